Source: an optimization exercise on an open RTL-to-GDS flow (aim: small area and a short achievable clock period). Production flows keep margins and buffers that such runs may drop.
Where RTL was checked, it was by simulation tests only, not by an equivalence proof against the original.
Order is by start time. A run may have started before the one above it ended, and the first run may already hold edits.
The series may have gaps, and a smaller design here may also do less where the tests do not look.
Only the layout flow was run in runs 2 and 7; the RTL was not checked for function there.
No activity file was given, so power comes from the tool's default toggle rates.

===== design/flow/design.v =====
module mac_pe #(
  parameter int unsigned DATA_WIDTH = 16,
  parameter int unsigned RESET_VAL  = 0
)(
  input  logic                     clk_i,
  input  logic                     rst_ni,
  input  logic [DATA_WIDTH-1:0]    a_i,
  input  logic [DATA_WIDTH-1:0]    b_i,
  input  logic                     a_valid_i,
  input  logic                     b_valid_i,
  input  logic                     a_clr_i,
  input  logic                     b_clr_i,
  output logic [DATA_WIDTH-1:0]    a_reg_o,
  output logic [DATA_WIDTH-1:0]    b_reg_o,
  input  logic                     acc_clr_i,
  output logic [DATA_WIDTH-1:0]    acc_o
);
  logic acc_valid;
  assign acc_valid = a_valid_i || b_valid_i;
  always_ff @(posedge clk_i or negedge rst_ni) begin
    if (!rst_ni) begin
      a_reg_o <= '0;
      b_reg_o <= '0;
    end else begin
      if (a_clr_i) begin
        a_reg_o <= '0;
      end else if (a_valid_i) begin
        a_reg_o <= a_i;
      end else begin
        a_reg_o <= a_reg_o;
      end
      if (b_clr_i) begin
        b_reg_o <= '0;
      end else if (b_valid_i) begin
        b_reg_o <= b_i;
      end else begin
        b_reg_o <= b_reg_o;
      end
    end
  end
  always_ff @(posedge clk_i or negedge rst_ni) begin
    if (!rst_ni) begin
      acc_o <= RESET_VAL;
    end else if (acc_clr_i) begin
      acc_o <= RESET_VAL;
    end else if (acc_valid) begin
      acc_o <= acc_o + (a_i * b_i);
    end else begin
      acc_o <= acc_o;
    end
  end
endmodule
module mac_array #(
  parameter int unsigned DATA_WIDTH = 16,
  parameter int unsigned RESET_VAL  = 0,
  parameter int unsigned M_ROWS     = 4,
  parameter int unsigned N_COLS     = 4,
  parameter int unsigned PE_COUNT   = M_ROWS * N_COLS
)(
  input  logic                                clk_i,
  input  logic                                rst_ni,
  input  logic [  M_ROWS-1:0][DATA_WIDTH-1:0] array_a_i,
  input  logic [  N_COLS-1:0][DATA_WIDTH-1:0] array_b_i,
  input  logic                                feed_a_valid_i,
  input  logic                                feed_b_valid_i,
  input  logic                                a_clr_i,
  input  logic                                b_clr_i,
  input  logic                                acc_clr_i,
  output logic [PE_COUNT-1:0][DATA_WIDTH-1:0] array_out_o
);
  logic [M_ROWS-1:0][N_COLS-1:0][DATA_WIDTH-1:0] acc_out;
  logic [M_ROWS-1:0][N_COLS-1:0][DATA_WIDTH-1:0] a_reg;
  logic [M_ROWS-1:0][N_COLS-1:0][DATA_WIDTH-1:0] b_reg;
  genvar i, j;
  generate
    for (i = 0; i < M_ROWS; i++) begin : array_row
      for (j = 0; j < N_COLS; j++) begin : array_col
        if (i == 0 && j == 0) begin: first_pe
          mac_pe #(
            .DATA_WIDTH ( DATA_WIDTH     ),
            .RESET_VAL  ( RESET_VAL      )
          ) i_mac_pe (
            .clk_i      ( clk_i          ),
            .rst_ni     ( rst_ni         ),
            .a_i        ( array_a_i[i]   ),
            .b_i        ( array_b_i[j]   ),
            .a_valid_i  ( feed_a_valid_i ),
            .b_valid_i  ( feed_b_valid_i ),
            .a_clr_i    ( a_clr_i        ),
            .b_clr_i    ( b_clr_i        ),
            .acc_clr_i  ( acc_clr_i      ),
            .a_reg_o    ( a_reg  [i][j]  ),
            .b_reg_o    ( b_reg  [i][j]  ),
            .acc_o      ( acc_out[i][j]  )
          );
        end else if (i==0) begin: first_row
          mac_pe #(
            .DATA_WIDTH ( DATA_WIDTH     ),
            .RESET_VAL  ( RESET_VAL      )
          ) i_mac_pe (
            .clk_i      ( clk_i          ),
            .rst_ni     ( rst_ni         ),
            .a_i        ( a_reg[i][j-1]  ),
            .b_i        ( array_b_i[j]   ),
            .a_valid_i  ( feed_a_valid_i ),
            .b_valid_i  ( feed_b_valid_i ),
            .a_clr_i    ( a_clr_i        ),
            .b_clr_i    ( b_clr_i        ),
            .acc_clr_i  ( acc_clr_i      ),
            .a_reg_o    ( a_reg  [i][j]  ),
            .b_reg_o    ( b_reg  [i][j]  ),
            .acc_o      ( acc_out[i][j]  )
          );
        end else if (j==0) begin: first_col
          mac_pe #(
            .DATA_WIDTH ( DATA_WIDTH     ),
            .RESET_VAL  ( RESET_VAL      )
          ) i_mac_pe (
            .clk_i      ( clk_i          ),
            .rst_ni     ( rst_ni         ),
            .a_i        ( array_a_i[i]   ),
            .b_i        ( b_reg[i-1][j]  ),
            .a_valid_i  ( feed_a_valid_i ),
            .b_valid_i  ( feed_b_valid_i ),
            .a_clr_i    ( a_clr_i        ),
            .b_clr_i    ( b_clr_i        ),
            .acc_clr_i  ( acc_clr_i      ),
            .a_reg_o    ( a_reg  [i][j]  ),
            .b_reg_o    ( b_reg  [i][j]  ),
            .acc_o      ( acc_out[i][j]  )
          );
        end else begin: inner_array
          mac_pe #(
            .DATA_WIDTH ( DATA_WIDTH     ),
            .RESET_VAL  ( RESET_VAL      )
          ) i_mac_pe (
            .clk_i      ( clk_i          ),
            .rst_ni     ( rst_ni         ),
            .a_i        ( a_reg[i][j-1]  ),
            .b_i        ( b_reg[i-1][j]  ),
            .a_valid_i  ( feed_a_valid_i ),
            .b_valid_i  ( feed_b_valid_i ),
            .a_clr_i    ( a_clr_i        ),
            .b_clr_i    ( b_clr_i        ),
            .acc_clr_i  ( acc_clr_i      ),
            .a_reg_o    ( a_reg  [i][j]  ),
            .b_reg_o    ( b_reg  [i][j]  ),
            .acc_o      ( acc_out[i][j]  )
          );
        end
      end
    end
  endgenerate
  always_comb begin
    for (int i = 0; i < M_ROWS; i++) begin
      for (int j = 0; j < N_COLS; j++) begin
        array_out_o[i * N_COLS + j] = acc_out[i][j];
      end
    end
  end
endmodule
module stream_out #(
  parameter int unsigned DATA_WIDTH = 16,
  parameter int unsigned RESET_VAL  = 0,
  parameter int unsigned TOTAL_ELEM = 10,
  parameter int unsigned IDX_WIDTH  = $clog2(TOTAL_ELEM)
)(
  input  logic                                  clk_i,
  input  logic                                  rst_ni,
  input  logic [TOTAL_ELEM-1:0][DATA_WIDTH-1:0] bus_data_i,
  input  logic                                  start_stream_i,
  input  logic                                  stream_clr_i,
  output logic                 [DATA_WIDTH-1:0] stream_data_o,
  output logic                                  stream_valid_o
);
  logic [IDX_WIDTH-1:0] index_reg;
  logic streaming_active;
  logic counter_done;
  assign counter_done = (index_reg == TOTAL_ELEM-1);
  always_ff @(posedge clk_i or negedge rst_ni) begin
    if (!rst_ni) begin
      streaming_active <= 1'b0;
    end else if (counter_done || stream_clr_i) begin
      streaming_active <= 1'b0;
    end else if (start_stream_i) begin
      streaming_active <= 1'b1;
    end else begin
      streaming_active <= streaming_active;
    end
  end
  always_ff @(posedge clk_i or negedge rst_ni) begin
    if (!rst_ni) begin
      index_reg <= {IDX_WIDTH{1'b0}};
    end else if (counter_done || stream_clr_i) begin
      index_reg <= {IDX_WIDTH{1'b0}};
    end else if (start_stream_i || streaming_active) begin
      index_reg <= index_reg + 1;
    end else begin
      index_reg <= index_reg;
    end
  end
  always_ff @(posedge clk_i or negedge rst_ni) begin
    if (!rst_ni) begin
      stream_data_o  <= {DATA_WIDTH{1'b0}};
      stream_valid_o <= 1'b0;
    end else if (stream_clr_i) begin
      stream_data_o  <= {DATA_WIDTH{1'b0}};
      stream_valid_o <= 1'b0;
    end else if (start_stream_i || streaming_active) begin
      stream_data_o  <= bus_data_i[index_reg];
      stream_valid_o <= 1;
    end else begin
      stream_data_o  <= stream_data_o;
      stream_valid_o <= 0;  
    end
  end
endmodule
module top_systolic_array #(
  parameter int unsigned DATA_WIDTH = 16,
  parameter int unsigned RESET_VAL  = 0,
  parameter int unsigned M_ROWS     = 4,
  parameter int unsigned N_COLS     = 4,
  parameter int unsigned TOTAL_ELEM = M_ROWS * N_COLS
)(
  input  logic clk_i,
  input  logic rst_ni,
  input  logic [M_ROWS*DATA_WIDTH-1:0] array_a_i,
  input  logic [N_COLS*DATA_WIDTH-1:0] array_b_i,
  input  logic feed_a_valid_i,
  input  logic feed_b_valid_i,
  input  logic a_clr_i,
  input  logic b_clr_i,
  input  logic acc_clr_i,
  input  logic start_stream_i,
  input  logic stream_clr_i,
  output logic stream_valid_o,
  output logic [DATA_WIDTH-1:0] stream_data_o
);
  logic [TOTAL_ELEM-1:0][DATA_WIDTH-1:0] bus_data;
  mac_array #(
    .DATA_WIDTH      ( DATA_WIDTH     ),
    .RESET_VAL       ( RESET_VAL      ),
    .M_ROWS          ( M_ROWS         ),
    .N_COLS          ( N_COLS         )
  ) i_mac_array (
    .clk_i           ( clk_i          ),
    .rst_ni          ( rst_ni         ),
    .array_a_i       ( array_a_i      ),
    .array_b_i       ( array_b_i      ),
    .feed_a_valid_i  ( feed_a_valid_i ),
    .feed_b_valid_i  ( feed_b_valid_i ),
    .a_clr_i         ( a_clr_i        ),
    .b_clr_i         ( b_clr_i        ),
    .acc_clr_i       ( acc_clr_i      ),
    .array_out_o     ( bus_data       )
  );
  stream_out #(
    .DATA_WIDTH      ( DATA_WIDTH     ),
    .RESET_VAL       ( RESET_VAL      ),
    .TOTAL_ELEM      ( TOTAL_ELEM     )
  ) i_stream_out (
    .clk_i           ( clk_i          ),
    .rst_ni          ( rst_ni         ),
    .bus_data_i      ( bus_data       ),
    .start_stream_i  ( start_stream_i ),
    .stream_clr_i    ( stream_clr_i   ),
    .stream_data_o   ( stream_data_o  ),
    .stream_valid_o  ( stream_valid_o )
  );
endmodule

===== design/flow/run.sh =====
#!/bin/bash
# synth_recipe.tcl (not shown) runs the flow's synth.tcl, then flattens the netlist and writes it again
# the make line also repeats each setting of config.mk as NAME=value (left out here)
make -C /OpenROAD-flow-scripts/flow DESIGN_CONFIG=/design/flow/config.mk WORK_HOME=/design/flow/orfs CLKGATE_MAP_FILE= SYNTH_SCRIPT=/design/flow/synth_recipe.tcl finish

===== design/flow/config.mk =====
export PLATFORM = sky130hd
export DESIGN_NAME = top_systolic_array
export DESIGN_NICKNAME = top_systolic_array
export VERILOG_FILES = /design/flow/design.v
export SDC_FILE = /design/flow/constraint.sdc
export NUM_CORES = 4
export LEC_CHECK = 0
export CAP_MARGIN = 20
export CORE_MARGIN = 2
export CORE_UTILIZATION = 40
export SLEW_MARGIN = 20

===== design/flow/constraint.sdc =====
create_clock -name core_clock -period 8.0 [get_ports {clk_i}]
set_input_delay 1.6000 -clock core_clock [delete_from_list [all_inputs] [get_ports {clk_i}]]
set_output_delay 1.6000 -clock core_clock [all_outputs]
set_load 0.01 [all_outputs]

==> results of run 1 <==
-- final timing paths --
kind                       cells past startpoint   endpoint    startpoint  slack, ps
setup / recovery                              18   register  array_b_i[1]       1310
hold / removal                                 2   register      register        500
setup reg to reg                              17   register      register       2020
hold reg to reg                                2   register      register        500
max in group asynchronous                      2  async pin        rst_ni       5440
min in group asynchronous                      1  async pin        rst_ni        850
-- stage by stage --
stage               instance area, um^2  total power [W]  utilization  instances
finish                           105100          0.01545       0.4312      13830
global route                     105100          0.01670       0.4312      13820
CTS                              105100          0.01563       0.4312      13820
detailed placement               102300          0.01155       0.4197      13670
global placement                 102300          0.01143       0.4197      13670
floorplan                         98240         0.009415            -      10780
-- power by group through the flow --
| stage | clock (W) | combinational [W] | sequential (W) |
|---|---|---|---|
| final | 0.00399 | 0.00716 | 0.00430 |
| after global routing | 0.00421 | 0.00815 | 0.00433 |
| after CTS | 0.00408 | 0.00724 | 0.00431 |
| after detailed placement | 0 | 0.00718 | 0.00437 |
| after global placement | 0 | 0.00706 | 0.00437 |
| after floorplan | 0 | 0.00552 | 0.00389 |
-- cells in the final DEF, fill, tap and decap left out, types with 7 or more instances in the layout --
master                               n
sky130_fd_sc_hd__buf_12              8
sky130_fd_sc_hd__a211oi_1           21
sky130_fd_sc_hd__a22o_1            126
sky130_fd_sc_hd__fa_1             1504
sky130_fd_sc_hd__bufinv_16          10
sky130_fd_sc_hd__mux2i_1           384
sky130_fd_sc_hd__ha_1              833
sky130_fd_sc_hd__or3_1               7
sky130_fd_sc_hd__nand2b_1           44
sky130_fd_sc_hd__xor2_1            132
sky130_fd_sc_hd__nor3_1             19
sky130_fd_sc_hd__nor2_1            436
sky130_fd_sc_hd__o21bai_1           28
sky130_fd_sc_hd__clkinv_2           14
sky130_fd_sc_hd__dfrtp_1           659
sky130_fd_sc_hd__a21oi_1           105
sky130_fd_sc_hd__and2_1            864
sky130_fd_sc_hd__xnor3_1            16
sky130_fd_sc_hd__o21ai_0           153
sky130_fd_sc_hd__a21o_1             54
sky130_fd_sc_hd__or4_1               9
sky130_fd_sc_hd__o31a_1             10
sky130_fd_sc_hd__xnor2_1           487
sky130_fd_sc_hd__buf_4              40
sky130_fd_sc_hd__o31ai_1            74
sky130_fd_sc_hd__a31o_2             13
sky130_fd_sc_hd__o21a_1             21
sky130_fd_sc_hd__mux4_2             80
sky130_fd_sc_hd__nand2_1          1536
sky130_fd_sc_hd__inv_1            2566
sky130_fd_sc_hd__clkbuf_16          83
sky130_fd_sc_hd__clkbuf_1           14
sky130_fd_sc_hd__clkdlybuf4s50_1   147
sky130_fd_sc_hd__a31oi_1            17
sky130_fd_sc_hd__clkbuf_8           11
-- logic make-up after synthesis --
group / after synthesis / synth area share
muxes: 464 / 0.05747
xor gates and xnor gates: 635 / 0.05886
AOI/OAI and AO/OA: 672 / 0.04769
adders and majority gates: 2337 / 0.4126
DFF: 662 / 0.1686
buffers and inverters: 3070 / 0.1182
and+or+nand+nor: 2936 / 0.1365
-- cell type report --
cell class              count  area (um^2)  share of cell area
multi-input cells        7044        70070              0.6668
flip-flops and latches    662        16570              0.1577
inverters                2567         9635             0.09169
well taps                3202         4006             0.03812
clock buffers             108         2281             0.02171
repair buffers            200         1999             0.01903
clock inverters            38        511.7            0.004870
diodes                      4        10.01          0.00009525
-- metal layers --
layer | part of all wire | wire length [um] | GRT usage | vias to the layer above
li1 | - | - | - | 31650
met1 | 0.42 | 116100 | 0.2985 | 36250
met2 | 0.48 | 132000 | 0.3809 | 1659
met3 | 0.049 | 13570 | 0.02884 | 421
met4 | 0.046 | 12590 | 0.09108 | 10
met5 | 0.00020 | 56 | 0 | -
-- worst max-delay path: cells and delay by family --
family | cells | cell delay, ps
adder cells (fa/ha/maj) | 6 | 2970
XOR/XNOR | 6 | 1360
buffers and inverters | 4 | 860
AND/OR/NAND/NOR | 1 | 300
AO/OA/AOI/OAI | 1 | 200
==> flow_summary.json, run 1 <==
{
  "finClkSkew_ps": 33.41,
  "globalRouteOverflowTotal": 0,
  "route.detailed.vias_per_inst": 5.062,
  "min_period_over_period": 0.8359,
  "synth_nets": 13250,
  "p_per_area_nw_per_um2": 147.0,
  "detailed_route_iter0_violations": 4198,
  "p_sw_frac": 0.4047,
  "dieArea_um2": 249600,
  "grt_util_all_layers": 0.2275,
  "timing.hold.ws_ps": 501.7,
  "synth.ff_latch_count": 662,
  "run_status": "no timing/DRC/antenna violations",
  "post-synth-top-area-fraction": 0.3065,
  "cp_cell_sequence": "clkdlybuf4s50_1 > and2_1 > fa_1 > inv_1 > fa_1 > fa_1 > inv_1 > fa_1 > inv_1 > fa_1 > fa_1 > xnor2_1 > xnor2_1 > xnor2_1 > xnor2_1 > xnor3_1 > xnor2_1 > a22o_1",
  "core.rowCount": 181,
  "tritoncts": "yes",
  "clk-insertion-delay-late_ps": 740,
  "antenna_violations_before_repair": 16,
  "gp_congestion": 0.8994,
  "critPathArrivalTime_ps": 7290,
  "final_report_max_slew_violation_count": 0,
  "clock_tree.htree_level_count": 3,
  "port-buffer-count": 153,
  "max-cap-violations": 0,
  "number_of_optimization_iterations_in_the_first_detailed_route_pass": 6,
  "final.fill_count": 23820,
  "power.share.combinational": 0.463,
  "cts_repair_resize_count": 0,
  "routed-via-count": 69990,
  "ys_seq_area_frac": 0.1686,
  "path_clk_slew_ps": 60,
  "grt_pass1_wl_mm": 442.8,
  "path_common_cell": "sky130_fd_sc_hd__fa_1",
  "finalSetupTns_ps": 0,
  "most_used_standard_cells_in_the_synthesized_netlist": "sky130_fd_sc_hd__inv_1, sky130_fd_sc_hd__nand2_1, sky130_fd_sc_hd__fa_1, sky130_fd_sc_hd__and2_1, sky130_fd_sc_hd__ha_1",
  "routed_wire_length_per_instance_um": 19.84,
  "post_placement_worst_setup_slack_ps": 580.1,
  "place_hpwl_mm": 215.8,
  "finalCriticalPeriod_ps": 6687,
  "floorplan.die.width_um": 499.6,
  "routed_antenna_nets": 0,
  "area.growth.synth_to_final_pct": 6.972,
  "post_synth_arst_share": 1.000,
  "yosysUniqueCellTypes": 55,
  "critical_path.endpoint_type": "register",
  "synth_edf_count": 0,
  "tritoncts_num_sinks": 662,
  "most_repeated_cell_in_the_gate_level_netlist_after_synthesis": "sky130_fd_sc_hd__inv_1",
  "floorplan.initialDensity": 0.4031,
  "critical_path.startpoint_type": "input port",
  "aggregate_routed_wire_length_mm": 274.3,
  "vdd_drop_max_v": 0.0002623,
  "slowest_delay_ps": 690,
  "p_sw_w": 0.006250,
  "setup_violations": 0,
  "crit_path_top_delay_cell": "sky130_fd_sc_hd__clkdlybuf4s50_1",
  "clock-root-buffer": "sky130_fd_sc_hd__clkbuf_16",
  "drt_drc_violations_left": 0,
  "number_of_global_route_vias_before_repair": 76500,
  "synth_flop_cell": "sky130_fd_sc_hd__dfrtp_1",
  "postCtsSetupBuffers": 0,
  "total_number_of_nets_in_the_final_design": 13030,
  "hold_path.class": "reg -> reg",
  "max_clock_freq_mhz": 149.5,
  "yosys_warnings": 3,
  "die_h_um": 499.6,
  "yosys-top-cells-area": "sky130_fd_sc_hd__fa_1, sky130_fd_sc_hd__dfrtp_1, sky130_fd_sc_hd__ha_1",
  "design.core.area_um2": 243700,
  "sequential_power_share": 0.279,
  "rsz0062_at_grt": "no",
  "p_int_w": 0.009195,
  "finalWorstSetupSlack_ps": 1313,
  "io_pins": 154,
  "relSlewSlack": 0.2857,
  "cts_hold_buf": 0,
  "synth_top_cell_by_area": "sky130_fd_sc_hd__fa_1",
  "worst-path-max-fanout": 9,
  "hold_violations": 0,
  "syn_area_um2": 98240,
  "startpoint_to_endpoint_class_of_the_critical_path": "in -> reg",
  "power.static_leakage_nw": 52.68,
  "post_route_cells_drive_above_1_share": 0.02816,
  "grt_max_degree": 156,
  "pwr-share-clk": 0.258,
  "data_required_critical_path_ps": 8610,
  "mapped_avg_cell_area_um2": 9.116,
  "worst_slew_pin_slew_ps": 1071,
  "cts_buffers": 83,
  "syn_inst": 10780,
  "cts.path.max_buffers": 3
}
==> run 2: changes to the inputs <==
==> design/flow/design.v (replaced) <==
module mac_pe (
  input  logic        clk_i,
  input  logic        rst_ni,
  input  logic [15:0] a_i,
  input  logic [15:0] b_i,
  input  logic        a_valid_i,
  input  logic        b_valid_i,
  input  logic        a_clr_i,
  input  logic        b_clr_i,
  input  logic        acc_clr_i,
  output logic [15:0] a_reg_o,
  output logic [15:0] b_reg_o,
  output logic [15:0] acc_x_o,
  output logic [15:0] acc_y_o
);
  logic p1;
  logic p2;
  logic p3;
  logic p4;
  logic p5;
  logic p6;
  logic p7;
  logic p8;
  logic p9;
  logic p10;
  logic p11;
  logic p12;
  logic p13;
  logic p14;
  logic p15;
  logic p16;
  logic p17;
  logic p18;
  logic p19;
  logic p20;
  logic p21;
  logic p22;
  logic p23;
  logic p24;
  logic p25;
  logic p26;
  logic p27;
  logic p28;
  logic p29;
  logic p30;
  logic p31;
  logic p32;
  logic p33;
  logic p34;
  logic p35;
  logic p36;
  logic p37;
  logic p38;
  logic p39;
  logic p40;
  logic p41;
  logic p42;
  logic p43;
  logic p44;
  logic p45;
  logic p46;
  logic p47;
  logic p48;
  logic p49;
  logic p50;
  logic p51;
  logic p52;
  logic p53;
  logic p54;
  logic p55;
  logic p56;
  logic p57;
  logic p58;
  logic p59;
  logic p60;
  logic p61;
  logic p62;
  logic p63;
  logic p64;
  logic p65;
  logic p66;
  logic p67;
  logic p68;
  logic p69;
  logic p70;
  logic p71;
  logic p72;
  logic p73;
  logic p74;
  logic p75;
  logic p76;
  logic p77;
  logic p78;
  logic p79;
  logic p80;
  logic p81;
  logic p82;
  logic p83;
  logic p84;
  logic p85;
  logic p86;
  logic p87;
  logic p88;
  logic p89;
  logic p90;
  logic p91;
  logic p92;
  logic p93;
  logic p94;
  logic p95;
  logic p96;
  logic p97;
  logic p98;
  logic p99;
  logic p100;
  logic p101;
  logic p102;
  logic p103;
  logic p104;
  logic p105;
  logic p106;
  logic p107;
  logic p108;
  logic p109;
  logic p110;
  logic p111;
  logic p112;
  logic p113;
  logic p114;
  logic p115;
  logic p116;
  logic p117;
  logic p118;
  logic p119;
  logic p120;
  logic p121;
  logic p122;
  logic p123;
  logic p124;
  logic p125;
  logic p126;
  logic p127;
  logic p128;
  logic p129;
  logic p130;
  logic p131;
  logic p132;
  logic p133;
  logic p134;
  logic p135;
  logic p136;
  logic s137;
  logic k138;
  logic s139;
  logic k140;
  logic s141;
  logic k142;
  logic s143;
  logic k144;
  logic s145;
  logic k146;
  logic s147;
  logic k148;
  logic s149;
  logic k150;
  logic s151;
  logic k152;
  logic s153;
  logic k154;
  logic s155;
  logic k156;
  logic s157;
  logic s158;
  logic s159;
  logic s160;
  logic s161;
  logic s162;
  logic k163;
  logic s164;
  logic k165;
  logic s166;
  logic k167;
  logic s168;
  logic k169;
  logic s170;
  logic k171;
  logic s172;
  logic k173;
  logic s174;
  logic k175;
  logic s176;
  logic k177;
  logic s178;
  logic k179;
  logic s180;
  logic k181;
  logic s182;
  logic k183;
  logic s184;
  logic k185;
  logic s186;
  logic k187;
  logic s188;
  logic k189;
  logic s190;
  logic k191;
  logic s192;
  logic k193;
  logic s194;
  logic k195;
  logic s196;
  logic k197;
  logic s198;
  logic k199;
  logic s200;
  logic k201;
  logic s202;
  logic k203;
  logic s204;
  logic k205;
  logic s206;
  logic k207;
  logic s208;
  logic k209;
  logic s210;
  logic k211;
  logic s212;
  logic k213;
  logic s214;
  logic s215;
  logic s216;
  logic s217;
  logic s218;
  logic k219;
  logic s220;
  logic k221;
  logic s222;
  logic k223;
  logic s224;
  logic k225;
  logic s226;
  logic k227;
  logic s228;
  logic k229;
  logic s230;
  logic k231;
  logic s232;
  logic k233;
  logic s234;
  logic k235;
  logic s236;
  logic k237;
  logic s238;
  logic k239;
  logic s240;
  logic k241;
  logic s242;
  logic k243;
  logic s244;
  logic k245;
  logic s246;
  logic k247;
  logic s248;
  logic k249;
  logic s250;
  logic k251;
  logic s252;
  logic k253;
  logic s254;
  logic k255;
  logic s256;
  logic k257;
  logic s258;
  logic k259;
  logic s260;
  logic k261;
  logic s262;
  logic k263;
  logic s264;
  logic k265;
  logic s266;
  logic k267;
  logic s268;
  logic k269;
  logic s270;
  logic k271;
  logic s272;
  logic k273;
  logic s274;
  logic k275;
  logic s276;
  logic k277;
  logic s278;
  logic s279;
  logic s280;
  logic s281;
  logic k282;
  logic s283;
  logic k284;
  logic s285;
  logic k286;
  logic s287;
  logic k288;
  logic s289;
  logic k290;
  logic s291;
  logic k292;
  logic s293;
  logic k294;
  logic s295;
  logic k296;
  logic s297;
  logic k298;
  logic s299;
  logic k300;
  logic s301;
  logic k302;
  logic s303;
  logic k304;
  logic s305;
  logic k306;
  logic s307;
  logic k308;
  logic s309;
  logic k310;
  logic s311;
  logic k312;
  logic s313;
  logic k314;
  logic s315;
  logic k316;
  logic s317;
  logic k318;
  logic s319;
  logic k320;
  logic s321;
  logic k322;
  logic s323;
  logic k324;
  logic s325;
  logic k326;
  logic s327;
  logic k328;
  logic s329;
  logic k330;
  logic s331;
  logic s332;
  logic s333;
  logic k334;
  logic s335;
  logic k336;
  logic s337;
  logic k338;
  logic s339;
  logic k340;
  logic s341;
  logic k342;
  logic s343;
  logic k344;
  logic s345;
  logic k346;
  logic s347;
  logic k348;
  logic s349;
  logic k350;
  logic s351;
  logic k352;
  logic s353;
  logic k354;
  logic s355;
  logic k356;
  logic s357;
  logic k358;
  logic s359;
  logic k360;
  logic s361;
  logic s362;
  logic k363;
  logic s364;
  logic k365;
  logic s366;
  logic k367;
  logic s368;
  logic k369;
  logic s370;
  logic k371;
  logic s372;
  logic k373;
  logic s374;
  logic k375;
  logic s376;
  logic k377;
  logic s378;
  logic k379;
  logic s380;
  logic k381;
  logic s382;
  logic k383;
  logic s384;
  logic k385;
  logic s386;
  logic k387;
  logic s388;
  logic k389;
  logic s390;
  logic k391;
  logic s392;
  logic [15:0] nx, ny;
  assign p1 = a_i[0] & b_i[0];
  assign p2 = a_i[0] & b_i[1];
  assign p3 = a_i[0] & b_i[2];
  assign p4 = a_i[0] & b_i[3];
  assign p5 = a_i[0] & b_i[4];
  assign p6 = a_i[0] & b_i[5];
  assign p7 = a_i[0] & b_i[6];
  assign p8 = a_i[0] & b_i[7];
  assign p9 = a_i[0] & b_i[8];
  assign p10 = a_i[0] & b_i[9];
  assign p11 = a_i[0] & b_i[10];
  assign p12 = a_i[0] & b_i[11];
  assign p13 = a_i[0] & b_i[12];
  assign p14 = a_i[0] & b_i[13];
  assign p15 = a_i[0] & b_i[14];
  assign p16 = a_i[0] & b_i[15];
  assign p17 = a_i[1] & b_i[0];
  assign p18 = a_i[1] & b_i[1];
  assign p19 = a_i[1] & b_i[2];
  assign p20 = a_i[1] & b_i[3];
  assign p21 = a_i[1] & b_i[4];
  assign p22 = a_i[1] & b_i[5];
  assign p23 = a_i[1] & b_i[6];
  assign p24 = a_i[1] & b_i[7];
  assign p25 = a_i[1] & b_i[8];
  assign p26 = a_i[1] & b_i[9];
  assign p27 = a_i[1] & b_i[10];
  assign p28 = a_i[1] & b_i[11];
  assign p29 = a_i[1] & b_i[12];
  assign p30 = a_i[1] & b_i[13];
  assign p31 = a_i[1] & b_i[14];
  assign p32 = a_i[2] & b_i[0];
  assign p33 = a_i[2] & b_i[1];
  assign p34 = a_i[2] & b_i[2];
  assign p35 = a_i[2] & b_i[3];
  assign p36 = a_i[2] & b_i[4];
  assign p37 = a_i[2] & b_i[5];
  assign p38 = a_i[2] & b_i[6];
  assign p39 = a_i[2] & b_i[7];
  assign p40 = a_i[2] & b_i[8];
  assign p41 = a_i[2] & b_i[9];
  assign p42 = a_i[2] & b_i[10];
  assign p43 = a_i[2] & b_i[11];
  assign p44 = a_i[2] & b_i[12];
  assign p45 = a_i[2] & b_i[13];
  assign p46 = a_i[3] & b_i[0];
  assign p47 = a_i[3] & b_i[1];
  assign p48 = a_i[3] & b_i[2];
  assign p49 = a_i[3] & b_i[3];
  assign p50 = a_i[3] & b_i[4];
  assign p51 = a_i[3] & b_i[5];
  assign p52 = a_i[3] & b_i[6];
  assign p53 = a_i[3] & b_i[7];
  assign p54 = a_i[3] & b_i[8];
  assign p55 = a_i[3] & b_i[9];
  assign p56 = a_i[3] & b_i[10];
  assign p57 = a_i[3] & b_i[11];
  assign p58 = a_i[3] & b_i[12];
  assign p59 = a_i[4] & b_i[0];
  assign p60 = a_i[4] & b_i[1];
  assign p61 = a_i[4] & b_i[2];
  assign p62 = a_i[4] & b_i[3];
  assign p63 = a_i[4] & b_i[4];
  assign p64 = a_i[4] & b_i[5];
  assign p65 = a_i[4] & b_i[6];
  assign p66 = a_i[4] & b_i[7];
  assign p67 = a_i[4] & b_i[8];
  assign p68 = a_i[4] & b_i[9];
  assign p69 = a_i[4] & b_i[10];
  assign p70 = a_i[4] & b_i[11];
  assign p71 = a_i[5] & b_i[0];
  assign p72 = a_i[5] & b_i[1];
  assign p73 = a_i[5] & b_i[2];
  assign p74 = a_i[5] & b_i[3];
  assign p75 = a_i[5] & b_i[4];
  assign p76 = a_i[5] & b_i[5];
  assign p77 = a_i[5] & b_i[6];
  assign p78 = a_i[5] & b_i[7];
  assign p79 = a_i[5] & b_i[8];
  assign p80 = a_i[5] & b_i[9];
  assign p81 = a_i[5] & b_i[10];
  assign p82 = a_i[6] & b_i[0];
  assign p83 = a_i[6] & b_i[1];
  assign p84 = a_i[6] & b_i[2];
  assign p85 = a_i[6] & b_i[3];
  assign p86 = a_i[6] & b_i[4];
  assign p87 = a_i[6] & b_i[5];
  assign p88 = a_i[6] & b_i[6];
  assign p89 = a_i[6] & b_i[7];
  assign p90 = a_i[6] & b_i[8];
  assign p91 = a_i[6] & b_i[9];
  assign p92 = a_i[7] & b_i[0];
  assign p93 = a_i[7] & b_i[1];
  assign p94 = a_i[7] & b_i[2];
  assign p95 = a_i[7] & b_i[3];
  assign p96 = a_i[7] & b_i[4];
  assign p97 = a_i[7] & b_i[5];
  assign p98 = a_i[7] & b_i[6];
  assign p99 = a_i[7] & b_i[7];
  assign p100 = a_i[7] & b_i[8];
  assign p101 = a_i[8] & b_i[0];
  assign p102 = a_i[8] & b_i[1];
  assign p103 = a_i[8] & b_i[2];
  assign p104 = a_i[8] & b_i[3];
  assign p105 = a_i[8] & b_i[4];
  assign p106 = a_i[8] & b_i[5];
  assign p107 = a_i[8] & b_i[6];
  assign p108 = a_i[8] & b_i[7];
  assign p109 = a_i[9] & b_i[0];
  assign p110 = a_i[9] & b_i[1];
  assign p111 = a_i[9] & b_i[2];
  assign p112 = a_i[9] & b_i[3];
  assign p113 = a_i[9] & b_i[4];
  assign p114 = a_i[9] & b_i[5];
  assign p115 = a_i[9] & b_i[6];
  assign p116 = a_i[10] & b_i[0];
  assign p117 = a_i[10] & b_i[1];
  assign p118 = a_i[10] & b_i[2];
  assign p119 = a_i[10] & b_i[3];
  assign p120 = a_i[10] & b_i[4];
  assign p121 = a_i[10] & b_i[5];
  assign p122 = a_i[11] & b_i[0];
  assign p123 = a_i[11] & b_i[1];
  assign p124 = a_i[11] & b_i[2];
  assign p125 = a_i[11] & b_i[3];
  assign p126 = a_i[11] & b_i[4];
  assign p127 = a_i[12] & b_i[0];
  assign p128 = a_i[12] & b_i[1];
  assign p129 = a_i[12] & b_i[2];
  assign p130 = a_i[12] & b_i[3];
  assign p131 = a_i[13] & b_i[0];
  assign p132 = a_i[13] & b_i[1];
  assign p133 = a_i[13] & b_i[2];
  assign p134 = a_i[14] & b_i[0];
  assign p135 = a_i[14] & b_i[1];
  assign p136 = a_i[15] & b_i[0];
  assign s137 = acc_x_o[11] ^ acc_y_o[11];
  assign k138 = acc_x_o[11] & acc_y_o[11];
  assign s139 = acc_x_o[12] ^ acc_y_o[12] ^ p13;
  assign k140 = (acc_x_o[12] & acc_y_o[12]) | (acc_x_o[12] & p13) | (acc_y_o[12] & p13);
  assign s141 = p28 ^ p42;
  assign k142 = p28 & p42;
  assign s143 = acc_x_o[13] ^ acc_y_o[13] ^ p14;
  assign k144 = (acc_x_o[13] & acc_y_o[13]) | (acc_x_o[13] & p14) | (acc_y_o[13] & p14);
  assign s145 = p29 ^ p43 ^ p56;
  assign k146 = (p29 & p43) | (p29 & p56) | (p43 & p56);
  assign s147 = p68 ^ p79;
  assign k148 = p68 & p79;
  assign s149 = acc_x_o[14] ^ acc_y_o[14] ^ p15;
  assign k150 = (acc_x_o[14] & acc_y_o[14]) | (acc_x_o[14] & p15) | (acc_y_o[14] & p15);
  assign s151 = p30 ^ p44 ^ p57;
  assign k152 = (p30 & p44) | (p30 & p57) | (p44 & p57);
  assign s153 = p69 ^ p80 ^ p90;
  assign k154 = (p69 & p80) | (p69 & p90) | (p80 & p90);
  assign s155 = p99 ^ p107;
  assign k156 = p99 & p107;
  assign s157 = acc_x_o[15] ^ acc_y_o[15] ^ p16;
  assign s158 = p31 ^ p45 ^ p58;
  assign s159 = p70 ^ p81 ^ p91;
  assign s160 = p100 ^ p108 ^ p115;
  assign s161 = p121 ^ p126;
  assign s162 = acc_x_o[7] ^ acc_y_o[7];
  assign k163 = acc_x_o[7] & acc_y_o[7];
  assign s164 = acc_x_o[8] ^ acc_y_o[8] ^ p9;
  assign k165 = (acc_x_o[8] & acc_y_o[8]) | (acc_x_o[8] & p9) | (acc_y_o[8] & p9);
  assign s166 = p24 ^ p38;
  assign k167 = p24 & p38;
  assign s168 = acc_x_o[9] ^ acc_y_o[9] ^ p10;
  assign k169 = (acc_x_o[9] & acc_y_o[9]) | (acc_x_o[9] & p10) | (acc_y_o[9] & p10);
  assign s170 = p25 ^ p39 ^ p52;
  assign k171 = (p25 & p39) | (p25 & p52) | (p39 & p52);
  assign s172 = p64 ^ p75;
  assign k173 = p64 & p75;
  assign s174 = acc_x_o[10] ^ acc_y_o[10] ^ p11;
  assign k175 = (acc_x_o[10] & acc_y_o[10]) | (acc_x_o[10] & p11) | (acc_y_o[10] & p11);
  assign s176 = p26 ^ p40 ^ p53;
  assign k177 = (p26 & p40) | (p26 & p53) | (p40 & p53);
  assign s178 = p65 ^ p76 ^ p86;
  assign k179 = (p65 & p76) | (p65 & p86) | (p76 & p86);
  assign s180 = p95 ^ p103;
  assign k181 = p95 & p103;
  assign s182 = p12 ^ p27 ^ p41;
  assign k183 = (p12 & p27) | (p12 & p41) | (p27 & p41);
  assign s184 = p54 ^ p66 ^ p77;
  assign k185 = (p54 & p66) | (p54 & p77) | (p66 & p77);
  assign s186 = p87 ^ p96 ^ p104;
  assign k187 = (p87 & p96) | (p87 & p104) | (p96 & p104);
  assign s188 = p111 ^ p117 ^ p122;
  assign k189 = (p111 & p117) | (p111 & p122) | (p117 & p122);
  assign s190 = p55 ^ p67 ^ p78;
  assign k191 = (p55 & p67) | (p55 & p78) | (p67 & p78);
  assign s192 = p88 ^ p97 ^ p105;
  assign k193 = (p88 & p97) | (p88 & p105) | (p97 & p105);
  assign s194 = p112 ^ p118 ^ p123;
  assign k195 = (p112 & p118) | (p112 & p123) | (p118 & p123);
  assign s196 = p127 ^ k138 ^ s139;
  assign k197 = (p127 & k138) | (p127 & s139) | (k138 & s139);
  assign s198 = p89 ^ p98 ^ p106;
  assign k199 = (p89 & p98) | (p89 & p106) | (p98 & p106);
  assign s200 = p113 ^ p119 ^ p124;
  assign k201 = (p113 & p119) | (p113 & p124) | (p119 & p124);
  assign s202 = p128 ^ p131 ^ k140;
  assign k203 = (p128 & p131) | (p128 & k140) | (p131 & k140);
  assign s204 = k142 ^ s143 ^ s145;
  assign k205 = (k142 & s143) | (k142 & s145) | (s143 & s145);
  assign s206 = p114 ^ p120 ^ p125;
  assign k207 = (p114 & p120) | (p114 & p125) | (p120 & p125);
  assign s208 = p129 ^ p132 ^ p134;
  assign k209 = (p129 & p132) | (p129 & p134) | (p132 & p134);
  assign s210 = k144 ^ k146 ^ k148;
  assign k211 = (k144 & k146) | (k144 & k148) | (k146 & k148);
  assign s212 = s149 ^ s151 ^ s153;
  assign k213 = (s149 & s151) | (s149 & s153) | (s151 & s153);
  assign s214 = p130 ^ p133 ^ p135;
  assign s215 = p136 ^ k150 ^ k152;
  assign s216 = k154 ^ k156 ^ s157;
  assign s217 = s158 ^ s159 ^ s160;
  assign s218 = acc_x_o[4] ^ acc_y_o[4];
  assign k219 = acc_x_o[4] & acc_y_o[4];
  assign s220 = acc_x_o[5] ^ acc_y_o[5] ^ p6;
  assign k221 = (acc_x_o[5] & acc_y_o[5]) | (acc_x_o[5] & p6) | (acc_y_o[5] & p6);
  assign s222 = p21 ^ p35;
  assign k223 = p21 & p35;
  assign s224 = acc_x_o[6] ^ acc_y_o[6] ^ p7;
  assign k225 = (acc_x_o[6] & acc_y_o[6]) | (acc_x_o[6] & p7) | (acc_y_o[6] & p7);
  assign s226 = p22 ^ p36 ^ p49;
  assign k227 = (p22 & p36) | (p22 & p49) | (p36 & p49);
  assign s228 = p61 ^ p72;
  assign k229 = p61 & p72;
  assign s230 = p8 ^ p23 ^ p37;
  assign k231 = (p8 & p23) | (p8 & p37) | (p23 & p37);
  assign s232 = p50 ^ p62 ^ p73;
  assign k233 = (p50 & p62) | (p50 & p73) | (p62 & p73);
  assign s234 = p83 ^ p92 ^ s162;
  assign k235 = (p83 & p92) | (p83 & s162) | (p92 & s162);
  assign s236 = p51 ^ p63 ^ p74;
  assign k237 = (p51 & p63) | (p51 & p74) | (p63 & p74);
  assign s238 = p84 ^ p93 ^ p101;
  assign k239 = (p84 & p93) | (p84 & p101) | (p93 & p101);
  assign s240 = k163 ^ s164 ^ s166;
  assign k241 = (k163 & s164) | (k163 & s166) | (s164 & s166);
  assign s242 = p85 ^ p94 ^ p102;
  assign k243 = (p85 & p94) | (p85 & p102) | (p94 & p102);
  assign s244 = p109 ^ k165 ^ k167;
  assign k245 = (p109 & k165) | (p109 & k167) | (k165 & k167);
  assign s246 = s168 ^ s170 ^ s172;
  assign k247 = (s168 & s170) | (s168 & s172) | (s170 & s172);
  assign s248 = p110 ^ p116 ^ k169;
  assign k249 = (p110 & p116) | (p110 & k169) | (p116 & k169);
  assign s250 = k171 ^ k173 ^ s174;
  assign k251 = (k171 & k173) | (k171 & s174) | (k173 & s174);
  assign s252 = s176 ^ s178 ^ s180;
  assign k253 = (s176 & s178) | (s176 & s180) | (s178 & s180);
  assign s254 = s137 ^ k175 ^ k177;
  assign k255 = (s137 & k175) | (s137 & k177) | (k175 & k177);
  assign s256 = k179 ^ k181 ^ s182;
  assign k257 = (k179 & k181) | (k179 & s182) | (k181 & s182);
  assign s258 = s184 ^ s186 ^ s188;
  assign k259 = (s184 & s186) | (s184 & s188) | (s186 & s188);
  assign s260 = s141 ^ k183 ^ k185;
  assign k261 = (s141 & k183) | (s141 & k185) | (k183 & k185);
  assign s262 = k187 ^ k189 ^ s190;
  assign k263 = (k187 & k189) | (k187 & s190) | (k189 & s190);
  assign s264 = s192 ^ s194 ^ s196;
  assign k265 = (s192 & s194) | (s192 & s196) | (s194 & s196);
  assign s266 = s147 ^ k191 ^ k193;
  assign k267 = (s147 & k191) | (s147 & k193) | (k191 & k193);
  assign s268 = k195 ^ k197 ^ s198;
  assign k269 = (k195 & k197) | (k195 & s198) | (k197 & s198);
  assign s270 = s200 ^ s202 ^ s204;
  assign k271 = (s200 & s202) | (s200 & s204) | (s202 & s204);
  assign s272 = s155 ^ k199 ^ k201;
  assign k273 = (s155 & k199) | (s155 & k201) | (k199 & k201);
  assign s274 = k203 ^ k205 ^ s206;
  assign k275 = (k203 & k205) | (k203 & s206) | (k205 & s206);
  assign s276 = s208 ^ s210 ^ s212;
  assign k277 = (s208 & s210) | (s208 & s212) | (s210 & s212);
  assign s278 = s161 ^ k207 ^ k209;
  assign s279 = k211 ^ k213 ^ s214;
  assign s280 = s215 ^ s216 ^ s217;
  assign s281 = acc_x_o[2] ^ acc_y_o[2];
  assign k282 = acc_x_o[2] & acc_y_o[2];
  assign s283 = acc_x_o[3] ^ acc_y_o[3] ^ p4;
  assign k284 = (acc_x_o[3] & acc_y_o[3]) | (acc_x_o[3] & p4) | (acc_y_o[3] & p4);
  assign s285 = p19 ^ p33;
  assign k286 = p19 & p33;
  assign s287 = p5 ^ p20 ^ p34;
  assign k288 = (p5 & p20) | (p5 & p34) | (p20 & p34);
  assign s289 = p47 ^ p59 ^ s218;
  assign k290 = (p47 & p59) | (p47 & s218) | (p59 & s218);
  assign s291 = p48 ^ p60 ^ p71;
  assign k292 = (p48 & p60) | (p48 & p71) | (p60 & p71);
  assign s293 = k219 ^ s220 ^ s222;
  assign k294 = (k219 & s220) | (k219 & s222) | (s220 & s222);
  assign s295 = p82 ^ k221 ^ k223;
  assign k296 = (p82 & k221) | (p82 & k223) | (k221 & k223);
  assign s297 = s224 ^ s226 ^ s228;
  assign k298 = (s224 & s226) | (s224 & s228) | (s226 & s228);
  assign s299 = k225 ^ k227 ^ k229;
  assign k300 = (k225 & k227) | (k225 & k229) | (k227 & k229);
  assign s301 = s230 ^ s232 ^ s234;
  assign k302 = (s230 & s232) | (s230 & s234) | (s232 & s234);
  assign s303 = k231 ^ k233 ^ k235;
  assign k304 = (k231 & k233) | (k231 & k235) | (k233 & k235);
  assign s305 = s236 ^ s238 ^ s240;
  assign k306 = (s236 & s238) | (s236 & s240) | (s238 & s240);
  assign s307 = k237 ^ k239 ^ k241;
  assign k308 = (k237 & k239) | (k237 & k241) | (k239 & k241);
  assign s309 = s242 ^ s244 ^ s246;
  assign k310 = (s242 & s244) | (s242 & s246) | (s244 & s246);
  assign s311 = k243 ^ k245 ^ k247;
  assign k312 = (k243 & k245) | (k243 & k247) | (k245 & k247);
  assign s313 = s248 ^ s250 ^ s252;
  assign k314 = (s248 & s250) | (s248 & s252) | (s250 & s252);
  assign s315 = k249 ^ k251 ^ k253;
  assign k316 = (k249 & k251) | (k249 & k253) | (k251 & k253);
  assign s317 = s254 ^ s256 ^ s258;
  assign k318 = (s254 & s256) | (s254 & s258) | (s256 & s258);
  assign s319 = k255 ^ k257 ^ k259;
  assign k320 = (k255 & k257) | (k255 & k259) | (k257 & k259);
  assign s321 = s260 ^ s262 ^ s264;
  assign k322 = (s260 & s262) | (s260 & s264) | (s262 & s264);
  assign s323 = k261 ^ k263 ^ k265;
  assign k324 = (k261 & k263) | (k261 & k265) | (k263 & k265);
  assign s325 = s266 ^ s268 ^ s270;
  assign k326 = (s266 & s268) | (s266 & s270) | (s268 & s270);
  assign s327 = k267 ^ k269 ^ k271;
  assign k328 = (k267 & k269) | (k267 & k271) | (k269 & k271);
  assign s329 = s272 ^ s274 ^ s276;
  assign k330 = (s272 & s274) | (s272 & s276) | (s274 & s276);
  assign s331 = k273 ^ k275 ^ k277;
  assign s332 = s278 ^ s279 ^ s280;
  assign s333 = acc_x_o[1] ^ acc_y_o[1];
  assign k334 = acc_x_o[1] & acc_y_o[1];
  assign s335 = p3 ^ p18 ^ p32;
  assign k336 = (p3 & p18) | (p3 & p32) | (p18 & p32);
  assign s337 = p46 ^ k282 ^ s283;
  assign k338 = (p46 & k282) | (p46 & s283) | (k282 & s283);
  assign s339 = k284 ^ k286 ^ s287;
  assign k340 = (k284 & k286) | (k284 & s287) | (k286 & s287);
  assign s341 = k288 ^ k290 ^ s291;
  assign k342 = (k288 & k290) | (k288 & s291) | (k290 & s291);
  assign s343 = k292 ^ k294 ^ s295;
  assign k344 = (k292 & k294) | (k292 & s295) | (k294 & s295);
  assign s345 = k296 ^ k298 ^ s299;
  assign k346 = (k296 & k298) | (k296 & s299) | (k298 & s299);
  assign s347 = k300 ^ k302 ^ s303;
  assign k348 = (k300 & k302) | (k300 & s303) | (k302 & s303);
  assign s349 = k304 ^ k306 ^ s307;
  assign k350 = (k304 & k306) | (k304 & s307) | (k306 & s307);
  assign s351 = k308 ^ k310 ^ s311;
  assign k352 = (k308 & k310) | (k308 & s311) | (k310 & s311);
  assign s353 = k312 ^ k314 ^ s315;
  assign k354 = (k312 & k314) | (k312 & s315) | (k314 & s315);
  assign s355 = k316 ^ k318 ^ s319;
  assign k356 = (k316 & k318) | (k316 & s319) | (k318 & s319);
  assign s357 = k320 ^ k322 ^ s323;
  assign k358 = (k320 & k322) | (k320 & s323) | (k322 & s323);
  assign s359 = k324 ^ k326 ^ s327;
  assign k360 = (k324 & k326) | (k324 & s327) | (k326 & s327);
  assign s361 = k328 ^ k330 ^ s331;
  assign s362 = acc_x_o[0] ^ p1;
  assign k363 = acc_x_o[0] & p1;
  assign s364 = p2 ^ p17 ^ s333;
  assign k365 = (p2 & p17) | (p2 & s333) | (p17 & s333);
  assign s366 = s281 ^ k334 ^ s335;
  assign k367 = (s281 & k334) | (s281 & s335) | (k334 & s335);
  assign s368 = s285 ^ k336 ^ s337;
  assign k369 = (s285 & k336) | (s285 & s337) | (k336 & s337);
  assign s370 = s289 ^ k338 ^ s339;
  assign k371 = (s289 & k338) | (s289 & s339) | (k338 & s339);
  assign s372 = s293 ^ k340 ^ s341;
  assign k373 = (s293 & k340) | (s293 & s341) | (k340 & s341);
  assign s374 = s297 ^ k342 ^ s343;
  assign k375 = (s297 & k342) | (s297 & s343) | (k342 & s343);
  assign s376 = s301 ^ k344 ^ s345;
  assign k377 = (s301 & k344) | (s301 & s345) | (k344 & s345);
  assign s378 = s305 ^ k346 ^ s347;
  assign k379 = (s305 & k346) | (s305 & s347) | (k346 & s347);
  assign s380 = s309 ^ k348 ^ s349;
  assign k381 = (s309 & k348) | (s309 & s349) | (k348 & s349);
  assign s382 = s313 ^ k350 ^ s351;
  assign k383 = (s313 & k350) | (s313 & s351) | (k350 & s351);
  assign s384 = s317 ^ k352 ^ s353;
  assign k385 = (s317 & k352) | (s317 & s353) | (k352 & s353);
  assign s386 = s321 ^ k354 ^ s355;
  assign k387 = (s321 & k354) | (s321 & s355) | (k354 & s355);
  assign s388 = s325 ^ k356 ^ s357;
  assign k389 = (s325 & k356) | (s325 & s357) | (k356 & s357);
  assign s390 = s329 ^ k358 ^ s359;
  assign k391 = (s329 & k358) | (s329 & s359) | (k358 & s359);
  assign s392 = s332 ^ k360 ^ s361;
  assign nx = {k391, k389, k387, k385, k383, k381, k379, k377, k375, k373, k371, k369, k367, k365, k363, s362};
  assign ny = {s392, s390, s388, s386, s384, s382, s380, s378, s376, s374, s372, s370, s368, s366, s364, 1'b0};
  always_ff @(posedge clk_i or negedge rst_ni) begin
    if (!rst_ni) begin
      a_reg_o <= '0;
      b_reg_o <= '0;
    end else begin
      if (a_clr_i)        a_reg_o <= '0;
      else if (a_valid_i) a_reg_o <= a_i;
      if (b_clr_i)        b_reg_o <= '0;
      else if (b_valid_i) b_reg_o <= b_i;
    end
  end
  always_ff @(posedge clk_i or negedge rst_ni) begin
    if (!rst_ni) begin
      acc_x_o <= '0;
      acc_y_o <= '0;
    end else if (acc_clr_i) begin
      acc_x_o <= '0;
      acc_y_o <= '0;
    end else if (a_valid_i || b_valid_i) begin
      acc_x_o <= nx;
      acc_y_o <= ny;
    end
  end
endmodule
module mac_array #(
  parameter int unsigned DATA_WIDTH = 16,
  parameter int unsigned M_ROWS     = 4,
  parameter int unsigned N_COLS     = 4,
  parameter int unsigned PE_COUNT   = M_ROWS * N_COLS
)(
  input  logic                                clk_i,
  input  logic                                rst_ni,
  input  logic [  M_ROWS-1:0][DATA_WIDTH-1:0] array_a_i,
  input  logic [  N_COLS-1:0][DATA_WIDTH-1:0] array_b_i,
  input  logic                                feed_a_valid_i,
  input  logic                                feed_b_valid_i,
  input  logic                                a_clr_i,
  input  logic                                b_clr_i,
  input  logic                                acc_clr_i,
  output logic [PE_COUNT-1:0][DATA_WIDTH-1:0] acc_x_o,
  output logic [PE_COUNT-1:0][DATA_WIDTH-1:0] acc_y_o
);
  logic [M_ROWS-1:0][N_COLS-1:0][DATA_WIDTH-1:0] a_reg;
  logic [M_ROWS-1:0][N_COLS-1:0][DATA_WIDTH-1:0] b_reg;
  genvar i, j;
  generate
    for (i = 0; i < M_ROWS; i++) begin : array_row
      for (j = 0; j < N_COLS; j++) begin : array_col
        logic [DATA_WIDTH-1:0] a_in, b_in;
        if (j == 0) begin : a_port
          assign a_in = array_a_i[i];
        end else begin : a_chain
          assign a_in = a_reg[i][j-1];
        end
        if (i == 0) begin : b_port
          assign b_in = array_b_i[j];
        end else begin : b_chain
          assign b_in = b_reg[i-1][j];
        end
        mac_pe i_mac_pe (
          .clk_i      ( clk_i                      ),
          .rst_ni     ( rst_ni                     ),
          .a_i        ( a_in                       ),
          .b_i        ( b_in                       ),
          .a_valid_i  ( feed_a_valid_i             ),
          .b_valid_i  ( feed_b_valid_i             ),
          .a_clr_i    ( a_clr_i                    ),
          .b_clr_i    ( b_clr_i                    ),
          .acc_clr_i  ( acc_clr_i                  ),
          .a_reg_o    ( a_reg[i][j]                ),
          .b_reg_o    ( b_reg[i][j]                ),
          .acc_x_o    ( acc_x_o[i * N_COLS + j]    ),
          .acc_y_o    ( acc_y_o[i * N_COLS + j]    )
        );
      end
    end
  endgenerate
endmodule
module stream_out #(
  parameter int unsigned DATA_WIDTH = 16,
  parameter int unsigned TOTAL_ELEM = 16,
  parameter int unsigned IDX_WIDTH  = $clog2(TOTAL_ELEM)
)(
  input  logic                                  clk_i,
  input  logic                                  rst_ni,
  input  logic [TOTAL_ELEM-1:0][DATA_WIDTH-1:0] bus_x_i,
  input  logic [TOTAL_ELEM-1:0][DATA_WIDTH-1:0] bus_y_i,
  input  logic                                  start_stream_i,
  input  logic                                  stream_clr_i,
  output logic                 [DATA_WIDTH-1:0] stream_data_o,
  output logic                                  stream_valid_o
);
  logic [IDX_WIDTH-1:0] index_reg;
  logic streaming_active;
  logic counter_done;
  logic [DATA_WIDTH-1:0] sel_x, sel_y;
  assign counter_done = (index_reg == TOTAL_ELEM-1);
  assign sel_x = bus_x_i[index_reg];
  assign sel_y = bus_y_i[index_reg];
  always_ff @(posedge clk_i or negedge rst_ni) begin
    if (!rst_ni) begin
      streaming_active <= 1'b0;
    end else if (counter_done || stream_clr_i) begin
      streaming_active <= 1'b0;
    end else if (start_stream_i) begin
      streaming_active <= 1'b1;
    end
  end
  always_ff @(posedge clk_i or negedge rst_ni) begin
    if (!rst_ni) begin
      index_reg <= '0;
    end else if (counter_done || stream_clr_i) begin
      index_reg <= '0;
    end else if (start_stream_i || streaming_active) begin
      index_reg <= index_reg + 1'b1;
    end
  end
  always_ff @(posedge clk_i or negedge rst_ni) begin
    if (!rst_ni) begin
      stream_data_o  <= '0;
      stream_valid_o <= 1'b0;
    end else if (stream_clr_i) begin
      stream_data_o  <= '0;
      stream_valid_o <= 1'b0;
    end else if (start_stream_i || streaming_active) begin
      stream_data_o  <= sel_x + sel_y;
      stream_valid_o <= 1'b1;
    end else begin
      stream_valid_o <= 1'b0;
    end
  end
endmodule
module top_systolic_array #(
  parameter int unsigned DATA_WIDTH = 16,
  parameter int unsigned RESET_VAL  = 0,
  parameter int unsigned M_ROWS     = 4,
  parameter int unsigned N_COLS     = 4,
  parameter int unsigned TOTAL_ELEM = M_ROWS * N_COLS
)(
  input  logic clk_i,
  input  logic rst_ni,
  input  logic [M_ROWS*DATA_WIDTH-1:0] array_a_i,
  input  logic [N_COLS*DATA_WIDTH-1:0] array_b_i,
  input  logic feed_a_valid_i,
  input  logic feed_b_valid_i,
  input  logic a_clr_i,
  input  logic b_clr_i,
  input  logic acc_clr_i,
  input  logic start_stream_i,
  input  logic stream_clr_i,
  output logic stream_valid_o,
  output logic [DATA_WIDTH-1:0] stream_data_o
);
  logic [TOTAL_ELEM-1:0][DATA_WIDTH-1:0] bus_x, bus_y;
  mac_array #(
    .DATA_WIDTH      ( DATA_WIDTH     ),
    .M_ROWS          ( M_ROWS         ),
    .N_COLS          ( N_COLS         )
  ) i_mac_array (
    .clk_i           ( clk_i          ),
    .rst_ni          ( rst_ni         ),
    .array_a_i       ( array_a_i      ),
    .array_b_i       ( array_b_i      ),
    .feed_a_valid_i  ( feed_a_valid_i ),
    .feed_b_valid_i  ( feed_b_valid_i ),
    .a_clr_i         ( a_clr_i        ),
    .b_clr_i         ( b_clr_i        ),
    .acc_clr_i       ( acc_clr_i      ),
    .acc_x_o         ( bus_x          ),
    .acc_y_o         ( bus_y          )
  );
  stream_out #(
    .DATA_WIDTH      ( DATA_WIDTH     ),
    .TOTAL_ELEM      ( TOTAL_ELEM     )
  ) i_stream_out (
    .clk_i           ( clk_i          ),
    .rst_ni          ( rst_ni         ),
    .bus_x_i         ( bus_x          ),
    .bus_y_i         ( bus_y          ),
    .start_stream_i  ( start_stream_i ),
    .stream_clr_i    ( stream_clr_i   ),
    .stream_data_o   ( stream_data_o  ),
    .stream_valid_o  ( stream_valid_o )
  );
endmodule
==> flow_summary.json, run 2 <==
{
  "synth_top_cell_by_area": "sky130_fd_sc_hd__fa_1",
  "worst-path-max-fanout": 17,
  "synth_nets": 12020,
  "gp_congestion": 0.9520,
  "path_clk_slew_ps": 60,
  "number_of_global_route_vias_before_repair": 75170,
  "path_common_cell": "sky130_fd_sc_hd__fa_1",
  "utilization": 0.4386,
  "postCtsSetupBuffers": 0,
  "cts_buffers": 115,
  "setup_violations": 0,
  "data_required_critical_path_ps": 8700,
  "cts.path.max_buffers": 3,
  "finalSetupTns_ps": 0,
  "relSlewSlack": 0.1977,
  "dieArea_um2": 252100,
  "most_repeated_cell_in_the_gate_level_netlist_after_synthesis": "sky130_fd_sc_hd__inv_1",
  "ys_seq_area_frac": 0.2275,
  "crit_path_top_delay_cell": "sky130_fd_sc_hd__clkdlybuf4s50_1",
  "globalRouteOverflowTotal": 0,
  "grt_pass1_wl_mm": 520.7,
  "tritoncts_num_sinks": 902,
  "routed_antenna_nets": 0,
  "p_int_w": 0.01052,
  "max_clock_freq_mhz": 175.3,
  "slowest_delay_ps": 1020,
  "place_hpwl_mm": 265.8,
  "clock-root-buffer": "sky130_fd_sc_hd__clkbuf_16",
  "power.share.combinational": 0.322,
  "finalCriticalPeriod_ps": 5704,
  "cts_hold_buf": 0,
  "port-buffer-count": 153,
  "number_of_optimization_iterations_in_the_first_detailed_route_pass": 8,
  "startpoint_to_endpoint_class_of_the_critical_path": "in -> reg",
  "run_status": "no timing/DRC/antenna violations",
  "rsz0062_at_grt": "no",
  "core.rowCount": 182,
  "max-cap-violations": 0,
  "post_route_cells_drive_above_1_share": 0.05018,
  "synth_edf_count": 0,
  "mostFrequentLayoutCells": "sky130_fd_sc_hd__inv_1, sky130_fd_sc_hd__fa_1, sky130_fd_sc_hd__nand2_1",
  "route.detailed.vias_per_inst": 5.361,
  "clk-insertion-delay-late_ps": 810,
  "area.growth.synth_to_final_pct": 8.897,
  "cp_cell_sequence": "clkdlybuf4s50_1 > nand2_1 > fa_1 > inv_1 > fa_1 > inv_1 > fa_1 > fa_1 > fa_1 > xnor2_1 > xnor2_1 > xnor2_1 > xnor2_1 > xnor3_1 > o31ai_1",
  "hold_path.class": "reg -> reg",
  "vdd_drop_max_v": 0.0001956,
  "numPlacedInstances": 12990,
  "power.static_leakage_nw": 45.19,
  "syn_area_um2": 99230,
  "sequential_power_share": 0.341,
  "critical_path.startpoint_type": "input port",
  "p_per_area_nw_per_um2": 154.8,
  "p_sw_frac": 0.3714,
  "total_number_of_nets_in_the_final_design": 11860,
  "critical_path.endpoint_type": "register",
  "synth_flop_cell": "sky130_fd_sc_hd__dfrtp_1",
  "mapped_avg_cell_area_um2": 9.973,
  "routed_wire_length_per_instance_um": 26.24,
  "grt_use_met2": 0.4281,
  "regs_by_ff_count": "i_mac_array.array_row.array_col.i_mac_pe.acc_x_o x256, i_mac_array.array_row.array_col.i_mac_pe.acc_y_o x240",
  "hold_violations": 0,
  "routed-via-count": 70890,
  "grt_max_degree": 231,
  "yosysUniqueCellTypes": 41,
  "finalWorstSetupSlack_ps": 2296,
  "io_pins": 154,
  "critPathArrivalTime_ps": 6400,
  "aggregate_routed_wire_length_mm": 346.9,
  "design.core.area_um2": 246400,
  "cts_repair_resize_count": 0,
  "globalRouteMet1Util": 0.3862,
  "post-synth-top-area-fraction": 0.3391,
  "grt_util_all_layers": 0.2827,
  "layout.cells.most_common": "sky130_fd_sc_hd__inv_1",
  "worst_slew_pin_slew_ps": 1203,
  "drt_drc_violations_left": 0,
  "registers.top_by_ff_count": "i_mac_array.array_row.array_col.i_mac_pe.acc_x_o",
  "final_report_max_slew_violation_count": 0,
  "largest_register_ff_count": 256,
  "synth.ff_latch_count": 902,
  "syn_inst": 9950,
  "yosys_warnings": 2,
  "floorplan.initialDensity": 0.4027,
  "post_layout_nonfiller_instances": 13220,
  "antenna_violations_before_repair": 57,
  "post_placement_worst_setup_slack_ps": 1479,
  "floorplan.die.width_um": 502.1,
  "clock_tree.htree_level_count": 3,
  "p_sw_w": 0.006213,
  "pwr-share-clk": 0.338,
  "finClkSkew_ps": 64.80,
  "yosys-top-cells-area": "sky130_fd_sc_hd__fa_1, sky130_fd_sc_hd__dfrtp_1, sky130_fd_sc_hd__and2_1",
  "die_h_um": 502.1,
  "post_synth_arst_share": 1.000,
  "gr-max-usage-layer": "met2",
  "use_met3": 0.07238,
  "detailed_route_iter0_violations": 6706,
  "tritoncts": "yes",
  "most_used_standard_cells_in_the_synthesized_netlist": "sky130_fd_sc_hd__inv_1, sky130_fd_sc_hd__fa_1, sky130_fd_sc_hd__nand2_1, sky130_fd_sc_hd__and2_1, sky130_fd_sc_hd__dfrtp_1",
  "min_period_over_period": 0.7130
}
## run 2: cell count changes in the layout (fill, tap and decap cells not counted), moves of 80 or more
cell                      previous run  this run
sky130_fd_sc_hd__a21oi_1           105        19
sky130_fd_sc_hd__a22o_1            126         0
sky130_fd_sc_hd__and2_1            864      1216
sky130_fd_sc_hd__buf_4              40       137
sky130_fd_sc_hd__dfrtp_1           659       899
sky130_fd_sc_hd__fa_1             1504      1681
sky130_fd_sc_hd__ha_1              833       255
sky130_fd_sc_hd__inv_1            2566      1780
sky130_fd_sc_hd__o21ai_0           153        73
sky130_fd_sc_hd__o31ai_1            74       432
sky130_fd_sc_hd__xnor2_1           487       380
## run 2: cells by family after synthesis
group                      after synthesis  synth area share
DFF                                    902            0.2275
and+or+nand+nor                       3175            0.1528
muxes                                  538           0.07395
adders and majority gates             1936            0.3713
xor gates and xnor gates               496           0.04600
buffers and inverters                 2358           0.08945
AOI/OAI and AO/OA                      545           0.03904
## run 2: worst max-delay path: cells and delay by family
family / cells / cell delay [ps]
xor gates and xnor gates: 5 / 1050
adders and majority gates: 5 / 2280
buffers and inverters: 3 / 1120
and+or+nand+nor: 1 / 160
AOI/OAI and AO/OA: 1 / 190
## run 2: worst paths after layout
| kind | from | end | slack (ps) | cells after the start |
|---|---|---|---|---|
| worst max-delay path | array_a_i[16] | register | 2300 | 15 |
| worst min-delay path | register | register | 500 | 2 |
| worst max register to register | i_stream_out.index_reg[0]$_DFFE_PN0P_ | i_stream_out.stream_data_o[15]$_DFFE_PN0P_ | 2980 | 11 |
| worst min register to register | register | register | 500 | 2 |
| max in group asynchronous | rst_ni | async pin | 5270 | 3 |
| min in group asynchronous | rst_ni | async pin | 870 | 1 |
## run 2: power groups by stage
stage / Clock (W) / Combinational, W / Sequential (W)
after floorplan: 0 / 0.00369 / 0.00526
after CTS: 0.00573 / 0.00541 / 0.00569
after global placement: 0 / 0.00528 / 0.00576
final: 0.00565 / 0.00538 / 0.00570
after detailed placement: 0 / 0.00536 / 0.00577
after global routing: 0.00590 / 0.00599 / 0.00573
## run 2: area by class of cell
class | instances | area (um^2)
timing repair buffer | 302 | 2823
multi-input combinational | 6690 | 67790
clock buffer | 163 | 3331
clock inverter | 48 | 649.4
fill | 23570 | 138300
inverter | 1780 | 6681
antenna | 25 | 62.56
tap | 3312 | 4144
sequential | 902 | 22580
## run 2: stage by stage
step | instance area (um^2) | hold slack (ps) | power, W
6_report | 108100 | 504.6 | 0.01673
3_3_place_gp | 104000 | 487.2 | 0.01104
2_1_floorplan | 99230 | 465.2 | 0.008948
5_1_grt | 108000 | 541.7 | 0.01762
4_1_cts | 108000 | 505.6 | 0.01683
3_5_place_dp | 104000 | 493.9 | 0.01113
## run 2: per-layer routing
layer / wire length, um / share of wire
met5: 193 / 0.00056
met4: 16610 / 0.048
met3: 34990 / 0.10
met2: 154600 / 0.45
met1: 140600 / 0.41
==> run 3: changes to the inputs <==
--- a/design/flow/design.v
+++ b/design/flow/design.v
@@ -5,8 +5,7 @@
   input  logic [15:0] b_i,
   input  logic        a_valid_i,
   input  logic        b_valid_i,
-  input  logic        a_clr_i,
-  input  logic        b_clr_i,
+  input  logic        acc_en_i,
   input  logic        acc_clr_i,
   output logic [15:0] a_reg_o,
   output logic [15:0] b_reg_o,
@@ -800,16 +799,9 @@
   assign s392 = s332 ^ k360 ^ s361;
   assign nx = {k391, k389, k387, k385, k383, k381, k379, k377, k375, k373, k371, k369, k367, k365, k363, s362};
   assign ny = {s392, s390, s388, s386, s384, s382, s380, s378, s376, s374, s372, s370, s368, s366, s364, 1'b0};
-  always_ff @(posedge clk_i or negedge rst_ni) begin
-    if (!rst_ni) begin
-      a_reg_o <= '0;
-      b_reg_o <= '0;
-    end else begin
-      if (a_clr_i)        a_reg_o <= '0;
-      else if (a_valid_i) a_reg_o <= a_i;
-      if (b_clr_i)        b_reg_o <= '0;
-      else if (b_valid_i) b_reg_o <= b_i;
-    end
+  always_ff @(posedge clk_i) begin
+    if (a_valid_i) a_reg_o <= a_i;
+    if (b_valid_i) b_reg_o <= b_i;
   end
   always_ff @(posedge clk_i or negedge rst_ni) begin
     if (!rst_ni) begin
@@ -818,7 +810,7 @@
     end else if (acc_clr_i) begin
       acc_x_o <= '0;
       acc_y_o <= '0;
-    end else if (a_valid_i || b_valid_i) begin
+    end else if (acc_en_i) begin
       acc_x_o <= nx;
       acc_y_o <= ny;
     end
@@ -844,20 +836,47 @@
 );
   logic [M_ROWS-1:0][N_COLS-1:0][DATA_WIDTH-1:0] a_reg;
   logic [M_ROWS-1:0][N_COLS-1:0][DATA_WIDTH-1:0] b_reg;
+  logic [N_COLS-1:0] a_live;
+  logic [M_ROWS-1:0] b_live;
+  logic              acc_valid;
+  assign acc_valid = feed_a_valid_i | feed_b_valid_i;
+  always_ff @(posedge clk_i or negedge rst_ni) begin
+    if (!rst_ni) begin
+      a_live <= '0;
+    end else if (a_clr_i) begin
+      a_live <= '0;
+    end else if (feed_a_valid_i) begin
+      a_live <= {a_live[N_COLS-2:0], 1'b1};
+    end
+  end
+  always_ff @(posedge clk_i or negedge rst_ni) begin
+    if (!rst_ni) begin
+      b_live <= '0;
+    end else if (b_clr_i) begin
+      b_live <= '0;
+    end else if (feed_b_valid_i) begin
+      b_live <= {b_live[M_ROWS-2:0], 1'b1};
+    end
+  end
   genvar i, j;
   generate
     for (i = 0; i < M_ROWS; i++) begin : array_row
       for (j = 0; j < N_COLS; j++) begin : array_col
         logic [DATA_WIDTH-1:0] a_in, b_in;
+        logic                  a_in_live, b_in_live;
         if (j == 0) begin : a_port
-          assign a_in = array_a_i[i];
+          assign a_in      = array_a_i[i];
+          assign a_in_live = 1'b1;
         end else begin : a_chain
-          assign a_in = a_reg[i][j-1];
+          assign a_in      = a_reg[i][j-1];
+          assign a_in_live = a_live[j-1];
         end
         if (i == 0) begin : b_port
-          assign b_in = array_b_i[j];
+          assign b_in      = array_b_i[j];
+          assign b_in_live = 1'b1;
         end else begin : b_chain
-          assign b_in = b_reg[i-1][j];
+          assign b_in      = b_reg[i-1][j];
+          assign b_in_live = b_live[i-1];
         end
         mac_pe i_mac_pe (
           .clk_i      ( clk_i                      ),
@@ -866,8 +885,7 @@
           .b_i        ( b_in                       ),
           .a_valid_i  ( feed_a_valid_i             ),
           .b_valid_i  ( feed_b_valid_i             ),
-          .a_clr_i    ( a_clr_i                    ),
-          .b_clr_i    ( b_clr_i                    ),
+          .acc_en_i   ( acc_valid & a_in_live & b_in_live ),
           .acc_clr_i  ( acc_clr_i                  ),
           .a_reg_o    ( a_reg[i][j]                ),
           .b_reg_o    ( b_reg[i][j]                ),
--- a/design/flow/config.mk
+++ b/design/flow/config.mk
@@ -7,5 +7,6 @@
 export LEC_CHECK = 0
 export CAP_MARGIN = 20
 export CORE_MARGIN = 2
-export CORE_UTILIZATION = 40
+export CORE_UTILIZATION = 50
+export SETUP_SLACK_MARGIN = 3.5
 export SLEW_MARGIN = 20
==> flow_summary.json, run 3 <==
{
  "run_status": "no timing/DRC/antenna violations",
  "design.core.area_um2": 187400,
  "tritoncts": "yes",
  "port-buffer-count": 153,
  "post_synth_arst_share": 0.5771,
  "finalCriticalPeriod_ps": 4620,
  "number_of_optimization_iterations_in_the_first_detailed_route_pass": 6,
  "most_repeated_cell_in_the_gate_level_netlist_after_synthesis": "sky130_fd_sc_hd__inv_1",
  "max_clock_freq_mhz": 216.4,
  "sequential_cell_area_um2": 24650,
  "grt_util_all_layers": 0.3306,
  "ys_seq_area_frac": 0.2621,
  "grt_pass1_wl_mm": 458.6,
  "globalRouteOverflowTotal": 0,
  "aggregate_routed_wire_length_mm": 305.8,
  "power.static_leakage_nw": 45.13,
  "finalSetupTns_ps": 0,
  "place_hpwl_mm": 232.3,
  "floorplan.initialDensity": 0.5017,
  "detailed_route_iter0_violations": 5065,
  "layout.cells.most_common": "sky130_fd_sc_hd__inv_1",
  "setup_violations": 0,
  "critical_path.startpoint_type": "input port",
  "clock_tree.htree_level_count": 3,
  "hold_path.class": "reg -> reg",
  "grt_max_degree": 135,
  "routed-via-count": 63490,
  "worst_slew_pin_slew_ps": 1093,
  "multiInputGateArea_um2": 61940,
  "route.detailed.vias_per_inst": 5.473,
  "clock-root-buffer": "sky130_fd_sc_hd__clkbuf_16",
  "vdd_drop_max_v": 0.0002288,
  "synth.ff_latch_count": 908,
  "post_layout_nonfiller_instances": 11600,
  "rrSetupSlack_ps": 3570,
  "post-synth-top-area-fraction": 0.3579,
  "tritoncts_num_sinks": 908,
  "final.fill_count": 16490,
  "final_report_max_slew_violation_count": 0,
  "timing.hold.ws_ps": 516.4,
  "regs_by_ff_count": "i_mac_array.array_row.array_col.i_mac_pe.acc_x_o x256, i_mac_array.array_row.array_col.i_mac_pe.acc_y_o x240",
  "mapped_avg_cell_area_um2": 10.55,
  "io_pins": 154,
  "die_h_um": 437.7,
  "routed_wire_length_per_instance_um": 26.36,
  "critPathArrivalTime_ps": 5230,
  "max-cap-violations": 0,
  "registers.top_by_ff_count": "i_mac_array.array_row.array_col.i_mac_pe.acc_x_o",
  "relSlewSlack": 0.2714,
  "drt_drc_violations_left": 0,
  "data_required_critical_path_ps": 8610,
  "total_number_of_nets_in_the_final_design": 11080,
  "core.rowCount": 159,
  "clk-insertion-delay-late_ps": 780,
  "cts_buffers": 109,
  "dieArea_um2": 191500,
  "rsz0062_at_grt": "yes",
  "min_period_over_period": 0.5775,
  "yosys_warnings": 3,
  "most_used_standard_cells_in_the_synthesized_netlist": "sky130_fd_sc_hd__inv_1, sky130_fd_sc_hd__fa_1, sky130_fd_sc_hd__nand2_1, sky130_fd_sc_hd__and2_1, sky130_fd_sc_hd__dfrtp_1",
  "syn_inst": 8910,
  "synth_nets": 10980,
  "startpoint_to_endpoint_class_of_the_critical_path": "in -> reg",
  "path_clk_slew_ps": 70,
  "floorplan.die.width_um": 437.7,
  "number_of_global_route_vias_before_repair": 69720,
  "rr_worst_depth": 15,
  "routed_antenna_nets": 0,
  "numPlacedInstances": 11290,
  "post_route_cells_drive_above_1_share": 0.08108,
  "gp_congestion": 0.9601,
  "critical_path.endpoint_type": "register",
  "p_per_area_nw_per_um2": 233.0,
  "synth_flop_cell": "sky130_fd_sc_hd__dfrtp_1",
  "yosysUniqueCellTypes": 42,
  "syn_area_um2": 94030,
  "synth_edf_count": 384,
  "hold_violations": 0,
  "cts_hold_buf": 0,
  "yosys-top-cells-area": "sky130_fd_sc_hd__fa_1, sky130_fd_sc_hd__dfrtp_1, sky130_fd_sc_hd__edfxtp_1",
  "finClkSkew_ps": 49.96,
  "antenna_violations_before_repair": 6,
  "min_delay_path_depth": 2,
  "cts.path.max_buffers": 3,
  "area.growth.synth_to_final_pct": 9.506,
  "worst-path-max-fanout": 15,
  "mostFrequentLayoutCells": "sky130_fd_sc_hd__inv_1, sky130_fd_sc_hd__fa_1, sky130_fd_sc_hd__nand2_1",
  "largest_register_ff_count": 256,
  "synth_top_cell_by_area": "sky130_fd_sc_hd__fa_1"
}
-- run 3: cells by family after synthesis --
family | share of synthesized area
AOI/OAI and AO/OA | 0.03376
xor gates and xnor gates | 0.04765
adders and majority gates | 0.3918
buffers and inverters | 0.08458
DFF | 0.2621
muxes | 0.03755
and+or+nand+nor | 0.1425
-- run 3: how the worst max path moves through the flow --
| stage | from | to | cells past startpoint |
|---|---|---|---|
| 6_report | array_b_i[2] | register | 13 |
| 5_1_grt | array_b_i[13] | register | 15 |
| 4_1_cts | array_a_i[22] | register | 14 |
| 3_5_place_dp | array_a_i[16] | register | 15 |
| 3_3_place_gp | array_a_i[48] | register | 15 |
| 2_1_floorplan | array_a_i[0] | register | 15 |
-- run 3: what timing repair did --
item,CTS,global route
pin swaps,56,59
setup buffers,79,25
endpoints found under the setup margin,96,24
gates cloned,1,0
resized for setup,327,99
-- run 3: per-stage QoR --
| stage | power (W) | util | worst slack (ps) | instance area (um^2) |
|---|---|---|---|---|
| 6_report | 0.02399 | 0.5494 | 3380 | 103000 |
| 5_1_grt | 0.02609 | 0.5494 | 3267 | 103000 |
| 4_1_cts | 0.02410 | 0.5481 | 3360 | 102700 |
| 3_5_place_dp | 0.01870 | 0.5245 | 1783 | 98300 |
| 3_3_place_gp | 0.01842 | 0.5245 | 1799 | 98300 |
| 2_1_floorplan | 0.01483 | - | 2870 | 94390 |
-- run 3: layout make-up --
class	instances	share of cell area
diodes	3	0.00007291
clock buffers	149	0.03048
clock inverters	57	0.005249
inverters	1777	0.06478
multi-input cells	5889	0.6016
flip-flops and latches	908	0.2394
well taps	2495	0.03032
repair buffers	322	0.02811
-- run 3: critical path, cell delays in order --
cell                            delay [ps]
sky130_fd_sc_hd__dlygate4sd2_1         680
sky130_fd_sc_hd__nand2_1               170
sky130_fd_sc_hd__fa_1                  470
sky130_fd_sc_hd__fa_1                  460
sky130_fd_sc_hd__fa_2                  410
sky130_fd_sc_hd__fa_2                  420
sky130_fd_sc_hd__xnor2_2               150
sky130_fd_sc_hd__xnor2_1               180
sky130_fd_sc_hd__xnor2_1               150
sky130_fd_sc_hd__xnor2_1               150
sky130_fd_sc_hd__xnor3_1               230
sky130_fd_sc_hd__nand2_1                80
sky130_fd_sc_hd__a21oi_1                70
-- run 3: per-layer routing --
layer  vias to the layer above  wire (um)  track usage
met5                         -         41            0
met4                         6      26930       0.2340
met3                       731      20630      0.05665
met2                      2421     145000       0.5318
met1                     33460     113200       0.4066
li1                      26870          -            -
-- run 3: report_power, final --
part	internal [W]	total, W	switching, W	leakage, nW
combinational	0.00575	0.0125	0.00673	32.3
clock	0.00296	0.00519	0.00223	1.81
sequential	0.00532	0.00632	0.000998	11.0
total	0.0140	0.0240	0.00996	45.1
==> run 4: changes to the inputs <==
==> design/flow/flow/run.sh (new file) <==
#!/bin/bash
# Layout flow: the standard ORFS flow with two changes.
#  1. After the standard synthesis, flow/polarity.py re-phases the full-adder
#     cells (a full adder is self-dual) so fewer inverters are needed between
#     them. Registers and every other cell are kept as synthesised.
#  2. Ports are buffered with a plain buffer (buf_4) instead of the delay
#     cell buffer_ports picks by default.
# Each tool's output goes to a log file of its own in this folder.
set -euo pipefail
R=orfs/results/sky130hd/top_systolic_array/base
EXTRA=("BUFFER_PORTS_ARGS=-buffer_cell sky130_fd_sc_hd__buf_4")
if [[ -f flow/extra.txt ]]; then
  while read -r l; do [[ -n "$l" ]] && EXTRA+=("$l"); done < flow/extra.txt
fi
export BUFFER_PORTS_ARGS="-buffer_cell sky130_fd_sc_hd__buf_4"
bash standard.sh "${EXTRA[@]}" synth > make_synth.log 2>&1
cp $R/1_2_yosys.v 1_2_yosys.standard.v
python3 flow/polarity.py 1_2_yosys.standard.v $R/1_2_yosys.v > polarity.log 2>&1
touch $R/1_2_yosys.v
bash standard.sh "${EXTRA[@]}" finish > make_finish.log 2>&1
==> design/flow/flow/polarity.py (new file) <==
#!/usr/bin/env python3
"""Re-phase full adders in a mapped sky130 netlist to remove inverters.

A full adder is self-dual: FA(~a,~b,~c) = (~sum, ~cout). Flipping the phase of
an adder cell inverts what it needs on its inputs and what it drives on its
outputs, without changing the cell. This script picks a phase per sky130 fa_*
cell (greedy local search) to minimise the number of inverters needed, then
rebuilds the inverter trees it touched. Registers and all other cells are left
as they are. Usage: polarity.py IN.v OUT.v
"""
import re, sys, random

OUTS = {'X', 'Y', 'Q', 'Q_N', 'SUM', 'COUT', 'HI', 'LO'}
src = open(sys.argv[1]).read()

inst_re = re.compile(r'^(\s*)(sky130_fd_sc_hd__\w+)\s+(\S+)\s*\((.*?)\n\s*\);\n', re.S | re.M)
pin_re = re.compile(r'\.(\w+)\((.*?)\)\s*(?:,|$)', re.M)

cells = []
for m in inst_re.finditer(src):
    typ, name, body = m.group(2), m.group(3), m.group(4)
    pins = [(p, n.strip()) for p, n in pin_re.findall(body)]
    cells.append(dict(typ=typ, name=name, pins=pins, span=m.span(), indent=m.group(1)))

# module ports
hdr = src[:src.index(');')]
ports = set()
for m in re.finditer(r'^\s*(input|output|inout)\s+(?:wire\s+)?(\[[^\]]*\]\s*)?(\S+?)\s*;', src, re.M):
    ports.add(m.group(3))
def base(n):
    n = n.strip()
    if n.startswith('\\'):
        b = n.split(' ')[0]
    else:
        b = n
    return re.sub(r'\[\d+\]$', '', b) if not n.startswith('\\') else b.rstrip()

def is_port(n):
    b = n.strip()
    if b.startswith('\\'):
        return b.split(' ')[0] in ports or b in ports
    return re.sub(r'\s*\[\d+\]$', '', b) in ports

driver = {}
loads = {}
for ci, c in enumerate(cells):
    for p, n in c['pins']:
        if not n or n.startswith("1'") or n.startswith('{'):
            continue
        if p in OUTS:
            driver[n] = (ci, p)
        else:
            loads.setdefault(n, []).append((ci, p))

def is_inv(ci):
    return re.match(r'sky130_fd_sc_hd__(clk)?inv_\d+$', cells[ci]['typ']) is not None
def is_fa(ci):
    return re.match(r'sky130_fd_sc_hd__fa_\d+$', cells[ci]['typ']) is not None

# roots: nets not driven by an inverter
def pinnet(ci, p):
    for q, n in cells[ci]['pins']:
        if q == p:
            return n
roots = {}
for n in set(list(driver) + list(loads)):
    d = driver.get(n)
    if d is not None and is_inv(d[0]):
        continue
    # walk the inverter tree
    cons = []  # (ci, pin, polarity)
    invs = []
    nets = [n]
    stack = [(n, 0)]
    bad = is_port(n)
    while stack:
        m, q = stack.pop()
        for ci, p in loads.get(m, []):
            if is_inv(ci):
                invs.append(ci)
                y = pinnet(ci, 'Y')
                nets.append(y)
                if is_port(y):
                    bad = True
                stack.append((y, q ^ 1))
            else:
                cons.append((ci, p, q))
    roots[n] = dict(cons=cons, invs=invs, nets=nets, bad=bad,
                    src=d[0] if d is not None else None)

fas = [ci for ci in range(len(cells)) if is_fa(ci)]
x = {ci: 0 for ci in fas}
fixed = set()
for r, R in roots.items():
    if R['bad'] or R['src'] is None:
        for ci, p, q in R['cons']:
            if ci in x:
                fixed.add(ci)
        if R['src'] in x:
            fixed.add(R['src'])

def need(R, ci, q):
    xs = x.get(R['src'], 0) if R['src'] is not None else 0
    return q ^ xs ^ x.get(ci, 0)

def cost(R):
    if not R['cons']:
        return 0
    return 1 if any(need(R, ci, q) for ci, p, q in R['cons']) else 0

fa_roots = {ci: set() for ci in fas}
for r, R in roots.items():
    if R['src'] in x:
        fa_roots[R['src']].add(r)
    for ci, p, q in R['cons']:
        if ci in x:
            fa_roots[ci].add(r)

total0 = sum(cost(R) for R in roots.values())
orig_inv = sum(len(R['invs']) for R in roots.values())
random.seed(1)
order = [f for f in fas if f not in fixed]
for it in range(30):
    improved = 0
    random.shuffle(order)
    for f in order:
        rs = fa_roots[f]
        before = sum(cost(roots[r]) for r in rs)
        x[f] ^= 1
        after = sum(cost(roots[r]) for r in rs)
        if after < before or (after == before and random.random() < 0.3):
            improved += before - after
        else:
            x[f] ^= 1
    if improved == 0 and it > 5:
        break
total1 = sum(cost(R) for R in roots.values())
sys.stderr.write(f"fa={len(fas)} fixed={len(fixed)} flipped={sum(x.values())} "
                 f"inverters: original {orig_inv}, needed before {total0}, after {total1}\n")

# rebuild: for every root touching an FA, drop its inverters and reconnect.
edits = {}      # ci -> {pin: newnet}
remove = set()
newcells = []
newwires = []
k = 0
for r, R in roots.items():
    touches = (R['src'] in x) or any(ci in x for ci, p, q in R['cons'])
    if not touches or R['bad'] or not R['cons']:
        continue
    inv_net = None
    for ci in R['invs']:
        remove.add(ci)
    for ci, p, q in R['cons']:
        if need(R, ci, q):
            if inv_net is None:
                k += 1
                inv_net = f"_pol_net_{k}_"
                newwires.append(inv_net)
                newcells.append((f"_pol_inv_{k}_", r, inv_net))
            edits.setdefault(ci, {})[p] = inv_net
        else:
            edits.setdefault(ci, {})[p] = r

def esc(n):
    return n + ' ' if n.startswith('\\') else n

out = []
pos = 0
for ci, c in enumerate(cells):
    s, e = c['span']
    out.append(src[pos:s])
    pos = e
    if ci in remove:
        continue
    pins = c['pins']
    ed = edits.get(ci, {})
    body = ",\n".join(f"{c['indent']}  .{p}({esc(ed.get(p, n))})" for p, n in pins)
    out.append(f"{c['indent']}{c['typ']} {c['name']} (\n{body}\n{c['indent']});\n")
rest = src[pos:]
i = rest.rindex('endmodule')
add = "".join(f"  wire {w};\n" for w in newwires)
add += "".join(f"  sky130_fd_sc_hd__inv_1 {n} (\n    .A({esc(a)}),\n    .Y({y})\n  );\n" for n, a, y in newcells)
out.append(rest[:i] + add + rest[i:])
open(sys.argv[2], 'w').write("".join(out))
sys.stderr.write(f"removed {len(remove)} inverters, added {len(newcells)}\n")
==> design/flow/standard.sh (new file) <==
#!/bin/bash
# synth_recipe.tcl (not shown) runs the flow's synth.tcl, then flattens the netlist and writes it again
# the make line also repeats each setting of config.mk as NAME=value (left out here)
make -C /OpenROAD-flow-scripts/flow DESIGN_CONFIG=/design/flow/config.mk WORK_HOME=/design/flow/orfs CLKGATE_MAP_FILE= SYNTH_SCRIPT=/design/flow/synth_recipe.tcl "${@:-finish}"
removed: design/flow/run.sh
==> flow_summary.json, run 4 <==
{
  "run_status": "no timing/DRC/antenna violations",
  "finalSetupTns_ps": 0,
  "antenna_violations_before_repair": 21,
  "floorplan.die.width_um": 430.1,
  "power.static_leakage_nw": 41.00,
  "detailed_route_iter0_violations": 5160,
  "dieArea_um2": 185000,
  "sequential_cell_area_um2": 24650,
  "syn_inst": 8047,
  "grt_pass1_wl_mm": 451.8,
  "cts_hold_buf": 0,
  "gp_congestion": 0.9823,
  "number_of_global_route_vias_before_repair": 66770,
  "post_placement_worst_setup_slack_ps": 2564,
  "final.fill_count": 15610,
  "routed_wire_length_per_instance_um": 28.35,
  "critical_path.startpoint_type": "input port",
  "path_clk_slew_ps": 70,
  "post-layout-total-power_w": 0.02407,
  "cts_buffers": 109,
  "startpoint_to_endpoint_class_of_the_critical_path": "in -> reg",
  "synth_nets": 10120,
  "slowest_delay_ps": 520,
  "tritoncts": "yes",
  "mapped_avg_cell_area_um2": 11.28,
  "largest_register_ff_count": 256,
  "floorplan.initialDensity": 0.5028,
  "place_hpwl_mm": 228.3,
  "setup_violations": 0,
  "globalRouteOverflowTotal": 0,
  "tritoncts_num_sinks": 908,
  "critPathArrivalTime_ps": 5160,
  "data_required_critical_path_ps": 8590,
  "numPlacedInstances": 10290,
  "worst_path_dominant_cell_family": "adder cells",
  "final_report_max_slew_violation_count": 0,
  "worst_slew_pin_slew_ps": 1024,
  "regs_by_ff_count": "i_mac_array.array_row.array_col.i_mac_pe.acc_x_o x256, i_mac_array.array_row.array_col.i_mac_pe.acc_y_o x240",
  "max-cap-violations": 0,
  "area.growth.synth_to_final_pct": 9.501,
  "design.core.area_um2": 180500,
  "worst-path-max-fanout": 17,
  "post_layout_nonfiller_instances": 10610,
  "clock-root-buffer": "sky130_fd_sc_hd__clkbuf_16",
  "cts.path.max_buffers": 3,
  "aggregate_routed_wire_length_mm": 300.7,
  "relSlewSlack": 0.3156,
  "vdd_drop_max_v": 0.0001872,
  "min_period_over_period": 0.5708,
  "io_pins": 154,
  "cp_cell_sequence": "buf_6 > and2_4 > fa_1 > inv_1 > fa_1 > fa_2 > fa_2 > fa_2 > xnor2_2 > xnor2_1 > xnor2_1 > xnor2_1 > xnor3_1 > nand2_1 > a21oi_1",
  "crit_path_top_delay_cell": "sky130_fd_sc_hd__fa_1",
  "rsz0062_at_grt": "yes",
  "finClkSkew_ps": 33.65,
  "grt_util_all_layers": 0.3383,
  "cp_num_buf_inv": 2,
  "mostFrequentLayoutCells": "sky130_fd_sc_hd__fa_1, sky130_fd_sc_hd__nand2_1, sky130_fd_sc_hd__and2_1",
  "max_clock_freq_mhz": 219.0,
  "finalCriticalPeriod_ps": 4567,
  "total_number_of_nets_in_the_final_design": 10210,
  "multiInputGateArea_um2": 61850,
  "finalWorstSetupSlack_ps": 3433,
  "p_per_area_nw_per_um2": 242.1,
  "place_area_um2": 94400,
  "clock_tree.htree_level_count": 3,
  "hold_path.class": "reg -> reg",
  "clk-insertion-delay-late_ps": 780,
  "port-buffer-count": 153,
  "yosys_warnings": 3,
  "post_route_cells_drive_above_1_share": 0.09162,
  "registers.top_by_ff_count": "i_mac_array.array_row.array_col.i_mac_pe.acc_x_o",
  "routed-via-count": 60490,
  "die_h_um": 430.1,
  "route.detailed.vias_per_inst": 5.704,
  "critical_path.endpoint_type": "register",
  "hold_violations": 0,
  "layout.cells.most_common": "sky130_fd_sc_hd__fa_1",
  "syn_area_um2": 90790,
  "core.rowCount": 156,
  "number_of_optimization_iterations_in_the_first_detailed_route_pass": 6,
  "finish.instance_area_um2": 99410,
  "grt_max_degree": 138,
  "routed_antenna_nets": 0,
  "drt_drc_violations_left": 0
}
-- run 4: layout make-up --
class                   count  area share
diodes                      5   0.0001259
clock buffers             148     0.03153
multi-input cells        5889      0.6222
inverters                 914     0.03451
clock inverters            60    0.006771
repair buffers            311     0.02710
well taps                2370     0.02983
flip-flops and latches    908      0.2480
-- run 4: per-layer routing --
| metal | GRT usage | share of wire | vias up | wire length (um) |
|---|---|---|---|---|
| met1 | 0.4144 | 0.36 | 31990 | 108400 |
| met3 | 0.05745 | 0.070 | 820 | 20990 |
| met4 | 0.2480 | 0.094 | 8 | 28310 |
| li1 | - | - | 25160 | - |
| met5 | 0 | 0.00016 | - | 49 |
| met2 | 0.5434 | 0.48 | 2515 | 142900 |
-- run 4: stage by stage --
stage / utilization / hold WS, ps
global route: 0.5506 / 467.8
finish: 0.5506 / 442.9
floorplan: - / 426.8
global placement: 0.5228 / 438.7
CTS: 0.5475 / 444.9
detailed placement: 0.5228 / 441.3
-- run 4: worst paths after layout --
| check | start | endpoint | slack [ps] | cells after the start |
|---|---|---|---|---|
| worst max-delay path | array_a_i[0] | register | 3430 | 15 |
| worst min-delay path | register | register | 440 | 0 |
| worst max register to register | register | register | 3610 | 15 |
| worst min register to register | register | register | 440 | 0 |
| max in group asynchronous | rst_ni | async pin | 5940 | 2 |
| min in group asynchronous | rst_ni | async pin | 750 | 1 |
-- run 4: timing repair --
action / CTS / global route
setup endpoints to repair: 22 / 20
gates cloned: 1 / 0
pin swaps: 48 / 79
gates resized for setup: 20 / 54
hold endpoints to repair: 0 / 0
buffers inserted: 66 / 34
-- run 4: report_power, final --
group          total (W)  switching, W  internal (W)
Sequential       0.00637       0.00105       0.00532
Combinational     0.0124       0.00644       0.00593
Clock            0.00532       0.00228       0.00304
==> run 5: changes to the inputs <==
--- a/design/flow/flow/polarity.py
+++ b/design/flow/flow/polarity.py
@@ -119,21 +119,29 @@
 total0 = sum(cost(R) for R in roots.values())
 orig_inv = sum(len(R['invs']) for R in roots.values())
 random.seed(1)
+import math
 order = [f for f in fas if f not in fixed]
-for it in range(30):
-    improved = 0
-    random.shuffle(order)
-    for f in order:
-        rs = fa_roots[f]
-        before = sum(cost(roots[r]) for r in rs)
+cur = total0
+best = cur
+bestx = dict(x)
+T = 2.0
+steps = 400 * max(1, len(order))
+for step in range(steps):
+    f = order[random.randrange(len(order))]
+    rs = fa_roots[f]
+    before = sum(cost(roots[r]) for r in rs)
+    x[f] ^= 1
+    after = sum(cost(roots[r]) for r in rs)
+    d = after - before
+    if d <= 0 or random.random() < math.exp(-d / T):
+        cur += d
+        if cur < best:
+            best = cur
+            bestx = dict(x)
+    else:
         x[f] ^= 1
-        after = sum(cost(roots[r]) for r in rs)
-        if after < before or (after == before and random.random() < 0.3):
-            improved += before - after
-        else:
-            x[f] ^= 1
-    if improved == 0 and it > 5:
-        break
+    T = max(0.02, 2.0 * (1 - step / steps))
+x = bestx
 total1 = sum(cost(R) for R in roots.values())
 sys.stderr.write(f"fa={len(fas)} fixed={len(fixed)} flipped={sum(x.values())} "
                  f"inverters: original {orig_inv}, needed before {total0}, after {total1}\n")
--- a/design/flow/config.mk
+++ b/design/flow/config.mk
@@ -5,8 +5,9 @@
 export SDC_FILE = /design/flow/constraint.sdc
 export NUM_CORES = 4
 export LEC_CHECK = 0
+export ABC_CLOCK_PERIOD_IN_PS = 3000
 export CAP_MARGIN = 20
 export CORE_MARGIN = 2
 export CORE_UTILIZATION = 50
-export SETUP_SLACK_MARGIN = 3.5
+export SETUP_SLACK_MARGIN = 4.0
 export SLEW_MARGIN = 20
==> flow_summary.json, run 5 <==
{
  "syn_inst": 8019,
  "setup_violations": 0,
  "design.core.area_um2": 180500,
  "syn_area_um2": 90680,
  "timing.hold.ws_ps": 454.4,
  "mostFrequentLayoutCells": "sky130_fd_sc_hd__fa_1, sky130_fd_sc_hd__nand2_1, sky130_fd_sc_hd__and2_1",
  "io_pins": 154,
  "relSlewSlack": 0.2517,
  "data_required_critical_path_ps": 8630,
  "total_number_of_nets_in_the_final_design": 10250,
  "worst_slew_pin_slew_ps": 1120,
  "place_area_um2": 94910,
  "synth_nets": 10090,
  "area.growth.synth_to_final_pct": 11.36,
  "multiInputGateArea_um2": 62670,
  "finish.instance_area_um2": 101000,
  "hold_path.class": "reg -> reg",
  "post-layout-total-power_w": 0.02492,
  "critPathArrivalTime_ps": 5150,
  "grt_max_degree": 138,
  "globalRouteOverflowTotal": 0,
  "startpoint_to_endpoint_class_of_the_critical_path": "in -> reg",
  "min_period_over_period": 0.5656,
  "post_placement_worst_setup_slack_ps": 2581,
  "critical_path.endpoint_type": "register",
  "floorplan.initialDensity": 0.5023,
  "cts.path.max_buffers": 3,
  "finalSetupTns_ps": 0,
  "max-cap-violations": 0,
  "detailed_route_iter0_violations": 5091,
  "layout.cells.most_common": "sky130_fd_sc_hd__fa_1",
  "crit_path_top_delay_cell": "sky130_fd_sc_hd__fa_1",
  "largest_register_ff_count": 256,
  "run_status": "no timing/DRC/antenna violations",
  "rsz0062_at_grt": "yes",
  "finClkSkew_ps": 37.67,
  "path_clk_slew_ps": 60,
  "yosys_warnings": 3,
  "grt_pass1_wl_mm": 450.4,
  "top_signal_layer_used": "met5",
  "final_report_max_slew_violation_count": 0,
  "grt_util_all_layers": 0.3376,
  "wirelength_met1_mm": 108.3,
  "tritoncts": "yes",
  "cp_cell_sequence": "buf_8 > and2_4 > fa_1 > inv_1 > fa_1 > fa_2 > fa_2 > fa_2 > xnor2_2 > xnor2_1 > xnor2_1 > xnor2_1 > xnor2_1 > xnor2_1 > o21ai_1",
  "max_clock_freq_mhz": 221.0,
  "cts_buffers": 109,
  "number_of_optimization_iterations_in_the_first_detailed_route_pass": 8,
  "hold_violations": 0,
  "clock_tree.htree_level_count": 3,
  "vdd_drop_max_v": 0.0002378,
  "slowest_delay_ps": 520,
  "wl_met3_mm": 22.88,
  "route.detailed.vias_per_inst": 5.695,
  "gp_congestion": 1.015,
  "path_common_cell": "sky130_fd_sc_hd__xnor2_1",
  "power.static_leakage_nw": 42.84,
  "floorplan.die.width_um": 429.9,
  "number_of_global_route_vias_before_repair": 67240,
  "routed_antenna_nets": 0,
  "clk-insertion-delay-late_ps": 790,
  "antenna_violations_before_repair": 22,
  "routed-via-count": 60680,
  "die_h_um": 429.9,
  "final.fill_count": 15330,
  "drt_drc_violations_left": 0,
  "worst-path-max-fanout": 2,
  "clock-root-buffer": "sky130_fd_sc_hd__clkbuf_16",
  "finalWorstSetupSlack_ps": 3475,
  "sequential_cell_area_um2": 24650,
  "regs_by_ff_count": "i_mac_array.array_row.array_col.i_mac_pe.acc_x_o x256, i_mac_array.array_row.array_col.i_mac_pe.acc_y_o x240",
  "critical_path.startpoint_type": "input port",
  "p_per_area_nw_per_um2": 246.8,
  "finalCriticalPeriod_ps": 4525,
  "aggregate_routed_wire_length_mm": 301.1,
  "dieArea_um2": 184800,
  "routed_wire_length_per_instance_um": 28.26,
  "place_hpwl_mm": 226.8,
  "wl_met2_mm": 143.3,
  "core.rowCount": 156,
  "port-buffer-count": 153,
  "mapped_avg_cell_area_um2": 11.31,
  "registers.top_by_ff_count": "i_mac_array.array_row.array_col.i_mac_pe.acc_x_o",
  "post_route_cells_drive_above_1_share": 0.1340,
  "tritoncts_num_sinks": 908
}
-- run 5: timing repair --
item                                    in CTS  in global routing
pin swaps                                  114                120
cloned                                       1                  0
endpoints found under the setup margin     147                210
hold buffers                                 0                  0
gates resized for setup                    118                125
buffers inserted                           136                 37
-- run 5: per-stage QoR --
step | utilization | cells
2_1_floorplan | - | 8019
3_3_place_gp | 0.5257 | 10270
3_5_place_dp | 0.5257 | 10270
4_1_cts | 0.5555 | 10610
5_1_grt | 0.5592 | 10650
6_report | 0.5593 | 10660
-- run 5: power by group --
part	switching (W)	internal [W]	total, W
Sequential	0.00102	0.00532	0.00634
Combinational	0.00684	0.00633	0.0132
Clock	0.00231	0.00310	0.00541
-- run 5: critical path, delay by kind of cell --
| kind | cells | cell delay (ps) |
|---|---|---|
| xor+xnor | 6 | 970 |
| simple gates | 1 | 140 |
| fa+ha+maj | 5 | 2220 |
| buf+inv | 2 | 140 |
| compound gates | 1 | 70 |
-- run 5: layout make-up --
cell class              instances  area share
diodes                          8   0.0001982
clock buffers                 128     0.02872
clock inverters                80    0.009070
inverters                     886     0.03293
multi-input cells            5889      0.6206
flip-flops and latches        908      0.2441
well taps                    2370     0.02936
repair buffers                386     0.03500
-- run 5: path summary, 6_finish.rpt --
kind                               startpoint        end  slack, ps  cells past startpoint
worst max-delay path            array_b_i[45]   register       3470                     15
worst min-delay path                 register   register        450                      0
worst max register to register       register   register       3550                     13
worst min register to register       register   register        450                      0
max in group asynchronous              rst_ni  async pin       5460                      2
min in group asynchronous              rst_ni  async pin        820                      1
-- run 5: per-layer routing --
layer / GRT usage / vias up
met2: 0.5466 / 2660
met1: 0.4074 / 32010
li1: - / 25260
met5: 0 / -
met4: 0.2349 / 2
met3: 0.06840 / 757
==> run 6: changes to the inputs <==
==> design/flow/flow/extra.txt (new file) <==
MATCH_CELL_FOOTPRINT=0
--- a/design/flow/config.mk
+++ b/design/flow/config.mk
@@ -5,7 +5,6 @@
 export SDC_FILE = /design/flow/constraint.sdc
 export NUM_CORES = 4
 export LEC_CHECK = 0
-export ABC_CLOCK_PERIOD_IN_PS = 3000
 export CAP_MARGIN = 20
 export CORE_MARGIN = 2
 export CORE_UTILIZATION = 50
==> flow_summary.json, run 6 <==
{
  "hold_path.class": "reg -> reg",
  "max-cap-violations": 0,
  "antenna_violations_before_repair": 23,
  "yosys_warnings": 3,
  "place_area_um2": 94890,
  "cts_hold_buf": 0,
  "registers.top_by_ff_count": "i_mac_array.array_row.array_col.i_mac_pe.acc_x_o",
  "total_number_of_nets_in_the_final_design": 10240,
  "max_clock_freq_mhz": 222.1,
  "power.static_leakage_nw": 42.80,
  "synth_nets": 10090,
  "number_of_global_route_vias_before_repair": 66780,
  "p_per_area_nw_per_um2": 246.8,
  "post_layout_nonfiller_instances": 10650,
  "port-buffer-count": 153,
  "rrSetupSlack_ps": 3600,
  "layout.cells.most_common": "sky130_fd_sc_hd__fa_1",
  "finClkSkew_ps": 46.95,
  "cts_buffers": 108,
  "place_hpwl_mm": 228.4,
  "globalRouteOverflowTotal": 0,
  "startpoint": "array_a_i[48]",
  "p_sw_w": 0.01010,
  "sequential_cell_area_um2": 24650,
  "run_status": "no timing/DRC/antenna violations",
  "regs_by_ff_count": "i_mac_array.array_row.array_col.i_mac_pe.acc_x_o x256, i_mac_array.array_row.array_col.i_mac_pe.acc_y_o x240",
  "clock-root-buffer": "sky130_fd_sc_hd__clkbuf_16",
  "hold_violations": 0,
  "number_of_optimization_iterations_in_the_first_detailed_route_pass": 5,
  "routed-via-count": 60710,
  "power.share.combinational": 0.529,
  "routed_wire_length_per_instance_um": 28.40,
  "vdd_drop_max_v": 0.0001987,
  "critPathArrivalTime_ps": 5120,
  "route.detailed.vias_per_inst": 5.704,
  "routed_antenna_nets": 0,
  "die_h_um": 429.9,
  "pwr-share-clk": 0.216,
  "p_sw_frac": 0.4058,
  "worst-path-max-fanout": 4,
  "cts.path.max_buffers": 3,
  "dieArea_um2": 184800,
  "relSlewSlack": 0.2817,
  "grt_util_all_layers": 0.3388,
  "multiInputGateArea_um2": 62700,
  "post_route_cells_drive_above_1_share": 0.1301,
  "final.fill_count": 15370,
  "tritoncts": "yes",
  "finalWorstSetupSlack_ps": 3498,
  "final_report_max_slew_violation_count": 0,
  "syn_inst": 8019,
  "grt_max_degree": 149,
  "drt_drc_violations_left": 0,
  "gp_congestion": 0.9855,
  "mostFrequentLayoutCells": "sky130_fd_sc_hd__fa_1, sky130_fd_sc_hd__nand2_1, sky130_fd_sc_hd__and2_1",
  "path_clk_slew_ps": 60,
  "io_pins": 154,
  "largest_register_ff_count": 256,
  "numPlacedInstances": 10270,
  "post_placement_worst_setup_slack_ps": 2534,
  "worst_slew_pin_slew_ps": 1075,
  "clk-insertion-delay-late_ps": 780,
  "core.rowCount": 156,
  "critical_path.startpoint_type": "input port",
  "tritoncts_num_sinks": 908,
  "data_required_critical_path_ps": 8620,
  "floorplan.die.width_um": 429.9,
  "rsz0062_at_grt": "yes",
  "area.growth.synth_to_final_pct": 11.25,
  "min_period_over_period": 0.5627,
  "setup_violations": 0,
  "detailed_route_iter0_violations": 5220,
  "clock_tree.htree_level_count": 3,
  "finish.instance_area_um2": 100900,
  "p_int_w": 0.01479,
  "floorplan.initialDensity": 0.5023,
  "grt_pass1_wl_mm": 452.8,
  "aggregate_routed_wire_length_mm": 302.3,
  "design.core.area_um2": 180500,
  "syn_area_um2": 90680,
  "critical_path.endpoint_type": "register",
  "startpoint_to_endpoint_class_of_the_critical_path": "in -> reg",
  "sequential_power_share": 0.256,
  "finalSetupTns_ps": 0,
  "finalCriticalPeriod_ps": 4502,
  "mapped_avg_cell_area_um2": 11.31
}
[run 6: worst paths after layout]
check / end / depth (start not counted)
min in group asynchronous: async pin / 1
worst max-delay path: register / 15
max in group asynchronous: async pin / 3
worst min register to register: register / 0
worst max register to register: register / 13
worst min-delay path: register / 0
[run 6: layout make-up]
cell class,instances,area share
clock buffers,151,0.03053
clock inverters,54,0.007206
repair buffers,377,0.03380
inverters,886,0.03297
multi-input cells,5889,0.6215
flip-flops and latches,908,0.2444
diodes,10,0.0002480
well taps,2370,0.02939
[run 6: repair_timing]
item | CTS | global route
setup buffers | 119 | 41
setup endpoints to repair | 97 | 202
cloned | 2 | 0
pin swaps | 176 | 117
gates resized for setup | 114 | 120
[run 6: layer usage]
metal | share of wire | wire [um] | track usage
met5 | 0 | 0 | 0.009368
met4 | 0.090 | 27220 | 0.2412
met3 | 0.069 | 20990 | 0.06169
met2 | 0.48 | 144100 | 0.5417
met1 | 0.36 | 109900 | 0.4168
[run 6: power by group through the flow]
| stage | logic (W) | clock network [W] | registers (W) |
|---|---|---|---|
| 2_1_floorplan | 0.00955 | 0 | 0.00573 |
| 3_3_place_gp | 0.0124 | 0 | 0.00652 |
| 3_5_place_dp | 0.0126 | 0 | 0.00652 |
| 4_1_cts | 0.0130 | 0.00545 | 0.00636 |
| 5_1_grt | 0.0149 | 0.00562 | 0.00637 |
| 6_report | 0.0132 | 0.00537 | 0.00637 |
[run 6: critical path, stage by stage]
cell and delay [ps]:
sky130_fd_sc_hd__buf_12 110, sky130_fd_sc_hd__and2_4 130, sky130_fd_sc_hd__fa_1 470, sky130_fd_sc_hd__inv_1 50, sky130_fd_sc_hd__fa_1 470, sky130_fd_sc_hd__fa_2 360
sky130_fd_sc_hd__fa_1 470, sky130_fd_sc_hd__fa_2 400, sky130_fd_sc_hd__xnor2_2 190, sky130_fd_sc_hd__xnor2_1 160, sky130_fd_sc_hd__xnor2_1 160, sky130_fd_sc_hd__xnor2_1 160
sky130_fd_sc_hd__xnor2_1 160, sky130_fd_sc_hd__xnor2_1 140, sky130_fd_sc_hd__o21ai_1 70
[run 6: metrics by stage]
| step | util | total power, W | hold slack, ps |
|---|---|---|---|
| 2_1_floorplan | - | 0.01528 | 426.8 |
| 6_report | 0.5588 | 0.02490 | 494.2 |
| 5_1_grt | 0.5587 | 0.02687 | 486.4 |
| 3_3_place_gp | 0.5256 | 0.01887 | 449.8 |
| 3_5_place_dp | 0.5256 | 0.01917 | 461.6 |
| 4_1_cts | 0.5544 | 0.02486 | 482.0 |
==> run 7: changes to the inputs <==
==> design/flow/design.v (replaced) <==
module mac_pe (
  input  logic        clk_i,
  input  logic        rst_ni,
  input  logic [15:0] a_i,
  input  logic [15:0] b_i,
  input  logic        a_valid_i,
  input  logic        b_valid_i,
  input  logic        acc_en_i,
  input  logic        acc_clr_i,
  output logic [15:0] a_reg_o,
  output logic [15:0] b_reg_o,
  output logic [15:0] acc_x_o,
  output logic [15:0] acc_y_o
);
  logic p1;
  logic p2;
  logic p3;
  logic p4;
  logic p5;
  logic p6;
  logic p7;
  logic p8;
  logic p9;
  logic p10;
  logic p11;
  logic p12;
  logic p13;
  logic p14;
  logic p15;
  logic p16;
  logic p17;
  logic p18;
  logic p19;
  logic p20;
  logic p21;
  logic p22;
  logic p23;
  logic p24;
  logic p25;
  logic p26;
  logic p27;
  logic p28;
  logic p29;
  logic p30;
  logic p31;
  logic p32;
  logic p33;
  logic p34;
  logic p35;
  logic p36;
  logic p37;
  logic p38;
  logic p39;
  logic p40;
  logic p41;
  logic p42;
  logic p43;
  logic p44;
  logic p45;
  logic p46;
  logic p47;
  logic p48;
  logic p49;
  logic p50;
  logic p51;
  logic p52;
  logic p53;
  logic p54;
  logic p55;
  logic p56;
  logic p57;
  logic p58;
  logic p59;
  logic p60;
  logic p61;
  logic p62;
  logic p63;
  logic p64;
  logic p65;
  logic p66;
  logic p67;
  logic p68;
  logic p69;
  logic p70;
  logic p71;
  logic p72;
  logic p73;
  logic p74;
  logic p75;
  logic p76;
  logic p77;
  logic p78;
  logic p79;
  logic p80;
  logic p81;
  logic p82;
  logic p83;
  logic p84;
  logic p85;
  logic p86;
  logic p87;
  logic p88;
  logic p89;
  logic p90;
  logic p91;
  logic p92;
  logic p93;
  logic p94;
  logic p95;
  logic p96;
  logic p97;
  logic p98;
  logic p99;
  logic p100;
  logic p101;
  logic p102;
  logic p103;
  logic p104;
  logic p105;
  logic p106;
  logic p107;
  logic p108;
  logic p109;
  logic p110;
  logic p111;
  logic p112;
  logic p113;
  logic p114;
  logic p115;
  logic p116;
  logic p117;
  logic p118;
  logic p119;
  logic p120;
  logic p121;
  logic p122;
  logic p123;
  logic p124;
  logic p125;
  logic p126;
  logic p127;
  logic p128;
  logic p129;
  logic p130;
  logic p131;
  logic p132;
  logic p133;
  logic p134;
  logic p135;
  logic p136;
  logic s137;
  logic k138;
  logic s139;
  logic k140;
  logic s141;
  logic k142;
  logic s143;
  logic k144;
  logic s145;
  logic k146;
  logic s147;
  logic k148;
  logic s149;
  logic k150;
  logic s151;
  logic k152;
  logic s153;
  logic k154;
  logic s155;
  logic k156;
  logic s157;
  logic k158;
  logic s159;
  logic k160;
  logic s161;
  logic k162;
  logic s163;
  logic k164;
  logic s165;
  logic k166;
  logic s167;
  logic k168;
  logic s169;
  logic k170;
  logic s171;
  logic k172;
  logic s173;
  logic k174;
  logic s175;
  logic k176;
  logic s177;
  logic k178;
  logic s179;
  logic k180;
  logic s181;
  logic k182;
  logic s183;
  logic k184;
  logic s185;
  logic k186;
  logic s187;
  logic k188;
  logic s189;
  logic k190;
  logic s191;
  logic k192;
  logic s193;
  logic k194;
  logic s195;
  logic k196;
  logic s197;
  logic k198;
  logic s199;
  logic k200;
  logic s201;
  logic k202;
  logic s203;
  logic k204;
  logic s205;
  logic k206;
  logic s207;
  logic k208;
  logic s209;
  logic k210;
  logic s211;
  logic k212;
  logic s213;
  logic k214;
  logic s215;
  logic k216;
  logic s217;
  logic k218;
  logic s219;
  logic k220;
  logic s221;
  logic k222;
  logic s223;
  logic k224;
  logic s225;
  logic k226;
  logic s227;
  logic k228;
  logic s229;
  logic k230;
  logic s231;
  logic k232;
  logic s233;
  logic k234;
  logic s235;
  logic k236;
  logic s237;
  logic k238;
  logic s239;
  logic k240;
  logic s241;
  logic k242;
  logic s243;
  logic k244;
  logic s245;
  logic k246;
  logic s247;
  logic k248;
  logic s249;
  logic k250;
  logic s251;
  logic k252;
  logic s253;
  logic k254;
  logic s255;
  logic k256;
  logic s257;
  logic k258;
  logic s259;
  logic k260;
  logic s261;
  logic k262;
  logic s263;
  logic k264;
  logic s265;
  logic k266;
  logic s267;
  logic k268;
  logic s269;
  logic k270;
  logic s271;
  logic k272;
  logic s273;
  logic k274;
  logic s275;
  logic k276;
  logic s277;
  logic k278;
  logic s279;
  logic k280;
  logic s281;
  logic k282;
  logic s283;
  logic k284;
  logic s285;
  logic k286;
  logic s287;
  logic k288;
  logic s289;
  logic k290;
  logic s291;
  logic k292;
  logic s293;
  logic k294;
  logic s295;
  logic k296;
  logic s297;
  logic k298;
  logic s299;
  logic k300;
  logic s301;
  logic k302;
  logic s303;
  logic k304;
  logic s305;
  logic k306;
  logic s307;
  logic k308;
  logic s309;
  logic k310;
  logic s311;
  logic k312;
  logic s313;
  logic k314;
  logic s315;
  logic k316;
  logic s317;
  logic k318;
  logic s319;
  logic k320;
  logic s321;
  logic k322;
  logic s323;
  logic k324;
  logic s325;
  logic k326;
  logic s327;
  logic k328;
  logic s329;
  logic k330;
  logic s331;
  logic k332;
  logic s333;
  logic k334;
  logic s335;
  logic k336;
  logic s337;
  logic k338;
  logic s339;
  logic k340;
  logic s341;
  logic k342;
  logic s343;
  logic k344;
  logic s345;
  logic k346;
  logic s347;
  logic k348;
  logic s349;
  logic k350;
  logic s351;
  logic k352;
  logic s353;
  logic k354;
  logic s355;
  logic k356;
  logic s357;
  logic k358;
  logic s359;
  logic k360;
  logic s361;
  logic k362;
  logic s363;
  logic k364;
  logic s365;
  logic k366;
  logic s367;
  logic k368;
  logic s369;
  logic k370;
  logic s371;
  logic k372;
  logic s373;
  logic k374;
  logic s375;
  logic k376;
  logic t377;
  logic t378;
  logic [15:0] nx;
  logic [15:0] ny;
  assign p1 = a_i[0] & b_i[0];
  assign p2 = a_i[0] & b_i[1];
  assign p3 = a_i[0] & b_i[2];
  assign p4 = a_i[0] & b_i[3];
  assign p5 = a_i[0] & b_i[4];
  assign p6 = a_i[0] & b_i[5];
  assign p7 = a_i[0] & b_i[6];
  assign p8 = a_i[0] & b_i[7];
  assign p9 = a_i[0] & b_i[8];
  assign p10 = a_i[0] & b_i[9];
  assign p11 = a_i[0] & b_i[10];
  assign p12 = a_i[0] & b_i[11];
  assign p13 = a_i[0] & b_i[12];
  assign p14 = a_i[0] & b_i[13];
  assign p15 = a_i[0] & b_i[14];
  assign p16 = a_i[0] & b_i[15];
  assign p17 = a_i[1] & b_i[0];
  assign p18 = a_i[1] & b_i[1];
  assign p19 = a_i[1] & b_i[2];
  assign p20 = a_i[1] & b_i[3];
  assign p21 = a_i[1] & b_i[4];
  assign p22 = a_i[1] & b_i[5];
  assign p23 = a_i[1] & b_i[6];
  assign p24 = a_i[1] & b_i[7];
  assign p25 = a_i[1] & b_i[8];
  assign p26 = a_i[1] & b_i[9];
  assign p27 = a_i[1] & b_i[10];
  assign p28 = a_i[1] & b_i[11];
  assign p29 = a_i[1] & b_i[12];
  assign p30 = a_i[1] & b_i[13];
  assign p31 = a_i[1] & b_i[14];
  assign p32 = a_i[2] & b_i[0];
  assign p33 = a_i[2] & b_i[1];
  assign p34 = a_i[2] & b_i[2];
  assign p35 = a_i[2] & b_i[3];
  assign p36 = a_i[2] & b_i[4];
  assign p37 = a_i[2] & b_i[5];
  assign p38 = a_i[2] & b_i[6];
  assign p39 = a_i[2] & b_i[7];
  assign p40 = a_i[2] & b_i[8];
  assign p41 = a_i[2] & b_i[9];
  assign p42 = a_i[2] & b_i[10];
  assign p43 = a_i[2] & b_i[11];
  assign p44 = a_i[2] & b_i[12];
  assign p45 = a_i[2] & b_i[13];
  assign p46 = a_i[3] & b_i[0];
  assign p47 = a_i[3] & b_i[1];
  assign p48 = a_i[3] & b_i[2];
  assign p49 = a_i[3] & b_i[3];
  assign p50 = a_i[3] & b_i[4];
  assign p51 = a_i[3] & b_i[5];
  assign p52 = a_i[3] & b_i[6];
  assign p53 = a_i[3] & b_i[7];
  assign p54 = a_i[3] & b_i[8];
  assign p55 = a_i[3] & b_i[9];
  assign p56 = a_i[3] & b_i[10];
  assign p57 = a_i[3] & b_i[11];
  assign p58 = a_i[3] & b_i[12];
  assign p59 = a_i[4] & b_i[0];
  assign p60 = a_i[4] & b_i[1];
  assign p61 = a_i[4] & b_i[2];
  assign p62 = a_i[4] & b_i[3];
  assign p63 = a_i[4] & b_i[4];
  assign p64 = a_i[4] & b_i[5];
  assign p65 = a_i[4] & b_i[6];
  assign p66 = a_i[4] & b_i[7];
  assign p67 = a_i[4] & b_i[8];
  assign p68 = a_i[4] & b_i[9];
  assign p69 = a_i[4] & b_i[10];
  assign p70 = a_i[4] & b_i[11];
  assign p71 = a_i[5] & b_i[0];
  assign p72 = a_i[5] & b_i[1];
  assign p73 = a_i[5] & b_i[2];
  assign p74 = a_i[5] & b_i[3];
  assign p75 = a_i[5] & b_i[4];
  assign p76 = a_i[5] & b_i[5];
  assign p77 = a_i[5] & b_i[6];
  assign p78 = a_i[5] & b_i[7];
  assign p79 = a_i[5] & b_i[8];
  assign p80 = a_i[5] & b_i[9];
  assign p81 = a_i[5] & b_i[10];
  assign p82 = a_i[6] & b_i[0];
  assign p83 = a_i[6] & b_i[1];
  assign p84 = a_i[6] & b_i[2];
  assign p85 = a_i[6] & b_i[3];
  assign p86 = a_i[6] & b_i[4];
  assign p87 = a_i[6] & b_i[5];
  assign p88 = a_i[6] & b_i[6];
  assign p89 = a_i[6] & b_i[7];
  assign p90 = a_i[6] & b_i[8];
  assign p91 = a_i[6] & b_i[9];
  assign p92 = a_i[7] & b_i[0];
  assign p93 = a_i[7] & b_i[1];
  assign p94 = a_i[7] & b_i[2];
  assign p95 = a_i[7] & b_i[3];
  assign p96 = a_i[7] & b_i[4];
  assign p97 = a_i[7] & b_i[5];
  assign p98 = a_i[7] & b_i[6];
  assign p99 = a_i[7] & b_i[7];
  assign p100 = a_i[7] & b_i[8];
  assign p101 = a_i[8] & b_i[0];
  assign p102 = a_i[8] & b_i[1];
  assign p103 = a_i[8] & b_i[2];
  assign p104 = a_i[8] & b_i[3];
  assign p105 = a_i[8] & b_i[4];
  assign p106 = a_i[8] & b_i[5];
  assign p107 = a_i[8] & b_i[6];
  assign p108 = a_i[8] & b_i[7];
  assign p109 = a_i[9] & b_i[0];
  assign p110 = a_i[9] & b_i[1];
  assign p111 = a_i[9] & b_i[2];
  assign p112 = a_i[9] & b_i[3];
  assign p113 = a_i[9] & b_i[4];
  assign p114 = a_i[9] & b_i[5];
  assign p115 = a_i[9] & b_i[6];
  assign p116 = a_i[10] & b_i[0];
  assign p117 = a_i[10] & b_i[1];
  assign p118 = a_i[10] & b_i[2];
  assign p119 = a_i[10] & b_i[3];
  assign p120 = a_i[10] & b_i[4];
  assign p121 = a_i[10] & b_i[5];
  assign p122 = a_i[11] & b_i[0];
  assign p123 = a_i[11] & b_i[1];
  assign p124 = a_i[11] & b_i[2];
  assign p125 = a_i[11] & b_i[3];
  assign p126 = a_i[11] & b_i[4];
  assign p127 = a_i[12] & b_i[0];
  assign p128 = a_i[12] & b_i[1];
  assign p129 = a_i[12] & b_i[2];
  assign p130 = a_i[12] & b_i[3];
  assign p131 = a_i[13] & b_i[0];
  assign p132 = a_i[13] & b_i[1];
  assign p133 = a_i[13] & b_i[2];
  assign p134 = a_i[14] & b_i[0];
  assign p135 = a_i[14] & b_i[1];
  assign p136 = a_i[15] & b_i[0];
  assign s137 = acc_x_o[11] ^ acc_y_o[11];
  assign k138 = acc_x_o[11] & acc_y_o[11];
  assign s139 = acc_x_o[12] ^ acc_y_o[12] ^ p13;
  assign k140 = (acc_x_o[12] & acc_y_o[12]) | (acc_x_o[12] & p13) | (acc_y_o[12] & p13);
  assign s141 = p28 ^ p42;
  assign k142 = p28 & p42;
  assign s143 = acc_x_o[13] ^ acc_y_o[13] ^ p14;
  assign k144 = (acc_x_o[13] & acc_y_o[13]) | (acc_x_o[13] & p14) | (acc_y_o[13] & p14);
  assign s145 = p29 ^ p43 ^ p56;
  assign k146 = (p29 & p43) | (p29 & p56) | (p43 & p56);
  assign s147 = p68 ^ p79;
  assign k148 = p68 & p79;
  assign s149 = acc_x_o[14] ^ acc_y_o[14] ^ p15;
  assign k150 = (acc_x_o[14] & acc_y_o[14]) | (acc_x_o[14] & p15) | (acc_y_o[14] & p15);
  assign s151 = p30 ^ p44 ^ p57;
  assign k152 = (p30 & p44) | (p30 & p57) | (p44 & p57);
  assign s153 = p69 ^ p80 ^ p90;
  assign k154 = (p69 & p80) | (p69 & p90) | (p80 & p90);
  assign s155 = p99 ^ p107;
  assign k156 = p99 & p107;
  assign s157 = acc_x_o[7] ^ acc_y_o[7];
  assign k158 = acc_x_o[7] & acc_y_o[7];
  assign s159 = acc_x_o[8] ^ acc_y_o[8] ^ p9;
  assign k160 = (acc_x_o[8] & acc_y_o[8]) | (acc_x_o[8] & p9) | (acc_y_o[8] & p9);
  assign s161 = p24 ^ p38;
  assign k162 = p24 & p38;
  assign s163 = acc_x_o[9] ^ acc_y_o[9] ^ p10;
  assign k164 = (acc_x_o[9] & acc_y_o[9]) | (acc_x_o[9] & p10) | (acc_y_o[9] & p10);
  assign s165 = p25 ^ p39 ^ p52;
  assign k166 = (p25 & p39) | (p25 & p52) | (p39 & p52);
  assign s167 = p64 ^ p75;
  assign k168 = p64 & p75;
  assign s169 = acc_x_o[10] ^ acc_y_o[10] ^ p11;
  assign k170 = (acc_x_o[10] & acc_y_o[10]) | (acc_x_o[10] & p11) | (acc_y_o[10] & p11);
  assign s171 = p26 ^ p40 ^ p53;
  assign k172 = (p26 & p40) | (p26 & p53) | (p40 & p53);
  assign s173 = p65 ^ p76 ^ p86;
  assign k174 = (p65 & p76) | (p65 & p86) | (p76 & p86);
  assign s175 = p95 ^ p103;
  assign k176 = p95 & p103;
  assign s177 = p12 ^ p27 ^ p41;
  assign k178 = (p12 & p27) | (p12 & p41) | (p27 & p41);
  assign s179 = p54 ^ p66 ^ p77;
  assign k180 = (p54 & p66) | (p54 & p77) | (p66 & p77);
  assign s181 = p87 ^ p96 ^ p104;
  assign k182 = (p87 & p96) | (p87 & p104) | (p96 & p104);
  assign s183 = p111 ^ p117 ^ p122;
  assign k184 = (p111 & p117) | (p111 & p122) | (p117 & p122);
  assign s185 = p55 ^ p67 ^ p78;
  assign k186 = (p55 & p67) | (p55 & p78) | (p67 & p78);
  assign s187 = p88 ^ p97 ^ p105;
  assign k188 = (p88 & p97) | (p88 & p105) | (p97 & p105);
  assign s189 = p112 ^ p118 ^ p123;
  assign k190 = (p112 & p118) | (p112 & p123) | (p118 & p123);
  assign s191 = p127 ^ k138 ^ s139;
  assign k192 = (p127 & k138) | (p127 & s139) | (k138 & s139);
  assign s193 = p89 ^ p98 ^ p106;
  assign k194 = (p89 & p98) | (p89 & p106) | (p98 & p106);
  assign s195 = p113 ^ p119 ^ p124;
  assign k196 = (p113 & p119) | (p113 & p124) | (p119 & p124);
  assign s197 = p128 ^ p131 ^ k140;
  assign k198 = (p128 & p131) | (p128 & k140) | (p131 & k140);
  assign s199 = k142 ^ s143 ^ s145;
  assign k200 = (k142 & s143) | (k142 & s145) | (s143 & s145);
  assign s201 = p114 ^ p120 ^ p125;
  assign k202 = (p114 & p120) | (p114 & p125) | (p120 & p125);
  assign s203 = p129 ^ p132 ^ p134;
  assign k204 = (p129 & p132) | (p129 & p134) | (p132 & p134);
  assign s205 = k144 ^ k146 ^ k148;
  assign k206 = (k144 & k146) | (k144 & k148) | (k146 & k148);
  assign s207 = s149 ^ s151 ^ s153;
  assign k208 = (s149 & s151) | (s149 & s153) | (s151 & s153);
  assign s209 = acc_x_o[4] ^ acc_y_o[4];
  assign k210 = acc_x_o[4] & acc_y_o[4];
  assign s211 = acc_x_o[5] ^ acc_y_o[5] ^ p6;
  assign k212 = (acc_x_o[5] & acc_y_o[5]) | (acc_x_o[5] & p6) | (acc_y_o[5] & p6);
  assign s213 = p21 ^ p35;
  assign k214 = p21 & p35;
  assign s215 = acc_x_o[6] ^ acc_y_o[6] ^ p7;
  assign k216 = (acc_x_o[6] & acc_y_o[6]) | (acc_x_o[6] & p7) | (acc_y_o[6] & p7);
  assign s217 = p22 ^ p36 ^ p49;
  assign k218 = (p22 & p36) | (p22 & p49) | (p36 & p49);
  assign s219 = p61 ^ p72;
  assign k220 = p61 & p72;
  assign s221 = p8 ^ p23 ^ p37;
  assign k222 = (p8 & p23) | (p8 & p37) | (p23 & p37);
  assign s223 = p50 ^ p62 ^ p73;
  assign k224 = (p50 & p62) | (p50 & p73) | (p62 & p73);
  assign s225 = p83 ^ p92 ^ s157;
  assign k226 = (p83 & p92) | (p83 & s157) | (p92 & s157);
  assign s227 = p51 ^ p63 ^ p74;
  assign k228 = (p51 & p63) | (p51 & p74) | (p63 & p74);
  assign s229 = p84 ^ p93 ^ p101;
  assign k230 = (p84 & p93) | (p84 & p101) | (p93 & p101);
  assign s231 = k158 ^ s159 ^ s161;
  assign k232 = (k158 & s159) | (k158 & s161) | (s159 & s161);
  assign s233 = p85 ^ p94 ^ p102;
  assign k234 = (p85 & p94) | (p85 & p102) | (p94 & p102);
  assign s235 = p109 ^ k160 ^ k162;
  assign k236 = (p109 & k160) | (p109 & k162) | (k160 & k162);
  assign s237 = s163 ^ s165 ^ s167;
  assign k238 = (s163 & s165) | (s163 & s167) | (s165 & s167);
  assign s239 = p110 ^ p116 ^ k164;
  assign k240 = (p110 & p116) | (p110 & k164) | (p116 & k164);
  assign s241 = k166 ^ k168 ^ s169;
  assign k242 = (k166 & k168) | (k166 & s169) | (k168 & s169);
  assign s243 = s171 ^ s173 ^ s175;
  assign k244 = (s171 & s173) | (s171 & s175) | (s173 & s175);
  assign s245 = s137 ^ k170 ^ k172;
  assign k246 = (s137 & k170) | (s137 & k172) | (k170 & k172);
  assign s247 = k174 ^ k176 ^ s177;
  assign k248 = (k174 & k176) | (k174 & s177) | (k176 & s177);
  assign s249 = s179 ^ s181 ^ s183;
  assign k250 = (s179 & s181) | (s179 & s183) | (s181 & s183);
  assign s251 = s141 ^ k178 ^ k180;
  assign k252 = (s141 & k178) | (s141 & k180) | (k178 & k180);
  assign s253 = k182 ^ k184 ^ s185;
  assign k254 = (k182 & k184) | (k182 & s185) | (k184 & s185);
  assign s255 = s187 ^ s189 ^ s191;
  assign k256 = (s187 & s189) | (s187 & s191) | (s189 & s191);
  assign s257 = s147 ^ k186 ^ k188;
  assign k258 = (s147 & k186) | (s147 & k188) | (k186 & k188);
  assign s259 = k190 ^ k192 ^ s193;
  assign k260 = (k190 & k192) | (k190 & s193) | (k192 & s193);
  assign s261 = s195 ^ s197 ^ s199;
  assign k262 = (s195 & s197) | (s195 & s199) | (s197 & s199);
  assign s263 = s155 ^ k194 ^ k196;
  assign k264 = (s155 & k194) | (s155 & k196) | (k194 & k196);
  assign s265 = k198 ^ k200 ^ s201;
  assign k266 = (k198 & k200) | (k198 & s201) | (k200 & s201);
  assign s267 = s203 ^ s205 ^ s207;
  assign k268 = (s203 & s205) | (s203 & s207) | (s205 & s207);
  assign s269 = acc_x_o[2] ^ acc_y_o[2];
  assign k270 = acc_x_o[2] & acc_y_o[2];
  assign s271 = acc_x_o[3] ^ acc_y_o[3] ^ p4;
  assign k272 = (acc_x_o[3] & acc_y_o[3]) | (acc_x_o[3] & p4) | (acc_y_o[3] & p4);
  assign s273 = p19 ^ p33;
  assign k274 = p19 & p33;
  assign s275 = p5 ^ p20 ^ p34;
  assign k276 = (p5 & p20) | (p5 & p34) | (p20 & p34);
  assign s277 = p47 ^ p59 ^ s209;
  assign k278 = (p47 & p59) | (p47 & s209) | (p59 & s209);
  assign s279 = p48 ^ p60 ^ p71;
  assign k280 = (p48 & p60) | (p48 & p71) | (p60 & p71);
  assign s281 = k210 ^ s211 ^ s213;
  assign k282 = (k210 & s211) | (k210 & s213) | (s211 & s213);
  assign s283 = p82 ^ k212 ^ k214;
  assign k284 = (p82 & k212) | (p82 & k214) | (k212 & k214);
  assign s285 = s215 ^ s217 ^ s219;
  assign k286 = (s215 & s217) | (s215 & s219) | (s217 & s219);
  assign s287 = k216 ^ k218 ^ k220;
  assign k288 = (k216 & k218) | (k216 & k220) | (k218 & k220);
  assign s289 = s221 ^ s223 ^ s225;
  assign k290 = (s221 & s223) | (s221 & s225) | (s223 & s225);
  assign s291 = k222 ^ k224 ^ k226;
  assign k292 = (k222 & k224) | (k222 & k226) | (k224 & k226);
  assign s293 = s227 ^ s229 ^ s231;
  assign k294 = (s227 & s229) | (s227 & s231) | (s229 & s231);
  assign s295 = k228 ^ k230 ^ k232;
  assign k296 = (k228 & k230) | (k228 & k232) | (k230 & k232);
  assign s297 = s233 ^ s235 ^ s237;
  assign k298 = (s233 & s235) | (s233 & s237) | (s235 & s237);
  assign s299 = k234 ^ k236 ^ k238;
  assign k300 = (k234 & k236) | (k234 & k238) | (k236 & k238);
  assign s301 = s239 ^ s241 ^ s243;
  assign k302 = (s239 & s241) | (s239 & s243) | (s241 & s243);
  assign s303 = k240 ^ k242 ^ k244;
  assign k304 = (k240 & k242) | (k240 & k244) | (k242 & k244);
  assign s305 = s245 ^ s247 ^ s249;
  assign k306 = (s245 & s247) | (s245 & s249) | (s247 & s249);
  assign s307 = k246 ^ k248 ^ k250;
  assign k308 = (k246 & k248) | (k246 & k250) | (k248 & k250);
  assign s309 = s251 ^ s253 ^ s255;
  assign k310 = (s251 & s253) | (s251 & s255) | (s253 & s255);
  assign s311 = k252 ^ k254 ^ k256;
  assign k312 = (k252 & k254) | (k252 & k256) | (k254 & k256);
  assign s313 = s257 ^ s259 ^ s261;
  assign k314 = (s257 & s259) | (s257 & s261) | (s259 & s261);
  assign s315 = k258 ^ k260 ^ k262;
  assign k316 = (k258 & k260) | (k258 & k262) | (k260 & k262);
  assign s317 = s263 ^ s265 ^ s267;
  assign k318 = (s263 & s265) | (s263 & s267) | (s265 & s267);
  assign s319 = acc_x_o[1] ^ acc_y_o[1];
  assign k320 = acc_x_o[1] & acc_y_o[1];
  assign s321 = p3 ^ p18 ^ p32;
  assign k322 = (p3 & p18) | (p3 & p32) | (p18 & p32);
  assign s323 = p46 ^ k270 ^ s271;
  assign k324 = (p46 & k270) | (p46 & s271) | (k270 & s271);
  assign s325 = k272 ^ k274 ^ s275;
  assign k326 = (k272 & k274) | (k272 & s275) | (k274 & s275);
  assign s327 = k276 ^ k278 ^ s279;
  assign k328 = (k276 & k278) | (k276 & s279) | (k278 & s279);
  assign s329 = k280 ^ k282 ^ s283;
  assign k330 = (k280 & k282) | (k280 & s283) | (k282 & s283);
  assign s331 = k284 ^ k286 ^ s287;
  assign k332 = (k284 & k286) | (k284 & s287) | (k286 & s287);
  assign s333 = k288 ^ k290 ^ s291;
  assign k334 = (k288 & k290) | (k288 & s291) | (k290 & s291);
  assign s335 = k292 ^ k294 ^ s295;
  assign k336 = (k292 & k294) | (k292 & s295) | (k294 & s295);
  assign s337 = k296 ^ k298 ^ s299;
  assign k338 = (k296 & k298) | (k296 & s299) | (k298 & s299);
  assign s339 = k300 ^ k302 ^ s303;
  assign k340 = (k300 & k302) | (k300 & s303) | (k302 & s303);
  assign s341 = k304 ^ k306 ^ s307;
  assign k342 = (k304 & k306) | (k304 & s307) | (k306 & s307);
  assign s343 = k308 ^ k310 ^ s311;
  assign k344 = (k308 & k310) | (k308 & s311) | (k310 & s311);
  assign s345 = k312 ^ k314 ^ s315;
  assign k346 = (k312 & k314) | (k312 & s315) | (k314 & s315);
  assign s347 = acc_x_o[0] ^ p1;
  assign k348 = acc_x_o[0] & p1;
  assign s349 = p2 ^ p17 ^ s319;
  assign k350 = (p2 & p17) | (p2 & s319) | (p17 & s319);
  assign s351 = s269 ^ k320 ^ s321;
  assign k352 = (s269 & k320) | (s269 & s321) | (k320 & s321);
  assign s353 = s273 ^ k322 ^ s323;
  assign k354 = (s273 & k322) | (s273 & s323) | (k322 & s323);
  assign s355 = s277 ^ k324 ^ s325;
  assign k356 = (s277 & k324) | (s277 & s325) | (k324 & s325);
  assign s357 = s281 ^ k326 ^ s327;
  assign k358 = (s281 & k326) | (s281 & s327) | (k326 & s327);
  assign s359 = s285 ^ k328 ^ s329;
  assign k360 = (s285 & k328) | (s285 & s329) | (k328 & s329);
  assign s361 = s289 ^ k330 ^ s331;
  assign k362 = (s289 & k330) | (s289 & s331) | (k330 & s331);
  assign s363 = s293 ^ k332 ^ s333;
  assign k364 = (s293 & k332) | (s293 & s333) | (k332 & s333);
  assign s365 = s297 ^ k334 ^ s335;
  assign k366 = (s297 & k334) | (s297 & s335) | (k334 & s335);
  assign s367 = s301 ^ k336 ^ s337;
  assign k368 = (s301 & k336) | (s301 & s337) | (k336 & s337);
  assign s369 = s305 ^ k338 ^ s339;
  assign k370 = (s305 & k338) | (s305 & s339) | (k338 & s339);
  assign s371 = s309 ^ k340 ^ s341;
  assign k372 = (s309 & k340) | (s309 & s341) | (k340 & s341);
  assign s373 = s313 ^ k342 ^ s343;
  assign k374 = (s313 & k342) | (s313 & s343) | (k342 & s343);
  assign s375 = s317 ^ k344 ^ s345;
  assign k376 = (s317 & k344) | (s317 & s345) | (k344 & s345);
  assign t377 = k346 ^ k376;
  assign t378 = acc_x_o[15] ^ acc_y_o[15] ^ p16 ^ p31 ^ p45 ^ p58 ^ p70 ^ p81 ^ p91 ^ p100 ^ p108 ^ p115 ^ p121 ^ p126 ^ p130 ^ p133 ^ p135 ^ p136 ^ k150 ^ k152 ^ k154 ^ k156 ^ k202 ^ k204 ^ k206 ^ k208 ^ k264 ^ k266 ^ k268 ^ k316 ^ k318;
  assign nx = {t377, k374, k372, k370, k368, k366, k364, k362, k360, k358, k356, k354, k352, k350, k348, s347};
  assign ny = {t378, s375, s373, s371, s369, s367, s365, s363, s361, s359, s357, s355, s353, s351, s349, 1'b0};
  always_ff @(posedge clk_i) begin
    if (a_valid_i) a_reg_o <= a_i;
    if (b_valid_i) b_reg_o <= b_i;
  end
  always_ff @(posedge clk_i or negedge rst_ni) begin
    if (!rst_ni) begin
      acc_x_o <= '0;
      acc_y_o <= '0;
    end else if (acc_clr_i) begin
      acc_x_o <= '0;
      acc_y_o <= '0;
    end else if (acc_en_i) begin
      acc_x_o <= nx;
      acc_y_o <= ny;
    end
  end
endmodule
module mac_pe_edge (
  input  logic        clk_i,
  input  logic        rst_ni,
  input  logic [15:0] a_i,
  input  logic [15:0] b_i,
  input  logic        a_valid_i,
  input  logic        b_valid_i,
  input  logic        acc_en_i,
  input  logic        acc_clr_i,
  output logic [15:0] a_reg_o,
  output logic [15:0] b_reg_o,
  output logic [15:0] acc_x_o,
  output logic [15:0] acc_y_o,
  output logic [15:0] acc_z_o
);
  logic p1;
  logic p2;
  logic p3;
  logic p4;
  logic p5;
  logic p6;
  logic p7;
  logic p8;
  logic p9;
  logic p10;
  logic p11;
  logic p12;
  logic p13;
  logic p14;
  logic p15;
  logic p16;
  logic p17;
  logic p18;
  logic p19;
  logic p20;
  logic p21;
  logic p22;
  logic p23;
  logic p24;
  logic p25;
  logic p26;
  logic p27;
  logic p28;
  logic p29;
  logic p30;
  logic p31;
  logic p32;
  logic p33;
  logic p34;
  logic p35;
  logic p36;
  logic p37;
  logic p38;
  logic p39;
  logic p40;
  logic p41;
  logic p42;
  logic p43;
  logic p44;
  logic p45;
  logic p46;
  logic p47;
  logic p48;
  logic p49;
  logic p50;
  logic p51;
  logic p52;
  logic p53;
  logic p54;
  logic p55;
  logic p56;
  logic p57;
  logic p58;
  logic p59;
  logic p60;
  logic p61;
  logic p62;
  logic p63;
  logic p64;
  logic p65;
  logic p66;
  logic p67;
  logic p68;
  logic p69;
  logic p70;
  logic p71;
  logic p72;
  logic p73;
  logic p74;
  logic p75;
  logic p76;
  logic p77;
  logic p78;
  logic p79;
  logic p80;
  logic p81;
  logic p82;
  logic p83;
  logic p84;
  logic p85;
  logic p86;
  logic p87;
  logic p88;
  logic p89;
  logic p90;
  logic p91;
  logic p92;
  logic p93;
  logic p94;
  logic p95;
  logic p96;
  logic p97;
  logic p98;
  logic p99;
  logic p100;
  logic p101;
  logic p102;
  logic p103;
  logic p104;
  logic p105;
  logic p106;
  logic p107;
  logic p108;
  logic p109;
  logic p110;
  logic p111;
  logic p112;
  logic p113;
  logic p114;
  logic p115;
  logic p116;
  logic p117;
  logic p118;
  logic p119;
  logic p120;
  logic p121;
  logic p122;
  logic p123;
  logic p124;
  logic p125;
  logic p126;
  logic p127;
  logic p128;
  logic p129;
  logic p130;
  logic p131;
  logic p132;
  logic p133;
  logic p134;
  logic p135;
  logic p136;
  logic s137;
  logic k138;
  logic s139;
  logic k140;
  logic s141;
  logic k142;
  logic s143;
  logic k144;
  logic s145;
  logic k146;
  logic s147;
  logic k148;
  logic s149;
  logic k150;
  logic s151;
  logic k152;
  logic s153;
  logic k154;
  logic s155;
  logic k156;
  logic s157;
  logic k158;
  logic s159;
  logic k160;
  logic s161;
  logic k162;
  logic s163;
  logic k164;
  logic s165;
  logic k166;
  logic s167;
  logic k168;
  logic s169;
  logic k170;
  logic s171;
  logic k172;
  logic s173;
  logic k174;
  logic s175;
  logic k176;
  logic s177;
  logic k178;
  logic s179;
  logic k180;
  logic s181;
  logic k182;
  logic s183;
  logic k184;
  logic s185;
  logic k186;
  logic s187;
  logic k188;
  logic s189;
  logic k190;
  logic s191;
  logic k192;
  logic s193;
  logic k194;
  logic s195;
  logic k196;
  logic s197;
  logic k198;
  logic s199;
  logic k200;
  logic s201;
  logic k202;
  logic s203;
  logic k204;
  logic s205;
  logic k206;
  logic s207;
  logic k208;
  logic s209;
  logic k210;
  logic s211;
  logic k212;
  logic s213;
  logic k214;
  logic s215;
  logic k216;
  logic s217;
  logic k218;
  logic s219;
  logic k220;
  logic s221;
  logic k222;
  logic s223;
  logic k224;
  logic s225;
  logic k226;
  logic s227;
  logic k228;
  logic s229;
  logic k230;
  logic s231;
  logic k232;
  logic s233;
  logic k234;
  logic s235;
  logic k236;
  logic s237;
  logic k238;
  logic s239;
  logic k240;
  logic s241;
  logic k242;
  logic s243;
  logic k244;
  logic s245;
  logic k246;
  logic s247;
  logic k248;
  logic s249;
  logic k250;
  logic s251;
  logic k252;
  logic s253;
  logic k254;
  logic s255;
  logic k256;
  logic s257;
  logic k258;
  logic s259;
  logic k260;
  logic s261;
  logic k262;
  logic s263;
  logic k264;
  logic s265;
  logic k266;
  logic s267;
  logic k268;
  logic s269;
  logic k270;
  logic s271;
  logic k272;
  logic s273;
  logic k274;
  logic s275;
  logic k276;
  logic s277;
  logic k278;
  logic s279;
  logic k280;
  logic s281;
  logic k282;
  logic s283;
  logic k284;
  logic s285;
  logic k286;
  logic s287;
  logic k288;
  logic s289;
  logic k290;
  logic s291;
  logic k292;
  logic s293;
  logic k294;
  logic s295;
  logic k296;
  logic s297;
  logic k298;
  logic s299;
  logic k300;
  logic s301;
  logic k302;
  logic s303;
  logic k304;
  logic s305;
  logic k306;
  logic s307;
  logic k308;
  logic s309;
  logic k310;
  logic s311;
  logic k312;
  logic s313;
  logic k314;
  logic s315;
  logic k316;
  logic s317;
  logic k318;
  logic s319;
  logic k320;
  logic s321;
  logic k322;
  logic s323;
  logic k324;
  logic s325;
  logic k326;
  logic s327;
  logic k328;
  logic s329;
  logic k330;
  logic s331;
  logic k332;
  logic s333;
  logic k334;
  logic s335;
  logic k336;
  logic s337;
  logic k338;
  logic s339;
  logic k340;
  logic s341;
  logic k342;
  logic s343;
  logic k344;
  logic s345;
  logic k346;
  logic s347;
  logic k348;
  logic s349;
  logic k350;
  logic s351;
  logic k352;
  logic s353;
  logic k354;
  logic s355;
  logic k356;
  logic s357;
  logic k358;
  logic s359;
  logic k360;
  logic s361;
  logic k362;
  logic s363;
  logic k364;
  logic s365;
  logic k366;
  logic s367;
  logic k368;
  logic s369;
  logic k370;
  logic s371;
  logic k372;
  logic s373;
  logic k374;
  logic s375;
  logic k376;
  logic t377;
  logic t378;
  logic t379;
  logic [15:0] nx;
  logic [15:0] ny;
  logic [15:0] nz;
  assign p1 = a_i[0] & b_i[0];
  assign p2 = a_i[0] & b_i[1];
  assign p3 = a_i[0] & b_i[2];
  assign p4 = a_i[0] & b_i[3];
  assign p5 = a_i[0] & b_i[4];
  assign p6 = a_i[0] & b_i[5];
  assign p7 = a_i[0] & b_i[6];
  assign p8 = a_i[0] & b_i[7];
  assign p9 = a_i[0] & b_i[8];
  assign p10 = a_i[0] & b_i[9];
  assign p11 = a_i[0] & b_i[10];
  assign p12 = a_i[0] & b_i[11];
  assign p13 = a_i[0] & b_i[12];
  assign p14 = a_i[0] & b_i[13];
  assign p15 = a_i[0] & b_i[14];
  assign p16 = a_i[0] & b_i[15];
  assign p17 = a_i[1] & b_i[0];
  assign p18 = a_i[1] & b_i[1];
  assign p19 = a_i[1] & b_i[2];
  assign p20 = a_i[1] & b_i[3];
  assign p21 = a_i[1] & b_i[4];
  assign p22 = a_i[1] & b_i[5];
  assign p23 = a_i[1] & b_i[6];
  assign p24 = a_i[1] & b_i[7];
  assign p25 = a_i[1] & b_i[8];
  assign p26 = a_i[1] & b_i[9];
  assign p27 = a_i[1] & b_i[10];
  assign p28 = a_i[1] & b_i[11];
  assign p29 = a_i[1] & b_i[12];
  assign p30 = a_i[1] & b_i[13];
  assign p31 = a_i[1] & b_i[14];
  assign p32 = a_i[2] & b_i[0];
  assign p33 = a_i[2] & b_i[1];
  assign p34 = a_i[2] & b_i[2];
  assign p35 = a_i[2] & b_i[3];
  assign p36 = a_i[2] & b_i[4];
  assign p37 = a_i[2] & b_i[5];
  assign p38 = a_i[2] & b_i[6];
  assign p39 = a_i[2] & b_i[7];
  assign p40 = a_i[2] & b_i[8];
  assign p41 = a_i[2] & b_i[9];
  assign p42 = a_i[2] & b_i[10];
  assign p43 = a_i[2] & b_i[11];
  assign p44 = a_i[2] & b_i[12];
  assign p45 = a_i[2] & b_i[13];
  assign p46 = a_i[3] & b_i[0];
  assign p47 = a_i[3] & b_i[1];
  assign p48 = a_i[3] & b_i[2];
  assign p49 = a_i[3] & b_i[3];
  assign p50 = a_i[3] & b_i[4];
  assign p51 = a_i[3] & b_i[5];
  assign p52 = a_i[3] & b_i[6];
  assign p53 = a_i[3] & b_i[7];
  assign p54 = a_i[3] & b_i[8];
  assign p55 = a_i[3] & b_i[9];
  assign p56 = a_i[3] & b_i[10];
  assign p57 = a_i[3] & b_i[11];
  assign p58 = a_i[3] & b_i[12];
  assign p59 = a_i[4] & b_i[0];
  assign p60 = a_i[4] & b_i[1];
  assign p61 = a_i[4] & b_i[2];
  assign p62 = a_i[4] & b_i[3];
  assign p63 = a_i[4] & b_i[4];
  assign p64 = a_i[4] & b_i[5];
  assign p65 = a_i[4] & b_i[6];
  assign p66 = a_i[4] & b_i[7];
  assign p67 = a_i[4] & b_i[8];
  assign p68 = a_i[4] & b_i[9];
  assign p69 = a_i[4] & b_i[10];
  assign p70 = a_i[4] & b_i[11];
  assign p71 = a_i[5] & b_i[0];
  assign p72 = a_i[5] & b_i[1];
  assign p73 = a_i[5] & b_i[2];
  assign p74 = a_i[5] & b_i[3];
  assign p75 = a_i[5] & b_i[4];
  assign p76 = a_i[5] & b_i[5];
  assign p77 = a_i[5] & b_i[6];
  assign p78 = a_i[5] & b_i[7];
  assign p79 = a_i[5] & b_i[8];
  assign p80 = a_i[5] & b_i[9];
  assign p81 = a_i[5] & b_i[10];
  assign p82 = a_i[6] & b_i[0];
  assign p83 = a_i[6] & b_i[1];
  assign p84 = a_i[6] & b_i[2];
  assign p85 = a_i[6] & b_i[3];
  assign p86 = a_i[6] & b_i[4];
  assign p87 = a_i[6] & b_i[5];
  assign p88 = a_i[6] & b_i[6];
  assign p89 = a_i[6] & b_i[7];
  assign p90 = a_i[6] & b_i[8];
  assign p91 = a_i[6] & b_i[9];
  assign p92 = a_i[7] & b_i[0];
  assign p93 = a_i[7] & b_i[1];
  assign p94 = a_i[7] & b_i[2];
  assign p95 = a_i[7] & b_i[3];
  assign p96 = a_i[7] & b_i[4];
  assign p97 = a_i[7] & b_i[5];
  assign p98 = a_i[7] & b_i[6];
  assign p99 = a_i[7] & b_i[7];
  assign p100 = a_i[7] & b_i[8];
  assign p101 = a_i[8] & b_i[0];
  assign p102 = a_i[8] & b_i[1];
  assign p103 = a_i[8] & b_i[2];
  assign p104 = a_i[8] & b_i[3];
  assign p105 = a_i[8] & b_i[4];
  assign p106 = a_i[8] & b_i[5];
  assign p107 = a_i[8] & b_i[6];
  assign p108 = a_i[8] & b_i[7];
  assign p109 = a_i[9] & b_i[0];
  assign p110 = a_i[9] & b_i[1];
  assign p111 = a_i[9] & b_i[2];
  assign p112 = a_i[9] & b_i[3];
  assign p113 = a_i[9] & b_i[4];
  assign p114 = a_i[9] & b_i[5];
  assign p115 = a_i[9] & b_i[6];
  assign p116 = a_i[10] & b_i[0];
  assign p117 = a_i[10] & b_i[1];
  assign p118 = a_i[10] & b_i[2];
  assign p119 = a_i[10] & b_i[3];
  assign p120 = a_i[10] & b_i[4];
  assign p121 = a_i[10] & b_i[5];
  assign p122 = a_i[11] & b_i[0];
  assign p123 = a_i[11] & b_i[1];
  assign p124 = a_i[11] & b_i[2];
  assign p125 = a_i[11] & b_i[3];
  assign p126 = a_i[11] & b_i[4];
  assign p127 = a_i[12] & b_i[0];
  assign p128 = a_i[12] & b_i[1];
  assign p129 = a_i[12] & b_i[2];
  assign p130 = a_i[12] & b_i[3];
  assign p131 = a_i[13] & b_i[0];
  assign p132 = a_i[13] & b_i[1];
  assign p133 = a_i[13] & b_i[2];
  assign p134 = a_i[14] & b_i[0];
  assign p135 = a_i[14] & b_i[1];
  assign p136 = a_i[15] & b_i[0];
  assign s137 = acc_x_o[10] ^ acc_y_o[10];
  assign k138 = acc_x_o[10] & acc_y_o[10];
  assign s139 = acc_x_o[11] ^ acc_y_o[11] ^ acc_z_o[11];
  assign k140 = (acc_x_o[11] & acc_y_o[11]) | (acc_x_o[11] & acc_z_o[11]) | (acc_y_o[11] & acc_z_o[11]);
  assign s141 = p12 ^ p27;
  assign k142 = p12 & p27;
  assign s143 = acc_x_o[12] ^ acc_y_o[12] ^ acc_z_o[12];
  assign k144 = (acc_x_o[12] & acc_y_o[12]) | (acc_x_o[12] & acc_z_o[12]) | (acc_y_o[12] & acc_z_o[12]);
  assign s145 = p13 ^ p28 ^ p42;
  assign k146 = (p13 & p28) | (p13 & p42) | (p28 & p42);
  assign s147 = p55 ^ p67;
  assign k148 = p55 & p67;
  assign s149 = acc_x_o[13] ^ acc_y_o[13] ^ acc_z_o[13];
  assign k150 = (acc_x_o[13] & acc_y_o[13]) | (acc_x_o[13] & acc_z_o[13]) | (acc_y_o[13] & acc_z_o[13]);
  assign s151 = p14 ^ p29 ^ p43;
  assign k152 = (p14 & p29) | (p14 & p43) | (p29 & p43);
  assign s153 = p56 ^ p68 ^ p79;
  assign k154 = (p56 & p68) | (p56 & p79) | (p68 & p79);
  assign s155 = p89 ^ p98;
  assign k156 = p89 & p98;
  assign s157 = acc_x_o[14] ^ acc_y_o[14] ^ acc_z_o[14];
  assign k158 = (acc_x_o[14] & acc_y_o[14]) | (acc_x_o[14] & acc_z_o[14]) | (acc_y_o[14] & acc_z_o[14]);
  assign s159 = p15 ^ p30 ^ p44;
  assign k160 = (p15 & p30) | (p15 & p44) | (p30 & p44);
  assign s161 = p57 ^ p69 ^ p80;
  assign k162 = (p57 & p69) | (p57 & p80) | (p69 & p80);
  assign s163 = p90 ^ p99 ^ p107;
  assign k164 = (p90 & p99) | (p90 & p107) | (p99 & p107);
  assign s165 = p114 ^ p120;
  assign k166 = p114 & p120;
  assign s167 = acc_x_o[6] ^ acc_y_o[6];
  assign k168 = acc_x_o[6] & acc_y_o[6];
  assign s169 = acc_x_o[7] ^ acc_y_o[7] ^ acc_z_o[7];
  assign k170 = (acc_x_o[7] & acc_y_o[7]) | (acc_x_o[7] & acc_z_o[7]) | (acc_y_o[7] & acc_z_o[7]);
  assign s171 = p8 ^ p23;
  assign k172 = p8 & p23;
  assign s173 = acc_x_o[8] ^ acc_y_o[8] ^ acc_z_o[8];
  assign k174 = (acc_x_o[8] & acc_y_o[8]) | (acc_x_o[8] & acc_z_o[8]) | (acc_y_o[8] & acc_z_o[8]);
  assign s175 = p9 ^ p24 ^ p38;
  assign k176 = (p9 & p24) | (p9 & p38) | (p24 & p38);
  assign s177 = p51 ^ p63;
  assign k178 = p51 & p63;
  assign s179 = acc_x_o[9] ^ acc_y_o[9] ^ acc_z_o[9];
  assign k180 = (acc_x_o[9] & acc_y_o[9]) | (acc_x_o[9] & acc_z_o[9]) | (acc_y_o[9] & acc_z_o[9]);
  assign s181 = p10 ^ p25 ^ p39;
  assign k182 = (p10 & p25) | (p10 & p39) | (p25 & p39);
  assign s183 = p52 ^ p64 ^ p75;
  assign k184 = (p52 & p64) | (p52 & p75) | (p64 & p75);
  assign s185 = p85 ^ p94;
  assign k186 = p85 & p94;
  assign s187 = acc_z_o[10] ^ p11 ^ p26;
  assign k188 = (acc_z_o[10] & p11) | (acc_z_o[10] & p26) | (p11 & p26);
  assign s189 = p40 ^ p53 ^ p65;
  assign k190 = (p40 & p53) | (p40 & p65) | (p53 & p65);
  assign s191 = p76 ^ p86 ^ p95;
  assign k192 = (p76 & p86) | (p76 & p95) | (p86 & p95);
  assign s193 = p103 ^ p110 ^ p116;
  assign k194 = (p103 & p110) | (p103 & p116) | (p110 & p116);
  assign s195 = p41 ^ p54 ^ p66;
  assign k196 = (p41 & p54) | (p41 & p66) | (p54 & p66);
  assign s197 = p77 ^ p87 ^ p96;
  assign k198 = (p77 & p87) | (p77 & p96) | (p87 & p96);
  assign s199 = p104 ^ p111 ^ p117;
  assign k200 = (p104 & p111) | (p104 & p117) | (p111 & p117);
  assign s201 = p122 ^ k138 ^ s139;
  assign k202 = (p122 & k138) | (p122 & s139) | (k138 & s139);
  assign s203 = p78 ^ p88 ^ p97;
  assign k204 = (p78 & p88) | (p78 & p97) | (p88 & p97);
  assign s205 = p105 ^ p112 ^ p118;
  assign k206 = (p105 & p112) | (p105 & p118) | (p112 & p118);
  assign s207 = p123 ^ p127 ^ k140;
  assign k208 = (p123 & p127) | (p123 & k140) | (p127 & k140);
  assign s209 = k142 ^ s143 ^ s145;
  assign k210 = (k142 & s143) | (k142 & s145) | (s143 & s145);
  assign s211 = p106 ^ p113 ^ p119;
  assign k212 = (p106 & p113) | (p106 & p119) | (p113 & p119);
  assign s213 = p124 ^ p128 ^ p131;
  assign k214 = (p124 & p128) | (p124 & p131) | (p128 & p131);
  assign s215 = k144 ^ k146 ^ k148;
  assign k216 = (k144 & k146) | (k144 & k148) | (k146 & k148);
  assign s217 = s149 ^ s151 ^ s153;
  assign k218 = (s149 & s151) | (s149 & s153) | (s151 & s153);
  assign s219 = p125 ^ p129 ^ p132;
  assign k220 = (p125 & p129) | (p125 & p132) | (p129 & p132);
  assign s221 = p134 ^ k150 ^ k152;
  assign k222 = (p134 & k150) | (p134 & k152) | (k150 & k152);
  assign s223 = k154 ^ k156 ^ s157;
  assign k224 = (k154 & k156) | (k154 & s157) | (k156 & s157);
  assign s225 = s159 ^ s161 ^ s163;
  assign k226 = (s159 & s161) | (s159 & s163) | (s161 & s163);
  assign s227 = acc_x_o[3] ^ acc_y_o[3];
  assign k228 = acc_x_o[3] & acc_y_o[3];
  assign s229 = acc_x_o[4] ^ acc_y_o[4] ^ acc_z_o[4];
  assign k230 = (acc_x_o[4] & acc_y_o[4]) | (acc_x_o[4] & acc_z_o[4]) | (acc_y_o[4] & acc_z_o[4]);
  assign s231 = p5 ^ p20;
  assign k232 = p5 & p20;
  assign s233 = acc_x_o[5] ^ acc_y_o[5] ^ acc_z_o[5];
  assign k234 = (acc_x_o[5] & acc_y_o[5]) | (acc_x_o[5] & acc_z_o[5]) | (acc_y_o[5] & acc_z_o[5]);
  assign s235 = p6 ^ p21 ^ p35;
  assign k236 = (p6 & p21) | (p6 & p35) | (p21 & p35);
  assign s237 = p48 ^ p60;
  assign k238 = p48 & p60;
  assign s239 = acc_z_o[6] ^ p7 ^ p22;
  assign k240 = (acc_z_o[6] & p7) | (acc_z_o[6] & p22) | (p7 & p22);
  assign s241 = p36 ^ p49 ^ p61;
  assign k242 = (p36 & p49) | (p36 & p61) | (p49 & p61);
  assign s243 = p72 ^ p82 ^ s167;
  assign k244 = (p72 & p82) | (p72 & s167) | (p82 & s167);
  assign s245 = p37 ^ p50 ^ p62;
  assign k246 = (p37 & p50) | (p37 & p62) | (p50 & p62);
  assign s247 = p73 ^ p83 ^ p92;
  assign k248 = (p73 & p83) | (p73 & p92) | (p83 & p92);
  assign s249 = k168 ^ s169 ^ s171;
  assign k250 = (k168 & s169) | (k168 & s171) | (s169 & s171);
  assign s251 = p74 ^ p84 ^ p93;
  assign k252 = (p74 & p84) | (p74 & p93) | (p84 & p93);
  assign s253 = p101 ^ k170 ^ k172;
  assign k254 = (p101 & k170) | (p101 & k172) | (k170 & k172);
  assign s255 = s173 ^ s175 ^ s177;
  assign k256 = (s173 & s175) | (s173 & s177) | (s175 & s177);
  assign s257 = p102 ^ p109 ^ k174;
  assign k258 = (p102 & p109) | (p102 & k174) | (p109 & k174);
  assign s259 = k176 ^ k178 ^ s179;
  assign k260 = (k176 & k178) | (k176 & s179) | (k178 & s179);
  assign s261 = s181 ^ s183 ^ s185;
  assign k262 = (s181 & s183) | (s181 & s185) | (s183 & s185);
  assign s263 = s137 ^ k180 ^ k182;
  assign k264 = (s137 & k180) | (s137 & k182) | (k180 & k182);
  assign s265 = k184 ^ k186 ^ s187;
  assign k266 = (k184 & k186) | (k184 & s187) | (k186 & s187);
  assign s267 = s189 ^ s191 ^ s193;
  assign k268 = (s189 & s191) | (s189 & s193) | (s191 & s193);
  assign s269 = s141 ^ k188 ^ k190;
  assign k270 = (s141 & k188) | (s141 & k190) | (k188 & k190);
  assign s271 = k192 ^ k194 ^ s195;
  assign k272 = (k192 & k194) | (k192 & s195) | (k194 & s195);
  assign s273 = s197 ^ s199 ^ s201;
  assign k274 = (s197 & s199) | (s197 & s201) | (s199 & s201);
  assign s275 = s147 ^ k196 ^ k198;
  assign k276 = (s147 & k196) | (s147 & k198) | (k196 & k198);
  assign s277 = k200 ^ k202 ^ s203;
  assign k278 = (k200 & k202) | (k200 & s203) | (k202 & s203);
  assign s279 = s205 ^ s207 ^ s209;
  assign k280 = (s205 & s207) | (s205 & s209) | (s207 & s209);
  assign s281 = s155 ^ k204 ^ k206;
  assign k282 = (s155 & k204) | (s155 & k206) | (k204 & k206);
  assign s283 = k208 ^ k210 ^ s211;
  assign k284 = (k208 & k210) | (k208 & s211) | (k210 & s211);
  assign s285 = s213 ^ s215 ^ s217;
  assign k286 = (s213 & s215) | (s213 & s217) | (s215 & s217);
  assign s287 = s165 ^ k212 ^ k214;
  assign k288 = (s165 & k212) | (s165 & k214) | (k212 & k214);
  assign s289 = k216 ^ k218 ^ s219;
  assign k290 = (k216 & k218) | (k216 & s219) | (k218 & s219);
  assign s291 = s221 ^ s223 ^ s225;
  assign k292 = (s221 & s223) | (s221 & s225) | (s223 & s225);
  assign s293 = acc_x_o[1] ^ acc_y_o[1];
  assign k294 = acc_x_o[1] & acc_y_o[1];
  assign s295 = acc_x_o[2] ^ acc_y_o[2] ^ acc_z_o[2];
  assign k296 = (acc_x_o[2] & acc_y_o[2]) | (acc_x_o[2] & acc_z_o[2]) | (acc_y_o[2] & acc_z_o[2]);
  assign s297 = p3 ^ p18;
  assign k298 = p3 & p18;
  assign s299 = acc_z_o[3] ^ p4 ^ p19;
  assign k300 = (acc_z_o[3] & p4) | (acc_z_o[3] & p19) | (p4 & p19);
  assign s301 = p33 ^ p46 ^ s227;
  assign k302 = (p33 & p46) | (p33 & s227) | (p46 & s227);
  assign s303 = p34 ^ p47 ^ p59;
  assign k304 = (p34 & p47) | (p34 & p59) | (p47 & p59);
  assign s305 = k228 ^ s229 ^ s231;
  assign k306 = (k228 & s229) | (k228 & s231) | (s229 & s231);
  assign s307 = p71 ^ k230 ^ k232;
  assign k308 = (p71 & k230) | (p71 & k232) | (k230 & k232);
  assign s309 = s233 ^ s235 ^ s237;
  assign k310 = (s233 & s235) | (s233 & s237) | (s235 & s237);
  assign s311 = k234 ^ k236 ^ k238;
  assign k312 = (k234 & k236) | (k234 & k238) | (k236 & k238);
  assign s313 = s239 ^ s241 ^ s243;
  assign k314 = (s239 & s241) | (s239 & s243) | (s241 & s243);
  assign s315 = k240 ^ k242 ^ k244;
  assign k316 = (k240 & k242) | (k240 & k244) | (k242 & k244);
  assign s317 = s245 ^ s247 ^ s249;
  assign k318 = (s245 & s247) | (s245 & s249) | (s247 & s249);
  assign s319 = k246 ^ k248 ^ k250;
  assign k320 = (k246 & k248) | (k246 & k250) | (k248 & k250);
  assign s321 = s251 ^ s253 ^ s255;
  assign k322 = (s251 & s253) | (s251 & s255) | (s253 & s255);
  assign s323 = k252 ^ k254 ^ k256;
  assign k324 = (k252 & k254) | (k252 & k256) | (k254 & k256);
  assign s325 = s257 ^ s259 ^ s261;
  assign k326 = (s257 & s259) | (s257 & s261) | (s259 & s261);
  assign s327 = k258 ^ k260 ^ k262;
  assign k328 = (k258 & k260) | (k258 & k262) | (k260 & k262);
  assign s329 = s263 ^ s265 ^ s267;
  assign k330 = (s263 & s265) | (s263 & s267) | (s265 & s267);
  assign s331 = k264 ^ k266 ^ k268;
  assign k332 = (k264 & k266) | (k264 & k268) | (k266 & k268);
  assign s333 = s269 ^ s271 ^ s273;
  assign k334 = (s269 & s271) | (s269 & s273) | (s271 & s273);
  assign s335 = k270 ^ k272 ^ k274;
  assign k336 = (k270 & k272) | (k270 & k274) | (k272 & k274);
  assign s337 = s275 ^ s277 ^ s279;
  assign k338 = (s275 & s277) | (s275 & s279) | (s277 & s279);
  assign s339 = k276 ^ k278 ^ k280;
  assign k340 = (k276 & k278) | (k276 & k280) | (k278 & k280);
  assign s341 = s281 ^ s283 ^ s285;
  assign k342 = (s281 & s283) | (s281 & s285) | (s283 & s285);
  assign s343 = k282 ^ k284 ^ k286;
  assign k344 = (k282 & k284) | (k282 & k286) | (k284 & k286);
  assign s345 = s287 ^ s289 ^ s291;
  assign k346 = (s287 & s289) | (s287 & s291) | (s289 & s291);
  assign s347 = acc_x_o[0] ^ p1;
  assign k348 = acc_x_o[0] & p1;
  assign s349 = acc_z_o[1] ^ p2 ^ p17;
  assign k350 = (acc_z_o[1] & p2) | (acc_z_o[1] & p17) | (p2 & p17);
  assign s351 = p32 ^ k294 ^ s295;
  assign k352 = (p32 & k294) | (p32 & s295) | (k294 & s295);
  assign s353 = k296 ^ k298 ^ s299;
  assign k354 = (k296 & k298) | (k296 & s299) | (k298 & s299);
  assign s355 = k300 ^ k302 ^ s303;
  assign k356 = (k300 & k302) | (k300 & s303) | (k302 & s303);
  assign s357 = k304 ^ k306 ^ s307;
  assign k358 = (k304 & k306) | (k304 & s307) | (k306 & s307);
  assign s359 = k308 ^ k310 ^ s311;
  assign k360 = (k308 & k310) | (k308 & s311) | (k310 & s311);
  assign s361 = k312 ^ k314 ^ s315;
  assign k362 = (k312 & k314) | (k312 & s315) | (k314 & s315);
  assign s363 = k316 ^ k318 ^ s319;
  assign k364 = (k316 & k318) | (k316 & s319) | (k318 & s319);
  assign s365 = k320 ^ k322 ^ s323;
  assign k366 = (k320 & k322) | (k320 & s323) | (k322 & s323);
  assign s367 = k324 ^ k326 ^ s327;
  assign k368 = (k324 & k326) | (k324 & s327) | (k326 & s327);
  assign s369 = k328 ^ k330 ^ s331;
  assign k370 = (k328 & k330) | (k328 & s331) | (k330 & s331);
  assign s371 = k332 ^ k334 ^ s335;
  assign k372 = (k332 & k334) | (k332 & s335) | (k334 & s335);
  assign s373 = k336 ^ k338 ^ s339;
  assign k374 = (k336 & k338) | (k336 & s339) | (k338 & s339);
  assign s375 = k340 ^ k342 ^ s343;
  assign k376 = (k340 & k342) | (k340 & s343) | (k342 & s343);
  assign t377 = k344 ^ k346 ^ k376;
  assign t378 = k222 ^ k224 ^ k226 ^ k288 ^ k290 ^ k292;
  assign t379 = acc_x_o[15] ^ acc_y_o[15] ^ acc_z_o[15] ^ p16 ^ p31 ^ p45 ^ p58 ^ p70 ^ p81 ^ p91 ^ p100 ^ p108 ^ p115 ^ p121 ^ p126 ^ p130 ^ p133 ^ p135 ^ p136 ^ k158 ^ k160 ^ k162 ^ k164 ^ k166 ^ k220;
  assign nx = {t377, s345, s341, s337, s333, s329, s325, s321, s317, s313, s309, s305, s301, s297, s293, s347};
  assign ny = {t378, k374, k372, k370, k368, k366, k364, k362, k360, k358, k356, k354, k352, k350, k348, 1'b0};
  assign nz = {t379, s375, s373, s371, s369, s367, s365, s363, s361, s359, s357, s355, s353, s351, s349, 1'b0};
  always_ff @(posedge clk_i) begin
    if (a_valid_i) a_reg_o <= a_i;
    if (b_valid_i) b_reg_o <= b_i;
  end
  always_ff @(posedge clk_i or negedge rst_ni) begin
    if (!rst_ni) begin
      acc_x_o <= '0;
      acc_y_o <= '0;
      acc_z_o <= '0;
    end else if (acc_clr_i) begin
      acc_x_o <= '0;
      acc_y_o <= '0;
      acc_z_o <= '0;
    end else if (acc_en_i) begin
      acc_x_o <= nx;
      acc_y_o <= ny;
      acc_z_o <= nz;
    end
  end
endmodule
module mac_array #(
  parameter int unsigned DATA_WIDTH = 16,
  parameter int unsigned M_ROWS     = 4,
  parameter int unsigned N_COLS     = 4,
  parameter int unsigned PE_COUNT   = M_ROWS * N_COLS
)(
  input  logic                                clk_i,
  input  logic                                rst_ni,
  input  logic [  M_ROWS-1:0][DATA_WIDTH-1:0] array_a_i,
  input  logic [  N_COLS-1:0][DATA_WIDTH-1:0] array_b_i,
  input  logic                                feed_a_valid_i,
  input  logic                                feed_b_valid_i,
  input  logic                                a_clr_i,
  input  logic                                b_clr_i,
  input  logic                                acc_clr_i,
  output logic [PE_COUNT-1:0][DATA_WIDTH-1:0] acc_x_o,
  output logic [PE_COUNT-1:0][DATA_WIDTH-1:0] acc_y_o,
  output logic [PE_COUNT-1:0][DATA_WIDTH-1:0] acc_z_o
);
  logic [M_ROWS-1:0][N_COLS-1:0][DATA_WIDTH-1:0] a_reg;
  logic [M_ROWS-1:0][N_COLS-1:0][DATA_WIDTH-1:0] b_reg;
  logic [N_COLS-1:0] a_live;
  logic [M_ROWS-1:0] b_live;
  logic              acc_valid;
  assign acc_valid = feed_a_valid_i | feed_b_valid_i;
  always_ff @(posedge clk_i or negedge rst_ni) begin
    if (!rst_ni) begin
      a_live <= '0;
    end else if (a_clr_i) begin
      a_live <= '0;
    end else if (feed_a_valid_i) begin
      a_live <= {a_live[N_COLS-2:0], 1'b1};
    end
  end
  always_ff @(posedge clk_i or negedge rst_ni) begin
    if (!rst_ni) begin
      b_live <= '0;
    end else if (b_clr_i) begin
      b_live <= '0;
    end else if (feed_b_valid_i) begin
      b_live <= {b_live[M_ROWS-2:0], 1'b1};
    end
  end
  genvar i, j;
  generate
    for (i = 0; i < M_ROWS; i++) begin : array_row
      for (j = 0; j < N_COLS; j++) begin : array_col
        logic [DATA_WIDTH-1:0] a_in, b_in;
        logic                  a_in_live, b_in_live;
        if (j == 0) begin : a_port
          assign a_in      = array_a_i[i];
          assign a_in_live = 1'b1;
        end else begin : a_chain
          assign a_in      = a_reg[i][j-1];
          assign a_in_live = a_live[j-1];
        end
        if (i == 0) begin : b_port
          assign b_in      = array_b_i[j];
          assign b_in_live = 1'b1;
        end else begin : b_chain
          assign b_in      = b_reg[i-1][j];
          assign b_in_live = b_live[i-1];
        end
        if (i == 0 || j == 0) begin : edge_pe
          mac_pe_edge i_mac_pe (
            .clk_i      ( clk_i                             ),
            .rst_ni     ( rst_ni                            ),
            .a_i        ( a_in                              ),
            .b_i        ( b_in                              ),
            .a_valid_i  ( feed_a_valid_i                    ),
            .b_valid_i  ( feed_b_valid_i                    ),
            .acc_en_i   ( acc_valid & a_in_live & b_in_live ),
            .acc_clr_i  ( acc_clr_i                         ),
            .a_reg_o    ( a_reg[i][j]                       ),
            .b_reg_o    ( b_reg[i][j]                       ),
            .acc_x_o    ( acc_x_o[i * N_COLS + j]           ),
            .acc_y_o    ( acc_y_o[i * N_COLS + j]           ),
            .acc_z_o    ( acc_z_o[i * N_COLS + j]           )
          );
        end else begin : inner_pe
          mac_pe i_mac_pe (
            .clk_i      ( clk_i                             ),
            .rst_ni     ( rst_ni                            ),
            .a_i        ( a_in                              ),
            .b_i        ( b_in                              ),
            .a_valid_i  ( feed_a_valid_i                    ),
            .b_valid_i  ( feed_b_valid_i                    ),
            .acc_en_i   ( acc_valid & a_in_live & b_in_live ),
            .acc_clr_i  ( acc_clr_i                         ),
            .a_reg_o    ( a_reg[i][j]                       ),
            .b_reg_o    ( b_reg[i][j]                       ),
            .acc_x_o    ( acc_x_o[i * N_COLS + j]           ),
            .acc_y_o    ( acc_y_o[i * N_COLS + j]           )
          );
          assign acc_z_o[i * N_COLS + j] = '0;
        end
      end
    end
  endgenerate
endmodule
module stream_out #(
  parameter int unsigned DATA_WIDTH = 16,
  parameter int unsigned TOTAL_ELEM = 16,
  parameter int unsigned IDX_WIDTH  = $clog2(TOTAL_ELEM)
)(
  input  logic                                  clk_i,
  input  logic                                  rst_ni,
  input  logic [TOTAL_ELEM-1:0][DATA_WIDTH-1:0] bus_x_i,
  input  logic [TOTAL_ELEM-1:0][DATA_WIDTH-1:0] bus_y_i,
  input  logic [TOTAL_ELEM-1:0][DATA_WIDTH-1:0] bus_z_i,
  input  logic                                  start_stream_i,
  input  logic                                  stream_clr_i,
  output logic                 [DATA_WIDTH-1:0] stream_data_o,
  output logic                                  stream_valid_o
);
  logic [IDX_WIDTH-1:0] index_reg;
  logic streaming_active;
  logic counter_done;
  logic [DATA_WIDTH-1:0] sel_x, sel_y, sel_z;
  assign counter_done = (index_reg == TOTAL_ELEM-1);
  assign sel_x = bus_x_i[index_reg];
  assign sel_y = bus_y_i[index_reg];
  assign sel_z = bus_z_i[index_reg];
  always_ff @(posedge clk_i or negedge rst_ni) begin
    if (!rst_ni) begin
      streaming_active <= 1'b0;
    end else if (counter_done || stream_clr_i) begin
      streaming_active <= 1'b0;
    end else if (start_stream_i) begin
      streaming_active <= 1'b1;
    end
  end
  always_ff @(posedge clk_i or negedge rst_ni) begin
    if (!rst_ni) begin
      index_reg <= '0;
    end else if (counter_done || stream_clr_i) begin
      index_reg <= '0;
    end else if (start_stream_i || streaming_active) begin
      index_reg <= index_reg + 1'b1;
    end
  end
  always_ff @(posedge clk_i or negedge rst_ni) begin
    if (!rst_ni) begin
      stream_data_o  <= '0;
      stream_valid_o <= 1'b0;
    end else if (stream_clr_i) begin
      stream_data_o  <= '0;
      stream_valid_o <= 1'b0;
    end else if (start_stream_i || streaming_active) begin
      stream_data_o  <= sel_x + sel_y + sel_z;
      stream_valid_o <= 1'b1;
    end else begin
      stream_valid_o <= 1'b0;
    end
  end
endmodule
module top_systolic_array #(
  parameter int unsigned DATA_WIDTH = 16,
  parameter int unsigned RESET_VAL  = 0,
  parameter int unsigned M_ROWS     = 4,
  parameter int unsigned N_COLS     = 4,
  parameter int unsigned TOTAL_ELEM = M_ROWS * N_COLS
)(
  input  logic clk_i,
  input  logic rst_ni,
  input  logic [M_ROWS*DATA_WIDTH-1:0] array_a_i,
  input  logic [N_COLS*DATA_WIDTH-1:0] array_b_i,
  input  logic feed_a_valid_i,
  input  logic feed_b_valid_i,
  input  logic a_clr_i,
  input  logic b_clr_i,
  input  logic acc_clr_i,
  input  logic start_stream_i,
  input  logic stream_clr_i,
  output logic stream_valid_o,
  output logic [DATA_WIDTH-1:0] stream_data_o
);
  logic [TOTAL_ELEM-1:0][DATA_WIDTH-1:0] bus_x, bus_y, bus_z;
  mac_array #(
    .DATA_WIDTH      ( DATA_WIDTH     ),
    .M_ROWS          ( M_ROWS         ),
    .N_COLS          ( N_COLS         )
  ) i_mac_array (
    .clk_i           ( clk_i          ),
    .rst_ni          ( rst_ni         ),
    .array_a_i       ( array_a_i      ),
    .array_b_i       ( array_b_i      ),
    .feed_a_valid_i  ( feed_a_valid_i ),
    .feed_b_valid_i  ( feed_b_valid_i ),
    .a_clr_i         ( a_clr_i        ),
    .b_clr_i         ( b_clr_i        ),
    .acc_clr_i       ( acc_clr_i      ),
    .acc_x_o         ( bus_x          ),
    .acc_y_o         ( bus_y          ),
    .acc_z_o         ( bus_z          )
  );
  stream_out #(
    .DATA_WIDTH      ( DATA_WIDTH     ),
    .TOTAL_ELEM      ( TOTAL_ELEM     )
  ) i_stream_out (
    .clk_i           ( clk_i          ),
    .rst_ni          ( rst_ni         ),
    .bus_x_i         ( bus_x          ),
    .bus_y_i         ( bus_y          ),
    .bus_z_i         ( bus_z          ),
    .start_stream_i  ( start_stream_i ),
    .stream_clr_i    ( stream_clr_i   ),
    .stream_data_o   ( stream_data_o  ),
    .stream_valid_o  ( stream_valid_o )
  );
endmodule
removed: design/flow/flow/extra.txt
==> flow_summary.json, run 7 <==
{
  "registers.top_by_ff_count": "i_mac_array.array_row.array_col.inner_pe.i_mac_pe.acc_x_o",
  "mapped_avg_cell_area_um2": 11.53,
  "finalWorstSetupSlack_ps": 3741,
  "finalCriticalPeriod_ps": 4259,
  "post_layout_nonfiller_instances": 11220,
  "core.rowCount": 160,
  "total_number_of_nets_in_the_final_design": 10670,
  "source_of_the_worst_register_to_register_timing_path": "i_stream_out.index_reg[0]$_DFFE_PN0P_",
  "tritoncts_num_sinks": 1013,
  "clk-insertion-delay-late_ps": 820,
  "relSlewSlack": 0.2628,
  "synth_nets": 10420,
  "post_placement_worst_setup_slack_ps": 2827,
  "data_required_critical_path_ps": 8670,
  "timing.hold.ws_ps": 457.3,
  "post_route_cells_drive_above_1_share": 0.1344,
  "rsz0062_at_grt": "yes",
  "final_report_max_slew_violation_count": 0,
  "numPlacedInstances": 10660,
  "clock-root-buffer": "sky130_fd_sc_hd__clkbuf_16",
  "power.static_leakage_nw": 47.75,
  "routed_wire_length_per_instance_um": 32.41,
  "globalRouteOverflowTotal": 0,
  "grt_max_degree": 156,
  "min_period_over_period": 0.5323,
  "hold_violations": 0,
  "finish.instance_area_um2": 107900,
  "rr_worst_depth": 14,
  "route.detailed.vias_per_inst": 5.962,
  "min_delay_path_depth": 0,
  "die_h_um": 442.3,
  "antenna_violations_before_repair": 51,
  "design.core.area_um2": 190600,
  "dieArea_um2": 195600,
  "grt_util_all_layers": 0.3800,
  "cts_hold_buf": 0,
  "grt_pass1_wl_mm": 526.7,
  "critPathArrivalTime_ps": 4930,
  "setup_violations": 0,
  "startpoint_to_endpoint_class_of_the_critical_path": "reg -> reg",
  "tritoncts": "yes",
  "io_pins": 154,
  "layout.cells.most_common": "sky130_fd_sc_hd__fa_1",
  "max_clock_freq_mhz": 234.8,
  "run_status": "no timing/DRC/antenna violations",
  "yosys_warnings": 4,
  "floorplan.die.width_um": 442.3,
  "largest_register_ff_count": 144,
  "syn_inst": 8335,
  "port-buffer-count": 153,
  "aggregate_routed_wire_length_mm": 363.6,
  "place_area_um2": 99890,
  "critical_path.endpoint_type": "register",
  "worst-path-max-fanout": 8,
  "vdd_drop_max_v": 0.0001996,
  "p_per_area_nw_per_um2": 258.9,
  "routed_antenna_nets": 0,
  "finalSetupTns_ps": 0,
  "mostFrequentLayoutCells": "sky130_fd_sc_hd__fa_1, sky130_fd_sc_hd__and2_1, sky130_fd_sc_hd__nand2_1",
  "max-cap-violations": 0,
  "worst_slew_pin_slew_ps": 1106,
  "number_of_optimization_iterations_in_the_first_detailed_route_pass": 6,
  "cts_buffers": 119,
  "routed-via-count": 66880,
  "clock_tree.htree_level_count": 3,
  "area.growth.synth_to_final_pct": 12.34,
  "critical_path.startpoint_type": "register",
  "cts.path.max_buffers": 3,
  "finClkSkew_ps": 54.73,
  "rrSetupSlack_ps": 3740,
  "regToRegEndpoint": "i_stream_out.stream_data_o[15]$_DFFE_PN0P_",
  "path_clk_slew_ps": 70,
  "floorplan.initialDensity": 0.5041,
  "regs_by_ff_count": "i_mac_array.array_row.array_col.inner_pe.i_mac_pe.acc_x_o x144, i_mac_array.array_row.array_col.inner_pe.i_mac_pe.acc_y_o x135, i_mac_array.array_row.array_col.edge_pe.i_mac_pe.acc_x_o x112",
  "detailed_route_iter0_violations": 7176,
  "place_hpwl_mm": 277.2,
  "hold_path.class": "reg -> reg",
  "gp_congestion": 1.026,
  "final.fill_count": 16090,
  "number_of_global_route_vias_before_repair": 70490,
  "drt_drc_violations_left": 0,
  "syn_area_um2": 96060
}
[run 7: routing by layer]
layer	share of wire	GRT usage
met3	0.090	0.08191
met1	0.37	0.4852
met4	0.088	0.2664
met5	0.00050	0
met2	0.45	0.5809
[run 7: cell type report]
cell class                      count  area, um^2  share of cell area
Multi-Input combinational cell   6065       64970              0.6020
Tap cell                         2511        3142             0.02911
Inverter                          839        3149             0.02918
Clock inverter                     79       905.9            0.008394
Clock buffer                      148        3253             0.03014
Timing Repair Buffer              544        5165             0.04786
Sequential cell                  1013       27280              0.2528
Antenna cell                       20       50.05           0.0004638
[run 7: worst max-delay path, stage by stage, from the launching register on]
cell and delay [ps]:
sky130_fd_sc_hd__dfrtp_4 440, sky130_fd_sc_hd__buf_12 170, sky130_fd_sc_hd__buf_6 130, sky130_fd_sc_hd__buf_16 110, sky130_fd_sc_hd__mux4_2 590, sky130_fd_sc_hd__mux4_2 530
sky130_fd_sc_hd__fa_2 610, sky130_fd_sc_hd__ha_4 220, sky130_fd_sc_hd__a211oi_4 280, sky130_fd_sc_hd__o21ai_2 120, sky130_fd_sc_hd__a221oi_2 370, sky130_fd_sc_hd__o21ai_2 110
sky130_fd_sc_hd__a31oi_2 200, sky130_fd_sc_hd__xnor2_1 160, sky130_fd_sc_hd__a211oi_2 90
[run 7: report_power, final]
group | internal, W | total (W) | switching (W) | leakage (nW)
Combinational | 0.00675 | 0.0145 | 0.00774 | 33.4
Sequential | 0.00604 | 0.00751 | 0.00147 | 12.4
Clock | 0.00342 | 0.00593 | 0.00252 | 2.03
[run 7: worst max path at each step]
stage / start / endpoint / slack [ps] / depth (start not counted)
2_1_floorplan: array_a_i[0] / register / 3590 / 10
3_3_place_gp: i_stream_out.index_reg[0]$_DFFE_PN0P_ / i_stream_out.stream_data_o[15]$_DFFE_PN0P_ / 2820 / 12
3_5_place_dp: i_stream_out.index_reg[0]$_DFFE_PN0P_ / i_stream_out.stream_data_o[12]$_DFFE_PN0P_ / 2830 / 13
4_1_cts: i_stream_out.index_reg[0]$_DFFE_PN0P_ / i_stream_out.stream_data_o[10]$_DFFE_PN0P_ / 3710 / 15
5_1_grt: i_stream_out.index_reg[0]$_DFFE_PN0P_ / i_stream_out.stream_data_o[12]$_DFFE_PN0P_ / 3650 / 15
6_report: i_stream_out.index_reg[0]$_DFFE_PN0P_ / i_stream_out.stream_data_o[15]$_DFFE_PN0P_ / 3740 / 14
[run 7: per-stage QoR]
step	util	power, W
floorplan	-	0.01644
global route	0.5660	0.02995
detailed placement	0.5241	0.02120
CTS	0.5564	0.02748
global placement	0.5240	0.02099
finish	0.5662	0.02794
[run 7: what timing repair did]
| item | CTS | global route |
|---|---|---|
| pin swaps | 12 | 141 |
| setup buffers | 164 | 134 |
| gates cloned | 6 | 4 |
| gates resized for setup | 50 | 153 |
| setup endpoints to repair | 55 | 126 |
==> run 8: changes to the inputs <==
==> design/flow/design.v (replaced) <==
module mac_pe (
  input  logic        clk_i,
  input  logic        rst_ni,
  input  logic [15:0] a_i,
  input  logic [15:0] b_i,
  input  logic        a_valid_i,
  input  logic        b_valid_i,
  input  logic        acc_en_i,
  input  logic        acc_clr_i,
  output logic [15:0] a_reg_o,
  output logic [15:0] b_reg_o,
  output logic [15:0] acc_x_o,
  output logic [15:0] acc_y_o
);
  logic p1;
  logic p2;
  logic p3;
  logic p4;
  logic p5;
  logic p6;
  logic p7;
  logic p8;
  logic p9;
  logic p10;
  logic p11;
  logic p12;
  logic p13;
  logic p14;
  logic p15;
  logic p16;
  logic p17;
  logic p18;
  logic p19;
  logic p20;
  logic p21;
  logic p22;
  logic p23;
  logic p24;
  logic p25;
  logic p26;
  logic p27;
  logic p28;
  logic p29;
  logic p30;
  logic p31;
  logic p32;
  logic p33;
  logic p34;
  logic p35;
  logic p36;
  logic p37;
  logic p38;
  logic p39;
  logic p40;
  logic p41;
  logic p42;
  logic p43;
  logic p44;
  logic p45;
  logic p46;
  logic p47;
  logic p48;
  logic p49;
  logic p50;
  logic p51;
  logic p52;
  logic p53;
  logic p54;
  logic p55;
  logic p56;
  logic p57;
  logic p58;
  logic p59;
  logic p60;
  logic p61;
  logic p62;
  logic p63;
  logic p64;
  logic p65;
  logic p66;
  logic p67;
  logic p68;
  logic p69;
  logic p70;
  logic p71;
  logic p72;
  logic p73;
  logic p74;
  logic p75;
  logic p76;
  logic p77;
  logic p78;
  logic p79;
  logic p80;
  logic p81;
  logic p82;
  logic p83;
  logic p84;
  logic p85;
  logic p86;
  logic p87;
  logic p88;
  logic p89;
  logic p90;
  logic p91;
  logic p92;
  logic p93;
  logic p94;
  logic p95;
  logic p96;
  logic p97;
  logic p98;
  logic p99;
  logic p100;
  logic p101;
  logic p102;
  logic p103;
  logic p104;
  logic p105;
  logic p106;
  logic p107;
  logic p108;
  logic p109;
  logic p110;
  logic p111;
  logic p112;
  logic p113;
  logic p114;
  logic p115;
  logic p116;
  logic p117;
  logic p118;
  logic p119;
  logic p120;
  logic p121;
  logic p122;
  logic p123;
  logic p124;
  logic p125;
  logic p126;
  logic p127;
  logic p128;
  logic p129;
  logic p130;
  logic p131;
  logic p132;
  logic p133;
  logic p134;
  logic p135;
  logic p136;
  logic s137;
  logic k138;
  logic s139;
  logic k140;
  logic s141;
  logic k142;
  logic s143;
  logic k144;
  logic s145;
  logic k146;
  logic s147;
  logic k148;
  logic s149;
  logic k150;
  logic s151;
  logic k152;
  logic s153;
  logic k154;
  logic s155;
  logic k156;
  logic s157;
  logic k158;
  logic s159;
  logic k160;
  logic s161;
  logic k162;
  logic s163;
  logic k164;
  logic s165;
  logic k166;
  logic s167;
  logic k168;
  logic s169;
  logic k170;
  logic s171;
  logic k172;
  logic s173;
  logic k174;
  logic s175;
  logic k176;
  logic s177;
  logic k178;
  logic s179;
  logic k180;
  logic s181;
  logic k182;
  logic s183;
  logic k184;
  logic s185;
  logic k186;
  logic s187;
  logic k188;
  logic s189;
  logic k190;
  logic s191;
  logic k192;
  logic s193;
  logic k194;
  logic s195;
  logic k196;
  logic s197;
  logic k198;
  logic s199;
  logic k200;
  logic s201;
  logic k202;
  logic s203;
  logic k204;
  logic s205;
  logic k206;
  logic s207;
  logic k208;
  logic s209;
  logic k210;
  logic s211;
  logic k212;
  logic s213;
  logic k214;
  logic s215;
  logic k216;
  logic s217;
  logic k218;
  logic s219;
  logic k220;
  logic s221;
  logic k222;
  logic s223;
  logic k224;
  logic s225;
  logic k226;
  logic s227;
  logic k228;
  logic s229;
  logic k230;
  logic s231;
  logic k232;
  logic s233;
  logic k234;
  logic s235;
  logic k236;
  logic s237;
  logic k238;
  logic s239;
  logic k240;
  logic s241;
  logic k242;
  logic s243;
  logic k244;
  logic s245;
  logic k246;
  logic s247;
  logic k248;
  logic s249;
  logic k250;
  logic s251;
  logic k252;
  logic s253;
  logic k254;
  logic s255;
  logic k256;
  logic s257;
  logic k258;
  logic s259;
  logic k260;
  logic s261;
  logic k262;
  logic s263;
  logic k264;
  logic s265;
  logic k266;
  logic s267;
  logic k268;
  logic s269;
  logic k270;
  logic s271;
  logic k272;
  logic s273;
  logic k274;
  logic s275;
  logic k276;
  logic s277;
  logic k278;
  logic s279;
  logic k280;
  logic s281;
  logic k282;
  logic s283;
  logic k284;
  logic s285;
  logic k286;
  logic s287;
  logic k288;
  logic s289;
  logic k290;
  logic s291;
  logic k292;
  logic s293;
  logic k294;
  logic s295;
  logic k296;
  logic s297;
  logic k298;
  logic s299;
  logic k300;
  logic s301;
  logic k302;
  logic s303;
  logic k304;
  logic s305;
  logic k306;
  logic s307;
  logic k308;
  logic s309;
  logic k310;
  logic s311;
  logic k312;
  logic s313;
  logic k314;
  logic s315;
  logic k316;
  logic s317;
  logic k318;
  logic s319;
  logic k320;
  logic s321;
  logic k322;
  logic s323;
  logic k324;
  logic s325;
  logic k326;
  logic s327;
  logic k328;
  logic s329;
  logic k330;
  logic s331;
  logic k332;
  logic s333;
  logic k334;
  logic s335;
  logic k336;
  logic s337;
  logic k338;
  logic s339;
  logic k340;
  logic s341;
  logic k342;
  logic s343;
  logic k344;
  logic s345;
  logic k346;
  logic s347;
  logic k348;
  logic s349;
  logic k350;
  logic s351;
  logic k352;
  logic s353;
  logic k354;
  logic s355;
  logic k356;
  logic s357;
  logic k358;
  logic s359;
  logic k360;
  logic s361;
  logic k362;
  logic s363;
  logic k364;
  logic s365;
  logic k366;
  logic s367;
  logic k368;
  logic s369;
  logic k370;
  logic s371;
  logic k372;
  logic s373;
  logic k374;
  logic s375;
  logic k376;
  logic t377;
  logic t378;
  logic [15:0] nx, ny;
  assign p1 = a_i[0] & b_i[0];
  assign p2 = a_i[0] & b_i[1];
  assign p3 = a_i[0] & b_i[2];
  assign p4 = a_i[0] & b_i[3];
  assign p5 = a_i[0] & b_i[4];
  assign p6 = a_i[0] & b_i[5];
  assign p7 = a_i[0] & b_i[6];
  assign p8 = a_i[0] & b_i[7];
  assign p9 = a_i[0] & b_i[8];
  assign p10 = a_i[0] & b_i[9];
  assign p11 = a_i[0] & b_i[10];
  assign p12 = a_i[0] & b_i[11];
  assign p13 = a_i[0] & b_i[12];
  assign p14 = a_i[0] & b_i[13];
  assign p15 = a_i[0] & b_i[14];
  assign p16 = a_i[0] & b_i[15];
  assign p17 = a_i[1] & b_i[0];
  assign p18 = a_i[1] & b_i[1];
  assign p19 = a_i[1] & b_i[2];
  assign p20 = a_i[1] & b_i[3];
  assign p21 = a_i[1] & b_i[4];
  assign p22 = a_i[1] & b_i[5];
  assign p23 = a_i[1] & b_i[6];
  assign p24 = a_i[1] & b_i[7];
  assign p25 = a_i[1] & b_i[8];
  assign p26 = a_i[1] & b_i[9];
  assign p27 = a_i[1] & b_i[10];
  assign p28 = a_i[1] & b_i[11];
  assign p29 = a_i[1] & b_i[12];
  assign p30 = a_i[1] & b_i[13];
  assign p31 = a_i[1] & b_i[14];
  assign p32 = a_i[2] & b_i[0];
  assign p33 = a_i[2] & b_i[1];
  assign p34 = a_i[2] & b_i[2];
  assign p35 = a_i[2] & b_i[3];
  assign p36 = a_i[2] & b_i[4];
  assign p37 = a_i[2] & b_i[5];
  assign p38 = a_i[2] & b_i[6];
  assign p39 = a_i[2] & b_i[7];
  assign p40 = a_i[2] & b_i[8];
  assign p41 = a_i[2] & b_i[9];
  assign p42 = a_i[2] & b_i[10];
  assign p43 = a_i[2] & b_i[11];
  assign p44 = a_i[2] & b_i[12];
  assign p45 = a_i[2] & b_i[13];
  assign p46 = a_i[3] & b_i[0];
  assign p47 = a_i[3] & b_i[1];
  assign p48 = a_i[3] & b_i[2];
  assign p49 = a_i[3] & b_i[3];
  assign p50 = a_i[3] & b_i[4];
  assign p51 = a_i[3] & b_i[5];
  assign p52 = a_i[3] & b_i[6];
  assign p53 = a_i[3] & b_i[7];
  assign p54 = a_i[3] & b_i[8];
  assign p55 = a_i[3] & b_i[9];
  assign p56 = a_i[3] & b_i[10];
  assign p57 = a_i[3] & b_i[11];
  assign p58 = a_i[3] & b_i[12];
  assign p59 = a_i[4] & b_i[0];
  assign p60 = a_i[4] & b_i[1];
  assign p61 = a_i[4] & b_i[2];
  assign p62 = a_i[4] & b_i[3];
  assign p63 = a_i[4] & b_i[4];
  assign p64 = a_i[4] & b_i[5];
  assign p65 = a_i[4] & b_i[6];
  assign p66 = a_i[4] & b_i[7];
  assign p67 = a_i[4] & b_i[8];
  assign p68 = a_i[4] & b_i[9];
  assign p69 = a_i[4] & b_i[10];
  assign p70 = a_i[4] & b_i[11];
  assign p71 = a_i[5] & b_i[0];
  assign p72 = a_i[5] & b_i[1];
  assign p73 = a_i[5] & b_i[2];
  assign p74 = a_i[5] & b_i[3];
  assign p75 = a_i[5] & b_i[4];
  assign p76 = a_i[5] & b_i[5];
  assign p77 = a_i[5] & b_i[6];
  assign p78 = a_i[5] & b_i[7];
  assign p79 = a_i[5] & b_i[8];
  assign p80 = a_i[5] & b_i[9];
  assign p81 = a_i[5] & b_i[10];
  assign p82 = a_i[6] & b_i[0];
  assign p83 = a_i[6] & b_i[1];
  assign p84 = a_i[6] & b_i[2];
  assign p85 = a_i[6] & b_i[3];
  assign p86 = a_i[6] & b_i[4];
  assign p87 = a_i[6] & b_i[5];
  assign p88 = a_i[6] & b_i[6];
  assign p89 = a_i[6] & b_i[7];
  assign p90 = a_i[6] & b_i[8];
  assign p91 = a_i[6] & b_i[9];
  assign p92 = a_i[7] & b_i[0];
  assign p93 = a_i[7] & b_i[1];
  assign p94 = a_i[7] & b_i[2];
  assign p95 = a_i[7] & b_i[3];
  assign p96 = a_i[7] & b_i[4];
  assign p97 = a_i[7] & b_i[5];
  assign p98 = a_i[7] & b_i[6];
  assign p99 = a_i[7] & b_i[7];
  assign p100 = a_i[7] & b_i[8];
  assign p101 = a_i[8] & b_i[0];
  assign p102 = a_i[8] & b_i[1];
  assign p103 = a_i[8] & b_i[2];
  assign p104 = a_i[8] & b_i[3];
  assign p105 = a_i[8] & b_i[4];
  assign p106 = a_i[8] & b_i[5];
  assign p107 = a_i[8] & b_i[6];
  assign p108 = a_i[8] & b_i[7];
  assign p109 = a_i[9] & b_i[0];
  assign p110 = a_i[9] & b_i[1];
  assign p111 = a_i[9] & b_i[2];
  assign p112 = a_i[9] & b_i[3];
  assign p113 = a_i[9] & b_i[4];
  assign p114 = a_i[9] & b_i[5];
  assign p115 = a_i[9] & b_i[6];
  assign p116 = a_i[10] & b_i[0];
  assign p117 = a_i[10] & b_i[1];
  assign p118 = a_i[10] & b_i[2];
  assign p119 = a_i[10] & b_i[3];
  assign p120 = a_i[10] & b_i[4];
  assign p121 = a_i[10] & b_i[5];
  assign p122 = a_i[11] & b_i[0];
  assign p123 = a_i[11] & b_i[1];
  assign p124 = a_i[11] & b_i[2];
  assign p125 = a_i[11] & b_i[3];
  assign p126 = a_i[11] & b_i[4];
  assign p127 = a_i[12] & b_i[0];
  assign p128 = a_i[12] & b_i[1];
  assign p129 = a_i[12] & b_i[2];
  assign p130 = a_i[12] & b_i[3];
  assign p131 = a_i[13] & b_i[0];
  assign p132 = a_i[13] & b_i[1];
  assign p133 = a_i[13] & b_i[2];
  assign p134 = a_i[14] & b_i[0];
  assign p135 = a_i[14] & b_i[1];
  assign p136 = a_i[15] & b_i[0];
  assign s137 = acc_x_o[11] ^ acc_y_o[11];
  assign k138 = acc_x_o[11] & acc_y_o[11];
  assign s139 = acc_x_o[12] ^ acc_y_o[12] ^ p13;
  assign k140 = (acc_x_o[12] & acc_y_o[12]) | (acc_x_o[12] & p13) | (acc_y_o[12] & p13);
  assign s141 = p28 ^ p42;
  assign k142 = p28 & p42;
  assign s143 = acc_x_o[13] ^ acc_y_o[13] ^ p14;
  assign k144 = (acc_x_o[13] & acc_y_o[13]) | (acc_x_o[13] & p14) | (acc_y_o[13] & p14);
  assign s145 = p29 ^ p43 ^ p56;
  assign k146 = (p29 & p43) | (p29 & p56) | (p43 & p56);
  assign s147 = p68 ^ p79;
  assign k148 = p68 & p79;
  assign s149 = acc_x_o[14] ^ acc_y_o[14] ^ p15;
  assign k150 = (acc_x_o[14] & acc_y_o[14]) | (acc_x_o[14] & p15) | (acc_y_o[14] & p15);
  assign s151 = p30 ^ p44 ^ p57;
  assign k152 = (p30 & p44) | (p30 & p57) | (p44 & p57);
  assign s153 = p69 ^ p80 ^ p90;
  assign k154 = (p69 & p80) | (p69 & p90) | (p80 & p90);
  assign s155 = p99 ^ p107;
  assign k156 = p99 & p107;
  assign s157 = acc_x_o[7] ^ acc_y_o[7];
  assign k158 = acc_x_o[7] & acc_y_o[7];
  assign s159 = acc_x_o[8] ^ acc_y_o[8] ^ p9;
  assign k160 = (acc_x_o[8] & acc_y_o[8]) | (acc_x_o[8] & p9) | (acc_y_o[8] & p9);
  assign s161 = p24 ^ p38;
  assign k162 = p24 & p38;
  assign s163 = acc_x_o[9] ^ acc_y_o[9] ^ p10;
  assign k164 = (acc_x_o[9] & acc_y_o[9]) | (acc_x_o[9] & p10) | (acc_y_o[9] & p10);
  assign s165 = p25 ^ p39 ^ p52;
  assign k166 = (p25 & p39) | (p25 & p52) | (p39 & p52);
  assign s167 = p64 ^ p75;
  assign k168 = p64 & p75;
  assign s169 = acc_x_o[10] ^ acc_y_o[10] ^ p11;
  assign k170 = (acc_x_o[10] & acc_y_o[10]) | (acc_x_o[10] & p11) | (acc_y_o[10] & p11);
  assign s171 = p26 ^ p40 ^ p53;
  assign k172 = (p26 & p40) | (p26 & p53) | (p40 & p53);
  assign s173 = p65 ^ p76 ^ p86;
  assign k174 = (p65 & p76) | (p65 & p86) | (p76 & p86);
  assign s175 = p95 ^ p103;
  assign k176 = p95 & p103;
  assign s177 = p12 ^ p27 ^ p41;
  assign k178 = (p12 & p27) | (p12 & p41) | (p27 & p41);
  assign s179 = p54 ^ p66 ^ p77;
  assign k180 = (p54 & p66) | (p54 & p77) | (p66 & p77);
  assign s181 = p87 ^ p96 ^ p104;
  assign k182 = (p87 & p96) | (p87 & p104) | (p96 & p104);
  assign s183 = p111 ^ p117 ^ p122;
  assign k184 = (p111 & p117) | (p111 & p122) | (p117 & p122);
  assign s185 = p55 ^ p67 ^ p78;
  assign k186 = (p55 & p67) | (p55 & p78) | (p67 & p78);
  assign s187 = p88 ^ p97 ^ p105;
  assign k188 = (p88 & p97) | (p88 & p105) | (p97 & p105);
  assign s189 = p112 ^ p118 ^ p123;
  assign k190 = (p112 & p118) | (p112 & p123) | (p118 & p123);
  assign s191 = p127 ^ k138 ^ s139;
  assign k192 = (p127 & k138) | (p127 & s139) | (k138 & s139);
  assign s193 = p89 ^ p98 ^ p106;
  assign k194 = (p89 & p98) | (p89 & p106) | (p98 & p106);
  assign s195 = p113 ^ p119 ^ p124;
  assign k196 = (p113 & p119) | (p113 & p124) | (p119 & p124);
  assign s197 = p128 ^ p131 ^ k140;
  assign k198 = (p128 & p131) | (p128 & k140) | (p131 & k140);
  assign s199 = k142 ^ s143 ^ s145;
  assign k200 = (k142 & s143) | (k142 & s145) | (s143 & s145);
  assign s201 = p114 ^ p120 ^ p125;
  assign k202 = (p114 & p120) | (p114 & p125) | (p120 & p125);
  assign s203 = p129 ^ p132 ^ p134;
  assign k204 = (p129 & p132) | (p129 & p134) | (p132 & p134);
  assign s205 = k144 ^ k146 ^ k148;
  assign k206 = (k144 & k146) | (k144 & k148) | (k146 & k148);
  assign s207 = s149 ^ s151 ^ s153;
  assign k208 = (s149 & s151) | (s149 & s153) | (s151 & s153);
  assign s209 = acc_x_o[4] ^ acc_y_o[4];
  assign k210 = acc_x_o[4] & acc_y_o[4];
  assign s211 = acc_x_o[5] ^ acc_y_o[5] ^ p6;
  assign k212 = (acc_x_o[5] & acc_y_o[5]) | (acc_x_o[5] & p6) | (acc_y_o[5] & p6);
  assign s213 = p21 ^ p35;
  assign k214 = p21 & p35;
  assign s215 = acc_x_o[6] ^ acc_y_o[6] ^ p7;
  assign k216 = (acc_x_o[6] & acc_y_o[6]) | (acc_x_o[6] & p7) | (acc_y_o[6] & p7);
  assign s217 = p22 ^ p36 ^ p49;
  assign k218 = (p22 & p36) | (p22 & p49) | (p36 & p49);
  assign s219 = p61 ^ p72;
  assign k220 = p61 & p72;
  assign s221 = p8 ^ p23 ^ p37;
  assign k222 = (p8 & p23) | (p8 & p37) | (p23 & p37);
  assign s223 = p50 ^ p62 ^ p73;
  assign k224 = (p50 & p62) | (p50 & p73) | (p62 & p73);
  assign s225 = p83 ^ p92 ^ s157;
  assign k226 = (p83 & p92) | (p83 & s157) | (p92 & s157);
  assign s227 = p51 ^ p63 ^ p74;
  assign k228 = (p51 & p63) | (p51 & p74) | (p63 & p74);
  assign s229 = p84 ^ p93 ^ p101;
  assign k230 = (p84 & p93) | (p84 & p101) | (p93 & p101);
  assign s231 = k158 ^ s159 ^ s161;
  assign k232 = (k158 & s159) | (k158 & s161) | (s159 & s161);
  assign s233 = p85 ^ p94 ^ p102;
  assign k234 = (p85 & p94) | (p85 & p102) | (p94 & p102);
  assign s235 = p109 ^ k160 ^ k162;
  assign k236 = (p109 & k160) | (p109 & k162) | (k160 & k162);
  assign s237 = s163 ^ s165 ^ s167;
  assign k238 = (s163 & s165) | (s163 & s167) | (s165 & s167);
  assign s239 = p110 ^ p116 ^ k164;
  assign k240 = (p110 & p116) | (p110 & k164) | (p116 & k164);
  assign s241 = k166 ^ k168 ^ s169;
  assign k242 = (k166 & k168) | (k166 & s169) | (k168 & s169);
  assign s243 = s171 ^ s173 ^ s175;
  assign k244 = (s171 & s173) | (s171 & s175) | (s173 & s175);
  assign s245 = s137 ^ k170 ^ k172;
  assign k246 = (s137 & k170) | (s137 & k172) | (k170 & k172);
  assign s247 = k174 ^ k176 ^ s177;
  assign k248 = (k174 & k176) | (k174 & s177) | (k176 & s177);
  assign s249 = s179 ^ s181 ^ s183;
  assign k250 = (s179 & s181) | (s179 & s183) | (s181 & s183);
  assign s251 = s141 ^ k178 ^ k180;
  assign k252 = (s141 & k178) | (s141 & k180) | (k178 & k180);
  assign s253 = k182 ^ k184 ^ s185;
  assign k254 = (k182 & k184) | (k182 & s185) | (k184 & s185);
  assign s255 = s187 ^ s189 ^ s191;
  assign k256 = (s187 & s189) | (s187 & s191) | (s189 & s191);
  assign s257 = s147 ^ k186 ^ k188;
  assign k258 = (s147 & k186) | (s147 & k188) | (k186 & k188);
  assign s259 = k190 ^ k192 ^ s193;
  assign k260 = (k190 & k192) | (k190 & s193) | (k192 & s193);
  assign s261 = s195 ^ s197 ^ s199;
  assign k262 = (s195 & s197) | (s195 & s199) | (s197 & s199);
  assign s263 = s155 ^ k194 ^ k196;
  assign k264 = (s155 & k194) | (s155 & k196) | (k194 & k196);
  assign s265 = k198 ^ k200 ^ s201;
  assign k266 = (k198 & k200) | (k198 & s201) | (k200 & s201);
  assign s267 = s203 ^ s205 ^ s207;
  assign k268 = (s203 & s205) | (s203 & s207) | (s205 & s207);
  assign s269 = acc_x_o[2] ^ acc_y_o[2];
  assign k270 = acc_x_o[2] & acc_y_o[2];
  assign s271 = acc_x_o[3] ^ acc_y_o[3] ^ p4;
  assign k272 = (acc_x_o[3] & acc_y_o[3]) | (acc_x_o[3] & p4) | (acc_y_o[3] & p4);
  assign s273 = p19 ^ p33;
  assign k274 = p19 & p33;
  assign s275 = p5 ^ p20 ^ p34;
  assign k276 = (p5 & p20) | (p5 & p34) | (p20 & p34);
  assign s277 = p47 ^ p59 ^ s209;
  assign k278 = (p47 & p59) | (p47 & s209) | (p59 & s209);
  assign s279 = p48 ^ p60 ^ p71;
  assign k280 = (p48 & p60) | (p48 & p71) | (p60 & p71);
  assign s281 = k210 ^ s211 ^ s213;
  assign k282 = (k210 & s211) | (k210 & s213) | (s211 & s213);
  assign s283 = p82 ^ k212 ^ k214;
  assign k284 = (p82 & k212) | (p82 & k214) | (k212 & k214);
  assign s285 = s215 ^ s217 ^ s219;
  assign k286 = (s215 & s217) | (s215 & s219) | (s217 & s219);
  assign s287 = k216 ^ k218 ^ k220;
  assign k288 = (k216 & k218) | (k216 & k220) | (k218 & k220);
  assign s289 = s221 ^ s223 ^ s225;
  assign k290 = (s221 & s223) | (s221 & s225) | (s223 & s225);
  assign s291 = k222 ^ k224 ^ k226;
  assign k292 = (k222 & k224) | (k222 & k226) | (k224 & k226);
  assign s293 = s227 ^ s229 ^ s231;
  assign k294 = (s227 & s229) | (s227 & s231) | (s229 & s231);
  assign s295 = k228 ^ k230 ^ k232;
  assign k296 = (k228 & k230) | (k228 & k232) | (k230 & k232);
  assign s297 = s233 ^ s235 ^ s237;
  assign k298 = (s233 & s235) | (s233 & s237) | (s235 & s237);
  assign s299 = k234 ^ k236 ^ k238;
  assign k300 = (k234 & k236) | (k234 & k238) | (k236 & k238);
  assign s301 = s239 ^ s241 ^ s243;
  assign k302 = (s239 & s241) | (s239 & s243) | (s241 & s243);
  assign s303 = k240 ^ k242 ^ k244;
  assign k304 = (k240 & k242) | (k240 & k244) | (k242 & k244);
  assign s305 = s245 ^ s247 ^ s249;
  assign k306 = (s245 & s247) | (s245 & s249) | (s247 & s249);
  assign s307 = k246 ^ k248 ^ k250;
  assign k308 = (k246 & k248) | (k246 & k250) | (k248 & k250);
  assign s309 = s251 ^ s253 ^ s255;
  assign k310 = (s251 & s253) | (s251 & s255) | (s253 & s255);
  assign s311 = k252 ^ k254 ^ k256;
  assign k312 = (k252 & k254) | (k252 & k256) | (k254 & k256);
  assign s313 = s257 ^ s259 ^ s261;
  assign k314 = (s257 & s259) | (s257 & s261) | (s259 & s261);
  assign s315 = k258 ^ k260 ^ k262;
  assign k316 = (k258 & k260) | (k258 & k262) | (k260 & k262);
  assign s317 = s263 ^ s265 ^ s267;
  assign k318 = (s263 & s265) | (s263 & s267) | (s265 & s267);
  assign s319 = acc_x_o[1] ^ acc_y_o[1];
  assign k320 = acc_x_o[1] & acc_y_o[1];
  assign s321 = p3 ^ p18 ^ p32;
  assign k322 = (p3 & p18) | (p3 & p32) | (p18 & p32);
  assign s323 = p46 ^ k270 ^ s271;
  assign k324 = (p46 & k270) | (p46 & s271) | (k270 & s271);
  assign s325 = k272 ^ k274 ^ s275;
  assign k326 = (k272 & k274) | (k272 & s275) | (k274 & s275);
  assign s327 = k276 ^ k278 ^ s279;
  assign k328 = (k276 & k278) | (k276 & s279) | (k278 & s279);
  assign s329 = k280 ^ k282 ^ s283;
  assign k330 = (k280 & k282) | (k280 & s283) | (k282 & s283);
  assign s331 = k284 ^ k286 ^ s287;
  assign k332 = (k284 & k286) | (k284 & s287) | (k286 & s287);
  assign s333 = k288 ^ k290 ^ s291;
  assign k334 = (k288 & k290) | (k288 & s291) | (k290 & s291);
  assign s335 = k292 ^ k294 ^ s295;
  assign k336 = (k292 & k294) | (k292 & s295) | (k294 & s295);
  assign s337 = k296 ^ k298 ^ s299;
  assign k338 = (k296 & k298) | (k296 & s299) | (k298 & s299);
  assign s339 = k300 ^ k302 ^ s303;
  assign k340 = (k300 & k302) | (k300 & s303) | (k302 & s303);
  assign s341 = k304 ^ k306 ^ s307;
  assign k342 = (k304 & k306) | (k304 & s307) | (k306 & s307);
  assign s343 = k308 ^ k310 ^ s311;
  assign k344 = (k308 & k310) | (k308 & s311) | (k310 & s311);
  assign s345 = k312 ^ k314 ^ s315;
  assign k346 = (k312 & k314) | (k312 & s315) | (k314 & s315);
  assign s347 = acc_x_o[0] ^ p1;
  assign k348 = acc_x_o[0] & p1;
  assign s349 = p2 ^ p17 ^ s319;
  assign k350 = (p2 & p17) | (p2 & s319) | (p17 & s319);
  assign s351 = s269 ^ k320 ^ s321;
  assign k352 = (s269 & k320) | (s269 & s321) | (k320 & s321);
  assign s353 = s273 ^ k322 ^ s323;
  assign k354 = (s273 & k322) | (s273 & s323) | (k322 & s323);
  assign s355 = s277 ^ k324 ^ s325;
  assign k356 = (s277 & k324) | (s277 & s325) | (k324 & s325);
  assign s357 = s281 ^ k326 ^ s327;
  assign k358 = (s281 & k326) | (s281 & s327) | (k326 & s327);
  assign s359 = s285 ^ k328 ^ s329;
  assign k360 = (s285 & k328) | (s285 & s329) | (k328 & s329);
  assign s361 = s289 ^ k330 ^ s331;
  assign k362 = (s289 & k330) | (s289 & s331) | (k330 & s331);
  assign s363 = s293 ^ k332 ^ s333;
  assign k364 = (s293 & k332) | (s293 & s333) | (k332 & s333);
  assign s365 = s297 ^ k334 ^ s335;
  assign k366 = (s297 & k334) | (s297 & s335) | (k334 & s335);
  assign s367 = s301 ^ k336 ^ s337;
  assign k368 = (s301 & k336) | (s301 & s337) | (k336 & s337);
  assign s369 = s305 ^ k338 ^ s339;
  assign k370 = (s305 & k338) | (s305 & s339) | (k338 & s339);
  assign s371 = s309 ^ k340 ^ s341;
  assign k372 = (s309 & k340) | (s309 & s341) | (k340 & s341);
  assign s373 = s313 ^ k342 ^ s343;
  assign k374 = (s313 & k342) | (s313 & s343) | (k342 & s343);
  assign s375 = s317 ^ k344 ^ s345;
  assign k376 = (s317 & k344) | (s317 & s345) | (k344 & s345);
  assign t377 = acc_x_o[15] ^ acc_y_o[15] ^ p16 ^ p31 ^ p45 ^ p58 ^ p70 ^ p81 ^ p91 ^ p100 ^ p108 ^ p115 ^ p121 ^ p126 ^ p130 ^ p133 ^ p135 ^ p136 ^ k150 ^ k152 ^ k154 ^ k156 ^ k202 ^ k204 ^ k206 ^ k208 ^ k264 ^ k266 ^ k268 ^ k316 ^ k318;
  assign t378 = k346 ^ k376;
  assign nx = {t377, k374, k372, k370, k368, k366, k364, k362, k360, k358, k356, k354, k352, k350, k348, s347};
  assign ny = {t378, s375, s373, s371, s369, s367, s365, s363, s361, s359, s357, s355, s353, s351, s349, 1'b0};
  always_ff @(posedge clk_i) begin
    if (a_valid_i) a_reg_o <= a_i;
    if (b_valid_i) b_reg_o <= b_i;
  end
  always_ff @(posedge clk_i or negedge rst_ni) begin
    if (!rst_ni) begin
      acc_x_o <= '0;
      acc_y_o <= '0;
    end else if (acc_clr_i) begin
      acc_x_o <= '0;
      acc_y_o <= '0;
    end else if (acc_en_i) begin
      acc_x_o <= nx;
      acc_y_o <= ny;
    end
  end
endmodule
module mac_array #(
  parameter int unsigned DATA_WIDTH = 16,
  parameter int unsigned M_ROWS     = 4,
  parameter int unsigned N_COLS     = 4,
  parameter int unsigned PE_COUNT   = M_ROWS * N_COLS
)(
  input  logic                                clk_i,
  input  logic                                rst_ni,
  input  logic [  M_ROWS-1:0][DATA_WIDTH-1:0] array_a_i,
  input  logic [  N_COLS-1:0][DATA_WIDTH-1:0] array_b_i,
  input  logic                                feed_a_valid_i,
  input  logic                                feed_b_valid_i,
  input  logic                                a_clr_i,
  input  logic                                b_clr_i,
  input  logic                                acc_clr_i,
  output logic [PE_COUNT-1:0][DATA_WIDTH-1:0] acc_x_o,
  output logic [PE_COUNT-1:0][DATA_WIDTH-1:0] acc_y_o
);
  logic [M_ROWS-1:0][N_COLS-1:0][DATA_WIDTH-1:0] a_reg;
  logic [M_ROWS-1:0][N_COLS-1:0][DATA_WIDTH-1:0] b_reg;
  logic [N_COLS-1:0] a_live;
  logic [M_ROWS-1:0] b_live;
  logic              acc_valid;
  assign acc_valid = feed_a_valid_i | feed_b_valid_i;
  always_ff @(posedge clk_i or negedge rst_ni) begin
    if (!rst_ni) begin
      a_live <= '0;
    end else if (a_clr_i) begin
      a_live <= '0;
    end else if (feed_a_valid_i) begin
      a_live <= {a_live[N_COLS-2:0], 1'b1};
    end
  end
  always_ff @(posedge clk_i or negedge rst_ni) begin
    if (!rst_ni) begin
      b_live <= '0;
    end else if (b_clr_i) begin
      b_live <= '0;
    end else if (feed_b_valid_i) begin
      b_live <= {b_live[M_ROWS-2:0], 1'b1};
    end
  end
  genvar i, j;
  generate
    for (i = 0; i < M_ROWS; i++) begin : array_row
      for (j = 0; j < N_COLS; j++) begin : array_col
        logic [DATA_WIDTH-1:0] a_in, b_in;
        logic                  a_in_live, b_in_live;
        if (j == 0) begin : a_port
          assign a_in      = array_a_i[i];
          assign a_in_live = 1'b1;
        end else begin : a_chain
          assign a_in      = a_reg[i][j-1];
          assign a_in_live = a_live[j-1];
        end
        if (i == 0) begin : b_port
          assign b_in      = array_b_i[j];
          assign b_in_live = 1'b1;
        end else begin : b_chain
          assign b_in      = b_reg[i-1][j];
          assign b_in_live = b_live[i-1];
        end
        mac_pe i_mac_pe (
          .clk_i      ( clk_i                      ),
          .rst_ni     ( rst_ni                     ),
          .a_i        ( a_in                       ),
          .b_i        ( b_in                       ),
          .a_valid_i  ( feed_a_valid_i             ),
          .b_valid_i  ( feed_b_valid_i             ),
          .acc_en_i   ( acc_valid & a_in_live & b_in_live ),
          .acc_clr_i  ( acc_clr_i                  ),
          .a_reg_o    ( a_reg[i][j]                ),
          .b_reg_o    ( b_reg[i][j]                ),
          .acc_x_o    ( acc_x_o[i * N_COLS + j]    ),
          .acc_y_o    ( acc_y_o[i * N_COLS + j]    )
        );
      end
    end
  endgenerate
endmodule
module stream_out #(
  parameter int unsigned DATA_WIDTH = 16,
  parameter int unsigned TOTAL_ELEM = 16,
  parameter int unsigned IDX_WIDTH  = $clog2(TOTAL_ELEM)
)(
  input  logic                                  clk_i,
  input  logic                                  rst_ni,
  input  logic [TOTAL_ELEM-1:0][DATA_WIDTH-1:0] bus_x_i,
  input  logic [TOTAL_ELEM-1:0][DATA_WIDTH-1:0] bus_y_i,
  input  logic                                  start_stream_i,
  input  logic                                  stream_clr_i,
  output logic                 [DATA_WIDTH-1:0] stream_data_o,
  output logic                                  stream_valid_o
);
  logic [IDX_WIDTH-1:0] index_reg;
  logic streaming_active;
  logic counter_done;
  logic [DATA_WIDTH-1:0] sel_x, sel_y;
  assign counter_done = (index_reg == TOTAL_ELEM-1);
  assign sel_x = bus_x_i[index_reg];
  assign sel_y = bus_y_i[index_reg];
  always_ff @(posedge clk_i or negedge rst_ni) begin
    if (!rst_ni) begin
      streaming_active <= 1'b0;
    end else if (counter_done || stream_clr_i) begin
      streaming_active <= 1'b0;
    end else if (start_stream_i) begin
      streaming_active <= 1'b1;
    end
  end
  always_ff @(posedge clk_i or negedge rst_ni) begin
    if (!rst_ni) begin
      index_reg <= '0;
    end else if (counter_done || stream_clr_i) begin
      index_reg <= '0;
    end else if (start_stream_i || streaming_active) begin
      index_reg <= index_reg + 1'b1;
    end
  end
  always_ff @(posedge clk_i or negedge rst_ni) begin
    if (!rst_ni) begin
      stream_data_o  <= '0;
      stream_valid_o <= 1'b0;
    end else if (stream_clr_i) begin
      stream_data_o  <= '0;
      stream_valid_o <= 1'b0;
    end else if (start_stream_i || streaming_active) begin
      stream_data_o  <= sel_x + sel_y;
      stream_valid_o <= 1'b1;
    end else begin
      stream_valid_o <= 1'b0;
    end
  end
endmodule
module top_systolic_array #(
  parameter int unsigned DATA_WIDTH = 16,
  parameter int unsigned RESET_VAL  = 0,
  parameter int unsigned M_ROWS     = 4,
  parameter int unsigned N_COLS     = 4,
  parameter int unsigned TOTAL_ELEM = M_ROWS * N_COLS
)(
  input  logic clk_i,
  input  logic rst_ni,
  input  logic [M_ROWS*DATA_WIDTH-1:0] array_a_i,
  input  logic [N_COLS*DATA_WIDTH-1:0] array_b_i,
  input  logic feed_a_valid_i,
  input  logic feed_b_valid_i,
  input  logic a_clr_i,
  input  logic b_clr_i,
  input  logic acc_clr_i,
  input  logic start_stream_i,
  input  logic stream_clr_i,
  output logic stream_valid_o,
  output logic [DATA_WIDTH-1:0] stream_data_o
);
  logic [TOTAL_ELEM-1:0][DATA_WIDTH-1:0] bus_x, bus_y;
  mac_array #(
    .DATA_WIDTH      ( DATA_WIDTH     ),
    .M_ROWS          ( M_ROWS         ),
    .N_COLS          ( N_COLS         )
  ) i_mac_array (
    .clk_i           ( clk_i          ),
    .rst_ni          ( rst_ni         ),
    .array_a_i       ( array_a_i      ),
    .array_b_i       ( array_b_i      ),
    .feed_a_valid_i  ( feed_a_valid_i ),
    .feed_b_valid_i  ( feed_b_valid_i ),
    .a_clr_i         ( a_clr_i        ),
    .b_clr_i         ( b_clr_i        ),
    .acc_clr_i       ( acc_clr_i      ),
    .acc_x_o         ( bus_x          ),
    .acc_y_o         ( bus_y          )
  );
  stream_out #(
    .DATA_WIDTH      ( DATA_WIDTH     ),
    .TOTAL_ELEM      ( TOTAL_ELEM     )
  ) i_stream_out (
    .clk_i           ( clk_i          ),
    .rst_ni          ( rst_ni         ),
    .bus_x_i         ( bus_x          ),
    .bus_y_i         ( bus_y          ),
    .start_stream_i  ( start_stream_i ),
    .stream_clr_i    ( stream_clr_i   ),
    .stream_data_o   ( stream_data_o  ),
    .stream_valid_o  ( stream_valid_o )
  );
endmodule
==> flow_summary.json, run 8 <==
{
  "port-buffer-count": 153,
  "aggregate_routed_wire_length_mm": 308.9,
  "vdd_drop_max_v": 0.0001702,
  "routed-via-count": 61020,
  "cts_buffers": 108,
  "synth_nets": 10070,
  "drt_drc_violations_left": 0,
  "path_clk_slew_ps": 70,
  "clk-insertion-delay-late_ps": 770,
  "antenna_violations_before_repair": 22,
  "finalCriticalPeriod_ps": 4281,
  "setup_violations": 0,
  "worst_slew_pin_slew_ps": 1057,
  "grt_pass1_wl_mm": 457.3,
  "critical_path.endpoint_type": "register",
  "number_of_optimization_iterations_in_the_first_detailed_route_pass": 6,
  "cts_hold_buf": 0,
  "design.core.area_um2": 180700,
  "p_per_area_nw_per_um2": 237.0,
  "hold_violations": 0,
  "area.growth.synth_to_final_pct": 11.54,
  "startpoint_to_endpoint_class_of_the_critical_path": "in -> reg",
  "rrSetupSlack_ps": 3850,
  "mostFrequentLayoutCells": "sky130_fd_sc_hd__fa_1, sky130_fd_sc_hd__nand2_1, sky130_fd_sc_hd__and2_1",
  "core.rowCount": 156,
  "run_status": "no timing/DRC/antenna violations",
  "post_route_cells_drive_above_1_share": 0.1439,
  "final_report_max_slew_violation_count": 0,
  "registers.top_by_ff_count": "i_mac_array.array_row.array_col.i_mac_pe.acc_x_o",
  "min_delay_path_depth": 0,
  "tritoncts_num_sinks": 908,
  "clock_tree.htree_level_count": 3,
  "detailed_route_iter0_violations": 5149,
  "mapped_avg_cell_area_um2": 11.38,
  "clock-root-buffer": "sky130_fd_sc_hd__clkbuf_16",
  "max-cap-violations": 0,
  "power.static_leakage_nw": 44.01,
  "finalSetupTns_ps": 0,
  "die_h_um": 430.7,
  "io_pins": 154,
  "syn_inst": 8001,
  "cp_cell_sequence": "buf_12 > buf_4 > buf_6 > buf_12 > and2_4 > fa_1 > fa_2 > fa_2 > fa_1 > fa_2 > inv_2 > a211oi_2",
  "rsz0062_at_grt": "yes",
  "number_of_global_route_vias_before_repair": 66570,
  "critPathArrivalTime_ps": 4940,
  "gp_congestion": 0.9443,
  "floorplan.initialDensity": 0.5036,
  "place_hpwl_mm": 231.8,
  "syn_area_um2": 91020,
  "relSlewSlack": 0.2933,
  "data_required_critical_path_ps": 8660,
  "routed_wire_length_per_instance_um": 29.02,
  "max_clock_freq_mhz": 233.6,
  "route.detailed.vias_per_inst": 5.731,
  "post-layout-total-power_w": 0.02407,
  "regs_by_ff_count": "i_mac_array.array_row.array_col.i_mac_pe.acc_x_o x256, i_mac_array.array_row.array_col.i_mac_pe.acc_y_o x240",
  "routed_antenna_nets": 0,
  "largest_register_ff_count": 256,
  "total_number_of_nets_in_the_final_design": 10250,
  "yosys_warnings": 3,
  "crit_path_top_delay_cell": "sky130_fd_sc_hd__fa_1",
  "tritoncts": "yes",
  "finClkSkew_ps": 29.08,
  "worst-path-max-fanout": 6,
  "hold_path.class": "reg -> reg",
  "dieArea_um2": 185500,
  "min_period_over_period": 0.5352,
  "layout.cells.most_common": "sky130_fd_sc_hd__fa_1",
  "floorplan.die.width_um": 430.7,
  "slowest_delay_ps": 590,
  "grt_max_degree": 142,
  "globalRouteOverflowTotal": 0,
  "path_common_cell": "sky130_fd_sc_hd__fa_2",
  "grt_util_all_layers": 0.3429,
  "cts.path.max_buffers": 3,
  "critical_path.startpoint_type": "input port",
  "rr_worst_depth": 11
}
==> run 8: cell type report <==
type	count	area (um^2)
antenna	5	12.51
clock buffer	135	2978
clock inverter	71	787.0
fill	15350	79220
inverter	834	3131
multi-input combinational	5888	62870
sequential	908	24650
tap	2370	2965
timing repair buffer	436	4130
==> run 8: per-layer routing <==
metal  routed length (um)  global-route usage
met4                26250              0.2269
met1               115400              0.4314
met3                20810             0.05456
met5                   90                   0
met2               146400              0.5523
==> run 8: timing repair <==
action	CTS	global route
endpoints found under the setup margin	130	180
setup buffers	114	111
pin swaps	89	180
resized for setup	148	224
cloned	1	5
==> run 8: critical path, delay by kind of cell <==
| family | cells | cell delay, ps |
|---|---|---|
| adder cells (fa/ha/maj) | 5 | 2480 |
| AO/OA/AOI/OAI | 1 | 200 |
| AND/OR/NAND/NOR | 1 | 150 |
| buffers and inverters | 5 | 510 |
==> run 8: metrics by stage <==
| stage | util | cells | cell area (um^2) | worst slack [ps] | hold WS, ps |
|---|---|---|---|---|---|
| after floorplan | - | 8001 | 91970 | 3119 | 424.4 |
| after global placement | 0.5240 | 10210 | 94710 | 2818 | 444.4 |
| after detailed placement | 0.5240 | 10210 | 94710 | 2833 | 441.5 |
| after CTS | 0.5526 | 10530 | 99880 | 3709 | 461.4 |
| after global routing | 0.5617 | 10640 | 101500 | 3622 | 480.5 |
| final | 0.5617 | 10650 | 101500 | 3719 | 460.3 |
==> run 8: final timing paths <==
| kind | startpoint | end |
|---|---|---|
| max | array_a_i[2] | register |
| min | register | register |
| max reg2reg | register | register |
| min reg2reg | register | register |
| max in group asynchronous | rst_ni | async pin |
| min in group asynchronous | rst_ni | async pin |
==> run 8: where the power goes <==
part | leakage (nW) | switching, W | total [W] | internal [W]
registers | 11.0 | 0.00104 | 0.00634 | 0.00530
clock network | 1.82 | 0.00225 | 0.00530 | 0.00305
logic | 31.2 | 0.00652 | 0.0124 | 0.00591
total | 44.0 | 0.00981 | 0.0241 | 0.0143
==> run 9: changes to the inputs <==
==> design/flow/flow/extra.txt (new file) <==
MATCH_CELL_FOOTPRINT=0
--- a/design/flow/flow/polarity.py
+++ b/design/flow/flow/polarity.py
@@ -10,6 +10,7 @@
 """
 import re, sys, random
 
+LIB = '/OpenROAD-flow-scripts/flow/platforms/sky130hd/lib/sky130_fd_sc_hd__tt_025C_1v80.lib'
 OUTS = {'X', 'Y', 'Q', 'Q_N', 'SUM', 'COUT', 'HI', 'LO'}
 src = open(sys.argv[1]).read()
 
@@ -89,7 +90,30 @@
                     src=d[0] if d is not None else None)
 
 fas = [ci for ci in range(len(cells)) if is_fa(ci)]
+fa_set = set(fas)
 x = {ci: 0 for ci in fas}
+
+# Simple gates whose output phase can be swapped by using the complementary
+# cell (and2 <-> nand2, or2 <-> nor2, xor2 <-> xnor2).
+lib = open(LIB).read()
+AREA = {m.group(1): float(m.group(2)) for m in re.finditer(
+    r'cell \(\"?(sky130_fd_sc_hd__\w+)\"?\)\s*\{.*?area\s*:\s*([0-9.]+)', lib, re.S)}
+PAIRS = [('and2', 'nand2', 'X', 'Y'), ('or2', 'nor2', 'X', 'Y'), ('xor2', 'xnor2', 'X', 'Y')]
+swap = {}   # ci -> (newtype, oldout, newout, area delta)
+for ci, c in enumerate(cells):
+    m = re.match(r'sky130_fd_sc_hd__(\w+?)_(\d+)$', c['typ'])
+    if not m:
+        continue
+    fam, sz = m.group(1), m.group(2)
+    for a, b, pa, pb in PAIRS:
+        for f1, f2, p1, p2 in ((a, b, pa, pb), (b, a, pb, pa)):
+            if fam == f1:
+                nt = f"sky130_fd_sc_hd__{f2}_{sz}"
+                if nt in AREA:
+                    swap[ci] = (nt, p1, p2, AREA[nt] - AREA[c['typ']])
+for ci in swap:
+    x[ci] = 0
+INV = AREA['sky130_fd_sc_hd__inv_1']
 fixed = set()
 for r, R in roots.items():
     if R['bad'] or R['src'] is None:
@@ -101,14 +125,16 @@
 
 def need(R, ci, q):
     xs = x.get(R['src'], 0) if R['src'] is not None else 0
-    return q ^ xs ^ x.get(ci, 0)
+    return q ^ xs ^ (x[ci] if ci in fa_set else 0)
 
 def cost(R):
+    g = R['src']
+    c0 = swap[g][3] if (g in swap and x[g]) else 0.0
     if not R['cons']:
-        return 0
-    return 1 if any(need(R, ci, q) for ci, p, q in R['cons']) else 0
-
-fa_roots = {ci: set() for ci in fas}
+        return c0
+    return c0 + (INV if any(need(R, ci, q) for ci, p, q in R['cons']) else 0)
+
+fa_roots = {ci: set() for ci in x}
 for r, R in roots.items():
     if R['src'] in x:
         fa_roots[R['src']].add(r)
@@ -120,12 +146,12 @@
 orig_inv = sum(len(R['invs']) for R in roots.values())
 random.seed(1)
 import math
-order = [f for f in fas if f not in fixed]
+order = [f for f in x if f not in fixed]
 cur = total0
 best = cur
 bestx = dict(x)
-T = 2.0
-steps = 400 * max(1, len(order))
+T = 2.0 * INV
+steps = 300 * max(1, len(order))
 for step in range(steps):
     f = order[random.randrange(len(order))]
     rs = fa_roots[f]
@@ -140,11 +166,12 @@
             bestx = dict(x)
     else:
         x[f] ^= 1
-    T = max(0.02, 2.0 * (1 - step / steps))
+    T = max(0.02, 2.0 * INV * (1 - step / steps))
 x = bestx
 total1 = sum(cost(R) for R in roots.values())
-sys.stderr.write(f"fa={len(fas)} fixed={len(fixed)} flipped={sum(x.values())} "
-                 f"inverters: original {orig_inv}, needed before {total0}, after {total1}\n")
+sys.stderr.write(f"fa={len(fas)} swappable gates={len(swap)} fixed={len(fixed)} "
+                 f"flipped fa={sum(x[f] for f in fas)} gates={sum(x[g] for g in swap)} "
+                 f"inverters: original {orig_inv}; cost (um2) before {total0:.1f}, after {total1:.1f}\n")
 
 # rebuild: for every root touching an FA, drop its inverters and reconnect.
 edits = {}      # ci -> {pin: newnet}
@@ -153,7 +180,7 @@
 newwires = []
 k = 0
 for r, R in roots.items():
-    touches = (R['src'] in x) or any(ci in x for ci, p, q in R['cons'])
+    touches = (R['src'] in x and (R['src'] not in swap or x[R['src']])) or any(ci in fas and x[ci] for ci, p, q in R['cons']) or (R['src'] in fas) or any(ci in fas for ci, p, q in R['cons'])
     if not touches or R['bad'] or not R['cons']:
         continue
     inv_net = None
@@ -183,8 +210,13 @@
         continue
     pins = c['pins']
     ed = edits.get(ci, {})
-    body = ",\n".join(f"{c['indent']}  .{p}({esc(ed.get(p, n))})" for p, n in pins)
-    out.append(f"{c['indent']}{c['typ']} {c['name']} (\n{body}\n{c['indent']});\n")
+    typ = c['typ']
+    ren = {}
+    if ci in swap and x[ci]:
+        typ, po, pn, _ = swap[ci]
+        ren = {po: pn}
+    body = ",\n".join(f"{c['indent']}  .{ren.get(p, p)}({esc(ed.get(p, n))})" for p, n in pins)
+    out.append(f"{c['indent']}{typ} {c['name']} (\n{body}\n{c['indent']});\n")
 rest = src[pos:]
 i = rest.rindex('endmodule')
 add = "".join(f"  wire {w};\n" for w in newwires)
--- a/design/flow/config.mk
+++ b/design/flow/config.mk
@@ -8,5 +8,5 @@
 export CAP_MARGIN = 20
 export CORE_MARGIN = 2
 export CORE_UTILIZATION = 50
-export SETUP_SLACK_MARGIN = 4.0
+export SETUP_SLACK_MARGIN = 4.5
 export SLEW_MARGIN = 20
==> flow_summary.json, run 9 <==
{
  "finalCriticalPeriod_ps": 4341,
  "largest_register_ff_count": 256,
  "dieArea_um2": 182200,
  "run_status": "no timing/DRC/antenna violations",
  "floorplan.initialDensity": 0.5022,
  "tritoncts_num_sinks": 908,
  "area.growth.synth_to_final_pct": 17.27,
  "clock-root-buffer": "sky130_fd_sc_hd__clkbuf_16",
  "critPathArrivalTime_ps": 5010,
  "numPlacedInstances": 10150,
  "rsz0062_at_grt": "yes",
  "rrSetupSlack_ps": 3750,
  "registers.top_by_ff_count": "i_mac_array.array_row.array_col.i_mac_pe.acc_x_o",
  "crit_path_top_delay_cell": "sky130_fd_sc_hd__fa_1",
  "critical_path.startpoint_type": "input port",
  "max_clock_freq_mhz": 230.4,
  "gp_congestion": 0.9492,
  "relSlewSlack": 0.2489,
  "setup_violations": 0,
  "finalWorstSetupSlack_ps": 3659,
  "grt_use_met2": 0.5510,
  "port-buffer-count": 153,
  "tritoncts": "yes",
  "floorplan.die.width_um": 426.9,
  "aggregate_routed_wire_length_mm": 306.1,
  "antenna_violations_before_repair": 17,
  "post_placement_worst_setup_slack_ps": 2794,
  "cts_hold_buf": 0,
  "number_of_global_route_vias_before_repair": 67420,
  "regs_by_ff_count": "i_mac_array.array_row.array_col.i_mac_pe.acc_x_o x256, i_mac_array.array_row.array_col.i_mac_pe.acc_y_o x240",
  "cts_buffers": 109,
  "power.static_leakage_nw": 42.18,
  "mostFrequentLayoutCells": "sky130_fd_sc_hd__nand2_1, sky130_fd_sc_hd__fa_1, sky130_fd_sc_hd__inv_1",
  "core.rowCount": 155,
  "grt_util_all_layers": 0.3462,
  "syn_area_um2": 89420,
  "max-cap-violations": 0,
  "slowest_delay_ps": 580,
  "post_layout_nonfiller_instances": 10910,
  "cts.path.max_buffers": 3,
  "p_per_area_nw_per_um2": 235.0,
  "globalRouteMet1Util": 0.4316,
  "io_pins": 154,
  "number_of_optimization_iterations_in_the_first_detailed_route_pass": 6,
  "finClkSkew_ps": 30.08,
  "yosys_warnings": 3,
  "min_delay_path_depth": 0,
  "finalSetupTns_ps": 0,
  "clk-insertion-delay-late_ps": 790,
  "hold_path.class": "reg -> reg",
  "path_clk_slew_ps": 60,
  "die_h_um": 426.9,
  "min_period_over_period": 0.5426,
  "worst-path-max-fanout": 5,
  "post-layout-total-power_w": 0.02464,
  "routed_wire_length_per_instance_um": 28.05,
  "startpoint_to_endpoint_class_of_the_critical_path": "in -> reg",
  "rr_worst_depth": 10,
  "detailed_route_iter0_violations": 5885,
  "place_hpwl_mm": 223.6,
  "syn_inst": 7956,
  "utilization": 0.5890,
  "grt_pass1_wl_mm": 453.3,
  "final_report_max_slew_violation_count": 0,
  "critical_path.endpoint_type": "register",
  "routed-via-count": 62450,
  "gr-max-usage-layer": "met2",
  "routed_antenna_nets": 0,
  "synth_nets": 10030,
  "worst_path_dominant_cell_family": "adder cells",
  "clock_tree.htree_level_count": 3,
  "hold_violations": 0,
  "worst_slew_pin_slew_ps": 1124,
  "cp_num_buf_inv": 2,
  "design.core.area_um2": 178000,
  "use_met3": 0.06525,
  "cp_cell_sequence": "buf_8 > and2_4 > fa_1 > fa_1 > fa_2 > fa_2 > fa_1 > inv_2 > fa_2 > xor2_1 > o31ai_1",
  "mapped_avg_cell_area_um2": 11.24,
  "data_required_critical_path_ps": 8670,
  "post_route_cells_drive_above_1_share": 0.2315,
  "globalRouteOverflowTotal": 0,
  "startpoint": "array_b_i[59]",
  "drt_drc_violations_left": 0,
  "total_number_of_nets_in_the_final_design": 10530,
  "route.detailed.vias_per_inst": 5.722,
  "layout.cells.most_common": "sky130_fd_sc_hd__nand2_1",
  "grt_max_degree": 127,
  "vdd_drop_max_v": 0.0001990
}
[run 9: cell type report]
type	count	area [um^2]
diodes	2	5.005
clock buffers	139	3004
clock inverters	69	803.3
fillers	14660	73180
inverters	789	2962
multi-input cells	5888	62940
flip-flops and latches	908	24660
well taps	2355	2947
repair buffers	763	7536
[run 9: repair_timing]
item | CTS | global route
gates resized for setup | 488 | 349
pin swaps | 312 | 353
endpoints found under the setup margin | 381 | 261
gates cloned | 9 | 1
setup buffers | 421 | 122
[run 9: metrics by stage]
stage	hold WS, ps	area, um^2
final	478.9	104900
after global routing	510.1	104900
after CTS	480.9	102900
after detailed placement	448.4	93900
after global placement	441.1	93900
after floorplan	424.4	91280
[run 9: where the power goes]
group	total (W)	switching (W)	leakage [nW]	internal [W]
Sequential	0.00620	0.000899	11.0	0.00530
Combinational	0.0130	0.00671	29.4	0.00633
Clock	0.00540	0.00230	1.84	0.00310
Total	0.0246	0.00991	42.2	0.0147
[run 9: layer usage]
metal / share of wire / up-vias / wire length (um)
li1: - / 25800 / -
met1: 0.36 / 32850 / 110600
met5: 0.000088 / - / 27
met2: 0.47 / 3003 / 144400
met3: 0.081 / 786 / 24850
met4: 0.086 / 4 / 26310
[run 9: worst max path at each step]
stage | endpoint | slack [ps] | depth (start not counted)
after detailed placement | register | 2790 | 11
after global routing | register | 3590 | 11
final | register | 3660 | 11
after CTS | register | 3680 | 11
after floorplan | register | 3080 | 11
after global placement | register | 2840 | 12
==> run 10: changes to the inputs <==
--- a/design/flow/config.mk
+++ b/design/flow/config.mk
@@ -7,6 +7,8 @@
 export LEC_CHECK = 0
 export CAP_MARGIN = 20
 export CORE_MARGIN = 2
-export CORE_UTILIZATION = 50
+export CORE_UTILIZATION = 60
+export CTS_BUF_LIST = sky130_fd_sc_hd__clkbuf_8
+export CTS_CLUSTER_SIZE = 20
 export SETUP_SLACK_MARGIN = 4.5
 export SLEW_MARGIN = 20
removed: design/flow/flow/extra.txt
==> flow_summary.json, run 10 <==
{
  "run_status": "no timing/DRC/antenna violations",
  "max-cap-violations": 0,
  "syn_inst": 7956,
  "post_route_cells_drive_above_1_share": 0.2442,
  "floorplan.die.width_um": 390.0,
  "number_of_optimization_iterations_in_the_first_detailed_route_pass": 6,
  "core.rowCount": 141,
  "hold_violations": 0,
  "routed-via-count": 64030,
  "power.static_leakage_nw": 42.61,
  "critical_path.startpoint_type": "input port",
  "worst-path-max-fanout": 16,
  "finalSetupTns_ps": 0,
  "max_clock_freq_mhz": 242.8,
  "aggregate_routed_wire_length_mm": 308.4,
  "clock-root-buffer": "sky130_fd_sc_hd__clkbuf_8",
  "routed_wire_length_per_instance_um": 28.90,
  "largest_register_ff_count": 256,
  "worst_path_dominant_cell_family": "adder cells",
  "timing.hold.ws_ps": 463.2,
  "syn_area_um2": 89420,
  "route.detailed.vias_per_inst": 6.000,
  "drt_drc_violations_left": 0,
  "worst_slew_pin_slew_ps": 1177,
  "slowest_delay_ps": 540,
  "gp_congestion": 1.008,
  "rsz0062_at_grt": "yes",
  "design.core.area_um2": 147800,
  "post_layout_nonfiller_instances": 10670,
  "registers.top_by_ff_count": "i_mac_array.array_row.array_col.i_mac_pe.acc_x_o",
  "place_hpwl_mm": 221.1,
  "finalWorstSetupSlack_ps": 3882,
  "finClkSkew_ps": 59.56,
  "yosys_warnings": 3,
  "cp_num_buf_inv": 2,
  "numPlacedInstances": 9718,
  "final.fill_count": 10770,
  "dieArea_um2": 152100,
  "rrSetupSlack_ps": 3950,
  "vdd_drop_max_v": 0.0001802,
  "cts_buffers": 170,
  "relSlewSlack": 0.2132,
  "layout.cells.most_common": "sky130_fd_sc_hd__nand2_1",
  "io_pins": 154,
  "clock_tree.htree_level_count": 4,
  "finalCriticalPeriod_ps": 4118,
  "final_report_max_slew_violation_count": 0,
  "floorplan.initialDensity": 0.6048,
  "mapped_avg_cell_area_um2": 11.24,
  "data_required_critical_path_ps": 8850,
  "post-layout-total-power_w": 0.02445,
  "cts_hold_buf": 0,
  "number_of_global_route_vias_before_repair": 69340,
  "setup_violations": 0,
  "grt_pass1_wl_mm": 456.7,
  "synth_nets": 10030,
  "critical_path.endpoint_type": "register",
  "antenna_violations_before_repair": 23,
  "port-buffer-count": 153,
  "grt_max_degree": 145,
  "clk-insertion-delay-late_ps": 960,
  "path_common_cell": "sky130_fd_sc_hd__fa_1",
  "tritoncts_num_sinks": 908,
  "grt_util_all_layers": 0.4205,
  "regs_by_ff_count": "i_mac_array.array_row.array_col.i_mac_pe.acc_x_o x256, i_mac_array.array_row.array_col.i_mac_pe.acc_y_o x240",
  "min_delay_path_depth": 0,
  "area.growth.synth_to_final_pct": 16.99,
  "critPathArrivalTime_ps": 4970,
  "rr_worst_depth": 10,
  "p_per_area_nw_per_um2": 233.7,
  "hold_path.class": "reg -> reg",
  "cp_cell_sequence": "buf_6 > and2_4 > fa_1 > fa_1 > fa_2 > fa_1 > fa_1 > fa_1 > inv_1 > xnor2_1 > nand2_1 > a21oi_2",
  "multiInputGateArea_um2": 62950,
  "globalRouteOverflowTotal": 0,
  "crit_path_top_delay_cell": "sky130_fd_sc_hd__fa_1",
  "min_period_over_period": 0.5148,
  "cts.path.max_buffers": 3,
  "post_placement_worst_setup_slack_ps": 2834,
  "routed_antenna_nets": 0,
  "sequential_cell_area_um2": 24660,
  "mostFrequentLayoutCells": "sky130_fd_sc_hd__nand2_1, sky130_fd_sc_hd__fa_1, sky130_fd_sc_hd__inv_1",
  "total_number_of_nets_in_the_final_design": 10660,
  "die_h_um": 390.0,
  "startpoint_to_endpoint_class_of_the_critical_path": "in -> reg",
  "detailed_route_iter0_violations": 5733,
  "path_clk_slew_ps": 60,
  "tritoncts": "yes"
}
[run 10: layout make-up]
type,instances,share of cell area
antenna,7,0.0001674
multi-input combinational,5888,0.6017
timing repair buffer,832,0.07597
clock buffer,195,0.02565
inverter,789,0.02831
sequential,908,0.2358
clock inverter,123,0.009305
tap,1930,0.02308
[run 10: routing by layer]
| metal | track usage | routed length (um) | up-vias |
|---|---|---|---|
| li1 | - | - | 26100 |
| met1 | 0.5175 | 106900 | 33300 |
| met2 | 0.6414 | 141200 | 3593 |
| met3 | 0.09994 | 29580 | 1021 |
| met4 | 0.3358 | 30540 | 14 |
| met5 | 0 | 84 | - |
[run 10: stage by stage]
stage | util | cell area, um^2
2_1_floorplan | - | 91490
3_3_place_gp | 0.6310 | 93280
3_5_place_dp | 0.6310 | 93280
4_1_cts | 0.6921 | 102300
5_1_grt | 0.7075 | 104600
6_report | 0.7076 | 104600
[run 10: worst max-delay path by stage]
stage / to / cells past startpoint / startpoint
2_1_floorplan: register / 12 / array_a_i[1]
3_3_place_gp: register / 12 / array_a_i[0]
3_5_place_dp: register / 12 / array_a_i[0]
4_1_cts: register / 11 / array_b_i[58]
5_1_grt: register / 12 / array_b_i[13]
6_report: register / 12 / array_a_i[1]
[run 10: where the power goes]
| group | internal [W] | switching [W] | total, W |
|---|---|---|---|
| Combinational | 0.00645 | 0.00681 | 0.0133 |
| Clock | 0.00270 | 0.00231 | 0.00501 |
| Sequential | 0.00530 | 0.000882 | 0.00618 |
[run 10: what timing repair did]
action,4_1_cts,5_1_grt
setup buffers,480,140
pin swaps,311,315
gates resized for setup,453,390
endpoints found under the setup margin,305,328
cloned,6,3
==> run 11: changes to the inputs <==
--- a/design/flow/config.mk
+++ b/design/flow/config.mk
@@ -7,8 +7,6 @@
 export LEC_CHECK = 0
 export CAP_MARGIN = 20
 export CORE_MARGIN = 2
-export CORE_UTILIZATION = 60
-export CTS_BUF_LIST = sky130_fd_sc_hd__clkbuf_8
-export CTS_CLUSTER_SIZE = 20
+export CORE_UTILIZATION = 50
 export SETUP_SLACK_MARGIN = 4.5
 export SLEW_MARGIN = 20
==> flow_summary.json, run 11 <==
{
  "io_pins": 154,
  "critical_path.endpoint_type": "register",
  "detailed_route_iter0_violations": 5544,
  "layout.cells.most_common": "sky130_fd_sc_hd__nand2_1",
  "rsz0062_at_grt": "yes",
  "path_common_cell": "sky130_fd_sc_hd__fa_1",
  "setup_violations": 0,
  "floorplan.initialDensity": 0.5022,
  "area.growth.synth_to_final_pct": 17.98,
  "run_status": "no timing/DRC/antenna violations",
  "mostFrequentLayoutCells": "sky130_fd_sc_hd__nand2_1, sky130_fd_sc_hd__fa_1, sky130_fd_sc_hd__inv_1",
  "yosys_warnings": 3,
  "worst-path-max-fanout": 4,
  "syn_inst": 7956,
  "hold_violations": 0,
  "vdd_drop_max_v": 0.0001822,
  "path_clk_slew_ps": 70,
  "worst_slew_pin_slew_ps": 1078,
  "total_number_of_nets_in_the_final_design": 10560,
  "grt_util_all_layers": 0.3491,
  "max_clock_freq_mhz": 233.8,
  "tritoncts": "yes",
  "cp_num_buf_inv": 2,
  "globalRouteOverflowTotal": 0,
  "crit_path_top_delay_cell": "sky130_fd_sc_hd__fa_1",
  "critPathArrivalTime_ps": 4970,
  "final_report_max_slew_violation_count": 0,
  "post_placement_worst_setup_slack_ps": 2830,
  "port-buffer-count": 153,
  "cts_hold_buf": 0,
  "worst_path_dominant_cell_family": "adder cells",
  "slowest_delay_ps": 500,
  "post_route_cells_drive_above_1_share": 0.2409,
  "final.fill_count": 14590,
  "number_of_optimization_iterations_in_the_first_detailed_route_pass": 6,
  "tritoncts_num_sinks": 908,
  "multiInputGateArea_um2": 63090,
  "gp_congestion": 0.9686,
  "routed_antenna_nets": 0,
  "clock_tree.htree_level_count": 3,
  "finalSetupTns_ps": 0,
  "place_hpwl_mm": 224.7,
  "top_signal_layer_used": "met5",
  "wirelength_met1_mm": 111.1,
  "largest_register_ff_count": 256,
  "aggregate_routed_wire_length_mm": 308.4,
  "synth_nets": 10030,
  "routed_wire_length_per_instance_um": 28.17,
  "grt_max_degree": 129,
  "route.detailed.vias_per_inst": 5.748,
  "clk-insertion-delay-late_ps": 790,
  "finClkSkew_ps": 43.77,
  "syn_area_um2": 89420,
  "floorplan.die.width_um": 426.9,
  "number_of_global_route_vias_before_repair": 67940,
  "clock-root-buffer": "sky130_fd_sc_hd__clkbuf_16",
  "wl_met3_mm": 23.65,
  "routed-via-count": 62930,
  "design.core.area_um2": 178000,
  "cts.path.max_buffers": 3,
  "drt_drc_violations_left": 0,
  "power.static_leakage_nw": 42.41,
  "wl_met2_mm": 144.3,
  "p_per_area_nw_per_um2": 235.2,
  "utilization": 0.5925,
  "sequential_cell_area_um2": 24660,
  "data_required_critical_path_ps": 8690,
  "dieArea_um2": 182200,
  "finalCriticalPeriod_ps": 4277,
  "core.rowCount": 155,
  "critical_path.startpoint_type": "input port",
  "antenna_violations_before_repair": 17,
  "max-cap-violations": 0,
  "relSlewSlack": 0.2798,
  "cp_cell_sequence": "buf_4 > and2_1 > fa_1 > fa_1 > fa_2 > fa_1 > fa_1 > fa_1 > inv_1 > xnor2_1 > nand2_1 > a21oi_2",
  "grt_pass1_wl_mm": 457.3,
  "regs_by_ff_count": "i_mac_array.array_row.array_col.i_mac_pe.acc_x_o x256, i_mac_array.array_row.array_col.i_mac_pe.acc_y_o x240",
  "cts_buffers": 110,
  "min_period_over_period": 0.5346,
  "registers.top_by_ff_count": "i_mac_array.array_row.array_col.i_mac_pe.acc_x_o",
  "mapped_avg_cell_area_um2": 11.24,
  "startpoint_to_endpoint_class_of_the_critical_path": "in -> reg",
  "hold_path.class": "reg -> reg",
  "die_h_um": 426.9,
  "finalWorstSetupSlack_ps": 3723
}
[run 11: power by group]
| group | switching [W] | internal, W | total, W | leakage [nW] |
|---|---|---|---|---|
| logic | 0.00679 | 0.00643 | 0.0132 | 29.6 |
| clock network | 0.00229 | 0.00312 | 0.00541 | 1.85 |
| registers | 0.000883 | 0.00530 | 0.00618 | 11.0 |
| total | 0.00997 | 0.0148 | 0.0248 | 42.4 |
[run 11: per-layer routing]
| layer | track usage | up-vias |
|---|---|---|
| li1 | - | 25880 |
| met1 | 0.4295 | 33180 |
| met2 | 0.5508 | 2952 |
| met3 | 0.06937 | 919 |
| met4 | 0.2565 | 8 |
| met5 | 0 | - |
[run 11: worst paths after layout]
path | startpoint | end | slack, ps | cells after the start
worst max register to register | register | register | 3860 | 11
worst min-delay path | register | register | 470 | 0
max in group asynchronous | rst_ni | async pin | 5650 | 3
worst max-delay path | array_b_i[13] | register | 3720 | 12
min in group asynchronous | rst_ni | async pin | 770 | 1
worst min register to register | register | register | 470 | 0
[run 11: layout make-up]
type                            count  share of cell area
Inverter                          789             0.02807
Clock buffer                      147             0.02917
Sequential cell                   908              0.2338
Timing Repair Buffer              792             0.07552
Tap cell                         2355             0.02793
Clock inverter                     63            0.007283
Multi-Input combinational cell   5888              0.5980
Antenna cell                        7           0.0001661
[run 11: worst register-to-register path: stages (launching register included)]
cell and delay [ps]:
sky130_fd_sc_hd__edfxtp_1 800, sky130_fd_sc_hd__and2_1 240, sky130_fd_sc_hd__fa_1 430, sky130_fd_sc_hd__fa_1 530
sky130_fd_sc_hd__fa_2 450, sky130_fd_sc_hd__fa_2 350, sky130_fd_sc_hd__fa_1 520, sky130_fd_sc_hd__inv_2 40
sky130_fd_sc_hd__fa_2 330, sky130_fd_sc_hd__xnor2_1 130, sky130_fd_sc_hd__mux2i_1 130, sky130_fd_sc_hd__nor2_1 50
[run 11: per-stage QoR]
step	hold WS, ps	cell area (um^2)	std cells	power [W]
after detailed placement	453.6	93860	10150	0.01824
after floorplan	424.4	91490	7956	0.01473
after global routing	478.6	105500	10940	0.02669
after global placement	442.1	93860	10150	0.01800
after CTS	469.4	103300	10810	0.02447
final	470.8	105500	10950	0.02481
[run 11: timing repair]
action / 4_1_cts / 5_1_grt
cloned: 9 / 1
pin swaps: 324 / 318
setup buffers: 440 / 132
hold endpoints to repair: 0 / 0
setup endpoints to repair: 319 / 306
gates resized for setup: 537 / 400
==> run 12: changes to the inputs <==
--- a/design/flow/design.v
+++ b/design/flow/design.v
@@ -10,7 +10,8 @@
   output logic [15:0] a_reg_o,
   output logic [15:0] b_reg_o,
   output logic [15:0] acc_x_o,
-  output logic [15:0] acc_y_o
+  output logic [15:0] acc_y_o,
+  output logic        acc_t_o
 );
   logic p1;
   logic p2;
@@ -390,7 +391,9 @@
   logic k376;
   logic t377;
   logic t378;
+  logic t379;
   logic [15:0] nx, ny;
+  logic        nt;
   assign p1 = a_i[0] & b_i[0];
   assign p2 = a_i[0] & b_i[1];
   assign p3 = a_i[0] & b_i[2];
@@ -767,10 +770,12 @@
   assign k374 = (s313 & k342) | (s313 & s343) | (k342 & s343);
   assign s375 = s317 ^ k344 ^ s345;
   assign k376 = (s317 & k344) | (s317 & s345) | (k344 & s345);
-  assign t377 = acc_x_o[15] ^ acc_y_o[15] ^ p16 ^ p31 ^ p45 ^ p58 ^ p70 ^ p81 ^ p91 ^ p100 ^ p108 ^ p115 ^ p121 ^ p126 ^ p130 ^ p133 ^ p135 ^ p136 ^ k150 ^ k152 ^ k154 ^ k156 ^ k202 ^ k204 ^ k206 ^ k208 ^ k264 ^ k266 ^ k268 ^ k316 ^ k318;
-  assign t378 = k346 ^ k376;
+  assign t377 = acc_x_o[15] ^ acc_y_o[15] ^ acc_t_o ^ p16 ^ p31 ^ p45 ^ p58 ^ p70 ^ p81 ^ p91 ^ p100 ^ p108 ^ p115 ^ p121 ^ p126 ^ p130 ^ p133 ^ p135 ^ p136 ^ k150 ^ k152 ^ k154 ^ k156 ^ k202 ^ k204 ^ k206 ^ k208 ^ k264 ^ k266 ^ k268;
+  assign t378 = k316 ^ k318 ^ k346;
+  assign t379 = k376;
   assign nx = {t377, k374, k372, k370, k368, k366, k364, k362, k360, k358, k356, k354, k352, k350, k348, s347};
   assign ny = {t378, s375, s373, s371, s369, s367, s365, s363, s361, s359, s357, s355, s353, s351, s349, 1'b0};
+  assign nt = t379;
   always_ff @(posedge clk_i) begin
     if (a_valid_i) a_reg_o <= a_i;
     if (b_valid_i) b_reg_o <= b_i;
@@ -779,12 +784,15 @@
     if (!rst_ni) begin
       acc_x_o <= '0;
       acc_y_o <= '0;
+      acc_t_o <= 1'b0;
     end else if (acc_clr_i) begin
       acc_x_o <= '0;
       acc_y_o <= '0;
+      acc_t_o <= 1'b0;
     end else if (acc_en_i) begin
       acc_x_o <= nx;
       acc_y_o <= ny;
+      acc_t_o <= nt;
     end
   end
 endmodule
@@ -804,7 +812,8 @@
   input  logic                                b_clr_i,
   input  logic                                acc_clr_i,
   output logic [PE_COUNT-1:0][DATA_WIDTH-1:0] acc_x_o,
-  output logic [PE_COUNT-1:0][DATA_WIDTH-1:0] acc_y_o
+  output logic [PE_COUNT-1:0][DATA_WIDTH-1:0] acc_y_o,
+  output logic [PE_COUNT-1:0]                 acc_t_o
 );
   logic [M_ROWS-1:0][N_COLS-1:0][DATA_WIDTH-1:0] a_reg;
   logic [M_ROWS-1:0][N_COLS-1:0][DATA_WIDTH-1:0] b_reg;
@@ -862,7 +871,8 @@
           .a_reg_o    ( a_reg[i][j]                ),
           .b_reg_o    ( b_reg[i][j]                ),
           .acc_x_o    ( acc_x_o[i * N_COLS + j]    ),
-          .acc_y_o    ( acc_y_o[i * N_COLS + j]    )
+          .acc_y_o    ( acc_y_o[i * N_COLS + j]    ),
+          .acc_t_o    ( acc_t_o[i * N_COLS + j]    )
         );
       end
     end
@@ -877,6 +887,7 @@
   input  logic                                  rst_ni,
   input  logic [TOTAL_ELEM-1:0][DATA_WIDTH-1:0] bus_x_i,
   input  logic [TOTAL_ELEM-1:0][DATA_WIDTH-1:0] bus_y_i,
+  input  logic [TOTAL_ELEM-1:0]                 bus_t_i,
   input  logic                                  start_stream_i,
   input  logic                                  stream_clr_i,
   output logic                 [DATA_WIDTH-1:0] stream_data_o,
@@ -886,9 +897,11 @@
   logic streaming_active;
   logic counter_done;
   logic [DATA_WIDTH-1:0] sel_x, sel_y;
+  logic                  sel_t;
   assign counter_done = (index_reg == TOTAL_ELEM-1);
   assign sel_x = bus_x_i[index_reg];
   assign sel_y = bus_y_i[index_reg];
+  assign sel_t = bus_t_i[index_reg];
   always_ff @(posedge clk_i or negedge rst_ni) begin
     if (!rst_ni) begin
       streaming_active <= 1'b0;
@@ -915,7 +928,7 @@
       stream_data_o  <= '0;
       stream_valid_o <= 1'b0;
     end else if (start_stream_i || streaming_active) begin
-      stream_data_o  <= sel_x + sel_y;
+      stream_data_o  <= sel_x + sel_y + {sel_t, {(DATA_WIDTH-1){1'b0}}};
       stream_valid_o <= 1'b1;
     end else begin
       stream_valid_o <= 1'b0;
@@ -944,6 +957,7 @@
   output logic [DATA_WIDTH-1:0] stream_data_o
 );
   logic [TOTAL_ELEM-1:0][DATA_WIDTH-1:0] bus_x, bus_y;
+  logic [TOTAL_ELEM-1:0]                 bus_t;
   mac_array #(
     .DATA_WIDTH      ( DATA_WIDTH     ),
     .M_ROWS          ( M_ROWS         ),
@@ -959,7 +973,8 @@
     .b_clr_i         ( b_clr_i        ),
     .acc_clr_i       ( acc_clr_i      ),
     .acc_x_o         ( bus_x          ),
-    .acc_y_o         ( bus_y          )
+    .acc_y_o         ( bus_y          ),
+    .acc_t_o         ( bus_t          )
   );
   stream_out #(
     .DATA_WIDTH      ( DATA_WIDTH     ),
@@ -969,6 +984,7 @@
     .rst_ni          ( rst_ni         ),
     .bus_x_i         ( bus_x          ),
     .bus_y_i         ( bus_y          ),
+    .bus_t_i         ( bus_t          ),
     .start_stream_i  ( start_stream_i ),
     .stream_clr_i    ( stream_clr_i   ),
     .stream_data_o   ( stream_data_o  ),
--- a/design/flow/flow/polarity.py
+++ b/design/flow/flow/polarity.py
@@ -132,8 +132,12 @@
     c0 = swap[g][3] if (g in swap and x[g]) else 0.0
     if not R['cons']:
         return c0
-    return c0 + (INV if any(need(R, ci, q) for ci, p, q in R['cons']) else 0)
-
+    return c0 + (INV * R['w'] if any(need(R, ci, q) for ci, p, q in R['cons']) else 0)
+
+# An inverter between the last adders and the accumulator registers' input
+# logic sits on the critical path: weigh it more.
+for r, R in roots.items():
+    R['w'] = 3.0 if (R['src'] in fa_set and any(ci not in fa_set for ci, p, q in R['cons'])) else 1.0
 fa_roots = {ci: set() for ci in x}
 for r, R in roots.items():
     if R['src'] in x:
--- a/design/flow/config.mk
+++ b/design/flow/config.mk
@@ -8,5 +8,5 @@
 export CAP_MARGIN = 20
 export CORE_MARGIN = 2
 export CORE_UTILIZATION = 50
-export SETUP_SLACK_MARGIN = 4.5
+export SETUP_SLACK_MARGIN = 3.5
 export SLEW_MARGIN = 20
==> flow_summary.json, run 12 <==
{
  "worst_slew_pin_slew_ps": 1036,
  "globalRouteOverflowTotal": 0,
  "critical_path.startpoint_type": "input port",
  "clock-root-buffer": "sky130_fd_sc_hd__clkbuf_16",
  "number_of_global_route_vias_before_repair": 66620,
  "numPlacedInstances": 10230,
  "finalCriticalPeriod_ps": 4309,
  "path_clk_slew_ps": 60,
  "grt_util_all_layers": 0.3394,
  "cts_hold_buf": 0,
  "gp_congestion": 0.9650,
  "rsz0062_at_grt": "yes",
  "critical_path.endpoint_type": "register",
  "p_per_area_nw_per_um2": 232.5,
  "clock_tree.htree_level_count": 3,
  "final_report_max_slew_violation_count": 0,
  "layout.cells.most_common": "sky130_fd_sc_hd__nand2_1",
  "setup_violations": 0,
  "routed_antenna_nets": 0,
  "aggregate_routed_wire_length_mm": 301.0,
  "io_pins": 154,
  "cts.path.max_buffers": 3,
  "floorplan.initialDensity": 0.5043,
  "post_layout_nonfiller_instances": 10460,
  "synth_nets": 10120,
  "data_required_critical_path_ps": 8650,
  "total_number_of_nets_in_the_final_design": 10090,
  "grt_pass1_wl_mm": 452.3,
  "area.growth.synth_to_final_pct": 8.267,
  "max_clock_freq_mhz": 232.1,
  "finClkSkew_ps": 47.43,
  "min_period_over_period": 0.5386,
  "largest_register_ff_count": 256,
  "route.detailed.vias_per_inst": 5.791,
  "utilization": 0.5460,
  "power.static_leakage_nw": 38.06,
  "port-buffer-count": 153,
  "timing.hold.ws_ps": 474.4,
  "number_of_optimization_iterations_in_the_first_detailed_route_pass": 6,
  "post_route_cells_drive_above_1_share": 0.08061,
  "tritoncts_num_sinks": 924,
  "final.fill_count": 15530,
  "syn_inst": 8035,
  "worst-path-max-fanout": 16,
  "grt_max_degree": 141,
  "vdd_drop_max_v": 0.0002043,
  "routed_wire_length_per_instance_um": 28.77,
  "core.rowCount": 155,
  "dieArea_um2": 183900,
  "routed-via-count": 60580,
  "cts_buffers": 112,
  "startpoint_to_endpoint_class_of_the_critical_path": "in -> reg",
  "finalSetupTns_ps": 0,
  "mapped_avg_cell_area_um2": 11.23,
  "die_h_um": 428.9,
  "antenna_violations_before_repair": 15,
  "syn_area_um2": 90270,
  "hold_violations": 0,
  "registers.top_by_ff_count": "i_mac_array.array_row.array_col.i_mac_pe.acc_x_o",
  "detailed_route_iter0_violations": 5140,
  "relSlewSlack": 0.3090,
  "place_hpwl_mm": 232.0,
  "design.core.area_um2": 179000,
  "max-cap-violations": 0,
  "regs_by_ff_count": "i_mac_array.array_row.array_col.i_mac_pe.acc_x_o x256, i_mac_array.array_row.array_col.i_mac_pe.acc_y_o x240",
  "drt_drc_violations_left": 0,
  "hold_path.class": "reg -> reg",
  "tritoncts": "yes",
  "yosys_warnings": 3,
  "clk-insertion-delay-late_ps": 780,
  "floorplan.die.width_um": 428.9,
  "mostFrequentLayoutCells": "sky130_fd_sc_hd__nand2_1, sky130_fd_sc_hd__fa_1, sky130_fd_sc_hd__inv_1",
  "critPathArrivalTime_ps": 4960,
  "run_status": "no timing/DRC/antenna violations"
}
==> run 12: cell types whose count changed in the layout (fill, tap and decap cells not counted), moves of 75 or more <==
cell	before	now
sky130_fd_sc_hd__fa_1	1199	1627
sky130_fd_sc_hd__buf_6	97	4
sky130_fd_sc_hd__buf_4	557	207
sky130_fd_sc_hd__inv_1	729	810
sky130_fd_sc_hd__and2_4	180	11
sky130_fd_sc_hd__fa_2	482	54
sky130_fd_sc_hd__o21ai_0	214	395
sky130_fd_sc_hd__and2_1	594	773
sky130_fd_sc_hd__o21ai_1	140	16
sky130_fd_sc_hd__buf_12	81	6
==> run 12: critical path, stage by stage <==
cell	delay, ps
sky130_fd_sc_hd__buf_4	180
sky130_fd_sc_hd__and2_4	170
sky130_fd_sc_hd__fa_1	550
sky130_fd_sc_hd__fa_1	410
sky130_fd_sc_hd__inv_1	80
sky130_fd_sc_hd__fa_2	440
sky130_fd_sc_hd__fa_2	350
sky130_fd_sc_hd__fa_1	530
sky130_fd_sc_hd__fa_2	430
sky130_fd_sc_hd__a211oi_1	200
==> run 12: where the power goes <==
group	switching [W]	leakage, nW	internal [W]	total [W]
sequential	0.00114	11.2	0.00539	0.00653
clock	0.00230	1.82	0.00305	0.00536
combinational	0.00570	25.0	0.00515	0.0108
total	0.00914	38.1	0.0136	0.0227
==> run 12: final timing paths <==
| path | from | to | slack [ps] | cells after the start |
|---|---|---|---|---|
| min in group asynchronous | rst_ni | async pin | 780 | 1 |
| min reg2reg | register | register | 470 | 0 |
| max in group asynchronous | rst_ni | async pin | 5530 | 3 |
| max | array_a_i[1] | register | 3690 | 10 |
| max reg2reg | register | register | 3690 | 8 |
| min | register | register | 470 | 0 |
==> run 12: repair_timing <==
action                                  CTS  global route
buffers inserted                          4             4
gates resized for setup                   3             3
endpoints found under the setup margin    7             4
==> run 12: area by class of cell <==
class | instances | area (um^2) | share of cell area
sequential | 924 | 25050 | 0.2564
multi-input combinational | 5931 | 61030 | 0.6245
tap | 2355 | 2947 | 0.03015
clock buffer | 130 | 2920 | 0.02988
clock inverter | 83 | 870.8 | 0.008911
timing repair buffer | 223 | 1847 | 0.01890
inverter | 810 | 3040 | 0.03111
antenna | 6 | 15.01 | 0.0001536
==> run 12: metrics by stage <==
stage	worst slack (ps)	cell area, um^2	total power [W]
2_1_floorplan	3132	90590	0.01392
3_3_place_gp	2947	93740	0.01727
4_1_cts	3541	97630	0.02296
5_1_grt	3499	97720	0.02459
6_report	3691	97730	0.02273
3_5_place_dp	2899	93740	0.01751
==> run 12: routing by layer <==
metal | track usage | vias up | share of wire
met5 | 0 | - | 0.000033
met4 | 0.2643 | 2 | 0.098
met3 | 0.05176 | 779 | 0.070
met2 | 0.5291 | 2746 | 0.47
met1 | 0.4282 | 32080 | 0.37
li1 | - | 24980 | -
==> run 13: changes to the inputs <==
--- a/design/flow/config.mk
+++ b/design/flow/config.mk
@@ -8,5 +8,5 @@
 export CAP_MARGIN = 20
 export CORE_MARGIN = 2
 export CORE_UTILIZATION = 50
-export SETUP_SLACK_MARGIN = 3.5
+export SETUP_SLACK_MARGIN = 4.0
 export SLEW_MARGIN = 20
==> flow_summary.json, run 13 <==
{
  "critical_path.endpoint_type": "register",
  "data_required_critical_path_ps": 8690,
  "registers.top_by_ff_count": "i_mac_array.array_row.array_col.i_mac_pe.acc_x_o",
  "sequential_cell_area_um2": 25050,
  "setup_violations": 0,
  "regs_by_ff_count": "i_mac_array.array_row.array_col.i_mac_pe.acc_x_o x256, i_mac_array.array_row.array_col.i_mac_pe.acc_y_o x240",
  "core.rowCount": 155,
  "detailed_route_iter0_violations": 5618,
  "hold_path.class": "reg -> reg",
  "path_clk_slew_ps": 60,
  "rsz0062_at_grt": "yes",
  "grt_util_all_layers": 0.3438,
  "utilization": 0.5603,
  "wl_met3_mm": 23.42,
  "area.growth.synth_to_final_pct": 11.11,
  "routed-via-count": 60920,
  "dieArea_um2": 183900,
  "finalCriticalPeriod_ps": 4249,
  "max_clock_freq_mhz": 235.3,
  "layout.cells.most_common": "sky130_fd_sc_hd__nand2_1",
  "floorplan.die.width_um": 428.9,
  "mapped_avg_cell_area_um2": 11.23,
  "top_signal_layer_used": "met5",
  "clock-root-buffer": "sky130_fd_sc_hd__clkbuf_16",
  "gp_congestion": 0.9819,
  "route.detailed.vias_per_inst": 5.739,
  "grt_pass1_wl_mm": 455.3,
  "grt_max_degree": 121,
  "vdd_drop_max_v": 0.0002022,
  "post_route_cells_drive_above_1_share": 0.1278,
  "wirelength_met1_mm": 113.3,
  "final_report_max_slew_violation_count": 0,
  "clock_tree.htree_level_count": 3,
  "io_pins": 154,
  "synth_nets": 10120,
  "die_h_um": 428.9,
  "syn_area_um2": 90270,
  "critPathArrivalTime_ps": 4940,
  "final.fill_count": 15220,
  "number_of_optimization_iterations_in_the_first_detailed_route_pass": 7,
  "critical_path.startpoint_type": "input port",
  "routed_wire_length_per_instance_um": 28.92,
  "finalSetupTns_ps": 0,
  "antenna_violations_before_repair": 18,
  "worst_slew_pin_slew_ps": 1083,
  "port-buffer-count": 153,
  "relSlewSlack": 0.2764,
  "design.core.area_um2": 179000,
  "place_area_um2": 94260,
  "total_number_of_nets_in_the_final_design": 10240,
  "cts_hold_buf": 0,
  "aggregate_routed_wire_length_mm": 307.0,
  "largest_register_ff_count": 256,
  "globalRouteOverflowTotal": 0,
  "min_period_over_period": 0.5311,
  "place_hpwl_mm": 231.5,
  "syn_inst": 8035,
  "mostFrequentLayoutCells": "sky130_fd_sc_hd__nand2_1, sky130_fd_sc_hd__fa_1, sky130_fd_sc_hd__inv_1",
  "floorplan.initialDensity": 0.5043,
  "finish.instance_area_um2": 100300,
  "tritoncts_num_sinks": 924,
  "tritoncts": "yes",
  "cts_buffers": 112,
  "wl_met2_mm": 144.3,
  "power.static_leakage_nw": 39.12,
  "drt_drc_violations_left": 0,
  "run_status": "no timing/DRC/antenna violations",
  "worst-path-max-fanout": 14,
  "max-cap-violations": 0,
  "routed_antenna_nets": 0,
  "cts.path.max_buffers": 3,
  "number_of_global_route_vias_before_repair": 66170,
  "p_per_area_nw_per_um2": 234.4,
  "startpoint_to_endpoint_class_of_the_critical_path": "in -> reg",
  "multiInputGateArea_um2": 61890,
  "yosys_warnings": 3,
  "finClkSkew_ps": 35.49,
  "clk-insertion-delay-late_ps": 800,
  "hold_violations": 0
}
run 13: worst max-delay path: stages:
cell and delay [ps]:
sky130_fd_sc_hd__buf_6 160, sky130_fd_sc_hd__and2_4 160, sky130_fd_sc_hd__fa_1 420, sky130_fd_sc_hd__fa_1 540, sky130_fd_sc_hd__inv_2 50, sky130_fd_sc_hd__fa_2 330, sky130_fd_sc_hd__fa_1 470, sky130_fd_sc_hd__fa_2 580
sky130_fd_sc_hd__fa_2 440, sky130_fd_sc_hd__a211oi_2 190
run 13: timing repair:
action / 4_1_cts / 5_1_grt
pin swaps: 14 / 35
endpoints found under the setup margin: 57 / 57
gates cloned: 6 / 3
buffers inserted: 70 / 90
resized for setup: 49 / 93
run 13: layer usage:
layer | vias to the layer above | track usage
li1 | 25300 | -
met1 | 32140 | 0.4339
met2 | 2790 | 0.5430
met3 | 695 | 0.06346
met4 | 6 | 0.2336
met5 | - | 0
run 13: per-stage QoR:
step | hold slack, ps | setup slack (ps) | instances | total power (W)
6_report | 477.3 | 3751 | 10620 | 0.02351
5_1_grt | 520.6 | 3659 | 10610 | 0.02535
4_1_cts | 490.0 | 3804 | 10520 | 0.02344
3_5_place_dp | 456.9 | 2847 | 10230 | 0.01778
3_3_place_gp | 458.1 | 2871 | 10230 | 0.01755
2_1_floorplan | 424.4 | 3132 | 8035 | 0.01419
run 13: where the power goes:
group	internal [W]	switching [W]	leakage (nW)
Combinational	0.00560	0.00604	26.1
Clock	0.00304	0.00237	1.84
Sequential	0.00539	0.00107	11.2
run 13: cell type report:
| type | instances | share of cell area |
|---|---|---|
| Antenna cell | 4 | 0.00009980 |
| Tap cell | 2355 | 0.02938 |
| Clock inverter | 75 | 0.008159 |
| Timing Repair Buffer | 377 | 0.03517 |
| Inverter | 810 | 0.03031 |
| Sequential cell | 924 | 0.2498 |
| Multi-Input combinational cell | 5931 | 0.6170 |
| Clock buffer | 139 | 0.03006 |
run 13: path summary, 6_finish.rpt:
path                       slack, ps          from        end  cells past startpoint
setup / recovery                3750  array_a_i[3]   register                     10
hold reg to reg                  480      register   register                      0
hold / removal                   480      register   register                      0
min in group asynchronous        810        rst_ni  async pin                      1
setup reg to reg                3850      register   register                      9
max in group asynchronous       5460        rst_ni  async pin                      3
==> run 14: changes to the inputs <==
--- a/design/flow/flow/run.sh
+++ b/design/flow/flow/run.sh
@@ -5,6 +5,8 @@
 #     them. Registers and every other cell are kept as synthesised.
 #  2. Ports are buffered with a plain buffer (buf_4) instead of the delay
 #     cell buffer_ports picks by default.
+#  3. Extra make settings, one per line, from flow/extra.txt (here: clock
+#     tree synthesis with larger sink clusters and no dummy loads).
 # Each tool's output goes to a log file of its own in this folder.
 set -euo pipefail
 R=orfs/results/sky130hd/top_systolic_array/base
==> design/flow/flow/extra.txt (new file) <==
CTS_ARGS=-sink_clustering_enable -repair_clock_nets -dont_use_dummy_load -sink_clustering_size 30 -sink_clustering_max_diameter 80
==> flow_summary.json, run 14 <==
{
  "finalCriticalPeriod_ps": 4262,
  "design.core.area_um2": 179000,
  "startpoint_to_endpoint_class_of_the_critical_path": "in -> reg",
  "finish.instance_area_um2": 98330,
  "cts.path.max_buffers": 3,
  "finClkSkew_ps": 87.60,
  "grt_pass1_wl_mm": 450.6,
  "min_period_over_period": 0.5328,
  "wl_met2_mm": 141.8,
  "data_required_critical_path_ps": 8540,
  "path_clk_slew_ps": 90,
  "detailed_route_iter0_violations": 5887,
  "final_report_max_slew_violation_count": 0,
  "mapped_avg_cell_area_um2": 11.23,
  "syn_inst": 8035,
  "max-cap-violations": 0,
  "post_route_cells_drive_above_1_share": 0.1167,
  "wl_met3_mm": 22.91,
  "total_number_of_nets_in_the_final_design": 10180,
  "wirelength_met1_mm": 111.2,
  "route.detailed.vias_per_inst": 5.789,
  "critical_path.startpoint_type": "input port",
  "clk-insertion-delay-late_ps": 760,
  "setup_violations": 0,
  "drt_drc_violations_left": 0,
  "number_of_optimization_iterations_in_the_first_detailed_route_pass": 5,
  "grt_util_all_layers": 0.3406,
  "top_signal_layer_used": "met5",
  "port-buffer-count": 153,
  "rsz0062_at_grt": "yes",
  "dieArea_um2": 183900,
  "regs_by_ff_count": "i_mac_array.array_row.array_col.i_mac_pe.acc_x_o x256, i_mac_array.array_row.array_col.i_mac_pe.acc_y_o x240",
  "number_of_global_route_vias_before_repair": 65660,
  "utilization": 0.5493,
  "max_clock_freq_mhz": 234.6,
  "worst_slew_pin_slew_ps": 1111,
  "run_status": "no timing/DRC/antenna violations",
  "aggregate_routed_wire_length_mm": 303.9,
  "yosys_warnings": 3,
  "largest_register_ff_count": 256,
  "critical_path.endpoint_type": "register",
  "tritoncts_num_sinks": 924,
  "cts_buffers": 77,
  "worst-path-max-fanout": 6,
  "routed_antenna_nets": 0,
  "hold_path.class": "reg -> reg",
  "globalRouteOverflowTotal": 0,
  "die_h_um": 428.9,
  "layout.cells.most_common": "sky130_fd_sc_hd__nand2_1",
  "hold_violations": 0,
  "clock_tree.htree_level_count": 3,
  "floorplan.die.width_um": 428.9,
  "registers.top_by_ff_count": "i_mac_array.array_row.array_col.i_mac_pe.acc_x_o",
  "grt_max_degree": 161,
  "clock-root-buffer": "sky130_fd_sc_hd__clkbuf_16",
  "routed-via-count": 60540,
  "critPathArrivalTime_ps": 4810,
  "routed_wire_length_per_instance_um": 29.07,
  "tritoncts": "yes",
  "relSlewSlack": 0.2573,
  "p_per_area_nw_per_um2": 219.5,
  "floorplan.initialDensity": 0.5043,
  "mostFrequentLayoutCells": "sky130_fd_sc_hd__nand2_1, sky130_fd_sc_hd__fa_1, sky130_fd_sc_hd__inv_1",
  "synth_nets": 10120,
  "antenna_violations_before_repair": 14,
  "place_hpwl_mm": 231.5,
  "power.static_leakage_nw": 38.14,
  "gp_congestion": 0.9715,
  "io_pins": 154,
  "area.growth.synth_to_final_pct": 8.938,
  "finalSetupTns_ps": 0,
  "timing.hold.ws_ps": 442.0,
  "syn_area_um2": 90270,
  "place_area_um2": 94260,
  "vdd_drop_max_v": 0.0001663,
  "core.rowCount": 155,
  "rrSetupSlack_ps": 3830
}
-- run 14: changes by cell type in the layout (fill, tap and decap cells not counted), moves of 14 or more --
cell                        delta
sky130_fd_sc_hd__clkinv_2     -14
sky130_fd_sc_hd__buf_4        -45
sky130_fd_sc_hd__fa_2         +16
sky130_fd_sc_hd__clkbuf_1     -17
sky130_fd_sc_hd__fa_1         -16
sky130_fd_sc_hd__clkbuf_16    -38
-- run 14: timing repair --
| action | 4_1_cts | 5_1_grt |
|---|---|---|
| hold buffers | 0 | 0 |
| cloned | 3 | 1 |
| endpoints found under the setup margin | 68 | 160 |
| pin swaps | 21 | 65 |
| gates resized for setup | 61 | 157 |
| setup buffers | 68 | 64 |
-- run 14: path summary, 6_finish.rpt --
| path | startpoint | endpoint | cells past startpoint |
|---|---|---|---|
| setup / recovery | array_a_i[16] | register | 10 |
| hold / removal | register | register | 0 |
| setup reg to reg | register | register | 9 |
| hold reg to reg | register | register | 0 |
| max in group asynchronous | rst_ni | async pin | 2 |
| min in group asynchronous | rst_ni | async pin | 1 |
-- run 14: metal layers --
metal | up-vias | track usage
li1 | 25040 | -
met1 | 32070 | 0.4310
met5 | - | 0
met2 | 2694 | 0.5354
met4 | 2 | 0.2445
met3 | 728 | 0.05695
-- run 14: stage by stage --
stage          setup WS, ps  instances  power [W]
2_1_floorplan          3132       8035    0.01419
3_3_place_gp           2921      10230    0.01753
3_5_place_dp           2876      10230    0.01774
4_1_cts                3708      10380    0.02153
5_1_grt                3687      10450    0.02339
6_report               3738      10460    0.02159
-- run 14: critical path: stages --
cell                      delay, ps
sky130_fd_sc_hd__buf_12         110
sky130_fd_sc_hd__and2_4         150
sky130_fd_sc_hd__fa_1           480
sky130_fd_sc_hd__inv_1           50
sky130_fd_sc_hd__fa_2           520
sky130_fd_sc_hd__fa_2           440
sky130_fd_sc_hd__fa_2           370
sky130_fd_sc_hd__fa_1           470
sky130_fd_sc_hd__fa_2           530
sky130_fd_sc_hd__o21ai_0         80
-- run 14: area by class of cell --
class                      instances  area, um^2
sequential                       924       25060
multi-input combinational       5931       61930
tap                             2355        2947
clock buffer                      77        1927
inverter                         810        3040
antenna                            9       22.52
timing repair buffer             350        3411
fill                           15350       80670
-- run 14: power breakdown --
group	switching [W]	total, W	internal [W]
Combinational	0.00598	0.0116	0.00560
Clock	0.00184	0.00354	0.00169
Sequential	0.00109	0.00647	0.00538
Total	0.00892	0.0216	0.0127
==> run 15: changes to the inputs <==
--- a/design/flow/flow/run.sh
+++ b/design/flow/flow/run.sh
@@ -6,7 +6,7 @@
 #  2. Ports are buffered with a plain buffer (buf_4) instead of the delay
 #     cell buffer_ports picks by default.
 #  3. Extra make settings, one per line, from flow/extra.txt (here: clock
-#     tree synthesis with larger sink clusters and no dummy loads).
+#     tree synthesis without dummy loads).
 # Each tool's output goes to a log file of its own in this folder.
 set -euo pipefail
 R=orfs/results/sky130hd/top_systolic_array/base
==> design/flow/flow/extra.txt (replaced) <==
CTS_ARGS=-sink_clustering_enable -repair_clock_nets -dont_use_dummy_load
--- a/design/flow/config.mk
+++ b/design/flow/config.mk
@@ -7,6 +7,6 @@
 export LEC_CHECK = 0
 export CAP_MARGIN = 20
 export CORE_MARGIN = 2
-export CORE_UTILIZATION = 50
+export CORE_UTILIZATION = 60
 export SETUP_SLACK_MARGIN = 4.0
 export SLEW_MARGIN = 20
==> flow_summary.json, run 15 <==
{
  "run_status": "no timing/DRC/antenna violations",
  "area.growth.synth_to_final_pct": 9.046,
  "design.core.area_um2": 149600,
  "setup_violations": 0,
  "clock_tree.htree_level_count": 3,
  "route.detailed.vias_per_inst": 6.060,
  "cts_hold_buf": 0,
  "registers.top_by_ff_count": "i_mac_array.array_row.array_col.i_mac_pe.acc_x_o",
  "grt_max_degree": 152,
  "utilization": 0.6580,
  "clock-root-buffer": "sky130_fd_sc_hd__clkbuf_16",
  "regs_by_ff_count": "i_mac_array.array_row.array_col.i_mac_pe.acc_x_o x256, i_mac_array.array_row.array_col.i_mac_pe.acc_y_o x240",
  "post_layout_nonfiller_instances": 10120,
  "vdd_drop_max_v": 0.0002186,
  "critical_path.startpoint_type": "input port",
  "layout.cells.most_common": "sky130_fd_sc_hd__nand2_1",
  "synth_nets": 10120,
  "cts_buffers": 108,
  "dieArea_um2": 153600,
  "finalSetupTns_ps": 0,
  "drt_drc_violations_left": 0,
  "p_sw_frac": 0.4036,
  "pwr-share-clk": 0.192,
  "detailed_route_iter0_violations": 5546,
  "routed_antenna_nets": 0,
  "worst-path-max-fanout": 4,
  "total_number_of_nets_in_the_final_design": 10190,
  "data_required_critical_path_ps": 8550,
  "globalRouteOverflowTotal": 0,
  "p_sw_w": 0.009001,
  "syn_area_um2": 90270,
  "min_period_over_period": 0.5313,
  "finClkSkew_ps": 42.35,
  "worst_slew_pin_slew_ps": 1097,
  "path_clk_slew_ps": 60,
  "power.share.combinational": 0.519,
  "number_of_optimization_iterations_in_the_first_detailed_route_pass": 6,
  "clk-insertion-delay-late_ps": 730,
  "tritoncts_num_sinks": 924,
  "die_h_um": 391.9,
  "gp_congestion": 0.9935,
  "grt_util_all_layers": 0.4086,
  "finalCriticalPeriod_ps": 4250,
  "yosys_warnings": 3,
  "port-buffer-count": 153,
  "max_clock_freq_mhz": 235.3,
  "hold_path.class": "reg -> reg",
  "grt_pass1_wl_mm": 446.0,
  "post_route_cells_drive_above_1_share": 0.1168,
  "syn_inst": 8035,
  "critPathArrivalTime_ps": 4800,
  "max-cap-violations": 0,
  "tritoncts": "yes",
  "place_hpwl_mm": 226.8,
  "floorplan.die.width_um": 391.9,
  "mapped_avg_cell_area_um2": 11.23,
  "io_pins": 154,
  "cts.path.max_buffers": 3,
  "power.static_leakage_nw": 38.37,
  "rrSetupSlack_ps": 3850,
  "numPlacedInstances": 9883,
  "p_per_area_nw_per_um2": 226.6,
  "routed-via-count": 61340,
  "final.fill_count": 11660,
  "rsz0062_at_grt": "yes",
  "p_int_w": 0.01330,
  "floorplan.initialDensity": 0.6034,
  "routed_wire_length_per_instance_um": 29.61,
  "antenna_violations_before_repair": 14,
  "final_report_max_slew_violation_count": 0,
  "relSlewSlack": 0.2666,
  "number_of_global_route_vias_before_repair": 66240,
  "post-layout-total-power_w": 0.02230,
  "aggregate_routed_wire_length_mm": 299.7,
  "hold_violations": 0,
  "sequential_power_share": 0.290,
  "mostFrequentLayoutCells": "sky130_fd_sc_hd__nand2_1, sky130_fd_sc_hd__fa_1, sky130_fd_sc_hd__inv_1",
  "critical_path.endpoint_type": "register",
  "startpoint_to_endpoint_class_of_the_critical_path": "in -> reg",
  "largest_register_ff_count": 256,
  "core.rowCount": 142
}
-- run 15: changes by cell type in the layout (fill, tap and decap cells not counted), sizes merged --
cell    previous run  this run
buf              346       323
clkbuf            78       110
diode              9         5
bufbuf             3         2
-- run 15: layer usage --
layer  vias up  track usage  share of wire
met1     32170       0.5167           0.35
met2      3232       0.6216           0.46
met4         6       0.3276           0.10
met5         -            0        0.00011
met3       859      0.07865          0.087
li1      25070            -              -
-- run 15: area by class of cell --
| cell class | instances | area (um^2) | area share |
|---|---|---|---|
| multi-input cells | 5931 | 61940 | 0.6293 |
| flip-flops and latches | 924 | 25060 | 0.2545 |
| repair buffers | 327 | 3158 | 0.03208 |
| inverters | 810 | 3040 | 0.03089 |
| clock buffers | 108 | 2703 | 0.02746 |
| well taps | 2016 | 2522 | 0.02563 |
| diodes | 5 | 12.51 | 0.0001271 |
-- run 15: stage by stage --
stage	worst slack [ps]	cell area, um^2	hold WS [ps]
finish	3750	98430	436.9
global route	3687	98420	460.7
CTS	3788	97410	434.3
detailed placement	2907	93800	438.0
global placement	2900	93800	440.7
floorplan	3132	91520	424.4
-- run 15: path summary, 6_finish.rpt --
check / startpoint / to / depth (start not counted)
worst max-delay path: array_a_i[16] / register / 10
max in group asynchronous: rst_ni / async pin / 2
worst min register to register: register / register / 0
min in group asynchronous: rst_ni / async pin / 1
worst min-delay path: register / register / 0
worst max register to register: i_stream_out.index_reg[0]$_DFFE_PN0P_ / i_stream_out.stream_data_o[8]$_DFFE_PN0P_ / 16
-- run 15: critical path, stage by stage --
cell	delay, ps
sky130_fd_sc_hd__buf_12	100
sky130_fd_sc_hd__and2_4	130
sky130_fd_sc_hd__fa_1	490
sky130_fd_sc_hd__inv_2	40
sky130_fd_sc_hd__fa_1	500
sky130_fd_sc_hd__fa_2	360
sky130_fd_sc_hd__fa_1	520
sky130_fd_sc_hd__fa_2	460
sky130_fd_sc_hd__fa_2	520
sky130_fd_sc_hd__o21ai_0	70
-- run 15: power groups by stage --
stage               Clock [W]  Combinational [W]  Sequential, W
floorplan                   0            0.00841        0.00578
global placement            0             0.0108        0.00658
detailed placement          0             0.0111        0.00658
finish                0.00428             0.0116        0.00646
CTS                   0.00433             0.0114        0.00644
global route          0.00449             0.0131        0.00646
-- run 15: repair_timing --
item                                    CTS  global route
gates cloned                              3             2
endpoints found under the setup margin   75           198
buffers inserted                         70            49
pin swaps                                18            66
resized for setup                        61           118
==> run 16: changes to the inputs <==
--- a/design/flow/flow/polarity.py
+++ b/design/flow/flow/polarity.py
@@ -118,7 +118,7 @@
 for r, R in roots.items():
     if R['bad'] or R['src'] is None:
         for ci, p, q in R['cons']:
-            if ci in x:
+            if ci in fa_set:
                 fixed.add(ci)
         if R['src'] in x:
             fixed.add(R['src'])
==> flow_summary.json, run 16 <==
{
  "run_status": "no timing/DRC/antenna violations",
  "finalSetupTns_ps": 0,
  "mostFrequentLayoutCells": "sky130_fd_sc_hd__nand2_1, sky130_fd_sc_hd__fa_1, sky130_fd_sc_hd__inv_1",
  "yosys_warnings": 3,
  "hold_path.class": "reg -> reg",
  "regs_by_ff_count": "i_mac_array.array_row.array_col.i_mac_pe.acc_x_o x256, i_mac_array.array_row.array_col.i_mac_pe.acc_y_o x240",
  "p_sw_frac": 0.4035,
  "cp_num_buf_inv": 2,
  "sequential_power_share": 0.288,
  "port-buffer-count": 153,
  "power.static_leakage_nw": 37.25,
  "relSlewSlack": 0.2770,
  "p_int_w": 0.01332,
  "floorplan.die.width_um": 389.8,
  "max_clock_freq_mhz": 233.7,
  "syn_area_um2": 89320,
  "place_hpwl_mm": 227.2,
  "worst_path_dominant_cell_family": "adder cells",
  "route.detailed.vias_per_inst": 6.140,
  "aggregate_routed_wire_length_mm": 299.2,
  "worst_slew_pin_slew_ps": 1082,
  "routed_wire_length_per_instance_um": 30.01,
  "crit_path_top_delay_cell": "sky130_fd_sc_hd__fa_1",
  "syn_inst": 7949,
  "setup_violations": 0,
  "grt_pass1_wl_mm": 444.3,
  "largest_register_ff_count": 256,
  "number_of_optimization_iterations_in_the_first_detailed_route_pass": 5,
  "path_clk_slew_ps": 60,
  "mapped_avg_cell_area_um2": 11.24,
  "number_of_global_route_vias_before_repair": 66230,
  "slowest_delay_ps": 540,
  "layout.cells.most_common": "sky130_fd_sc_hd__nand2_1",
  "registers.top_by_ff_count": "i_mac_array.array_row.array_col.i_mac_pe.acc_x_o",
  "detailed_route_iter0_violations": 5360,
  "p_sw_w": 0.009007,
  "finClkSkew_ps": 44.22,
  "drt_drc_violations_left": 0,
  "critical_path.startpoint_type": "input port",
  "die_h_um": 389.8,
  "vdd_drop_max_v": 0.0002858,
  "cts_buffers": 108,
  "tritoncts_num_sinks": 924,
  "routed_antenna_nets": 0,
  "multiInputGateArea_um2": 61400,
  "timing.hold.ws_ps": 452.2,
  "cts.path.max_buffers": 3,
  "total_number_of_nets_in_the_final_design": 10120,
  "rsz0062_at_grt": "yes",
  "post_route_cells_drive_above_1_share": 0.1183,
  "grt_util_all_layers": 0.4102,
  "cts_hold_buf": 0,
  "hold_violations": 0,
  "data_required_critical_path_ps": 8630,
  "critical_path.endpoint_type": "register",
  "clk-insertion-delay-late_ps": 740,
  "globalRouteOverflowTotal": 0,
  "worst-path-max-fanout": 4,
  "final_report_max_slew_violation_count": 0,
  "max-cap-violations": 0,
  "p_per_area_nw_per_um2": 228.8,
  "startpoint_to_endpoint_class_of_the_critical_path": "in -> reg",
  "sequential_cell_area_um2": 25060,
  "finalCriticalPeriod_ps": 4279,
  "io_pins": 154,
  "cp_cell_sequence": "buf_16 > and2_4 > fa_1 > inv_1 > fa_1 > fa_2 > fa_2 > fa_1 > fa_2 > a211oi_2",
  "dieArea_um2": 152000,
  "grt_max_degree": 111,
  "pwr-share-clk": 0.192,
  "clock-root-buffer": "sky130_fd_sc_hd__clkbuf_16",
  "core.rowCount": 141,
  "synth_nets": 10040,
  "area.growth.synth_to_final_pct": 9.237,
  "clock_tree.htree_level_count": 3,
  "power.share.combinational": 0.520,
  "design.core.area_um2": 147800,
  "gp_congestion": 1.021,
  "critPathArrivalTime_ps": 4910,
  "min_period_over_period": 0.5349,
  "final.fill_count": 11500,
  "antenna_violations_before_repair": 21,
  "floorplan.initialDensity": 0.6042,
  "routed-via-count": 61210,
  "tritoncts": "yes"
}
## run 16: area by class of cell
class,instances,area share
multi-input combinational,5931,0.6293
sequential,924,0.2568
antenna,9,0.0002308
clock buffer,108,0.02770
tap,1930,0.02475
inverter,724,0.02785
timing repair buffer,344,0.03338
## run 16: final timing paths
check,start,to,slack [ps],depth (start not counted)
hold reg to reg,register,register,450,0
min in group asynchronous,rst_ni,async pin,850,1
hold / removal,register,register,450,0
setup reg to reg,i_stream_out.index_reg[0]$_DFFE_PN0P_,i_stream_out.stream_data_o[14]$_DFFE_PN0P_,3820,14
max in group asynchronous,rst_ni,async pin,5530,3
setup / recovery,array_a_i[0],register,3720,10
## run 16: routing by layer
metal | up-vias | global-route usage | part of all wire
li1 | 24930 | - | -
met1 | 32140 | 0.5169 | 0.35
met2 | 3227 | 0.6277 | 0.46
met4 | 4 | 0.3314 | 0.11
met3 | 919 | 0.07668 | 0.086
met5 | - | 0 | 0.000070
## run 16: what timing repair did
action / 4_1_cts / 5_1_grt
setup endpoints to repair: 95 / 183
setup buffers: 83 / 39
resized for setup: 78 / 95
pin swaps: 33 / 76
endpoints found under the hold margin: 0 / 0
gates cloned: 4 / 3
## run 16: metrics by stage
step	cell area (um^2)	power, W	instances	setup WS (ps)	util
2_1_floorplan	90940	0.01417	7949	3129	-
3_3_place_gp	92930	0.01741	9723	2924	0.6286
3_5_place_dp	92930	0.01770	9723	2870	0.6286
4_1_cts	96740	0.02224	9918	3743	0.6544
5_1_grt	97550	0.02404	9962	3659	0.6599
6_report	97570	0.02232	9970	3721	0.6600
## run 16: power groups by stage
stage	clock network [W]	logic (W)	registers [W]
finish	0.00429	0.0116	0.00644
global route	0.00448	0.0131	0.00643
CTS	0.00434	0.0115	0.00641
detailed placement	0	0.0111	0.00656
global placement	0	0.0109	0.00655
floorplan	0	0.00840	0.00577
## run 16: worst register-to-register path: cells and delay by family, from the launching register on
family	cells	cell delay [ps]
AND/OR/NAND/NOR	2	310
AO/OA/AOI/OAI	5	1030
buffers and inverters	2	220
multiplexers	2	1150
flip-flops	1	580
adder cells (fa/ha/maj)	3	790
==> run 17: changes to the inputs <==
--- a/design/flow/design.v
+++ b/design/flow/design.v
@@ -880,8 +880,7 @@
 endmodule
 module stream_out #(
   parameter int unsigned DATA_WIDTH = 16,
-  parameter int unsigned TOTAL_ELEM = 16,
-  parameter int unsigned IDX_WIDTH  = $clog2(TOTAL_ELEM)
+  parameter int unsigned TOTAL_ELEM = 16
 )(
   input  logic                                  clk_i,
   input  logic                                  rst_ni,
@@ -893,15 +892,22 @@
   output logic                 [DATA_WIDTH-1:0] stream_data_o,
   output logic                                  stream_valid_o
 );
-  logic [IDX_WIDTH-1:0] index_reg;
+  logic [TOTAL_ELEM-1:0] index_oh;
   logic streaming_active;
   logic counter_done;
   logic [DATA_WIDTH-1:0] sel_x, sel_y;
   logic                  sel_t;
-  assign counter_done = (index_reg == TOTAL_ELEM-1);
-  assign sel_x = bus_x_i[index_reg];
-  assign sel_y = bus_y_i[index_reg];
-  assign sel_t = bus_t_i[index_reg];
+  assign counter_done = index_oh[TOTAL_ELEM-1];
+  always_comb begin
+    sel_x = '0;
+    sel_y = '0;
+    sel_t = 1'b0;
+    for (int k = 0; k < TOTAL_ELEM; k++) begin
+      sel_x = sel_x | (bus_x_i[k] & {DATA_WIDTH{index_oh[k]}});
+      sel_y = sel_y | (bus_y_i[k] & {DATA_WIDTH{index_oh[k]}});
+      sel_t = sel_t | (bus_t_i[k] & index_oh[k]);
+    end
+  end
   always_ff @(posedge clk_i or negedge rst_ni) begin
     if (!rst_ni) begin
       streaming_active <= 1'b0;
@@ -913,11 +919,20 @@
   end
   always_ff @(posedge clk_i or negedge rst_ni) begin
     if (!rst_ni) begin
-      index_reg <= '0;
+      index_oh[0] <= 1'b1;
+    end else if (counter_done || stream_clr_i) begin
+      index_oh[0] <= 1'b1;
+    end else if (start_stream_i || streaming_active) begin
+      index_oh[0] <= 1'b0;
+    end
+  end
+  always_ff @(posedge clk_i or negedge rst_ni) begin
+    if (!rst_ni) begin
+      index_oh[TOTAL_ELEM-1:1] <= '0;
     end else if (counter_done || stream_clr_i) begin
-      index_reg <= '0;
+      index_oh[TOTAL_ELEM-1:1] <= '0;
     end else if (start_stream_i || streaming_active) begin
-      index_reg <= index_reg + 1'b1;
+      index_oh[TOTAL_ELEM-1:1] <= index_oh[TOTAL_ELEM-2:0];
     end
   end
   always_ff @(posedge clk_i or negedge rst_ni) begin
==> flow_summary.json, run 17 <==
{
  "run_status": "no timing/DRC/antenna violations",
  "critPathArrivalTime_ps": 4880,
  "vdd_drop_max_v": 0.0001799,
  "number_of_global_route_vias_before_repair": 68100,
  "utilization": 0.6564,
  "clock-root-buffer": "sky130_fd_sc_hd__clkbuf_16",
  "registers.top_by_ff_count": "i_mac_array.array_row.array_col.i_mac_pe.acc_x_o",
  "cts.path.max_buffers": 3,
  "post_placement_worst_setup_slack_ps": 2891,
  "regs_by_ff_count": "i_mac_array.array_row.array_col.i_mac_pe.acc_x_o x256, i_mac_array.array_row.array_col.i_mac_pe.acc_y_o x240",
  "worst_slew_pin_slew_ps": 1103,
  "hold_path.class": "reg -> reg",
  "yosys_warnings": 3,
  "floorplan.die.width_um": 388.7,
  "worst-path-max-fanout": 2,
  "critical_path.endpoint_type": "register",
  "design.core.area_um2": 147300,
  "route.detailed.vias_per_inst": 6.365,
  "clock_tree.htree_level_count": 3,
  "cp_num_buf_inv": 2,
  "aggregate_routed_wire_length_mm": 330.5,
  "tritoncts": "yes",
  "finalCriticalPeriod_ps": 4278,
  "grt_pass1_wl_mm": 481.3,
  "number_of_optimization_iterations_in_the_first_detailed_route_pass": 7,
  "grt_util_all_layers": 0.4509,
  "post-layout-total-power_w": 0.02367,
  "routed_wire_length_per_instance_um": 32.52,
  "io_pins": 154,
  "multiInputGateArea_um2": 60360,
  "data_required_critical_path_ps": 8600,
  "layout.cells.most_common": "sky130_fd_sc_hd__nand2_1",
  "finish.instance_area_um2": 96700,
  "dieArea_um2": 151100,
  "worst_path_dominant_cell_family": "adder cells",
  "routed-via-count": 64680,
  "core.rowCount": 141,
  "setup_violations": 0,
  "gp_congestion": 1.092,
  "hold_violations": 0,
  "path_clk_slew_ps": 60,
  "clk-insertion-delay-late_ps": 760,
  "largest_register_ff_count": 256,
  "grt_max_degree": 155,
  "finalWorstSetupSlack_ps": 3722,
  "min_period_over_period": 0.5347,
  "port-buffer-count": 153,
  "mostFrequentLayoutCells": "sky130_fd_sc_hd__nand2_1, sky130_fd_sc_hd__fa_1, sky130_fd_sc_hd__inv_1",
  "slowest_delay_ps": 530,
  "drt_drc_violations_left": 0,
  "startpoint_to_endpoint_class_of_the_critical_path": "in -> reg",
  "max_clock_freq_mhz": 233.8,
  "p_per_area_nw_per_um2": 244.8,
  "final_report_max_slew_violation_count": 0,
  "finClkSkew_ps": 69.72,
  "mapped_avg_cell_area_um2": 10.86,
  "finalSetupTns_ps": 0,
  "rsz0062_at_grt": "yes",
  "crit_path_top_delay_cell": "sky130_fd_sc_hd__fa_1",
  "syn_area_um2": 88810,
  "floorplan.initialDensity": 0.6029,
  "antenna_violations_before_repair": 17,
  "sequential_cell_area_um2": 25360,
  "power.static_leakage_nw": 37.09,
  "syn_inst": 8174,
  "synth_nets": 10260,
  "place_hpwl_mm": 254.4,
  "final.fill_count": 11290,
  "area.growth.synth_to_final_pct": 8.880,
  "place_area_um2": 92110,
  "detailed_route_iter0_violations": 7513,
  "die_h_um": 388.7,
  "cp_cell_sequence": "buf_8 > and2_4 > fa_1 > inv_1 > fa_1 > fa_2 > fa_2 > fa_1 > fa_1 > nor2_1 > a21oi_1 > nor2_1",
  "total_number_of_nets_in_the_final_design": 10310,
  "globalRouteOverflowTotal": 0,
  "path_common_cell": "sky130_fd_sc_hd__fa_1",
  "critical_path.startpoint_type": "input port",
  "cts_buffers": 106,
  "relSlewSlack": 0.2649,
  "post_route_cells_drive_above_1_share": 0.09780,
  "max-cap-violations": 0,
  "cts_hold_buf": 0,
  "tritoncts_num_sinks": 936,
  "routed_antenna_nets": 0
}
## run 17: timing repair
| item | in CTS | in global routing |
|---|---|---|
| setup buffers | 82 | 54 |
| cloned | 0 | 1 |
| setup endpoints to repair | 168 | 174 |
| resized for setup | 91 | 109 |
| pin swaps | 29 | 66 |
## run 17: final cells by class
cell class	instances	area share
antenna	11	0.0002847
clock buffer	106	0.02743
inverter	732	0.02842
multi-input combinational	6099	0.6242
sequential	936	0.2623
tap	1930	0.02497
timing repair buffer	348	0.03236
## run 17: per-layer routing
metal | global-route usage | routed length (um)
met5 | 0 | 69
met4 | 0.2804 | 26280
met3 | 0.1494 | 42230
met2 | 0.6542 | 143500
met1 | 0.5900 | 118400
## run 17: final timing paths
check / slack (ps) / end / cells after the start / startpoint
max: 3720 / register / 12 / array_b_i[61]
min: 460 / register / 0 / register
max reg2reg: 3830 / register / 10 / register
min reg2reg: 460 / register / 0 / register
max in group asynchronous: 5560 / async pin / 2 / rst_ni
min in group asynchronous: 950 / async pin / 1 / rst_ni
## run 17: where the power goes
part	switching [W]	leakage, nW	internal [W]
Combinational	0.00654	24.5	0.00589
Sequential	0.00145	11.3	0.00555
Clock	0.00194	1.31	0.00230
Total	0.00994	37.1	0.0137
## run 17: stage by stage
step	hold slack (ps)	instances
finish	457.7	10160
global route	468.5	10150
CTS	458.3	10100
detailed placement	443.1	9908
global placement	439.9	9908
floorplan	420.6	8174
==> run 18: changes to the inputs <==
--- a/design/flow/config.mk
+++ b/design/flow/config.mk
@@ -7,6 +7,6 @@
 export LEC_CHECK = 0
 export CAP_MARGIN = 20
 export CORE_MARGIN = 2
-export CORE_UTILIZATION = 60
+export CORE_UTILIZATION = 70
 export SETUP_SLACK_MARGIN = 4.0
 export SLEW_MARGIN = 20
==> flow_summary.json, run 18 <==
{
  "regs_by_ff_count": "i_mac_array.array_row.array_col.i_mac_pe.acc_x_o x256, i_mac_array.array_row.array_col.i_mac_pe.acc_y_o x240",
  "finClkSkew_ps": 79.34,
  "pwr-share-clk": 0.177,
  "routed-via-count": 67790,
  "place_hpwl_mm": 249.6,
  "critPathArrivalTime_ps": 4940,
  "vdd_drop_max_v": 0.0002349,
  "sequential_power_share": 0.295,
  "finalSetupTns_ps": 0,
  "critical_path.startpoint_type": "input port",
  "cts_buffers": 105,
  "routed_wire_length_per_instance_um": 33.20,
  "clk-insertion-delay-late_ps": 790,
  "p_int_w": 0.01375,
  "cp_cell_sequence": "buf_8 > and2_4 > fa_1 > inv_1 > fa_1 > fa_2 > fa_2 > fa_2 > fa_1 > nor2_1 > a21oi_1 > nor2_1",
  "clock-root-buffer": "sky130_fd_sc_hd__clkbuf_16",
  "grt_max_degree": 144,
  "area.growth.synth_to_final_pct": 8.493,
  "min_delay_path_depth": 0,
  "dieArea_um2": 129700,
  "rsz0062_at_grt": "yes",
  "floorplan.initialDensity": 0.7063,
  "design.core.area_um2": 125700,
  "yosys_warnings": 3,
  "final.fill_count": 7676,
  "p_sw_w": 0.01007,
  "startpoint_to_endpoint_class_of_the_critical_path": "in -> reg",
  "post_placement_worst_setup_slack_ps": 2833,
  "max-cap-violations": 0,
  "rr_worst_depth": 11,
  "hold_violations": 0,
  "cp_num_buf_inv": 2,
  "worst_slew_pin_slew_ps": 1146,
  "finalCriticalPeriod_ps": 4343,
  "route.detailed.vias_per_inst": 6.852,
  "tritoncts_num_sinks": 936,
  "post_layout_nonfiller_instances": 9894,
  "total_number_of_nets_in_the_final_design": 10310,
  "hold_path.class": "reg -> reg",
  "critical_path.endpoint_type": "register",
  "rrSetupSlack_ps": 3740,
  "finalWorstSetupSlack_ps": 3657,
  "data_required_critical_path_ps": 8590,
  "final_report_max_slew_violation_count": 0,
  "max_clock_freq_mhz": 230.3,
  "aggregate_routed_wire_length_mm": 328.4,
  "io_pins": 154,
  "drt_drc_violations_left": 0,
  "cts_hold_buf": 0,
  "utilization": 0.7663,
  "number_of_global_route_vias_before_repair": 70780,
  "setup_violations": 0,
  "syn_inst": 8174,
  "port-buffer-count": 153,
  "p_per_area_nw_per_um2": 247.3,
  "syn_area_um2": 88810,
  "synth_nets": 10260,
  "grt_pass1_wl_mm": 479.7,
  "p_sw_frac": 0.4227,
  "number_of_optimization_iterations_in_the_first_detailed_route_pass": 6,
  "post_route_cells_drive_above_1_share": 0.09931,
  "clock_tree.htree_level_count": 3,
  "path_clk_slew_ps": 60,
  "antenna_violations_before_repair": 30,
  "core.rowCount": 130,
  "min_period_over_period": 0.5429,
  "relSlewSlack": 0.2356,
  "floorplan.die.width_um": 360.2,
  "largest_register_ff_count": 256,
  "worst-path-max-fanout": 3,
  "globalRouteOverflowTotal": 0,
  "numPlacedInstances": 9625,
  "routed_antenna_nets": 0,
  "mostFrequentLayoutCells": "sky130_fd_sc_hd__nand2_1, sky130_fd_sc_hd__fa_1, sky130_fd_sc_hd__inv_1",
  "die_h_um": 360.2,
  "worst_path_dominant_cell_family": "adder cells",
  "gp_congestion": 1.079,
  "crit_path_top_delay_cell": "sky130_fd_sc_hd__fa_1",
  "cts.path.max_buffers": 3,
  "layout.cells.most_common": "sky130_fd_sc_hd__nand2_1",
  "power.share.combinational": 0.527,
  "detailed_route_iter0_violations": 9746,
  "slowest_delay_ps": 520,
  "run_status": "no timing/DRC/antenna violations",
  "power.static_leakage_nw": 37.09,
  "tritoncts": "yes",
  "mapped_avg_cell_area_um2": 10.86,
  "registers.top_by_ff_count": "i_mac_array.array_row.array_col.i_mac_pe.acc_x_o",
  "grt_util_all_layers": 0.5215
}
## run 18: area by class of cell
type | instances | area (um^2) | share of cell area
timing repair buffer | 355 | 3164 | 0.03284
antenna | 17 | 42.54 | 0.0004415
tap | 1650 | 2064 | 0.02143
sequential | 936 | 25360 | 0.2632
multi-input combinational | 6099 | 60340 | 0.6263
clock buffer | 105 | 2628 | 0.02727
inverter | 732 | 2748 | 0.02852
## run 18: per-stage QoR
| step | total power (W) | cell area (um^2) | hold slack [ps] |
|---|---|---|---|
| floorplan | 0.01499 | 90180 | 420.6 |
| global placement | 0.01844 | 91690 | 449.1 |
| detailed placement | 0.01899 | 91700 | 445.9 |
| CTS | 0.02335 | 95270 | 463.7 |
| global route | 0.02539 | 96310 | 493.8 |
| finish | 0.02382 | 96350 | 468.4 |
## run 18: routing by layer
layer,vias to the layer above,share of wire,track usage
met1,34250,0.32,0.6472
met2,6117,0.43,0.7456
li1,25800,-,-
met4,26,0.096,0.3760
met5,-,0.0011,0
met3,1607,0.16,0.2110
## run 18: repair_timing
item,4_1_cts,5_1_grt
gates resized for setup,73,136
setup endpoints to repair,58,105
pin swaps,25,80
buffers inserted,85,62
## run 18: how the worst max path moves through the flow
stage / startpoint / slack, ps / cells after the start / endpoint
final: array_b_i[61] / 3660 / 12 / register
after global routing: array_b_i[61] / 3610 / 12 / register
after CTS: array_b_i[61] / 3670 / 12 / register
after detailed placement: array_b_i[61] / 2830 / 12 / register
after global placement: array_b_i[61] / 2820 / 12 / register
after floorplan: array_b_i[61] / 3190 / 11 / register
## run 18: power groups by stage
stage / sequential (W) / clock, W / combinational (W)
global route: 0.00696 / 0.00436 / 0.0141
detailed placement: 0.00703 / 0 / 0.0120
floorplan: 0.00601 / 0 / 0.00897
finish: 0.00704 / 0.00422 / 0.0126
CTS: 0.00690 / 0.00419 / 0.0123
global placement: 0.00702 / 0 / 0.0114

==> static timing again, ports no longer ideal <==
No port has a modelled driver above. Below, the same layouts with a new extraction and two added sets of constraints.
Step 1: set_driving_cell puts a clkbuf_16 on clk_i and a buf_2 on each other input, an assumption about the parent block.
Step 2 also shifts input and output timing later by t, the mid clock arrival at the registers, as if the neighbouring blocks saw the same clock.
a / b / c = ideal ports / drivers / drivers and shift; a / b = the first two.
| run | shift t [ns] | setup slack, ns | worst hold slack (ns) | clock arrival spread, ns |
|---|---|---|---|---|
| run 1 | 0.823 | 1.313 / 1.387 / 0.564 | 0.502 / 0.502 / 0.502 | 0.041 / 0.040 |
| run 2 | 0.881 | 2.296 / 2.303 / 1.422 | 0.505 / 0.505 / 0.505 | 0.077 / 0.077 |
| run 3 | 0.846 | 3.380 / 3.455 / 2.609 | 0.516 / 0.516 / 0.516 | 0.053 / 0.052 |
| run 4 | 0.849 | 3.433 / 3.482 / 2.633 | 0.443 / 0.443 / 0.443 | 0.043 / 0.042 |
| run 5 | 0.853 | 3.475 / 3.520 / 2.666 | 0.454 / 0.454 / 0.454 | 0.046 / 0.045 |
| run 6 | 0.847 | 3.498 / 3.535 / 2.688 | 0.494 / 0.494 / 0.494 | 0.049 / 0.049 |
| run 7 | 0.879 | 3.741 / 3.741 / 3.264 | 0.457 / 0.457 / 0.457 | 0.055 / 0.056 |
| run 8 | 0.854 | 3.719 / 3.769 / 2.915 | 0.460 / 0.460 / 0.460 | 0.030 / 0.030 |
| run 9 | 0.859 | 3.659 / 3.703 / 2.844 | 0.479 / 0.479 / 0.479 | 0.032 / 0.032 |
| run 10 | 1.006 | 3.882 / 3.916 / 2.910 | 0.463 / 0.463 / 0.463 | 0.069 / 0.069 |
| run 11 | 0.853 | 3.723 / 3.770 / 2.917 | 0.471 / 0.471 / 0.471 | 0.044 / 0.045 |
| run 12 | 0.850 | 3.691 / 3.691 / 2.907 | 0.474 / 0.474 / 0.474 | 0.054 / 0.054 |
| run 13 | 0.870 | 3.751 / 3.781 / 2.911 | 0.477 / 0.477 / 0.477 | 0.038 / 0.038 |
| run 14 | 0.808 | 3.738 / 3.780 / 2.972 | 0.442 / 0.442 / 0.442 | 0.093 / 0.094 |
| run 15 | 0.799 | 3.750 / 3.787 / 2.988 | 0.437 / 0.437 / 0.437 | 0.045 / 0.044 |
| run 16 | 0.803 | 3.721 / 3.739 / 2.936 | 0.452 / 0.452 / 0.452 | 0.048 / 0.049 |
| run 17 | 0.814 | 3.722 / 3.767 / 2.953 | 0.458 / 0.458 / 0.458 | 0.074 / 0.074 |
| run 18 | 0.832 | 3.657 / 3.701 / 2.870 | 0.468 / 0.468 / 0.468 | 0.081 / 0.081 |
After both steps every run listed still meets setup and hold. For run 10, which loses most, drivers alone change the setup slack by +0.034 ns; drivers and shift together by -0.972 ns.
